What follows belongs to an exercise in optimizing a design on an open flow for a short achievable clock period and few clock cycles; a production flow would make more cautious choices. Where RTL was checked, it was by simulation tests only, not by an equivalence proof against the original. The runs stand in the order in which they began. Some may have run side by side, so a run need not build on the results above it, and the first need not be the original design. Not every run is shown, and edits may drop behaviour that the tests do not exercise. No functional check of the RTL was part of runs 2, 3, 6, 9 and 12. Power is estimated from default activity; no workload was simulated.

==> design.v <==
`timescale 1ns / 1ps
module ALU (ALUCtrl, Sign, In1, In2, Zero, Result);
    input [4:0] ALUCtrl;
    input Sign;
    input [31:0] In1;
    input [31:0] In2;
    output Zero;
    output reg [31:0] Result;
    assign Zero = (Result == 0);
    wire [1:0] ss;
    wire lt_31;
    wire lt_signed;
    assign ss = {In1[31], In2[31]};
    assign lt_31 = (In1[30:0] < In2[30:0]);
    assign lt_signed = (In1[31] ^ In2[31])? ((ss == 2'b01)? 0: 1): lt_31;
    always @(*) begin
        case (ALUCtrl)
            5'b00000: Result <= In1 & In2;
            5'b00001: Result <= In1 | In2;
            5'b00010: Result <= In1 + In2;
            5'b00110: Result <= In1 - In2;
            5'b00111: Result <= {31'h00000000, Sign? lt_signed: (In1 < In2)};
            5'b01100: Result <= ~(In1 | In2);
            5'b01101: Result <= In1 ^ In2;
            5'b10000: Result <= (In2 << In1[10:6]);
            5'b10001: Result <= (In2 >> In1[10:6]);
            5'b10010: Result <= ({{32{In2[31]}}, In2} >> In1[10:6]);
            default: Result <= 32'h00000000;
        endcase
    end
endmodule
`timescale 1ns / 1ps
module ALUControl(ALUOp, Funct, ALUCtrl, Sign);
    input [3:0] ALUOp;
    input [5:0] Funct;
    output reg [4:0] ALUCtrl;
    output Sign;
    parameter aluAND = 5'b00000;
    parameter aluOR  = 5'b00001;
    parameter aluADD = 5'b00010;
    parameter aluSUB = 5'b00110;
    parameter aluSLT = 5'b00111;
    parameter aluNOR = 5'b01100;
    parameter aluXOR = 5'b01101;
    parameter aluSLL = 5'b10000;
    parameter aluSRL = 5'b10001;
    parameter aluSRA = 5'b10010;
    assign Sign = (ALUOp[2:0] == 3'b001)? ~Funct[0]: ~ALUOp[3];
    reg [4:0] aluFunct;
    always @(*)
        case (Funct)
            6'b00_0000: aluFunct <= aluSLL;
            6'b00_0010: aluFunct <= aluSRL;
            6'b00_0011: aluFunct <= aluSRA;
            6'b10_0000: aluFunct <= aluADD;
            6'b10_0001: aluFunct <= aluADD;
            6'b10_0010: aluFunct <= aluSUB;
            6'b10_0011: aluFunct <= aluSUB;
            6'b10_0100: aluFunct <= aluAND;
            6'b10_0101: aluFunct <= aluOR;
            6'b10_0110: aluFunct <= aluXOR;
            6'b10_0111: aluFunct <= aluNOR;
            6'b10_1010: aluFunct <= aluSLT;
            6'b10_1011: aluFunct <= aluSLT;
            default: aluFunct <= aluADD;
        endcase
    always @(*)
        case (ALUOp[2:0])
            3'b000: ALUCtrl <= aluADD;
            3'b001: ALUCtrl <= aluFunct;
            3'b010: ALUCtrl <= aluAND;
            3'b011: ALUCtrl <= aluOR;
            3'b100: ALUCtrl <= aluXOR;
            3'b101: ALUCtrl <= aluSLT;
            default: ALUCtrl <= aluADD;
        endcase
endmodule
`timescale 1ns / 1ps
module Branch(In1, In2, BranchOp, flag, branch_hazard);
    input [31:0] In1, In2;
    input [2:0] BranchOp;
    input [4:0] flag;
    output reg branch_hazard;
    always @(*)
        begin
            case (BranchOp)
                3'h4:        
                    branch_hazard <= In1 == In2;
                3'h7:        
                    branch_hazard <= ~In1[31] && (| In1);
                3'h6:        
                    branch_hazard <= In1[31] || ~| In1;
                3'h1:        
                    branch_hazard <= (flag == 5'b00001) ? ~In1[31] :
                        (flag == 5'b0) ? In1[31] : 0;
                3'h5:        
                    branch_hazard <= ~(In1 == In2);
                default:
                branch_hazard <= 0;
            endcase
        end
endmodule
`timescale 1ns / 1ps
module Control(OpCode, Funct, ImmSrc, PCSrc, BranchOp, RegDst, ALUSrc,
               ALUOp, ExtOp, RegWrite, MemWrite, MemRead, MemToReg, jump_hazard, is_lb);
    input [5:0] OpCode, Funct;
    output ImmSrc, RegWrite, MemWrite, MemRead, ExtOp, jump_hazard, is_lb;
    output [2:0] ALUSrc, BranchOp;
    output [1:0] PCSrc;
    output [3:0] ALUOp;
    output [1:0] MemToReg, RegDst;
    wire is_R;
    assign is_R = (OpCode == 6'h00);
    assign ImmSrc = ~(OpCode == 6'h0f);
    assign ExtOp = (~is_R && (OpCode != 6'h0c) && (OpCode != 6'h0d) && (OpCode !=6'h0e));
    assign PCSrc = (OpCode == 6'h02 || OpCode == 6'h03)? 2'b01:
                   (OpCode == 6'h00 && (Funct == 6'h08 || Funct == 6'h09))? 2'b10:
                   2'b00;
    assign BranchOp = ((OpCode == 6'h1) || (OpCode == 6'h4) || (OpCode == 6'h5) || (OpCode == 6'h6) || (OpCode == 6'h7)) ? OpCode[2:0]:
                      3'h0;
    assign RegWrite = (~((OpCode == 6'h2b) || (| BranchOp) || (OpCode == 6'h02) || (OpCode == 6'h00 && Funct == 6'h08)));
    assign MemRead = (OpCode == 6'h23 || OpCode == 6'h20);
    assign MemWrite = (OpCode == 6'h2b);
    assign is_lb = (OpCode == 6'h20);
    assign RegDst = (OpCode == 6'h03 || (OpCode == 6'h00 && Funct == 6'h09))? 2'b10:
                    is_R? 2'b01:
                    2'b00;
    assign ALUOp[3] = OpCode[0];
    assign ALUOp[2:0] = (OpCode == 6'h00)? 3'b001:
                        (OpCode == 6'h0c)? 3'b010:
                        (OpCode == 6'h0d)? 3'b011:
                        (OpCode == 6'h0e)? 3'b100:
                        (OpCode == 6'h0a || OpCode == 6'h0b)? 3'b101:
                        3'b000;
    assign ALUSrc[1:0] = (is_R && (Funct == 6'h00 || Funct == 6'h02 || Funct == 6'h03))? 2'b01:
                         (OpCode == 6'h0f)? 2'b10:
                         2'b00;
    assign ALUSrc[2] = ~is_R;
    assign MemToReg = (OpCode == 6'h03 || (OpCode == 6'h00 && Funct == 6'h09))? 2'b10:
                      (OpCode == 6'h23 || OpCode == 6'h20)? 2'b01:
                      2'b00;
    assign jump_hazard = (OpCode == 6'h02) || (OpCode == 6'h03) || (is_R && (Funct == 6'h08 || Funct == 6'h09));
endmodule
`timescale 1ns / 1ps
module DataMem(Address, Mem_data, Read_data, MemRead, is_lb);
    input [31:0] Address, Mem_data;
    input MemRead, is_lb;
    output [31:0] Read_data;
    assign Read_data = (MemRead == 0)? 32'b0:
                       (is_lb && Address[1:0] == 2'b00)? {24'h0, Mem_data[7:0]}:
                       (is_lb && Address[1:0] == 2'b01)? {24'h0, Mem_data[15:8]}:
                       (is_lb && Address[1:0] == 2'b10)? {24'h0, Mem_data[23:16]}:
                       (is_lb && Address[1:0] == 2'b11)? {24'h0, Mem_data[31:24]}:
                       Mem_data;
endmodule
`timescale 1ns / 1ps
module EX_Forward(EX_MEM_Rd, MEM_WB_Rd, EX_MEM_RegWrite, MEM_WB_RegWrite,
                  ID_EX_Rs, ID_EX_Rt, EX_Forward_1, EX_Forward_2);
    input EX_MEM_RegWrite, MEM_WB_RegWrite;
    input [4:0] EX_MEM_Rd, MEM_WB_Rd, ID_EX_Rs, ID_EX_Rt;
    output [1:0] EX_Forward_1, EX_Forward_2;
    assign EX_Forward_1 = (EX_MEM_RegWrite && (EX_MEM_Rd != 5'h0) && (EX_MEM_Rd == ID_EX_Rs))? 2'b01:
                          (MEM_WB_RegWrite && (MEM_WB_Rd != 5'h0) && (MEM_WB_Rd == ID_EX_Rs))? 2'b10:
                          2'b00;
    assign EX_Forward_2 = (EX_MEM_RegWrite && (EX_MEM_Rd != 5'h0) && (EX_MEM_Rd == ID_EX_Rt))? 2'b01:
                          (MEM_WB_RegWrite && (MEM_WB_Rd != 5'h0) && (MEM_WB_Rd == ID_EX_Rt))? 2'b10:
                          2'b00;
endmodule
`timescale 1ns / 1ps
module ID_Forward(EX_MEM_Rd, MEM_WB_Rd, EX_MEM_RegWrite, MEM_WB_RegWrite,
                  IF_ID_Rs, IF_ID_Rt, ID_Forward_1, ID_Forward_2);
    input EX_MEM_RegWrite, MEM_WB_RegWrite;
    input [4:0] EX_MEM_Rd, MEM_WB_Rd, IF_ID_Rs, IF_ID_Rt;
    output [1:0] ID_Forward_1;
    output ID_Forward_2;
    assign ID_Forward_1 = (EX_MEM_RegWrite && (EX_MEM_Rd != 5'h0) && (EX_MEM_Rd == IF_ID_Rs))? 2'b01:
                          (MEM_WB_RegWrite && (MEM_WB_Rd != 5'h0) && (MEM_WB_Rd == IF_ID_Rs))? 2'b10:
                          2'b00;
    assign ID_Forward_2 = (MEM_WB_RegWrite && (MEM_WB_Rd != 5'h0) && (MEM_WB_Rd == IF_ID_Rt));
endmodule
`timescale 1ns / 1ps
module Hazard(reset, branch_hazard, jump_hazard, ID_EX_MemRead,
              ID_EX_Rt, IF_ID_Rs, IF_ID_Rt, PC_Wen, IF_Flush, IF_Wen, ID_Flush,
              IF_ID_is_jr, ID_EX_RegWrite, ID_EX_Rd, EX_MEM_MemRead, EX_MEM_Rd);
    input reset, branch_hazard, jump_hazard, ID_EX_MemRead;
    input [4:0] ID_EX_Rt, IF_ID_Rs, IF_ID_Rt;
    input IF_ID_is_jr, ID_EX_RegWrite, EX_MEM_MemRead;
    input [4:0] ID_EX_Rd, EX_MEM_Rd;
    output PC_Wen, IF_Flush, IF_Wen, ID_Flush;
    wire load_use_hazard;
    assign load_use_hazard = reset? 1'b0: (ID_EX_MemRead && (ID_EX_Rt != 0) && ((ID_EX_Rt == IF_ID_Rs) || (ID_EX_Rt == IF_ID_Rt)));
    wire jr_hazard;
    assign jr_hazard = reset? 1'b0: (IF_ID_is_jr && (IF_ID_Rs != 0) &&
                                     ((ID_EX_RegWrite && (ID_EX_Rd == IF_ID_Rs)) ||
                                      (EX_MEM_MemRead && (EX_MEM_Rd == IF_ID_Rs))));
    wire stall;
    assign stall = load_use_hazard || jr_hazard;
    assign PC_Wen = ~stall || branch_hazard;
    assign IF_Wen = ~stall || branch_hazard;
    assign IF_Flush = reset? 1'b0: (jump_hazard || branch_hazard);
    assign ID_Flush = reset? 1'b0: (branch_hazard || stall);
endmodule
`timescale 1ns / 1ps
module PC(reset, clk, PCWrite, PC_i, PC_o);
    input reset;
    input clk;
    input PCWrite;
    input [31:0] PC_i;
    output reg [31:0] PC_o;
    always @(posedge reset or posedge clk)
    begin
        if (reset) begin
            PC_o <= 32'h00400000;
        end
        else if(PCWrite) begin
            PC_o <= PC_i;
        end 
    end
endmodule
`timescale 1ns / 1ps
module RegisterFile(reset, clk, RegWrite, Read_register1, Read_register2, Write_register, Write_data, Read_data1, Read_data2);
    input reset, clk;
    input RegWrite;
    input [4:0] Read_register1, Read_register2, Write_register;
    input [31:0] Write_data;
    output [31:0] Read_data1, Read_data2;
    reg [31:0] RF_data[31:1];
    assign Read_data1 = (Read_register1 == 5'b00000)? 32'h00000000: RF_data[Read_register1];
    assign Read_data2 = (Read_register2 == 5'b00000)? 32'h00000000: RF_data[Read_register2];
    integer i;
    always @(posedge reset or posedge clk)
        if (reset)
            for (i = 1; i < 32; i = i + 1)
                RF_data[i] <= 32'h00000000;
        else if (RegWrite && (Write_register != 5'b00000))
            RF_data[Write_register] <= Write_data;
endmodule
`timescale 1ns / 1ps
module IF_ID_Reg(reset, clk, wen, Flush, IF_Instuction, IF_PC_plus4, Instruction, PC_plus4);
    input reset, clk, wen, Flush;
    input [31:0] IF_Instuction, IF_PC_plus4;
    output [31:0] Instruction, PC_plus4;
    reg [31:0] Instruction, PC_plus4;
    always @(posedge clk or posedge reset) begin
        if (reset) begin
            Instruction <= 32'h0;
            PC_plus4 <= 32'h0;
        end
        else if (wen) begin
            Instruction <= Flush? 32'h0: IF_Instuction;
            PC_plus4 <= IF_PC_plus4; 
        end
    end
endmodule
`timescale 1ns / 1ps
module ID_EX_Reg(reset, clk, Flush, ID_PC_plus4, ID_Rs_Data, 
                 ID_Rt_Data, ID_Imm, ID_Rs, ID_Rt, ID_Rd, 
                 ID_BranchOp, ID_ALUSrc, ID_ALUOp, ID_RegDst,
                 ID_MemWrite, ID_MemRead, ID_MemToReg, ID_RegWrite, ID_is_lb,
                 PC_plus4, Rs_Data, Rt_Data, Imm, Rs, Rt, Rd, ALUOp, ALUSrc, BranchOp,
                 RegDst, MemToReg, MemWrite, MemRead, RegWrite, is_lb);
    input reset, clk, Flush;
    input [31:0] ID_PC_plus4, ID_Rs_Data, ID_Rt_Data, ID_Imm;
    input [4:0] ID_Rs, ID_Rt, ID_Rd;
    input [3:0] ID_ALUOp;
    input [2:0] ID_ALUSrc, ID_BranchOp;
    input [1:0] ID_RegDst, ID_MemToReg;
    input ID_MemWrite, ID_MemRead, ID_RegWrite, ID_is_lb;
    output [31:0] PC_plus4, Rs_Data, Rt_Data, Imm;
    output [4:0] Rs, Rt, Rd;
    output [3:0] ALUOp;
    output [2:0] ALUSrc, BranchOp;
    output [1:0] RegDst, MemToReg;
    output MemWrite, MemRead, RegWrite, is_lb;
    reg [31:0] PC_plus4, Rs_Data, Rt_Data, Imm;
    reg [4:0] Rs, Rt, Rd;
    reg [3:0] ALUOp;
    reg [2:0] ALUSrc, BranchOp;
    reg [1:0] RegDst, MemToReg;
    reg MemWrite, MemRead, RegWrite, is_lb;
    always @(posedge clk or posedge reset) begin
        if (reset) begin
            PC_plus4 <= 32'h0;
            Rs <= 5'h0;
            Rt <= 5'h0;
            Rd <= 5'h0;
            Rs_Data <= 32'h0;
            Rt_Data <= 32'h0;
            Imm <= 32'h0;
            ALUOp <= 4'h0;
            BranchOp <= 3'h0;
            ALUSrc <= 3'h0;
            RegDst <= 3'h0;
            MemToReg <= 2'h0;
            MemWrite <= 1'b0;
            MemRead <= 1'b0;
            RegWrite <= 1'b0;
            is_lb <= 1'b0;
        end
        else if (Flush) begin
            PC_plus4 <= 32'h0;
            Rs <= 5'h0;
            Rt <= 5'h0;
            Rd <= 5'h0;
            Rs_Data <= 32'h0;
            Rt_Data <= 32'h0;
            Imm <= 32'h0;
            ALUOp <= 4'h0;
            BranchOp <= 3'h0;
            ALUSrc <= 3'h0;
            RegDst <= 3'h0;
            MemToReg <= 2'h0;
            MemWrite <= 1'b0;
            MemRead <= 1'b0;
            RegWrite <= 1'b0;
            is_lb <= 1'b0;
        end
        else begin
            PC_plus4 <= ID_PC_plus4;
            Rs_Data <= ID_Rs_Data;
            Rt_Data <= ID_Rt_Data;
            Imm <= ID_Imm;
            Rs <= ID_Rs;
            Rt <= ID_Rt;
            Rd <= ID_Rd;
            ALUOp <= ID_ALUOp;
            BranchOp <= ID_BranchOp;
            ALUSrc <= ID_ALUSrc;
            RegDst <= ID_RegDst; 
            MemToReg <= ID_MemToReg;
            is_lb <= ID_is_lb;
            MemWrite <= ID_MemWrite;
            MemRead <= ID_MemRead;
            RegWrite <= ID_RegWrite;
        end
    end
endmodule    
`timescale 1ns / 1ps
module EX_MEM_Reg(reset, clk, EX_PC_plus4, EX_ALUOut, EX_Rt_Data, EX_Rd,
                  EX_MemWrite, EX_MemRead, EX_MemToReg, EX_RegWrite, EX_is_lb,
                  PC_plus4, ALUOut, Rt_Data, Rd, MemWrite, MemRead, MemToReg, RegWrite, is_lb);
    input reset, clk;
    input [31:0] EX_PC_plus4, EX_ALUOut, EX_Rt_Data;
    input [4:0] EX_Rd;
    input [1:0] EX_MemToReg;
    input EX_MemWrite, EX_MemRead, EX_RegWrite, EX_is_lb;
    output [31:0] PC_plus4, ALUOut, Rt_Data;
    output [4:0] Rd;
    output [1:0] MemToReg;
    output MemWrite, MemRead, RegWrite, is_lb;
    reg [31:0] PC_plus4, ALUOut, Rt_Data;
    reg [4:0] Rd;
    reg [1:0] MemToReg;
    reg MemWrite, MemRead, RegWrite, is_lb;
    always @(posedge reset or posedge clk) begin
        if (reset) begin
            PC_plus4 <= 32'h0;
            ALUOut <= 32'h0;
            Rt_Data <= 32'h0;
            Rd <= 5'h0;
            MemToReg <= 2'h0;
            MemWrite <= 1'b0;
            MemRead <= 1'b0;
            RegWrite <= 1'b0;
            is_lb <= 1'b0;
        end
        else begin
            PC_plus4 <= EX_PC_plus4;
            ALUOut <= EX_ALUOut;
            Rt_Data <= EX_Rt_Data;
            Rd <= EX_Rd;
            is_lb <= EX_is_lb;
            MemToReg <= EX_MemToReg;
            MemRead <= EX_MemRead;
            MemWrite <= EX_MemWrite;
            RegWrite <= EX_RegWrite;
        end
    end
endmodule
`timescale 1ns / 1ps
module MEM_WB_Reg(reset, clk, MEM_Write_Data, MEM_Rd, MEM_RegWrite, Write_data, Rd, RegWrite);
    input reset, clk;
    input [31:0] MEM_Write_Data;
    input [4:0] MEM_Rd;
    input MEM_RegWrite;
    output [31:0] Write_data;
    output [4:0] Rd;
    output RegWrite;
    reg [31:0] Write_data;
    reg [4:0] Rd;
    reg RegWrite;
    always @(posedge reset or posedge clk) begin
        if (reset) begin
            Write_data <= 32'h0;
            Rd <= 5'h0;
            RegWrite <= 1'b0;
        end
        else begin
            Write_data <= MEM_Write_Data;
            Rd <= MEM_Rd;
            RegWrite <= MEM_RegWrite;
        end
    end
endmodule
`timescale 1ns / 1ps
module CPU(reset, clk, imem_addr, imem_data, dmem_addr, dmem_wdata, dmem_we, dmem_rdata);
    input reset, clk;
    output [31:0] imem_addr;
    input  [31:0] imem_data;
    output [31:0] dmem_addr, dmem_wdata;
    output dmem_we;
    input  [31:0] dmem_rdata;
    wire IF_Wen, IF_Flush, ID_Flush;
    wire [31:0] branch_target, jump_target, jr_target;
    wire [1:0] PCSrc;
    wire branch_hazard;
    wire [31:0] PC_o, PC_next, PC_plus4;
    wire PC_Wen;
    assign PC_plus4 = {PC_o[31], PC_o[30:0] + 31'd4};
    assign PC_next = branch_hazard? branch_target:
                     (PCSrc == 2'b00)? PC_plus4:
                     (PCSrc == 2'b01)? jump_target:
                     (PCSrc == 2'b10)? jr_target:
                     32'h00400000;
    PC pc(.reset(reset), .clk(clk), .PCWrite(PC_Wen), .PC_i(PC_next), .PC_o(PC_o));
    wire [31:0] Instruction;
    assign imem_addr = PC_o;
    assign Instruction = imem_data;
    wire [31:0] if_id_Instruction, if_id_PC_plus4;
    IF_ID_Reg if_id(.reset(reset), .clk(clk), .wen(IF_Wen), .Flush(IF_Flush), .IF_Instuction(Instruction), .IF_PC_plus4(PC_plus4),
                    .Instruction(if_id_Instruction), .PC_plus4(if_id_PC_plus4));
    wire [31:0] id_ex_PC_plus4, id_ex_Rs_Data, id_ex_Rt_Data, id_ex_Imm;
    wire [4:0] id_ex_Rs, id_ex_Rt, id_ex_Rd;
    wire [3:0] id_ex_ALUOp;
    wire [2:0] id_ex_ALUSrc, id_ex_BranchOp;
    wire [1:0] id_ex_RegDst, id_ex_MemToReg;
    wire id_ex_MemWrite, id_ex_MemRead, id_ex_RegWrite, id_ex_is_lb;
    wire [31:0] ex_mem_PC_plus4, ex_mem_ALUOut, ex_mem_Rt_Data;
    wire [4:0] ex_mem_Rd;
    wire [1:0] ex_mem_MemToReg;
    wire ex_mem_MemWrite, ex_mem_MemRead, ex_mem_RegWrite, ex_mem_is_lb;
    wire [31:0] mem_wb_Write_data;
    wire [4:0] mem_wb_Rd;
    wire mem_wb_RegWrite;
    wire [1:0] RegDst, MemToReg;
    wire [2:0] BranchOp, ALUSrc;
    wire [3:0] ALUOp;
    wire ImmSrc, ExtOp, RegWrite, MemWrite, MemRead, jump_hazard, is_lb;
    Control control(.OpCode(if_id_Instruction[31:26]), .Funct(if_id_Instruction[5:0]), .ImmSrc(ImmSrc), .PCSrc(PCSrc),
                    .BranchOp(BranchOp), .RegDst(RegDst), .ALUSrc(ALUSrc), .ALUOp(ALUOp), .ExtOp(ExtOp),
                    .RegWrite(RegWrite), .MemWrite(MemWrite), .MemRead(MemRead), .MemToReg(MemToReg),
                    .jump_hazard(jump_hazard), .is_lb(is_lb));
    wire [4:0] Rd;
    Hazard hazard(.reset(reset), .branch_hazard(branch_hazard), .jump_hazard(jump_hazard), .ID_EX_MemRead(id_ex_MemRead),
                  .ID_EX_Rt(id_ex_Rt), .IF_ID_Rs(if_id_Instruction[25:21]), .IF_ID_Rt(if_id_Instruction[20:16]),
                  .PC_Wen(PC_Wen), .IF_Flush(IF_Flush), .IF_Wen(IF_Wen), .ID_Flush(ID_Flush),
                  .IF_ID_is_jr(PCSrc == 2'b10), .ID_EX_RegWrite(id_ex_RegWrite), .ID_EX_Rd(Rd),
                  .EX_MEM_MemRead(ex_mem_MemRead), .EX_MEM_Rd(ex_mem_Rd));
    wire [31:0] rs_data, rt_data;
    RegisterFile regs(.reset(reset), .clk(clk), .RegWrite(mem_wb_RegWrite), .Read_register1(if_id_Instruction[25:21]),
                      .Read_register2(if_id_Instruction[20:16]), .Write_register(mem_wb_Rd), .Write_data(mem_wb_Write_data),
                      .Read_data1(rs_data), .Read_data2(rt_data));
    wire [31:0] Imm;
    assign Imm = ImmSrc? (ExtOp? {{17{if_id_Instruction[15]}}, if_id_Instruction[14:0]}:
                                 {16'b0, if_id_Instruction[15:0]}):
                                 {if_id_Instruction[15:0], 16'b0};
    assign jump_target = {if_id_PC_plus4[31:28], if_id_Instruction[25:0], 2'b00};
    wire [31:0] ex_mem_Forward_data;
    assign ex_mem_Forward_data = (ex_mem_MemToReg == 2'b10)? ex_mem_PC_plus4: ex_mem_ALUOut;
    wire [1:0] id_forward_1;
    wire id_forward_2;
    ID_Forward id_forward_control(.EX_MEM_Rd(ex_mem_Rd), .MEM_WB_Rd(mem_wb_Rd), .EX_MEM_RegWrite(ex_mem_RegWrite),
                                  .MEM_WB_RegWrite(mem_wb_RegWrite), .IF_ID_Rs(if_id_Instruction[25:21]),
                                  .IF_ID_Rt(if_id_Instruction[20:16]), .ID_Forward_1(id_forward_1), .ID_Forward_2(id_forward_2));
    wire [31:0] rs_data_foward_id, rt_data_foward_id;
    assign rs_data_foward_id = (id_forward_1 == 2'b00)? rs_data:
                               (id_forward_1 == 2'b01)? ex_mem_Forward_data:
                               mem_wb_Write_data;
    assign rt_data_foward_id = id_forward_2? mem_wb_Write_data: rt_data;
    assign jr_target = rs_data_foward_id;
    ID_EX_Reg id_ex(.reset(reset), .clk(clk), .Flush(ID_Flush), .ID_PC_plus4(if_id_PC_plus4), .ID_Rs_Data(rs_data_foward_id),
                    .ID_Rt_Data(rt_data_foward_id), .ID_Imm(Imm), .ID_Rs(if_id_Instruction[25:21]), .ID_Rt(if_id_Instruction[20:16]),
                    .ID_Rd(if_id_Instruction[15:11]), .ID_BranchOp(BranchOp), .ID_ALUSrc(ALUSrc), .ID_ALUOp(ALUOp), .ID_RegDst(RegDst),
                    .ID_MemWrite(MemWrite), .ID_MemRead(MemRead), .ID_MemToReg(MemToReg), .ID_RegWrite(RegWrite), .ID_is_lb(is_lb),
                    .PC_plus4(id_ex_PC_plus4), .Rs_Data(id_ex_Rs_Data), .Rt_Data(id_ex_Rt_Data), .Imm(id_ex_Imm),
                    .Rs(id_ex_Rs), .Rt(id_ex_Rt), .Rd(id_ex_Rd), .ALUOp(id_ex_ALUOp), .ALUSrc(id_ex_ALUSrc),
                    .BranchOp(id_ex_BranchOp), .RegDst(id_ex_RegDst), .MemToReg(id_ex_MemToReg), .MemWrite(id_ex_MemWrite),
                    .MemRead(id_ex_MemRead), .RegWrite(id_ex_RegWrite), .is_lb(id_ex_is_lb));
    wire [4:0] ALUCtrl;
    wire sign;
    ALUControl alu_control(.ALUOp(id_ex_ALUOp), .Funct(id_ex_Imm[5:0]), .ALUCtrl(ALUCtrl), .Sign(sign));
    wire [1:0] ex_forward_1, ex_forward_2;
    EX_Forward ex_forward_control(.EX_MEM_Rd(ex_mem_Rd), .MEM_WB_Rd(mem_wb_Rd), .EX_MEM_RegWrite(ex_mem_RegWrite),
                                  .MEM_WB_RegWrite(mem_wb_RegWrite), .ID_EX_Rs(id_ex_Rs), .ID_EX_Rt(id_ex_Rt),
                                  .EX_Forward_1(ex_forward_1), .EX_Forward_2(ex_forward_2));
    wire [31:0] rs_data_foward_ex, rt_data_foward_ex;
    assign rs_data_foward_ex = (ex_forward_1 == 2'b01)? ex_mem_Forward_data:
                               (ex_forward_1 == 2'b10)? mem_wb_Write_data:
                               id_ex_Rs_Data;
    assign rt_data_foward_ex = (ex_forward_2 == 2'b01)? ex_mem_Forward_data:
                               (ex_forward_2 == 2'b10)? mem_wb_Write_data:
                               id_ex_Rt_Data;
    wire [31:0] alu_src1, alu_src2;
    assign alu_src1 = (id_ex_ALUSrc[1:0] == 2'b01)? id_ex_Imm:
                      (id_ex_ALUSrc[1:0] == 2'b10)? 32'h0:
                      rs_data_foward_ex;
    assign alu_src2 = id_ex_ALUSrc[2]? id_ex_Imm: rt_data_foward_ex;
    wire [31:0] alu_out;
    wire zero;
    ALU alu(.ALUCtrl(ALUCtrl), .Sign(sign), .In1(alu_src1), .In2(alu_src2), .Zero(zero), .Result(alu_out));
    assign branch_target = id_ex_PC_plus4 + {id_ex_Imm[29:0], 2'b00};
    Branch branch(.In1(rs_data_foward_ex), .In2(rt_data_foward_ex), .BranchOp(id_ex_BranchOp), .flag(id_ex_Rt), .branch_hazard(branch_hazard));
    assign Rd = (id_ex_RegDst == 2'b01)? id_ex_Rd:
                (id_ex_RegDst == 2'b10)? 5'd31:
                id_ex_Rt;
    EX_MEM_Reg ex_mem(.reset(reset), .clk(clk), .EX_PC_plus4(id_ex_PC_plus4), .EX_ALUOut(alu_out), .EX_Rt_Data(rt_data_foward_ex),
                      .EX_Rd(Rd), .EX_MemWrite(id_ex_MemWrite), .EX_MemRead(id_ex_MemRead), .EX_MemToReg(id_ex_MemToReg),
                      .EX_RegWrite(id_ex_RegWrite), .EX_is_lb(id_ex_is_lb),
                      .PC_plus4(ex_mem_PC_plus4), .ALUOut(ex_mem_ALUOut), .Rt_Data(ex_mem_Rt_Data), .Rd(ex_mem_Rd),
                      .MemWrite(ex_mem_MemWrite), .MemRead(ex_mem_MemRead), .MemToReg(ex_mem_MemToReg),
                      .RegWrite(ex_mem_RegWrite), .is_lb(ex_mem_is_lb));
    wire [31:0] mem_out, write_data;
    assign write_data = (ex_mem_MemToReg == 2'b10)? ex_mem_PC_plus4:
                        (ex_mem_MemToReg == 2'b01)? mem_out:
                        ex_mem_ALUOut;
    assign dmem_addr = ex_mem_ALUOut;
    assign dmem_wdata = ex_mem_Rt_Data;
    assign dmem_we = ex_mem_MemWrite;
    DataMem data_mem(.Address(ex_mem_ALUOut), .Mem_data(dmem_rdata), .Read_data(mem_out),
                     .MemRead(ex_mem_MemRead), .is_lb(ex_mem_is_lb));
    MEM_WB_Reg mem_wb(.reset(reset), .clk(clk), .MEM_Write_Data(write_data), .MEM_Rd(ex_mem_Rd), .MEM_RegWrite(ex_mem_RegWrite),
                      .Write_data(mem_wb_Write_data), .Rd(mem_wb_Rd), .RegWrite(mem_wb_RegWrite));
endmodule
==> run.sh <==
#!/bin/bash
# synth_recipe.tcl (not shown) runs the flow's synth.tcl, then flattens the netlist and writes it again
# the make line also repeats each setting of config.mk as NAME=value (left out here)
make -C /OpenROAD-flow-scripts/flow DESIGN_CONFIG=/design/flow/config.mk WORK_HOME=/design/flow/orfs CLKGATE_MAP_FILE= SYNTH_SCRIPT=/design/flow/synth_recipe.tcl finish
==> config.mk <==
export PLATFORM = sky130hd
export DESIGN_NAME = CPU
export DESIGN_NICKNAME = CPU
export VERILOG_FILES = /design/flow/design.v
export SDC_FILE = /design/flow/constraint.sdc
export NUM_CORES = 8
export LEC_CHECK = 0
export CAP_MARGIN = 30
export CORE_MARGIN = 2
export CORE_UTILIZATION = 40
export SLEW_MARGIN = 30
==> constraint.sdc <==
create_clock -name core_clock -period 10.0 [get_ports {clk}]
set_input_delay 2.0000 -clock core_clock [delete_from_list [all_inputs] [get_ports {clk}]]
set_output_delay 2.0000 -clock core_clock [all_outputs]
set_load 0.01 [all_outputs]
==> results of run 1 <==
## synthesized netlist by cell type, types with 71 or more instances
| cell type | instances |
|---|---|
| sky130_fd_sc_hd__dfrtp_1 | 1392 |
| sky130_fd_sc_hd__nor2_1 | 280 |
| sky130_fd_sc_hd__clkbuf_1 | 553 |
| sky130_fd_sc_hd__xnor2_1 | 91 |
| sky130_fd_sc_hd__nand2_1 | 404 |
| sky130_fd_sc_hd__a221oi_1 | 307 |
| sky130_fd_sc_hd__nand3_1 | 136 |
| sky130_fd_sc_hd__a31oi_1 | 74 |
| sky130_fd_sc_hd__a22oi_1 | 444 |
| sky130_fd_sc_hd__nor4_1 | 104 |
| sky130_fd_sc_hd__nor2b_1 | 71 |
| sky130_fd_sc_hd__a21oi_1 | 295 |
| sky130_fd_sc_hd__mux2_2 | 1029 |
| sky130_fd_sc_hd__mux2i_1 | 251 |
| sky130_fd_sc_hd__ha_1 | 138 |
| sky130_fd_sc_hd__inv_1 | 143 |
| sky130_fd_sc_hd__nor3_1 | 95 |
| sky130_fd_sc_hd__o21ai_0 | 239 |
| sky130_fd_sc_hd__nand4_1 | 171 |
| sky130_fd_sc_hd__a22o_1 | 231 |
## area by class of cell
class / instances / share of cell area, %
tap: 2624 / 3.65
clock inverter: 71 / 0.966
timing repair buffer: 445 / 4.47
antenna: 22 / 0.0612
inverter: 147 / 0.618
sequential: 1393 / 38.8
multi-input combinational: 5191 / 46.3
clock buffer: 224 / 5.17
## power groups by stage
stage	logic [W]	registers [W]	clock network [W]
6_report	0.0107	0.0110	0.00626
5_1_grt	0.0111	0.0111	0.00648
4_1_cts	0.0102	0.0108	0.00625
3_5_place_dp	0.0102	0.0109	0
3_3_place_gp	0.0101	0.0108	0
2_1_floorplan	0.00644	0.00969	0
## routing by layer
layer  up-vias  global-route usage, %
li1      28300                      -
met1     36900                   49.3
met2      6568                   58.8
met3      2326                   14.6
met4        26                   36.1
met5         -                  0.457
## layout by cell type (no fill, tap or decap), types with 32 or more instances in the layout
cell	n
sky130_fd_sc_hd__a221oi_1	304
sky130_fd_sc_hd__o221ai_1	51
sky130_fd_sc_hd__a21o_1	42
sky130_fd_sc_hd__a32o_1	32
sky130_fd_sc_hd__a211oi_1	50
sky130_fd_sc_hd__nor2_1	198
sky130_fd_sc_hd__nor3_1	85
sky130_fd_sc_hd__xnor2_1	91
sky130_fd_sc_hd__ha_1	138
sky130_fd_sc_hd__nor2b_1	70
sky130_fd_sc_hd__xor2_1	46
sky130_fd_sc_hd__nand3_1	134
sky130_fd_sc_hd__nand4_1	171
sky130_fd_sc_hd__a222oi_1	65
sky130_fd_sc_hd__buf_4	257
sky130_fd_sc_hd__dfrtp_1	1386
sky130_fd_sc_hd__nand2_1	397
sky130_fd_sc_hd__mux2i_1	251
sky130_fd_sc_hd__and3_1	40
sky130_fd_sc_hd__nor2_4	74
sky130_fd_sc_hd__o22ai_1	38
sky130_fd_sc_hd__a22oi_1	444
sky130_fd_sc_hd__o21ai_0	237
sky130_fd_sc_hd__inv_1	141
sky130_fd_sc_hd__a31oi_1	70
sky130_fd_sc_hd__and2_1	43
sky130_fd_sc_hd__a22o_1	231
sky130_fd_sc_hd__a21oi_1	295
sky130_fd_sc_hd__clkbuf_8	36
sky130_fd_sc_hd__nor4_1	100
sky130_fd_sc_hd__clkdlybuf4s50_1	162
sky130_fd_sc_hd__clkbuf_16	162
sky130_fd_sc_hd__mux2_2	1029
## final timing paths
kind                                         start                   end  slack [ns]  cells after the start
worst min-delay path                id_ex.MemWrite       ex_mem.MemWrite        0.35                      0
worst min register to register      id_ex.MemWrite       ex_mem.MemWrite        0.35                      0
min in group asynchronous                    reset    id_ex.PC_plus4[22]        2.47                      3
worst max register to register  ex_mem.MemToReg[1]      ex_mem.ALUOut[0]        1.48                     26
max in group asynchronous                    reset  regs.RF_data[23][31]        6.00                      4
worst max-delay path            ex_mem.MemToReg[1]      ex_mem.ALUOut[0]        1.48                     26
## worst max-delay path, cell delays in order (launching register included)
cell and delay [ns]:
sky130_fd_sc_hd__dfrtp_1 0.80, sky130_fd_sc_hd__nor2b_4 0.63, sky130_fd_sc_hd__mux2_2 0.50, sky130_fd_sc_hd__nor4_1 0.19, sky130_fd_sc_hd__a31oi_1 0.07, sky130_fd_sc_hd__buf_4 0.19, sky130_fd_sc_hd__mux2i_1 0.58, sky130_fd_sc_hd__inv_1 0.19
sky130_fd_sc_hd__ha_1 0.36, sky130_fd_sc_hd__o21ba_2 0.24, sky130_fd_sc_hd__o21ai_0 0.31, sky130_fd_sc_hd__a21oi_1 0.15, sky130_fd_sc_hd__o21ai_0 0.56, sky130_fd_sc_hd__a2111oi_1 0.20, sky130_fd_sc_hd__buf_4 0.20, sky130_fd_sc_hd__o41ai_2 0.64
sky130_fd_sc_hd__a31oi_1 0.39, sky130_fd_sc_hd__o21ai_0 0.37, sky130_fd_sc_hd__o211a_1 0.21, sky130_fd_sc_hd__nor2_1 0.05, sky130_fd_sc_hd__o31ai_1 0.32, sky130_fd_sc_hd__fa_1 0.23, sky130_fd_sc_hd__nand2b_1 0.10, sky130_fd_sc_hd__a311oi_1 0.09
sky130_fd_sc_hd__a2111oi_0 0.50, sky130_fd_sc_hd__nand2_1 0.09, sky130_fd_sc_hd__a211o_1 0.24
## through the flow
stage,worst slack (ns),cells,hold slack [ns],util [%]
6_report,1.48,10100,0.350,46.0
5_1_grt,1.07,10100,0.354,46.0
4_1_cts,1.76,10100,0.351,45.9
3_5_place_dp,1.77,9798,0.337,43.1
3_3_place_gp,1.57,9787,0.337,43.0
2_1_floorplan,-13.35,7414,0.331,-
## cell families (layout without fill, tap and decap cells)
group,after synthesis,count (layout),share of synthesized area [%]
muxes,1317,1317,18.5
xor gates and xnor gates,139,139,1.54
AOI/OAI and AO/OA,2107,2107,19.8
buffers and inverters,830,887,4.17
adders and majority gates,146,146,2.34
other,0,22,0
and+or+nand+nor,1482,1482,9.48
DFF,1393,1393,44.2
==> notes.md, run 1 <==
Route:
- Wire segments on met2 add up to 175,000 µm in the final route.
- The met3 wire length is 55,000 µm.
- The met1 routed wirelength after detailed routing is 148,000 µm.
- The number of iterations in the first detailed-routing pass is 10.
- The number of DRC markers in iteration 0 is 13,500.
- The final wirelength is 425,000 µm.
- The detailed router used layers up to and including met5.
- After detailed routing, the average wire length per cell comes to 42.0 µm.
- The remaining number of nets flagged by the antenna check after routing is 0.
- The routed layout has 74,100 vias.
- The ratio of routed vias to standard cells is 7.33.
- For this run, design rule violations remaining after detail routing come to 0.

Synthesis:
- The register area share after synthesis is 44.2%.
- Yosys printed 10 warnings.
- The synthesized area is 78,900 µm².
- Counting every net in the synthesized netlist gives approximately 7,600.
- The flip-flop and latch count after synthesis is 1,393.
- The largest area contributor in the netlist is sky130_fd_sc_hd__dfrtp_1.
- Summed over its instances, the top area cell type makes up 44.2% of the synthesized netlist area.
- The proportion of synthesized flip-flops having asynchronous set or reset is 100%.
- After synthesis, the cell types taking the most area are sky130_fd_sc_hd__dfrtp_1 (44%), sky130_fd_sc_hd__mux2_2 (15%), sky130_fd_sc_hd__a22oi_1 (4.2%).
- Dividing the synthesized area by the synthesized cell count gives around 11 µm².
- The number of synthesized flops with an enable pin is 0.
- The number of library cell types mapped by synthesis is 103.
- The prevailing post-synth register cell is sky130_fd_sc_hd__dfrtp_1.
- Synthesis handed over a netlist of 7,414 instances.

Floorplanning:
- The area inside the core boundary is slightly below 200,000 µm².
- In this run the horizontal extent of the chip is roughly 450 µm.
- The number of placed I/O pins is about 160.
- The floorplan has between 150 and 200 rows.
- The y dimension of the die is around 450 µm.
- The die covers approximately 200,000 µm².
- The effective utilization at floorplan is 40.4%.

Timing:
- Setup violations remaining at the end of the flow were counted as 0.
- The final hold violation count came to 0.
- Timing would allow up to 117 MHz.
- Summed over all failing endpoints, the final setup total negative slack is 0 ns.
- The relative slew slack is 19.6%.
- The shortest period the worst path allows is around 8.5 ns.
- For the pin with the worst max-slew slack, the measured transition is 1.20 ns.
- Setup repair after global routing left no endpoint under its margin.
- After layout, the worst path uses 85.2% of the clock period.
- Clock skew on the completed layout was measured at 0.0361 ns.
- The count of pins over their slew limit is 0.

Worst setup path:
- The worst setup path is captured at a register.
- Along the worst path, the maximum fanout reaches 22.
- Data on the critical path is required at its endpoint by 10.73 ns.
- The worst setup path is launched from a register.
- Data arrives at the worst endpoint at 9.26 ns.
- By startpoint and endpoint, the worst setup path is classified as reg -> reg.

Clocking:
- After clock tree synthesis, the clock-pin slew on the worst setup and hold paths is 0.06 ns.
- The post-cts hold buffer count is 0.
- The number of buffers inserted during clock tree synthesis is 159.
- The clock tree buffer depth is 3.
- At the later pin of the worst-skew pair, clock insertion delay measures 0.86 ns.
- The CTS tree is done.
- The number of H-tree levels is 4.
- Post-CTS timing repair inserted 0 buffers for setup.
- The tree is rooted in a sky130_fd_sc_hd__clkbuf_16.
- The clock drives 1,393 sinks.
- The quantity of gates resized following cts is 0.

GRT:
- The global route total overflow is 0.
- The via count of the first global-routing pass is 70,500.
- The initial antenna violation count is 27.
- The first global-routing pass estimated 580,000 µm of wire.
- For this run, the total global-route usage over all layers was measured as 41.3%.
- Entering global routing, the biggest net connects 163 pins.

Pwr:
- The worst-case IR drop observed on VDD is 0.175 mV.
- The net switching power of the design is about 0.012 W.
- The fraction of power spent switching nets is 42.9%.
- Summed over all cells, the static leakage comes to roughly 38 nW.
- The total chip power is between 0.02 and 0.03 W.
- Combinational logic burns 38.1% of the power.
- Internal power comes to 0.0159 W.
- Dividing total power by cell area gives a power density of slightly above 300 nW/µm².
- The clock network fraction of total power is around 22%.
- Sequential cells burn 39.5% of the power.

Status:
- The flow ran to the end and the layout has no timing, DRC or antenna violations.

Layout:
- Summing all multi-input logic gate instances after layout gives roughly 42,000 µm².
- The final-layout fill cell count is 18,200.
- The register ranked first by flip-flop count is regs.RF_data.
- The cell area after layout is 89,900 µm².
- The flip-flop count of the largest register, all copies and words added is 992.
- The sequential cells in the finished layout cover a total of 34,900 µm².
- In the final layout, the share of cells above drive strength 1 is 23.8%.
- The final layout contains roughly 7,500 nets.
- Relative to the synthesized area, the layout overhead comes to 14.0%.

Place:
- The cell area after placement is 84,300 µm².
- Port buffering added 162 buffers.
- After legalization and detailed placement, the total HPWL measured 272,000 µm.
- Routability-driven placement finished with a final weighted congestion of 1.06.

Flow run:
- The tool flagged a number of max-cap violations equal to 0.

Worst hold path:
- The type of the tightest min-delay check is reg -> reg.
Testbench counts, summed over its fixed seeds: cycles 426,985.
==> inputs of run 2 (changes only) <==
==> design.v (replaced) <==
`timescale 1ns / 1ps
module CPU(reset, clk, imem_addr, imem_data, dmem_addr, dmem_wdata, dmem_we, dmem_rdata);
    input reset, clk;
    output [31:0] imem_addr;
    input  [31:0] imem_data;
    output [31:0] dmem_addr, dmem_wdata;
    output dmem_we;
    input  [31:0] dmem_rdata;
    integer i;
    reg  [31:0] pc;
    reg  [15:0] btb_v;
    reg  [5:0]  btb_tag [0:15];
    reg  [29:0] btb_tgt [0:15];
    reg  [1:0]  btb_ctr [0:15];
    reg         d_v;
    reg  [31:0] d_ir;
    reg  [31:0] d_pc4;
    reg  [9:0]  d_pcl;       
    reg         d_pt;        
    reg  [29:0] d_ptgt;      
    reg         d_hit;
    reg  [1:0]  d_ctr;
    reg  [31:0] x_a, x_b, x_sd;
    reg         x_sa_d, x_sa_m, x_sa_w;    
    reg         x_sb_d, x_sb_m, x_sb_w;
    reg         x_ss_d, x_ss_m, x_ss_w;    
    reg  [4:0]  x_rd;
    reg         x_ld, x_lb, x_st;
    reg         x_sub, x_uns;
    reg  [3:0]  x_tt;
    reg         x_radd, x_rlog, x_rslt, x_rshl, x_rshr, x_sra;
    reg  [4:0]  x_sh;
    reg         x_beq, x_bne, x_blez, x_bgtz, x_bltz, x_bgez, x_jmp, x_jr;
    reg         x_pt, x_mpt, x_sk;
    reg  [31:0] x_tgt, x_pc4;
    reg         x_hit;
    reg  [1:0]  x_ctr;
    reg  [9:0]  x_pcl;
    reg  [31:0] m_res, m_sd;
    reg  [4:0]  m_rd;
    reg         m_ld, m_lb, m_st;
    reg  [31:0] w_res;
    reg  [4:0]  w_rd;
    reg  [31:0] rf [1:31];
    reg         u_en;
    reg  [3:0]  u_idx;
    reg  [5:0]  u_tag;
    reg  [29:0] u_tgt;
    reg  [1:0]  u_ctr;
    wire [31:0] pc4_f = {pc[31], pc[30:0] + 31'd4};
    wire [3:0]  f_idx = pc[5:2];
    wire [5:0]  f_tag = btb_tag[f_idx];
    wire [29:0] f_tgt = btb_tgt[f_idx];
    wire [1:0]  f_ctr = btb_ctr[f_idx];
    wire        f_hit = btb_v[f_idx] && (f_tag == pc[11:6]);
    wire        f_pt  = f_hit && f_ctr[1];
    assign imem_addr = pc;
    wire [5:0] op = d_ir[31:26];
    wire [5:0] fn = d_ir[5:0];
    wire [4:0] rs = d_ir[25:21];
    wire [4:0] rt = d_ir[20:16];
    wire [4:0] rdf = d_ir[15:11];
    wire [15:0] imm = d_ir[15:0];
    wire is_r    = (op == 6'h00);
    wire i_sll   = is_r && (fn == 6'h00);
    wire i_srl   = is_r && (fn == 6'h02);
    wire i_sra   = is_r && (fn == 6'h03);
    wire i_jr    = is_r && (fn == 6'h08);
    wire i_jalr  = is_r && (fn == 6'h09);
    wire i_subr  = is_r && (fn == 6'h22 || fn == 6'h23);
    wire i_andr  = is_r && (fn == 6'h24);
    wire i_orr   = is_r && (fn == 6'h25);
    wire i_xorr  = is_r && (fn == 6'h26);
    wire i_norr  = is_r && (fn == 6'h27);
    wire i_sltr  = is_r && (fn == 6'h2a);
    wire i_sltur = is_r && (fn == 6'h2b);
    wire i_j     = (op == 6'h02);
    wire i_jal   = (op == 6'h03);
    wire i_beq   = (op == 6'h04);
    wire i_bne   = (op == 6'h05);
    wire i_blez  = (op == 6'h06);
    wire i_bgtz  = (op == 6'h07);
    wire i_bltz  = (op == 6'h01) && (rt == 5'd0);
    wire i_bgez  = (op == 6'h01) && (rt == 5'd1);
    wire i_addi  = (op == 6'h08) || (op == 6'h09);
    wire i_slti  = (op == 6'h0a);
    wire i_sltiu = (op == 6'h0b);
    wire i_andi  = (op == 6'h0c);
    wire i_ori   = (op == 6'h0d);
    wire i_xori  = (op == 6'h0e);
    wire i_lui   = (op == 6'h0f);
    wire i_lw    = (op == 6'h23);
    wire i_lb    = (op == 6'h20);
    wire i_sw    = (op == 6'h2b);
    wire i_shift = i_sll || i_srl || i_sra;
    wire i_cbr   = i_beq || i_bne || i_blez || i_bgtz || i_bltz || i_bgez;
    wire i_link  = i_jal || i_jalr;
    wire i_ld    = i_lw || i_lb;
    wire i_immop = i_addi || i_slti || i_sltiu || i_andi || i_ori || i_xori || i_lui || i_ld || i_sw;
    wire use_rs = !(i_j || i_jal || i_lui || i_shift);
    wire use_rt = (is_r && !i_jr && !i_jalr) || i_beq || i_bne || i_sw;
    wire [4:0] dest = i_link ? 5'd31 :
                      (is_r && !i_jr) ? rdf :
                      (i_addi || i_slti || i_sltiu || i_andi || i_ori || i_xori || i_lui || i_ld) ? rt :
                      5'd0;
    wire [31:0] rs_val = (rs == 5'd0) ? 32'd0 : (rs == w_rd) ? w_res : rf[rs];
    wire [31:0] rt_val = (rt == 5'd0) ? 32'd0 : (rt == w_rd) ? w_res : rf[rt];
    wire stall = d_v && x_ld && (x_rd != 5'd0) &&
                 ((use_rs && (rs == x_rd)) || (use_rt && (rt == x_rd)));
    wire fa_m = (rs != 5'd0) && (rs == x_rd);
    wire fa_w = (rs != 5'd0) && (rs == m_rd) && !fa_m;
    wire fb_m = (rt != 5'd0) && (rt == x_rd);
    wire fb_w = (rt != 5'd0) && (rt == m_rd) && !fb_m;
    wire b_rt = !(i_immop || i_link);
    wire [31:0] imm_s = {{16{imm[15]}}, imm};
    wire [31:0] imm_v = i_lui ? {imm, 16'd0} :
                        (i_andi || i_ori || i_xori) ? {16'd0, imm} :
                        imm_s;
    wire [31:0] b_val = i_link ? d_pc4 : i_immop ? imm_v : rt_val;
    wire [31:0] br_tgt = d_pc4 + {imm_s[29:0], 2'b00};
    wire [31:0] j_tgt  = {d_pc4[31:28], d_ir[25:0], 2'b00};
    wire [31:0] tgt    = (i_j || i_jal) ? j_tgt : br_tgt;
    wire        mpt    = !(d_pt && ({d_ptgt, 2'b00} == tgt));
    wire [3:0] tt = (i_andr || i_andi) ? 4'b1000 :
                    (i_orr  || i_ori)  ? 4'b1110 :
                    (i_xorr || i_xori) ? 4'b0110 :
                    i_norr             ? 4'b0001 :
                                         4'b1010;    
    wire [31:0] ea = ({32{x_sa_d}} & x_a) | ({32{x_sa_m}} & m_res) | ({32{x_sa_w}} & w_res);
    wire [31:0] eb = ({32{x_sb_d}} & x_b) | ({32{x_sb_m}} & m_res) | ({32{x_sb_w}} & w_res);
    wire [31:0] es = ({32{x_ss_d}} & x_sd) | ({32{x_ss_m}} & m_res) | ({32{x_ss_w}} & w_res);
    wire [31:0] ebx = eb ^ {32{x_sub}};
    wire [33:0] sum34 = {1'b0, ea, 1'b1} + {1'b0, ebx, x_sub};
    wire [31:0] sum = sum34[32:1];
    wire        cout = sum34[33];
    wire        lt = x_uns ? !cout : ((ea[31] ^ eb[31]) ? ea[31] : sum[31]);
    wire [31:0] logic_r;
    genvar g;
    generate
        for (g = 0; g < 32; g = g + 1) begin : lu
            assign logic_r[g] = x_tt[{ea[g], eb[g]}];
        end
    endgenerate
    wire [31:0] shl = eb << x_sh;
    wire [31:0] shr = $signed({x_sra & eb[31], eb}) >>> x_sh;
    wire [31:0] res = ({32{x_radd}} & sum) | ({32{x_rlog}} & logic_r) |
                      ({32{x_rshl}} & shl) | ({32{x_rshr}} & shr) |
                      {31'd0, x_rslt & lt};
    wire a_neg  = ea[31];
    wire a_zero = (ea == 32'd0);
    wire eq     = (ea == eb);
    wire taken  = (x_beq && eq) || (x_bne && !eq) || (x_blez && (a_neg || a_zero)) ||
                  (x_bgtz && !a_neg && !a_zero) || (x_bltz && a_neg) || (x_bgez && !a_neg) || x_jmp;
    wire skip_ok  = x_sk && !d_pt;           
    wire redirect = x_jr || (taken ? (x_mpt && !skip_ok) : x_pt);
    wire kill_d   = redirect || (taken && skip_ok);
    wire [31:0] redirect_pc = x_jr ? ea : taken ? x_tgt : x_pc4;
    wire x_isbr = x_beq || x_bne || x_blez || x_bgtz || x_bltz || x_bgez;
    wire [7:0] ld_byte = (m_res[1:0] == 2'd0) ? dmem_rdata[7:0] :
                         (m_res[1:0] == 2'd1) ? dmem_rdata[15:8] :
                         (m_res[1:0] == 2'd2) ? dmem_rdata[23:16] :
                                                dmem_rdata[31:24];
    wire [31:0] ld_val = m_lb ? {24'd0, ld_byte} : dmem_rdata;
    assign dmem_addr  = m_res;
    assign dmem_wdata = m_sd;
    assign dmem_we    = m_st;
    always @(posedge clk or posedge reset)
        if (reset)
            pc <= 32'h00400000;
        else if (redirect)
            pc <= redirect_pc;
        else if (!stall)
            pc <= f_pt ? {f_tgt, 2'b00} : pc4_f;
    always @(posedge clk or posedge reset)
        if (reset) begin
            d_v  <= 1'b0;
            d_pt <= 1'b0;
        end else if (redirect) begin
            d_v  <= 1'b0;
            d_pt <= 1'b0;
        end else if (!stall) begin
            d_v  <= 1'b1;
            d_pt <= f_pt;
        end
    always @(posedge clk)
        if (!stall) begin
            d_ir   <= imem_data;
            d_pc4  <= pc4_f;
            d_pcl  <= pc[11:2];
            d_ptgt <= f_tgt;
            d_hit  <= f_hit;
            d_ctr  <= f_ctr;
        end
    wire go = d_v && !stall && !kill_d;
    always @(posedge clk or posedge reset)
        if (reset) begin
            x_rd <= 5'd0; x_ld <= 1'b0; x_st <= 1'b0;
            x_beq <= 1'b0; x_bne <= 1'b0; x_blez <= 1'b0; x_bgtz <= 1'b0;
            x_bltz <= 1'b0; x_bgez <= 1'b0; x_jmp <= 1'b0; x_jr <= 1'b0;
            x_pt <= 1'b0; x_sk <= 1'b0;
        end else begin
            x_rd   <= go ? dest : 5'd0;
            x_ld   <= go && i_ld;
            x_st   <= go && i_sw;
            x_beq  <= go && i_beq;
            x_bne  <= go && i_bne;
            x_blez <= go && i_blez;
            x_bgtz <= go && i_bgtz;
            x_bltz <= go && i_bltz;
            x_bgez <= go && i_bgez;
            x_jmp  <= go && (i_j || i_jal);
            x_jr   <= go && (i_jr || i_jalr);
            x_pt   <= go && d_pt;
            x_sk   <= go && i_cbr && (imm == 16'd1) && !d_pt;
        end
    always @(posedge clk) begin
        x_a    <= rs_val;
        x_b    <= b_val;
        x_sd   <= rt_val;
        x_sa_m <= fa_m;
        x_sa_w <= fa_w;
        x_sa_d <= !fa_m && !fa_w;
        x_sb_m <= b_rt && fb_m;
        x_sb_w <= b_rt && fb_w;
        x_sb_d <= !(b_rt && (fb_m || fb_w));
        x_ss_m <= fb_m;
        x_ss_w <= fb_w;
        x_ss_d <= !fb_m && !fb_w;
        x_lb   <= i_lb;
        x_sub  <= i_subr || i_sltr || i_sltur || i_slti || i_sltiu;
        x_uns  <= i_sltur || i_sltiu;
        x_tt   <= tt;
        x_radd <= !(i_andr || i_orr || i_xorr || i_norr || i_andi || i_ori || i_xori || i_lui || i_link ||
                    i_sltr || i_sltur || i_slti || i_sltiu || i_shift);
        x_rlog <= i_andr || i_orr || i_xorr || i_norr || i_andi || i_ori || i_xori || i_lui || i_link;
        x_rslt <= i_sltr || i_sltur || i_slti || i_sltiu;
        x_rshl <= i_sll;
        x_rshr <= i_srl || i_sra;
        x_sra  <= i_sra;
        x_sh   <= d_ir[10:6];
        x_mpt  <= mpt;
        x_tgt  <= tgt;
        x_pc4  <= d_pc4;
        x_hit  <= d_hit;
        x_ctr  <= d_ctr;
        x_pcl  <= d_pcl;
    end
    always @(posedge clk or posedge reset)
        if (reset) begin
            m_rd <= 5'd0; m_ld <= 1'b0; m_st <= 1'b0;
        end else begin
            m_rd <= x_rd;
            m_ld <= x_ld;
            m_st <= x_st;
        end
    always @(posedge clk) begin
        m_res <= res;
        m_sd  <= es;
        m_lb  <= x_lb;
    end
    always @(posedge clk or posedge reset)
        if (reset)
            w_rd <= 5'd0;
        else
            w_rd <= m_rd;
    always @(posedge clk)
        w_res <= m_ld ? ld_val : m_res;
    always @(posedge clk or posedge reset)
        if (reset) begin
            for (i = 1; i < 32; i = i + 1)
                rf[i] <= 32'd0;
        end else if (w_rd != 5'd0)
            rf[w_rd] <= w_res;
    always @(posedge clk or posedge reset)
        if (reset)
            u_en <= 1'b0;
        else
            u_en <= (x_isbr || x_jmp) && (x_hit || taken);
    always @(posedge clk) begin
        u_idx <= x_pcl[3:0];
        u_tag <= x_pcl[9:4];
        u_tgt <= x_tgt[31:2];
        u_ctr <= x_jmp ? 2'd3 :
                 !x_hit ? 2'd2 :
                 taken ? ((x_ctr == 2'd3) ? 2'd3 : x_ctr + 2'd1) :
                         ((x_ctr == 2'd0) ? 2'd0 : x_ctr - 2'd1);
    end
    always @(posedge clk or posedge reset)
        if (reset)
            btb_v <= 16'd0;
        else if (u_en)
            btb_v[u_idx] <= 1'b1;
    always @(posedge clk)
        if (u_en) begin
            btb_tag[u_idx] <= u_tag;
            btb_tgt[u_idx] <= u_tgt;
            btb_ctr[u_idx] <= u_ctr;
        end
endmodule
--- a/config.mk
+++ b/config.mk
@@ -8,4 +8,5 @@
 export CAP_MARGIN = 30
 export CORE_MARGIN = 2
 export CORE_UTILIZATION = 40
+export SETUP_SLACK_MARGIN = 5
 export SLEW_MARGIN = 30
==> notes.md, run 2 <==
Clocking:
- The post-cts hold buffer count is 0 (unchanged).
- The source-to-sink clock delay at the later pin of the worst-skew pair is 0.95 ns (was 0.86 ns).
- The CTS tree was done (unchanged).
- The root buffer cell is sky130_fd_sc_hd__clkbuf_16 (unchanged).
- The clock tree buffer depth is 3 (unchanged).
- The clock input transition at the sequential cells of the worst setup and hold paths was 0.06 ns (about the same).
- The clock net sink count is 2,127 (was 1,393).
- The number of H-tree levels was 4 (unchanged).
- The number of buffers inserted during clock tree synthesis is 219 (was 159).

Pwr:
- The internal cell power came to 0.0183 W (was 0.0159 W).
- The total power per unit cell area is 246 nW/µm² (was 311 nW/µm²).
- The sequential share of power is 43.7% (was 39.5%).
- The fraction of power spent switching nets is 35.3% (was 42.9%).
- The clock network fraction of total power is 30.4% (was 22.4%).
- The combinational fraction of design power is 26.0% (was 38.1%).
- The leakage power came to 46.9 nW (was 37.9 nW).
- The total chip power is 0.0283 W (was 0.0279 W).
- The net switching power of the design came to 0.0100 W (was 0.0120 W).
- The largest voltage drop on the vdd net is 0.193 mV (was 0.175 mV).

GRT:
- The via count of the first global-routing pass is 78,200 (was 70,500).
- The global route total overflow is 0 (unchanged).
- The pin count of the biggest net entering global routing is 176 (was 163).
- The aggregate global-route resource usage is 33.6% (was 41.3%).
- The global-route wire length before repair is 616,000 µm (was 580,000 µm).
- The initial antenna violation count is 31 (was 27).

Place:
- The final weighted congestion in routability-driven placement came to 1.01 (was 1.06).
- The post-DP HPWL is 273,000 µm (was 272,000 µm).
- The number of I/O port buffers is 162 (unchanged).

Synthesis:
- The most frequent cell after synthesis was sky130_fd_sc_hd__dfrtp_1 (unchanged).
- Most instantiated cells after synthesis: sky130_fd_sc_hd__dfrtp_1 (1,071), sky130_fd_sc_hd__mux2_2 (1,042), sky130_fd_sc_hd__edfxtp_1 (715) (was sky130_fd_sc_hd__dfrtp_1 (1,392), sky130_fd_sc_hd__mux2_2 (1,029), sky130_fd_sc_hd__clkbuf_1 (553)).
- The proportion of synthesized flip-flops having asynchronous set or reset is 50.4% (was 100%).
- The prevailing post-synth register cell is sky130_fd_sc_hd__dfrtp_1 (unchanged).
- The mean instance size in the synthesized netlist is 11.9 µm² (was 10.6 µm²).
- The largest area contributor in the netlist was sky130_fd_sc_hd__dfrtp_1 (unchanged).
- Top post-synthesis cells by area: sky130_fd_sc_hd__dfrtp_1 (27%), sky130_fd_sc_hd__edfxtp_1 (21%), sky130_fd_sc_hd__mux2_2 (12%) (was sky130_fd_sc_hd__dfrtp_1 (44%), sky130_fd_sc_hd__mux2_2 (15%), sky130_fd_sc_hd__a22oi_1 (4.2%)).
- The register area share after synthesis is 54.8% (was 44.2%).
- The proportion of netlist area held by the largest area contributor is 26.7% (was 44.2%).
- The number of synthesized flops with an enable pin was 715 (was 0).
- The number of instances in the synthesized netlist is 8,425 (was 7,414).
- The count of synthesis-stage warnings from yosys is 2 (was 10).
- The flip-flop and latch count after synthesis is 2,127 (was 1,393).
- The number of library cell types mapped by synthesis came to 100 (was 103).
- The synthesized area is 100,000 µm² (was 78,900 µm²).
- The net count of the mapped netlist was 8,537 (was 7,622).

Layout:
- The synthesis-to-layout area growth is 14.5% (was 14.0%).
- The post-layout net count came to 8,522 (was 7,545).
- The final-layout fill cell count is 22,600 (was 18,200).
- Most frequent cells in the layout: sky130_fd_sc_hd__dfrtp_1 (1,067), sky130_fd_sc_hd__mux2_2 (1,042), sky130_fd_sc_hd__edfxtp_1 (715) (was sky130_fd_sc_hd__dfrtp_1 (1,386), sky130_fd_sc_hd__mux2_2 (1,029), sky130_fd_sc_hd__a22oi_1 (444)).
- The fraction of layout cells with a size suffix above 1 is 24.1% (was 23.8%).
- The end-of-flow core utilization came to 46.2% (was 46.0%).
- The most common library cell in the layout ignoring fill and taps was sky130_fd_sc_hd__dfrtp_1 (unchanged).
- The register ranked first by flip-flop count is rf (was regs.RF_data).
- The flip-flop count of the largest register, all copies and words added is 992 (unchanged).

Worst setup path:
- The arrival time reported for the critical path endpoint came to 5.88 ns (was 9.26 ns).
- The start-to-end type of the worst setup path is reg -> reg (unchanged).
- The largest fanout on the critical path came to 20 (was 22).
- The type of destination of the critical path is a register (unchanged).
- The worst endpoint required time is 10.71 ns (was 10.73 ns).
- The category of the worst setup path launch point is a register (unchanged).

Route:
- The via count is 82,600 (was 74,100).
- The ratio of routed vias to standard cells was 6.91 (was 7.33).
- The uppermost layer routed is met5 (unchanged).
- The final routed wire length divided by cell count is 37.3 µm (was 42.0 µm).
- The met1 routed wirelength after detailed routing is 166,000 µm (was 148,000 µm).
- The number of iterations in the first detailed-routing pass is 14 (was 10).
- The met3 wire length was 64,700 µm (was 55,000 µm).
- The number of design rule violations left after detail routing came to 0 (unchanged).
- The final wirelength is 445,000 µm (was 425,000 µm).
- The remaining number of nets flagged by the antenna check after routing is 0 (unchanged).
- The total met2 wirelength after detailed routing is 181,000 µm (was 175,000 µm).
- The number of DRC markers in iteration 0 is 16,900 (was 13,500).

Timing:
- The shortest period the worst path allows was 5.17 ns (was 8.52 ns).
- The count of endpoints failing setup in the final report is 0 (unchanged).
- The relative slew slack is 21.5% (was 19.6%).
- The count of pins over their slew limit is 0 (unchanged).
- The final hold slack is 0.324 ns (was 0.350 ns).
- The fraction of the cycle the final worst path needs came to 51.7% (was 85.2%).
- Unrepaired setup endpoints after global routing: false (unchanged).
- The highest achievable clock rate was 193 MHz (was 117 MHz).
- The transition time of the tightest slew-check pin is 1.17 ns (was 1.20 ns).
- The final setup skew is 0.107 ns (was 0.0361 ns).
- The post-route setup TNS came to 0 ns (unchanged).
- The final hold violation count was 0 (unchanged).

Floorplanning:
- The area inside the core boundary is 249,000 µm² (was 195,000 µm²).
- The width of the die is 505 µm (was 448 µm).
- The effective utilization at floorplan was 40.3% (was 40.4%).
- The standard-cell row count came to 183 (was 162).
- The y dimension of the die is 505 µm (was 448 µm).
- The die area is 255,000 µm² (was 201,000 µm²).
- The number of placed I/O pins is 163 (unchanged).

Status:
- Outcome: no timing/DRC/antenna violations (unchanged).

Worst hold path:
- The type of the tightest min-delay check is reg -> reg (unchanged).

Flow run:
- The number of maximum-capacitance violations was 0 (unchanged).
## run 2: cell types whose count changed after synthesis, sizes merged, moves of 98 or more
cell    delta
a22oi    +199
dfrtp    -321
edfxtp   +715
a222oi    +98
o21ai    +124
dfxtp    +340
nor2     +143
## run 2: cells by family (layout without fill, tap and decap cells)
kind of cell             count (synthesis)  in the layout  synth area share (%)
buffers and inverters                  897           1070                  3.44
adder cells (fa/ha/maj)                 69             69                 0.811
other                                    0             13                     0
XOR/XNOR                               222            222                  1.96
multiplexers                          1325           1325                  15.7
AO/OA/AOI/OAI                         2205           2205                  15.7
flip-flops                            2127           2127                  54.8
AND/OR/NAND/NOR                       1580           1580                  7.46
## run 2: power by group through the flow
stage               registers (W)  clock network [W]  logic [W]
global route               0.0125            0.00898    0.00771
CTS                        0.0123            0.00864    0.00711
finish                     0.0123            0.00860    0.00734
global placement           0.0124                  0    0.00697
detailed placement         0.0124                  0    0.00702
floorplan                  0.0116                  0    0.00449
## run 2: worst paths after layout
kind,end,slack (ns),startpoint,depth (start not counted)
max in group asynchronous,u_en,6.44,reset,4
min in group asynchronous,rf[5][20],1.46,reset,2
worst max-delay path,x_b[9],4.83,d_ir[19],11
worst min register to register,m_lb,0.32,x_lb,0
worst min-delay path,m_lb,0.32,x_lb,0
worst max register to register,x_b[9],4.83,d_ir[19],11
## run 2: per-layer routing
metal / vias up / global-route usage [%]
li1: 32400 / -
met1: 41500 / 43.9
met2: 6859 / 47.0
met3: 1822 / 13.2
met4: 10 / 19.8
met5: - / 0.244
## run 2: area by class of cell
| class | instances | area (µm²) | area share, % |
|---|---|---|---|
| clock buffer | 301 | 6170 | 5.36 |
| antenna | 13 | 32.5 | 0.0283 |
| tap | 3330 | 4170 | 3.62 |
| timing repair buffer | 541 | 4690 | 4.08 |
| multi-input combinational | 5401 | 43000 | 37.4 |
| clock inverter | 108 | 1430 | 1.24 |
| sequential | 2127 | 55100 | 47.9 |
| inverter | 120 | 459 | 0.399 |
## run 2: through the flow
stage | cells | worst slack (ns) | instance area, µm²
2_1_floorplan | 8425 | -6.78 | 100000
3_3_place_gp | 11500 | 3.98 | 107000
3_5_place_dp | 11500 | 4.00 | 107000
4_1_cts | 11900 | 5.01 | 115000
5_1_grt | 11900 | 5.05 | 115000
6_report | 11900 | 4.83 | 115000
## run 2: timing repair
action                                  4_1_cts  5_1_grt
buffers inserted                             15       14
pin swaps                                     7        3
endpoints found under the setup margin       53       42
gates resized for setup                      10       17
## run 2: worst max-delay path, cell delays in order, from the launching register on
cell	delay [ns]
sky130_fd_sc_hd__edfxtp_1	0.37
sky130_fd_sc_hd__buf_4	0.22
sky130_fd_sc_hd__nand2b_1	0.51
sky130_fd_sc_hd__nor2_4	1.00
sky130_fd_sc_hd__buf_4	0.69
sky130_fd_sc_hd__a22o_1	0.25
sky130_fd_sc_hd__a221oi_1	0.05
sky130_fd_sc_hd__nand3_1	0.19
sky130_fd_sc_hd__nor4_2	0.12
sky130_fd_sc_hd__a221oi_1	0.79
sky130_fd_sc_hd__a21oi_1	0.15
sky130_fd_sc_hd__o21ai_0	0.58
==> inputs of run 3 (changes only) <==
--- a/design.v
+++ b/design.v
@@ -33,12 +33,23 @@
     reg         x_beq, x_bne, x_blez, x_bgtz, x_bltz, x_bgez, x_jmp, x_jr;
     reg         x_pt, x_mpt, x_sk;
     reg  [31:0] x_tgt, x_pc4;
+    reg         x_late;                    
+    reg         x_lbeq, x_lbne, x_lblez, x_lbgtz, x_lbltz, x_lbgez;
+    reg         x_lpt, x_lsk;
+    reg         x_la, x_lbo;               
+    reg         x_ptr;                     
     reg         x_hit;
     reg  [1:0]  x_ctr;
     reg  [9:0]  x_pcl;
     reg  [31:0] m_res, m_sd;
     reg  [4:0]  m_rd;
     reg         m_ld, m_lb, m_st;
+    reg         m_late;
+    reg         m_beq, m_bne, m_blez, m_bgtz, m_bltz, m_bgez;
+    reg         m_pt, m_sk, m_mpt, m_la, m_lbo, m_hit;
+    reg  [1:0]  m_ctr;
+    reg  [9:0]  m_pcl;
+    reg  [31:0] m_a, m_b, m_tgt, m_pc4;
     reg  [31:0] w_res;
     reg  [4:0]  w_rd;
     reg  [31:0] rf [1:31];
@@ -105,8 +116,11 @@
                       5'd0;
     wire [31:0] rs_val = (rs == 5'd0) ? 32'd0 : (rs == w_rd) ? w_res : rf[rs];
     wire [31:0] rt_val = (rt == 5'd0) ? 32'd0 : (rt == w_rd) ? w_res : rf[rt];
-    wire stall = d_v && x_ld && (x_rd != 5'd0) &&
-                 ((use_rs && (rs == x_rd)) || (use_rt && (rt == x_rd)));
+    wire dep_rs = use_rs && (rs == x_rd);
+    wire dep_rt = use_rt && (rt == x_rd);
+    wire ld_dep = d_v && x_ld && (x_rd != 5'd0) && (dep_rs || dep_rt);
+    wire stall  = ld_dep && !i_cbr;
+    wire late   = ld_dep && i_cbr;
     wire fa_m = (rs != 5'd0) && (rs == x_rd);
     wire fa_w = (rs != 5'd0) && (rs == m_rd) && !fa_m;
     wire fb_m = (rt != 5'd0) && (rt == x_rd);
@@ -152,9 +166,22 @@
     wire taken  = (x_beq && eq) || (x_bne && !eq) || (x_blez && (a_neg || a_zero)) ||
                   (x_bgtz && !a_neg && !a_zero) || (x_bltz && a_neg) || (x_bgez && !a_neg) || x_jmp;
     wire skip_ok  = x_sk && !d_pt;           
-    wire redirect = x_jr || (taken ? (x_mpt && !skip_ok) : x_pt);
-    wire kill_d   = redirect || (taken && skip_ok);
-    wire [31:0] redirect_pc = x_jr ? ea : taken ? x_tgt : x_pc4;
+    wire redir_x  = x_jr || (taken ? (x_mpt && !skip_ok) : x_pt);
+    wire [31:0] rpc_x = x_jr ? ea : taken ? x_tgt : x_pc4;
+    wire [31:0] ma = m_la ? w_res : m_a;
+    wire [31:0] mb = m_lbo ? w_res : m_b;
+    wire ma_neg  = ma[31];
+    wire ma_zero = (ma == 32'd0);
+    wire m_eq    = (ma == mb);
+    wire taken_m = (m_beq && m_eq) || (m_bne && !m_eq) || (m_blez && (ma_neg || ma_zero)) ||
+                   (m_bgtz && !ma_neg && !ma_zero) || (m_bltz && ma_neg) || (m_bgez && !ma_neg);
+    wire skip_m  = m_sk && !x_ptr;
+    wire redir_m = taken_m ? (m_mpt && !skip_m) : m_pt;
+    wire kill_x  = redir_m || (taken_m && skip_m);    
+    wire [31:0] rpc_m = taken_m ? m_tgt : m_pc4;
+    wire redirect = redir_m || (redir_x && !kill_x);
+    wire kill_d   = redirect || (taken && skip_ok && !kill_x);
+    wire [31:0] redirect_pc = redir_m ? rpc_m : rpc_x;
     wire x_isbr = x_beq || x_bne || x_blez || x_bgtz || x_bltz || x_bgez;
     wire [7:0] ld_byte = (m_res[1:0] == 2'd0) ? dmem_rdata[7:0] :
                          (m_res[1:0] == 2'd1) ? dmem_rdata[15:8] :
@@ -197,21 +224,31 @@
             x_rd <= 5'd0; x_ld <= 1'b0; x_st <= 1'b0;
             x_beq <= 1'b0; x_bne <= 1'b0; x_blez <= 1'b0; x_bgtz <= 1'b0;
             x_bltz <= 1'b0; x_bgez <= 1'b0; x_jmp <= 1'b0; x_jr <= 1'b0;
-            x_pt <= 1'b0; x_sk <= 1'b0;
+            x_pt <= 1'b0; x_sk <= 1'b0; x_ptr <= 1'b0; x_late <= 1'b0;
+            x_lbeq <= 1'b0; x_lbne <= 1'b0; x_lblez <= 1'b0; x_lbgtz <= 1'b0;
+            x_lbltz <= 1'b0; x_lbgez <= 1'b0;
         end else begin
             x_rd   <= go ? dest : 5'd0;
             x_ld   <= go && i_ld;
             x_st   <= go && i_sw;
-            x_beq  <= go && i_beq;
-            x_bne  <= go && i_bne;
-            x_blez <= go && i_blez;
-            x_bgtz <= go && i_bgtz;
-            x_bltz <= go && i_bltz;
-            x_bgez <= go && i_bgez;
+            x_beq  <= go && !late && i_beq;
+            x_bne  <= go && !late && i_bne;
+            x_blez <= go && !late && i_blez;
+            x_bgtz <= go && !late && i_bgtz;
+            x_bltz <= go && !late && i_bltz;
+            x_bgez <= go && !late && i_bgez;
             x_jmp  <= go && (i_j || i_jal);
             x_jr   <= go && (i_jr || i_jalr);
-            x_pt   <= go && d_pt;
-            x_sk   <= go && i_cbr && (imm == 16'd1) && !d_pt;
+            x_pt   <= go && !late && d_pt;
+            x_sk   <= go && !late && i_cbr && (imm == 16'd1) && !d_pt;
+            x_ptr  <= go && d_pt;
+            x_late  <= go && late;
+            x_lbeq  <= go && late && i_beq;
+            x_lbne  <= go && late && i_bne;
+            x_lblez <= go && late && i_blez;
+            x_lbgtz <= go && late && i_bgtz;
+            x_lbltz <= go && late && i_bltz;
+            x_lbgez <= go && late && i_bgez;
         end
     always @(posedge clk) begin
         x_a    <= rs_val;
@@ -244,19 +281,44 @@
         x_hit  <= d_hit;
         x_ctr  <= d_ctr;
         x_pcl  <= d_pcl;
+        x_lpt  <= d_pt;
+        x_lsk  <= (imm == 16'd1) && !d_pt;
+        x_la   <= dep_rs;
+        x_lbo  <= dep_rt;
     end
     always @(posedge clk or posedge reset)
         if (reset) begin
             m_rd <= 5'd0; m_ld <= 1'b0; m_st <= 1'b0;
+            m_beq <= 1'b0; m_bne <= 1'b0; m_blez <= 1'b0; m_bgtz <= 1'b0;
+            m_bltz <= 1'b0; m_bgez <= 1'b0; m_pt <= 1'b0; m_sk <= 1'b0; m_late <= 1'b0;
         end else begin
-            m_rd <= x_rd;
-            m_ld <= x_ld;
-            m_st <= x_st;
+            m_rd   <= kill_x ? 5'd0 : x_rd;
+            m_ld   <= !kill_x && x_ld;
+            m_st   <= !kill_x && x_st;
+            m_late <= !kill_x && x_late;
+            m_beq  <= !kill_x && x_lbeq;
+            m_bne  <= !kill_x && x_lbne;
+            m_blez <= !kill_x && x_lblez;
+            m_bgtz <= !kill_x && x_lbgtz;
+            m_bltz <= !kill_x && x_lbltz;
+            m_bgez <= !kill_x && x_lbgez;
+            m_pt   <= !kill_x && x_late && x_lpt;
+            m_sk   <= !kill_x && x_late && x_lsk;
         end
     always @(posedge clk) begin
         m_res <= res;
         m_sd  <= es;
         m_lb  <= x_lb;
+        m_a   <= ea;
+        m_b   <= eb;
+        m_la  <= x_la;
+        m_lbo <= x_lbo;
+        m_mpt <= x_mpt;
+        m_tgt <= x_tgt;
+        m_pc4 <= x_pc4;
+        m_hit <= x_hit;
+        m_ctr <= x_ctr;
+        m_pcl <= x_pcl;
     end
     always @(posedge clk or posedge reset)
         if (reset)
@@ -275,12 +337,15 @@
         if (reset)
             u_en <= 1'b0;
         else
-            u_en <= (x_isbr || x_jmp) && (x_hit || taken);
+            u_en <= m_late ? (m_hit || taken_m) : (!kill_x && (x_isbr || x_jmp) && (x_hit || taken));
     always @(posedge clk) begin
-        u_idx <= x_pcl[3:0];
-        u_tag <= x_pcl[9:4];
-        u_tgt <= x_tgt[31:2];
-        u_ctr <= x_jmp ? 2'd3 :
+        u_idx <= m_late ? m_pcl[3:0] : x_pcl[3:0];
+        u_tag <= m_late ? m_pcl[9:4] : x_pcl[9:4];
+        u_tgt <= m_late ? m_tgt[31:2] : x_tgt[31:2];
+        u_ctr <= m_late ? (!m_hit ? 2'd2 :
+                           taken_m ? ((m_ctr == 2'd3) ? 2'd3 : m_ctr + 2'd1) :
+                                     ((m_ctr == 2'd0) ? 2'd0 : m_ctr - 2'd1)) :
+                 x_jmp ? 2'd3 :
                  !x_hit ? 2'd2 :
                  taken ? ((x_ctr == 2'd3) ? 2'd3 : x_ctr + 2'd1) :
                          ((x_ctr == 2'd0) ? 2'd0 : x_ctr - 2'd1);
==> flow/run.sh (new file) <==
#!/bin/bash
# Standard ORFS layout (standard.sh) with a larger setup slack margin, so that
# repair_timing keeps improving paths beyond the slack the design's clock period leaves.
set -euo pipefail
MARGIN=$(cat flow/margin.txt)
bash standard.sh SETUP_SLACK_MARGIN=$MARGIN finish > standard_flow.log 2>&1
==> flow/margin.txt (new file) <==
6.5
==> standard.sh (new file) <==
#!/bin/bash
# synth_recipe.tcl (not shown) runs the flow's synth.tcl, then flattens the netlist and writes it again
# the make line also repeats each setting of config.mk as NAME=value (left out here)
make -C /OpenROAD-flow-scripts/flow DESIGN_CONFIG=/design/flow/config.mk WORK_HOME=/design/flow/orfs CLKGATE_MAP_FILE= SYNTH_SCRIPT=/design/flow/synth_recipe.tcl "${@:-finish}"
--- a/config.mk
+++ b/config.mk
@@ -8,5 +8,4 @@
 export CAP_MARGIN = 30
 export CORE_MARGIN = 2
 export CORE_UTILIZATION = 40
-export SETUP_SLACK_MARGIN = 5
 export SLEW_MARGIN = 30
removed: run.sh
==> notes.md, run 3 <==
Status:
- Outcome: no timing/DRC/antenna violations (unchanged).

Worst setup path:
- Critical-path cell list: buf_12, buf_8, a222oi_1, buf_4, xor2_4, nor4_2, nand4_1, nor3_4, mux2i_1, nand4b_1, buf_12, mux2_4, nor2_4, a32o_2, buf_12, nand3_4, or3_4, nor3_2 (was buf_4, nand2b_1, nor2_4, buf_4, a22o_1, a221oi_1, nand3_1, nor4_2, a221oi_1, a21oi_1, o21ai_0).
- The dominant delay contributor by cell family on the critical path is simple AND/OR/NAND/NOR gates (unchanged).
- The number of buffer and inverter instances along the worst setup path is 5 (was 2).
- The arrival time reported for the critical path endpoint is 5.45 ns (was 5.88 ns).
- The type of destination of the critical path was a register (unchanged).
- The start-to-end type of the worst setup path is reg -> reg (unchanged).
- The cell depth of the worst setup path is 18 (was 11).
- The number of cells on the worst reg-to-reg path is 18 (was 11).
- The worst reg2reg path endpoint is x_ld (was x_b[9]).
- The worst flop-to-flop path startpoint is x_sb_w (was d_ir[19]).
- The largest fanout on the critical path is 6 (was 20).
- The critical path's slowest cell is sky130_fd_sc_hd__a222oi_1 (was sky130_fd_sc_hd__nor2_4).
- The category of the worst setup path launch point is a register (unchanged).
- The worst endpoint required time is 10.86 ns (was 10.71 ns).
- The stage delay of the slowest cell on the critical path is 0.68 ns (was 1.00 ns).
- The internal reg-to-reg setup slack was 5.41 ns (was 4.83 ns).
- Counting stages on the worst path, the most repeated cell is sky130_fd_sc_hd__buf_12.

Floorplanning:
- The y dimension of the die was 519 µm (was 505 µm).
- The standard-cell row count is 189 (was 183).
- The number of placed I/O pins came to 163 (unchanged).
- The die area is 269,000 µm² (was 255,000 µm²).
- The width of the die is 519 µm (was 505 µm).
- The effective utilization at floorplan is 40.1% (was 40.3%).
- The area inside the core boundary is 264,000 µm² (was 249,000 µm²).

Pwr:
- The sequential share of power is 39.6% (was 43.7%).
- The fraction of power spent switching nets is 37.3% (was 35.3%).
- The total power per unit cell area came to 259 nW/µm² (was 246 nW/µm²).
- The combinational fraction of design power is 31.9% (was 26.0%).
- The net switching power of the design was 0.0126 W (was 0.0100 W).
- The leakage power is 52.4 nW (was 46.9 nW).
- The total chip power was 0.0337 W (was 0.0283 W).
- The internal cell power is 0.0211 W (was 0.0183 W).
- The largest voltage drop on the vdd net is 0.248 mV (was 0.193 mV).
- The clock network fraction of total power is 28.5% (was 30.4%).

Layout:
- The final-layout fill cell count is 23,700 (was 22,600).
- The synthesis-to-layout area growth is 22.5% (was 14.5%).
- The area taken by multi-input logic gates is 47,000 µm² (was 43,000 µm²).
- The sequential cell area is 58,700 µm² (was 55,100 µm²).
- The register ranked first by flip-flop count is rf (unchanged).
- The filler-free cell count of the finished design was 13,800 (was 11,900).
- The flip-flop count of the largest register, all copies and words added is 992 (unchanged).
- The post-layout net count came to 10,200 (was 8,522).
- The most common library cell in the layout ignoring fill and taps was sky130_fd_sc_hd__dfrtp_1 (unchanged).
- The fraction of layout cells with a size suffix above 1 is 26.3% (was 24.1%).
- Most frequent cells in the layout: sky130_fd_sc_hd__dfrtp_1 (1,061), sky130_fd_sc_hd__nand2_1 (961), sky130_fd_sc_hd__o21ai_0 (761) (was sky130_fd_sc_hd__dfrtp_1 (1,067), sky130_fd_sc_hd__mux2_2 (1,042), sky130_fd_sc_hd__edfxtp_1 (715)).

Worst hold path:
- The type of the tightest min-delay check is reg -> reg (unchanged).
- The number of cells on the worst hold path is 0 (unchanged).
- The end of the worst hold path is m_pc4[27] (was m_lb).
- The hold path startpoint is x_pc4[27] (was x_lb).

Route:
- The final routed wire length divided by cell count is 37.6 µm (was 37.3 µm).
- The number of DRC markers in iteration 0 came to 19,200 (was 16,900).
- The remaining number of nets flagged by the antenna check after routing was 0 (unchanged).
- The ratio of routed vias to standard cells is 6.91 (about the same).
- The final wirelength is 521,000 µm (was 445,000 µm).
- The number of iterations in the first detailed-routing pass was 17 (was 14).
- The number of design rule violations left after detail routing is 0 (unchanged).
- The via count came to 95,600 (was 82,600).

GRT:
- The aggregate global-route resource usage is 37.0% (was 33.6%).
- The pin count of the biggest net entering global routing is 169 (was 176).
- The via count of the first global-routing pass is 89,900 (was 78,200).
- The global route total overflow is 0 (unchanged).
- The global-route wire length before repair is 710,000 µm (was 616,000 µm).
- The initial antenna violation count was 40 (was 31).

Synthesis:
- The proportion of synthesized flip-flops having asynchronous set or reset is 47.5% (was 50.4%).
- The proportion of netlist area held by the largest area contributor is 25.7% (was 26.7%).
- The register area share after synthesis is 55.2% (was 54.8%).
- The most frequent cell after synthesis is sky130_fd_sc_hd__dfrtp_1 (unchanged).
- The largest area contributor in the netlist is sky130_fd_sc_hd__dfrtp_1 (unchanged).
- The net count of the mapped netlist was 9,812 (was 8,537).
- The mean instance size in the synthesized netlist is 10.9 µm² (was 11.9 µm²).
- The number of instances in the synthesized netlist is 9,695 (was 8,425).
- Most instantiated cells after synthesis: sky130_fd_sc_hd__dfrtp_1 (1,088), sky130_fd_sc_hd__nand2_1 (989), sky130_fd_sc_hd__o21ai_0 (805) (was sky130_fd_sc_hd__dfrtp_1 (1,071), sky130_fd_sc_hd__mux2_2 (1,042), sky130_fd_sc_hd__edfxtp_1 (715)).
- The number of library cell types mapped by synthesis is 89 (was 100).
- The number of synthesized flops with an enable pin is 715 (unchanged).
- The synthesized area is 106,000 µm² (was 100,000 µm²).
- Top post-synthesis cells by area: sky130_fd_sc_hd__dfrtp_1 (26%), sky130_fd_sc_hd__edfxtp_1 (20%), sky130_fd_sc_hd__dfxtp_1 (9.2%) (was sky130_fd_sc_hd__dfrtp_1 (27%), sky130_fd_sc_hd__edfxtp_1 (21%), sky130_fd_sc_hd__mux2_2 (12%)).
- The count of synthesis-stage warnings from yosys is 2 (unchanged).
- The flip-flop and latch count after synthesis is 2,292 (was 2,127).
- The prevailing post-synth register cell was sky130_fd_sc_hd__dfrtp_1 (unchanged).

Timing:
- The highest achievable clock rate is 218 MHz (was 193 MHz).
- The relative slew slack is 21.3% (was 21.5%).
- Unrepaired setup endpoints after global routing: true (was false).
- The final hold violation count is 0 (unchanged).
- The transition time of the tightest slew-check pin is 1.18 ns (was 1.17 ns).
- The final setup skew is 0.0823 ns (was 0.107 ns).
- The count of pins over their slew limit is 0 (unchanged).
- The post-route setup TNS is 0 ns (unchanged).
- The shortest period the worst path allows is 4.59 ns (was 5.17 ns).
- The count of endpoints failing setup in the final report is 0 (unchanged).
- The fraction of the cycle the final worst path needs is 45.9% (was 51.7%).

Clocking:
- The number of buffers inserted during clock tree synthesis is 243 (was 219).
- The clock net sink count is 2,292 (was 2,127).
- The CTS tree was done (unchanged).
- The clock tree buffer depth is 4 (was 3).
- The root buffer cell is sky130_fd_sc_hd__clkbuf_16 (unchanged).
- The clock input transition at the sequential cells of the worst setup and hold paths came to 0.06 ns (about the same).
- The source-to-sink clock delay at the later pin of the worst-skew pair is 0.98 ns (was 0.95 ns).
- The number of H-tree levels came to 4 (unchanged).

Place:
- The final weighted congestion in routability-driven placement is 0.998 (was 1.01).
- The placed instance count is 12,900 (was 11,500).
- The number of I/O port buffers came to 162 (unchanged).
- The post-DP HPWL is 301,000 µm (was 273,000 µm).

Flow run:
- The number of maximum-capacitance violations is 0 (unchanged).
run 3: cell types whose count changed after synthesis, moves of 47 or more:
cell and delta:
sky130_fd_sc_hd__a21oi_1 +87, sky130_fd_sc_hd__clkbuf_1 +155, sky130_fd_sc_hd__dfxtp_1 +148, sky130_fd_sc_hd__inv_1 +92
sky130_fd_sc_hd__mux2_2 -451, sky130_fd_sc_hd__nand2_1 +539, sky130_fd_sc_hd__nor2_1 +78, sky130_fd_sc_hd__nor3_1 +47
sky130_fd_sc_hd__o21ai_0 +434
run 3: final cells by class:
type,count,share of cell area (%)
Clock buffer,345,5.48
Clock inverter,108,1.00
Multi-Input combinational cell,6308,36.2
Antenna cell,23,0.0443
Sequential cell,2292,45.2
Timing Repair inverter,25,0.104
Tap cell,3533,3.40
Timing Repair Buffer,991,7.89
Inverter,216,0.732
run 3: power groups by stage:
| stage | Sequential [W] | Combinational [W] | Clock [W] |
|---|---|---|---|
| final | 0.0133 | 0.0107 | 0.00959 |
| after global routing | 0.0134 | 0.0111 | 0.00998 |
| after CTS | 0.0132 | 0.00993 | 0.00959 |
| after detailed placement | 0.0135 | 0.00807 | 0 |
| after global placement | 0.0135 | 0.00799 | 0 |
| after floorplan | 0.0126 | 0.00499 | 0 |
run 3: cells by family (layout without fill, tap and decap cells):
kind of cell / count (synthesis) / count (layout) / share of synthesized area (%)
xor+xnor: 248 / 248 / 2.05
flops: 2292 / 2292 / 55.2
other cells: 0 / 23 / 0
simple gates: 2271 / 2272 / 9.62
buf+inv: 1096 / 1685 / 3.93
mux: 917 / 917 / 10.5
fa+ha+maj: 69 / 69 / 0.779
compound gates: 2802 / 2802 / 18.0
run 3: how the worst max path moves through the flow:
stage | start | to | slack, ns
3_5_place_dp | w_res[21] | x_ld | 4.06
4_1_cts | x_sb_m | m_res[0] | 5.67
5_1_grt | x_sb_w | pc[2] | 5.42
6_report | x_sb_w | x_ld | 5.41
3_3_place_gp | m_la | x_ld | 4.07
2_1_floorplan | reset | btb_v[0] | -7.02
run 3: timing repair:
item / in CTS / in global routing
gates cloned: 56 / 9
setup buffers: 358 / 81
hold buffers: 0 / 0
gates resized for setup: 1193 / 264
pin swaps: 166 / 89
endpoints found under the setup margin: 1240 / 661
run 3: metal layers:
layer | global-route usage [%] | routed length (µm) | up-vias
li1 | - | - | 37200
met1 | 46.7 | 187000 | 47100
met2 | 51.2 | 207000 | 8643
met3 | 15.5 | 79100 | 2610
met4 | 25.0 | 47100 | 48
met5 | 1.23 | 989 | -
run 3: metrics by stage:
stage / area, µm² / hold slack [ns] / setup WS (ns) / utilization (%)
floorplan: 106000 / 0.310 / -7.02 / -
global placement: 112000 / 0.315 / 4.07 / 42.5
detailed placement: 112000 / 0.318 / 4.06 / 42.5
CTS: 128000 / 0.291 / 5.67 / 48.3
global route: 130000 / 0.304 / 5.42 / 49.1
finish: 130000 / 0.311 / 5.41 / 49.1
==> inputs of run 4 (changes only) <==
--- a/design.v
+++ b/design.v
@@ -33,23 +33,12 @@
     reg         x_beq, x_bne, x_blez, x_bgtz, x_bltz, x_bgez, x_jmp, x_jr;
     reg         x_pt, x_mpt, x_sk;
     reg  [31:0] x_tgt, x_pc4;
-    reg         x_late;                    
-    reg         x_lbeq, x_lbne, x_lblez, x_lbgtz, x_lbltz, x_lbgez;
-    reg         x_lpt, x_lsk;
-    reg         x_la, x_lbo;               
-    reg         x_ptr;                     
     reg         x_hit;
     reg  [1:0]  x_ctr;
     reg  [9:0]  x_pcl;
     reg  [31:0] m_res, m_sd;
     reg  [4:0]  m_rd;
     reg         m_ld, m_lb, m_st;
-    reg         m_late;
-    reg         m_beq, m_bne, m_blez, m_bgtz, m_bltz, m_bgez;
-    reg         m_pt, m_sk, m_mpt, m_la, m_lbo, m_hit;
-    reg  [1:0]  m_ctr;
-    reg  [9:0]  m_pcl;
-    reg  [31:0] m_a, m_b, m_tgt, m_pc4;
     reg  [31:0] w_res;
     reg  [4:0]  w_rd;
     reg  [31:0] rf [1:31];
@@ -116,11 +105,8 @@
                       5'd0;
     wire [31:0] rs_val = (rs == 5'd0) ? 32'd0 : (rs == w_rd) ? w_res : rf[rs];
     wire [31:0] rt_val = (rt == 5'd0) ? 32'd0 : (rt == w_rd) ? w_res : rf[rt];
-    wire dep_rs = use_rs && (rs == x_rd);
-    wire dep_rt = use_rt && (rt == x_rd);
-    wire ld_dep = d_v && x_ld && (x_rd != 5'd0) && (dep_rs || dep_rt);
-    wire stall  = ld_dep && !i_cbr;
-    wire late   = ld_dep && i_cbr;
+    wire stall = d_v && x_ld && (x_rd != 5'd0) &&
+                 ((use_rs && (rs == x_rd)) || (use_rt && (rt == x_rd)));
     wire fa_m = (rs != 5'd0) && (rs == x_rd);
     wire fa_w = (rs != 5'd0) && (rs == m_rd) && !fa_m;
     wire fb_m = (rt != 5'd0) && (rt == x_rd);
@@ -156,7 +142,7 @@
         end
     endgenerate
     wire [31:0] shl = eb << x_sh;
-    wire [31:0] shr = $signed({x_sra & eb[31], eb}) >>> x_sh;
+    wire [31:0] shr = (eb >> x_sh) | ({32{x_sra & eb[31]}} & ~(32'hffffffff >> x_sh));
     wire [31:0] res = ({32{x_radd}} & sum) | ({32{x_rlog}} & logic_r) |
                       ({32{x_rshl}} & shl) | ({32{x_rshr}} & shr) |
                       {31'd0, x_rslt & lt};
@@ -166,22 +152,9 @@
     wire taken  = (x_beq && eq) || (x_bne && !eq) || (x_blez && (a_neg || a_zero)) ||
                   (x_bgtz && !a_neg && !a_zero) || (x_bltz && a_neg) || (x_bgez && !a_neg) || x_jmp;
     wire skip_ok  = x_sk && !d_pt;           
-    wire redir_x  = x_jr || (taken ? (x_mpt && !skip_ok) : x_pt);
-    wire [31:0] rpc_x = x_jr ? ea : taken ? x_tgt : x_pc4;
-    wire [31:0] ma = m_la ? w_res : m_a;
-    wire [31:0] mb = m_lbo ? w_res : m_b;
-    wire ma_neg  = ma[31];
-    wire ma_zero = (ma == 32'd0);
-    wire m_eq    = (ma == mb);
-    wire taken_m = (m_beq && m_eq) || (m_bne && !m_eq) || (m_blez && (ma_neg || ma_zero)) ||
-                   (m_bgtz && !ma_neg && !ma_zero) || (m_bltz && ma_neg) || (m_bgez && !ma_neg);
-    wire skip_m  = m_sk && !x_ptr;
-    wire redir_m = taken_m ? (m_mpt && !skip_m) : m_pt;
-    wire kill_x  = redir_m || (taken_m && skip_m);    
-    wire [31:0] rpc_m = taken_m ? m_tgt : m_pc4;
-    wire redirect = redir_m || (redir_x && !kill_x);
-    wire kill_d   = redirect || (taken && skip_ok && !kill_x);
-    wire [31:0] redirect_pc = redir_m ? rpc_m : rpc_x;
+    wire redirect = x_jr || (taken ? (x_mpt && !skip_ok) : x_pt);
+    wire kill_d   = redirect || (taken && skip_ok);
+    wire [31:0] redirect_pc = x_jr ? ea : taken ? x_tgt : x_pc4;
     wire x_isbr = x_beq || x_bne || x_blez || x_bgtz || x_bltz || x_bgez;
     wire [7:0] ld_byte = (m_res[1:0] == 2'd0) ? dmem_rdata[7:0] :
                          (m_res[1:0] == 2'd1) ? dmem_rdata[15:8] :
@@ -224,31 +197,21 @@
             x_rd <= 5'd0; x_ld <= 1'b0; x_st <= 1'b0;
             x_beq <= 1'b0; x_bne <= 1'b0; x_blez <= 1'b0; x_bgtz <= 1'b0;
             x_bltz <= 1'b0; x_bgez <= 1'b0; x_jmp <= 1'b0; x_jr <= 1'b0;
-            x_pt <= 1'b0; x_sk <= 1'b0; x_ptr <= 1'b0; x_late <= 1'b0;
-            x_lbeq <= 1'b0; x_lbne <= 1'b0; x_lblez <= 1'b0; x_lbgtz <= 1'b0;
-            x_lbltz <= 1'b0; x_lbgez <= 1'b0;
+            x_pt <= 1'b0; x_sk <= 1'b0;
         end else begin
             x_rd   <= go ? dest : 5'd0;
             x_ld   <= go && i_ld;
             x_st   <= go && i_sw;
-            x_beq  <= go && !late && i_beq;
-            x_bne  <= go && !late && i_bne;
-            x_blez <= go && !late && i_blez;
-            x_bgtz <= go && !late && i_bgtz;
-            x_bltz <= go && !late && i_bltz;
-            x_bgez <= go && !late && i_bgez;
+            x_beq  <= go && i_beq;
+            x_bne  <= go && i_bne;
+            x_blez <= go && i_blez;
+            x_bgtz <= go && i_bgtz;
+            x_bltz <= go && i_bltz;
+            x_bgez <= go && i_bgez;
             x_jmp  <= go && (i_j || i_jal);
             x_jr   <= go && (i_jr || i_jalr);
-            x_pt   <= go && !late && d_pt;
-            x_sk   <= go && !late && i_cbr && (imm == 16'd1) && !d_pt;
-            x_ptr  <= go && d_pt;
-            x_late  <= go && late;
-            x_lbeq  <= go && late && i_beq;
-            x_lbne  <= go && late && i_bne;
-            x_lblez <= go && late && i_blez;
-            x_lbgtz <= go && late && i_bgtz;
-            x_lbltz <= go && late && i_bltz;
-            x_lbgez <= go && late && i_bgez;
+            x_pt   <= go && d_pt;
+            x_sk   <= go && i_cbr && (imm == 16'd1) && !d_pt;
         end
     always @(posedge clk) begin
         x_a    <= rs_val;
@@ -281,44 +244,19 @@
         x_hit  <= d_hit;
         x_ctr  <= d_ctr;
         x_pcl  <= d_pcl;
-        x_lpt  <= d_pt;
-        x_lsk  <= (imm == 16'd1) && !d_pt;
-        x_la   <= dep_rs;
-        x_lbo  <= dep_rt;
     end
     always @(posedge clk or posedge reset)
         if (reset) begin
             m_rd <= 5'd0; m_ld <= 1'b0; m_st <= 1'b0;
-            m_beq <= 1'b0; m_bne <= 1'b0; m_blez <= 1'b0; m_bgtz <= 1'b0;
-            m_bltz <= 1'b0; m_bgez <= 1'b0; m_pt <= 1'b0; m_sk <= 1'b0; m_late <= 1'b0;
         end else begin
-            m_rd   <= kill_x ? 5'd0 : x_rd;
-            m_ld   <= !kill_x && x_ld;
-            m_st   <= !kill_x && x_st;
-            m_late <= !kill_x && x_late;
-            m_beq  <= !kill_x && x_lbeq;
-            m_bne  <= !kill_x && x_lbne;
-            m_blez <= !kill_x && x_lblez;
-            m_bgtz <= !kill_x && x_lbgtz;
-            m_bltz <= !kill_x && x_lbltz;
-            m_bgez <= !kill_x && x_lbgez;
-            m_pt   <= !kill_x && x_late && x_lpt;
-            m_sk   <= !kill_x && x_late && x_lsk;
+            m_rd <= x_rd;
+            m_ld <= x_ld;
+            m_st <= x_st;
         end
     always @(posedge clk) begin
         m_res <= res;
         m_sd  <= es;
         m_lb  <= x_lb;
-        m_a   <= ea;
-        m_b   <= eb;
-        m_la  <= x_la;
-        m_lbo <= x_lbo;
-        m_mpt <= x_mpt;
-        m_tgt <= x_tgt;
-        m_pc4 <= x_pc4;
-        m_hit <= x_hit;
-        m_ctr <= x_ctr;
-        m_pcl <= x_pcl;
     end
     always @(posedge clk or posedge reset)
         if (reset)
@@ -337,15 +275,12 @@
         if (reset)
             u_en <= 1'b0;
         else
-            u_en <= m_late ? (m_hit || taken_m) : (!kill_x && (x_isbr || x_jmp) && (x_hit || taken));
+            u_en <= (x_isbr || x_jmp) && (x_hit || taken);
     always @(posedge clk) begin
-        u_idx <= m_late ? m_pcl[3:0] : x_pcl[3:0];
-        u_tag <= m_late ? m_pcl[9:4] : x_pcl[9:4];
-        u_tgt <= m_late ? m_tgt[31:2] : x_tgt[31:2];
-        u_ctr <= m_late ? (!m_hit ? 2'd2 :
-                           taken_m ? ((m_ctr == 2'd3) ? 2'd3 : m_ctr + 2'd1) :
-                                     ((m_ctr == 2'd0) ? 2'd0 : m_ctr - 2'd1)) :
-                 x_jmp ? 2'd3 :
+        u_idx <= x_pcl[3:0];
+        u_tag <= x_pcl[9:4];
+        u_tgt <= x_tgt[31:2];
+        u_ctr <= x_jmp ? 2'd3 :
                  !x_hit ? 2'd2 :
                  taken ? ((x_ctr == 2'd3) ? 2'd3 : x_ctr + 2'd1) :
                          ((x_ctr == 2'd0) ? 2'd0 : x_ctr - 2'd1);
==> run.sh (new file) <==
#!/bin/bash
# synth_recipe.tcl (not shown) runs the flow's synth.tcl, then flattens the netlist and writes it again
# the make line also repeats each setting of config.mk as NAME=value (left out here)
make -C /OpenROAD-flow-scripts/flow DESIGN_CONFIG=/design/flow/config.mk WORK_HOME=/design/flow/orfs CLKGATE_MAP_FILE= SYNTH_SCRIPT=/design/flow/synth_recipe.tcl finish
--- a/config.mk
+++ b/config.mk
@@ -8,4 +8,5 @@
 export CAP_MARGIN = 30
 export CORE_MARGIN = 2
 export CORE_UTILIZATION = 40
+export SETUP_SLACK_MARGIN = 5
 export SLEW_MARGIN = 30
removed: flow/run.sh
removed: flow/margin.txt
removed: standard.sh
==> notes.md, run 4 <==
Worst setup path:
- The arrival time reported for the critical path endpoint is 6.15 ns (was 5.45 ns).
- The dominant delay contributor by cell family on the critical path was simple AND/OR/NAND/NOR gates (unchanged).
- The largest fanout on the critical path is 44 (was 6).
- The type of destination of the critical path was a register (unchanged).
- The category of the worst setup path launch point is a register (unchanged).
- The critical path's slowest cell was sky130_fd_sc_hd__nor2_4 (was sky130_fd_sc_hd__a222oi_1).
- Critical-path cell list: buf_4, nand2_1, nor2_4, buf_4, a221oi_1, nand4_1, nor3_1, a221oi_1, a21oi_1, o21ai_0 (was buf_12, buf_8, a222oi_1, buf_4, xor2_4, nor4_2, nand4_1, nor3_4, mux2i_1, nand4b_1, buf_12, mux2_4, nor2_4, a32o_2, buf_12, nand3_4, or3_4, nor3_2).
- The stage delay of the slowest cell on the critical path is 1.04 ns (was 0.68 ns).
- The number of buffer and inverter instances along the worst setup path was 2 (was 5).
- The worst endpoint required time is 10.68 ns (was 10.86 ns).
- The start-to-end type of the worst setup path was reg -> reg (unchanged).

Timing:
- The count of pins over their slew limit came to 0 (unchanged).
- The final hold slack is 0.324 ns (was 0.311 ns).
- The relative slew slack is 17.1% (was 21.3%).
- The fraction of the cycle the final worst path needs was 54.7% (was 45.9%).
- The setup slack after layout is 4.53 ns (was 5.41 ns).
- The count of endpoints failing setup in the final report was 0 (unchanged).
- The transition time of the tightest slew-check pin is 1.23 ns (was 1.18 ns).
- The final setup skew was 0.109 ns (was 0.0823 ns).
- The shortest period the worst path allows is 5.47 ns (was 4.59 ns).
- Unrepaired setup endpoints after global routing: true (unchanged).
- The final hold violation count was 0 (unchanged).
- The highest achievable clock rate is 183 MHz (was 218 MHz).

Layout:
- The flip-flop count of the largest register, all copies and words added is 992 (unchanged).
- The end-of-flow core utilization is 46.1% (was 49.1%).
- Most frequent cells in the layout: sky130_fd_sc_hd__dfrtp_1 (1,067), sky130_fd_sc_hd__mux2_2 (1,058), sky130_fd_sc_hd__edfxtp_1 (715) (was sky130_fd_sc_hd__dfrtp_1 (1,061), sky130_fd_sc_hd__nand2_1 (961), sky130_fd_sc_hd__o21ai_0 (761)).
- The final-layout fill cell count is 22,700 (was 23,700).
- The most common library cell in the layout ignoring fill and taps is sky130_fd_sc_hd__dfrtp_1 (unchanged).
- The cell area after layout is 116,000 µm² (was 130,000 µm²).
- The fraction of layout cells with a size suffix above 1 is 24.1% (was 26.3%).
- The register ranked first by flip-flop count was rf (unchanged).
- The area taken by multi-input logic gates came to 43,700 µm² (was 47,000 µm²).
- The sequential cell area is 55,100 µm² (was 58,700 µm²).
- The post-layout net count is 8,635 (was 10,200).
- The synthesis-to-layout area growth is 14.5% (was 22.5%).

GRT:
- The global-route wire length before repair was 628,000 µm (was 710,000 µm).
- The global route total overflow is 0 (unchanged).
- The aggregate global-route resource usage is 34.3% (was 37.0%).
- The via count of the first global-routing pass is 79,600 (was 89,900).
- The pin count of the biggest net entering global routing was 152 (was 169).
- The initial antenna violation count came to 27 (was 40).

Floorplanning:
- The number of placed I/O pins is 163 (unchanged).
- The effective utilization at floorplan is 40.3% (was 40.1%).
- The area inside the core boundary came to 252,000 µm² (was 264,000 µm²).
- The y dimension of the die is 507 µm (was 519 µm).
- The standard-cell row count came to 184 (was 189).
- The width of the die was 507 µm (was 519 µm).
- The die area is 257,000 µm² (was 269,000 µm²).

Place:
- The final weighted congestion in routability-driven placement is 0.979 (was 0.998).
- The number of I/O port buffers came to 162 (unchanged).
- The post-DP HPWL is 276,000 µm (was 301,000 µm).
- The cell area after placement was 108,000 µm² (was 112,000 µm²).
- The setup slack at placement was 4.76 ns (was 4.06 ns).

Synthesis:
- The mean instance size in the synthesized netlist came to 11.8 µm² (was 10.9 µm²).
- The proportion of netlist area held by the largest area contributor is 26.5% (was 25.7%).
- The register area share after synthesis is 54.4% (was 55.2%).
- The proportion of synthesized flip-flops having asynchronous set or reset is 50.4% (was 47.5%).
- The flip-flop and latch count after synthesis is 2,127 (was 2,292).
- Most instantiated cells after synthesis: sky130_fd_sc_hd__dfrtp_1 (1,071), sky130_fd_sc_hd__mux2_2 (1,058), sky130_fd_sc_hd__edfxtp_1 (715) (was sky130_fd_sc_hd__dfrtp_1 (1,088), sky130_fd_sc_hd__nand2_1 (989), sky130_fd_sc_hd__o21ai_0 (805)).
- The prevailing post-synth register cell is sky130_fd_sc_hd__dfrtp_1 (unchanged).
- Top post-synthesis cells by area: sky130_fd_sc_hd__dfrtp_1 (26%), sky130_fd_sc_hd__edfxtp_1 (21%), sky130_fd_sc_hd__mux2_2 (12%) (was sky130_fd_sc_hd__dfrtp_1 (26%), sky130_fd_sc_hd__edfxtp_1 (20%), sky130_fd_sc_hd__dfxtp_1 (9.2%)).
- The synthesized area was 101,000 µm² (was 106,000 µm²).
- The count of synthesis-stage warnings from yosys is 2 (unchanged).
- The net count of the mapped netlist is 8,672 (was 9,812).
- The number of library cell types mapped by synthesis is 102 (was 89).
- The number of synthesized flops with an enable pin is 715 (unchanged).
- The largest area contributor in the netlist is sky130_fd_sc_hd__dfrtp_1 (unchanged).
- The most frequent cell after synthesis is sky130_fd_sc_hd__dfrtp_1 (unchanged).
- The number of instances in the synthesized netlist is 8,560 (was 9,695).

Route:
- The number of DRC markers in iteration 0 is 16,800 (was 19,200).
- The final routed wire length divided by cell count is 37.7 µm (was 37.6 µm).
- The via count came to 84,000 (was 95,600).
- The remaining number of nets flagged by the antenna check after routing is 0 (unchanged).
- The final wirelength was 456,000 µm (was 521,000 µm).
- The number of design rule violations left after detail routing was 0 (unchanged).
- The met3 wire length came to 64,200 µm (was 79,100 µm).
- The number of iterations in the first detailed-routing pass is 14 (was 17).
- The uppermost layer routed is met5 (unchanged).
- The ratio of routed vias to standard cells was 6.95 (was 6.91).
- The total met2 wirelength after detailed routing came to 187,000 µm (was 207,000 µm).
- The met1 routed wirelength after detailed routing is 174,000 µm (was 187,000 µm).

Clocking:
- The CTS tree is done (unchanged).
- The clock tree buffer depth is 3 (was 4).
- The post-cts hold buffer count was 0 (unchanged).
- The clock input transition at the sequential cells of the worst setup and hold paths is 0.06 ns (about the same).
- The root buffer cell is sky130_fd_sc_hd__clkbuf_16 (unchanged).
- The number of buffers inserted during clock tree synthesis is 219 (was 243).
- The clock net sink count is 2,127 (was 2,292).
- The number of H-tree levels came to 4 (unchanged).
- The source-to-sink clock delay at the later pin of the worst-skew pair was 0.93 ns (was 0.98 ns).

Pwr:
- The largest voltage drop on the vdd net is 0.242 mV (was 0.248 mV).
- The total power per unit cell area was 246 nW/µm² (was 259 nW/µm²).
- The total chip power is 0.0285 W (was 0.0337 W).
- The leakage power is 47.3 nW (was 52.4 nW).

Flow run:
- The number of maximum-capacitance violations was 0 (unchanged).

Worst hold path:
- The type of the tightest min-delay check was reg -> reg (unchanged).

Status:
- Outcome: no timing/DRC/antenna violations (unchanged).
run 4: cell types whose count changed in the layout (fill, tap and decap cells not counted), sizes merged, moves of 60 or more:
| cell | previous run | this run |
|---|---|---|
| a22oi | 630 | 690 |
| buf | 899 | 377 |
| clkdlybuf4s50 | 65 | 162 |
| dfxtp | 488 | 340 |
| inv | 197 | 127 |
| mux2 | 591 | 1058 |
| nand2 | 989 | 453 |
| nor2 | 502 | 431 |
| o21ai | 811 | 350 |
run 4: cell type report:
class,count,share of cell area [%]
antenna,19,0.0410
clock buffer,301,5.29
clock inverter,115,1.26
inverter,122,0.406
multi-input combinational,5512,37.7
sequential,2127,47.6
tap,3348,3.61
timing repair buffer,541,4.13
run 4: cell families (layout without fill, tap and decap cells):
family                   count (synthesis)  count (layout)  synth area share (%)
AO/OA/AOI/OAI                         2280            2280                  16.1
XOR/XNOR                               213             213                  1.86
adder cells (fa/ha/maj)                 68              68                 0.796
buffers and inverters                  921            1079                  3.51
flip-flops                            2127            2127                  54.4
multiplexers                          1337            1337                  15.7
other                                    0              19                     0
AND/OR/NAND/NOR                       1614            1614                  7.57
run 4: timing repair:
| item | in CTS | in global routing |
|---|---|---|
| pin swaps | 2 | 5 |
| setup endpoints to repair | 11 | 42 |
| gates resized for setup | 4 | 15 |
| setup buffers | 5 | 16 |
run 4: power breakdown:
| group | internal [W] | switching [W] | total, W |
|---|---|---|---|
| clock | 0.00482 | 0.00380 | 0.00862 |
| sequential | 0.0107 | 0.00190 | 0.0126 |
| combinational | 0.00279 | 0.00457 | 0.00736 |
run 4: stage by stage:
| stage | TNS (ns) | std cells |
|---|---|---|
| after floorplan | -7268.76 | 8560 |
| after global placement | 0 | 11600 |
| after detailed placement | 0 | 11600 |
| after CTS | 0 | 12000 |
| after global routing | 0 | 12100 |
| final | 0 | 12100 |
run 4: layer usage:
layer | vias to the layer above | track usage, %
met2 | 7016 | 48.4
met3 | 1786 | 13.3
met1 | 42300 | 45.0
met5 | - | 0
met4 | 10 | 18.7
li1 | 32900 | -
run 4: worst paths after layout:
path	depth (start not counted)	slack, ns	startpoint	endpoint
min in group asynchronous	3	1.54	reset	rf[15][21]
min	0	0.32	x_pcl[4]	u_tag[0]
max	10	4.53	d_ir[16]	x_b[10]
max reg2reg	10	4.53	d_ir[16]	x_b[10]
min reg2reg	0	0.32	x_pcl[4]	u_tag[0]
max in group asynchronous	4	6.57	reset	pc[3]
Testbench counts for the RTL of run 4, summed over its fixed seeds: cycles 367,798.
==> inputs of run 5 (changes only) <==
==> design.v (replaced) <==
`timescale 1ns / 1ps
module CPU(reset, clk, imem_addr, imem_data, dmem_addr, dmem_wdata, dmem_we, dmem_rdata);
    input reset, clk;
    output [31:0] imem_addr;
    input  [31:0] imem_data;
    output [31:0] dmem_addr, dmem_wdata;
    output dmem_we;
    input  [31:0] dmem_rdata;
    integer i, j;
    genvar g;
    reg  [31:0] pc;
    reg  [15:0] btb_v;
    reg  [5:0]  btb_tag [0:15];
    reg  [9:0]  btb_tgt [0:15];
    reg  [1:0]  btb_ctr [0:15];
    reg         d_v;
    reg  [31:0] d_ir;
    reg  [31:0] d_pc4;
    reg  [9:0]  d_pcl;       
    reg         d_pt;        
    reg  [31:2] d_ptgt;      
    reg         d_hit;
    reg  [1:0]  d_ctr;
    reg         d_urs, d_urt, d_cbr;
    reg  [31:0] d_rs_oh, d_rt_oh;    
    reg         stall;               
    reg         x_v;
    reg  [31:0] x_a, x_b, x_sd;            
    reg  [4:0]  x_rd;                      
    reg         x_ld, x_lb, x_st;
    reg         x_sub, x_uns;
    reg  [3:0]  x_tt;
    reg         x_radd, x_rlog, x_rslt, x_rshl, x_rshr, x_sra;
    reg  [4:0]  x_sh;
    reg         x_beq, x_bne, x_blez, x_bgtz, x_bltz, x_bgez, x_jmp, x_jr;
    reg         x_pt, x_sk;
    reg  [31:2] x_ptgt;
    reg  [31:0] x_tgt, x_pc4;
    reg         x_hit;
    reg  [1:0]  x_ctr;
    reg  [9:0]  x_pcl;
    reg         x_late;                    
    reg         x_la, x_lbo;               
    reg         m_v;
    reg  [31:0] m_res, m_sd;
    reg  [4:0]  m_rd;
    reg         m_ld, m_lb, m_st;
    reg         m_late;
    reg         m_beq, m_bne, m_blez, m_bgtz, m_bltz, m_bgez;
    reg         m_pt, m_mpt, m_hit;
    reg         m_eq, m_aneg, m_azero;      
    reg  [1:0]  m_ctr;
    reg  [9:0]  m_pcl;
    reg  [31:0] m_tgt, m_pc4;
    reg  [31:0] w_res;
    reg  [4:0]  w_rd;
    reg  [31:0] rf [1:31];
    reg         u_br, u_taken, u_hit, u_jmp;
    reg  [1:0]  u_ctr;
    reg  [9:0]  u_pcl;
    reg  [9:0]  u_tgt;
    wire [31:0] pc4_f = {pc[31], pc[30:0] + 31'd4};
    wire [3:0]  f_idx = pc[5:2];
    wire [9:0]  f_tl  = btb_tgt[f_idx];
    wire [1:0]  f_ctr = btb_ctr[f_idx];
    wire        f_hit = btb_v[f_idx] && (btb_tag[f_idx] == pc[11:6]);
    wire        f_pt  = f_hit && f_ctr[1];
    wire [31:0] f_tgt = {pc[31:12], f_tl, 2'b00};
    wire [5:0] f_op  = imem_data[31:26];
    wire [5:0] f_fn  = imem_data[5:0];
    wire       f_isr = (f_op == 6'h00);
    wire       f_shift = f_isr && (f_fn == 6'h00 || f_fn == 6'h02 || f_fn == 6'h03);
    wire       f_jrx = f_isr && (f_fn == 6'h08 || f_fn == 6'h09);
    wire       f_urs = !(f_op == 6'h02 || f_op == 6'h03 || f_op == 6'h0f || f_shift);
    wire       f_urt = (f_isr && !f_jrx) || f_op == 6'h04 || f_op == 6'h05 || f_op == 6'h2b;
    wire       f_cbr = (f_op[5:2] == 4'b0001) || (f_op == 6'h01 && imem_data[20:17] == 4'd0);
    wire [4:0] f_rs  = imem_data[25:21];
    wire [4:0] f_rt  = imem_data[20:16];
    assign imem_addr = pc;
    wire [5:0] op = d_ir[31:26];
    wire [5:0] fn = d_ir[5:0];
    wire [4:0] rs = d_ir[25:21];
    wire [4:0] rt = d_ir[20:16];
    wire [4:0] rdf = d_ir[15:11];
    wire [15:0] imm = d_ir[15:0];
    wire is_r    = (op == 6'h00);
    wire i_sll   = is_r && (fn == 6'h00);
    wire i_srl   = is_r && (fn == 6'h02);
    wire i_sra   = is_r && (fn == 6'h03);
    wire i_jr    = is_r && (fn == 6'h08);
    wire i_jalr  = is_r && (fn == 6'h09);
    wire i_subr  = is_r && (fn == 6'h22 || fn == 6'h23);
    wire i_andr  = is_r && (fn == 6'h24);
    wire i_orr   = is_r && (fn == 6'h25);
    wire i_xorr  = is_r && (fn == 6'h26);
    wire i_norr  = is_r && (fn == 6'h27);
    wire i_sltr  = is_r && (fn == 6'h2a);
    wire i_sltur = is_r && (fn == 6'h2b);
    wire i_j     = (op == 6'h02);
    wire i_jal   = (op == 6'h03);
    wire i_beq   = (op == 6'h04);
    wire i_bne   = (op == 6'h05);
    wire i_blez  = (op == 6'h06);
    wire i_bgtz  = (op == 6'h07);
    wire i_bltz  = (op == 6'h01) && (rt == 5'd0);
    wire i_bgez  = (op == 6'h01) && (rt == 5'd1);
    wire i_addi  = (op == 6'h08) || (op == 6'h09);
    wire i_slti  = (op == 6'h0a);
    wire i_sltiu = (op == 6'h0b);
    wire i_andi  = (op == 6'h0c);
    wire i_ori   = (op == 6'h0d);
    wire i_xori  = (op == 6'h0e);
    wire i_lui   = (op == 6'h0f);
    wire i_lw    = (op == 6'h23);
    wire i_lb    = (op == 6'h20);
    wire i_sw    = (op == 6'h2b);
    wire i_shift = i_sll || i_srl || i_sra;
    wire i_cbr   = i_beq || i_bne || i_blez || i_bgtz || i_bltz || i_bgez;
    wire i_link  = i_jal || i_jalr;
    wire i_ld    = i_lw || i_lb;
    wire i_immop = i_addi || i_slti || i_sltiu || i_andi || i_ori || i_xori || i_lui || i_ld || i_sw;
    wire [4:0] dest = i_link ? 5'd31 :
                      (is_r && !i_jr) ? rdf :
                      (i_addi || i_slti || i_sltiu || i_andi || i_ori || i_xori || i_lui || i_ld) ? rt :
                      5'd0;
    reg  [31:0] rs_rd, rt_rd;
    always @(*) begin
        rs_rd = 32'd0;
        rt_rd = 32'd0;
        for (j = 1; j < 32; j = j + 1) begin
            rs_rd = rs_rd | ({32{d_rs_oh[j]}} & rf[j]);
            rt_rd = rt_rd | ({32{d_rt_oh[j]}} & rf[j]);
        end
    end
    wire [31:0] rs_val = (rs != 5'd0 && rs == w_rd) ? w_res : rs_rd;
    wire [31:0] rt_val = (rt != 5'd0 && rt == w_rd) ? w_res : rt_rd;
    wire x_ldv  = x_v && x_ld && (x_rd != 5'd0);
    wire dep_rs = d_urs && (rs == x_rd);
    wire dep_rt = d_urt && (rt == x_rd);
    wire ld_dep = d_v && x_ldv && (dep_rs || dep_rt);
    wire late   = ld_dep && d_cbr;
    wire id_ldd = d_v && i_ld && (rt != 5'd0);
    wire stall_next = !stall && !kill_d && id_ldd && !f_cbr &&
                      ((f_urs && (f_rs == rt)) || (f_urt && (f_rt == rt)));
    wire xw = x_v && (x_rd != 5'd0);
    wire mw = m_v && (m_rd != 5'd0);
    wire fa_x = xw && (rs == x_rd);
    wire fa_m = mw && (rs == m_rd) && !fa_x;
    wire fb_x = xw && (rt == x_rd);
    wire fb_m = mw && (rt == m_rd) && !fb_x;
    wire b_rt = !(i_immop || i_link);
    wire [31:0] imm_s = {{16{imm[15]}}, imm};
    wire [31:0] imm_v = i_lui ? {imm, 16'd0} :
                        (i_andi || i_ori || i_xori) ? {16'd0, imm} :
                        imm_s;
    wire [31:0] b_val = i_link ? d_pc4 : i_immop ? imm_v : rt_val;
    wire [31:0] br_tgt = d_pc4 + {imm_s[29:0], 2'b00};
    wire [31:0] j_tgt  = {d_pc4[31:28], d_ir[25:0], 2'b00};
    wire [31:0] tgt    = (i_j || i_jal) ? j_tgt : br_tgt;
    wire [3:0] tt = (i_andr || i_andi) ? 4'b1000 :
                    (i_orr  || i_ori)  ? 4'b1110 :
                    (i_xorr || i_xori) ? 4'b0110 :
                    i_norr             ? 4'b0001 :
                                         4'b1010;    
    wire [31:0] ea = x_a;
    wire [31:0] eb = x_b;
    wire [31:0] ebx = eb ^ {32{x_sub}};
    wire [33:0] sum34 = {1'b0, ea, 1'b1} + {1'b0, ebx, x_sub};
    wire [31:0] sum = sum34[32:1];
    wire        cout = sum34[33];
    wire        lt = x_uns ? !cout : ((ea[31] ^ eb[31]) ? ea[31] : sum[31]);
    wire [31:0] logic_r;
    generate
        for (g = 0; g < 32; g = g + 1) begin : lu
            assign logic_r[g] = x_tt[{ea[g], eb[g]}];
        end
    endgenerate
    wire [31:0] shl = eb << x_sh;
    wire [31:0] shr = (eb >> x_sh) | ({32{x_sra & eb[31]}} & ~(32'hffffffff >> x_sh));
    wire [31:0] res = ({32{x_radd}} & sum) | ({32{x_rlog}} & logic_r) |
                      ({32{x_rshl}} & shl) | ({32{x_rshr}} & shr) |
                      {31'd0, x_rslt & lt};
    wire a_neg  = ea[31];
    wire a_zero = (ea == 32'd0);
    wire eq     = (ea == eb);
    wire taken_x = (x_beq && eq) || (x_bne && !eq) || (x_blez && (a_neg || a_zero)) ||
                   (x_bgtz && !a_neg && !a_zero) || (x_bltz && a_neg) || (x_bgez && !a_neg) || x_jmp;
    wire taken_m = (m_beq && m_eq) || (m_bne && !m_eq) || (m_blez && (m_aneg || m_azero)) ||
                   (m_bgtz && !m_aneg && !m_azero) || (m_bltz && m_aneg) || (m_bgez && !m_aneg);
    wire ml      = m_v && m_late;
    wire mr_t    = ml && m_mpt;
    wire mr_n    = ml && m_pt;
    wire x_mpt   = !(x_pt && ({x_ptgt, 2'b00} == x_tgt));
    wire skip_x  = x_sk && !d_pt;
    wire xe      = x_v && !x_late;                   
    wire xr_t    = xe && x_mpt && !skip_x;
    wire xk_t    = xe && (x_mpt || skip_x);          
    wire xr_n    = xe && (x_jr || x_pt);
    wire [31:0] x_rpcn = x_jr ? ea : x_pc4;
    wire redir_m = taken_m ? mr_t : mr_n;
    wire kill_x  = redir_m;                          
    wire redir_x = !kill_x && (taken_x ? xr_t : xr_n);
    wire redirect = redir_m || redir_x;
    wire kill_d  = redirect || (!kill_x && taken_x && xk_t);
    wire s_mt = taken_m && mr_t;
    wire s_mn = !taken_m && mr_n;
    wire s_xt = !kill_x && taken_x && xr_t;
    wire s_xn = !kill_x && !taken_x && xr_n;
    wire [31:0] pc_if = stall ? pc : f_pt ? f_tgt : pc4_f;
    wire [31:0] pc_next = ({32{s_mt}} & m_tgt) | ({32{s_mn}} & m_pc4) |
                          ({32{s_xt}} & x_tgt) | ({32{s_xn}} & x_rpcn) |
                          ({32{!redirect}} & pc_if);
    wire x_isbr = x_beq || x_bne || x_blez || x_bgtz || x_bltz || x_bgez;
    wire [7:0] ld_byte = (m_res[1:0] == 2'd0) ? dmem_rdata[7:0] :
                         (m_res[1:0] == 2'd1) ? dmem_rdata[15:8] :
                         (m_res[1:0] == 2'd2) ? dmem_rdata[23:16] :
                                                dmem_rdata[31:24];
    wire [31:0] ld_val = m_lb ? {24'd0, ld_byte} : dmem_rdata;
    wire [31:0] mem_val = m_ld ? ld_val : m_res;
    wire [31:0] la_a = x_la ? mem_val : ea;
    wire [31:0] la_b = x_lbo ? mem_val : eb;
    wire [31:0] a_next  = fa_x ? res : fa_m ? mem_val : rs_val;
    wire [31:0] b_next  = (b_rt && fb_x) ? res : (b_rt && fb_m) ? mem_val : b_val;
    wire [31:0] sd_next = fb_x ? res : fb_m ? mem_val : rt_val;
    assign dmem_addr  = m_res;
    assign dmem_wdata = m_sd;
    assign dmem_we    = m_st;
    always @(posedge clk or posedge reset)
        if (reset)
            pc <= 32'h00400000;
        else
            pc <= pc_next;
    always @(posedge clk or posedge reset)
        if (reset)
            d_v <= 1'b0;
        else if (redirect)
            d_v <= 1'b0;
        else if (!stall)
            d_v <= 1'b1;
    always @(posedge clk)
        if (!stall) begin
            d_ir   <= imem_data;
            d_pc4  <= pc4_f;
            d_pcl  <= pc[11:2];
            d_pt   <= f_pt;
            d_ptgt <= f_tgt[31:2];
            d_hit  <= f_hit;
            d_ctr  <= f_ctr;
            d_urs  <= f_urs;
            d_urt  <= f_urt;
            d_cbr  <= f_cbr;
            d_rs_oh <= 32'd1 << f_rs;
            d_rt_oh <= 32'd1 << f_rt;
        end
    always @(posedge clk or posedge reset)
        if (reset)
            stall <= 1'b0;
        else
            stall <= stall_next;
    always @(posedge clk or posedge reset)
        if (reset)
            x_v <= 1'b0;
        else
            x_v <= d_v && !stall && !kill_d;
    always @(posedge clk) begin
        x_rd   <= dest;
        x_ld   <= i_ld;
        x_st   <= i_sw;
        x_beq  <= i_beq;
        x_bne  <= i_bne;
        x_blez <= i_blez;
        x_bgtz <= i_bgtz;
        x_bltz <= i_bltz;
        x_bgez <= i_bgez;
        x_jmp  <= i_j || i_jal;
        x_jr   <= i_jr || i_jalr;
        x_pt   <= d_pt;
        x_sk   <= i_cbr && (imm == 16'd1) && !d_pt;
        x_late <= late;
        x_la   <= dep_rs;
        x_lbo  <= dep_rt;
        x_a    <= a_next;
        x_b    <= b_next;
        x_sd   <= sd_next;
        x_lb   <= i_lb;
        x_sub  <= i_subr || i_sltr || i_sltur || i_slti || i_sltiu;
        x_uns  <= i_sltur || i_sltiu;
        x_tt   <= tt;
        x_radd <= !(i_andr || i_orr || i_xorr || i_norr || i_andi || i_ori || i_xori || i_lui || i_link ||
                    i_sltr || i_sltur || i_slti || i_sltiu || i_shift);
        x_rlog <= i_andr || i_orr || i_xorr || i_norr || i_andi || i_ori || i_xori || i_lui || i_link;
        x_rslt <= i_sltr || i_sltur || i_slti || i_sltiu;
        x_rshl <= i_sll;
        x_rshr <= i_srl || i_sra;
        x_sra  <= i_sra;
        x_sh   <= d_ir[10:6];
        x_ptgt <= d_ptgt;
        x_tgt  <= tgt;
        x_pc4  <= d_pc4;
        x_hit  <= d_hit;
        x_ctr  <= d_ctr;
        x_pcl  <= d_pcl;
    end
    always @(posedge clk or posedge reset)
        if (reset) begin
            m_v  <= 1'b0;
            m_st <= 1'b0;
        end else begin
            m_v  <= x_v && !kill_x;
            m_st <= x_v && x_st && !kill_x;
        end
    always @(posedge clk) begin
        m_rd   <= x_rd;
        m_ld   <= x_ld;
        m_res  <= res;
        m_sd   <= x_sd;
        m_lb   <= x_lb;
        m_late <= x_late;
        m_beq  <= x_late && x_beq;
        m_bne  <= x_late && x_bne;
        m_blez <= x_late && x_blez;
        m_bgtz <= x_late && x_bgtz;
        m_bltz <= x_late && x_bltz;
        m_bgez <= x_late && x_bgez;
        m_pt   <= x_pt;
        m_eq   <= (la_a == la_b);
        m_aneg <= la_a[31];
        m_azero <= (la_a == 32'd0);
        m_mpt  <= x_mpt;
        m_tgt  <= x_tgt;
        m_pc4  <= x_pc4;
        m_hit  <= x_hit;
        m_ctr  <= x_ctr;
        m_pcl  <= x_pcl;
    end
    always @(posedge clk or posedge reset)
        if (reset)
            w_rd <= 5'd0;
        else
            w_rd <= m_v ? m_rd : 5'd0;
    always @(posedge clk)
        w_res <= mem_val;
    always @(posedge clk or posedge reset)
        if (reset) begin
            for (i = 1; i < 32; i = i + 1)
                rf[i] <= 32'd0;
        end else if (w_rd != 5'd0)
            rf[w_rd] <= w_res;
    always @(posedge clk or posedge reset)
        if (reset)
            u_br <= 1'b0;
        else
            u_br <= ml || (xe && !kill_x && (x_isbr || x_jmp));
    always @(posedge clk) begin
        u_taken <= ml ? taken_m : taken_x;
        u_jmp   <= !ml && x_jmp;
        u_hit   <= ml ? m_hit : x_hit;
        u_ctr   <= ml ? m_ctr : x_ctr;
        u_pcl   <= ml ? m_pcl : x_pcl;
        u_tgt   <= ml ? m_tgt[11:2] : x_tgt[11:2];
    end
    wire       u_en  = u_br && (u_hit || u_taken);
    wire [1:0] u_new = u_jmp ? 2'd3 :
                       !u_hit ? 2'd2 :
                       u_taken ? ((u_ctr == 2'd3) ? 2'd3 : u_ctr + 2'd1) :
                                 ((u_ctr == 2'd0) ? 2'd0 : u_ctr - 2'd1);
    always @(posedge clk or posedge reset)
        if (reset)
            btb_v <= 16'd0;
        else if (u_en)
            btb_v[u_pcl[3:0]] <= 1'b1;
    always @(posedge clk)
        if (u_en) begin
            btb_tag[u_pcl[3:0]] <= u_pcl[9:4];
            btb_tgt[u_pcl[3:0]] <= u_tgt;
            btb_ctr[u_pcl[3:0]] <= u_new;
        end
endmodule
==> flow/run.sh (new file) <==
#!/bin/bash
# The standard layout (standard.sh), with two changes to how it is made:
#  - ADDER_MAP_FILE is emptied, so adders are left to abc as plain logic instead of being
#    mapped onto the library's full/half adder cells (which gave much slower carry chains);
#    registers and their names are the same as the standard synthesis's.
#  - repair_timing aims for a setup slack margin larger than the design's clock period
#    leaves, so it keeps shortening paths (flow/margin.txt, in ns).
# make's output goes to standard_flow.log; ORFS's per-step logs are under orfs/logs/.
set -euo pipefail
MARGIN=$(cat flow/margin.txt)
bash standard.sh ADDER_MAP_FILE= SETUP_SLACK_MARGIN=$MARGIN finish > standard_flow.log 2>&1
==> flow/margin.txt (new file) <==
6.5
==> standard.sh (new file) <==
#!/bin/bash
# synth_recipe.tcl (not shown) runs the flow's synth.tcl, then flattens the netlist and writes it again
# the make line also repeats each setting of config.mk as NAME=value (left out here)
make -C /OpenROAD-flow-scripts/flow DESIGN_CONFIG=/design/flow/config.mk WORK_HOME=/design/flow/orfs CLKGATE_MAP_FILE= SYNTH_SCRIPT=/design/flow/synth_recipe.tcl "${@:-finish}"
--- a/config.mk
+++ b/config.mk
@@ -8,5 +8,4 @@
 export CAP_MARGIN = 30
 export CORE_MARGIN = 2
 export CORE_UTILIZATION = 40
-export SETUP_SLACK_MARGIN = 5
 export SLEW_MARGIN = 30
removed: run.sh
==> notes.md, run 5 <==
Layout:
- The fraction of layout cells with a size suffix above 1 is 30.8% (was 24.1%).
- The synthesis-to-layout area growth came to 17.7% (was 14.5%).
- The most common library cell in the layout ignoring fill and taps was sky130_fd_sc_hd__mux2_2 (was sky130_fd_sc_hd__dfrtp_1).
- The post-layout net count is 8,256 (was 8,635).
- The final-layout fill cell count is 21,000 (was 22,700).
- The flip-flop count of the largest register, all copies and words added is 992 (unchanged).
- Most frequent cells in the layout: sky130_fd_sc_hd__mux2_2 (1,028), sky130_fd_sc_hd__dfrtp_1 (1,021), sky130_fd_sc_hd__edfxtp_1 (460) (was sky130_fd_sc_hd__dfrtp_1 (1,067), sky130_fd_sc_hd__mux2_2 (1,058), sky130_fd_sc_hd__edfxtp_1 (715)).
- The register ranked first by flip-flop count was rf (unchanged).
- The end-of-flow core utilization is 47.4% (was 46.1%).
- The filler-free cell count of the finished design is 11,500 (was 12,100).

Synthesis:
- The number of synthesized flops with an enable pin is 460 (was 715).
- The proportion of synthesized flip-flops having asynchronous set or reset is 53.4% (was 50.4%).
- Top post-synthesis cells by area: sky130_fd_sc_hd__dfrtp_1 (28%), sky130_fd_sc_hd__edfxtp_1 (15%), sky130_fd_sc_hd__mux2_2 (12%) (was sky130_fd_sc_hd__dfrtp_1 (26%), sky130_fd_sc_hd__edfxtp_1 (21%), sky130_fd_sc_hd__mux2_2 (12%)).
- The count of synthesis-stage warnings from yosys is 2 (unchanged).
- The flip-flop and latch count after synthesis came to 1,968 (was 2,127).
- The largest area contributor in the netlist is sky130_fd_sc_hd__dfrtp_1 (unchanged).
- The number of instances in the synthesized netlist was 8,083 (was 8,560).
- The proportion of netlist area held by the largest area contributor is 27.8% (was 26.5%).
- The mean instance size in the synthesized netlist came to 11.7 µm² (was 11.8 µm²).
- Most instantiated cells after synthesis: sky130_fd_sc_hd__dfrtp_1 (1,050), sky130_fd_sc_hd__mux2_2 (1,037), sky130_fd_sc_hd__clkbuf_1 (559) (was sky130_fd_sc_hd__dfrtp_1 (1,071), sky130_fd_sc_hd__mux2_2 (1,058), sky130_fd_sc_hd__edfxtp_1 (715)).
- The register area share after synthesis is 52.1% (was 54.4%).
- The net count of the mapped netlist was 8,149 (was 8,672).
- The number of library cell types mapped by synthesis is 94 (was 102).
- The synthesized area is 94,600 µm² (was 101,000 µm²).
- The prevailing post-synth register cell is sky130_fd_sc_hd__dfrtp_1 (unchanged).
- The most frequent cell after synthesis was sky130_fd_sc_hd__dfrtp_1 (unchanged).

Worst setup path:
- The startpoint of the most critical setup path is d_rt_oh[31] (was d_ir[16]).
- The worst flop-to-flop path startpoint is d_rt_oh[31] (was d_ir[16]).
- The largest fanout on the critical path is 25 (was 44).
- The arrival time reported for the critical path endpoint came to 4.59 ns (was 6.15 ns).
- Critical-path cell list: buf_4, a22oi_1, nand3_1, nor3_1, a21oi_1, o21ai_0, o21ai_0, a21oi_1, nor2_1, a221o_1 (was buf_4, nand2_1, nor2_4, buf_4, a221oi_1, nand4_1, nor3_1, a221oi_1, a21oi_1, o21ai_0).
- The critical path capture point is x_b[22] (was x_b[10]).
- The worst reg2reg path endpoint was x_b[22] (was x_b[10]).
- The dominant delay contributor by cell family on the critical path is compound AO/OA/AOI/OAI gates (was simple AND/OR/NAND/NOR gates).
- The cell depth of the worst setup path is 10 (unchanged).
- The number of buffer and inverter instances along the worst setup path is 1 (was 2).
- The category of the worst setup path launch point is a register (unchanged).
- The critical path's slowest cell is sky130_fd_sc_hd__edfxtp_1 (was sky130_fd_sc_hd__nor2_4).
- The number of cells on the worst reg-to-reg path is 10 (unchanged).
- The internal reg-to-reg setup slack is 6.22 ns (was 4.53 ns).
- The stage delay of the slowest cell on the critical path came to 0.94 ns (was 1.04 ns).
- The worst endpoint required time came to 10.82 ns (was 10.68 ns).
- The type of destination of the critical path is a register (unchanged).
- The start-to-end type of the worst setup path is reg -> reg (unchanged).

GRT:
- The initial antenna violation count is 51 (was 27).
- The global-route wire length before repair came to 591,000 µm (was 628,000 µm).
- The aggregate global-route resource usage is 34.2% (was 34.3%).
- The global route total overflow was 0 (unchanged).
- The via count of the first global-routing pass is 76,300 (was 79,600).
- The pin count of the biggest net entering global routing came to 170 (was 152).

Clocking:
- The source-to-sink clock delay at the later pin of the worst-skew pair is 0.89 ns (was 0.93 ns).
- The root buffer cell is sky130_fd_sc_hd__clkbuf_16 (unchanged).
- The clock tree buffer depth is 3 (unchanged).
- The post-cts hold buffer count is 0 (unchanged).
- The number of buffers inserted during clock tree synthesis was 203 (was 219).
- The CTS tree is done (unchanged).
- The number of H-tree levels is 4 (unchanged).
- The clock net sink count is 1,968 (was 2,127).
- The clock input transition at the sequential cells of the worst setup and hold paths is 0.07 ns (was 0.06 ns).

Timing:
- The final hold violation count is 0 (unchanged).
- The count of pins over their slew limit is 0 (unchanged).
- The relative slew slack is 24.9% (was 17.1%).
- The fraction of the cycle the final worst path needs is 37.8% (was 54.7%).
- The highest achievable clock rate is 265 MHz (was 183 MHz).
- Unrepaired setup endpoints after global routing: true (unchanged).
- The final setup skew is 0.100 ns (was 0.109 ns).
- The shortest period the worst path allows is 3.78 ns (was 5.47 ns).
- The count of endpoints failing setup in the final report is 0 (unchanged).
- The transition time of the tightest slew-check pin was 1.13 ns (was 1.23 ns).

Worst hold path:
- The type of the tightest min-delay check is reg -> reg (unchanged).

Place:
- The placed instance count came to 10,900 (was 11,600).
- The number of I/O port buffers is 162 (unchanged).
- The post-DP HPWL is 255,000 µm (was 276,000 µm).
- The final weighted congestion in routability-driven placement is 1.02 (was 0.979).

Pwr:
- The total power per unit cell area is 236 nW/µm² (was 246 nW/µm²).
- The largest voltage drop on the vdd net was 0.200 mV (was 0.242 mV).
- The leakage power came to 45.7 nW (was 47.3 nW).

Floorplanning:
- The area inside the core boundary is 235,000 µm² (was 252,000 µm²).
- The y dimension of the die was 490 µm (was 507 µm).
- The effective utilization at floorplan is 40.2% (was 40.3%).
- The die area is 240,000 µm² (was 257,000 µm²).
- The standard-cell row count is 178 (was 184).
- The width of the die is 490 µm (was 507 µm).
- The number of placed I/O pins is 163 (unchanged).

Route:
- The final routed wire length divided by cell count is 37.3 µm (was 37.7 µm).
- The number of design rule violations left after detail routing is 0 (unchanged).
- The via count is 80,800 (was 84,000).
- The final wirelength came to 430,000 µm (was 456,000 µm).
- The remaining number of nets flagged by the antenna check after routing is 0 (unchanged).
- The number of iterations in the first detailed-routing pass is 17 (was 14).
- The ratio of routed vias to standard cells is 7.00 (was 6.95).
- The number of DRC markers in iteration 0 is 15,300 (was 16,800).

Flow run:
- The number of maximum-capacitance violations is 0 (unchanged).

Status:
- Outcome: no timing/DRC/antenna violations (unchanged).
## run 5: timing repair
action,in CTS,in global routing
cloned,6,7
resized for setup,692,234
endpoints found under the setup margin,372,339
pin swaps,53,87
setup buffers,112,98
## run 5: worst min-delay path by stage
| stage | startpoint | to | slack, ns | cells past startpoint |
|---|---|---|---|---|
| after global placement | x_lb | m_lb | 0.31 | 0 |
| after CTS | x_sd[11] | m_sd[11] | 0.33 | 0 |
| after global routing | x_sd[25] | m_sd[25] | 0.34 | 0 |
| after detailed placement | x_sd[11] | m_sd[11] | 0.31 | 0 |
| final | x_sd[11] | m_sd[11] | 0.33 | 0 |
| after floorplan | x_lb | m_lb | 0.31 | 0 |
## run 5: area by class of cell
type                    count  area [µm²]  share of cell area (%)
repair buffers            685        6440                    5.78
flip-flops and latches   1968       49500                    44.5
well taps                3150        3940                    3.54
diodes                     26        65.1                  0.0584
inverters                 116         464                   0.417
clock inverters            98        1260                    1.13
clock buffers             284        5960                    5.35
multi-input cells        5216       43700                    39.2
## run 5: logic make-up after synthesis
group,share of synthesized area [%]
AOI/OAI and AO/OA,15.7
DFF,52.1
and+or+nand+nor,7.76
muxes,17.2
buffers and inverters,3.79
xor gates and xnor gates,3.10
adders and majority gates,0.339
## run 5: through the flow
step | hold slack [ns] | worst slack [ns] | total power (W) | instance area (µm²) | setup TNS [ns]
floorplan | 0.310 | -6.49 | 0.0145 | 94600 | -6817.65
finish | 0.326 | 6.22 | 0.0263 | 111000 | 0
CTS | 0.327 | 6.36 | 0.0257 | 109000 | 0
global placement | 0.313 | 4.82 | 0.0169 | 99700 | 0
detailed placement | 0.312 | 4.78 | 0.0170 | 99800 | 0
global route | 0.335 | 6.27 | 0.0270 | 111000 | 0
## run 5: per-layer routing
metal / wire (µm) / track usage [%]
met4: 33600 / 21.3
met5: 348 / 0.0992
met3: 66900 / 14.4
met2: 172000 / 46.9
met1: 158000 / 44.2
## run 5: power breakdown
group | internal (W) | switching (W) | total [W]
clock network | 0.00475 | 0.00346 | 0.00821
logic | 0.00285 | 0.00380 | 0.00665
registers | 0.00979 | 0.00168 | 0.0115
## run 5: worst register-to-register path, delay by kind of cell (launching register included)
kind | cells | cell delay [ns]
flops | 1 | 0.94
compound gates | 6 | 1.79
simple gates | 3 | 0.34
buf+inv | 1 | 0.75
Testbench counts for the RTL of run 5, summed over its fixed seeds: cycles 358,060.
==> inputs of run 6 (changes only) <==
--- a/design.v
+++ b/design.v
@@ -9,6 +9,7 @@
     integer i, j;
     genvar g;
     reg  [31:0] pc;
+    reg  [31:0] pc_o;        
     reg  [15:0] btb_v;
     reg  [5:0]  btb_tag [0:15];
     reg  [9:0]  btb_tgt [0:15];
@@ -43,6 +44,7 @@
     reg         x_la, x_lbo;               
     reg         m_v;
     reg  [31:0] m_res, m_sd;
+    reg  [31:0] m_addr;      
     reg  [4:0]  m_rd;
     reg         m_ld, m_lb, m_st;
     reg         m_late;
@@ -76,7 +78,7 @@
     wire       f_cbr = (f_op[5:2] == 4'b0001) || (f_op == 6'h01 && imem_data[20:17] == 4'd0);
     wire [4:0] f_rs  = imem_data[25:21];
     wire [4:0] f_rt  = imem_data[20:16];
-    assign imem_addr = pc;
+    assign imem_addr = pc_o;
     wire [5:0] op = d_ir[31:26];
     wire [5:0] fn = d_ir[5:0];
     wire [4:0] rs = d_ir[25:21];
@@ -222,16 +224,26 @@
     wire [31:0] a_next  = fa_x ? res : fa_m ? mem_val : rs_val;
     wire [31:0] b_next  = (b_rt && fb_x) ? res : (b_rt && fb_m) ? mem_val : b_val;
     wire [31:0] sd_next = fb_x ? res : fb_m ? mem_val : rt_val;
-    assign dmem_addr  = m_res;
+    assign dmem_addr  = m_addr;
     assign dmem_wdata = m_sd;
     assign dmem_we    = m_st;
-    always @(posedge clk or posedge reset)
+    always @(posedge clk)
         if (reset)
             pc <= 32'h00400000;
         else
             pc <= pc_next;
     always @(posedge clk or posedge reset)
         if (reset)
+            pc_o <= 32'h00400000;
+        else
+            pc_o <= pc_next;
+    always @(posedge clk or posedge reset)
+        if (reset)
+            m_addr <= 32'd0;
+        else
+            m_addr <= res;
+    always @(posedge clk or posedge reset)
+        if (reset)
             d_v <= 1'b0;
         else if (redirect)
             d_v <= 1'b0;
@@ -249,9 +261,11 @@
             d_urs  <= f_urs;
             d_urt  <= f_urt;
             d_cbr  <= f_cbr;
-            d_rs_oh <= 32'd1 << f_rs;
-            d_rt_oh <= 32'd1 << f_rt;
         end
+    always @(posedge clk) begin
+        d_rs_oh <= stall ? (32'd1 << rs) : (32'd1 << f_rs);
+        d_rt_oh <= stall ? (32'd1 << rt) : (32'd1 << f_rt);
+    end
     always @(posedge clk or posedge reset)
         if (reset)
             stall <= 1'b0;
==> flow/run.sh (replaced) <==
#!/bin/bash
# The standard layout (standard.sh), with these changes to how it is made:
#  - synthesis: the standard flow's own script (synth_recipe.tcl), except that abc maps with flow/abc.script
#    (a delay-driven "map -D"), and ADDER_MAP_FILE is emptied so adders are left to abc as plain
#    logic rather than full/half adder cells. Registers and their names are unchanged.
#  - repair_timing aims for a setup slack margin larger than the design's clock period
#    leaves (flow/margin.txt, in ns), so it keeps shortening paths.
# Each tool's full output: make's in standard_flow.log, ORFS's per-step logs under orfs/logs/.
set -euo pipefail
W=$(pwd)
export MY_FLOW_DIR=$W/flow
MARGIN=$(cat flow/margin.txt)
sed 's#log_cmd abc {\*}$abc_args#set abc_args [lreplace $abc_args 1 1 $::env(MY_FLOW_DIR)/abc.script]\n  log_cmd abc {*}$abc_args#' \
    "$FLOW_HOME/scripts/synth.tcl" > "$W/synth_orfs.tcl"
grep -q 'MY_FLOW_DIR)/abc.script' "$W/synth_orfs.tcl"
sed "s#source \$::env(SCRIPTS_DIR)/synth.tcl#source $W/synth_orfs.tcl#" synth_recipe.tcl > "$W/my_synth.tcl"
grep -q "source $W/synth_orfs.tcl" "$W/my_synth.tcl"
bash standard.sh ADDER_MAP_FILE= SYNTH_SCRIPT="$W/my_synth.tcl" SETUP_SLACK_MARGIN=$MARGIN finish > standard_flow.log 2>&1
==> flow/abc.script (new file) <==
strash
dch -f
map -D 500
topo
buffer -c
upsize -D 500
dnsize -D 500
stime -p
==> notes.md, run 6 <==
Clocking:
- The number of buffers inserted during clock tree synthesis is 216 (was 203).
- The clock input transition at the sequential cells of the worst setup and hold paths is 0.06 ns (was 0.07 ns).
- The CTS tree is done (unchanged).
- The root buffer cell is sky130_fd_sc_hd__clkbuf_16 (unchanged).
- The source-to-sink clock delay at the later pin of the worst-skew pair is 0.92 ns (was 0.89 ns).
- The post-cts hold buffer count was 0 (unchanged).
- The clock tree buffer depth was 3 (unchanged).
- The clock net sink count came to 2,032 (was 1,968).
- The number of H-tree levels is 4 (unchanged).

Pwr:
- The sequential share of power is 45.5% (was 43.5%).
- The internal cell power is 0.0154 W (was 0.0174 W).
- The leakage power was 44.2 nW (was 45.7 nW).
- The fraction of power spent switching nets is 33.4% (was 33.9%).
- The net switching power of the design is 0.00774 W (was 0.00894 W).
- The combinational fraction of design power came to 17.7% (was 25.3%).
- The largest voltage drop on the vdd net came to 0.185 mV (was 0.200 mV).
- The total power per unit cell area is 212 nW/µm² (was 236 nW/µm²).
- The clock network fraction of total power was 36.8% (was 31.2%).

Floorplanning:
- The standard-cell row count is 178 (unchanged).
- The die area is 241,000 µm² (was 240,000 µm²).
- The y dimension of the die is 491 µm (was 490 µm).
- The number of placed I/O pins was 163 (unchanged).
- The effective utilization at floorplan is 40.3% (was 40.2%).
- The area inside the core boundary was 235,000 µm² (about the same).
- The width of the die was 491 µm (was 490 µm).

Layout:
- The most common library cell in the layout ignoring fill and taps was sky130_fd_sc_hd__nand2_1 (was sky130_fd_sc_hd__mux2_2).
- The synthesis-to-layout area growth is 15.1% (was 17.7%).
- The flip-flop count of the largest register, all copies and words added is 992 (unchanged).
- The cell area after layout is 109,000 µm² (was 111,000 µm²).
- The fraction of layout cells with a size suffix above 1 is 10.2% (was 30.8%).
- The post-layout net count came to 11,100 (was 8,256).
- The final-layout fill cell count is 22,600 (was 21,000).
- The register ranked first by flip-flop count is rf (unchanged).
- Most frequent cells in the layout: sky130_fd_sc_hd__nand2_1 (2,179), sky130_fd_sc_hd__o21ai_0 (1,560), sky130_fd_sc_hd__dfrtp_1 (1,064) (was sky130_fd_sc_hd__mux2_2 (1,028), sky130_fd_sc_hd__dfrtp_1 (1,021), sky130_fd_sc_hd__edfxtp_1 (460)).
- The end-of-flow core utilization came to 46.4% (was 47.4%).

Route:
- The number of DRC markers in iteration 0 came to 17,000 (was 15,300).
- The remaining number of nets flagged by the antenna check after routing is 0 (unchanged).
- The final wirelength came to 476,000 µm (was 430,000 µm).
- The number of iterations in the first detailed-routing pass is 22 (was 17).
- The final routed wire length divided by cell count is 33.1 µm (was 37.3 µm).
- The number of design rule violations left after detail routing is 0 (unchanged).
- The ratio of routed vias to standard cells was 6.53 (was 7.00).
- The via count is 93,800 (was 80,800).

Synthesis:
- The register area share after synthesis is 52.8% (was 52.1%).
- The proportion of netlist area held by the largest area contributor is 28.5% (was 27.8%).
- The number of instances in the synthesized netlist is 11,000 (was 8,083).
- The most frequent cell after synthesis is sky130_fd_sc_hd__nand2_1 (was sky130_fd_sc_hd__dfrtp_1).
- The flip-flop and latch count after synthesis came to 2,032 (was 1,968).
- The mean instance size in the synthesized netlist is 8.59 µm² (was 11.7 µm²).
- The synthesized area is 94,900 µm² (was 94,600 µm²).
- The number of library cell types mapped by synthesis is 89 (was 94).
- The number of synthesized flops with an enable pin was 398 (was 460).
- Most instantiated cells after synthesis: sky130_fd_sc_hd__nand2_1 (2,192), sky130_fd_sc_hd__o21ai_0 (1,591), sky130_fd_sc_hd__dfrtp_1 (1,082) (was sky130_fd_sc_hd__dfrtp_1 (1,050), sky130_fd_sc_hd__mux2_2 (1,037), sky130_fd_sc_hd__clkbuf_1 (559)).
- The count of synthesis-stage warnings from yosys is 2 (unchanged).
- Top post-synthesis cells by area: sky130_fd_sc_hd__dfrtp_1 (29%), sky130_fd_sc_hd__edfxtp_1 (13%), sky130_fd_sc_hd__dfxtp_1 (12%) (was sky130_fd_sc_hd__dfrtp_1 (28%), sky130_fd_sc_hd__edfxtp_1 (15%), sky130_fd_sc_hd__mux2_2 (12%)).
- The prevailing post-synth register cell is sky130_fd_sc_hd__dfrtp_1 (unchanged).
- The largest area contributor in the netlist is sky130_fd_sc_hd__dfrtp_1 (unchanged).
- The net count of the mapped netlist is 11,100 (was 8,149).
- The proportion of synthesized flip-flops having asynchronous set or reset came to 53.3% (was 53.4%).

GRT:
- The via count of the first global-routing pass is 86,000 (was 76,300).
- The pin count of the biggest net entering global routing came to 178 (was 170).
- The global route total overflow was 0 (unchanged).
- The initial antenna violation count is 75 (was 51).
- The aggregate global-route resource usage was 37.9% (was 34.2%).
- The global-route wire length before repair is 657,000 µm (was 591,000 µm).

Timing:
- The transition time of the tightest slew-check pin was 1.12 ns (was 1.13 ns).
- The count of endpoints failing setup in the final report was 0 (unchanged).
- The relative slew slack is 24.8% (was 24.9%).
- The count of pins over their slew limit is 0 (unchanged).
- The shortest period the worst path allows was 3.69 ns (was 3.78 ns).
- The fraction of the cycle the final worst path needs is 36.9% (was 37.8%).
- The post-route setup TNS was 0 ns (unchanged).
- The final hold violation count was 0 (unchanged).
- The highest achievable clock rate is 271 MHz (was 265 MHz).
- The final setup skew was 0.0977 ns (was 0.100 ns).
- Unrepaired setup endpoints after global routing: true (unchanged).

Worst setup path:
- The worst endpoint required time is 10.82 ns (about the same).
- The category of the worst setup path launch point is a register (unchanged).
- The arrival time reported for the critical path endpoint is 4.51 ns (was 4.59 ns).
- The dominant delay contributor by cell family on the critical path was compound AO/OA/AOI/OAI gates (unchanged).
- Critical-path cell list: buf_4, buf_4, inv_1, o21ai_0, a211oi_1, nand3b_1, a21oi_4, a21oi_1, o21ai_0, a21oi_1, a211oi_2, a21oi_1 (was buf_4, a22oi_1, nand3_1, nor3_1, a21oi_1, o21ai_0, o21ai_0, a21oi_1, nor2_1, a221o_1).
- The start-to-end type of the worst setup path was reg -> reg (unchanged).
- The most numerous cell type found on the critical path is sky130_fd_sc_hd__a21oi_1.
- The critical path's slowest cell is sky130_fd_sc_hd__a21oi_1 (was sky130_fd_sc_hd__edfxtp_1).
- The type of destination of the critical path is a register (unchanged).
- The number of buffer and inverter instances along the worst setup path is 3 (was 1).
- The stage delay of the slowest cell on the critical path was 0.58 ns (was 0.94 ns).
- The largest fanout on the critical path is 16 (was 25).

Place:
- The number of I/O port buffers is 162 (unchanged).
- The cell area after placement is 100,000 µm² (was 99,800 µm²).
- The post-DP HPWL is 314,000 µm (was 255,000 µm).
- The final weighted congestion in routability-driven placement is 1.07 (was 1.02).

Worst hold path:
- The type of the tightest min-delay check is reg -> reg (unchanged).

Status:
- Outcome: no timing/DRC/antenna violations (unchanged).

Flow run:
- The number of maximum-capacitance violations is 0 (unchanged).
run 6: changes by cell type in the layout (fill, tap and decap cells not counted), moves of 115 or more:
cell                       previous run  this run
sky130_fd_sc_hd__nand2_1            295      2179
sky130_fd_sc_hd__o21ai_0            219      1560
sky130_fd_sc_hd__mux2_2            1028         0
sky130_fd_sc_hd__inv_1              105       693
sky130_fd_sc_hd__nor2_1             397       860
sky130_fd_sc_hd__a21oi_1            262       525
sky130_fd_sc_hd__a22o_1             279        27
sky130_fd_sc_hd__buf_4              445       253
sky130_fd_sc_hd__xnor2_1            205        38
sky130_fd_sc_hd__mux4_2             157         0
sky130_fd_sc_hd__a22oi_1            427       559
sky130_fd_sc_hd__o22ai_1             25       151
sky130_fd_sc_hd__dfxtp_1            364       488
sky130_fd_sc_hd__a221oi_1           274       159
run 6: what timing repair did:
| item | in CTS | in global routing |
|---|---|---|
| endpoints found under the hold margin | 0 | 0 |
| pin swaps | 10 | 9 |
| endpoints found under the setup margin | 841 | 581 |
| gates cloned | 7 | 3 |
| setup buffers | 31 | 25 |
| resized for setup | 494 | 154 |
run 6: kinds of logic after synthesis:
| group | synth area share (%) |
|---|---|
| AO/OA/AOI/OAI | 23.1 |
| XOR/XNOR | 1.27 |
| buffers and inverters | 6.22 |
| flip-flops | 52.8 |
| multiplexers | 0.179 |
| AND/OR/NAND/NOR | 16.4 |
run 6: per-stage QoR:
stage	hold WS (ns)	std cells	total power [W]	worst slack, ns
finish	0.320	14400	0.0231	6.31
global route	0.328	14300	0.0238	6.39
CTS	0.321	14300	0.0228	6.38
detailed placement	0.312	13900	0.0144	5.03
global placement	0.315	13800	0.0143	5.07
floorplan	0.310	11000	0.0124	-8.61
run 6: layer usage:
metal | GRT usage, % | wire length [µm] | share of wire [%] | up-vias
met3 | 16.5 | 74500 | 16 | 1890
met1 | 49.7 | 180000 | 38 | 45300
met2 | 51.1 | 186000 | 39 | 7892
met5 | 0 | 677 | 0.14 | -
li1 | - | - | - | 38600
met4 | 22.6 | 35400 | 7.4 | 82
run 6: power groups by stage:
stage / Sequential, W / Clock (W) / Combinational [W]
floorplan: 0.0101 / 0 / 0.00227
global route: 0.0106 / 0.00886 / 0.00433
global placement: 0.0106 / 0 / 0.00376
detailed placement: 0.0106 / 0 / 0.00380
CTS: 0.0105 / 0.00851 / 0.00381
finish: 0.0105 / 0.00850 / 0.00410
run 6: final timing paths:
kind / start / to / slack [ns] / cells past startpoint
setup / recovery: d_rt_oh[5] / x_b[20] / 6.31 / 12
hold / removal: d_ptgt[16] / x_ptgt[16] / 0.32 / 0
setup reg to reg: d_rt_oh[5] / x_b[20] / 6.31 / 12
hold reg to reg: d_ptgt[16] / x_ptgt[16] / 0.32 / 0
max in group asynchronous: reset / rf[15][16] / 6.60 / 6
min in group asynchronous: reset / rf[2][4] / 1.94 / 4
run 6: worst reg2reg max path, delay by kind of cell, from the launching register on:
kind | cells | cell delay [ns]
simple gates | 1 | 0.29
flops | 1 | 0.32
compound gates | 8 | 1.70
buf+inv | 3 | 1.31
run 6: layout make-up:
type,count,area (µm²),area share (%)
flip-flops and latches,2032,50200,46.0
repair buffers,478,4420,4.05
repair inverters,3,15.0,0.0137
clock buffers,308,6150,5.63
inverters,758,2950,2.70
diodes,36,90.1,0.0825
well taps,3150,3940,3.61
clock inverters,96,1370,1.25
multi-input cells,7501,40100,36.7
==> inputs of run 7 (changes only) <==
--- a/design.v
+++ b/design.v
@@ -14,7 +14,13 @@
     reg  [5:0]  btb_tag [0:15];
     reg  [9:0]  btb_tgt [0:15];
     reg  [1:0]  btb_ctr [0:15];
+    reg  [1:0]  fo_v;
+    reg  [31:2] fo_tag0, fo_tag1, fo_tgt0, fo_tgt1;
+    reg         fo_ptr;
+    reg         fu_en;
+    reg  [31:2] fu_tag, fu_tgt;
     reg         d_v;
+    reg         d_fold;      
     reg  [31:0] d_ir;
     reg  [31:0] d_pc4;
     reg  [9:0]  d_pcl;       
@@ -35,6 +41,7 @@
     reg  [4:0]  x_sh;
     reg         x_beq, x_bne, x_blez, x_bgtz, x_bltz, x_bgez, x_jmp, x_jr;
     reg         x_pt, x_sk;
+    reg         x_fold, x_ctl, x_jp;       
     reg  [31:2] x_ptgt;
     reg  [31:0] x_tgt, x_pc4;
     reg         x_hit;
@@ -48,6 +55,7 @@
     reg  [4:0]  m_rd;
     reg         m_ld, m_lb, m_st;
     reg         m_late;
+    reg         m_nc;                      
     reg         m_beq, m_bne, m_blez, m_bgtz, m_bltz, m_bgez;
     reg         m_pt, m_mpt, m_hit;
     reg         m_eq, m_aneg, m_azero;      
@@ -68,6 +76,12 @@
     wire        f_hit = btb_v[f_idx] && (btb_tag[f_idx] == pc[11:6]);
     wire        f_pt  = f_hit && f_ctr[1];
     wire [31:0] f_tgt = {pc[31:12], f_tl, 2'b00};
+    wire        fo_h0  = fo_v[0] && (fo_tag0 == pc[31:2]);
+    wire        fo_h1  = fo_v[1] && (fo_tag1 == pc[31:2]);
+    wire        f_fold = fo_h0 || fo_h1;
+    wire [31:2] fo_t   = fo_h0 ? fo_tgt0 : fo_tgt1;
+    wire        f_ptx  = f_pt || f_fold;
+    wire [31:2] f_ptgt = f_fold ? fo_t : f_tgt[31:2];
     wire [5:0] f_op  = imem_data[31:26];
     wire [5:0] f_fn  = imem_data[5:0];
     wire       f_isr = (f_op == 6'h00);
@@ -197,7 +211,7 @@
     wire xe      = x_v && !x_late;                   
     wire xr_t    = xe && x_mpt && !skip_x;
     wire xk_t    = xe && (x_mpt || skip_x);          
-    wire xr_n    = xe && (x_jr || x_pt);
+    wire xr_n    = xe && (x_jr || (x_pt && !(x_fold && !x_ctl)));
     wire [31:0] x_rpcn = x_jr ? ea : x_pc4;
     wire redir_m = taken_m ? mr_t : mr_n;
     wire kill_x  = redir_m;                          
@@ -208,7 +222,7 @@
     wire s_mn = !taken_m && mr_n;
     wire s_xt = !kill_x && taken_x && xr_t;
     wire s_xn = !kill_x && !taken_x && xr_n;
-    wire [31:0] pc_if = stall ? pc : f_pt ? f_tgt : pc4_f;
+    wire [31:0] pc_if = stall ? pc : f_ptx ? {f_ptgt, 2'b00} : pc4_f;
     wire [31:0] pc_next = ({32{s_mt}} & m_tgt) | ({32{s_mn}} & m_pc4) |
                           ({32{s_xt}} & x_tgt) | ({32{s_xn}} & x_rpcn) |
                           ({32{!redirect}} & pc_if);
@@ -254,8 +268,9 @@
             d_ir   <= imem_data;
             d_pc4  <= pc4_f;
             d_pcl  <= pc[11:2];
-            d_pt   <= f_pt;
-            d_ptgt <= f_tgt[31:2];
+            d_pt   <= f_ptx;
+            d_ptgt <= f_ptgt;
+            d_fold <= f_fold;
             d_hit  <= f_hit;
             d_ctr  <= f_ctr;
             d_urs  <= f_urs;
@@ -289,6 +304,9 @@
         x_jmp  <= i_j || i_jal;
         x_jr   <= i_jr || i_jalr;
         x_pt   <= d_pt;
+        x_fold <= d_fold;
+        x_ctl  <= i_cbr || i_j || i_jal || i_jr || i_jalr;
+        x_jp   <= i_j;
         x_sk   <= i_cbr && (imm == 16'd1) && !d_pt;
         x_late <= late;
         x_la   <= dep_rs;
@@ -343,6 +361,7 @@
         m_mpt  <= x_mpt;
         m_tgt  <= x_tgt;
         m_pc4  <= x_pc4;
+        m_nc   <= !x_ctl;
         m_hit  <= x_hit;
         m_ctr  <= x_ctr;
         m_pcl  <= x_pcl;
@@ -380,6 +399,33 @@
                                  ((u_ctr == 2'd0) ? 2'd0 : u_ctr - 2'd1);
     always @(posedge clk or posedge reset)
         if (reset)
+            fu_en <= 1'b0;
+        else
+            fu_en <= xe && !kill_x && x_jp && m_v && m_nc && (m_pc4[31:2] + 30'd1 == x_pc4[31:2]);
+    always @(posedge clk) begin
+        fu_tag <= m_pc4[31:2] - 30'd1;
+        fu_tgt <= x_tgt[31:2];
+    end
+    always @(posedge clk or posedge reset)
+        if (reset) begin
+            fo_v   <= 2'b00;
+            fo_ptr <= 1'b0;
+        end else if (fu_en) begin
+            fo_v[fo_ptr] <= 1'b1;
+            fo_ptr <= !fo_ptr;
+        end
+    always @(posedge clk)
+        if (fu_en) begin
+            if (fo_ptr) begin
+                fo_tag1 <= fu_tag;
+                fo_tgt1 <= fu_tgt;
+            end else begin
+                fo_tag0 <= fu_tag;
+                fo_tgt0 <= fu_tgt;
+            end
+        end
+    always @(posedge clk or posedge reset)
+        if (reset)
             btb_v <= 16'd0;
         else if (u_en)
             btb_v[u_pcl[3:0]] <= 1'b1;
==> notes.md, run 7 <==
Worst setup path:
- The dominant delay contributor by cell family on the critical path is compound AO/OA/AOI/OAI gates (unchanged).
- The worst flop-to-flop path startpoint is d_rs_oh[5] (was d_rt_oh[5]).
- The number of cells on the worst reg-to-reg path is 10 (was 12).
- The number of buffer and inverter instances along the worst setup path is 3 (unchanged).
- The most prevalent standard cell on the critical path was sky130_fd_sc_hd__buf_4 (was sky130_fd_sc_hd__a21oi_1).
- The critical path's slowest cell is sky130_fd_sc_hd__a211oi_2 (was sky130_fd_sc_hd__a21oi_1).
- Critical-path cell list: buf_4, buf_4, inv_1, o211ai_1, a221oi_1, o2111ai_1, nor2_1, a211oi_2, a21oi_1, o21ai_0 (was buf_4, buf_4, inv_1, o21ai_0, a211oi_1, nand3b_1, a21oi_4, a21oi_1, o21ai_0, a21oi_1, a211oi_2, a21oi_1).
- The stage delay of the slowest cell on the critical path is 0.67 ns (was 0.58 ns).
- The internal reg-to-reg setup slack is 6.15 ns (was 6.31 ns).
- The largest fanout on the critical path is 16 (unchanged).
- The type of destination of the critical path was a register (unchanged).
- The worst endpoint required time is 10.72 ns (was 10.82 ns).
- The start-to-end type of the worst setup path is reg -> reg (unchanged).
- The arrival time reported for the critical path endpoint was 4.57 ns (was 4.51 ns).
- The worst reg2reg path endpoint is x_a[22] (was x_b[20]).
- The category of the worst setup path launch point was a register (unchanged).

Worst hold path:
- The number of cells on the worst hold path is 0 (unchanged).
- The end of the worst hold path is x_fold (was x_ptgt[16]).
- The type of the tightest min-delay check is reg -> reg (unchanged).
- The hold path startpoint is d_fold (was d_ptgt[16]).

Layout:
- The most common library cell in the layout ignoring fill and taps is sky130_fd_sc_hd__nand2_1 (unchanged).
- The cell area after layout is 120,000 µm² (was 109,000 µm²).
- The final-layout fill cell count was 24,400 (was 22,600).
- The register ranked first by flip-flop count is rf (unchanged).
- The post-layout net count is 12,100 (was 11,100).
- The flip-flop count of the largest register, all copies and words added is 992 (unchanged).
- Most frequent cells in the layout: sky130_fd_sc_hd__nand2_1 (2,376), sky130_fd_sc_hd__o21ai_0 (1,561), sky130_fd_sc_hd__dfrtp_1 (1,068) (was sky130_fd_sc_hd__nand2_1 (2,179), sky130_fd_sc_hd__o21ai_0 (1,560), sky130_fd_sc_hd__dfrtp_1 (1,064)).
- The end-of-flow core utilization came to 46.7% (was 46.4%).
- The fraction of layout cells with a size suffix above 1 is 11.3% (was 10.2%).
- The synthesis-to-layout area growth came to 16.4% (was 15.1%).

GRT:
- The global-route wire length before repair came to 760,000 µm (was 657,000 µm).
- The aggregate global-route resource usage came to 41.3% (was 37.9%).
- The initial antenna violation count is 49 (was 75).
- The pin count of the biggest net entering global routing came to 188 (was 178).
- The global route total overflow is 0 (unchanged).
- The via count of the first global-routing pass is 92,900 (was 86,000).

Clocking:
- The clock input transition at the sequential cells of the worst setup and hold paths is 0.06 ns (about the same).
- The CTS tree is done (unchanged).
- The post-cts hold buffer count is 0 (unchanged).
- The root buffer cell is sky130_fd_sc_hd__clkbuf_16 (unchanged).
- The number of buffers inserted during clock tree synthesis came to 233 (was 216).
- The clock tree buffer depth was 3 (unchanged).
- The clock net sink count came to 2,193 (was 2,032).
- The source-to-sink clock delay at the later pin of the worst-skew pair is 0.97 ns (was 0.92 ns).
- The number of H-tree levels came to 4 (unchanged).

Timing:
- The final hold slack is 0.325 ns (was 0.320 ns).
- The setup slack after layout is 6.15 ns (was 6.31 ns).
- The post-route setup TNS is 0 ns (unchanged).
- The final setup skew is 0.113 ns (was 0.0977 ns).
- The fraction of the cycle the final worst path needs is 38.5% (was 36.9%).
- The shortest period the worst path allows is 3.85 ns (was 3.69 ns).
- The count of pins over their slew limit is 0 (unchanged).
- The transition time of the tightest slew-check pin is 1.21 ns (was 1.12 ns).
- Unrepaired setup endpoints after global routing: true (unchanged).
- The final hold violation count is 0 (unchanged).
- The count of endpoints failing setup in the final report is 0 (unchanged).
- The highest achievable clock rate came to 260 MHz (was 271 MHz).
- The relative slew slack is 19.1% (was 24.8%).

Synthesis:
- Top post-synthesis cells by area: sky130_fd_sc_hd__dfrtp_1 (26%), sky130_fd_sc_hd__edfxtp_1 (15%), sky130_fd_sc_hd__dfxtp_1 (11%) (was sky130_fd_sc_hd__dfrtp_1 (29%), sky130_fd_sc_hd__edfxtp_1 (13%), sky130_fd_sc_hd__dfxtp_1 (12%)).
- The mean instance size in the synthesized netlist is 8.58 µm² (was 8.59 µm²).
- The proportion of synthesized flip-flops having asynchronous set or reset is 49.6% (was 53.3%).
- The count of synthesis-stage warnings from yosys is 2 (unchanged).
- The largest area contributor in the netlist is sky130_fd_sc_hd__dfrtp_1 (unchanged).
- The number of instances in the synthesized netlist is 12,000 (was 11,000).
- Most instantiated cells after synthesis: sky130_fd_sc_hd__nand2_1 (2,395), sky130_fd_sc_hd__o21ai_0 (1,612), sky130_fd_sc_hd__dfrtp_1 (1,086) (was sky130_fd_sc_hd__nand2_1 (2,192), sky130_fd_sc_hd__o21ai_0 (1,591), sky130_fd_sc_hd__dfrtp_1 (1,082)).
- The number of library cell types mapped by synthesis is 85 (was 89).
- The number of synthesized flops with an enable pin is 520 (was 398).
- The most frequent cell after synthesis was sky130_fd_sc_hd__nand2_1 (unchanged).
- The net count of the mapped netlist is 12,000 (was 11,100).
- The flip-flop and latch count after synthesis is 2,193 (was 2,032).
- The synthesized area is 103,000 µm² (was 94,900 µm²).
- The register area share after synthesis is 53.1% (was 52.8%).
- The prevailing post-synth register cell is sky130_fd_sc_hd__dfrtp_1 (unchanged).
- The proportion of netlist area held by the largest area contributor is 26.5% (was 28.5%).

Place:
- The cell area after placement came to 109,000 µm² (was 100,000 µm²).
- The number of I/O port buffers is 162 (unchanged).
- The setup slack at placement is 5.00 ns (was 5.03 ns).
- The post-DP HPWL is 386,000 µm (was 314,000 µm).
- The final weighted congestion in routability-driven placement is 1.04 (was 1.07).

Route:
- The final routed wire length divided by cell count is 35.8 µm (was 33.1 µm).
- The ratio of routed vias to standard cells is 6.48 (was 6.53).
- The final wirelength is 560,000 µm (was 476,000 µm).
- The via count is 101,000 (was 93,800).
- The remaining number of nets flagged by the antenna check after routing is 0 (unchanged).
- The number of iterations in the first detailed-routing pass is 17 (was 22).
- The number of design rule violations left after detail routing is 0 (unchanged).
- The number of DRC markers in iteration 0 was 18,100 (was 17,000).

Pwr:
- The leakage power is 48.2 nW (was 44.2 nW).
- The combinational fraction of design power was 18.8% (was 17.7%).
- The fraction of power spent switching nets is 34.4% (was 33.4%).
- The clock network fraction of total power was 36.1% (was 36.8%).
- The net switching power of the design is 0.00865 W (was 0.00774 W).
- The sequential share of power is 45.1% (was 45.5%).
- The largest voltage drop on the vdd net was 0.180 mV (was 0.185 mV).
- The internal cell power is 0.0165 W (was 0.0154 W).
- The total power per unit cell area came to 211 nW/µm² (was 212 nW/µm²).

Floorplanning:
- The number of placed I/O pins came to 163 (unchanged).
- The effective utilization at floorplan was 40.1% (was 40.3%).
- The area inside the core boundary is 256,000 µm² (was 235,000 µm²).
- The die area was 261,000 µm² (was 241,000 µm²).
- The y dimension of the die is 511 µm (was 491 µm).
- The standard-cell row count came to 186 (was 178).
- The width of the die is 511 µm (was 491 µm).

Status:
- Outcome: no timing/DRC/antenna violations (unchanged).

Flow run:
- The number of maximum-capacitance violations was 0 (unchanged).
==> run 7: changes by cell type in the layout (fill, tap and decap cells not counted), moves of 63 or more <==
cell                       previous run  this run
sky130_fd_sc_hd__o211ai_1            55       128
sky130_fd_sc_hd__nand2_1           2179      2376
sky130_fd_sc_hd__buf_4              253       345
sky130_fd_sc_hd__inv_1              693       781
sky130_fd_sc_hd__nor2_1             860       958
sky130_fd_sc_hd__nand4_1            214       291
sky130_fd_sc_hd__nand3_1            223       298
sky130_fd_sc_hd__a21oi_1            525       588
sky130_fd_sc_hd__edfxtp_1           398       520
==> run 7: timing repair <==
item,4_1_cts,5_1_grt
resized for setup,691,201
endpoints found under the setup margin,1188,836
cloned,6,5
buffers inserted,53,37
pin swaps,27,44
==> run 7: routing by layer <==
layer | GRT usage (%) | routed length [µm]
met3 | 18.0 | 81000
met4 | 23.2 | 37800
met5 | 2.06 | 1160
met1 | 53.1 | 213000
met2 | 57.6 | 227000
==> run 7: kinds of logic (layout without fill, tap and decap cells) <==
kind of cell    after synthesis  count (layout)  share of synthesized area, %
flops                      2193            2193                          53.1
mux                          22              22                         0.214
simple gates               4273            4276                          17.3
xor+xnor                    199             199                          1.71
fa+ha+maj                     1               1                       0.00974
compound gates             3665            3665                          21.6
other cells                   0              39                             0
buf+inv                    1622            1874                          6.08
==> run 7: final cells by class <==
| class | count | area (µm²) | share of cell area, % |
|---|---|---|---|
| multi-input cells | 8163 | 43700 | 36.6 |
| well taps | 3384 | 4230 | 3.54 |
| flip-flops and latches | 2193 | 54700 | 45.7 |
| inverters | 839 | 3300 | 2.76 |
| repair buffers | 598 | 5490 | 4.59 |
| clock inverters | 97 | 1280 | 1.07 |
| repair inverters | 1 | 7.51 | 0.00628 |
| diodes | 39 | 97.6 | 0.0816 |
| clock buffers | 339 | 6780 | 5.67 |
==> run 7: how the worst max path moves through the flow <==
stage,to,start,cells after the start
2_1_floorplan,pc[22],reset,2
3_3_place_gp,x_a[27],x_sub,11
3_5_place_dp,rf[4][20],reset,5
4_1_cts,imem_addr[11],pc_o[11],1
6_report,x_a[22],d_rs_oh[5],10
5_1_grt,x_a[30],d_rs_oh[28],10
==> run 7: stage by stage <==
stage | std cells | power, W
3_5_place_dp | 15100 | 0.0157
2_1_floorplan | 12000 | 0.0132
5_1_grt | 15600 | 0.0258
6_report | 15700 | 0.0252
3_3_place_gp | 15100 | 0.0157
4_1_cts | 15600 | 0.0248
==> run 7: power by group through the flow <==
stage | clock network [W] | registers [W] | logic [W]
after floorplan | 0 | 0.0109 | 0.00231
after global placement | 0 | 0.0114 | 0.00429
after detailed placement | 0 | 0.0114 | 0.00432
after CTS | 0.00912 | 0.0113 | 0.00441
after global routing | 0.00947 | 0.0114 | 0.00492
final | 0.00909 | 0.0114 | 0.00473
Testbench counts for the RTL of run 7, summed over its fixed seeds: cycles 338,621.
==> inputs of run 8 (changes only) <==
--- a/design.v
+++ b/design.v
@@ -30,6 +30,7 @@
     reg  [1:0]  d_ctr;
     reg         d_urs, d_urt, d_cbr;
     reg  [31:0] d_rs_oh, d_rt_oh;    
+    reg         d_rs_wb, d_rt_wb;    
     reg         stall;               
     reg         x_v;
     reg  [31:0] x_a, x_b, x_sd;            
@@ -148,8 +149,8 @@
             rt_rd = rt_rd | ({32{d_rt_oh[j]}} & rf[j]);
         end
     end
-    wire [31:0] rs_val = (rs != 5'd0 && rs == w_rd) ? w_res : rs_rd;
-    wire [31:0] rt_val = (rt != 5'd0 && rt == w_rd) ? w_res : rt_rd;
+    wire [31:0] rs_val = rs_rd | ({32{d_rs_wb}} & w_res);
+    wire [31:0] rt_val = rt_rd | ({32{d_rt_wb}} & w_res);
     wire x_ldv  = x_v && x_ld && (x_rd != 5'd0);
     wire dep_rs = d_urs && (rs == x_rd);
     wire dep_rt = d_urt && (rt == x_rd);
@@ -169,7 +170,7 @@
     wire [31:0] imm_v = i_lui ? {imm, 16'd0} :
                         (i_andi || i_ori || i_xori) ? {16'd0, imm} :
                         imm_s;
-    wire [31:0] b_val = i_link ? d_pc4 : i_immop ? imm_v : rt_val;
+    wire [31:0] b_imm = i_link ? d_pc4 : imm_v;
     wire [31:0] br_tgt = d_pc4 + {imm_s[29:0], 2'b00};
     wire [31:0] j_tgt  = {d_pc4[31:28], d_ir[25:0], 2'b00};
     wire [31:0] tgt    = (i_j || i_jal) ? j_tgt : br_tgt;
@@ -235,9 +236,12 @@
     wire [31:0] mem_val = m_ld ? ld_val : m_res;
     wire [31:0] la_a = x_la ? mem_val : ea;
     wire [31:0] la_b = x_lbo ? mem_val : eb;
-    wire [31:0] a_next  = fa_x ? res : fa_m ? mem_val : rs_val;
-    wire [31:0] b_next  = (b_rt && fb_x) ? res : (b_rt && fb_m) ? mem_val : b_val;
-    wire [31:0] sd_next = fb_x ? res : fb_m ? mem_val : rt_val;
+    wire fa_d = !fa_x && !fa_m;
+    wire fb_d = !fb_x && !fb_m;
+    wire [31:0] a_next  = ({32{fa_x}} & res) | ({32{fa_m}} & mem_val) | ({32{fa_d}} & rs_val);
+    wire [31:0] b_next  = ({32{b_rt && fb_x}} & res) | ({32{b_rt && fb_m}} & mem_val) |
+                          ({32{b_rt && fb_d}} & rt_val) | ({32{!b_rt}} & b_imm);
+    wire [31:0] sd_next = ({32{fb_x}} & res) | ({32{fb_m}} & mem_val) | ({32{fb_d}} & rt_val);
     assign dmem_addr  = m_addr;
     assign dmem_wdata = m_sd;
     assign dmem_we    = m_st;
@@ -277,9 +281,16 @@
             d_urt  <= f_urt;
             d_cbr  <= f_cbr;
         end
+    wire [4:0] nw_rd  = m_v ? m_rd : 5'd0;
+    wire [4:0] rs_n   = stall ? rs : f_rs;
+    wire [4:0] rt_n   = stall ? rt : f_rt;
+    wire       rs_wbn = (rs_n != 5'd0) && (rs_n == nw_rd);
+    wire       rt_wbn = (rt_n != 5'd0) && (rt_n == nw_rd);
     always @(posedge clk) begin
-        d_rs_oh <= stall ? (32'd1 << rs) : (32'd1 << f_rs);
-        d_rt_oh <= stall ? (32'd1 << rt) : (32'd1 << f_rt);
+        d_rs_oh <= rs_wbn ? 32'd0 : (32'd1 << rs_n);
+        d_rt_oh <= rt_wbn ? 32'd0 : (32'd1 << rt_n);
+        d_rs_wb <= rs_wbn;
+        d_rt_wb <= rt_wbn;
     end
     always @(posedge clk or posedge reset)
         if (reset)
==> notes.md, run 8 <==
Synthesis:
- The most frequent cell after synthesis is sky130_fd_sc_hd__nand2_1 (unchanged).
- The number of synthesized flops with an enable pin is 520 (unchanged).
- The flip-flop and latch count after synthesis is 2,195 (was 2,193).
- The count of synthesis-stage warnings from yosys came to 2 (unchanged).
- The number of instances in the synthesized netlist was 11,800 (was 12,000).
- The register area share after synthesis was 53.4% (was 53.1%).
- The proportion of synthesized flip-flops having asynchronous set or reset is 49.5% (was 49.6%).
- The number of library cell types mapped by synthesis was 88 (was 85).
- The prevailing post-synth register cell is sky130_fd_sc_hd__dfrtp_1 (unchanged).
- The largest area contributor in the netlist was sky130_fd_sc_hd__dfrtp_1 (unchanged).
- The synthesized area is 102,000 µm² (was 103,000 µm²).
- The proportion of netlist area held by the largest area contributor came to 26.6% (was 26.5%).
- Top post-synthesis cells by area: sky130_fd_sc_hd__dfrtp_1 (27%), sky130_fd_sc_hd__edfxtp_1 (15%), sky130_fd_sc_hd__dfxtp_1 (12%) (was sky130_fd_sc_hd__dfrtp_1 (26%), sky130_fd_sc_hd__edfxtp_1 (15%), sky130_fd_sc_hd__dfxtp_1 (11%)).
- Most instantiated cells after synthesis: sky130_fd_sc_hd__nand2_1 (2,479), sky130_fd_sc_hd__o21ai_0 (1,547), sky130_fd_sc_hd__dfrtp_1 (1,086) (was sky130_fd_sc_hd__nand2_1 (2,395), sky130_fd_sc_hd__o21ai_0 (1,612), sky130_fd_sc_hd__dfrtp_1 (1,086)).
- The net count of the mapped netlist is 11,900 (was 12,000).
- The mean instance size in the synthesized netlist is 8.64 µm² (was 8.58 µm²).

Floorplanning:
- The width of the die came to 510 µm (was 511 µm).
- The number of placed I/O pins is 163 (unchanged).
- The effective utilization at floorplan is 40.2% (was 40.1%).
- The standard-cell row count is 185 (was 186).
- The y dimension of the die is 510 µm (was 511 µm).
- The die area came to 260,000 µm² (was 261,000 µm²).
- The area inside the core boundary is 254,000 µm² (was 256,000 µm²).

Worst setup path:
- The critical path's slowest cell is sky130_fd_sc_hd__dfxtp_1 (was sky130_fd_sc_hd__a211oi_2).
- The start-to-end type of the worst setup path was reg -> reg (unchanged).
- Critical-path cell list: inv_1, nand2_1, nand4_1, o22ai_1, a21oi_1, o21ai_1, o21bai_1, nand3_1, nand3_2, nand2_1, o2111ai_1 (was buf_4, buf_4, inv_1, o211ai_1, a221oi_1, o2111ai_1, nor2_1, a211oi_2, a21oi_1, o21ai_0).
- The internal reg-to-reg setup slack is 6.36 ns (was 6.15 ns).
- The worst flop-to-flop path startpoint was x_a[22] (was d_rs_oh[5]).
- The arrival time reported for the critical path endpoint came to 4.31 ns (was 4.57 ns).
- The category of the worst setup path launch point was a register (unchanged).
- The worst endpoint required time is 10.67 ns (was 10.72 ns).
- The largest fanout on the critical path is 5 (was 16).
- The worst reg2reg path endpoint was x_b[31] (was x_a[22]).
- The most prevalent standard cell on the critical path is sky130_fd_sc_hd__nand2_1 (was sky130_fd_sc_hd__buf_4).
- The number of cells on the worst reg-to-reg path is 11 (was 10).
- The type of destination of the critical path was a register (unchanged).
- The stage delay of the slowest cell on the critical path came to 0.66 ns (was 0.67 ns).

Pwr:
- The combinational fraction of design power is 19.6% (was 18.8%).
- The total power per unit cell area was 222 nW/µm² (was 211 nW/µm²).
- The sequential share of power is 45.4% (was 45.1%).
- The net switching power of the design is 0.00908 W (was 0.00865 W).
- The leakage power is 47.5 nW (was 48.2 nW).
- The fraction of power spent switching nets is 34.7% (was 34.4%).
- The largest voltage drop on the vdd net came to 0.200 mV (was 0.180 mV).
- The internal cell power is 0.0171 W (was 0.0165 W).
- The total chip power was 0.0262 W (was 0.0252 W).
- The clock network fraction of total power is 35.0% (was 36.1%).

Layout:
- The flip-flop count of the largest register, all copies and words added is 992 (unchanged).
- The cell area after layout is 118,000 µm² (was 120,000 µm²).
- The most common library cell in the layout ignoring fill and taps is sky130_fd_sc_hd__nand2_1 (unchanged).
- The fraction of layout cells with a size suffix above 1 came to 9.60% (was 11.3%).
- The post-layout net count is 11,800 (was 12,100).
- The filler-free cell count of the finished design is 15,400 (was 15,700).
- The synthesis-to-layout area growth is 15.0% (was 16.4%).
- The final-layout fill cell count is 24,400 (about the same).
- The register ranked first by flip-flop count is rf (unchanged).
- Most frequent cells in the layout: sky130_fd_sc_hd__nand2_1 (2,462), sky130_fd_sc_hd__o21ai_0 (1,518), sky130_fd_sc_hd__dfrtp_1 (1,076) (was sky130_fd_sc_hd__nand2_1 (2,376), sky130_fd_sc_hd__o21ai_0 (1,561), sky130_fd_sc_hd__dfrtp_1 (1,068)).
- The end-of-flow core utilization is 46.3% (was 46.7%).
- The sequential cell area is 54,700 µm² (about the same).
- The area taken by multi-input logic gates is 42,800 µm² (was 43,700 µm²).

GRT:
- The pin count of the biggest net entering global routing is 177 (was 188).
- The global-route wire length before repair is 711,000 µm (was 760,000 µm).
- The global route total overflow is 0 (unchanged).
- The initial antenna violation count is 40 (was 49).
- The via count of the first global-routing pass is 92,300 (was 92,900).
- The aggregate global-route resource usage is 38.5% (was 41.3%).

Timing:
- The count of endpoints failing setup in the final report was 0 (unchanged).
- The post-route setup TNS is 0 ns (unchanged).
- The transition time of the tightest slew-check pin was 1.12 ns (was 1.21 ns).
- The relative slew slack is 25.5% (was 19.1%).
- The final setup skew was 0.134 ns (was 0.113 ns).
- The highest achievable clock rate is 275 MHz (was 260 MHz).
- The fraction of the cycle the final worst path needs is 36.4% (was 38.5%).
- The final hold violation count is 0 (unchanged).
- The count of pins over their slew limit is 0 (unchanged).
- The shortest period the worst path allows came to 3.64 ns (was 3.85 ns).
- Unrepaired setup endpoints after global routing: true (unchanged).

Clocking:
- The CTS tree is done (unchanged).
- The source-to-sink clock delay at the later pin of the worst-skew pair is 0.94 ns (was 0.97 ns).
- The clock net sink count is 2,195 (was 2,193).
- The clock input transition at the sequential cells of the worst setup and hold paths came to 0.07 ns (was 0.06 ns).
- The number of buffers inserted during clock tree synthesis is 232 (was 233).
- The root buffer cell is sky130_fd_sc_hd__clkbuf_16 (unchanged).
- The number of H-tree levels is 4 (unchanged).
- The clock tree buffer depth is 3 (unchanged).

Route:
- The number of iterations in the first detailed-routing pass was 10 (was 17).
- The number of DRC markers in iteration 0 is 17,400 (was 18,100).
- The final wirelength is 515,000 µm (was 560,000 µm).
- The remaining number of nets flagged by the antenna check after routing came to 0 (unchanged).
- The number of design rule violations left after detail routing is 0 (unchanged).
- The via count is 99,500 (was 101,000).
- The final routed wire length divided by cell count is 33.5 µm (was 35.8 µm).
- The ratio of routed vias to standard cells is 6.47 (was 6.48).

Worst hold path:
- The end of the worst hold path is m_pcl[3] (was x_fold).
- The type of the tightest min-delay check is reg -> reg (unchanged).
- The number of cells on the worst hold path is 0 (unchanged).
- The hold path startpoint was x_pcl[3] (was d_fold).

Place:
- The placed instance count is 14,900 (was 15,100).
- The final weighted congestion in routability-driven placement is 1.07 (was 1.04).
- The cell area after placement is 108,000 µm² (was 109,000 µm²).
- The post-DP HPWL was 345,000 µm (was 386,000 µm).
- The number of I/O port buffers is 162 (unchanged).

Status:
- Outcome: no timing/DRC/antenna violations (unchanged).

Flow run:
- The number of maximum-capacitance violations is 0 (unchanged).
==> run 8: cell count changes after synthesis, sizes merged, moves of 31 or more <==
cell | previous run | this run
nor2 | 1020 | 924
nand2 | 2398 | 2482
a21oi | 619 | 539
o22ai | 177 | 116
a22oi | 546 | 588
a211oi | 53 | 18
inv | 828 | 797
==> run 8: final cells by class <==
cell class              count  area share (%)
flip-flops and latches   2195            46.5
multi-input cells        8051            36.4
clock buffers             329            5.61
repair buffers            485            3.85
well taps                3366            3.58
inverters                 816            2.71
clock inverters           113            1.27
diodes                     19          0.0404
repair inverters            1         0.00638
==> run 8: through the flow <==
| stage | worst slack, ns | hold slack [ns] |
|---|---|---|
| floorplan | -8.36 | 0.310 |
| global placement | 4.98 | 0.314 |
| detailed placement | 4.95 | 0.313 |
| CTS | 6.35 | 0.275 |
| global route | 6.37 | 0.282 |
| finish | 6.36 | 0.292 |
==> run 8: cells by family after synthesis <==
logic type                synth area share [%]
muxes                                    0.117
and+or+nand+nor                           17.4
xor gates and xnor gates                  1.64
DFF                                       53.4
buffers and inverters                     5.96
AOI/OAI and AO/OA                         21.5
==> run 8: worst max path at each step <==
stage	slack [ns]	depth (start not counted)	from	to
after CTS	6.35	1	pc_o[22]	imem_addr[22]
after global placement	4.98	5	reset	rf[3][21]
final	6.36	11	x_a[22]	x_b[31]
after detailed placement	4.95	6	reset	rf[7][17]
after global routing	6.37	1	pc_o[22]	imem_addr[22]
after floorplan	-8.36	2	reset	pc[22]
==> run 8: what timing repair did <==
action / in CTS / in global routing
hold buffers: 0 / 0
gates cloned: 2 / 2
buffers inserted: 20 / 21
setup endpoints to repair: 729 / 477
hold endpoints to repair: 0 / 0
pin swaps: 5 / 5
gates resized for setup: 443 / 154
==> run 8: worst max-delay path: cells and delay by family (launching register included) <==
kind | cells | cell delay (ns)
buffers and inverters | 1 | 0.54
and+or+nand+nor | 5 | 1.17
DFF | 1 | 0.66
AOI/OAI and AO/OA | 5 | 1.00
==> run 8: power by group through the flow <==
| stage | clock, W | combinational, W | sequential [W] |
|---|---|---|---|
| finish | 0.00916 | 0.00514 | 0.0119 |
| global route | 0.00955 | 0.00545 | 0.0119 |
| CTS | 0.00918 | 0.00484 | 0.0118 |
| detailed placement | 0 | 0.00481 | 0.0119 |
| global placement | 0 | 0.00474 | 0.0119 |
| floorplan | 0 | 0.00292 | 0.0112 |
==> run 8: per-layer routing <==
layer	track usage [%]	vias to the layer above	share of wire (%)
li1	-	41400	-
met1	46.5	47800	36
met2	56.8	7914	42
met3	12.6	2347	13
met4	29.1	30	9.5
met5	0.128	-	0.036
Testbench counts for the RTL of run 8, summed over its fixed seeds: cycles 338,621.
==> inputs of run 9 (changes only) <==
--- a/design.v
+++ b/design.v
@@ -7,8 +7,9 @@
     output dmem_we;
     input  [31:0] dmem_rdata;
     integer i, j;
-    genvar g;
-    reg  [31:0] pc;
+    genvar g, h;
+    reg  [31:0] pc_n;        
+    wire [31:0] pc = ~pc_n;
     reg  [31:0] pc_o;        
     reg  [15:0] btb_v;
     reg  [5:0]  btb_tag [0:15];
@@ -31,6 +32,8 @@
     reg         d_urs, d_urt, d_cbr;
     reg  [31:0] d_rs_oh, d_rt_oh;    
     reg         d_rs_wb, d_rt_wb;    
+    reg         d_fax, d_fam, d_fbx, d_fbm;   
+    reg         d_brt;               
     reg         stall;               
     reg         x_v;
     reg  [31:0] x_a, x_b, x_sd;            
@@ -93,6 +96,9 @@
     wire       f_cbr = (f_op[5:2] == 4'b0001) || (f_op == 6'h01 && imem_data[20:17] == 4'd0);
     wire [4:0] f_rs  = imem_data[25:21];
     wire [4:0] f_rt  = imem_data[20:16];
+    wire       f_immop = (f_op[5:3] == 3'b001) || f_op == 6'h20 || f_op == 6'h23 || f_op == 6'h2b;
+    wire       f_link  = (f_op == 6'h03) || (f_isr && f_fn == 6'h09);
+    wire       f_brt   = !(f_immop || f_link);
     assign imem_addr = pc_o;
     wire [5:0] op = d_ir[31:26];
     wire [5:0] fn = d_ir[5:0];
@@ -140,15 +146,17 @@
                       (is_r && !i_jr) ? rdf :
                       (i_addi || i_slti || i_sltiu || i_andi || i_ori || i_xori || i_lui || i_ld) ? rt :
                       5'd0;
-    reg  [31:0] rs_rd, rt_rd;
-    always @(*) begin
-        rs_rd = 32'd0;
-        rt_rd = 32'd0;
-        for (j = 1; j < 32; j = j + 1) begin
-            rs_rd = rs_rd | ({32{d_rs_oh[j]}} & rf[j]);
-            rt_rd = rt_rd | ({32{d_rt_oh[j]}} & rf[j]);
+    wire [31:0] rs_rd, rt_rd;
+    generate
+        for (g = 0; g < 32; g = g + 1) begin : rd
+            wire [31:1] col;
+            for (h = 1; h < 32; h = h + 1) begin : c
+                assign col[h] = rf[h][g];
+            end
+            assign rs_rd[g] = |(d_rs_oh[31:1] & col);
+            assign rt_rd[g] = |(d_rt_oh[31:1] & col);
         end
-    end
+    endgenerate
     wire [31:0] rs_val = rs_rd | ({32{d_rs_wb}} & w_res);
     wire [31:0] rt_val = rt_rd | ({32{d_rt_wb}} & w_res);
     wire x_ldv  = x_v && x_ld && (x_rd != 5'd0);
@@ -161,10 +169,10 @@
                       ((f_urs && (f_rs == rt)) || (f_urt && (f_rt == rt)));
     wire xw = x_v && (x_rd != 5'd0);
     wire mw = m_v && (m_rd != 5'd0);
-    wire fa_x = xw && (rs == x_rd);
-    wire fa_m = mw && (rs == m_rd) && !fa_x;
-    wire fb_x = xw && (rt == x_rd);
-    wire fb_m = mw && (rt == m_rd) && !fb_x;
+    wire fa_x = x_v && d_fax;
+    wire fa_m = m_v && d_fam && !fa_x;
+    wire fb_x = x_v && d_fbx;
+    wire fb_m = m_v && d_fbm && !fb_x;
     wire b_rt = !(i_immop || i_link);
     wire [31:0] imm_s = {{16{imm[15]}}, imm};
     wire [31:0] imm_v = i_lui ? {imm, 16'd0} :
@@ -239,27 +247,22 @@
     wire fa_d = !fa_x && !fa_m;
     wire fb_d = !fb_x && !fb_m;
     wire [31:0] a_next  = ({32{fa_x}} & res) | ({32{fa_m}} & mem_val) | ({32{fa_d}} & rs_val);
-    wire [31:0] b_next  = ({32{b_rt && fb_x}} & res) | ({32{b_rt && fb_m}} & mem_val) |
-                          ({32{b_rt && fb_d}} & rt_val) | ({32{!b_rt}} & b_imm);
+    wire [31:0] b_next  = ({32{d_brt && fb_x}} & res) | ({32{d_brt && fb_m}} & mem_val) |
+                          ({32{d_brt && fb_d}} & rt_val) | ({32{!d_brt}} & b_imm);
     wire [31:0] sd_next = ({32{fb_x}} & res) | ({32{fb_m}} & mem_val) | ({32{fb_d}} & rt_val);
     assign dmem_addr  = m_addr;
     assign dmem_wdata = m_sd;
     assign dmem_we    = m_st;
     always @(posedge clk)
-        if (reset)
-            pc <= 32'h00400000;
-        else
-            pc <= pc_next;
-    always @(posedge clk or posedge reset)
-        if (reset)
+        if (reset) begin
+            pc_n <= ~32'h00400000;
             pc_o <= 32'h00400000;
-        else
+        end else begin
+            pc_n <= ~pc_next;
             pc_o <= pc_next;
-    always @(posedge clk or posedge reset)
-        if (reset)
-            m_addr <= 32'd0;
-        else
-            m_addr <= res;
+        end
+    always @(posedge clk)
+        m_addr <= res;
     always @(posedge clk or posedge reset)
         if (reset)
             d_v <= 1'b0;
@@ -291,6 +294,11 @@
         d_rt_oh <= rt_wbn ? 32'd0 : (32'd1 << rt_n);
         d_rs_wb <= rs_wbn;
         d_rt_wb <= rt_wbn;
+        d_fax <= !stall && (dest != 5'd0) && (dest == f_rs);
+        d_fbx <= !stall && (dest != 5'd0) && (dest == f_rt);
+        d_fam <= (x_rd != 5'd0) && (x_rd == rs_n);
+        d_fbm <= (x_rd != 5'd0) && (x_rd == rt_n);
+        d_brt <= stall ? b_rt : f_brt;
     end
     always @(posedge clk or posedge reset)
         if (reset)
@@ -348,14 +356,15 @@
         if (reset) begin
             m_v  <= 1'b0;
             m_st <= 1'b0;
+            m_res <= 32'd0;
         end else begin
+            m_res <= res;
             m_v  <= x_v && !kill_x;
             m_st <= x_v && x_st && !kill_x;
         end
     always @(posedge clk) begin
         m_rd   <= x_rd;
         m_ld   <= x_ld;
-        m_res  <= res;
         m_sd   <= x_sd;
         m_lb   <= x_lb;
         m_late <= x_late;
--- a/flow/run.sh
+++ b/flow/run.sh
@@ -3,6 +3,7 @@
 #  - synthesis: the standard flow's own script (synth_recipe.tcl), except that abc maps with flow/abc.script
 #    (a delay-driven "map -D"), and ADDER_MAP_FILE is emptied so adders are left to abc as plain
 #    logic rather than full/half adder cells. Registers and their names are unchanged.
+#  - the port buffers are buf_4 cells (buffer_ports -buffer_cell), not the library's smallest buffer.
 #  - repair_timing aims for a setup slack margin larger than the design's clock period
 #    leaves (flow/margin.txt, in ns), so it keeps shortening paths.
 # Each tool's full output: make's in standard_flow.log, ORFS's per-step logs under orfs/logs/.
@@ -15,4 +16,5 @@
 grep -q 'MY_FLOW_DIR)/abc.script' "$W/synth_orfs.tcl"
 sed "s#source \$::env(SCRIPTS_DIR)/synth.tcl#source $W/synth_orfs.tcl#" synth_recipe.tcl > "$W/my_synth.tcl"
 grep -q "source $W/synth_orfs.tcl" "$W/my_synth.tcl"
-bash standard.sh ADDER_MAP_FILE= SYNTH_SCRIPT="$W/my_synth.tcl" SETUP_SLACK_MARGIN=$MARGIN finish > standard_flow.log 2>&1
+bash standard.sh ADDER_MAP_FILE= SYNTH_SCRIPT="$W/my_synth.tcl" SETUP_SLACK_MARGIN=$MARGIN \
+    BUFFER_PORTS_ARGS="-buffer_cell sky130_fd_sc_hd__buf_4" finish > standard_flow.log 2>&1
==> notes.md, run 9 <==
Layout:
- The fraction of layout cells with a size suffix above 1 is 10.9% (was 9.60%).
- The most common library cell in the layout ignoring fill and taps is sky130_fd_sc_hd__nand2_1 (unchanged).
- The register ranked first by flip-flop count is rf (unchanged).
- Most frequent cells in the layout: sky130_fd_sc_hd__nand2_1 (2,319), sky130_fd_sc_hd__o21ai_0 (1,579), sky130_fd_sc_hd__dfrtp_1 (1,053) (was sky130_fd_sc_hd__nand2_1 (2,462), sky130_fd_sc_hd__o21ai_0 (1,518), sky130_fd_sc_hd__dfrtp_1 (1,076)).
- The cell area after layout is 119,000 µm² (was 118,000 µm²).
- The sequential cell area is 54,700 µm² (about the same).
- The final-layout fill cell count came to 24,700 (was 24,400).
- The area taken by multi-input logic gates is 43,800 µm² (was 42,800 µm²).
- The post-layout net count is 12,000 (was 11,800).
- The synthesis-to-layout area growth is 15.2% (was 15.0%).
- The flip-flop count of the largest register, all copies and words added is 992 (unchanged).
- The filler-free cell count of the finished design is 15,600 (was 15,400).

Clocking:
- The clock net sink count is 2,200 (was 2,195).
- The post-cts hold buffer count is 0 (unchanged).
- The clock input transition at the sequential cells of the worst setup and hold paths came to 0.06 ns (was 0.07 ns).
- The root buffer cell is sky130_fd_sc_hd__clkbuf_16 (unchanged).
- The CTS tree is done (unchanged).
- The source-to-sink clock delay at the later pin of the worst-skew pair came to 0.98 ns (was 0.94 ns).
- The clock tree buffer depth is 3 (unchanged).
- The number of buffers inserted during clock tree synthesis is 231 (was 232).
- The number of H-tree levels was 4 (unchanged).

Worst setup path:
- Critical-path cell list: buf_4, inv_1, buf_4, o21ai_0, a2111oi_1, nand4_1, nor2_1, o21ai_0, a22oi_1, o21ai_0, buf_4 (was inv_1, nand2_1, nand4_1, o22ai_1, a21oi_1, o21ai_1, o21bai_1, nand3_1, nand3_2, nand2_1, o2111ai_1).
- The arrival time reported for the critical path endpoint was 4.38 ns (was 4.31 ns).
- The type of destination of the critical path is a register (unchanged).
- The largest fanout on the critical path came to 13 (was 5).
- The stage delay of the slowest cell on the critical path was 0.52 ns (was 0.66 ns).
- The number of buffer and inverter instances along the worst setup path is 4 (was 1).
- The dominant delay contributor by cell family on the critical path was compound AO/OA/AOI/OAI gates (was simple AND/OR/NAND/NOR gates).
- The critical path's slowest cell is sky130_fd_sc_hd__dfxtp_1 (unchanged).
- The worst endpoint required time is 10.77 ns (was 10.67 ns).
- The category of the worst setup path launch point is a register (unchanged).
- The start-to-end type of the worst setup path was reg -> reg (unchanged).

Timing:
- The fraction of the cycle the final worst path needs is 36.1% (was 36.4%).
- The transition time of the tightest slew-check pin came to 1.09 ns (was 1.12 ns).
- The highest achievable clock rate is 277 MHz (was 275 MHz).
- The final hold violation count is 0 (unchanged).
- The shortest period the worst path allows is 3.61 ns (was 3.64 ns).
- The count of endpoints failing setup in the final report was 0 (unchanged).
- The count of pins over their slew limit is 0 (unchanged).
- The relative slew slack is 26.8% (was 25.5%).
- The post-route setup TNS came to 0 ns (unchanged).
- The setup slack after layout is 6.39 ns (was 6.36 ns).
- Unrepaired setup endpoints after global routing: true (unchanged).
- The final setup skew is 0.140 ns (was 0.134 ns).

GRT:
- The aggregate global-route resource usage is 38.0% (was 38.5%).
- The via count of the first global-routing pass was 93,600 (was 92,300).
- The global-route wire length before repair was 716,000 µm (was 711,000 µm).
- The pin count of the biggest net entering global routing was 173 (was 177).
- The initial antenna violation count is 38 (was 40).
- The global route total overflow is 0 (unchanged).

Synthesis:
- The register area share after synthesis is 52.7% (was 53.4%).
- The number of synthesized flops with an enable pin is 520 (unchanged).
- The count of synthesis-stage warnings from yosys is 2 (unchanged).
- Top post-synthesis cells by area: sky130_fd_sc_hd__dfrtp_1 (26%), sky130_fd_sc_hd__edfxtp_1 (15%), sky130_fd_sc_hd__dfxtp_1 (12%) (was sky130_fd_sc_hd__dfrtp_1 (27%), sky130_fd_sc_hd__edfxtp_1 (15%), sky130_fd_sc_hd__dfxtp_1 (12%)).
- Most instantiated cells after synthesis: sky130_fd_sc_hd__nand2_1 (2,328), sky130_fd_sc_hd__o21ai_0 (1,614), sky130_fd_sc_hd__dfrtp_1 (1,055) (was sky130_fd_sc_hd__nand2_1 (2,479), sky130_fd_sc_hd__o21ai_0 (1,547), sky130_fd_sc_hd__dfrtp_1 (1,086)).
- The synthesized area came to 103,000 µm² (was 102,000 µm²).
- The proportion of netlist area held by the largest area contributor is 25.5% (was 26.6%).
- The mean instance size in the synthesized netlist is 8.62 µm² (was 8.64 µm²).
- The prevailing post-synth register cell was sky130_fd_sc_hd__dfrtp_1 (unchanged).
- The flip-flop and latch count after synthesis is 2,200 (was 2,195).
- The number of library cell types mapped by synthesis came to 79 (was 88).
- The largest area contributor in the netlist was sky130_fd_sc_hd__dfrtp_1 (unchanged).
- The net count of the mapped netlist is 12,100 (was 11,900).
- The most frequent cell after synthesis is sky130_fd_sc_hd__nand2_1 (unchanged).
- The proportion of synthesized flip-flops having asynchronous set or reset was 48.0% (was 49.5%).
- The number of instances in the synthesized netlist came to 12,000 (was 11,800).

Pwr:
- The combinational fraction of design power was 17.7% (was 19.6%).
- The internal cell power is 0.0166 W (was 0.0171 W).
- The net switching power of the design is 0.00822 W (was 0.00908 W).
- The clock network fraction of total power is 37.2% (was 35.0%).
- The total power per unit cell area was 208 nW/µm² (was 222 nW/µm²).
- The fraction of power spent switching nets is 33.1% (was 34.7%).
- The largest voltage drop on the vdd net is 0.209 mV (was 0.200 mV).
- The total chip power is 0.0248 W (was 0.0262 W).
- The leakage power was 47.7 nW (was 47.5 nW).
- The sequential share of power came to 45.1% (was 45.4%).

Route:
- The remaining number of nets flagged by the antenna check after routing is 0 (unchanged).
- The uppermost layer routed is met5 (unchanged).
- The met1 routed wirelength after detailed routing is 196,000 µm (was 184,000 µm).
- The number of design rule violations left after detail routing is 0 (unchanged).
- The total met2 wirelength after detailed routing is 213,000 µm (was 217,000 µm).
- The via count was 101,000 (was 99,500).
- The ratio of routed vias to standard cells is 6.48 (was 6.47).
- The final routed wire length divided by cell count is 33.2 µm (was 33.5 µm).
- The number of DRC markers in iteration 0 is 16,800 (was 17,400).
- The met3 wire length came to 66,800 µm (was 65,600 µm).
- The number of iterations in the first detailed-routing pass is 9 (was 10).
- The final wirelength is 517,000 µm (was 515,000 µm).

Flow run:
- The number of maximum-capacitance violations came to 0 (unchanged).

Place:
- The setup slack at placement is 5.41 ns (was 4.95 ns).
- The number of I/O port buffers was 162 (unchanged).
- The cell area after placement is 109,000 µm² (was 108,000 µm²).
- The placed instance count is 15,000 (was 14,900).
- The post-DP HPWL came to 358,000 µm (was 345,000 µm).
- The final weighted congestion in routability-driven placement is 1.06 (was 1.07).

Worst hold path:
- The type of the tightest min-delay check is reg -> reg (unchanged).

Status:
- Outcome: no timing/DRC/antenna violations (unchanged).

Floorplanning:
- The standard-cell row count is 186 (was 185).
- The number of placed I/O pins was 163 (unchanged).
- The effective utilization at floorplan came to 40.3% (was 40.2%).
- The area inside the core boundary came to 257,000 µm² (was 254,000 µm²).
- The y dimension of the die came to 513 µm (was 510 µm).
- The width of the die is 513 µm (was 510 µm).
- The die area is 263,000 µm² (was 260,000 µm²).
## run 9: cell count changes after synthesis, sizes merged, moves of 31 or more
cell,before,now
nand2,2482,2329
a22oi,588,728
a21oi,539,430
o22ai,116,216
a221oi,181,92
o21ai,1611,1666
clkbuf,651,699
o2111ai,62,107
dfxtp,588,625
a2111oi,25,56
dfrtp,1086,1055
nor2,924,955
## run 9: repair_timing
| action | in CTS | in global routing |
|---|---|---|
| setup endpoints to repair | 319 | 486 |
| cloned | 1 | 5 |
| pin swaps | 12 | 14 |
| hold endpoints to repair | 0 | 0 |
| buffers inserted | 26 | 19 |
| gates resized for setup | 219 | 133 |
## run 9: cell families after synthesis
logic type      after synthesis  synth area share (%)
flops                      2200                  52.7
buf+inv                    1664                  6.18
compound gates             3811                  22.9
xor+xnor                    162                  1.37
mux                          11                 0.106
simple gates               4146                  16.7
## run 9: worst paths after layout
| kind | startpoint | endpoint | slack (ns) | cells past startpoint |
|---|---|---|---|---|
| worst max-delay path | d_rt_oh[13] | x_sd[17] | 6.39 | 11 |
| worst min-delay path | x_sd[12] | m_sd[12] | 0.28 | 0 |
| worst max register to register | d_rt_oh[13] | x_sd[17] | 6.39 | 11 |
| worst min register to register | x_sd[12] | m_sd[12] | 0.28 | 0 |
| max in group asynchronous | reset | rf[27][15] | 6.70 | 6 |
| min in group asynchronous | reset | m_st | 1.24 | 2 |
## run 9: worst register-to-register path: cells and delay by family (launching register included)
family / cells / cell delay (ns)
simple gates: 2 / 0.70
compound gates: 5 / 1.20
buf+inv: 4 / 1.03
flops: 1 / 0.52
## run 9: power groups by stage
stage / clock network [W] / logic (W) / registers (W)
4_1_cts: 0.00928 / 0.00414 / 0.0111
6_report: 0.00924 / 0.00439 / 0.0112
5_1_grt: 0.00964 / 0.00461 / 0.0113
3_5_place_dp: 0 / 0.00403 / 0.0113
2_1_floorplan: 0 / 0.00228 / 0.0108
3_3_place_gp: 0 / 0.00398 / 0.0113
## run 9: layout make-up
type	count	area share, %
clock inverter	110	1.23
timing repair buffer	551	4.07
sequential	2200	45.9
antenna	34	0.0714
inverter	842	2.73
tap	3384	3.55
clock buffer	330	5.67
multi-input combinational	8131	36.8
## run 9: through the flow
stage	hold WS (ns)	util (%)
finish	0.284	46.4
global route	0.302	46.4
CTS	0.302	46.0
detailed placement	0.315	42.4
global placement	0.311	42.3
floorplan	0.310	-
## run 9: metal layers
| layer | track usage, % | vias to the layer above |
|---|---|---|
| met5 | 0.201 | - |
| met4 | 25.6 | 26 |
| met3 | 11.9 | 1699 |
| met2 | 54.0 | 7633 |
| met1 | 49.3 | 49200 |
| li1 | - | 42400 |
==> inputs of run 10 (changes only) <==
--- a/design.v
+++ b/design.v
@@ -32,8 +32,9 @@
     reg         d_urs, d_urt, d_cbr;
     reg  [31:0] d_rs_oh, d_rt_oh;    
     reg         d_rs_wb, d_rt_wb;    
-    reg         d_fax, d_fam, d_fbx, d_fbm;   
-    reg         d_brt;               
+    reg         d_sax, d_sam, d_sad;
+    reg         d_sbx, d_sbm, d_sbd, d_sbi;
+    reg         d_ssx, d_ssm, d_ssd;
     reg         stall;               
     reg         x_v;
     reg  [31:0] x_a, x_b, x_sd;            
@@ -169,10 +170,6 @@
                       ((f_urs && (f_rs == rt)) || (f_urt && (f_rt == rt)));
     wire xw = x_v && (x_rd != 5'd0);
     wire mw = m_v && (m_rd != 5'd0);
-    wire fa_x = x_v && d_fax;
-    wire fa_m = m_v && d_fam && !fa_x;
-    wire fb_x = x_v && d_fbx;
-    wire fb_m = m_v && d_fbm && !fb_x;
     wire b_rt = !(i_immop || i_link);
     wire [31:0] imm_s = {{16{imm[15]}}, imm};
     wire [31:0] imm_v = i_lui ? {imm, 16'd0} :
@@ -182,18 +179,19 @@
     wire [31:0] br_tgt = d_pc4 + {imm_s[29:0], 2'b00};
     wire [31:0] j_tgt  = {d_pc4[31:28], d_ir[25:0], 2'b00};
     wire [31:0] tgt    = (i_j || i_jal) ? j_tgt : br_tgt;
+    wire sub_n = i_subr || i_sltr || i_sltur || i_slti || i_sltiu;
     wire [3:0] tt = (i_andr || i_andi) ? 4'b1000 :
                     (i_orr  || i_ori)  ? 4'b1110 :
                     (i_xorr || i_xori) ? 4'b0110 :
                     i_norr             ? 4'b0001 :
                                          4'b1010;    
     wire [31:0] ea = x_a;
-    wire [31:0] eb = x_b;
-    wire [31:0] ebx = eb ^ {32{x_sub}};
+    wire [31:0] eb = x_b;              
+    wire [31:0] ebx = x_b;             
     wire [33:0] sum34 = {1'b0, ea, 1'b1} + {1'b0, ebx, x_sub};
     wire [31:0] sum = sum34[32:1];
     wire        cout = sum34[33];
-    wire        lt = x_uns ? !cout : ((ea[31] ^ eb[31]) ? ea[31] : sum[31]);
+    wire        lt = x_uns ? !cout : ((ea[31] ^ !ebx[31]) ? ea[31] : sum[31]);
     wire [31:0] logic_r;
     generate
         for (g = 0; g < 32; g = g + 1) begin : lu
@@ -244,12 +242,10 @@
     wire [31:0] mem_val = m_ld ? ld_val : m_res;
     wire [31:0] la_a = x_la ? mem_val : ea;
     wire [31:0] la_b = x_lbo ? mem_val : eb;
-    wire fa_d = !fa_x && !fa_m;
-    wire fb_d = !fb_x && !fb_m;
-    wire [31:0] a_next  = ({32{fa_x}} & res) | ({32{fa_m}} & mem_val) | ({32{fa_d}} & rs_val);
-    wire [31:0] b_next  = ({32{d_brt && fb_x}} & res) | ({32{d_brt && fb_m}} & mem_val) |
-                          ({32{d_brt && fb_d}} & rt_val) | ({32{!d_brt}} & b_imm);
-    wire [31:0] sd_next = ({32{fb_x}} & res) | ({32{fb_m}} & mem_val) | ({32{fb_d}} & rt_val);
+    wire [31:0] a_next  = ({32{d_sax}} & res) | ({32{d_sam}} & mem_val) | ({32{d_sad}} & rs_val);
+    wire [31:0] b_next  = ({32{d_sbx}} & res) | ({32{d_sbm}} & mem_val) |
+                          ({32{d_sbd}} & rt_val) | ({32{d_sbi}} & b_imm);
+    wire [31:0] sd_next = ({32{d_ssx}} & res) | ({32{d_ssm}} & mem_val) | ({32{d_ssd}} & rt_val);
     assign dmem_addr  = m_addr;
     assign dmem_wdata = m_sd;
     assign dmem_we    = m_st;
@@ -289,16 +285,28 @@
     wire [4:0] rt_n   = stall ? rt : f_rt;
     wire       rs_wbn = (rs_n != 5'd0) && (rs_n == nw_rd);
     wire       rt_wbn = (rt_n != 5'd0) && (rt_n == nw_rd);
+    wire       id_go  = d_v && !stall && !kill_d;
+    wire       ex_go  = x_v && !kill_x;
+    wire       nfax   = id_go && (dest != 5'd0) && (dest == f_rs);
+    wire       nfbx   = id_go && (dest != 5'd0) && (dest == f_rt);
+    wire       nfam   = ex_go && (x_rd != 5'd0) && (x_rd == rs_n) && !nfax;
+    wire       nfbm   = ex_go && (x_rd != 5'd0) && (x_rd == rt_n) && !nfbx;
+    wire       nbrt   = stall ? b_rt : f_brt;
     always @(posedge clk) begin
         d_rs_oh <= rs_wbn ? 32'd0 : (32'd1 << rs_n);
         d_rt_oh <= rt_wbn ? 32'd0 : (32'd1 << rt_n);
         d_rs_wb <= rs_wbn;
         d_rt_wb <= rt_wbn;
-        d_fax <= !stall && (dest != 5'd0) && (dest == f_rs);
-        d_fbx <= !stall && (dest != 5'd0) && (dest == f_rt);
-        d_fam <= (x_rd != 5'd0) && (x_rd == rs_n);
-        d_fbm <= (x_rd != 5'd0) && (x_rd == rt_n);
-        d_brt <= stall ? b_rt : f_brt;
+        d_sax <= nfax;
+        d_sam <= nfam;
+        d_sad <= !nfax && !nfam;
+        d_sbx <= nbrt && nfbx;
+        d_sbm <= nbrt && nfbm;
+        d_sbd <= nbrt && !nfbx && !nfbm;
+        d_sbi <= !nbrt;
+        d_ssx <= nfbx;
+        d_ssm <= nfbm;
+        d_ssd <= !nfbx && !nfbm;
     end
     always @(posedge clk or posedge reset)
         if (reset)
@@ -331,10 +339,10 @@
         x_la   <= dep_rs;
         x_lbo  <= dep_rt;
         x_a    <= a_next;
-        x_b    <= b_next;
+        x_b    <= b_next ^ {32{sub_n}};
         x_sd   <= sd_next;
         x_lb   <= i_lb;
-        x_sub  <= i_subr || i_sltr || i_sltur || i_slti || i_sltiu;
+        x_sub  <= sub_n;
         x_uns  <= i_sltur || i_sltiu;
         x_tt   <= tt;
         x_radd <= !(i_andr || i_orr || i_xorr || i_norr || i_andi || i_ori || i_xori || i_lui || i_link ||
==> flow/margin.txt (replaced) <==
7.0
==> notes.md, run 10 <==
Route:
- The final wirelength is 518,000 µm (was 517,000 µm).
- The remaining number of nets flagged by the antenna check after routing is 0 (unchanged).
- The number of design rule violations left after detail routing came to 0 (unchanged).
- The number of DRC markers in iteration 0 was 16,000 (was 16,800).
- The number of iterations in the first detailed-routing pass is 10 (was 9).
- The ratio of routed vias to standard cells is 6.39 (was 6.48).
- The final routed wire length divided by cell count is 32.9 µm (was 33.2 µm).
- The via count came to 101,000 (about the same).

Worst setup path:
- The start-to-end type of the worst setup path is reg -> out (was reg -> reg).
- The largest fanout on the critical path is 1 (was 13).
- The number of cells on the worst reg-to-reg path is 9 (was 11).
- The arrival time reported for the critical path endpoint is 1.51 ns (was 4.38 ns).
- Critical-path cell list: buf_6 (was buf_4, inv_1, buf_4, o21ai_0, a2111oi_1, nand4_1, nor2_1, o21ai_0, a22oi_1, o21ai_0, buf_4).
- The worst flop-to-flop path startpoint is x_tt[2] (was d_rt_oh[13]).
- The number of buffer and inverter instances along the worst setup path is 1 (was 4).
- The dominant delay contributor by cell family on the critical path was flip-flops (was compound AO/OA/AOI/OAI gates).
- The stage delay of the slowest cell on the critical path was 0.46 ns (was 0.52 ns).
- The worst reg2reg path endpoint is x_b[27] (was x_sd[17]).
- The type of destination of the critical path is an output port (was register).
- The internal reg-to-reg setup slack is 6.85 ns (was 6.39 ns).
- The category of the worst setup path launch point is a register (unchanged).
- The worst endpoint required time is 8.00 ns (was 10.77 ns).
- The critical path's slowest cell is sky130_fd_sc_hd__dfrtp_2 (was sky130_fd_sc_hd__dfxtp_1).

Worst hold path:
- The type of the tightest min-delay check is reg -> reg (unchanged).
- The number of cells on the worst hold path was 0 (unchanged).
- The hold path startpoint is x_sd[14] (was x_sd[12]).
- The end of the worst hold path is m_sd[14] (was m_sd[12]).

Synthesis:
- Most instantiated cells after synthesis: sky130_fd_sc_hd__nand2_1 (2,344), sky130_fd_sc_hd__o21ai_0 (1,648), sky130_fd_sc_hd__dfrtp_1 (1,055) (was sky130_fd_sc_hd__nand2_1 (2,328), sky130_fd_sc_hd__o21ai_0 (1,614), sky130_fd_sc_hd__dfrtp_1 (1,055)).
- The mean instance size in the synthesized netlist is 8.66 µm² (was 8.62 µm²).
- The synthesized-area fraction occupied by xor and xnor cells was 1.60% (was 1.37%).
- The proportion of netlist area held by the largest area contributor is 25.7% (was 25.5%).
- The share of synthesized area spent on multiplexers is 0.107% (was 0.106%).
- The adder-cell share of the synthesized area came to 0.0584% (was 0%).
- The net count of the mapped netlist is 12,000 (was 12,100).
- The register area share after synthesis is 53.1% (was 52.7%).
- The prevailing post-synth register cell is sky130_fd_sc_hd__dfrtp_1 (unchanged).
- The main combinational cell family by area after synthesis is compound AO/OA/AOI/OAI gates (unchanged).
- The proportion of synthesized flip-flops having asynchronous set or reset is 47.8% (was 48.0%).
- The number of instances in the synthesized netlist is 11,900 (was 12,000).
- The synthesized area was 103,000 µm² (about the same).
- The simple logic cell fraction of the synthesized area is 17.0% (was 16.7%).
- The post-synthesis compound-gate area fraction was 21.9% (was 22.9%).
- The count of synthesis-stage warnings from yosys was 2 (unchanged).
- The number of library cell types mapped by synthesis is 89 (was 79).
- The number of synthesized flops with an enable pin is 520 (unchanged).
- Top post-synthesis cells by area: sky130_fd_sc_hd__dfrtp_1 (26%), sky130_fd_sc_hd__edfxtp_1 (15%), sky130_fd_sc_hd__dfxtp_1 (12%) (unchanged).
- The most frequent cell after synthesis is sky130_fd_sc_hd__nand2_1 (unchanged).
- The flip-flop and latch count after synthesis came to 2,205 (was 2,200).
- The largest area contributor in the netlist is sky130_fd_sc_hd__dfrtp_1 (unchanged).

Floorplanning:
- The y dimension of the die was 511 µm (was 513 µm).
- The number of placed I/O pins is 163 (unchanged).
- The effective utilization at floorplan is 40.1% (was 40.3%).
- The standard-cell row count is 186 (unchanged).
- The width of the die is 511 µm (was 513 µm).
- The die area came to 261,000 µm² (was 263,000 µm²).
- The area inside the core boundary was 256,000 µm² (was 257,000 µm²).

Layout:
- The area taken by multi-input logic gates is 45,900 µm² (was 43,800 µm²).
- The most common library cell in the layout ignoring fill and taps is sky130_fd_sc_hd__nand2_1 (unchanged).
- The synthesis-to-layout area growth was 21.0% (was 15.2%).
- The post-layout net count came to 12,200 (was 12,000).
- The sequential cell area is 55,000 µm² (was 54,700 µm²).
- The fraction of layout cells with a size suffix above 1 is 17.3% (was 10.9%).
- The final-layout fill cell count was 24,000 (was 24,700).
- The flip-flop count of the largest register, all copies and words added is 992 (unchanged).
- The end-of-flow core utilization is 48.6% (was 46.4%).
- Most frequent cells in the layout: sky130_fd_sc_hd__nand2_1 (2,255), sky130_fd_sc_hd__o21ai_0 (1,501), sky130_fd_sc_hd__dfrtp_1 (1,053) (was sky130_fd_sc_hd__nand2_1 (2,319), sky130_fd_sc_hd__o21ai_0 (1,579), sky130_fd_sc_hd__dfrtp_1 (1,053)).
- The register ranked first by flip-flop count is rf (unchanged).

Place:
- The number of I/O port buffers is 162 (unchanged).
- The setup slack at placement is 5.16 ns (was 5.41 ns).
- The final weighted congestion in routability-driven placement was 1.07 (was 1.06).
- The post-DP HPWL is 344,000 µm (was 358,000 µm).

GRT:
- The global route total overflow is 0 (unchanged).
- The global-route wire length before repair is 711,000 µm (was 716,000 µm).
- The pin count of the biggest net entering global routing came to 183 (was 173).
- The initial antenna violation count is 48 (was 38).
- The aggregate global-route resource usage is 37.8% (was 38.0%).
- The via count of the first global-routing pass is 93,300 (was 93,600).

Timing:
- The final hold violation count was 0 (unchanged).
- The transition time of the tightest slew-check pin is 1.09 ns (about the same).
- The setup slack after layout came to 6.49 ns (was 6.39 ns).
- Unrepaired setup endpoints after global routing: true (unchanged).
- The final setup skew was 0.0916 ns (was 0.140 ns).
- The fraction of the cycle the final worst path needs is 35.1% (was 36.1%).
- The shortest period the worst path allows is 3.51 ns (was 3.61 ns).
- The count of pins over their slew limit came to 0 (unchanged).
- The count of endpoints failing setup in the final report was 0 (unchanged).
- The highest achievable clock rate is 285 MHz (was 277 MHz).
- The relative slew slack came to 27.0% (was 26.8%).
- The post-route setup TNS is 0 ns (unchanged).

Clocking:
- The post-cts hold buffer count is 0 (unchanged).
- The root buffer cell is sky130_fd_sc_hd__clkbuf_16 (unchanged).
- The clock net sink count is 2,205 (was 2,200).
- The clock input transition at the sequential cells of the worst setup and hold paths was 0.06 ns (about the same).
- The number of buffers inserted during clock tree synthesis is 232 (was 231).
- The clock tree buffer depth is 3 (unchanged).
- The CTS tree is done (unchanged).
- The number of H-tree levels is 4 (unchanged).
- The source-to-sink clock delay at the later pin of the worst-skew pair was 0.96 ns (was 0.98 ns).

Flow run:
- The number of maximum-capacitance violations is 0 (unchanged).

Status:
- Outcome: no timing/DRC/antenna violations (unchanged).

Pwr:
- The total power per unit cell area is 196 nW/µm² (was 208 nW/µm²).
- The leakage power is 49.6 nW (was 47.7 nW).
- The largest voltage drop on the vdd net was 0.181 mV (was 0.209 mV).
-- run 10: cell types whose count changed in the layout (fill, tap and decap cells not counted), moves of 45 or more --
cell / change
sky130_fd_sc_hd__a221oi_1: +54
sky130_fd_sc_hd__buf_6: +109
sky130_fd_sc_hd__inv_1: -46
sky130_fd_sc_hd__o21ai_0: -78
sky130_fd_sc_hd__a21oi_2: +45
sky130_fd_sc_hd__nand3_1: -45
sky130_fd_sc_hd__a22oi_1: -106
sky130_fd_sc_hd__dfxtp_1: -89
sky130_fd_sc_hd__clkinvlp_4: +47
sky130_fd_sc_hd__o2111ai_1: -84
sky130_fd_sc_hd__dfxtp_2: +76
sky130_fd_sc_hd__nand2_1: -64
sky130_fd_sc_hd__buf_4: +61
sky130_fd_sc_hd__nor2_1: -67
-- run 10: report_power, final --
group	switching [W]	total (W)	internal, W	leakage, nW
clock	0.00394	0.00899	0.00505	3.84
sequential	0.000858	0.0109	0.0100	24.8
combinational	0.00312	0.00453	0.00141	21.0
-- run 10: worst max path at each step --
stage,end,cells after the start,start
2_1_floorplan,btb_v[0],3,reset
3_3_place_gp,d_sbd,10,m_v
3_5_place_dp,pc_o[2],13,pc_n[2]
4_1_cts,dmem_we,1,m_st
5_1_grt,dmem_we,1,m_st
6_report,dmem_we,1,m_st
-- run 10: what timing repair did --
item | 4_1_cts | 5_1_grt
buffers inserted | 132 | 144
setup endpoints to repair | 953 | 387
cloned | 23 | 26
resized for setup | 887 | 529
pin swaps | 76 | 134
-- run 10: layer usage --
metal,global-route usage [%],vias up,share of wire [%]
li1,-,42300,-
met1,49.3,49100,38
met2,54.6,7388,42
met3,10.6,1728,12
met4,25.5,24,8.2
met5,0,-,0.064
-- run 10: cell type report --
class	instances	area share, %
multi-input cells	8031	36.9
repair inverters	7	0.0432
flip-flops and latches	2205	44.1
clock inverters	106	0.982
inverters	873	2.87
repair buffers	771	6.27
well taps	3384	3.40
clock buffers	328	5.37
diodes	24	0.0482
-- run 10: worst register-to-register path, delay by kind of cell (launching register included) --
kind / cells / cell delay (ns)
buffers and inverters: 3 / 0.72
AND/OR/NAND/NOR: 2 / 0.32
flip-flops: 1 / 0.75
AO/OA/AOI/OAI: 4 / 1.27
-- run 10: cell families (layout without fill, tap and decap cells) --
group / after synthesis / in the layout
AND/OR/NAND/NOR: 4153 / 4165
AO/OA/AOI/OAI: 3661 / 3662
flip-flops: 2205 / 2205
buffers and inverters: 1664 / 2085
XOR/XNOR: 187 / 187
multiplexers: 11 / 11
adder cells (fa/ha/maj): 6 / 6
other: 0 / 24
-- run 10: through the flow --
| step | hold WS [ns] | power [W] | instances | instance area (µm²) |
|---|---|---|---|---|
| 2_1_floorplan | 0.310 | 0.0126 | 11900 | 103000 |
| 3_3_place_gp | 0.311 | 0.0145 | 14900 | 108000 |
| 3_5_place_dp | 0.314 | 0.0146 | 14900 | 108000 |
| 4_1_cts | 0.309 | 0.0239 | 15500 | 121000 |
| 5_1_grt | 0.317 | 0.0251 | 15700 | 124000 |
| 6_report | 0.303 | 0.0244 | 15700 | 125000 |
Testbench counts for the RTL of run 10, summed over its fixed seeds: cycles 338,621.
==> inputs of run 11 (changes only) <==
--- a/flow/run.sh
+++ b/flow/run.sh
@@ -4,6 +4,9 @@
 #    (a delay-driven "map -D"), and ADDER_MAP_FILE is emptied so adders are left to abc as plain
 #    logic rather than full/half adder cells. Registers and their names are unchanged.
 #  - the port buffers are buf_4 cells (buffer_ports -buffer_cell), not the library's smallest buffer.
+#  - after detailed placement, each register that drives an output port (through the port's
+#    buffer only) is moved next to that buffer, and the placement legalized again
+#    (flow/place_out_flops.tcl, an ORFS POST_DETAIL_PLACE hook).
 #  - repair_timing aims for a setup slack margin larger than the design's clock period
 #    leaves (flow/margin.txt, in ns), so it keeps shortening paths.
 # Each tool's full output: make's in standard_flow.log, ORFS's per-step logs under orfs/logs/.
@@ -17,4 +20,5 @@
 sed "s#source \$::env(SCRIPTS_DIR)/synth.tcl#source $W/synth_orfs.tcl#" synth_recipe.tcl > "$W/my_synth.tcl"
 grep -q "source $W/synth_orfs.tcl" "$W/my_synth.tcl"
 bash standard.sh ADDER_MAP_FILE= SYNTH_SCRIPT="$W/my_synth.tcl" SETUP_SLACK_MARGIN=$MARGIN \
-    BUFFER_PORTS_ARGS="-buffer_cell sky130_fd_sc_hd__buf_4" finish > standard_flow.log 2>&1
+    BUFFER_PORTS_ARGS="-buffer_cell sky130_fd_sc_hd__buf_4" \
+    POST_DETAIL_PLACE_TCL="$W/flow/place_out_flops.tcl" finish > standard_flow.log 2>&1
==> flow/place_out_flops.tcl (new file) <==
# Move each register that drives an output port (through the port's buffer, and nothing
# else) next to that buffer, then legalize the placement again.
set block [ord::get_db_block]
set moved 0
foreach bterm [$block getBTerms] {
  if {[$bterm getIoType] != "OUTPUT"} { continue }
  set net [$bterm getNet]
  if {$net == "NULL"} { continue }
  set buf ""
  foreach it [$net getITerms] {
    if {[$it isOutputSignal]} { set buf [$it getInst] }
  }
  if {$buf == ""} { continue }
  set in_it ""
  foreach it [$buf getITerms] {
    if {[$it isInputSignal]} { set in_it $it }
  }
  if {$in_it == ""} { continue }
  set n2 [$in_it getNet]
  if {$n2 == "NULL"} { continue }
  set ff ""
  set nload 0
  foreach it [$n2 getITerms] {
    if {[$it isOutputSignal]} { set ff [$it getInst] } else { incr nload }
  }
  if {$ff == "" || $nload != 1} { continue }
  if {![string match "*__df*" [[$ff getMaster] getName]]} { continue }
  lassign [$buf getLocation] x y
  $ff setLocation $x $y
  incr moved
}
puts "place_out_flops: moved $moved registers next to their output buffers"
detailed_placement
optimize_mirroring
puts "place_out_flops: placement violations [check_placement -verbose]"
estimate_parasitics -placement
==> notes.md, run 11 <==
Synthesis:
- The proportion of netlist area held by the largest area contributor is 25.7% (unchanged).
- The net count of the mapped netlist is 12,000 (unchanged).
- The number of library cell types mapped by synthesis is 89 (unchanged).
- The prevailing post-synth register cell is sky130_fd_sc_hd__dfrtp_1 (unchanged).
- The largest area contributor in the netlist is sky130_fd_sc_hd__dfrtp_1 (unchanged).
- The share of synthesized area spent on multiplexers came to 0.107% (unchanged).
- The number of instances in the synthesized netlist came to 11,900 (unchanged).
- Top post-synthesis cells by area: sky130_fd_sc_hd__dfrtp_1 (26%), sky130_fd_sc_hd__edfxtp_1 (15%), sky130_fd_sc_hd__dfxtp_1 (12%) (unchanged).
- The synthesized-area fraction occupied by xor and xnor cells is 1.60% (unchanged).
- The most frequent cell after synthesis is sky130_fd_sc_hd__nand2_1 (unchanged).
- The synthesized area is 103,000 µm² (unchanged).
- Most instantiated cells after synthesis: sky130_fd_sc_hd__nand2_1 (2,344), sky130_fd_sc_hd__o21ai_0 (1,648), sky130_fd_sc_hd__dfrtp_1 (1,055) (unchanged).
- The proportion of synthesized flip-flops having asynchronous set or reset came to 47.8% (unchanged).
- The mean instance size in the synthesized netlist was 8.66 µm² (unchanged).
- The main combinational cell family by area after synthesis is compound AO/OA/AOI/OAI gates (unchanged).
- The register area share after synthesis is 53.1% (unchanged).
- The simple logic cell fraction of the synthesized area is 17.0% (unchanged).
- The number of synthesized flops with an enable pin is 520 (unchanged).
- The count of synthesis-stage warnings from yosys came to 2 (unchanged).
- The post-synthesis compound-gate area fraction is 21.9% (unchanged).
- The flip-flop and latch count after synthesis is 2,205 (unchanged).
- The adder-cell share of the synthesized area is 0.0584% (unchanged).

Floorplanning:
- The effective utilization at floorplan was 40.1% (unchanged).
- The y dimension of the die is 511 µm (unchanged).
- The area inside the core boundary is 256,000 µm² (unchanged).
- The number of placed I/O pins is 163 (unchanged).
- The standard-cell row count came to 186 (unchanged).
- The width of the die is 511 µm (unchanged).
- The die area is 261,000 µm² (unchanged).

Place:
- The cell area after placement is 108,000 µm² (unchanged).
- The number of I/O port buffers is 162 (unchanged).
- The final weighted congestion in routability-driven placement was 1.07 (unchanged).
- The setup slack at placement is 5.16 ns (unchanged).
- The post-DP HPWL is 345,000 µm (was 344,000 µm).

Pwr:
- The clock network fraction of total power is 37.5% (was 36.8%).
- The fraction of power spent switching nets is 31.8% (was 32.4%).
- The sequential share of power is 43.9% (was 44.6%).
- The total power per unit cell area is 197 nW/µm² (was 196 nW/µm²).
- The largest voltage drop on the vdd net is 0.147 mV (was 0.181 mV).
- The internal cell power is 0.0169 W (was 0.0165 W).
- The leakage power is 49.9 nW (was 49.6 nW).
- The total chip power is 0.0248 W (was 0.0244 W).
- The combinational fraction of design power was 18.6% (about the same).
- The net switching power of the design is 0.00787 W (was 0.00792 W).

Worst setup path:
- The type of destination of the critical path is an output port (unchanged).
- The critical path's slowest cell is sky130_fd_sc_hd__dfrtp_1 (was sky130_fd_sc_hd__dfrtp_2).
- The stage delay of the slowest cell on the critical path is 0.38 ns (was 0.46 ns).
- The dominant delay contributor by cell family on the critical path is flip-flops (unchanged).
- The number of buffer and inverter instances along the worst setup path came to 1 (unchanged).
- The start-to-end type of the worst setup path is reg -> out (unchanged).
- The worst endpoint required time came to 8.00 ns (about the same).
- The largest fanout on the critical path is 1 (unchanged).
- The arrival time reported for the critical path endpoint was 1.40 ns (was 1.51 ns).
- The category of the worst setup path launch point is a register (unchanged).
- Critical-path cell list: buf_6 (unchanged).

Layout:
- The final-layout fill cell count was 23,900 (was 24,000).
- The area taken by multi-input logic gates was 46,600 µm² (was 45,900 µm²).
- The cell area after layout is 126,000 µm² (was 125,000 µm²).
- The synthesis-to-layout area growth was 22.0% (was 21.0%).
- The flip-flop count of the largest register, all copies and words added is 992 (unchanged).
- The fraction of layout cells with a size suffix above 1 is 17.9% (was 17.3%).
- The post-layout net count is 12,200 (about the same).
- The sequential cell area is 54,900 µm² (was 55,000 µm²).
- The register ranked first by flip-flop count is rf (unchanged).
- Most frequent cells in the layout: sky130_fd_sc_hd__nand2_1 (2,252), sky130_fd_sc_hd__o21ai_0 (1,501), sky130_fd_sc_hd__dfrtp_1 (1,054) (was sky130_fd_sc_hd__nand2_1 (2,255), sky130_fd_sc_hd__o21ai_0 (1,501), sky130_fd_sc_hd__dfrtp_1 (1,053)).
- The most common library cell in the layout ignoring fill and taps is sky130_fd_sc_hd__nand2_1 (unchanged).

Route:
- The via count came to 101,000 (about the same).
- The final routed wire length divided by cell count came to 33.1 µm (was 32.9 µm).
- The final wirelength was 521,000 µm (was 518,000 µm).
- The ratio of routed vias to standard cells is 6.39 (about the same).
- The remaining number of nets flagged by the antenna check after routing is 0 (unchanged).
- The number of design rule violations left after detail routing is 0 (unchanged).
- The number of DRC markers in iteration 0 was 16,100 (was 16,000).
- The number of iterations in the first detailed-routing pass is 9 (was 10).

Timing:
- The setup slack after layout was 6.60 ns (was 6.49 ns).
- Unrepaired setup endpoints after global routing: true (unchanged).
- The post-route setup TNS is 0 ns (unchanged).
- The transition time of the tightest slew-check pin was 1.06 ns (was 1.09 ns).
- The final hold violation count is 0 (unchanged).
- The count of endpoints failing setup in the final report is 0 (unchanged).
- The final hold slack is 0.320 ns (was 0.303 ns).
- The fraction of the cycle the final worst path needs is 34.0% (was 35.1%).
- The highest achievable clock rate is 294 MHz (was 285 MHz).
- The relative slew slack came to 28.4% (was 27.0%).
- The shortest period the worst path allows is 3.40 ns (was 3.51 ns).
- The count of pins over their slew limit is 0 (unchanged).
- The final setup skew is 0.0953 ns (was 0.0916 ns).

GRT:
- The global-route wire length before repair is 718,000 µm (was 711,000 µm).
- The aggregate global-route resource usage is 38.2% (was 37.8%).
- The initial antenna violation count is 45 (was 48).
- The via count of the first global-routing pass is 94,000 (was 93,300).
- The pin count of the biggest net entering global routing is 183 (unchanged).
- The global route total overflow was 0 (unchanged).

Clocking:
- The clock input transition at the sequential cells of the worst setup and hold paths came to 0.06 ns (about the same).
- The number of buffers inserted during clock tree synthesis is 243 (was 232).
- The source-to-sink clock delay at the later pin of the worst-skew pair is 0.95 ns (was 0.96 ns).
- The root buffer cell is sky130_fd_sc_hd__clkbuf_16 (unchanged).
- The number of H-tree levels is 4 (unchanged).
- The clock tree buffer depth is 4 (was 3).
- The CTS tree is done (unchanged).
- The clock net sink count is 2,205 (unchanged).
- The post-cts hold buffer count is 0 (unchanged).

Flow run:
- The number of maximum-capacitance violations is 0 (unchanged).

Worst hold path:
- The type of the tightest min-delay check is reg -> reg (unchanged).

Status:
- Outcome: no timing/DRC/antenna violations (unchanged).
-- run 11: worst reg2reg max path, delay by kind of cell, from the launching register on --
kind | cells | cell delay, ns
buf+inv | 10 | 1.31
compound gates | 5 | 0.74
simple gates | 3 | 0.62
flops | 1 | 0.35
-- run 11: final cells by class --
type,instances,share of cell area (%)
sequential,2205,43.8
multi-input combinational,8033,37.1
timing repair buffer,781,6.36
clock buffer,343,5.64
tap,3384,3.37
inverter,873,2.84
clock inverter,95,0.846
antenna,22,0.0438
timing repair inverter,7,0.0389
-- run 11: cell families after synthesis --
family / after synthesis
buf+inv: 1664
flops: 2205
mux: 11
fa+ha+maj: 6
simple gates: 4153
compound gates: 3661
xor+xnor: 187
-- run 11: path summary, 6_finish.rpt --
kind	startpoint	endpoint	slack [ns]	cells past startpoint
max	m_st	dmem_we	6.60	1
min	d_pcl[0]	x_pcl[0]	0.32	0
max reg2reg	pc_n[3]	pc_o[17]	6.87	18
min reg2reg	d_pcl[0]	x_pcl[0]	0.32	0
max in group asynchronous	reset	rf[4][13]	7.07	4
min in group asynchronous	reset	rf[18][14]	1.59	2
-- run 11: per-stage QoR --
stage / utilization, % / instances
after floorplan: - / 11900
after global placement: 42.0 / 14900
after detailed placement: 42.1 / 14900
after CTS: 47.6 / 15600
after global routing: 48.9 / 15700
final: 49.0 / 15700
-- run 11: power groups by stage --
stage	registers [W]	logic (W)	clock network, W
after floorplan	0.0106	0.00199	0
after global placement	0.0109	0.00359	0
after detailed placement	0.0110	0.00361	0
after CTS	0.0108	0.00421	0.00935
after global routing	0.0109	0.00478	0.00971
final	0.0109	0.00461	0.00930
-- run 11: what timing repair did --
| action | 4_1_cts | 5_1_grt |
|---|---|---|
| buffers inserted | 179 | 111 |
| pin swaps | 116 | 161 |
| setup endpoints to repair | 956 | 368 |
| cloned | 35 | 12 |
| resized for setup | 1005 | 549 |
-- run 11: metal layers --
layer / vias to the layer above / global-route usage, % / routed length, µm
li1: 42300 / - / -
met1: 49300 / 50.1 / 199000
met2: 7217 / 55.1 / 216000
met3: 1687 / 9.91 / 61900
met4: 20 / 26.3 / 43500
met5: - / 0 / 162
==> inputs of run 12 (changes only) <==
--- a/design.v
+++ b/design.v
@@ -14,7 +14,10 @@
     reg  [15:0] btb_v;
     reg  [5:0]  btb_tag [0:15];
     reg  [9:0]  btb_tgt [0:15];
-    reg  [1:0]  btb_ctr [0:15];
+    reg  [15:0] btb_c [0:15];       
+    reg         btb_isc [0:15];     
+    reg         btb_sk [0:15];      
+    reg  [2:0]  gh;                 
     reg  [1:0]  fo_v;
     reg  [31:2] fo_tag0, fo_tag1, fo_tgt0, fo_tgt1;
     reg         fo_ptr;
@@ -29,34 +32,39 @@
     reg  [31:2] d_ptgt;      
     reg         d_hit;
     reg  [1:0]  d_ctr;
+    reg  [2:0]  d_g;         
     reg         d_urs, d_urt, d_cbr;
     reg  [31:0] d_rs_oh, d_rt_oh;    
     reg         d_rs_wb, d_rt_wb;    
-    reg         d_sax, d_sam, d_sad;
-    reg         d_sbx, d_sbm, d_sbd, d_sbi;
-    reg         d_ssx, d_ssm, d_ssd;
+    reg         d_sax, d_sae, d_sam, d_sad;   
+    reg         d_sbx, d_sbe, d_sbm, d_sbd, d_sbi;
+    reg         d_ssx, d_sse, d_ssm, d_ssd;
     reg         stall;               
     reg         x_v;
     reg  [31:0] x_a, x_b, x_sd;            
     reg  [4:0]  x_rd;                      
     reg         x_ld, x_lb, x_st;
+    reg         x_early;                   
     reg         x_sub, x_uns;
     reg  [3:0]  x_tt;
     reg         x_radd, x_rlog, x_rslt, x_rshl, x_rshr, x_sra;
     reg  [4:0]  x_sh;
     reg         x_beq, x_bne, x_blez, x_bgtz, x_bltz, x_bgez, x_jmp, x_jr;
-    reg         x_pt, x_sk;
+    reg         x_pt, x_sk, x_sk1;
     reg         x_fold, x_ctl, x_jp;       
     reg  [31:2] x_ptgt;
     reg  [31:0] x_tgt, x_pc4;
     reg         x_hit;
     reg  [1:0]  x_ctr;
+    reg  [2:0]  x_g;
     reg  [9:0]  x_pcl;
     reg         x_late;                    
     reg         x_la, x_lbo;               
     reg         m_v;
     reg  [31:0] m_res, m_sd;
     reg  [31:0] m_addr;      
+    reg  [1:0]  a_bsel;      
+    reg         a_lb;
     reg  [4:0]  m_rd;
     reg         m_ld, m_lb, m_st;
     reg         m_late;
@@ -65,21 +73,27 @@
     reg         m_pt, m_mpt, m_hit;
     reg         m_eq, m_aneg, m_azero;      
     reg  [1:0]  m_ctr;
+    reg  [2:0]  m_g;
+    reg         m_sk1;
     reg  [9:0]  m_pcl;
     reg  [31:0] m_tgt, m_pc4;
     reg  [31:0] w_res;
     reg  [4:0]  w_rd;
     reg  [31:0] rf [1:31];
-    reg         u_br, u_taken, u_hit, u_jmp;
+    reg         u_br, u_taken, u_hit, u_jmp, u_sk;
     reg  [1:0]  u_ctr;
+    reg  [2:0]  u_g;
     reg  [9:0]  u_pcl;
     reg  [9:0]  u_tgt;
     wire [31:0] pc4_f = {pc[31], pc[30:0] + 31'd4};
     wire [3:0]  f_idx = pc[5:2];
     wire [9:0]  f_tl  = btb_tgt[f_idx];
-    wire [1:0]  f_ctr = btb_ctr[f_idx];
+    wire [15:0] f_cs  = btb_c[f_idx];
+    wire [1:0]  f_ctr = f_cs[2*gh +: 2];
+    wire        f_isc = btb_isc[f_idx];
+    wire        f_sk  = btb_sk[f_idx];
     wire        f_hit = btb_v[f_idx] && (btb_tag[f_idx] == pc[11:6]);
-    wire        f_pt  = f_hit && f_ctr[1];
+    wire        f_pt  = f_hit && f_ctr[1] && (f_ctr[0] || !f_sk);
     wire [31:0] f_tgt = {pc[31:12], f_tl, 2'b00};
     wire        fo_h0  = fo_v[0] && (fo_tag0 == pc[31:2]);
     wire        fo_h1  = fo_v[1] && (fo_tag1 == pc[31:2]);
@@ -160,12 +174,14 @@
     endgenerate
     wire [31:0] rs_val = rs_rd | ({32{d_rs_wb}} & w_res);
     wire [31:0] rt_val = rt_rd | ({32{d_rt_wb}} & w_res);
-    wire x_ldv  = x_v && x_ld && (x_rd != 5'd0);
+    wire x_ldv  = x_v && x_ld && !x_early && (x_rd != 5'd0);
     wire dep_rs = d_urs && (rs == x_rd);
     wire dep_rt = d_urt && (rt == x_rd);
     wire ld_dep = d_v && x_ldv && (dep_rs || dep_rt);
     wire late   = ld_dep && d_cbr;
-    wire id_ldd = d_v && i_ld && (rt != 5'd0);
+    wire x_memu   = x_v && ((x_ld && !x_early) || x_st);
+    wire early_ok = i_ld && (imm == 16'd0) && !x_memu;
+    wire id_ldd = d_v && i_ld && !early_ok && (rt != 5'd0);
     wire stall_next = !stall && !kill_d && id_ldd && !f_cbr &&
                       ((f_urs && (f_rs == rt)) || (f_urt && (f_rt == rt)));
     wire xw = x_v && (x_rd != 5'd0);
@@ -234,18 +250,20 @@
                           ({32{s_xt}} & x_tgt) | ({32{s_xn}} & x_rpcn) |
                           ({32{!redirect}} & pc_if);
     wire x_isbr = x_beq || x_bne || x_blez || x_bgtz || x_bltz || x_bgez;
-    wire [7:0] ld_byte = (m_res[1:0] == 2'd0) ? dmem_rdata[7:0] :
-                         (m_res[1:0] == 2'd1) ? dmem_rdata[15:8] :
-                         (m_res[1:0] == 2'd2) ? dmem_rdata[23:16] :
-                                                dmem_rdata[31:24];
-    wire [31:0] ld_val = m_lb ? {24'd0, ld_byte} : dmem_rdata;
+    wire [7:0] ld_byte = (a_bsel == 2'd0) ? dmem_rdata[7:0] :
+                         (a_bsel == 2'd1) ? dmem_rdata[15:8] :
+                         (a_bsel == 2'd2) ? dmem_rdata[23:16] :
+                                            dmem_rdata[31:24];
+    wire [31:0] ld_val = a_lb ? {24'd0, ld_byte} : dmem_rdata;
     wire [31:0] mem_val = m_ld ? ld_val : m_res;
     wire [31:0] la_a = x_la ? mem_val : ea;
     wire [31:0] la_b = x_lbo ? mem_val : eb;
-    wire [31:0] a_next  = ({32{d_sax}} & res) | ({32{d_sam}} & mem_val) | ({32{d_sad}} & rs_val);
-    wire [31:0] b_next  = ({32{d_sbx}} & res) | ({32{d_sbm}} & mem_val) |
+    wire [31:0] a_next  = ({32{d_sax}} & res) | ({32{d_sae}} & ld_val) | ({32{d_sam}} & mem_val) |
+                          ({32{d_sad}} & rs_val);
+    wire [31:0] b_next  = ({32{d_sbx}} & res) | ({32{d_sbe}} & ld_val) | ({32{d_sbm}} & mem_val) |
                           ({32{d_sbd}} & rt_val) | ({32{d_sbi}} & b_imm);
-    wire [31:0] sd_next = ({32{d_ssx}} & res) | ({32{d_ssm}} & mem_val) | ({32{d_ssd}} & rt_val);
+    wire [31:0] sd_next = ({32{d_ssx}} & res) | ({32{d_sse}} & ld_val) | ({32{d_ssm}} & mem_val) |
+                          ({32{d_ssd}} & rt_val);
     assign dmem_addr  = m_addr;
     assign dmem_wdata = m_sd;
     assign dmem_we    = m_st;
@@ -257,8 +275,15 @@
             pc_n <= ~pc_next;
             pc_o <= pc_next;
         end
-    always @(posedge clk)
-        m_addr <= res;
+    always @(posedge clk) begin
+        m_addr <= early_ok ? a_next : res;
+        a_lb   <= early_ok ? i_lb : x_lb;
+    end
+    always @(posedge clk or posedge reset)
+        if (reset)
+            a_bsel <= 2'd0;
+        else
+            a_bsel <= early_ok ? a_next[1:0] : res[1:0];
     always @(posedge clk or posedge reset)
         if (reset)
             d_v <= 1'b0;
@@ -276,6 +301,7 @@
             d_fold <= f_fold;
             d_hit  <= f_hit;
             d_ctr  <= f_ctr;
+            d_g    <= gh;
             d_urs  <= f_urs;
             d_urt  <= f_urt;
             d_cbr  <= f_cbr;
@@ -297,14 +323,17 @@
         d_rt_oh <= rt_wbn ? 32'd0 : (32'd1 << rt_n);
         d_rs_wb <= rs_wbn;
         d_rt_wb <= rt_wbn;
-        d_sax <= nfax;
+        d_sax <= nfax && !early_ok;
+        d_sae <= nfax && early_ok;
         d_sam <= nfam;
         d_sad <= !nfax && !nfam;
-        d_sbx <= nbrt && nfbx;
+        d_sbx <= nbrt && nfbx && !early_ok;
+        d_sbe <= nbrt && nfbx && early_ok;
         d_sbm <= nbrt && nfbm;
         d_sbd <= nbrt && !nfbx && !nfbm;
         d_sbi <= !nbrt;
-        d_ssx <= nfbx;
+        d_ssx <= nfbx && !early_ok;
+        d_sse <= nfbx && early_ok;
         d_ssm <= nfbm;
         d_ssd <= !nfbx && !nfbm;
     end
@@ -335,6 +364,7 @@
         x_ctl  <= i_cbr || i_j || i_jal || i_jr || i_jalr;
         x_jp   <= i_j;
         x_sk   <= i_cbr && (imm == 16'd1) && !d_pt;
+        x_sk1  <= (imm == 16'd1);
         x_late <= late;
         x_la   <= dep_rs;
         x_lbo  <= dep_rt;
@@ -342,6 +372,7 @@
         x_b    <= b_next ^ {32{sub_n}};
         x_sd   <= sd_next;
         x_lb   <= i_lb;
+        x_early <= early_ok;
         x_sub  <= sub_n;
         x_uns  <= i_sltur || i_sltiu;
         x_tt   <= tt;
@@ -358,6 +389,7 @@
         x_pc4  <= d_pc4;
         x_hit  <= d_hit;
         x_ctr  <= d_ctr;
+        x_g    <= d_g;
         x_pcl  <= d_pcl;
     end
     always @(posedge clk or posedge reset)
@@ -366,13 +398,13 @@
             m_st <= 1'b0;
             m_res <= 32'd0;
         end else begin
-            m_res <= res;
+            m_res <= x_early ? ld_val : res;
             m_v  <= x_v && !kill_x;
             m_st <= x_v && x_st && !kill_x;
         end
     always @(posedge clk) begin
         m_rd   <= x_rd;
-        m_ld   <= x_ld;
+        m_ld   <= x_ld && !x_early;
         m_sd   <= x_sd;
         m_lb   <= x_lb;
         m_late <= x_late;
@@ -392,6 +424,8 @@
         m_nc   <= !x_ctl;
         m_hit  <= x_hit;
         m_ctr  <= x_ctr;
+        m_g    <= x_g;
+        m_sk1  <= x_sk1;
         m_pcl  <= x_pcl;
     end
     always @(posedge clk or posedge reset)
@@ -417,10 +451,17 @@
         u_jmp   <= !ml && x_jmp;
         u_hit   <= ml ? m_hit : x_hit;
         u_ctr   <= ml ? m_ctr : x_ctr;
+        u_g     <= ml ? m_g : x_g;
+        u_sk    <= ml ? m_sk1 : x_sk1;
         u_pcl   <= ml ? m_pcl : x_pcl;
         u_tgt   <= ml ? m_tgt[11:2] : x_tgt[11:2];
     end
     wire       u_en  = u_br && (u_hit || u_taken);
+    reg  [15:0] u_cs;
+    always @(*) begin
+        u_cs = u_hit ? btb_c[u_pcl[3:0]] : {8{u_new}};
+        u_cs[2*u_g +: 2] = u_new;
+    end
     wire [1:0] u_new = u_jmp ? 2'd3 :
                        !u_hit ? 2'd2 :
                        u_taken ? ((u_ctr == 2'd3) ? 2'd3 : u_ctr + 2'd1) :
@@ -461,6 +502,18 @@
         if (u_en) begin
             btb_tag[u_pcl[3:0]] <= u_pcl[9:4];
             btb_tgt[u_pcl[3:0]] <= u_tgt;
-            btb_ctr[u_pcl[3:0]] <= u_new;
+            btb_isc[u_pcl[3:0]] <= !u_jmp;
+            btb_sk[u_pcl[3:0]]  <= u_sk;
+            btb_c[u_pcl[3:0]]   <= u_cs;
         end
+    wire       skip_kill = kill_d && !redirect;
+    wire [2:0] gh_rep = redir_m ? {m_g[1:0], taken_m} :
+                        x_isbr ? {x_g[1:0], taken_x} : x_g;
+    always @(posedge clk or posedge reset)
+        if (reset)
+            gh <= 3'd0;
+        else if (redirect || skip_kill)
+            gh <= gh_rep;
+        else if (!stall && f_hit && f_isc)
+            gh <= {gh[1:0], f_pt};
 endmodule
==> notes.md, run 12 <==
Layout:
- The synthesis-to-layout area growth is 22.6% (was 22.0%).
- Most frequent cells in the layout: sky130_fd_sc_hd__nand2_1 (2,402), sky130_fd_sc_hd__o21ai_0 (1,578), sky130_fd_sc_hd__dfrtp_1 (1,059) (was sky130_fd_sc_hd__nand2_1 (2,252), sky130_fd_sc_hd__o21ai_0 (1,501), sky130_fd_sc_hd__dfrtp_1 (1,054)).
- The most common library cell in the layout ignoring fill and taps was sky130_fd_sc_hd__nand2_1 (unchanged).
- The flip-flop count of the largest register, all copies and words added was 992 (unchanged).
- The final-layout fill cell count is 27,700 (was 23,900).
- The filler-free cell count of the finished design is 17,900 (was 15,700).
- The register ranked first by flip-flop count is rf (unchanged).
- The fraction of layout cells with a size suffix above 1 is 18.1% (was 17.9%).
- The post-layout net count is 13,800 (was 12,200).
- The area taken by multi-input logic gates is 53,100 µm² (was 46,600 µm²).
- The sequential cell area is 63,200 µm² (was 54,900 µm²).

Route:
- The remaining number of nets flagged by the antenna check after routing was 0 (unchanged).
- The ratio of routed vias to standard cells is 6.40 (was 6.39).
- The final routed wire length divided by cell count is 32.4 µm (was 33.1 µm).
- The number of DRC markers in iteration 0 is 19,200 (was 16,100).
- The via count is 115,000 (was 101,000).
- The number of iterations in the first detailed-routing pass is 7 (was 9).
- The number of design rule violations left after detail routing came to 0 (unchanged).
- The final wirelength is 580,000 µm (was 521,000 µm).

Clocking:
- The clock net sink count was 2,485 (was 2,205).
- The number of H-tree levels came to 5 (was 4).
- The clock input transition at the sequential cells of the worst setup and hold paths is 0.07 ns (was 0.06 ns).
- The root buffer cell was sky130_fd_sc_hd__clkbuf_16 (unchanged).
- The number of buffers inserted during clock tree synthesis is 279 (was 243).
- The CTS tree is done (unchanged).
- The source-to-sink clock delay at the later pin of the worst-skew pair is 0.97 ns (was 0.95 ns).
- The post-cts hold buffer count is 0 (unchanged).
- The clock tree buffer depth is 4 (unchanged).

Floorplanning:
- The standard-cell row count is 199 (was 186).
- The effective utilization at floorplan is 40.1% (about the same).
- The y dimension of the die is 547 µm (was 511 µm).
- The die area is 299,000 µm² (was 261,000 µm²).
- The number of placed I/O pins is 163 (unchanged).
- The width of the die is 547 µm (was 511 µm).
- The area inside the core boundary was 293,000 µm² (was 256,000 µm²).

Synthesis:
- The most frequent cell after synthesis is sky130_fd_sc_hd__nand2_1 (unchanged).
- The register area share after synthesis came to 53.4% (was 53.1%).
- The number of synthesized flops with an enable pin was 779 (was 520).
- The mean instance size in the synthesized netlist is 8.74 µm² (was 8.66 µm²).
- The number of instances in the synthesized netlist is 13,500 (was 11,900).
- The largest area contributor in the netlist is sky130_fd_sc_hd__dfrtp_1 (unchanged).
- The synthesized area is 118,000 µm² (was 103,000 µm²).
- The proportion of netlist area held by the largest area contributor is 22.5% (was 25.7%).
- The prevailing post-synth register cell is sky130_fd_sc_hd__dfrtp_1 (unchanged).
- Most instantiated cells after synthesis: sky130_fd_sc_hd__nand2_1 (2,485), sky130_fd_sc_hd__o21ai_0 (1,748), sky130_fd_sc_hd__nor2_1 (1,111) (was sky130_fd_sc_hd__nand2_1 (2,344), sky130_fd_sc_hd__o21ai_0 (1,648), sky130_fd_sc_hd__dfrtp_1 (1,055)).
- The number of library cell types mapped by synthesis is 83 (was 89).
- Top post-synthesis cells by area: sky130_fd_sc_hd__dfrtp_1 (23%), sky130_fd_sc_hd__edfxtp_1 (20%), sky130_fd_sc_hd__dfxtp_1 (11%) (was sky130_fd_sc_hd__dfrtp_1 (26%), sky130_fd_sc_hd__edfxtp_1 (15%), sky130_fd_sc_hd__dfxtp_1 (12%)).
- The proportion of synthesized flip-flops having asynchronous set or reset is 42.7% (was 47.8%).
- The net count of the mapped netlist is 13,500 (was 12,000).
- The count of synthesis-stage warnings from yosys is 2 (unchanged).
- The flip-flop and latch count after synthesis is 2,485 (was 2,205).

Timing:
- The shortest period the worst path allows is 3.46 ns (was 3.40 ns).
- The final hold violation count is 0 (unchanged).
- Unrepaired setup endpoints after global routing: true (unchanged).
- The highest achievable clock rate is 289 MHz (was 294 MHz).
- The relative slew slack is 17.9% (was 28.4%).
- The final setup skew was 0.0645 ns (was 0.0953 ns).
- The setup slack after layout was 6.54 ns (was 6.60 ns).
- The transition time of the tightest slew-check pin is 1.23 ns (was 1.06 ns).
- The post-route setup TNS is 0 ns (unchanged).
- The fraction of the cycle the final worst path needs came to 34.6% (was 34.0%).
- The count of endpoints failing setup in the final report is 0 (unchanged).
- The count of pins over their slew limit is 0 (unchanged).
- The final hold slack is 0.325 ns (was 0.320 ns).

GRT:
- The pin count of the biggest net entering global routing is 151 (was 183).
- The global-route wire length before repair is 785,000 µm (was 718,000 µm).
- The via count of the first global-routing pass is 103,000 (was 94,000).
- The initial antenna violation count came to 51 (was 45).
- The aggregate global-route resource usage is 36.4% (was 38.2%).
- The global route total overflow is 0 (unchanged).

Worst setup path:
- The arrival time reported for the critical path endpoint is 4.26 ns (was 1.40 ns).
- The stage delay of the slowest cell on the critical path is 0.43 ns (was 0.38 ns).
- The number of cells on the worst reg-to-reg path is 15 (was 18).
- The startpoint of the most critical setup path was x_a[28] (was m_st).
- The critical path's slowest cell is sky130_fd_sc_hd__nor3_4 (was sky130_fd_sc_hd__dfrtp_1).
- The worst reg2reg path endpoint was pc_o[2] (was pc_o[17]).
- The worst endpoint required time is 10.80 ns (was 8.00 ns).
- The critical path capture point is pc_o[2] (was dmem_we).
- The category of the worst setup path launch point was a register (unchanged).
- The internal reg-to-reg setup slack is 6.54 ns (was 6.87 ns).
- Critical-path cell list: inv_1, buf_12, nand4_1, nor3_4, a21oi_2, a211oi_2, buf_4, nand4_1, buf_6, buf_4, clkbuf_16, clkbuf_16, o311ai_4, inv_1, a21oi_2 (was buf_6).
- The type of destination of the critical path is a register (was output port).
- The largest fanout on the critical path was 9 (was 1).
- The start-to-end type of the worst setup path is reg -> reg (was reg -> out).
- The worst flop-to-flop path startpoint was x_a[28] (was pc_n[3]).

Worst hold path:
- The number of cells on the worst hold path is 0 (unchanged).
- The hold path startpoint is d_g[1] (was d_pcl[0]).
- The type of the tightest min-delay check was reg -> reg (unchanged).

Place:
- The final weighted congestion in routability-driven placement is 1.04 (was 1.07).
- The post-DP HPWL is 364,000 µm (was 345,000 µm).
- The placed instance count is 17,000 (was 14,900).
- The setup slack at placement is 4.73 ns (was 5.16 ns).
- The number of I/O port buffers is 162 (unchanged).

Pwr:
- The leakage power came to 56.6 nW (was 49.9 nW).
- The largest voltage drop on the vdd net is 0.161 mV (was 0.147 mV).
- The total power per unit cell area is 196 nW/µm² (was 197 nW/µm²).

Flow run:
- The number of maximum-capacitance violations is 0 (unchanged).

Status:
- Outcome: no timing/DRC/antenna violations (unchanged).
-- run 12: worst min path at each step --
stage               endpoint
global placement    m_sd[17]
CTS                   x_g[1]
finish                x_g[1]
detailed placement   m_sd[9]
global route          x_g[1]
floorplan            m_sd[0]
-- run 12: power by group --
part           internal [W]  switching, W  total (W)
registers            0.0114       0.00102     0.0124
clock network       0.00598       0.00452     0.0105
logic               0.00168       0.00370    0.00538
-- run 12: per-stage QoR --
step	total power, W	util, %	area (µm²)
finish	0.0283	49.2	144000
global route	0.0290	49.2	144000
CTS	0.0275	47.1	138000
detailed placement	0.0167	42.1	123000
global placement	0.0167	42.1	123000
floorplan	0.0146	-	118000
-- run 12: final cells by class --
cell class | count | share of cell area [%]
Sequential cell | 2485 | 43.8
Antenna cell | 26 | 0.0451
Tap cell | 3919 | 3.40
Inverter | 1029 | 2.90
Clock inverter | 103 | 0.822
Multi-Input combinational cell | 9056 | 36.8
Timing Repair inverter | 5 | 0.0338
Clock buffer | 398 | 5.52
Timing Repair Buffer | 895 | 6.72
-- run 12: cells by family (layout without fill, tap and decap cells) --
family / count (synthesis) / count (layout) / share of synthesized area (%)
xor+xnor: 160 / 160 / 1.19
compound gates: 4283 / 4283 / 22.6
buf+inv: 1947 / 2430 / 6.38
other cells: 0 / 26 / 0
fa+ha+maj: 4 / 4 / 0.0340
flops: 2485 / 2485 / 53.4
simple gates: 4597 / 4605 / 16.4
mux: 4 / 4 / 0.0351
-- run 12: routing by layer --
| metal | wire [µm] | track usage (%) |
|---|---|---|
| met1 | 217000 | 47.9 |
| met2 | 235000 | 50.7 |
| met3 | 82900 | 12.5 |
| met4 | 45500 | 23.5 |
| met5 | 210 | 0.0475 |
-- run 12: critical path: cells and delay by family, from the launching register on --
family          cells  cell delay [ns]
compound gates      4             0.88
buf+inv             8             1.29
simple gates        3             0.74
flops               1             0.38
-- run 12: timing repair --
action	in CTS	in global routing
cloned	25	42
endpoints found under the hold margin	0	0
buffers inserted	141	210
pin swaps	100	225
resized for setup	1004	880
setup endpoints to repair	1436	707
==> inputs of run 13 (changes only) <==
--- a/design.v
+++ b/design.v
@@ -14,10 +14,7 @@
     reg  [15:0] btb_v;
     reg  [5:0]  btb_tag [0:15];
     reg  [9:0]  btb_tgt [0:15];
-    reg  [15:0] btb_c [0:15];       
-    reg         btb_isc [0:15];     
-    reg         btb_sk [0:15];      
-    reg  [2:0]  gh;                 
+    reg  [1:0]  btb_ctr [0:15];
     reg  [1:0]  fo_v;
     reg  [31:2] fo_tag0, fo_tag1, fo_tgt0, fo_tgt1;
     reg         fo_ptr;
@@ -32,7 +29,6 @@
     reg  [31:2] d_ptgt;      
     reg         d_hit;
     reg  [1:0]  d_ctr;
-    reg  [2:0]  d_g;         
     reg         d_urs, d_urt, d_cbr;
     reg  [31:0] d_rs_oh, d_rt_oh;    
     reg         d_rs_wb, d_rt_wb;    
@@ -50,13 +46,12 @@
     reg         x_radd, x_rlog, x_rslt, x_rshl, x_rshr, x_sra;
     reg  [4:0]  x_sh;
     reg         x_beq, x_bne, x_blez, x_bgtz, x_bltz, x_bgez, x_jmp, x_jr;
-    reg         x_pt, x_sk, x_sk1;
+    reg         x_pt, x_sk;
     reg         x_fold, x_ctl, x_jp;       
     reg  [31:2] x_ptgt;
     reg  [31:0] x_tgt, x_pc4;
     reg         x_hit;
     reg  [1:0]  x_ctr;
-    reg  [2:0]  x_g;
     reg  [9:0]  x_pcl;
     reg         x_late;                    
     reg         x_la, x_lbo;               
@@ -73,27 +68,21 @@
     reg         m_pt, m_mpt, m_hit;
     reg         m_eq, m_aneg, m_azero;      
     reg  [1:0]  m_ctr;
-    reg  [2:0]  m_g;
-    reg         m_sk1;
     reg  [9:0]  m_pcl;
     reg  [31:0] m_tgt, m_pc4;
     reg  [31:0] w_res;
     reg  [4:0]  w_rd;
     reg  [31:0] rf [1:31];
-    reg         u_br, u_taken, u_hit, u_jmp, u_sk;
+    reg         u_br, u_taken, u_hit, u_jmp;
     reg  [1:0]  u_ctr;
-    reg  [2:0]  u_g;
     reg  [9:0]  u_pcl;
     reg  [9:0]  u_tgt;
     wire [31:0] pc4_f = {pc[31], pc[30:0] + 31'd4};
     wire [3:0]  f_idx = pc[5:2];
     wire [9:0]  f_tl  = btb_tgt[f_idx];
-    wire [15:0] f_cs  = btb_c[f_idx];
-    wire [1:0]  f_ctr = f_cs[2*gh +: 2];
-    wire        f_isc = btb_isc[f_idx];
-    wire        f_sk  = btb_sk[f_idx];
+    wire [1:0]  f_ctr = btb_ctr[f_idx];
     wire        f_hit = btb_v[f_idx] && (btb_tag[f_idx] == pc[11:6]);
-    wire        f_pt  = f_hit && f_ctr[1] && (f_ctr[0] || !f_sk);
+    wire        f_pt  = f_hit && f_ctr[1];
     wire [31:0] f_tgt = {pc[31:12], f_tl, 2'b00};
     wire        fo_h0  = fo_v[0] && (fo_tag0 == pc[31:2]);
     wire        fo_h1  = fo_v[1] && (fo_tag1 == pc[31:2]);
@@ -277,15 +266,11 @@
         end
     always @(posedge clk) begin
         m_addr <= early_ok ? a_next : res;
+        a_bsel <= early_ok ? a_next[1:0] : res[1:0];
         a_lb   <= early_ok ? i_lb : x_lb;
     end
     always @(posedge clk or posedge reset)
         if (reset)
-            a_bsel <= 2'd0;
-        else
-            a_bsel <= early_ok ? a_next[1:0] : res[1:0];
-    always @(posedge clk or posedge reset)
-        if (reset)
             d_v <= 1'b0;
         else if (redirect)
             d_v <= 1'b0;
@@ -301,7 +286,6 @@
             d_fold <= f_fold;
             d_hit  <= f_hit;
             d_ctr  <= f_ctr;
-            d_g    <= gh;
             d_urs  <= f_urs;
             d_urt  <= f_urt;
             d_cbr  <= f_cbr;
@@ -364,7 +348,6 @@
         x_ctl  <= i_cbr || i_j || i_jal || i_jr || i_jalr;
         x_jp   <= i_j;
         x_sk   <= i_cbr && (imm == 16'd1) && !d_pt;
-        x_sk1  <= (imm == 16'd1);
         x_late <= late;
         x_la   <= dep_rs;
         x_lbo  <= dep_rt;
@@ -389,7 +372,6 @@
         x_pc4  <= d_pc4;
         x_hit  <= d_hit;
         x_ctr  <= d_ctr;
-        x_g    <= d_g;
         x_pcl  <= d_pcl;
     end
     always @(posedge clk or posedge reset)
@@ -424,8 +406,6 @@
         m_nc   <= !x_ctl;
         m_hit  <= x_hit;
         m_ctr  <= x_ctr;
-        m_g    <= x_g;
-        m_sk1  <= x_sk1;
         m_pcl  <= x_pcl;
     end
     always @(posedge clk or posedge reset)
@@ -451,17 +431,10 @@
         u_jmp   <= !ml && x_jmp;
         u_hit   <= ml ? m_hit : x_hit;
         u_ctr   <= ml ? m_ctr : x_ctr;
-        u_g     <= ml ? m_g : x_g;
-        u_sk    <= ml ? m_sk1 : x_sk1;
         u_pcl   <= ml ? m_pcl : x_pcl;
         u_tgt   <= ml ? m_tgt[11:2] : x_tgt[11:2];
     end
     wire       u_en  = u_br && (u_hit || u_taken);
-    reg  [15:0] u_cs;
-    always @(*) begin
-        u_cs = u_hit ? btb_c[u_pcl[3:0]] : {8{u_new}};
-        u_cs[2*u_g +: 2] = u_new;
-    end
     wire [1:0] u_new = u_jmp ? 2'd3 :
                        !u_hit ? 2'd2 :
                        u_taken ? ((u_ctr == 2'd3) ? 2'd3 : u_ctr + 2'd1) :
@@ -502,18 +475,6 @@
         if (u_en) begin
             btb_tag[u_pcl[3:0]] <= u_pcl[9:4];
             btb_tgt[u_pcl[3:0]] <= u_tgt;
-            btb_isc[u_pcl[3:0]] <= !u_jmp;
-            btb_sk[u_pcl[3:0]]  <= u_sk;
-            btb_c[u_pcl[3:0]]   <= u_cs;
+            btb_ctr[u_pcl[3:0]] <= u_new;
         end
-    wire       skip_kill = kill_d && !redirect;
-    wire [2:0] gh_rep = redir_m ? {m_g[1:0], taken_m} :
-                        x_isbr ? {x_g[1:0], taken_x} : x_g;
-    always @(posedge clk or posedge reset)
-        if (reset)
-            gh <= 3'd0;
-        else if (redirect || skip_kill)
-            gh <= gh_rep;
-        else if (!stall && f_hit && f_isc)
-            gh <= {gh[1:0], f_pt};
 endmodule
==> notes.md, run 13 <==
Worst setup path:
- The critical path's slowest cell is sky130_fd_sc_hd__dfxtp_4 (was sky130_fd_sc_hd__nor3_4).
- Critical-path cell list: buf_6 (was inv_1, buf_12, nand4_1, nor3_4, a21oi_2, a211oi_2, buf_4, nand4_1, buf_6, buf_4, clkbuf_16, clkbuf_16, o311ai_4, inv_1, a21oi_2).
- The stage delay of the slowest cell on the critical path came to 0.42 ns (was 0.43 ns).
- The worst endpoint required time is 8.00 ns (was 10.80 ns).
- The start-to-end type of the worst setup path is reg -> out (was reg -> reg).
- The dominant delay contributor by cell family on the critical path is flip-flops (was buffers and inverters).
- The category of the worst setup path launch point is a register (unchanged).
- The number of buffer and inverter instances along the worst setup path is 1 (was 8).
- The arrival time reported for the critical path endpoint is 1.42 ns (was 4.26 ns).
- The type of destination of the critical path is an output port (was register).
- The largest fanout on the critical path is 2 (was 9).

Pwr:
- The leakage power was 51.2 nW (was 56.6 nW).
- The largest voltage drop on the vdd net came to 0.150 mV (was 0.161 mV).
- The total power per unit cell area is 199 nW/µm² (was 196 nW/µm²).

Synthesis:
- The register area share after synthesis is 52.8% (was 53.4%).
- The synthesized area is 104,000 µm² (was 118,000 µm²).
- The mean instance size in the synthesized netlist is 8.57 µm² (was 8.74 µm²).
- The prevailing post-synth register cell is sky130_fd_sc_hd__dfrtp_1 (unchanged).
- The number of synthesized flops with an enable pin came to 520 (was 779).
- The most frequent cell after synthesis is sky130_fd_sc_hd__nand2_1 (unchanged).
- The number of instances in the synthesized netlist was 12,100 (was 13,500).
- The flip-flop and latch count after synthesis was 2,209 (was 2,485).
- The proportion of netlist area held by the largest area contributor is 25.5% (was 22.5%).
- The number of library cell types mapped by synthesis is 79 (was 83).
- The count of synthesis-stage warnings from yosys is 2 (unchanged).
- The net count of the mapped netlist was 12,200 (was 13,500).
- The largest area contributor in the netlist is sky130_fd_sc_hd__dfrtp_1 (unchanged).
- The proportion of synthesized flip-flops having asynchronous set or reset is 47.8% (was 42.7%).
- Top post-synthesis cells by area: sky130_fd_sc_hd__dfrtp_1 (25%), sky130_fd_sc_hd__edfxtp_1 (15%), sky130_fd_sc_hd__dfxtp_1 (12%) (was sky130_fd_sc_hd__dfrtp_1 (23%), sky130_fd_sc_hd__edfxtp_1 (20%), sky130_fd_sc_hd__dfxtp_1 (11%)).
- Most instantiated cells after synthesis: sky130_fd_sc_hd__nand2_1 (2,390), sky130_fd_sc_hd__o21ai_0 (1,663), sky130_fd_sc_hd__dfrtp_1 (1,055) (was sky130_fd_sc_hd__nand2_1 (2,485), sky130_fd_sc_hd__o21ai_0 (1,748), sky130_fd_sc_hd__nor2_1 (1,111)).

GRT:
- The global-route met1 utilization is 49.9% (was 47.9%).
- The global-route met3 utilization is 8.69% (was 12.5%).
- The initial antenna violation count came to 41 (was 51).
- The routing layer with the top usage in global route was met2 (unchanged).
- The aggregate global-route resource usage is 37.2% (was 36.4%).
- The global route total overflow came to 0 (unchanged).
- The via count of the first global-routing pass is 94,100 (was 103,000).
- The global-route wire length before repair is 708,000 µm (was 785,000 µm).
- The global routing usage on met2 is 53.7% (was 50.7%).
- The pin count of the biggest net entering global routing came to 144 (was 151).

Timing:
- The final hold slack is 0.320 ns (was 0.325 ns).
- The shortest period the worst path allows is 3.42 ns (was 3.46 ns).
- The highest achievable clock rate is 292 MHz (was 289 MHz).
- The post-route setup TNS is 0 ns (unchanged).
- The fraction of the cycle the final worst path needs is 34.2% (was 34.6%).
- Unrepaired setup endpoints after global routing: true (unchanged).
- The final setup skew is 0.0880 ns (was 0.0645 ns).
- The final hold violation count came to 0 (unchanged).
- The transition time of the tightest slew-check pin is 1.20 ns (was 1.23 ns).
- The relative slew slack is 19.7% (was 17.9%).
- The count of pins over their slew limit is 0 (unchanged).
- The count of endpoints failing setup in the final report is 0 (unchanged).

Clocking:
- The clock input transition at the sequential cells of the worst setup and hold paths is 0.06 ns (was 0.07 ns).
- The source-to-sink clock delay at the later pin of the worst-skew pair was 0.96 ns (was 0.97 ns).
- The root buffer cell is sky130_fd_sc_hd__clkbuf_16 (unchanged).
- The clock tree buffer depth is 4 (unchanged).
- The number of H-tree levels is 4 (was 5).
- The clock net sink count came to 2,209 (was 2,485).
- The CTS tree was done (unchanged).
- The post-cts hold buffer count was 0 (unchanged).
- The number of buffers inserted during clock tree synthesis is 241 (was 279).

Floorplanning:
- The area inside the core boundary came to 257,000 µm² (was 293,000 µm²).
- The width of the die was 513 µm (was 547 µm).
- The y dimension of the die was 513 µm (was 547 µm).
- The die area is 263,000 µm² (was 299,000 µm²).
- The number of placed I/O pins came to 163 (unchanged).
- The effective utilization at floorplan is 40.3% (was 40.1%).
- The standard-cell row count is 186 (was 199).

Route:
- The remaining number of nets flagged by the antenna check after routing is 0 (unchanged).
- The number of DRC markers in iteration 0 is 15,100 (was 19,200).
- The via count came to 102,000 (was 115,000).
- The final routed wire length divided by cell count was 32.0 µm (was 32.4 µm).
- The number of iterations in the first detailed-routing pass was 9 (was 7).
- The ratio of routed vias to standard cells came to 6.38 (was 6.40).
- The final wirelength was 512,000 µm (was 580,000 µm).
- The number of design rule violations left after detail routing is 0 (unchanged).

Place:
- The number of I/O port buffers was 162 (unchanged).
- The final weighted congestion in routability-driven placement is 1.03 (was 1.04).
- The cell area after placement is 109,000 µm² (was 123,000 µm²).
- The post-DP HPWL is 340,000 µm (was 364,000 µm).

Layout:
- The fraction of layout cells with a size suffix above 1 is 18.9% (was 18.1%).
- The final-layout fill cell count is 23,900 (was 27,700).
- The register ranked first by flip-flop count is rf (unchanged).
- The cell area after layout was 127,000 µm² (was 144,000 µm²).
- Most frequent cells in the layout: sky130_fd_sc_hd__nand2_1 (2,304), sky130_fd_sc_hd__o21ai_0 (1,460), sky130_fd_sc_hd__dfrtp_1 (1,054) (was sky130_fd_sc_hd__nand2_1 (2,402), sky130_fd_sc_hd__o21ai_0 (1,578), sky130_fd_sc_hd__dfrtp_1 (1,059)).
- The synthesis-to-layout area growth is 23.0% (was 22.6%).
- The flip-flop count of the largest register, all copies and words added is 992 (unchanged).
- The most common library cell in the layout ignoring fill and taps was sky130_fd_sc_hd__nand2_1 (unchanged).
- The post-layout net count was 12,400 (was 13,800).
- The end-of-flow core utilization is 49.5% (was 49.2%).

Worst hold path:
- The type of the tightest min-delay check is reg -> reg (unchanged).

Status:
- Outcome: no timing/DRC/antenna violations (unchanged).

Flow run:
- The number of maximum-capacitance violations came to 0 (unchanged).
run 13: cell count changes after synthesis, moves of 47 or more:
cell,delta
sky130_fd_sc_hd__nand2_1,-95
sky130_fd_sc_hd__edfxtp_1,-259
sky130_fd_sc_hd__nor2_1,-115
sky130_fd_sc_hd__a22oi_1,-145
sky130_fd_sc_hd__o21ai_0,-85
sky130_fd_sc_hd__nand3_1,-71
sky130_fd_sc_hd__o211ai_1,-56
sky130_fd_sc_hd__clkbuf_1,-47
sky130_fd_sc_hd__a21oi_1,-128
sky130_fd_sc_hd__inv_1,-127
run 13: worst paths after layout:
kind / start / to / slack (ns) / cells past startpoint
min: x_sd[4] / m_sd[4] / 0.32 / 0
max reg2reg: x_a[29] / pc_o[20] / 6.63 / 16
max in group asynchronous: reset / rf[24][7] / 7.01 / 6
min in group asynchronous: reset / rf[8][30] / 1.79 / 4
min reg2reg: x_sd[4] / m_sd[4] / 0.32 / 0
max: a_bsel[0] / dmem_addr[0] / 6.58 / 1
run 13: timing repair:
| item | in CTS | in global routing |
|---|---|---|
| gates cloned | 23 | 21 |
| pin swaps | 119 | 228 |
| gates resized for setup | 1098 | 685 |
| buffers inserted | 175 | 184 |
| endpoints found under the setup margin | 1218 | 535 |
run 13: cell families after synthesis:
family | Yosys count | synth area share [%]
simple gates | 4266 | 17.2
compound gates | 3756 | 22.4
flops | 2209 | 52.8
buf+inv | 1685 | 6.17
xor+xnor | 153 | 1.29
mux | 11 | 0.106
fa+ha+maj | 4 | 0.0387
run 13: stage by stage:
| step | power [W] | setup slack, ns | instances |
|---|---|---|---|
| after floorplan | 0.0130 | 4.40 | 12100 |
| after global placement | 0.0149 | 4.86 | 15100 |
| after detailed placement | 0.0150 | 4.91 | 15100 |
| after CTS | 0.0248 | 6.55 | 15700 |
| after global routing | 0.0260 | 6.57 | 16000 |
| final | 0.0253 | 6.58 | 16000 |
run 13: metal layers:
metal  part of all wire [%]  up-vias  wire length [µm]
met2                     42     7309            214000
met5                  0.019        -                98
met1                     39    49900            198000
met4                    7.9       16             40400
li1                       -    43200                 -
met3                     12     1562             59300
run 13: power breakdown:
part           switching, W  internal, W
Sequential         0.000944       0.0102
Combinational       0.00328      0.00158
Clock               0.00392      0.00543
Total               0.00815       0.0172
run 13: final cells by class:
cell class | instances | area [µm²] | area share [%]
Sequential cell | 2209 | 55100 | 43.2
Multi-Input combinational cell | 8195 | 47500 | 37.3
Timing Repair Buffer | 836 | 8680 | 6.81
Clock buffer | 345 | 7170 | 5.63
Tap cell | 3384 | 4230 | 3.32
Inverter | 886 | 3580 | 2.81
Clock inverter | 98 | 1060 | 0.832
Timing Repair inverter | 6 | 78.8 | 0.0619
Antenna cell | 23 | 57.6 | 0.0452
Testbench counts for the RTL of run 13, summed over its fixed seeds: cycles 321,947.
==> inputs of run 14 (changes only) <==
--- a/design.v
+++ b/design.v
@@ -14,7 +14,10 @@
     reg  [15:0] btb_v;
     reg  [5:0]  btb_tag [0:15];
     reg  [9:0]  btb_tgt [0:15];
-    reg  [1:0]  btb_ctr [0:15];
+    reg  [15:0] btb_c [0:15];       
+    reg         btb_isc [0:15];     
+    reg         btb_sk [0:15];      
+    reg  [2:0]  gh;                 
     reg  [1:0]  fo_v;
     reg  [31:2] fo_tag0, fo_tag1, fo_tgt0, fo_tgt1;
     reg         fo_ptr;
@@ -29,6 +32,7 @@
     reg  [31:2] d_ptgt;      
     reg         d_hit;
     reg  [1:0]  d_ctr;
+    reg  [2:0]  d_g;         
     reg         d_urs, d_urt, d_cbr;
     reg  [31:0] d_rs_oh, d_rt_oh;    
     reg         d_rs_wb, d_rt_wb;    
@@ -46,15 +50,14 @@
     reg         x_radd, x_rlog, x_rslt, x_rshl, x_rshr, x_sra;
     reg  [4:0]  x_sh;
     reg         x_beq, x_bne, x_blez, x_bgtz, x_bltz, x_bgez, x_jmp, x_jr;
-    reg         x_pt, x_sk;
+    reg         x_pt, x_sk, x_sk1;
     reg         x_fold, x_ctl, x_jp;       
     reg  [31:2] x_ptgt;
     reg  [31:0] x_tgt, x_pc4;
     reg         x_hit;
     reg  [1:0]  x_ctr;
+    reg  [2:0]  x_g;
     reg  [9:0]  x_pcl;
-    reg         x_late;                    
-    reg         x_la, x_lbo;               
     reg         m_v;
     reg  [31:0] m_res, m_sd;
     reg  [31:0] m_addr;      
@@ -62,27 +65,25 @@
     reg         a_lb;
     reg  [4:0]  m_rd;
     reg         m_ld, m_lb, m_st;
-    reg         m_late;
     reg         m_nc;                      
-    reg         m_beq, m_bne, m_blez, m_bgtz, m_bltz, m_bgez;
-    reg         m_pt, m_mpt, m_hit;
-    reg         m_eq, m_aneg, m_azero;      
-    reg  [1:0]  m_ctr;
-    reg  [9:0]  m_pcl;
-    reg  [31:0] m_tgt, m_pc4;
+    reg  [31:0] m_pc4;
     reg  [31:0] w_res;
     reg  [4:0]  w_rd;
     reg  [31:0] rf [1:31];
-    reg         u_br, u_taken, u_hit, u_jmp;
+    reg         u_br, u_taken, u_hit, u_jmp, u_sk;
     reg  [1:0]  u_ctr;
+    reg  [2:0]  u_g;
     reg  [9:0]  u_pcl;
     reg  [9:0]  u_tgt;
     wire [31:0] pc4_f = {pc[31], pc[30:0] + 31'd4};
     wire [3:0]  f_idx = pc[5:2];
     wire [9:0]  f_tl  = btb_tgt[f_idx];
-    wire [1:0]  f_ctr = btb_ctr[f_idx];
+    wire [15:0] f_cs  = btb_c[f_idx];
+    wire [1:0]  f_ctr = f_cs[2*gh +: 2];
+    wire        f_isc = btb_isc[f_idx];
+    wire        f_sk  = btb_sk[f_idx];
     wire        f_hit = btb_v[f_idx] && (btb_tag[f_idx] == pc[11:6]);
-    wire        f_pt  = f_hit && f_ctr[1];
+    wire        f_pt  = f_hit && f_ctr[1] && (f_ctr[0] || !f_sk);
     wire [31:0] f_tgt = {pc[31:12], f_tl, 2'b00};
     wire        fo_h0  = fo_v[0] && (fo_tag0 == pc[31:2]);
     wire        fo_h1  = fo_v[1] && (fo_tag1 == pc[31:2]);
@@ -167,11 +168,10 @@
     wire dep_rs = d_urs && (rs == x_rd);
     wire dep_rt = d_urt && (rt == x_rd);
     wire ld_dep = d_v && x_ldv && (dep_rs || dep_rt);
-    wire late   = ld_dep && d_cbr;
     wire x_memu   = x_v && ((x_ld && !x_early) || x_st);
     wire early_ok = i_ld && (imm == 16'd0) && !x_memu;
     wire id_ldd = d_v && i_ld && !early_ok && (rt != 5'd0);
-    wire stall_next = !stall && !kill_d && id_ldd && !f_cbr &&
+    wire stall_next = !stall && !kill_d && id_ldd &&
                       ((f_urs && (f_rs == rt)) || (f_urt && (f_rt == rt)));
     wire xw = x_v && (x_rd != 5'd0);
     wire mw = m_v && (m_rd != 5'd0);
@@ -213,30 +213,19 @@
     wire eq     = (ea == eb);
     wire taken_x = (x_beq && eq) || (x_bne && !eq) || (x_blez && (a_neg || a_zero)) ||
                    (x_bgtz && !a_neg && !a_zero) || (x_bltz && a_neg) || (x_bgez && !a_neg) || x_jmp;
-    wire taken_m = (m_beq && m_eq) || (m_bne && !m_eq) || (m_blez && (m_aneg || m_azero)) ||
-                   (m_bgtz && !m_aneg && !m_azero) || (m_bltz && m_aneg) || (m_bgez && !m_aneg);
-    wire ml      = m_v && m_late;
-    wire mr_t    = ml && m_mpt;
-    wire mr_n    = ml && m_pt;
     wire x_mpt   = !(x_pt && ({x_ptgt, 2'b00} == x_tgt));
     wire skip_x  = x_sk && !d_pt;
-    wire xe      = x_v && !x_late;                   
+    wire xe      = x_v;
     wire xr_t    = xe && x_mpt && !skip_x;
     wire xk_t    = xe && (x_mpt || skip_x);          
     wire xr_n    = xe && (x_jr || (x_pt && !(x_fold && !x_ctl)));
     wire [31:0] x_rpcn = x_jr ? ea : x_pc4;
-    wire redir_m = taken_m ? mr_t : mr_n;
-    wire kill_x  = redir_m;                          
-    wire redir_x = !kill_x && (taken_x ? xr_t : xr_n);
-    wire redirect = redir_m || redir_x;
-    wire kill_d  = redirect || (!kill_x && taken_x && xk_t);
-    wire s_mt = taken_m && mr_t;
-    wire s_mn = !taken_m && mr_n;
-    wire s_xt = !kill_x && taken_x && xr_t;
-    wire s_xn = !kill_x && !taken_x && xr_n;
+    wire redirect = taken_x ? xr_t : xr_n;
+    wire kill_d  = redirect || (taken_x && xk_t);
+    wire s_xt = taken_x && xr_t;
+    wire s_xn = !taken_x && xr_n;
     wire [31:0] pc_if = stall ? pc : f_ptx ? {f_ptgt, 2'b00} : pc4_f;
-    wire [31:0] pc_next = ({32{s_mt}} & m_tgt) | ({32{s_mn}} & m_pc4) |
-                          ({32{s_xt}} & x_tgt) | ({32{s_xn}} & x_rpcn) |
+    wire [31:0] pc_next = ({32{s_xt}} & x_tgt) | ({32{s_xn}} & x_rpcn) |
                           ({32{!redirect}} & pc_if);
     wire x_isbr = x_beq || x_bne || x_blez || x_bgtz || x_bltz || x_bgez;
     wire [7:0] ld_byte = (a_bsel == 2'd0) ? dmem_rdata[7:0] :
@@ -245,8 +234,6 @@
                                             dmem_rdata[31:24];
     wire [31:0] ld_val = a_lb ? {24'd0, ld_byte} : dmem_rdata;
     wire [31:0] mem_val = m_ld ? ld_val : m_res;
-    wire [31:0] la_a = x_la ? mem_val : ea;
-    wire [31:0] la_b = x_lbo ? mem_val : eb;
     wire [31:0] a_next  = ({32{d_sax}} & res) | ({32{d_sae}} & ld_val) | ({32{d_sam}} & mem_val) |
                           ({32{d_sad}} & rs_val);
     wire [31:0] b_next  = ({32{d_sbx}} & res) | ({32{d_sbe}} & ld_val) | ({32{d_sbm}} & mem_val) |
@@ -266,11 +253,15 @@
         end
     always @(posedge clk) begin
         m_addr <= early_ok ? a_next : res;
-        a_bsel <= early_ok ? a_next[1:0] : res[1:0];
         a_lb   <= early_ok ? i_lb : x_lb;
     end
     always @(posedge clk or posedge reset)
         if (reset)
+            a_bsel <= 2'd0;
+        else
+            a_bsel <= early_ok ? a_next[1:0] : res[1:0];
+    always @(posedge clk or posedge reset)
+        if (reset)
             d_v <= 1'b0;
         else if (redirect)
             d_v <= 1'b0;
@@ -286,6 +277,7 @@
             d_fold <= f_fold;
             d_hit  <= f_hit;
             d_ctr  <= f_ctr;
+            d_g    <= gh;
             d_urs  <= f_urs;
             d_urt  <= f_urt;
             d_cbr  <= f_cbr;
@@ -296,7 +288,7 @@
     wire       rs_wbn = (rs_n != 5'd0) && (rs_n == nw_rd);
     wire       rt_wbn = (rt_n != 5'd0) && (rt_n == nw_rd);
     wire       id_go  = d_v && !stall && !kill_d;
-    wire       ex_go  = x_v && !kill_x;
+    wire       ex_go  = x_v;
     wire       nfax   = id_go && (dest != 5'd0) && (dest == f_rs);
     wire       nfbx   = id_go && (dest != 5'd0) && (dest == f_rt);
     wire       nfam   = ex_go && (x_rd != 5'd0) && (x_rd == rs_n) && !nfax;
@@ -348,9 +340,7 @@
         x_ctl  <= i_cbr || i_j || i_jal || i_jr || i_jalr;
         x_jp   <= i_j;
         x_sk   <= i_cbr && (imm == 16'd1) && !d_pt;
-        x_late <= late;
-        x_la   <= dep_rs;
-        x_lbo  <= dep_rt;
+        x_sk1  <= (imm == 16'd1);
         x_a    <= a_next;
         x_b    <= b_next ^ {32{sub_n}};
         x_sd   <= sd_next;
@@ -372,6 +362,7 @@
         x_pc4  <= d_pc4;
         x_hit  <= d_hit;
         x_ctr  <= d_ctr;
+        x_g    <= d_g;
         x_pcl  <= d_pcl;
     end
     always @(posedge clk or posedge reset)
@@ -381,32 +372,16 @@
             m_res <= 32'd0;
         end else begin
             m_res <= x_early ? ld_val : res;
-            m_v  <= x_v && !kill_x;
-            m_st <= x_v && x_st && !kill_x;
+            m_v  <= x_v;
+            m_st <= x_v && x_st;
         end
     always @(posedge clk) begin
         m_rd   <= x_rd;
         m_ld   <= x_ld && !x_early;
         m_sd   <= x_sd;
         m_lb   <= x_lb;
-        m_late <= x_late;
-        m_beq  <= x_late && x_beq;
-        m_bne  <= x_late && x_bne;
-        m_blez <= x_late && x_blez;
-        m_bgtz <= x_late && x_bgtz;
-        m_bltz <= x_late && x_bltz;
-        m_bgez <= x_late && x_bgez;
-        m_pt   <= x_pt;
-        m_eq   <= (la_a == la_b);
-        m_aneg <= la_a[31];
-        m_azero <= (la_a == 32'd0);
-        m_mpt  <= x_mpt;
-        m_tgt  <= x_tgt;
         m_pc4  <= x_pc4;
         m_nc   <= !x_ctl;
-        m_hit  <= x_hit;
-        m_ctr  <= x_ctr;
-        m_pcl  <= x_pcl;
     end
     always @(posedge clk or posedge reset)
         if (reset)
@@ -425,16 +400,23 @@
         if (reset)
             u_br <= 1'b0;
         else
-            u_br <= ml || (xe && !kill_x && (x_isbr || x_jmp));
+            u_br <= xe && (x_isbr || x_jmp);
     always @(posedge clk) begin
-        u_taken <= ml ? taken_m : taken_x;
-        u_jmp   <= !ml && x_jmp;
-        u_hit   <= ml ? m_hit : x_hit;
-        u_ctr   <= ml ? m_ctr : x_ctr;
-        u_pcl   <= ml ? m_pcl : x_pcl;
-        u_tgt   <= ml ? m_tgt[11:2] : x_tgt[11:2];
+        u_taken <= taken_x;
+        u_jmp   <= x_jmp;
+        u_hit   <= x_hit;
+        u_ctr   <= x_ctr;
+        u_g     <= x_g;
+        u_sk    <= x_sk1;
+        u_pcl   <= x_pcl;
+        u_tgt   <= x_tgt[11:2];
     end
     wire       u_en  = u_br && (u_hit || u_taken);
+    reg  [15:0] u_cs;
+    always @(*) begin
+        u_cs = u_hit ? btb_c[u_pcl[3:0]] : {8{u_new}};
+        u_cs[2*u_g +: 2] = u_new;
+    end
     wire [1:0] u_new = u_jmp ? 2'd3 :
                        !u_hit ? 2'd2 :
                        u_taken ? ((u_ctr == 2'd3) ? 2'd3 : u_ctr + 2'd1) :
@@ -443,7 +425,7 @@
         if (reset)
             fu_en <= 1'b0;
         else
-            fu_en <= xe && !kill_x && x_jp && m_v && m_nc && (m_pc4[31:2] + 30'd1 == x_pc4[31:2]);
+            fu_en <= xe && x_jp && m_v && m_nc && (m_pc4[31:2] + 30'd1 == x_pc4[31:2]);
     always @(posedge clk) begin
         fu_tag <= m_pc4[31:2] - 30'd1;
         fu_tgt <= x_tgt[31:2];
@@ -475,6 +457,17 @@
         if (u_en) begin
             btb_tag[u_pcl[3:0]] <= u_pcl[9:4];
             btb_tgt[u_pcl[3:0]] <= u_tgt;
-            btb_ctr[u_pcl[3:0]] <= u_new;
+            btb_isc[u_pcl[3:0]] <= !u_jmp;
+            btb_sk[u_pcl[3:0]]  <= u_sk;
+            btb_c[u_pcl[3:0]]   <= u_cs;
         end
+    wire       skip_kill = kill_d && !redirect;
+    wire [2:0] gh_rep = x_isbr ? {x_g[1:0], taken_x} : x_g;
+    always @(posedge clk or posedge reset)
+        if (reset)
+            gh <= 3'd0;
+        else if (redirect || skip_kill)
+            gh <= gh_rep;
+        else if (!stall && f_hit && f_isc)
+            gh <= {gh[1:0], f_pt};
 endmodule
==> notes.md, run 14 <==
Worst setup path:
- The arrival time reported for the critical path endpoint is 1.44 ns (was 1.42 ns).
- The category of the worst setup path launch point was a register (unchanged).
- Critical-path cell list: buf_6 (unchanged).
- The largest fanout on the critical path was 1 (was 2).
- The start-to-end type of the worst setup path is reg -> out (unchanged).
- The critical path's slowest cell is sky130_fd_sc_hd__dfrtp_1 (was sky130_fd_sc_hd__dfxtp_4).
- The type of destination of the critical path is an output port (unchanged).
- The number of buffer and inverter instances along the worst setup path was 1 (unchanged).
- The stage delay of the slowest cell on the critical path is 0.38 ns (was 0.42 ns).
- The worst endpoint required time is 8.00 ns (about the same).
- The dominant delay contributor by cell family on the critical path is flip-flops (unchanged).

Place:
- The final weighted congestion in routability-driven placement came to 1.03 (about the same).
- The post-DP HPWL came to 340,000 µm (about the same).
- The number of I/O port buffers is 162 (unchanged).
- The placed instance count is 16,300 (was 15,100).

GRT:
- The pin count of the biggest net entering global routing is 154 (was 144).
- The global route total overflow was 0 (unchanged).
- The via count of the first global-routing pass was 99,800 (was 94,100).
- The aggregate global-route resource usage came to 35.5% (was 37.2%).
- The global-route wire length before repair is 749,000 µm (was 708,000 µm).
- The initial antenna violation count is 37 (was 41).

Route:
- The final wirelength was 538,000 µm (was 512,000 µm).
- The number of design rule violations left after detail routing is 0 (unchanged).
- The via count came to 109,000 (was 102,000).
- The ratio of routed vias to standard cells is 6.32 (was 6.38).
- The number of DRC markers in iteration 0 came to 17,300 (was 15,100).
- The remaining number of nets flagged by the antenna check after routing was 0 (unchanged).
- The number of iterations in the first detailed-routing pass came to 10 (was 9).
- The final routed wire length divided by cell count is 31.2 µm (was 32.0 µm).

Pwr:
- The fraction of power spent switching nets was 34.7% (was 32.2%).
- The sequential share of power was 42.2% (was 43.8%).
- The internal cell power came to 0.0198 W (was 0.0172 W).
- The clock network fraction of total power came to 33.9% (was 37.0%).
- The leakage power came to 55.5 nW (was 51.2 nW).
- The largest voltage drop on the vdd net is 0.142 mV (was 0.150 mV).
- The net switching power of the design is 0.0105 W (was 0.00815 W).
- The combinational fraction of design power is 23.9% (was 19.2%).
- The total power per unit cell area is 216 nW/µm² (was 199 nW/µm²).

Layout:
- Most frequent cells in the layout: sky130_fd_sc_hd__nand2_1 (2,320), sky130_fd_sc_hd__o21ai_0 (1,473), sky130_fd_sc_hd__dfrtp_1 (1,057) (was sky130_fd_sc_hd__nand2_1 (2,304), sky130_fd_sc_hd__o21ai_0 (1,460), sky130_fd_sc_hd__dfrtp_1 (1,054)).
- The flip-flop count of the largest register, all copies and words added is 992 (unchanged).
- The fraction of layout cells with a size suffix above 1 was 18.9% (about the same).
- The synthesis-to-layout area growth is 23.0% (about the same).
- The filler-free cell count of the finished design is 17,300 (was 16,000).
- The register ranked first by flip-flop count is rf (unchanged).
- The post-layout net count is 13,300 (was 12,400).
- The most common library cell in the layout ignoring fill and taps is sky130_fd_sc_hd__nand2_1 (unchanged).

Timing:
- The relative slew slack was 22.8% (was 19.7%).
- The post-route setup TNS is 0 ns (unchanged).
- The count of pins over their slew limit is 0 (unchanged).
- The final hold violation count is 0 (unchanged).
- The final setup skew is 0.0847 ns (was 0.0880 ns).
- The highest achievable clock rate came to 291 MHz (was 292 MHz).
- The transition time of the tightest slew-check pin came to 1.15 ns (was 1.20 ns).
- The fraction of the cycle the final worst path needs is 34.4% (was 34.2%).
- The shortest period the worst path allows was 3.44 ns (was 3.42 ns).
- The count of endpoints failing setup in the final report is 0 (unchanged).
- Unrepaired setup endpoints after global routing: true (unchanged).

Worst hold path:
- The type of the tightest min-delay check is reg -> reg (unchanged).

Synthesis:
- Top post-synthesis cells by area: sky130_fd_sc_hd__dfrtp_1 (23%), sky130_fd_sc_hd__edfxtp_1 (20%), sky130_fd_sc_hd__dfxtp_1 (11%) (was sky130_fd_sc_hd__dfrtp_1 (25%), sky130_fd_sc_hd__edfxtp_1 (15%), sky130_fd_sc_hd__dfxtp_1 (12%)).
- The flip-flop and latch count after synthesis is 2,436 (was 2,209).
- The prevailing post-synth register cell is sky130_fd_sc_hd__dfrtp_1 (unchanged).
- The largest area contributor in the netlist was sky130_fd_sc_hd__dfrtp_1 (unchanged).
- The proportion of netlist area held by the largest area contributor is 23.2% (was 25.5%).
- The proportion of synthesized flip-flops having asynchronous set or reset is 43.5% (was 47.8%).
- The synthesized area was 114,000 µm² (was 104,000 µm²).
- The register area share after synthesis was 54.1% (was 52.8%).
- The most frequent cell after synthesis is sky130_fd_sc_hd__nand2_1 (unchanged).
- Most instantiated cells after synthesis: sky130_fd_sc_hd__nand2_1 (2,416), sky130_fd_sc_hd__o21ai_0 (1,638), sky130_fd_sc_hd__nor2_1 (1,069) (was sky130_fd_sc_hd__nand2_1 (2,390), sky130_fd_sc_hd__o21ai_0 (1,663), sky130_fd_sc_hd__dfrtp_1 (1,055)).
- The number of synthesized flops with an enable pin is 776 (was 520).
- The net count of the mapped netlist is 13,000 (was 12,200).
- The count of synthesis-stage warnings from yosys is 2 (unchanged).
- The mean instance size in the synthesized netlist is 8.84 µm² (was 8.57 µm²).
- The number of instances in the synthesized netlist is 12,900 (was 12,100).
- The number of library cell types mapped by synthesis is 86 (was 79).

Clocking:
- The source-to-sink clock delay at the later pin of the worst-skew pair was 0.93 ns (was 0.96 ns).
- The number of buffers inserted during clock tree synthesis is 273 (was 241).
- The clock tree buffer depth is 4 (unchanged).
- The root buffer cell was sky130_fd_sc_hd__clkbuf_16 (unchanged).
- The clock input transition at the sequential cells of the worst setup and hold paths is 0.06 ns (about the same).
- The number of H-tree levels is 5 (was 4).
- The CTS tree is done (unchanged).
- The clock net sink count was 2,436 (was 2,209).

Floorplanning:
- The y dimension of the die came to 538 µm (was 513 µm).
- The area inside the core boundary is 284,000 µm² (was 257,000 µm²).
- The die area is 290,000 µm² (was 263,000 µm²).
- The effective utilization at floorplan is 40.1% (was 40.3%).
- The width of the die is 538 µm (was 513 µm).
- The standard-cell row count is 196 (was 186).
- The number of placed I/O pins is 163 (unchanged).

Flow run:
- The number of maximum-capacitance violations came to 0 (unchanged).

Status:
- Outcome: no timing/DRC/antenna violations (unchanged).
[run 14: cell count changes after synthesis, moves of 28 or more]
| cell | before | now |
|---|---|---|
| sky130_fd_sc_hd__edfxtp_1 | 520 | 776 |
| sky130_fd_sc_hd__buf_2 | 43 | 89 |
| sky130_fd_sc_hd__nand3_1 | 306 | 396 |
| sky130_fd_sc_hd__a21oi_1 | 407 | 613 |
| sky130_fd_sc_hd__xnor2_1 | 53 | 25 |
| sky130_fd_sc_hd__o221ai_1 | 36 | 73 |
| sky130_fd_sc_hd__o21ai_1 | 47 | 18 |
| sky130_fd_sc_hd__o211ai_1 | 113 | 173 |
| sky130_fd_sc_hd__a22oi_1 | 722 | 804 |
| sky130_fd_sc_hd__dfxtp_1 | 634 | 600 |
| sky130_fd_sc_hd__nor2_1 | 996 | 1069 |
[run 14: cell families (layout without fill, tap and decap cells)]
family / count (synthesis) / count (layout) / synth area share [%]
simple gates: 4461 / 4474 / 16.4
compound gates: 4112 / 4112 / 22.3
mux: 7 / 7 / 0.0614
flops: 2436 / 2436 / 54.1
buf+inv: 1758 / 2316 / 6.00
fa+ha+maj: 8 / 8 / 0.0701
xor+xnor: 138 / 138 / 1.06
other cells: 0 / 12 / 0
[run 14: repair_timing]
action                                 4_1_cts  5_1_grt
hold buffers                                 0        0
cloned                                      52       20
gates resized for setup                   1078      711
setup endpoints to repair                 1744      756
pin swaps                                  135      270
endpoints found under the hold margin        0        0
buffers inserted                           232      196
[run 14: stage by stage]
| step | area (µm²) | setup slack, ns | hold WS (ns) | utilization, % | power (W) |
|---|---|---|---|---|---|
| detailed placement | 120000 | 5.06 | 0.312 | 42.0 | 0.0182 |
| finish | 141000 | 6.56 | 0.319 | 49.4 | 0.0303 |
| floorplan | 114000 | 4.35 | 0.310 | - | 0.0155 |
| CTS | 136000 | 6.53 | 0.311 | 47.7 | 0.0295 |
| global route | 140000 | 6.52 | 0.328 | 49.4 | 0.0312 |
| global placement | 119000 | 4.85 | 0.310 | 42.0 | 0.0181 |
[run 14: final timing paths]
path / from / end / slack [ns] / cells after the start
max: m_st / dmem_we / 6.56 / 1
min: x_sd[31] / m_sd[31] / 0.32 / 0
max reg2reg: pc_n[21] / pc_o[13] / 6.74 / 12
min reg2reg: x_sd[31] / m_sd[31] / 0.32 / 0
max in group asynchronous: reset / rf[1][11] / 7.09 / 5
min in group asynchronous: reset / fo_v[1] / 1.60 / 3
[run 14: routing by layer]
layer | wire, µm | global-route usage, % | up-vias
li1 | - | - | 46600
met1 | 201000 | 46.4 | 52600
met2 | 220000 | 50.1 | 8116
met3 | 75800 | 11.8 | 1748
met4 | 40900 | 22.8 | 30
met5 | 206 | 0 | -
[run 14: cell type report]
type                       count  area (µm²)
antenna                       12        30.0
clock buffer                 387        7930
clock inverter               104        1100
fill                       26500      144000
inverter                     876        3570
multi-input combinational   8739       50600
sequential                  2436       62300
tap                         3762        4710
timing repair buffer         939       10200
timing repair inverter        10         109
[run 14: worst reg2reg max path: cells and delay by family, from the launching register on]
family	cells	cell delay (ns)
compound gates	3	0.74
buf+inv	3	0.74
flops	1	0.46
simple gates	6	1.18
[run 14: power by group through the flow]
stage                     clock, W  sequential, W  combinational [W]
after floorplan                  0         0.0122            0.00329
after global placement           0         0.0129            0.00523
after detailed placement         0         0.0129            0.00526
after CTS                   0.0103         0.0127            0.00647
after global routing        0.0107         0.0129            0.00759
final                       0.0103         0.0128            0.00725
Testbench counts for the RTL of run 14, summed over its fixed seeds: cycles 316,822.
==> inputs of run 15 (changes only) <==
--- a/design.v
+++ b/design.v
@@ -14,10 +14,10 @@
     reg  [15:0] btb_v;
     reg  [5:0]  btb_tag [0:15];
     reg  [9:0]  btb_tgt [0:15];
-    reg  [15:0] btb_c [0:15];       
+    reg  [7:0]  btb_c [0:15];       
     reg         btb_isc [0:15];     
     reg         btb_sk [0:15];      
-    reg  [2:0]  gh;                 
+    reg  [1:0]  gh;                 
     reg  [1:0]  fo_v;
     reg  [31:2] fo_tag0, fo_tag1, fo_tgt0, fo_tgt1;
     reg         fo_ptr;
@@ -32,7 +32,7 @@
     reg  [31:2] d_ptgt;      
     reg         d_hit;
     reg  [1:0]  d_ctr;
-    reg  [2:0]  d_g;         
+    reg  [1:0]  d_g;         
     reg         d_urs, d_urt, d_cbr;
     reg  [31:0] d_rs_oh, d_rt_oh;    
     reg         d_rs_wb, d_rt_wb;    
@@ -56,7 +56,7 @@
     reg  [31:0] x_tgt, x_pc4;
     reg         x_hit;
     reg  [1:0]  x_ctr;
-    reg  [2:0]  x_g;
+    reg  [1:0]  x_g;
     reg  [9:0]  x_pcl;
     reg         m_v;
     reg  [31:0] m_res, m_sd;
@@ -72,13 +72,13 @@
     reg  [31:0] rf [1:31];
     reg         u_br, u_taken, u_hit, u_jmp, u_sk;
     reg  [1:0]  u_ctr;
-    reg  [2:0]  u_g;
+    reg  [1:0]  u_g;
     reg  [9:0]  u_pcl;
     reg  [9:0]  u_tgt;
     wire [31:0] pc4_f = {pc[31], pc[30:0] + 31'd4};
     wire [3:0]  f_idx = pc[5:2];
     wire [9:0]  f_tl  = btb_tgt[f_idx];
-    wire [15:0] f_cs  = btb_c[f_idx];
+    wire [7:0]  f_cs  = btb_c[f_idx];
     wire [1:0]  f_ctr = f_cs[2*gh +: 2];
     wire        f_isc = btb_isc[f_idx];
     wire        f_sk  = btb_sk[f_idx];
@@ -412,9 +412,9 @@
         u_tgt   <= x_tgt[11:2];
     end
     wire       u_en  = u_br && (u_hit || u_taken);
-    reg  [15:0] u_cs;
+    reg  [7:0]  u_cs;
     always @(*) begin
-        u_cs = u_hit ? btb_c[u_pcl[3:0]] : {8{u_new}};
+        u_cs = u_hit ? btb_c[u_pcl[3:0]] : {4{u_new}};
         u_cs[2*u_g +: 2] = u_new;
     end
     wire [1:0] u_new = u_jmp ? 2'd3 :
@@ -462,12 +462,12 @@
             btb_c[u_pcl[3:0]]   <= u_cs;
         end
     wire       skip_kill = kill_d && !redirect;
-    wire [2:0] gh_rep = x_isbr ? {x_g[1:0], taken_x} : x_g;
+    wire [1:0] gh_rep = x_isbr ? {x_g[0], taken_x} : x_g;
     always @(posedge clk or posedge reset)
         if (reset)
-            gh <= 3'd0;
+            gh <= 2'd0;
         else if (redirect || skip_kill)
             gh <= gh_rep;
         else if (!stall && f_hit && f_isc)
-            gh <= {gh[1:0], f_pt};
+            gh <= {gh[0], f_pt};
 endmodule
==> notes.md, run 15 <==
Status:
- Outcome: no timing/DRC/antenna violations (unchanged).

Route:
- The number of DRC markers in iteration 0 is 16,500 (was 17,300).
- The remaining number of nets flagged by the antenna check after routing is 0 (unchanged).
- The number of iterations in the first detailed-routing pass was 10 (unchanged).
- The final routed wire length divided by cell count is 32.5 µm (was 31.2 µm).
- The number of design rule violations left after detail routing came to 0 (unchanged).
- The ratio of routed vias to standard cells is 6.41 (was 6.32).
- The via count was 106,000 (was 109,000).
- The final wirelength was 535,000 µm (was 538,000 µm).

GRT:
- The global-route wire length before repair is 736,000 µm (was 749,000 µm).
- The pin count of the biggest net entering global routing is 85 (was 154).
- The via count of the first global-routing pass was 97,300 (was 99,800).
- The initial antenna violation count is 39 (was 37).
- The aggregate global-route resource usage is 37.2% (was 35.5%).
- The global route total overflow is 0 (unchanged).

Synthesis:
- Top post-synthesis cells by area: sky130_fd_sc_hd__dfrtp_1 (24%), sky130_fd_sc_hd__edfxtp_1 (18%), sky130_fd_sc_hd__dfxtp_1 (11%) (was sky130_fd_sc_hd__dfrtp_1 (23%), sky130_fd_sc_hd__edfxtp_1 (20%), sky130_fd_sc_hd__dfxtp_1 (11%)).
- The number of library cell types mapped by synthesis is 86 (unchanged).
- The net count of the mapped netlist came to 12,500 (was 13,000).
- The number of synthesized flops with an enable pin is 647 (was 776).
- The most frequent cell after synthesis was sky130_fd_sc_hd__nand2_1 (unchanged).
- The mean instance size in the synthesized netlist was 8.73 µm² (was 8.84 µm²).
- The flip-flop and latch count after synthesis is 2,304 (was 2,436).
- The register area share after synthesis is 53.5% (was 54.1%).
- The prevailing post-synth register cell is sky130_fd_sc_hd__dfrtp_1 (unchanged).
- The count of synthesis-stage warnings from yosys is 2 (unchanged).
- The largest area contributor in the netlist is sky130_fd_sc_hd__dfrtp_1 (unchanged).
- The synthesized area is 108,000 µm² (was 114,000 µm²).
- The number of instances in the synthesized netlist is 12,400 (was 12,900).
- Most instantiated cells after synthesis: sky130_fd_sc_hd__nand2_1 (2,379), sky130_fd_sc_hd__o21ai_0 (1,601), sky130_fd_sc_hd__nor2_1 (1,092) (was sky130_fd_sc_hd__nand2_1 (2,416), sky130_fd_sc_hd__o21ai_0 (1,638), sky130_fd_sc_hd__nor2_1 (1,069)).
- The proportion of netlist area held by the largest area contributor is 24.5% (was 23.2%).
- The proportion of synthesized flip-flops having asynchronous set or reset came to 46.0% (was 43.5%).

Clocking:
- The CTS tree is done (unchanged).
- The number of buffers inserted during clock tree synthesis was 264 (was 273).
- The clock input transition at the sequential cells of the worst setup and hold paths is 0.06 ns (about the same).
- The number of H-tree levels came to 5 (unchanged).
- The source-to-sink clock delay at the later pin of the worst-skew pair is 0.94 ns (was 0.93 ns).
- The clock net sink count is 2,304 (was 2,436).
- The root buffer cell is sky130_fd_sc_hd__clkbuf_16 (unchanged).
- The post-cts hold buffer count is 0 (unchanged).
- The clock tree buffer depth is 4 (unchanged).

Pwr:
- The leakage power is 52.7 nW (was 55.5 nW).
- The total power per unit cell area was 193 nW/µm² (was 216 nW/µm²).
- The total chip power was 0.0257 W (was 0.0303 W).
- The largest voltage drop on the vdd net was 0.135 mV (was 0.142 mV).

Worst hold path:
- The hold path startpoint is x_pcl[2] (was x_sd[31]).
- The type of the tightest min-delay check was reg -> reg (unchanged).
- The number of cells on the worst hold path came to 0 (unchanged).
- The end of the worst hold path is u_pcl[2] (was m_sd[31]).

Layout:
- The most common library cell in the layout ignoring fill and taps is sky130_fd_sc_hd__nand2_1 (unchanged).
- The end-of-flow core utilization came to 49.5% (was 49.4%).
- The post-layout net count is 12,700 (was 13,300).
- Most frequent cells in the layout: sky130_fd_sc_hd__nand2_1 (2,275), sky130_fd_sc_hd__o21ai_0 (1,438), sky130_fd_sc_hd__dfrtp_1 (1,058) (was sky130_fd_sc_hd__nand2_1 (2,320), sky130_fd_sc_hd__o21ai_0 (1,473), sky130_fd_sc_hd__dfrtp_1 (1,057)).
- The fraction of layout cells with a size suffix above 1 was 18.5% (was 18.9%).
- The flip-flop count of the largest register, all copies and words added is 992 (unchanged).
- The synthesis-to-layout area growth came to 22.9% (was 23.0%).
- The register ranked first by flip-flop count is rf (unchanged).

Worst setup path:
- The arrival time reported for the critical path endpoint is 1.43 ns (was 1.44 ns).
- The type of destination of the critical path is an output port (unchanged).
- The internal reg-to-reg setup slack came to 6.75 ns (was 6.74 ns).
- The start-to-end type of the worst setup path is reg -> out (unchanged).
- Critical-path cell list: buf_6 (unchanged).
- The worst flop-to-flop path startpoint is pc_n[2] (was pc_n[21]).
- The stage delay of the slowest cell on the critical path came to 0.38 ns (about the same).
- The critical path's slowest cell is sky130_fd_sc_hd__dfrtp_1 (unchanged).
- The worst endpoint required time is 8.00 ns (about the same).
- The number of cells on the worst reg-to-reg path is 18 (was 12).
- The cell depth of the worst setup path is 1 (unchanged).
- The worst reg2reg path endpoint is pc_n[2] (was pc_o[13]).
- The number of buffer and inverter instances along the worst setup path is 1 (unchanged).
- The largest fanout on the critical path came to 1 (unchanged).
- The category of the worst setup path launch point is a register (unchanged).
- The dominant delay contributor by cell family on the critical path is flip-flops (unchanged).

Floorplanning:
- The standard-cell row count came to 190 (was 196).
- The y dimension of the die is 524 µm (was 538 µm).
- The area inside the core boundary is 269,000 µm² (was 284,000 µm²).
- The effective utilization at floorplan is 40.3% (was 40.1%).
- The width of the die is 524 µm (was 538 µm).
- The number of placed I/O pins came to 163 (unchanged).
- The die area is 275,000 µm² (was 290,000 µm²).

Place:
- The post-DP HPWL was 336,000 µm (was 340,000 µm).
- The setup slack at placement was 4.60 ns (was 5.06 ns).
- The final weighted congestion in routability-driven placement was 1.00 (was 1.03).
- The number of I/O port buffers is 162 (unchanged).

Timing:
- The final setup skew was 0.0946 ns (was 0.0847 ns).
- The count of pins over their slew limit is 0 (unchanged).
- Unrepaired setup endpoints after global routing: true (unchanged).
- The setup slack after layout is 6.57 ns (was 6.56 ns).
- The final hold slack was 0.316 ns (was 0.319 ns).
- The relative slew slack is 25.1% (was 22.8%).
- The highest achievable clock rate came to 292 MHz (was 291 MHz).
- The count of endpoints failing setup in the final report is 0 (unchanged).
- The fraction of the cycle the final worst path needs is 34.3% (was 34.4%).
- The transition time of the tightest slew-check pin is 1.12 ns (was 1.15 ns).
- The post-route setup TNS was 0 ns (unchanged).
- The final hold violation count came to 0 (unchanged).
- The shortest period the worst path allows is 3.43 ns (was 3.44 ns).

Flow run:
- The number of maximum-capacitance violations was 0 (unchanged).
==> run 15: routing by layer <==
metal | part of all wire [%] | GRT usage [%]
met1 | 37 | 47.8
met2 | 42 | 54.1
met3 | 13 | 11.1
met4 | 7.8 | 24.6
met5 | 0.018 | 0
==> run 15: layout make-up <==
cell class | count | area [µm²]
fill | 24800 | 136000
sequential | 2304 | 58200
multi-input combinational | 8419 | 48600
timing repair buffer | 822 | 9250
clock buffer | 380 | 7800
tap | 3552 | 4440
inverter | 856 | 3540
clock inverter | 94 | 1000
timing repair inverter | 9 | 88.8
antenna | 29 | 72.6
==> run 15: cells by family (layout without fill, tap and decap cells) <==
| kind of cell | after synthesis | after routing | share of synthesized area (%) |
|---|---|---|---|
| AND/OR/NAND/NOR | 4393 | 4398 | 17.1 |
| XOR/XNOR | 138 | 138 | 1.12 |
| buffers and inverters | 1687 | 2161 | 6.04 |
| flip-flops | 2304 | 2304 | 53.5 |
| multiplexers | 14 | 14 | 0.129 |
| other | 0 | 29 | 0 |
| AO/OA/AOI/OAI | 3861 | 3861 | 22.1 |
| adder cells (fa/ha/maj) | 8 | 8 | 0.0740 |
==> run 15: per-stage QoR <==
step,instances,instance area [µm²]
floorplan,12400,108000
detailed placement,15500,113000
global placement,15500,113000
CTS,16300,129000
finish,16500,133000
global route,16400,133000
==> run 15: worst max path at each step <==
stage / slack, ns / start / to
after detailed placement: 4.60 / pc_n[3] / pc_n[14]
after global placement: 4.60 / pc_n[3] / pc_n[29]
after CTS: 6.54 / m_st / dmem_we
final: 6.57 / m_st / dmem_we
after global routing: 6.54 / m_st / dmem_we
after floorplan: 4.38 / reset / a_bsel[0]
==> run 15: timing repair <==
item	CTS	global route
gates cloned	48	18
gates resized for setup	1090	636
pin swaps	159	215
buffers inserted	200	145
setup endpoints to repair	1440	858
==> run 15: power breakdown <==
group          total [W]  internal [W]  switching, W
Clock             0.0100       0.00584       0.00417
Sequential        0.0113        0.0105      0.000844
Combinational    0.00434       0.00140       0.00294
Testbench counts for the RTL of run 15, summed over its fixed seeds: cycles 317,480.
==> inputs of run 16 (changes only) <==
--- a/config.mk
+++ b/config.mk
@@ -8,4 +8,6 @@
 export CAP_MARGIN = 30
 export CORE_MARGIN = 2
 export CORE_UTILIZATION = 40
+export CTS_CLUSTER_DIAMETER = 100
+export CTS_CLUSTER_SIZE = 30
 export SLEW_MARGIN = 30
==> notes.md, run 16 <==
Worst setup path:
- The number of cells on the worst reg-to-reg path is 18 (unchanged).
- The largest fanout on the critical path came to 1 (unchanged).
- The start-to-end type of the worst setup path is reg -> out (unchanged).
- Critical-path cell list: buf_6 (unchanged).
- The critical path's slowest cell is sky130_fd_sc_hd__dfrtp_1 (unchanged).
- The stage delay of the slowest cell on the critical path is 0.40 ns (was 0.38 ns).
- The cell depth of the worst setup path is 1 (unchanged).
- The arrival time reported for the critical path endpoint is 1.36 ns (was 1.43 ns).
- The category of the worst setup path launch point is a register (unchanged).
- The startpoint of the most critical setup path is m_st (unchanged).
- The number of buffer and inverter instances along the worst setup path is 1 (unchanged).
- The type of destination of the critical path is an output port (unchanged).
- The worst flop-to-flop path startpoint is pc_n[2] (unchanged).
- The worst endpoint required time was 8.00 ns (about the same).
- The dominant delay contributor by cell family on the critical path is flip-flops (unchanged).

Route:
- The final wirelength is 534,000 µm (was 535,000 µm).
- The final routed wire length divided by cell count is 32.8 µm (was 32.5 µm).
- The number of iterations in the first detailed-routing pass came to 9 (was 10).
- The total met2 wirelength after detailed routing was 226,000 µm (was 225,000 µm).
- The via count is 105,000 (was 106,000).
- The uppermost layer routed is met5 (unchanged).
- The ratio of routed vias to standard cells was 6.44 (was 6.41).
- The number of design rule violations left after detail routing is 0 (unchanged).
- The remaining number of nets flagged by the antenna check after routing is 0 (unchanged).
- The met3 wire length came to 67,000 µm (was 67,300 µm).
- The number of DRC markers in iteration 0 is 16,700 (was 16,500).
- The met1 routed wirelength after detailed routing is 200,000 µm (about the same).

Synthesis:
- Top post-synthesis cells by area: sky130_fd_sc_hd__dfrtp_1 (24%), sky130_fd_sc_hd__edfxtp_1 (18%), sky130_fd_sc_hd__dfxtp_1 (11%) (unchanged).
- Most instantiated cells after synthesis: sky130_fd_sc_hd__nand2_1 (2,379), sky130_fd_sc_hd__o21ai_0 (1,601), sky130_fd_sc_hd__nor2_1 (1,092) (unchanged).
- The count of synthesis-stage warnings from yosys is 2 (unchanged).
- The mean instance size in the synthesized netlist is 8.73 µm² (unchanged).
- The simple logic cell fraction of the synthesized area is 17.1% (unchanged).
- The net count of the mapped netlist is 12,500 (unchanged).
- The synthesized area is 108,000 µm² (unchanged).
- The register area share after synthesis came to 53.5% (unchanged).
- The main combinational cell family by area after synthesis was compound AO/OA/AOI/OAI gates (unchanged).
- The largest area contributor in the netlist was sky130_fd_sc_hd__dfrtp_1 (unchanged).
- The proportion of synthesized flip-flops having asynchronous set or reset is 46.0% (unchanged).
- The most frequent cell after synthesis is sky130_fd_sc_hd__nand2_1 (unchanged).
- The post-synthesis compound-gate area fraction is 22.1% (unchanged).
- The flip-flop and latch count after synthesis is 2,304 (unchanged).
- The number of library cell types mapped by synthesis was 86 (unchanged).
- The adder-cell share of the synthesized area is 0.0740% (unchanged).
- The number of synthesized flops with an enable pin is 647 (unchanged).
- The number of instances in the synthesized netlist is 12,400 (unchanged).
- The proportion of netlist area held by the largest area contributor came to 24.5% (unchanged).
- The synthesized-area fraction occupied by xor and xnor cells is 1.12% (unchanged).
- The prevailing post-synth register cell was sky130_fd_sc_hd__dfrtp_1 (unchanged).
- The share of synthesized area spent on multiplexers came to 0.129% (unchanged).

Floorplanning:
- The number of placed I/O pins is 163 (unchanged).
- The y dimension of the die is 524 µm (unchanged).
- The effective utilization at floorplan is 40.3% (unchanged).
- The standard-cell row count is 190 (unchanged).
- The area inside the core boundary came to 269,000 µm² (unchanged).
- The width of the die is 524 µm (unchanged).
- The die area is 275,000 µm² (unchanged).

Clocking:
- The number of H-tree levels came to 3 (was 5).
- The number of buffers inserted during clock tree synthesis is 108 (was 264).
- The source-to-sink clock delay at the later pin of the worst-skew pair came to 0.85 ns (was 0.94 ns).
- The CTS tree was done (unchanged).
- The clock input transition at the sequential cells of the worst setup and hold paths is 0.11 ns (was 0.06 ns).
- The root buffer cell is sky130_fd_sc_hd__clkbuf_16 (unchanged).
- The clock tree buffer depth came to 3 (was 4).
- The clock net sink count is 2,304 (unchanged).

Layout:
- The flip-flop count of the largest register, all copies and words added came to 992 (unchanged).
- The post-layout net count is 12,700 (about the same).
- The register ranked first by flip-flop count is rf (unchanged).
- The synthesis-to-layout area growth was 20.2% (was 22.9%).
- Most frequent cells in the layout: sky130_fd_sc_hd__nand2_1 (2,258), sky130_fd_sc_hd__o21ai_0 (1,405), sky130_fd_sc_hd__dfrtp_1 (1,058) (was sky130_fd_sc_hd__nand2_1 (2,275), sky130_fd_sc_hd__o21ai_0 (1,438), sky130_fd_sc_hd__dfrtp_1 (1,058)).
- The most common library cell in the layout ignoring fill and taps is sky130_fd_sc_hd__nand2_1 (unchanged).
- The fraction of layout cells with a size suffix above 1 is 18.3% (was 18.5%).
- The end-of-flow core utilization is 48.4% (was 49.5%).
- The final-layout fill cell count came to 25,200 (was 24,800).

Timing:
- The relative slew slack is 20.2% (was 25.1%).
- The count of endpoints failing setup in the final report is 0 (unchanged).
- The final setup skew came to 0.0800 ns (was 0.0946 ns).
- Unrepaired setup endpoints after global routing: true (unchanged).
- The final hold violation count is 0 (unchanged).
- The post-route setup TNS was 0 ns (unchanged).
- The transition time of the tightest slew-check pin is 1.20 ns (was 1.12 ns).
- The fraction of the cycle the final worst path needs is 33.6% (was 34.3%).
- The highest achievable clock rate was 297 MHz (was 292 MHz).
- The shortest period the worst path allows is 3.36 ns (was 3.43 ns).
- The count of pins over their slew limit was 0 (unchanged).

Pwr:
- The leakage power came to 51.2 nW (was 52.7 nW).
- The largest voltage drop on the vdd net is 0.170 mV (was 0.135 mV).
- The total chip power was 0.0217 W (was 0.0257 W).
- The total power per unit cell area is 167 nW/µm² (was 193 nW/µm²).

Worst hold path:
- The hold path startpoint is x_sd[9] (was x_pcl[2]).
- The number of cells on the worst hold path is 0 (unchanged).
- The type of the tightest min-delay check is reg -> reg (unchanged).

GRT:
- The initial antenna violation count is 49 (was 39).
- The global route total overflow is 0 (unchanged).
- The global-route wire length before repair is 731,000 µm (was 736,000 µm).
- The aggregate global-route resource usage was 37.1% (was 37.2%).
- The via count of the first global-routing pass is 95,900 (was 97,300).
- The pin count of the biggest net entering global routing is 85 (unchanged).

Place:
- The final weighted congestion in routability-driven placement is 1.00 (unchanged).
- The number of I/O port buffers was 162 (unchanged).
- The post-DP HPWL is 336,000 µm (unchanged).

Flow run:
- The number of maximum-capacitance violations came to 0 (unchanged).

Status:
- Outcome: no timing/DRC/antenna violations (unchanged).
## run 16: what timing repair did
item	CTS	global route
buffers inserted	250	184
gates resized for setup	1210	724
setup endpoints to repair	1454	536
hold buffers	0	0
cloned	60	23
pin swaps	182	277
## run 16: cell families (layout without fill, tap and decap cells)
family,after synthesis,after routing
simple gates,4393,4397
compound gates,3861,3861
flops,2304,2304
buf+inv,1687,1995
xor+xnor,138,138
mux,14,14
fa+ha+maj,8,8
other cells,0,23
## run 16: cell type report
class	count	area (µm²)	share of cell area (%)
repair buffers	931	10700	8.24
repair inverters	8	70.1	0.0539
well taps	3552	4440	3.42
flip-flops and latches	2304	58300	44.8
multi-input cells	8418	49100	37.8
clock buffers	137	2960	2.27
diodes	23	57.6	0.0442
inverters	856	3560	2.74
clock inverters	63	872	0.670
## run 16: through the flow
stage,setup WS [ns],cells,hold WS (ns),area (µm²)
5_1_grt,6.60,16300,0.334,130000
3_5_place_dp,4.60,15500,0.312,113000
3_3_place_gp,4.60,15500,0.310,113000
6_report,6.64,16300,0.334,130000
4_1_cts,6.60,16100,0.337,125000
2_1_floorplan,4.38,12400,0.310,108000
## run 16: power by group
part / internal, W / total [W] / switching [W] / leakage [nW]
Clock: 0.00233 / 0.00585 / 0.00352 / 1.85
Combinational: 0.00153 / 0.00455 / 0.00302 / 23.5
Sequential: 0.0105 / 0.0113 / 0.000837 / 25.8
Total: 0.0143 / 0.0217 / 0.00737 / 51.2
## run 16: per-layer routing
layer | vias up | global-route usage, %
li1 | 44200 | -
met1 | 51200 | 47.8
met2 | 7639 | 54.8
met3 | 1843 | 10.9
met4 | 24 | 22.8
met5 | - | 0
## run 16: worst paths after layout
check | endpoint | slack (ns)
max reg2reg | pc_o[6] | 6.73
min in group asynchronous | fu_en | 1.45
min reg2reg | m_sd[9] | 0.33
min | m_sd[9] | 0.33
max in group asynchronous | m_res[30] | 7.10
max | dmem_we | 6.64
==> inputs of run 17 (changes only) <==
--- a/config.mk
+++ b/config.mk
@@ -8,6 +8,6 @@
 export CAP_MARGIN = 30
 export CORE_MARGIN = 2
 export CORE_UTILIZATION = 40
-export CTS_CLUSTER_DIAMETER = 100
-export CTS_CLUSTER_SIZE = 30
+export CTS_CLUSTER_DIAMETER = 80
+export CTS_CLUSTER_SIZE = 24
 export SLEW_MARGIN = 30
==> notes.md, run 17 <==
Clocking:
- The clock input transition at the sequential cells of the worst setup and hold paths is 0.10 ns (was 0.11 ns).
- The number of H-tree levels is 4 (was 3).
- The post-cts hold buffer count is 0 (unchanged).
- The clock tree buffer depth came to 4 (was 3).
- The source-to-sink clock delay at the later pin of the worst-skew pair is 0.92 ns (was 0.85 ns).
- The root buffer cell is sky130_fd_sc_hd__clkbuf_16 (unchanged).
- The clock net sink count is 2,304 (unchanged).
- The number of buffers inserted during clock tree synthesis was 143 (was 108).
- The CTS tree is done (unchanged).

Worst setup path:
- The dominant delay contributor by cell family on the critical path is flip-flops (unchanged).
- The number of cells on the worst reg-to-reg path was 20 (was 18).
- The type of destination of the critical path was an output port (unchanged).
- The arrival time reported for the critical path endpoint is 1.42 ns (was 1.36 ns).
- The critical path's slowest cell is sky130_fd_sc_hd__dfrtp_1 (unchanged).
- The number of buffer and inverter instances along the worst setup path is 1 (unchanged).
- The worst reg2reg path endpoint is pc_n[12] (was pc_o[6]).
- The category of the worst setup path launch point is a register (unchanged).
- The worst flop-to-flop path startpoint is pc_n[2] (unchanged).
- The start-to-end type of the worst setup path is reg -> out (unchanged).
- The worst endpoint required time came to 8.00 ns (about the same).
- The stage delay of the slowest cell on the critical path was 0.39 ns (was 0.40 ns).
- The largest fanout on the critical path was 1 (unchanged).
- The internal reg-to-reg setup slack is 6.70 ns (was 6.73 ns).
- Critical-path cell list: buf_6 (unchanged).

Synthesis:
- The number of instances in the synthesized netlist is 12,400 (unchanged).
- The simple logic cell fraction of the synthesized area is 17.1% (unchanged).
- The prevailing post-synth register cell is sky130_fd_sc_hd__dfrtp_1 (unchanged).
- The proportion of synthesized flip-flops having asynchronous set or reset is 46.0% (unchanged).
- The share of synthesized area spent on multiplexers is 0.129% (unchanged).
- The number of library cell types mapped by synthesis is 86 (unchanged).
- Top post-synthesis cells by area: sky130_fd_sc_hd__dfrtp_1 (24%), sky130_fd_sc_hd__edfxtp_1 (18%), sky130_fd_sc_hd__dfxtp_1 (11%) (unchanged).
- The adder-cell share of the synthesized area is 0.0740% (unchanged).
- Most instantiated cells after synthesis: sky130_fd_sc_hd__nand2_1 (2,379), sky130_fd_sc_hd__o21ai_0 (1,601), sky130_fd_sc_hd__nor2_1 (1,092) (unchanged).
- The net count of the mapped netlist is 12,500 (unchanged).
- The most frequent cell after synthesis is sky130_fd_sc_hd__nand2_1 (unchanged).
- The synthesized area is 108,000 µm² (unchanged).
- The post-synthesis compound-gate area fraction came to 22.1% (unchanged).
- The register area share after synthesis is 53.5% (unchanged).
- The main combinational cell family by area after synthesis is compound AO/OA/AOI/OAI gates (unchanged).
- The flip-flop and latch count after synthesis came to 2,304 (unchanged).
- The mean instance size in the synthesized netlist is 8.73 µm² (unchanged).
- The proportion of netlist area held by the largest area contributor is 24.5% (unchanged).
- The count of synthesis-stage warnings from yosys is 2 (unchanged).
- The number of synthesized flops with an enable pin is 647 (unchanged).
- The largest area contributor in the netlist is sky130_fd_sc_hd__dfrtp_1 (unchanged).
- The synthesized-area fraction occupied by xor and xnor cells came to 1.12% (unchanged).

GRT:
- The pin count of the biggest net entering global routing is 85 (unchanged).
- The global-route wire length before repair came to 732,000 µm (was 731,000 µm).
- The initial antenna violation count came to 42 (was 49).
- The global route total overflow came to 0 (unchanged).
- The global-route met1 utilization is 48.0% (was 47.8%).
- The global routing usage on met2 is 54.4% (was 54.8%).
- The routing layer with the top usage in global route is met2 (unchanged).
- The via count of the first global-routing pass is 96,000 (was 95,900).
- The global-route met3 utilization was 10.8% (was 10.9%).
- The aggregate global-route resource usage came to 37.1% (about the same).

Pwr:
- The fraction of power spent switching nets was 33.1% (was 34.0%).
- The net switching power of the design is 0.00749 W (was 0.00737 W).
- The leakage power is 51.2 nW (about the same).
- The largest voltage drop on the vdd net was 0.145 mV (was 0.170 mV).
- The total power per unit cell area is 174 nW/µm² (was 167 nW/µm²).
- The internal cell power is 0.0151 W (was 0.0143 W).
- The clock network fraction of total power is 30.4% (was 27.0%).
- The combinational fraction of design power came to 19.6% (was 21.0%).
- The sequential share of power came to 50.0% (was 52.1%).

Worst hold path:
- The type of the tightest min-delay check is reg -> reg (unchanged).
- The hold path startpoint is d_g[1] (was x_sd[9]).
- The end of the worst hold path was x_g[1] (was m_sd[9]).
- The number of cells on the worst hold path came to 0 (unchanged).

Route:
- The final routed wire length divided by cell count is 32.7 µm (was 32.8 µm).
- The number of design rule violations left after detail routing came to 0 (unchanged).
- The number of iterations in the first detailed-routing pass is 7 (was 9).
- The final wirelength is 532,000 µm (was 534,000 µm).
- The via count is 104,000 (was 105,000).
- The ratio of routed vias to standard cells is 6.42 (was 6.44).
- The remaining number of nets flagged by the antenna check after routing is 0 (unchanged).
- The number of DRC markers in iteration 0 is 16,700 (about the same).

Timing:
- The transition time of the tightest slew-check pin is 1.12 ns (was 1.20 ns).
- The final hold violation count is 0 (unchanged).
- The shortest period the worst path allows is 3.42 ns (was 3.36 ns).
- The fraction of the cycle the final worst path needs is 34.2% (was 33.6%).
- The count of pins over their slew limit is 0 (unchanged).
- The final setup skew is 0.104 ns (was 0.0800 ns).
- The final hold slack came to 0.308 ns (was 0.334 ns).
- The highest achievable clock rate was 292 MHz (was 297 MHz).
- Unrepaired setup endpoints after global routing: true (unchanged).
- The count of endpoints failing setup in the final report is 0 (unchanged).
- The post-route setup TNS is 0 ns (unchanged).
- The relative slew slack is 25.4% (was 20.2%).

Floorplanning:
- The standard-cell row count was 190 (unchanged).
- The y dimension of the die is 524 µm (unchanged).
- The effective utilization at floorplan is 40.3% (unchanged).
- The number of placed I/O pins is 163 (unchanged).
- The width of the die was 524 µm (unchanged).
- The area inside the core boundary is 269,000 µm² (unchanged).
- The die area is 275,000 µm² (unchanged).

Status:
- Outcome: no timing/DRC/antenna violations (unchanged).

Layout:
- The flip-flop count of the largest register, all copies and words added is 992 (unchanged).
- The register ranked first by flip-flop count was rf (unchanged).
- The post-layout net count is 12,700 (about the same).
- The synthesis-to-layout area growth is 20.1% (was 20.2%).
- Most frequent cells in the layout: sky130_fd_sc_hd__nand2_1 (2,269), sky130_fd_sc_hd__o21ai_0 (1,433), sky130_fd_sc_hd__dfrtp_1 (1,058) (was sky130_fd_sc_hd__nand2_1 (2,258), sky130_fd_sc_hd__o21ai_0 (1,405), sky130_fd_sc_hd__dfrtp_1 (1,058)).
- The cell area after layout was 130,000 µm² (about the same).
- The final-layout fill cell count is 25,100 (was 25,200).
- The fraction of layout cells with a size suffix above 1 is 17.7% (was 18.3%).
- The most common library cell in the layout ignoring fill and taps is sky130_fd_sc_hd__nand2_1 (unchanged).

Place:
- The number of I/O port buffers is 162 (unchanged).
- The cell area after placement is 113,000 µm² (unchanged).
- The final weighted congestion in routability-driven placement is 1.00 (unchanged).
- The post-DP HPWL came to 336,000 µm (unchanged).

Flow run:
- The number of maximum-capacitance violations is 0 (unchanged).
==> run 17: cell types whose count changed in the layout (fill, tap and decap cells not counted), moves of 12 or more <==
cell	delta
sky130_fd_sc_hd__nor2_4	-12
sky130_fd_sc_hd__o21ai_0	+28
sky130_fd_sc_hd__buf_4	-35
sky130_fd_sc_hd__nand3_4	+12
sky130_fd_sc_hd__buf_6	-13
sky130_fd_sc_hd__a21oi_1	+13
sky130_fd_sc_hd__nor2_1	+18
sky130_fd_sc_hd__clkbuf_16	+28
==> run 17: timing repair <==
item / CTS / global route
setup buffers: 234 / 144
pin swaps: 172 / 215
resized for setup: 1115 / 677
endpoints found under the setup margin: 1435 / 806
gates cloned: 56 / 16
==> run 17: metal layers <==
metal / up-vias / wire length (µm)
li1: 44200 / -
met1: 50900 / 200000
met2: 7638 / 225000
met3: 1775 / 66700
met4: 24 / 39900
met5: - / 278
==> run 17: worst max path at each step <==
stage,cells past startpoint,endpoint,slack (ns),start
global route,1,dmem_we,6.55,m_st
global placement,14,pc_n[29],4.60,pc_n[3]
CTS,1,dmem_we,6.55,m_st
detailed placement,14,pc_n[14],4.60,pc_n[3]
finish,1,dmem_we,6.58,m_st
floorplan,2,a_bsel[0],4.38,reset
==> run 17: worst reg2reg max path, stage by stage, from the launching register on <==
cell                       delay (ns)
sky130_fd_sc_hd__dfxtp_4         0.39
sky130_fd_sc_hd__buf_6           0.12
sky130_fd_sc_hd__buf_12          0.15
sky130_fd_sc_hd__buf_12          0.15
sky130_fd_sc_hd__buf_16          0.17
sky130_fd_sc_hd__a21oi_1         0.16
sky130_fd_sc_hd__o21ai_1         0.08
sky130_fd_sc_hd__o21ai_1         0.14
sky130_fd_sc_hd__o211ai_1        0.17
sky130_fd_sc_hd__o31ai_2         0.12
sky130_fd_sc_hd__nand4_1         0.20
sky130_fd_sc_hd__nor2_4          0.15
sky130_fd_sc_hd__buf_6           0.13
sky130_fd_sc_hd__nand4_4         0.20
sky130_fd_sc_hd__buf_12          0.21
sky130_fd_sc_hd__buf_12          0.15
sky130_fd_sc_hd__nand2_8         0.12
sky130_fd_sc_hd__buf_4           0.13
sky130_fd_sc_hd__nand2_1         0.04
sky130_fd_sc_hd__a31oi_1         0.13
sky130_fd_sc_hd__o21ai_1         0.09
==> run 17: metrics by stage <==
step,setup slack [ns],cells,power [W],utilization [%]
2_1_floorplan,4.38,12400,0.0131,-
3_3_place_gp,4.60,15500,0.0147,42.1
3_5_place_dp,4.60,15500,0.0147,42.1
4_1_cts,6.55,16100,0.0221,46.8
5_1_grt,6.55,16300,0.0232,48.4
6_report,6.58,16300,0.0226,48.4
==> run 17: area by class of cell <==
cell class	count	area, µm²	share of cell area [%]
diodes	22	55.1	0.0423
clock buffers	180	3860	2.97
clock inverters	75	1050	0.809
inverters	856	3550	2.73
multi-input cells	8419	48900	37.6
flip-flops and latches	2304	58200	44.8
well taps	3552	4440	3.42
repair buffers	860	9870	7.59
repair inverters	9	75.1	0.0577
==> run 17: power by group through the flow <==
stage          logic [W]  registers (W)  clock network (W)
4_1_cts          0.00402         0.0112            0.00689
6_report         0.00443         0.0113            0.00687
2_1_floorplan    0.00201         0.0111                  0
3_3_place_gp     0.00326         0.0114                  0
5_1_grt          0.00465         0.0114            0.00723
3_5_place_dp     0.00329         0.0114                  0
==> run 17: cell families after synthesis <==
kind of cell               after synthesis
xor gates and xnor gates               138
AOI/OAI and AO/OA                     3861
DFF                                   2304
and+or+nand+nor                       4393
muxes                                   14
buffers and inverters                 1687
adders and majority gates                8

what the ideal ports hide:
The flow's constraints put no driver on any port. The routed layouts listed below were extracted and timed again, unchanged, in two steps.
Step 1, drivers: a clkbuf_16 drives clk and a buf_2 each remaining input, both assumed.
Step 2 times the ports against the registers' clock, not the clock port: input delays grow and output delays shrink by t, the midpoint of the rising clock arrivals with the driver on.
Three values: no drivers, after step 1, after step 2; two values: the first two.
| run | t (ns) | slack for setup (ns) | latest minus earliest clock arrival (ns) | worst register clock-pin slew, ns | worst slew at a driven data input, ns |
|---|---|---|---|---|---|
| run 1 | 0.924 | 1.478 / 1.478 / 1.478 | 0.043 / 0.043 | 0.07 / 0.07 | 0.16 |
| run 2 | 0.972 | 4.829 / 4.829 / 4.829 | 0.117 / 0.117 | 0.07 / 0.07 | 0.05 |
| run 3 | 1.055 | 5.407 / 5.407 / 5.407 | 0.087 / 0.087 | 0.07 / 0.07 | 0.07 |
| run 4 | 0.990 | 4.530 / 4.530 / 4.530 | 0.115 / 0.116 | 0.08 / 0.08 | 0.16 |
| run 5 | 0.947 | 6.223 / 6.223 / 5.505 | 0.144 / 0.144 | 0.08 / 0.08 | 0.17 |
| run 6 | 0.964 | 6.310 / 6.310 / 5.553 | 0.099 / 0.099 | 0.07 / 0.07 | 0.16 |
| run 7 | 1.008 | 6.150 / 6.150 / 5.531 | 0.115 / 0.116 | 0.07 / 0.07 | 0.14 |
| run 8 | 0.980 | 6.358 / 6.311 / 5.636 | 0.152 / 0.152 | 0.07 / 0.07 | 0.06 |
| run 9 | 0.998 | 6.385 / 6.372 / 5.558 | 0.159 / 0.158 | 0.07 / 0.07 | 0.20 |
| run 10 | 1.015 | 6.490 / 6.387 / 5.888 | 0.095 / 0.096 | 0.07 / 0.07 | 0.25 |
| run 11 | 1.012 | 6.600 / 6.493 / 5.842 | 0.096 / 0.097 | 0.07 / 0.07 | 0.25 |
| run 12 | 1.046 | 6.541 / 6.478 / 5.771 | 0.067 / 0.067 | 0.07 / 0.07 | 0.09 |
| run 13 | 1.008 | 6.577 / 6.480 / 5.737 | 0.093 / 0.092 | 0.07 / 0.07 | 0.23 |
| run 14 | 1.006 | 6.558 / 6.450 / 6.058 | 0.125 / 0.125 | 0.08 / 0.08 | 0.12 |
| run 15 | 1.003 | 6.575 / 6.464 / 6.001 | 0.099 / 0.099 | 0.07 / 0.07 | 0.23 |
| run 16 | 0.914 | 6.635 / 6.535 / 6.125 | 0.080 / 0.080 | 0.12 / 0.12 | 0.22 |
| run 17 | 0.976 | 6.578 / 6.470 / 6.039 | 0.104 / 0.105 | 0.10 / 0.10 | 0.24 |
After both steps every run listed still meets setup and hold. For run 13, which loses most, drivers alone change the setup slack by -0.097 ns; drivers and shift together by -0.840 ns.
